Background: an optimization exercise with open tools, aiming at small area, a short achievable clock period and few clock cycles. Do not read the settings as production practice.
In this exercise RTL edits were held to simulation tests only and were not proved equivalent to the original.
Order is by start time. A run may have started before the one above it ended, and the first run may already hold edits.
The series may have gaps, and a smaller design here may also do less where the tests do not look.
Power figures rest on the tool's default switching activity, not on a simulated workload.

==> design/flow/design.v <==
module MyDesign (
  input   wire dut_run,
  output  reg  dut_busy,
  input   wire reset_b,
  input   wire clk,
  output wire        input_sram_write_enable,
  output wire [11:0] input_sram_write_addresss,
  output wire [15:0] input_sram_write_data,
  output reg  [11:0] input_sram_read_address,
  input  wire [15:0] input_sram_read_data,
  output reg         output_sram_write_enable,
  output reg  [11:0] output_sram_write_addresss,
  output reg  [15:0] output_sram_write_data,
  output wire [11:0] output_sram_read_address,
  input  wire [15:0] output_sram_read_data,
  output reg         scratchpad_sram_write_enable,
  output reg  [11:0] scratchpad_sram_write_addresss,
  output reg  [15:0] scratchpad_sram_write_data,
  output wire [11:0] scratchpad_sram_read_address,
  input  wire [15:0] scratchpad_sram_read_data,
  output wire        weights_sram_write_enable,
  output wire [11:0] weights_sram_write_addresss,
  output wire [15:0] weights_sram_write_data,
  output reg  [11:0] weights_sram_read_address,
  input  wire [15:0] weights_sram_read_data
);
  assign input_sram_write_enable   = 1'b0;
  assign input_sram_write_addresss = 12'h0;
  assign input_sram_write_data     = 16'h0;
  assign output_sram_read_address  = 12'h0;
  assign weights_sram_write_enable = 1'b0;
  assign weights_sram_write_addresss = 12'h0;
  assign weights_sram_write_data   = 16'h0;
  localparam M_IDLE = 2'd0, M_SIZE = 2'd1, M_PRE = 2'd2, M_STRIP = 2'd3;
  reg  [1:0] mode;
  reg        draining;      
  reg        first;         
  reg        phi;           
  reg  [3:0] w;             
  reg  [3:0] s;             
  reg  [3:0] nh;            
  reg  [2:0] kcnt;
  wire [4:0] hN = {nh, 1'b0};           
  wire [3:0] hNm1 = hN[3:0] - 4'd1;     
  wire       wlast = (w == hNm1);
  wire       slast = (s == hNm1);
  wire       endword = (input_sram_read_data == 16'hffff);
  wire       stop = first & endword;
  assign scratchpad_sram_read_address = {7'd0, phi, w};
  wire dv0  = (mode == M_PRE & ~stop) | (mode == M_STRIP);
  wire cv0  = (mode == M_STRIP) & phi & (w != 4'd0);
  wire lst0 = (mode == M_STRIP) & phi & wlast & slast;
  always @(posedge clk) begin
    if (~reset_b) begin
      mode <= M_IDLE;
      first <= 1'b0;
      phi <= 1'b0;
      w <= 4'd0;
      s <= 4'd0;
      nh <= 4'b0001;
      input_sram_read_address <= 12'd0;
    end else begin
      first <= 1'b0;
      case (mode)
        M_IDLE: begin
          input_sram_read_address <= 12'd0;
          phi <= 1'b0; w <= 4'd0; s <= 4'd0;
          if (dut_run & ~dut_busy) mode <= M_SIZE;
        end
        M_SIZE: begin
          mode <= M_PRE;
          first <= 1'b1;
          phi <= 1'b0; w <= 4'd0; s <= 4'd0;
          input_sram_read_address <= input_sram_read_address + 12'd1;
        end
        M_PRE: begin
          if (first)
            nh <= input_sram_read_data[5:2];
          input_sram_read_address <= input_sram_read_address + 12'd1;
          if (stop) begin
            mode <= M_IDLE;
            input_sram_read_address <= 12'd0;
          end else if (wlast & ~first) begin
            w <= 4'd0;
            phi <= ~phi;
            if (phi) begin
              mode <= M_STRIP;
              phi <= 1'b0;
              s <= 4'd1;
            end
          end else
            w <= w + 4'd1;
        end
        M_STRIP: begin
          phi <= ~phi;
          if (~phi)
            input_sram_read_address <= input_sram_read_address + {7'd0, hN};
          else if (~wlast)
            input_sram_read_address <= input_sram_read_address - {7'd0, hN} + 12'd1;
          else
            input_sram_read_address <= input_sram_read_address + 12'd1;
          if (phi) begin
            w <= w + 4'd1;
            if (wlast) begin
              w <= 4'd0;
              s <= s + 4'd1;
              if (slast) begin
                mode <= M_SIZE;
              end
            end
          end
        end
      endcase
    end
  end
  reg [7:0] K [0:8];
  reg [5:0] kld;
  always @(posedge clk) begin
    if (~reset_b) begin
      weights_sram_read_address <= 12'd0;
      kld <= 6'd0;
    end else begin
      kld <= {kld[4:0], (mode == M_IDLE) & dut_run & ~dut_busy};
      if (mode == M_IDLE)
        weights_sram_read_address <= 12'd0;
      else if (weights_sram_read_address != 12'd4)
        weights_sram_read_address <= weights_sram_read_address + 12'd1;
    end
  end
  always @(posedge clk) begin
    if (kld[1]) begin K[0] <= weights_sram_read_data[15:8]; K[1] <= weights_sram_read_data[7:0]; end
    if (kld[2]) begin K[2] <= weights_sram_read_data[15:8]; K[3] <= weights_sram_read_data[7:0]; end
    if (kld[3]) begin K[4] <= weights_sram_read_data[15:8]; K[5] <= weights_sram_read_data[7:0]; end
    if (kld[4]) begin K[6] <= weights_sram_read_data[15:8]; K[7] <= weights_sram_read_data[7:0]; end
    if (kld[5]) begin K[8] <= weights_sram_read_data[15:8]; end
  end
  reg dv1, cv1, lst1, phi1;
  reg [3:0] w1;
  always @(posedge clk) begin
    if (~reset_b) begin
      dv1 <= 1'b0; cv1 <= 1'b0; lst1 <= 1'b0;
    end else begin
      dv1 <= dv0; cv1 <= cv0; lst1 <= lst0;
    end
    phi1 <= phi;
    w1 <= w;
  end
  reg [15:0] I0, I1, I2, I3, I4;
  reg [15:0] S0, S1, S2, S3, S4;
  reg cv2, lst2, ph3;
  always @(posedge clk) begin
    I0 <= input_sram_read_data; I1 <= I0; I2 <= I1; I3 <= I2; I4 <= I3;
    S0 <= scratchpad_sram_read_data; S1 <= S0; S2 <= S1; S3 <= S2; S4 <= S3;
    scratchpad_sram_write_data <= input_sram_read_data;
    scratchpad_sram_write_addresss <= {7'd0, phi1, w1};
  end
  always @(posedge clk) begin
    if (~reset_b) begin
      cv2 <= 1'b0; lst2 <= 1'b0; ph3 <= 1'b0;
      scratchpad_sram_write_enable <= 1'b0;
    end else begin
      cv2 <= cv1; lst2 <= lst1;
      ph3 <= cv2;
      scratchpad_sram_write_enable <= dv1;
    end
  end
  wire e2 = stop;    
  wire [15:0] ra_c = ph3 ? S2 : S0;
  wire [15:0] ra_p = ph3 ? S4 : S2;
  wire [15:0] rb_c = ph3 ? S1 : I1;
  wire [15:0] rb_p = ph3 ? S3 : I3;
  wire [15:0] rc_c = ph3 ? I2 : I0;
  wire [15:0] rc_p = ph3 ? I4 : I2;
  wire signed [7:0] px [0:11];
  assign px[0] = ra_p[15:8]; assign px[1] = ra_p[7:0]; assign px[2]  = ra_c[15:8]; assign px[3]  = ra_c[7:0];
  assign px[4] = rb_p[15:8]; assign px[5] = rb_p[7:0]; assign px[6]  = rb_c[15:8]; assign px[7]  = rb_c[7:0];
  assign px[8] = rc_p[15:8]; assign px[9] = rc_p[7:0]; assign px[10] = rc_c[15:8]; assign px[11] = rc_c[7:0];
  wire signed [7:0] k0 = K[0], k1 = K[1], k2 = K[2], k3 = K[3], k4 = K[4], k5 = K[5], k6 = K[6], k7 = K[7], k8 = K[8];
  reg signed [16:0] ha0, ha1, ha2, hb0, hb1, hb2;
  always @(posedge clk) begin
    ha0 <= px[0]*k0 + px[1]*k1 + px[2]*k2;
    ha1 <= px[4]*k3 + px[5]*k4 + px[6]*k5;
    ha2 <= px[8]*k6 + px[9]*k7 + px[10]*k8;
    hb0 <= px[1]*k0 + px[2]*k1 + px[3]*k2;
    hb1 <= px[5]*k3 + px[6]*k4 + px[7]*k5;
    hb2 <= px[9]*k6 + px[10]*k7 + px[11]*k8;
  end
  reg cv3, lst3, e3;
  always @(posedge clk) begin
    if (~reset_b) begin
      cv3 <= 1'b0; lst3 <= 1'b0; e3 <= 1'b0;
    end else begin
      cv3 <= cv2; lst3 <= lst2; e3 <= e2;
    end
  end
  wire signed [18:0] ca = ha0 + ha1 + ha2;
  wire signed [18:0] cb = hb0 + hb1 + hb2;
  wire [6:0] qa = ca[18] ? 7'd0 : (|ca[17:7]) ? 7'd127 : ca[6:0];
  wire [6:0] qb = cb[18] ? 7'd0 : (|cb[17:7]) ? 7'd127 : cb[6:0];
  wire [6:0] qm = (qa > qb) ? qa : qb;
  reg  [6:0] modd;
  always @(posedge clk) modd <= qm;
  wire [6:0] pooled = (qm > modd) ? qm : modd;
  reg c4, lst4, e4;
  reg pv4, plst4, pe4;
  reg [6:0] pool4;
  always @(posedge clk) begin
    if (~reset_b) begin
      c4 <= 1'b0; lst4 <= 1'b0; e4 <= 1'b0;
      pv4 <= 1'b0; plst4 <= 1'b0; pe4 <= 1'b0;
    end else begin
      c4 <= cv3; lst4 <= lst3; e4 <= e3;
      pv4 <= c4; plst4 <= lst4; pe4 <= e4;
    end
    pool4 <= pooled;
  end
  reg have;
  reg [6:0] held;
  reg e5;
  always @(posedge clk) begin
    if (~reset_b) begin
      have <= 1'b0;
      e5 <= 1'b0;
      output_sram_write_enable <= 1'b0;
      output_sram_write_addresss <= 12'd0;
      dut_busy <= 1'b0;
    end else begin
      e5 <= pe4;
      output_sram_write_enable <= 1'b0;
      if (output_sram_write_enable)
        output_sram_write_addresss <= output_sram_write_addresss + 12'd1;
      if (~dut_busy)
        output_sram_write_addresss <= 12'd0;
      if (pv4) begin
        if (have) begin
          output_sram_write_enable <= 1'b1;
          output_sram_write_data <= {1'b0, held, 1'b0, pool4};
          have <= 1'b0;
        end else if (plst4) begin
          output_sram_write_enable <= 1'b1;
          output_sram_write_data <= {1'b0, pool4, 8'h00};
        end else begin
          held <= pool4;
          have <= 1'b1;
        end
      end
      if (~dut_busy) have <= 1'b0;
      if (dut_run & ~dut_busy) dut_busy <= 1'b1;
      if (e5) dut_busy <= 1'b0;
    end
  end
endmodule
==> design/flow/run.sh <==
#!/bin/bash
# synth_recipe.tcl (not shown) runs the flow's synth.tcl, then flattens the netlist and writes it again
# the make line also repeats each setting of config.mk as NAME=value (left out here)
make -C /OpenROAD-flow-scripts/flow DESIGN_CONFIG=/design/flow/config.mk WORK_HOME=/design/flow/orfs CLKGATE_MAP_FILE= SYNTH_SCRIPT=/design/flow/synth_recipe.tcl finish
==> design/flow/config.mk <==
export PLATFORM = sky130hd
export DESIGN_NAME = MyDesign
export DESIGN_NICKNAME = MyDesign
export VERILOG_FILES = /design/flow/design.v
export SDC_FILE = /design/flow/constraint.sdc
export NUM_CORES = 4
export LEC_CHECK = 0
export CAP_MARGIN = 20
export CORE_MARGIN = 2
export CORE_UTILIZATION = 40
export SLEW_MARGIN = 20
==> design/flow/constraint.sdc <==
create_clock -name core_clock -period 10.0 [get_ports {clk}]
set_input_delay 2.0000 -clock core_clock [delete_from_list [all_inputs] [get_ports {clk}]]
set_output_delay 2.0000 -clock core_clock [all_outputs]
set_load 0.01 [all_outputs]
==> metrics list, run 1 <==
* CTS tree: built
* RSZ-0062 raised after global routing: false
* Buffers inserted by post-CTS timing repair: 0
* Critical path fanouts, max: 36
- Root buffer cell: sky130_fd_sc_hd__clkbuf_16
- The number of antenna violations at the first check in global routing came to 14.
- For this design, the sink count on the clock tree is between 400 and 500.
- Estimated wirelength of the detail-placed design: ~140 mm
* Proportion of layout cells with a drive suffix above 1: 0.0400
- Gates resized during post-CTS repair numbered 0.
- WP data required: approximately 11 ns
* Portion of the post-synthesis area used by sequential elements: 0.155
* Largest net degree at the start of global routing: 38
- The first global-routing pass estimated around 270 mm of wire.
- Clock-pin slew was measured on the worst setup and hold paths at 0.08 ns.
- Dividing the synthesized area by the synthesized cell count gives 10.1 um^2.
- Clock latency of the later-clocked register in the worst-skew pair: around 0.66 ns
* Outcome: timing/DRC/antenna clean
- Area of the multi-input gates: 48100 um^2
- The die is around 400 um wide.
- Primary FF master, synth: sky130_fd_sc_hd__dfxtp_1
- The via count of the first global-routing pass was approximately 46000.
* Buffers added on ports: 129
- Fin crit period: around 8.6 ns
* Top-area cell type share of the netlist area: 0.427
- Relative to the synthesized area, the layout overhead comes to 7.92%.
- Reg-to-reg critical path endpoint: hb1[16]$_DFF_P_
- At the end of the flow, the number of nets in the layout was approximately 8500.
- At the end of routability-driven placement, the weighted congestion stood at around 0.89.
* Final setup TNS: 0 ns
- Via count: around 42000
- The path with the worst hold slack has its endpoint at scratchpad_sram_write_addresss[2]$_DFF_P_.
- Worst R2R Path Depth: 24
- Number of cells traversed by the worst hold path: 0
- Of the available clock period, the critical path in the final layout requires 0.860.
* Combined flip-flop and latch cell area: around 10000 um^2
* Total wirelength of the detailed-routed design: 174 mm
* Commonest cells after routing, fill and taps aside: sky130_fd_sc_hd__inv_1, sky130_fd_sc_hd__fa_1, sky130_fd_sc_hd__nand2_1, sky130_fd_sc_hd__ha_1, sky130_fd_sc_hd__and2_1
- The total area inside the core boundary comes to between 150000 and 200000 um^2.
* Slew HR: 0.310
- Using the TritonRoute via totals, the vias-per-cell ratio works out to roughly 4.9.
- The cell area that synthesis handed to floorplanning was between 60000 and 70000 um^2.
- Wire length per cell after detailed routing: 19.9 um
* Hold_sp: w1[2]$_DFF_P_
* Number of buffers inserted during clock tree synthesis: 52
- Setup violations remaining at the end of the flow were counted as 0.
* Kind of capture point of the worst setup path: flop
- Most common cell after layout, fill and taps aside: sky130_fd_sc_hd__inv_1
- Worst-case clock skew: approximately 0.031 ns
* Remaining design rule violation count: 0
- Hold/Removal Path Class: flop to flop
- The pre-antenna-repair detailed-routing pass consisted of 5 iterations.
- In this run, distinct cell masters in the synthesized netlist total 73.
* Violation count after the first detailed-routing iteration: around 2900
- Counting flops with an async set or reset pin after synthesis yields a share of 0.
- Boundary Pins: roughly 230
- In the post-synthesis netlist, the biggest area contributors are sky130_fd_sc_hd__fa_1, sky130_fd_sc_hd__dfxtp_1, sky130_fd_sc_hd__ha_1.
- Yosys warning count: 2
- The number of hold buffers added after CTS was 0.
* Post-synthesis register bit count: between 400 and 500
* Fillers: approximately 15000
- The count of nets left with antenna violations once routing finished came out at 0.
- Data arrival time of the worst path: just over 9 ns
- Counting flops with a built-in enable in the synthesized netlist gives 93.
- In this run the critical register-to-register path is launched from cv3$_SDFF_PN0_.
* Final Hold Vio Count: 0
* Tightest Pin Transition: slightly above 1 ns
* R2R Setup Slk: 1.40 ns
- Die Outline Area: about 170000 um^2
* Library cell occupying the most area in the post-synthesis netlist: sky130_fd_sc_hd__fa_1
- Deepest level of the CTS H-tree: 2
- The critical path is of the flop to flop type.
- Row generation in the floorplan step produced 147 rows.
- From bottom edge to top edge, the die measures 407 um.
- Effective utilization at floorplan: 0.403
- Number of cells produced by synthesis: roughly 6500
- Overall global routing resource usage: 0.218
- Final slew viol count: 0
- Across the run, the number of max-cap violations was 0.
- For this run, the top clock speed supported by timing is 116 MHz.
* Critical path launch point type: flop
* Clock Tree Buf Depth: 3
- Aggregate global routing overflow: 0
[kinds of logic after synthesis]
logic type,after synthesis,synth area share
mux,128,0.0214
other cells,1,0.0000578
fa+ha+maj,1901,0.527
buf+inv,1798,0.109
xor+xnor,246,0.0334
flops,456,0.155
compound gates,321,0.0317
simple gates,1599,0.123
[worst max path at each step]
stage,slack (ns),cells after the start,to,start
2_1_floorplan,2.47,25,ha0[16]$_DFF_P_,cv3$_SDFF_PN0_
3_3_place_gp,1.51,24,hb1[16]$_DFF_P_,cv3$_SDFF_PN0_
3_5_place_dp,1.53,24,hb1[16]$_DFF_P_,cv3$_SDFF_PN0_
4_1_cts,1.46,24,hb1[16]$_DFF_P_,cv3$_SDFF_PN0_
5_1_grt,1.05,24,hb1[16]$_DFF_P_,cv3$_SDFF_PN0_
6_report,1.40,24,hb1[16]$_DFF_P_,cv3$_SDFF_PN0_
[stage by stage]
step,hold slack (ns),cell area [um^2],setup WS [ns],util,cells
floorplan,0.310,65200,2.47,-,6535
global placement,0.310,68200,1.51,0.424,8613
finish,0.326,70100,1.40,0.435,8712
detailed placement,0.312,68200,1.53,0.424,8613
CTS,0.326,70000,1.46,0.435,8711
global route,0.330,70000,1.05,0.435,8711
[metal layers]
metal,routed length (um),vias to the layer above,track usage
li1,-,19100,-
met1,76800,21900,0.306
met2,80700,1154,0.349
met3,10600,214,0.0323
met4,5750,6,0.0656
met5,33,-,0
[synth_stat cells, types with 34 or more instances]
cell                       number
sky130_fd_sc_hd__a21oi_1       91
sky130_fd_sc_hd__and2_1       403
sky130_fd_sc_hd__buf_4         87
sky130_fd_sc_hd__clkbuf_1     142
sky130_fd_sc_hd__dfxtp_1      363
sky130_fd_sc_hd__edfxtp_1      93
sky130_fd_sc_hd__fa_1        1385
sky130_fd_sc_hd__ha_1         516
sky130_fd_sc_hd__inv_1       1553
sky130_fd_sc_hd__mux2_2        84
sky130_fd_sc_hd__mux2i_1       44
sky130_fd_sc_hd__nand2_1      573
sky130_fd_sc_hd__nand2b_1      45
sky130_fd_sc_hd__nand3_1       41
sky130_fd_sc_hd__nor2_1       212
sky130_fd_sc_hd__nor2b_1      201
sky130_fd_sc_hd__nor3_1        34
sky130_fd_sc_hd__o21ai_0       89
sky130_fd_sc_hd__or2_2         39
sky130_fd_sc_hd__xnor2_1      197
sky130_fd_sc_hd__xor2_1        48
[flip-flops by register name, summed over array words and instances (netlist names), 17 cells and up]
| name | flops |
|---|---|
| K | 72 |
| ha0 | 17 |
| ha1 | 17 |
| ha2 | 17 |
| hb0 | 17 |
| hb1 | 17 |
| hb2 | 17 |
[critical path, stage by stage, from the launching register on]
cell                      delay [ns]
sky130_fd_sc_hd__dfxtp_4        0.78
sky130_fd_sc_hd__buf_4          0.52
sky130_fd_sc_hd__buf_4          0.31
sky130_fd_sc_hd__mux2_2         0.52
sky130_fd_sc_hd__and2_1         0.24
sky130_fd_sc_hd__fa_1           0.51
sky130_fd_sc_hd__fa_1           0.55
sky130_fd_sc_hd__inv_1          0.06
sky130_fd_sc_hd__fa_1           0.53
sky130_fd_sc_hd__inv_1          0.05
sky130_fd_sc_hd__fa_1           0.49
sky130_fd_sc_hd__inv_1          0.06
sky130_fd_sc_hd__fa_1           0.50
sky130_fd_sc_hd__fa_1           0.49
sky130_fd_sc_hd__inv_1          0.05
sky130_fd_sc_hd__fa_1           0.44
sky130_fd_sc_hd__ha_1           0.33
sky130_fd_sc_hd__a21oi_1        0.26
sky130_fd_sc_hd__o21ai_0        0.15
sky130_fd_sc_hd__a31oi_1        0.28
sky130_fd_sc_hd__nor2b_1        0.12
sky130_fd_sc_hd__o21a_1         0.22
sky130_fd_sc_hd__o41ai_1        0.58
sky130_fd_sc_hd__o21ai_0        0.23
sky130_fd_sc_hd__xnor2_1        0.16
[cell type report]
| cell class | instances | share of cell area |
|---|---|---|
| Multi-Input combinational cell | 4281 | 0.686 |
| Antenna cell | 1 | 0.0000357 |
| Sequential cell | 456 | 0.144 |
| Tap cell | 2160 | 0.0386 |
| Clock inverter | 33 | 0.00564 |
| Timing Repair Buffer | 161 | 0.0220 |
| Clock buffer | 65 | 0.0204 |
| Inverter | 1555 | 0.0833 |
Testbench counts, summed over its fixed seeds: cycles 34,034.
Power of run 1 is left out: the tool's default activity adds up to more than one toggle a clock period on the data nets, which glitch-free logic cannot reach.
==> run 2: too many edits to list; what changed since run 1 <==
design/flow/design.v: 252 -> 1123 lines; modules unchanged: 0
  MyDesign: edited, 252 -> 1123 lines, shown in part
==> module MyDesign, changes in run 2, first 44 of 1174 lines <==
@@ -14,14 +14,14 @@
   output wire [11:0] output_sram_read_address,
   input  wire [15:0] output_sram_read_data,
   output reg         scratchpad_sram_write_enable,
-  output reg  [11:0] scratchpad_sram_write_addresss,
-  output reg  [15:0] scratchpad_sram_write_data,
+  output wire [11:0] scratchpad_sram_write_addresss,
+  output wire [15:0] scratchpad_sram_write_data,
   output wire [11:0] scratchpad_sram_read_address,
   input  wire [15:0] scratchpad_sram_read_data,
   output wire        weights_sram_write_enable,
   output wire [11:0] weights_sram_write_addresss,
   output wire [15:0] weights_sram_write_data,
-  output reg  [11:0] weights_sram_read_address,
+  output wire [11:0] weights_sram_read_address,
   input  wire [15:0] weights_sram_read_data
 );
   assign input_sram_write_enable   = 1'b0;
@@ -33,19 +33,19 @@
   assign weights_sram_write_data   = 16'h0;
   localparam M_IDLE = 2'd0, M_SIZE = 2'd1, M_PRE = 2'd2, M_STRIP = 2'd3;
   reg  [1:0] mode;
-  reg        draining;      
   reg        first;         
   reg        phi;           
   reg  [3:0] w;             
   reg  [3:0] s;             
   reg  [3:0] nh;            
-  reg  [2:0] kcnt;
   wire [4:0] hN = {nh, 1'b0};           
   wire [3:0] hNm1 = hN[3:0] - 4'd1;     
   wire       wlast = (w == hNm1);
   wire       slast = (s == hNm1);
   wire       endword = (input_sram_read_data == 16'hffff);
-  wire       stop = first & endword;
+  reg        isend;         
+  wire       stop = isend;
+  wire       start = (mode == M_IDLE) & dut_run & ~dut_busy;
   assign scratchpad_sram_read_address = {7'd0, phi, w};
   wire dv0  = (mode == M_PRE & ~stop) | (mode == M_STRIP);
   wire cv0  = (mode == M_STRIP) & phi & (w != 4'd0);
@@ -54,6 +54,7 @@
     if (~reset_b) begin
       mode <= M_IDLE;
==> run 2 against run 1 <==
  * Cell count fell by 30%
  * Still clean
  * Critical path type unchanged
  * Sequential share of layout area rose by 9.4 points
  * Largest cell class unchanged
  * Synthesized cell count fell by 28%
==> metrics list, run 2 <==
- The flip-flop count of the largest register after layout is 72 (unchanged).
* CP Class: flop to flop
- Hold/Removal Path Class: flop to flop
- Worst R2R Path Depth: 14 (-42%)
* Primary FF master, synth: sky130_fd_sc_hd__dfxtp_1
- Overall global routing resource usage: 0.245 (+0.0272)
- Final #Nets: 5365 (-37%)
* First-pass GRT wire length: 214 mm (-22%)
* Estimated wirelength of the detail-placed design: 106 mm (-26%)
- The number of buffers inserted during clock tree synthesis was 67 (+29%).
- Post-cts repair resize count: 0 (unchanged)
- The iteration-0 DRC count of the detailed router was 4154 (+45%).
- WP data required: 10.53 ns (about the same)
* # rows: 124 (-16%)
- Critical path fanouts, max: 34 (-5.6%)
- sky130_fd_sc_hd__fa_1 takes more of the synthesized area than any other cell.
* Final setup violating endpoints: 0 (unchanged)
* Clock latency of the later-clocked register in the worst-skew pair: 0.66 ns (about the same)
- Commonest cells after routing, fill and taps aside: sky130_fd_sc_hd__inv_1, sky130_fd_sc_hd__fa_1, sky130_fd_sc_hd__xor2_1, sky130_fd_sc_hd__dfxtp_1, sky130_fd_sc_hd__a22oi_1
- Critical path launch point type: flop
- Deepest level of the CTS H-tree: 3 (+1)
* Final RePlAce weighted congestion: 0.915 (+3.0%)
- The number of synthesized register bits is 551 (+21%).
- Commonest cells post-synth: sky130_fd_sc_hd__inv_1, sky130_fd_sc_hd__fa_1, sky130_fd_sc_hd__xor2_1
- Async set or reset register ratio after synthesis: 0 (unchanged)
- Worst R2R Start: K[1][1]$_DFFE_PP_
- The number of flops mapped to enable cells by yosys came to 103 (+11%).
* Buffers added on ports: 120 (-7.0%)
- In the final layout, the registers with the most flip-flops are K x72, ri1 x16, rs1 x16.
- The per-instance average area after synthesis is 10.0 um^2 (-0.58%).
- The part of the Yosys area used for sequential elements was 0.261 (+0.106).
- CTS tree: built
- Total wirelength of the detailed-routed design: 145 mm (-16%)
- Synthesis-to-finish area growth: 9.89%
* Number of cells traversed by the worst hold path: 0 (unchanged)
- Drt via density: 5.47 (+13%)
- More flip-flops sit in one register than any other, and that register is K.
- The worst setup path is captured at a flop.
- The total of hold buffers inserted after clock tree synthesis was 0 (unchanged).
* Reg-to-reg critical path endpoint: uo_r10_5$_DFF_P_
- Number of max-cap violations: 0 (unchanged)
- Detail Route Antenna Nets: 0 (unchanged)
- Number of global-route vias before repair: 33400 (-27%)
- The total congestion overflow was 0 (unchanged).
- The gate count of the mapped netlist was 4619 (-28%).
* Share of the clock period used by the worst path: 0.545 (-0.315)
* Top-area cell type share of the netlist area: 0.260 (-0.167)
- Std-Cell Core Area: 115000 um^2 (-29%)
- Wire length per cell after detailed routing: 23.8 um (+20%)
- In this run the most critical hold path is launched from w1[3]$_DFF_P_.
* Largest net degree at the start of global routing: 35 (-7.9%)
- The clock-pin slew reported for the worst setup and hold paths after clock tree synthesis came to 0.06 ns (-0.02 ns).
- The count of unresolved DRC violations after routing came to 0 (unchanged).
- The total of warnings raised by yosys is 2 (unchanged).
- Final setup TNS: 0 ns (unchanged)
- # diodes: 0 (-1)
- Fillers: 10800 (-30%)
- Final slew viol count: 0 (unchanged)
- The number of unique standard cell types used by synthesis is 78 (+6.8%).
- The floorplan die area is 118000 um^2 (-29%).
- RSZ-0062 raised after global routing: false
- The horizontal extent of the die is 344 um (-15%).
- The worst-case register-to-register setup slack is 4.55 ns (+3.15 ns).
* Fin crit period: 5.45 ns (-3.15 ns)
* Worst-case clock skew: 0.0357 ns (+0.00493 ns)
* Buffers inserted by post-CTS timing repair: 0 (unchanged)
- The data arrival time of the critical path is 5.98 ns (-3.15 ns).
- Post-synth design cell area: 46200 um^2 (-29%)
- Effective utilization at floorplan: 0.404 (about the same)
* Boundary Pins: 232 (unchanged)
* Most common cell after layout, fill and taps aside: sky130_fd_sc_hd__inv_1
* Antenna violations before repair: 2 (-12)
* Proportion of layout cells with a drive suffix above 1: 0.0690 (+0.0290)
- The via total after detailed routing is 33300 (-21%).
- The path with the worst hold slack has its endpoint at wa2[3]$_DFF_P_.
- The run finished with no timing, DRC or antenna violations.
* Top area cells in the synthesized netlist: sky130_fd_sc_hd__fa_1, sky130_fd_sc_hd__dfxtp_1, sky130_fd_sc_hd__xor2_1
* Peak Freq: 184 MHz (+58%)
* Root buffer cell: sky130_fd_sc_hd__clkbuf_16
- The worst slew margin relative to its limit came to 0.173 (-0.137).
* Tightest Pin Transition: 1.24 ns (+0.205 ns)
* Die Height: 344 um (-15%)
* First drt pass iteration count: 9 (+4)
* Clock Tree Buf Depth: 3 (unchanged)
- The count of clock tree sinks came to 551 (+21%).
- The number of hold violations in the final report is 0 (unchanged).
- Yosys instantiated no cell more often than sky130_fd_sc_hd__inv_1.
[run 2: cell types whose count changed after synthesis, sizes merged, moves of 85 or more]
cell,change
inv,-939
a22oi,+387
nand2,-375
and2,-383
xor2,+420
nor2b,-148
dfxtp,+85
ha,-351
fa,-785
clkbuf,+163
[run 2: kinds of logic (layout without fill, tap and decap cells)]
logic type / Yosys count / count (layout) / share of synthesized area
other: 1 / 95 / 0.0000811
buffers and inverters: 1069 / 938 / 0.0951
xor gates and xnor gates: 658 / 658 / 0.125
and+or+nand+nor: 625 / 625 / 0.0681
AOI/OAI and AO/OA: 840 / 840 / 0.121
adders and majority gates: 765 / 765 / 0.305
muxes: 110 / 110 / 0.0251
DFF: 551 / 551 / 0.261
[run 2: worst max-delay path, stage by stage (launching register included)]
cell                       delay (ns)
sky130_fd_sc_hd__edfxtp_1        0.36
sky130_fd_sc_hd__buf_4           0.30
sky130_fd_sc_hd__ha_1            1.17
sky130_fd_sc_hd__o21ai_0         0.27
sky130_fd_sc_hd__xnor2_1         0.21
sky130_fd_sc_hd__fa_1            0.56
sky130_fd_sc_hd__inv_1           0.06
sky130_fd_sc_hd__fa_1            0.53
sky130_fd_sc_hd__inv_1           0.05
sky130_fd_sc_hd__fa_1            0.63
sky130_fd_sc_hd__inv_1           0.09
sky130_fd_sc_hd__fa_1            0.53
sky130_fd_sc_hd__inv_1           0.05
sky130_fd_sc_hd__fa_1            0.49
sky130_fd_sc_hd__inv_1           0.04
[run 2: final cells by class]
class	count	area [um^2]	share of cell area
multi-input cells	3093	30400	0.598
flip-flops and latches	551	12100	0.238
inverters	614	2300	0.0454
clock buffers	84	1900	0.0375
well taps	1512	1890	0.0373
repair buffers	206	1870	0.0367
clock inverters	34	403	0.00793
[run 2: worst max path at each step]
| stage | startpoint | endpoint | slack [ns] |
|---|---|---|---|
| 6_report | K[1][1]$_DFFE_PP_ | uo_r10_5$_DFF_P_ | 4.55 |
| 5_1_grt | K[1][1]$_DFFE_PP_ | uo_r10_5$_DFF_P_ | 4.51 |
| 4_1_cts | K[1][1]$_DFFE_PP_ | uo_r10_5$_DFF_P_ | 4.69 |
| 3_5_place_dp | K[1][1]$_DFFE_PP_ | uo_r10_5$_DFF_P_ | 4.70 |
| 3_3_place_gp | K[1][1]$_DFFE_PP_ | uo_r10_5$_DFF_P_ | 4.74 |
| 2_1_floorplan | K[1][5]$_DFFE_PP_ | ue_r10_5$_DFF_P_ | 5.42 |
[run 2: metal layers]
layer	routed length, um	GRT usage
met1	57300	0.329
met2	62200	0.362
met3	17300	0.0726
met4	8400	0.121
met5	25	0
[run 2: through the flow]
stage,area [um^2],instances,util,setup WS (ns),hold WS [ns]
2_1_floorplan,46600,4713,-,5.42,0.310
3_3_place_gp,48400,5972,0.423,4.74,0.311
3_5_place_dp,48400,5972,0.423,4.70,0.314
4_1_cts,50700,6090,0.443,4.69,0.326
5_1_grt,50800,6094,0.444,4.51,0.331
6_report,50800,6094,0.444,4.55,0.325
Testbench counts for the RTL of run 2, summed over its fixed seeds: cycles 34,034.
Power of run 2 is not shown: the default activity estimate is doubtful for this run.
==> inputs of run 3 (changes only) <==
--- a/design/flow/design.v
+++ b/design/flow/design.v
@@ -114,7 +114,6 @@
       endcase
     end
   end
-  reg [7:0] K [0:8];
   reg [5:0] kld;
   reg [2:0] waddr;
   reg [9:0] cacc;           
@@ -140,81 +139,37 @@
         waddr <= waddr + 3'd1;
     end
   end
+  reg [3:0] one0, one1, one2, one3, one4, one5, one6, one7, one8;
+  reg [3:0] two0, two1, two2, two3, two4, two5, two6, two7, two8;
+  reg [3:0] neg0, neg1, neg2, neg3, neg4, neg5, neg6, neg7, neg8;
+  function [3:0] bone;
+    input [7:0] k;
+    bone = {k[6] ^ k[5], k[4] ^ k[3], k[2] ^ k[1], k[0]};
+  endfunction
+  function [3:0] btwo;
+    input [7:0] k;
+    btwo = {(k[7] & ~k[6] & ~k[5]) | (~k[7] & k[6] & k[5]),
+            (k[5] & ~k[4] & ~k[3]) | (~k[5] & k[4] & k[3]),
+            (k[3] & ~k[2] & ~k[1]) | (~k[3] & k[2] & k[1]),
+            k[1] & ~k[0]};
+  endfunction
+  function [3:0] bneg;
+    input [7:0] k;
+    bneg = {k[7] & ~(k[6] & k[5]), k[5] & ~(k[4] & k[3]), k[3] & ~(k[2] & k[1]), k[1]};
+  endfunction
   always @(posedge clk) begin
     if (start) cacc <= 10'd0;
-    if (kld[1]) begin K[0] <= weights_sram_read_data[15:8]; K[1] <= weights_sram_read_data[7:0]; end
-    if (kld[2]) begin K[2] <= weights_sram_read_data[15:8]; K[3] <= weights_sram_read_data[7:0]; end
-    if (kld[3]) begin K[4] <= weights_sram_read_data[15:8]; K[5] <= weights_sram_read_data[7:0]; end
-    if (kld[4]) begin K[6] <= weights_sram_read_data[15:8]; K[7] <= weights_sram_read_data[7:0]; end
-    if (kld[5]) begin K[8] <= weights_sram_read_data[15:8]; end
+    if (kld[1]) begin one0 <= bone(weights_sram_read_data[15:8]); two0 <= btwo(weights_sram_read_data[15:8]); neg0 <= bneg(weights_sram_read_data[15:8]); one1 <= bone(weights_sram_read_data[7:0]); two1 <= btwo(weights_sram_read_data[7:0]); neg1 <= bneg(weights_sram_read_data[7:0]); end
+    if (kld[2]) begin one2 <= bone(weights_sram_read_data[15:8]); two2 <= btwo(weights_sram_read_data[15:8]); neg2 <= bneg(weights_sram_read_data[15:8]); one3 <= bone(weights_sram_read_data[7:0]); two3 <= btwo(weights_sram_read_data[7:0]); neg3 <= bneg(weights_sram_read_data[7:0]); end
+    if (kld[3]) begin one4 <= bone(weights_sram_read_data[15:8]); two4 <= btwo(weights_sram_read_data[15:8]); neg4 <= bneg(weights_sram_read_data[15:8]); one5 <= bone(weights_sram_read_data[7:0]); two5 <= btwo(weights_sram_read_data[7:0]); neg5 <= bneg(weights_sram_read_data[7:0]); end
+    if (kld[4]) begin one6 <= bone(weights_sram_read_data[15:8]); two6 <= btwo(weights_sram_read_data[15:8]); neg6 <= bneg(weights_sram_read_data[15:8]); one7 <= bone(weights_sram_read_data[7:0]); two7 <= btwo(weights_sram_read_data[7:0]); neg7 <= bneg(weights_sram_read_data[7:0]); end
+    if (kld[5]) begin one8 <= bone(weights_sram_read_data[15:8]); two8 <= btwo(weights_sram_read_data[15:8]); neg8 <= bneg(weights_sram_read_data[15:8]); end
     kw <= weights_sram_read_data;
     if (|kacc[4:1])
       cacc <= cacc + gneg(kw[15:8]) + gneg(kw[7:0]);
     else if (kacc[5])
       cacc <= cacc + gneg(kw[15:8]);
   end
-  wire [3:0] one0, one1, one2, one3, one4, one5, one6, one7, one8;
-  wire [3:0] two0, two1, two2, two3, two4, two5, two6, two7, two8;
-  wire [3:0] neg0, neg1, neg2, neg3, neg4, neg5, neg6, neg7, neg8;
-  genvar gi, gd;
-  generate
-    for (gd = 0; gd < 4; gd = gd + 1) begin : booth
-        wire b2_0 = K[0][2*gd+1]; 
-        wire b1_0 = K[0][2*gd]; 
-        wire b0_0 = (gd == 0) ? 1'b0 : K[0][(gd == 0) ? 0 : 2*gd-1]; 
-        assign one0[gd] = b1_0 ^ b0_0; 
-        assign two0[gd] = (b2_0 & ~b1_0 & ~b0_0) | (~b2_0 & b1_0 & b0_0); 
-        assign neg0[gd] = b2_0 & ~(b1_0 & b0_0);
-        wire b2_1 = K[1][2*gd+1]; 
-        wire b1_1 = K[1][2*gd]; 
-        wire b0_1 = (gd == 0) ? 1'b0 : K[1][(gd == 0) ? 0 : 2*gd-1]; 
-        assign one1[gd] = b1_1 ^ b0_1; 
-        assign two1[gd] = (b2_1 & ~b1_1 & ~b0_1) | (~b2_1 & b1_1 & b0_1); 
-        assign neg1[gd] = b2_1 & ~(b1_1 & b0_1);
-        wire b2_2 = K[2][2*gd+1]; 
-        wire b1_2 = K[2][2*gd]; 
-        wire b0_2 = (gd == 0) ? 1'b0 : K[2][(gd == 0) ? 0 : 2*gd-1]; 
-        assign one2[gd] = b1_2 ^ b0_2; 
-        assign two2[gd] = (b2_2 & ~b1_2 & ~b0_2) | (~b2_2 & b1_2 & b0_2); 
-        assign neg2[gd] = b2_2 & ~(b1_2 & b0_2);
-        wire b2_3 = K[3][2*gd+1]; 
-        wire b1_3 = K[3][2*gd]; 
-        wire b0_3 = (gd == 0) ? 1'b0 : K[3][(gd == 0) ? 0 : 2*gd-1]; 
-        assign one3[gd] = b1_3 ^ b0_3; 
-        assign two3[gd] = (b2_3 & ~b1_3 & ~b0_3) | (~b2_3 & b1_3 & b0_3); 
-        assign neg3[gd] = b2_3 & ~(b1_3 & b0_3);
-        wire b2_4 = K[4][2*gd+1]; 
-        wire b1_4 = K[4][2*gd]; 
-        wire b0_4 = (gd == 0) ? 1'b0 : K[4][(gd == 0) ? 0 : 2*gd-1]; 
-        assign one4[gd] = b1_4 ^ b0_4; 
-        assign two4[gd] = (b2_4 & ~b1_4 & ~b0_4) | (~b2_4 & b1_4 & b0_4); 
-        assign neg4[gd] = b2_4 & ~(b1_4 & b0_4);
-        wire b2_5 = K[5][2*gd+1]; 
-        wire b1_5 = K[5][2*gd]; 
-        wire b0_5 = (gd == 0) ? 1'b0 : K[5][(gd == 0) ? 0 : 2*gd-1]; 
-        assign one5[gd] = b1_5 ^ b0_5; 
-        assign two5[gd] = (b2_5 & ~b1_5 & ~b0_5) | (~b2_5 & b1_5 & b0_5); 
-        assign neg5[gd] = b2_5 & ~(b1_5 & b0_5);
-        wire b2_6 = K[6][2*gd+1]; 
-        wire b1_6 = K[6][2*gd]; 
-        wire b0_6 = (gd == 0) ? 1'b0 : K[6][(gd == 0) ? 0 : 2*gd-1]; 
-        assign one6[gd] = b1_6 ^ b0_6; 
-        assign two6[gd] = (b2_6 & ~b1_6 & ~b0_6) | (~b2_6 & b1_6 & b0_6); 
-        assign neg6[gd] = b2_6 & ~(b1_6 & b0_6);
-        wire b2_7 = K[7][2*gd+1]; 
-        wire b1_7 = K[7][2*gd]; 
-        wire b0_7 = (gd == 0) ? 1'b0 : K[7][(gd == 0) ? 0 : 2*gd-1]; 
-        assign one7[gd] = b1_7 ^ b0_7; 
-        assign two7[gd] = (b2_7 & ~b1_7 & ~b0_7) | (~b2_7 & b1_7 & b0_7); 
-        assign neg7[gd] = b2_7 & ~(b1_7 & b0_7);
-        wire b2_8 = K[8][2*gd+1]; 
-        wire b1_8 = K[8][2*gd]; 
-        wire b0_8 = (gd == 0) ? 1'b0 : K[8][(gd == 0) ? 0 : 2*gd-1]; 
-        assign one8[gd] = b1_8 ^ b0_8; 
-        assign two8[gd] = (b2_8 & ~b1_8 & ~b0_8) | (~b2_8 & b1_8 & b0_8); 
-        assign neg8[gd] = b2_8 & ~(b1_8 & b0_8);
-    end
-  endgenerate
   reg dv1, phi1, ph2;
   reg [3:0] w1;
   reg [4:0] pvd, lstd;
@@ -1079,13 +1034,12 @@
   wire uof_126, uof_127; assign {uof_127, uof_126} = {1'b0, uof_91} + {1'b0, uof_92} + {1'b0, uof_60};
   wire uof_128, uof_129; assign {uof_129, uof_128} = {1'b0, uof_93} + {1'b0, uof_94} + {1'b0, 1'b1};
   wire [18:0] uo_s = {1'b1, uof_129, uof_127, uof_125, uof_123, uof_121, uof_119, uof_117, uof_115, uof_113, uof_111, uof_109, uof_107, uof_105, uof_103, uof_101, uof_99, uof_97, uof_96} + {1'b0, uof_95, uof_128, uof_126, uof_124, uof_122, uof_120, uof_118, uof_116, uof_114, uof_112, uof_110, uof_108, uof_106, uof_104, uof_102, uof_100, uof_98, uo_r0_5};
-  wire [6:0] qe = ue_s[18] ? 7'd0 : (|ue_s[17:7]) ? 7'd127 : ue_s[6:0];
-  wire [6:0] qo = uo_s[18] ? 7'd0 : (|uo_s[17:7]) ? 7'd127 : uo_s[6:0];
-  reg  [6:0] qe_r, qo_r, mo;
-  always @(posedge clk) begin
-    qe_r <= qe; qo_r <= qo;
-    mo <= (qe_r > qo_r) ? qe_r : qo_r;
-  end
+  reg  [18:0] se_r, so_r;
+  always @(posedge clk) begin se_r <= ue_s; so_r <= uo_s; end
+  wire [6:0] qe_r = se_r[18] ? 7'd0 : (|se_r[17:7]) ? 7'd127 : se_r[6:0];
+  wire [6:0] qo_r = so_r[18] ? 7'd0 : (|so_r[17:7]) ? 7'd127 : so_r[6:0];
+  reg  [6:0] mo;
+  always @(posedge clk) mo <= (qe_r > qo_r) ? qe_r : qo_r;
   wire ab = qe_r > qo_r, am = qe_r > mo, bm = qo_r > mo;
   wire [6:0] pooled = (ab & am) ? qe_r : (~ab & bm) ? qo_r : mo;
   reg have;
--- a/design/flow/config.mk
+++ b/design/flow/config.mk
@@ -5,7 +5,8 @@
 export SDC_FILE = /design/flow/constraint.sdc
 export NUM_CORES = 4
 export LEC_CHECK = 0
+export ABC_AREA = 1
 export CAP_MARGIN = 20
 export CORE_MARGIN = 2
-export CORE_UTILIZATION = 40
+export CORE_UTILIZATION = 50
 export SLEW_MARGIN = 20
==> run 3 against run 2 <==
  * Die area fell by 18%
  * Setup slack improved by 0.28 ns
  * Critical path type unchanged
  * Largest cell class unchanged
  * Routed wire length rose by 15%
  * Highest routed layer unchanged
  * Synthesized area rose by 1.9%
  * First-iteration DRC count rose by 8.6%
  * Sequential share of layout area rose by 2.8 points
==> metrics list, run 3 <==
- Outcome: timing/DRC/antenna clean
- Detail Route Antenna Nets: 0 (unchanged)
- Via count: 35500 (+6.5%)
- Buffers added on ports: 120 (unchanged)
- Final slew viol count: 0 (unchanged)
- Boundary Pins: 232 (unchanged)
- Drt via density: 5.69 (+4.2%)
- Die Height: 311 um (-9.6%)
- Number of buffers inserted during clock tree synthesis: 69 (+3.0%)
- By area the synthesized netlist is led by sky130_fd_sc_hd__fa_1, sky130_fd_sc_hd__dfxtp_1, sky130_fd_sc_hd__xor2_1.
- Worst hold slack across all endpoints: 0.326 ns (+0.000685 ns)
* Library cell occupying the most area in the post-synthesis netlist: sky130_fd_sc_hd__fa_1
* Clock latency of the later-clocked register in the worst-skew pair: 0.66 ns (about the same)
- Buffers inserted by post-CTS timing repair: 0 (unchanged)
* Aggregate global routing overflow: 0 (unchanged)
- Wire length per cell after detailed routing: 26.8 um (+12%)
* CTS Hold Buffers Added: 0 (unchanged)
- Most instantiated library cell after synthesis: sky130_fd_sc_hd__inv_1
- Std-Cell Core Area: 93300 um^2 (-18%)
* Portion of the post-synthesis area used by sequential elements: 0.289 (+0.0282)
- Clock transition at the registers of the reported paths: 0.06 ns (about the same)
- CP Class: flop to flop
- The number of H-tree levels was 3 (unchanged).
- Data arrival time of the worst path: 5.67 ns (-0.31 ns)
- The iteration-0 DRC count of the detailed router came to 4511 (+8.6%).
* Yosys warning count: 1 (-1)
- Number of global-route vias before repair: 34400 (+3.0%)
- Registers with the most flip-flops: se_r x19, so_r x19
- The worst hold path belongs to the class flop to flop.
- The global-route wire length before repair is 238 mm (+11%).
- Peak Freq: 194 MHz (+5.5%)
- Number of synthesized flops with an enable pin: 139 (+35%)
- The shortest period the worst path allows is 5.16 ns (-0.283 ns).
* Cell with the largest stage delay on the worst path: sky130_fd_sc_hd__clkinv_1
* Clock Tree Buf Depth: 3 (unchanged)
- Critical path fanouts, max: 14 (-59%)
* Worst-path cell chain: clkinv_1, xor2_1, fa_1, fa_1, inv_1, fa_1, inv_1, fa_1, inv_1, fa_1
* Final Hold Vio Count: 0 (unchanged)
- Post-synth design cell area: 47100 um^2 (+1.9%)
- Async set or reset register ratio after synthesis: 0 (unchanged)
- Number of cells produced by synthesis: 4902 (+6.1%)
- Largest net degree at the start of global routing: 34 (-2.9%)
* First drt pass iteration count: 6 (-3)
* Post-cts repair resize count: 0 (unchanged)
- The number of fill cells came to 8552 (-21%).
* Crit-path most repeated cell: sky130_fd_sc_hd__fa_1
* Clock sink count: 611 (+11%)
* Number of max-cap violations: 0 (unchanged)
- The fraction of the cycle the final worst path needs was 0.516 (-0.0283).
* Antenna violations before repair: 9 (+7)
- Proportion of layout cells with a drive suffix above 1: 0.0450 (-0.0239)
* Commonest cells after routing, fill and taps aside: sky130_fd_sc_hd__inv_1, sky130_fd_sc_hd__xor2_1, sky130_fd_sc_hd__fa_1, sky130_fd_sc_hd__o22ai_1, sky130_fd_sc_hd__dfxtp_1
* Remaining design rule violation count: 0 (unchanged)
* Root buffer cell: sky130_fd_sc_hd__clkbuf_16
* Final RePlAce weighted congestion: 1.05 (+15%)
- The share of the synthesized area in the top cell type came to 0.255 (-0.00489).
* Synthesized area divided by synthesized cell count: 9.61 um^2 (-4.0%)
- Total wirelength of the detailed-routed design: 167 mm (+15%)
- The count of nets after finishing is 5732 (+6.8%).
* Primary FF master, synth: sky130_fd_sc_hd__dfxtp_1
- By count the netlist is led by sky130_fd_sc_hd__inv_1, sky130_fd_sc_hd__xor2_1, sky130_fd_sc_hd__fa_1.
- The critical path data required time was 10.51 ns (-0.02 ns).
- The number of synthesized register bits came to 611 (+11%).
- Leaving out fill and tap cells, the most frequent cell in the layout is sky130_fd_sc_hd__inv_1.
- TritonCTS built the clock tree.
* Effective utilization at floorplan: 0.505 (+0.101)
* Estimated wirelength of the detail-placed design: 132 mm (+24%)
* Final setup TNS: 0 ns (unchanged)
- Yosys cell types: 55 (-29%)
- Kind of capture point of the worst setup path: flop
* Largest stage delay on the critical path: 1.01 ns (-0.16 ns)
* Synthesis-to-finish area growth: 8.96%
- The final-report setup violation count was 0 (unchanged).
- The cell row count came to 112 (-9.7%).
* Overall global routing resource usage: 0.343 (+0.0975)
- The worst slew margin relative to its limit was 0.245 (+0.0717).
- The slew at the pin with the worst max-slew slack came to 1.13 ns (-0.110 ns).
- STA classifies the critical path startpoint as a flop.
* Worst-case clock skew: 0.0494 ns (+0.0138 ns)
- Die extent in x: 311 um (-9.6%)
- The floorplan die area came to 96700 um^2 (-18%).
* RSZ-0062 raised after global routing: false
-- run 3: changes by cell type in the layout (fill, tap and decap cells not counted), sizes merged, moves of 36 or more --
cell    before  now
a21oi      173   94
nand2b      54    0
edfxtp     103  139
xnor2      189   11
o22ai        6  504
xor2       468  683
inv        625  955
nand3       41  115
nor3b       43    2
buf         86   26
mux2i       63    0
nor2b       53    0
nand2      198  462
a22oi      389    1
-- run 3: area by class of cell --
type	instances	area [um^2]	share of cell area
inverter	963	3610	0.0704
clock buffer	84	1850	0.0360
sequential	611	13600	0.266
antenna	2	5.00	0.0000975
tap	1254	1570	0.0306
multi-input combinational	3129	28700	0.559
timing repair buffer	146	1400	0.0272
clock inverter	42	594	0.0116
-- run 3: critical path: cells and delay by family, from the launching register on --
family	cells	cell delay, ns
xor gates and xnor gates	1	0.52
DFF	1	0.75
buffers and inverters	4	1.19
adders and majority gates	5	2.54
-- run 3: cells by family (layout without fill, tap and decap cells) --
kind of cell	after synthesis	after routing	synth area share
adders and majority gates	745	745	0.294
muxes	32	32	0.00765
AOI/OAI and AO/OA	772	772	0.0982
other	1	97	0.0000796
xor gates and xnor gates	694	694	0.129
DFF	611	611	0.289
and+or+nand+nor	791	791	0.0724
buffers and inverters	1256	1235	0.110
-- run 3: path summary, 6_finish.rpt --
path / start / end / slack [ns] / depth (start not counted)
max: neg4[0]$_DFFE_PP_ / ue_r7_5$_DFF_P_ / 4.84 / 10
min: w1[0]$_DFF_P_ / wa2[0]$_DFF_P_ / 0.33 / 0
max reg2reg: neg4[0]$_DFFE_PP_ / ue_r7_5$_DFF_P_ / 4.84 / 10
min reg2reg: w1[0]$_DFF_P_ / wa2[0]$_DFF_P_ / 0.33 / 0
-- run 3: routing by layer --
metal  global-route usage  up-vias  part of all wire
li1                     -    15400                 -
met1                0.458    17400              0.39
met2                0.488     2285              0.41
met3                0.130      422              0.14
met4                0.170        4             0.060
met5                    0        -           0.00014
-- run 3: per-stage QoR --
stage          instances  utilization  cell area, um^2  setup slack (ns)
6_report            6231        0.550            51300              4.84
5_1_grt             6229        0.550            51300              4.85
4_1_cts             6229        0.550            51300              5.01
3_5_place_dp        6103        0.524            48900              5.02
3_3_place_gp        6103        0.524            48900              5.00
2_1_floorplan       4996            -            47500              6.12
Testbench counts for the RTL of run 3, summed over its fixed seeds: cycles 34,034.
Power of run 3 is not shown: default switching activity piles up to over one toggle a cycle in this logic, so the estimate is an artifact.
==> inputs of run 4 (changes only) <==
--- a/design/flow/config.mk
+++ b/design/flow/config.mk
@@ -6,7 +6,7 @@
 export NUM_CORES = 4
 export LEC_CHECK = 0
 export ABC_AREA = 1
-export CAP_MARGIN = 20
+export CAP_MARGIN = 50
 export CORE_MARGIN = 2
 export CORE_UTILIZATION = 50
-export SLEW_MARGIN = 20
+export SLEW_MARGIN = 70
==> run 4 against run 3 <==
  * Worst hold slack lost 0.0027 ns
  * Flip-flop and latch count stayed put
  * Design area rose by 1.0%
  * Non-clock buffer count up 67
  * Critical endpoint unchanged
==> metrics list, run 4 <==
- The run finished with no timing, DRC or antenna violations.
* Buffers inserted by post-CTS timing repair: 0 (unchanged)
- Yosys cell types: 55 (unchanged)
- The final weighted congestion in routability-driven placement was 1.05 (unchanged).
- RSZ-0062 raised after global routing: false
- In the layout the commonest cells are sky130_fd_sc_hd__inv_1, sky130_fd_sc_hd__xor2_1, sky130_fd_sc_hd__fa_1, sky130_fd_sc_hd__o22ai_1, sky130_fd_sc_hd__dfxtp_1.
- STA classifies the critical path endpoint as a flop.
- The wire length per cell is 26.7 um (-0.48%).
- The max-slew violation count was 0 (unchanged).
* Clock sink count: 611 (unchanged)
- Proportion of layout cells with a drive suffix above 1: 0.0935 (+0.0485)
- The number of nets with antenna violations after routing was 0 (unchanged).
- In this run the critical register-to-register path is captured at ue_r7_5$_DFF_P_.
- The total routing usage reported by global routing is 0.345 (+0.00207).
- Summed over all instances, the cell type with the most area after synthesis is sky130_fd_sc_hd__fa_1.
- In the post-synthesis netlist, the cell with the most instances is sky130_fd_sc_hd__inv_1.
- Effective utilization at floorplan: 0.505 (unchanged)
- Final setup violating endpoints: 0 (unchanged)
* Die Height: 311 um (unchanged)
- The cell row count came to 112 (unchanged).
- The floorplan die area is 96700 um^2 (unchanged).
- Drt via density: 5.67 (-0.35%)
* Number of cells traversed by the worst hold path: 0 (unchanged)
- CP Class: flop to flop
- Buffers added on ports: 120 (unchanged)
* Post-synthesis register bit count: 611 (unchanged)
* Hold_sp: phi1$_DFF_P_
- Remaining design rule violation count: 0 (unchanged)
- The detailed-route wire length was 168 mm (+0.52%).
- The number of iterations in the first detailed-routing pass came to 6 (unchanged).
* Number of buffers inserted during clock tree synthesis: 68 (-1.4%)
- The logic depth of the worst register-to-register path is 13 (+3).
- CTS tree: built
- Antenna violations before repair: 6 (-3)
- Post-synth design cell area: 47100 um^2 (unchanged)
- Hold/Removal Path Class: flop to flop
- Worst R2R Start: neg4[1]$_DFFE_PP_
- Worst-case clock skew: 0.0632 ns (+0.0138 ns)
* Peak Freq: 216 MHz (+11%)
* Boundary Pins: 232 (unchanged)
- The via count of the first global-routing pass came to 35000 (+1.6%).
- Share of the clock period used by the worst path: 0.464 (-0.0528)
- Hold Crit Endpoint: ph2$_DFF_P_
- The largest driver fanout on the critical path is 7 (-7).
- Leaving out fill and tap cells, the most frequent cell in the layout is sky130_fd_sc_hd__inv_1.
- Largest net degree at the start of global routing: 33 (-2.9%)
- Post-cts repair resize count: 0 (unchanged)
- The commonest cells after synthesis are sky130_fd_sc_hd__inv_1, sky130_fd_sc_hd__xor2_1, sky130_fd_sc_hd__fa_1.
- Root buffer cell: sky130_fd_sc_hd__clkbuf_16
* Fin crit period: 4.64 ns (-0.528 ns)
- Among all flip-flop cells after synthesis, the most frequent one is sky130_fd_sc_hd__dfxtp_1.
- The data arrival time of the critical path came to 5.16 ns (-0.51 ns).
- The reported max-cap violation count is 0 (unchanged).
- STA classifies the critical path startpoint as a flop.
* Yosys warning count: 1 (unchanged)
- WP data required: 10.52 ns (about the same)
* Std-Cell Core Area: 93300 um^2 (unchanged)
- Deepest level of the CTS H-tree: 3 (unchanged)
* Clock transition at the registers of the reported paths: 0.06 ns (about the same)
* First-pass GRT wire length: 240 mm (+1.0%)
- Die extent in x: 311 um (unchanged)
* Aggregate global routing overflow: 0 (unchanged)
- The number of flops mapped to enable cells by yosys came to 139 (unchanged).
- The count of nets after finishing came to 5798 (+1.2%).
* Registers with the most flip-flops: se_r x19, so_r x19
- The sum of negative setup slack was 0 ns (unchanged).
- Violation count after the first detailed-routing iteration: 4791 (+6.2%)
- Clock latency of the later-clocked register in the worst-skew pair: 0.67 ns (about the same)
* Synthesis-to-finish area growth: 10.1%
* Tightest Pin Transition: 0.526 ns (-0.603 ns)
- Top area cells in the synthesized netlist: sky130_fd_sc_hd__fa_1, sky130_fd_sc_hd__dfxtp_1, sky130_fd_sc_hd__xor2_1
- The number of buffers on the longest clock path is 3 (unchanged).
- Slew HR: 0.649 (+0.405)
- Final Hold Vio Count: 0 (unchanged)
- The HPWL after detailed placement is 134 mm (+1.6%).
- Async set or reset register ratio after synthesis: 0 (unchanged)
- Synthesized area divided by synthesized cell count: 9.61 um^2 (unchanged)
* Via count: 35700 (+0.66%)
- Number of cells produced by synthesis: 4902 (unchanged)
- R2R Setup Slk: 5.36 ns (+0.53 ns)
- The share of the synthesized area in the top cell type was 0.255 (unchanged).
* Portion of the post-synthesis area used by sequential elements: 0.289 (unchanged)
* CTS Hold Buffers Added: 0 (unchanged)
## run 4: through the flow
stage / hold slack [ns] / worst slack [ns] / util / area [um^2] / cells
5_1_grt: 0.333 / 5.32 / 0.556 / 51800 / 6292
3_3_place_gp: 0.311 / 5.00 / 0.524 / 48900 / 6103
6_report: 0.323 / 5.36 / 0.556 / 51900 / 6294
3_5_place_dp: 0.312 / 5.48 / 0.530 / 49500 / 6162
4_1_cts: 0.324 / 5.45 / 0.554 / 51700 / 6284
2_1_floorplan: 0.310 / 6.12 / - / 47500 / 4996
## run 4: worst max path at each step
stage / startpoint / to / slack [ns] / depth (start not counted)
finish: neg4[1]$_DFFE_PP_ / ue_r7_5$_DFF_P_ / 5.36 / 13
global route: neg4[1]$_DFFE_PP_ / ue_r7_5$_DFF_P_ / 5.32 / 13
CTS: neg4[1]$_DFFE_PP_ / ue_r7_5$_DFF_P_ / 5.45 / 13
detailed placement: neg4[1]$_DFFE_PP_ / ue_r7_5$_DFF_P_ / 5.48 / 13
global placement: neg4[0]$_DFFE_PP_ / ue_r7_5$_DFF_P_ / 5.00 / 10
floorplan: one0[0]$_DFFE_PP_ / uo_r7_5$_DFF_P_ / 6.12 / 12
## run 4: worst max-delay path: stages (launching register included)
cell	delay [ns]
sky130_fd_sc_hd__edfxtp_1	0.47
sky130_fd_sc_hd__buf_2	0.24
sky130_fd_sc_hd__buf_2	0.18
sky130_fd_sc_hd__inv_1	0.35
sky130_fd_sc_hd__buf_4	0.30
sky130_fd_sc_hd__xor2_1	0.22
sky130_fd_sc_hd__fa_1	0.48
sky130_fd_sc_hd__fa_1	0.51
sky130_fd_sc_hd__inv_1	0.06
sky130_fd_sc_hd__fa_1	0.54
sky130_fd_sc_hd__inv_1	0.08
sky130_fd_sc_hd__fa_1	0.53
sky130_fd_sc_hd__inv_1	0.05
sky130_fd_sc_hd__fa_1	0.45
## run 4: final cells by class
type | count | area [um^2]
antenna | 2 | 5.00
inverter | 963 | 3670
timing repair buffer | 213 | 1820
clock buffer | 91 | 1840
clock inverter | 31 | 393
tap | 1254 | 1570
fill | 8542 | 41500
sequential | 611 | 13600
multi-input combinational | 3129 | 28900
## run 4: routing by layer
layer	global-route usage	part of all wire	vias to the layer above
li1	-	-	15500
met1	0.458	0.39	17500
met2	0.490	0.41	2253
met3	0.136	0.14	413
met4	0.169	0.059	4
met5	0	0.00016	-
## run 4: cell families (layout without fill, tap and decap cells)
kind of cell	Yosys count	count (layout)	share of synthesized area
AOI/OAI and AO/OA	772	772	0.0982
xor gates and xnor gates	694	694	0.129
adders and majority gates	745	745	0.294
buffers and inverters	1256	1298	0.110
DFF	611	611	0.289
muxes	32	32	0.00765
other	1	97	0.0000796
and+or+nand+nor	791	791	0.0724
Power of run 4 is left out for the same reason.
==> inputs of run 5 (changes only) <==
--- a/design/flow/config.mk
+++ b/design/flow/config.mk
@@ -9,4 +9,5 @@
 export CAP_MARGIN = 50
 export CORE_MARGIN = 2
 export CORE_UTILIZATION = 50
+export SETUP_SLACK_MARGIN = 5
 export SLEW_MARGIN = 70
==> run 5 against run 4 <==
  * Non-clock buffer count unchanged
  * Die area unchanged
  * Via count did not move
  * Fmax unchanged
  * Highest routed layer unchanged
  * Core utilization did not move
  * Clock-buffer cell count is the same
  * Still clean on timing, DRC and antenna
==> metrics list, run 5 <==
* Kind of capture point of the worst setup path: flop
- Library cell occupying the most area in the post-synthesis netlist: sky130_fd_sc_hd__fa_1
* Data arrival time of the worst path: 5.16 ns (about the same)
- The worst setup path is of the flop to flop kind.
- The number of buffers on the longest clock path is 3 (unchanged).
* Die extent in x: 311 um (unchanged)
- The HPWL after detailed placement was 134 mm (unchanged).
- The commonest cells after synthesis are sky130_fd_sc_hd__inv_1, sky130_fd_sc_hd__xor2_1, sky130_fd_sc_hd__fa_1.
* Total wirelength of the detailed-routed design: 168 mm (unchanged)
* Non-filler cells, final: 6294 (unchanged)
* Buffers inserted by post-CTS timing repair: 0 (unchanged)
- Number of synthesized flops with an enable pin: 139 (unchanged)
* Final #Nets: 5798 (unchanged)
- Worst R2R Start: neg4[1]$_DFFE_PP_
* WP data required: 10.52 ns (about the same)
- Portion of the post-synthesis area used by sequential elements: 0.289 (unchanged)
- The wire length per cell came to 26.7 um (unchanged).
* Number of buffers inserted during clock tree synthesis: 68 (unchanged)
- Number of global-route vias before repair: 35000 (unchanged)
- Yosys cell types: 55 (unchanged)
* Clock transition at the registers of the reported paths: 0.06 ns (about the same)
* Final setup violating endpoints: 0 (unchanged)
- Antenna violations before repair: 6 (unchanged)
- The total of hold buffers inserted after clock tree synthesis is 0 (unchanged).
- Number of cells traversed by the worst hold path: 0 (unchanged)
- Grt peak-use layer: met2
* Final slew viol count: 0 (unchanged)
* Final Hold Vio Count: 0 (unchanged)
- The logic depth of the worst register-to-register path came to 13 (unchanged).
* CTS tree: built
- Aggregate global routing overflow: 0 (unchanged)
- The cell row count was 112 (unchanged).
* Outcome: timing/DRC/antenna clean
- The library cell used most frequently in the layout, excluding fill and tap cells, is sky130_fd_sc_hd__inv_1.
- R2R Setup Slk: 5.36 ns (about the same)
* Final RePlAce weighted congestion: 1.05 (unchanged)
- In this run the critical register-to-register path is captured at ue_r7_5$_DFF_P_.
- The per-instance average area after synthesis came to 9.61 um^2 (unchanged).
- The height of the die was 311 um (unchanged).
* Boundary Pins: 232 (unchanged)
* Number of cells produced by synthesis: 4902 (unchanged)
- DP Cell Count: 6162 (unchanged)
- Crit path from: neg4[1]$_DFFE_PP_
- Drt via density: 5.67 (unchanged)
- The met3 layer usage reported by global route was 0.136 (unchanged).
- The share of the synthesized area in the top cell type came to 0.255 (unchanged).
- sky130_fd_sc_hd__inv_1 is the most common cell in the netlist.
- Tightest Pin Transition: 0.526 ns (unchanged)
* Die Outline Area: 96700 um^2 (unchanged)
* First drt pass iteration count: 6 (unchanged)
* Post-synth design cell area: 47100 um^2 (unchanged)
- The maximum operating frequency came to 216 MHz (unchanged).
* Met1 track demand over resource in global routing: 0.458 (unchanged)
* Final setup TNS: 0 ns (unchanged)
- Violation count after the first detailed-routing iteration: 4791 (unchanged)
* First-pass GRT wire length: 240 mm (unchanged)
* Largest net degree at the start of global routing: 33 (unchanged)
- Clock sink count: 611 (unchanged)
* Worst-case clock skew: 0.0632 ns (unchanged)
- The min-delay analysis places its worst path in the category flop to flop.
* Registers with the most flip-flops: se_r x19, so_r x19
- Setup repair after global routing left no endpoint under its margin.
* Effective utilization at floorplan: 0.505 (unchanged)
* Deepest level of the CTS H-tree: 3 (unchanged)
- Yosys warning count: 1 (unchanged)
* Primary FF master, synth: sky130_fd_sc_hd__dfxtp_1
- Ranked by total cell area, the synthesized netlist is headed by sky130_fd_sc_hd__fa_1, sky130_fd_sc_hd__dfxtp_1, sky130_fd_sc_hd__xor2_1.
- The latest clock arrival within the worst-skew pair came to 0.67 ns (about the same).
- Post-synthesis register bit count: 611 (unchanged)
- The library cells used most frequently in the layout, excluding fill and tap cells, are sky130_fd_sc_hd__inv_1, sky130_fd_sc_hd__xor2_1, sky130_fd_sc_hd__fa_1, sky130_fd_sc_hd__o22ai_1, sky130_fd_sc_hd__dfxtp_1.
- GRT met2 Usage: 0.490 (unchanged)
* Critical path launch point type: flop
- The fraction of layout cells with a size suffix above 1 came to 0.0935 (unchanged).
- Number of max-cap violations: 0 (unchanged)
- Post-cts repair resize count: 0 (unchanged)
- The area added between synthesis and finish came to 10.1% (unchanged).
* Critical path fanouts, max: 7 (unchanged)
- Overall global routing resource usage: 0.345 (unchanged)
* Root buffer cell: sky130_fd_sc_hd__clkbuf_16
- Buffers added on ports: 120 (unchanged)
* Hold_sp: phi1$_DFF_P_
* Remaining design rule violation count: 0 (unchanged)
* Async set or reset register ratio after synthesis: 0 (unchanged)
- The fraction of the cycle the final worst path needs came to 0.464 (unchanged).
- The utilization of the core after routing came to 0.556 (unchanged).
* Hold Crit Endpoint: ph2$_DFF_P_
- The number of nets with antenna violations after routing came to 0 (unchanged).
- The via total after detailed routing came to 35700 (unchanged).
- The core area came to 93300 um^2 (unchanged).
* Slew HR: 0.649 (unchanged)
* Fin crit period: 4.64 ns (unchanged)
-- run 5: worst max path at each step --
stage	to	slack, ns	depth (start not counted)
2_1_floorplan	uo_r7_5$_DFF_P_	6.12	12
3_3_place_gp	ue_r7_5$_DFF_P_	5.00	10
3_5_place_dp	ue_r7_5$_DFF_P_	5.48	13
4_1_cts	ue_r7_5$_DFF_P_	5.45	13
5_1_grt	ue_r7_5$_DFF_P_	5.32	13
6_report	ue_r7_5$_DFF_P_	5.36	13
-- run 5: area by class of cell --
| cell class | instances | area (um^2) |
|---|---|---|
| Fill cell | 8542 | 41500 |
| Multi-Input combinational cell | 3129 | 28900 |
| Sequential cell | 611 | 13600 |
| Inverter | 963 | 3670 |
| Clock buffer | 91 | 1840 |
| Timing Repair Buffer | 213 | 1820 |
| Tap cell | 1254 | 1570 |
| Clock inverter | 31 | 393 |
| Antenna cell | 2 | 5.00 |
-- run 5: cell families after synthesis --
group | Yosys count | share of synthesized area
and+or+nand+nor | 791 | 0.0724
other | 1 | 0.0000796
adders and majority gates | 745 | 0.294
buffers and inverters | 1256 | 0.110
AOI/OAI and AO/OA | 772 | 0.0982
DFF | 611 | 0.289
xor gates and xnor gates | 694 | 0.129
muxes | 32 | 0.00765
-- run 5: routing by layer --
layer	up-vias	routed length, um
met4	4	9840
met5	-	27
met1	17500	65800
li1	15500	-
met2	2253	69000
met3	413	23300
-- run 5: per-stage QoR --
step | cell area, um^2 | setup WS (ns) | hold slack (ns)
after floorplan | 47500 | 6.12 | 0.310
after global placement | 48900 | 5.00 | 0.311
after CTS | 51700 | 5.45 | 0.324
final | 51900 | 5.36 | 0.323
after global routing | 51800 | 5.32 | 0.333
after detailed placement | 49500 | 5.48 | 0.312
-- run 5: critical path, cell delays in order, from the launching register on --
cell,delay (ns)
sky130_fd_sc_hd__edfxtp_1,0.47
sky130_fd_sc_hd__buf_2,0.24
sky130_fd_sc_hd__buf_2,0.18
sky130_fd_sc_hd__inv_1,0.35
sky130_fd_sc_hd__buf_4,0.30
sky130_fd_sc_hd__xor2_1,0.22
sky130_fd_sc_hd__fa_1,0.48
sky130_fd_sc_hd__fa_1,0.51
sky130_fd_sc_hd__inv_1,0.06
sky130_fd_sc_hd__fa_1,0.54
sky130_fd_sc_hd__inv_1,0.08
sky130_fd_sc_hd__fa_1,0.53
sky130_fd_sc_hd__inv_1,0.05
sky130_fd_sc_hd__fa_1,0.45
Power of run 5 is left out for the same reason.
--- run 6: outline of the changes from run 5 ---
design/flow/design.v: 1077 -> 1157 lines; modules unchanged: 0
  MyDesign: edited, 1077 -> 1157 lines, shown in part
==> module MyDesign, changes in run 6, first 11 of 916 lines <==
@@ -415,212 +415,252 @@
   wire ue_408, ue_409; assign {ue_409, ue_408} = {1'b0, ue_307} + {1'b0, ue_309} + {1'b0, ~((neg0[3] ^ ((one0[3] | two0[3]) & w0_0[7])))};
   wire ue_410, ue_411; assign {ue_411, ue_410} = {1'b0, ~((neg1[3] ^ ((one1[3] | two1[3]) & w0_1[7])))} + {1'b0, ~((neg2[3] ^ ((one2[3] | two2[3]) & w0_2[7])))} + {1'b0, ~((neg3[3] ^ ((one3[3] | two3[3]) & w1_0[7])))};
   wire ue_412, ue_413; assign {ue_413, ue_412} = {1'b0, ~((neg4[3] ^ ((one4[3] | two4[3]) & w1_1[7])))} + {1'b0, ~((neg5[3] ^ ((one5[3] | two5[3]) & w1_2[7])))} + {1'b0, ~((neg6[3] ^ ((one6[3] | two6[3]) & w2_0[7])))};
-  wire ue_414, ue_415; assign {ue_415, ue_414} = {1'b0, ue_310} + {1'b0, (neg2[0] ^ (one2[0] & w0_2[0]))} + {1'b0, (neg3[0] ^ (one3[0] & w1_0[0]))};
-  wire ue_416, ue_417; assign {ue_417, ue_416} = {1'b0, (neg4[0] ^ (one4[0] & w1_1[0]))} + {1'b0, (neg5[0] ^ (one5[0] & w1_2[0]))};
-  wire ue_418, ue_419; assign {ue_419, ue_418} = {1'b0, ue_311} + {1'b0, ue_312} + {1'b0, (neg3[0] ^ ((one3[0] & w1_0[1]) | (two3[0] & w1_0[0])))};
-  wire ue_420, ue_421; assign {ue_421, ue_420} = {1'b0, (neg4[0] ^ ((one4[0] & w1_1[1]) | (two4[0] & w1_1[0])))} + {1'b0, (neg5[0] ^ ((one5[0] & w1_2[1]) | (two5[0] & w1_2[0])))} + {1'b0, (neg6[0] ^ ((one6[0] & w2_0[1]) | (two6[0] & w2_0[0])))};
-  wire ue_422, ue_423; assign {ue_423, ue_422} = {1'b0, (neg7[0] ^ ((one7[0] & w2_1[1]) | (two7[0] & w2_1[0])))} + {1'b0, (neg8[0] ^ ((one8[0] & w2_2[1]) | (two8[0] & w2_2[0])))};
-  wire ue_424, ue_425; assign {ue_425, ue_424} = {1'b0, ue_313} + {1'b0, ue_314} + {1'b0, ue_316};
-  wire ue_426, ue_427; assign {ue_427, ue_426} = {1'b0, ue_318} + {1'b0, (neg7[0] ^ ((one7[0] & w2_1[2]) | (two7[0] & w2_1[1])))} + {1'b0, (neg7[1] ^ (one7[1] & w2_1[0]))};
--- a/design/flow/config.mk
+++ b/design/flow/config.mk
@@ -9,5 +9,4 @@
 export CAP_MARGIN = 50
 export CORE_MARGIN = 2
 export CORE_UTILIZATION = 50
-export SETUP_SLACK_MARGIN = 5
 export SLEW_MARGIN = 70
==> run 6 against run 5 <==
  * Still clean on timing, DRC and antenna
  * Sequential share of layout area is 1.6 points higher
  * Routed wire length is 1.3% higher
  * Core utilization is 0.48 points higher
  * Register-to-register slack better by 0.43 ns
==> metrics list, run 6 <==
- CTS Hold Buffers Added: 0 (unchanged)
- The cell row count came to 114 (+1.8%).
- Hold_sp: phi1$_DFF_P_
* Estimated wirelength of the detail-placed design: 137 mm (+2.1%)
* Deepest level of the CTS H-tree: 3 (unchanged)
* Aggregate global routing overflow: 0 (unchanged)
* Synthesis-to-finish area growth: 11.2%
- Worst-path cell chain: clkinv_1, o22ai_1, xor2_1, fa_1, fa_1, inv_1, fa_1, inv_1, fa_1, inv_1
- The via total after detailed routing is 36500 (+2.1%).
* Hold/Removal Path Class: flop to flop
* Final #Nets: 5972 (+3.0%)
- The number of unique standard cell types used by synthesis was 49 (-11%).
- Largest stage delay on the critical path: 0.61 ns (+0.07 ns)
* Yosys warning count: 1 (unchanged)
- The vias per cell is 5.61 (-1.2%).
- CTS tree: built
- Post-synth design cell area: 48800 um^2 (+3.5%)
- Post-layout utilization of the core: 0.560 (+0.00479)
- The max-slew violation count was 0 (unchanged).
- Counting stages on the worst path, the most repeated cell is sky130_fd_sc_hd__fa_1.
- The number of buffers on the longest clock path was 3 (unchanged).
- First drt pass iteration count: 6 (unchanged)
- Largest net degree at the start of global routing: 34 (+3.0%)
* Commonest cells post-synth: sky130_fd_sc_hd__inv_1, sky130_fd_sc_hd__xor2_1, sky130_fd_sc_hd__fa_1
- The share of the synthesized area in the top cell type came to 0.246 (-0.00865).
- Total wirelength of the detailed-routed design: 170 mm (+1.3%)
- Setup repair after global routing left no endpoint under its margin.
* Portion of the post-synthesis area used by sequential elements: 0.310 (+0.0206)
- The number of nets with antenna violations after routing is 0 (unchanged).
- Buffers added on ports: 120 (unchanged)
- STA classifies the critical path endpoint as a flop.
- Registers with the most flip-flops: se_r x19, so_r x19
- The via count of the first global-routing pass was 36300 (+3.8%).
- Crit path from: w1_2[7]$_DFF_P_
* Tightest Pin Transition: 0.509 ns (-0.0171 ns)
- WP data required: 10.56 ns (+0.04 ns)
- Worst R2R Start: w1_2[7]$_DFF_P_
- For this run, the leading register cell type out of synthesis is sky130_fd_sc_hd__dfxtp_1.
- Most common cell after layout, fill and taps aside: sky130_fd_sc_hd__inv_1
- The latest clock arrival within the worst-skew pair is 0.70 ns (+0.03 ns).
- The clock-pin slew reported for the worst setup and hold paths after clock tree synthesis was 0.06 ns (about the same).
- Effective utilization at floorplan: 0.504 (-0.000538)
- The shortest period the worst path allows was 4.20 ns (-0.433 ns).
- The number of buffers inserted during clock tree synthesis is 77 (+13%).
- GRT met2 Usage: 0.497 (+0.00761)
- Sorting the synthesized cells by area gives the leading types as sky130_fd_sc_hd__fa_1, sky130_fd_sc_hd__dfxtp_1, sky130_fd_sc_hd__xor2_1.
- Wire length per cell after detailed routing: 26.2 um (-1.9%)
- Remaining design rule violation count: 0 (unchanged)
- Among all stages on the critical path, the largest delay is contributed by sky130_fd_sc_hd__fa_1.
- The iteration-0 DRC count of the detailed router is 4174 (-13%).
- The largest driver fanout on the critical path came to 10 (+3).
* Hold Crit Endpoint: ph2$_DFF_P_
* Number of max-cap violations: 0 (unchanged)
* First-pass GRT wire length: 245 mm (+2.2%)
* Synthesized area divided by synthesized cell count: 9.65 um^2 (+0.42%)
* Boundary Pins: 232 (unchanged)
* Antenna violations before repair: 7 (+1)
- The core area was 96700 um^2 (+3.6%).
- The fraction of the cycle the final worst path needs came to 0.420 (-0.0433).
- Number of cells produced by synthesis: 5053 (+3.1%)
* Final setup TNS: 0 ns (unchanged)
- Reg-to-reg critical path endpoint: uo_r7_7$_DFF_P_
- Commonest cells after routing, fill and taps aside: sky130_fd_sc_hd__inv_1, sky130_fd_sc_hd__xor2_1, sky130_fd_sc_hd__fa_1, sky130_fd_sc_hd__dfxtp_1, sky130_fd_sc_hd__o22ai_1
- The number of flops mapped to enable cells by yosys is 139 (unchanged).
* Library cell occupying the most area in the post-synthesis netlist: sky130_fd_sc_hd__fa_1
- Broken down by cell family, the worst path's largest delay share belongs to adder cells.
- The worst-case register-to-register setup slack came to 5.80 ns (+0.43 ns).
* Met1 track demand over resource in global routing: 0.463 (+0.00489)
- Worst R2R Path Depth: 10 (-3)
- Number of cells traversed by the worst hold path: 0 (unchanged)
- Outcome: timing/DRC/antenna clean
* Buffers inserted by post-CTS timing repair: 0 (unchanged)
* CP Class: flop to flop
* Root buffer cell: sky130_fd_sc_hd__clkbuf_16
- The worst clock skew on the final layout came to 0.0398 ns (-0.0234 ns).
* Met3 usage in global routing: 0.112 (-0.0239)
* Die Height: 316 um (+1.7%)
- Final RePlAce weighted congestion: 1.02 (-2.5%)
- The proportion of synthesized flip-flops having asynchronous set or reset was 0 (unchanged).
* Peak Freq: 238 MHz (+10%)
* Data arrival time of the worst path: 4.77 ns (-0.39 ns)
* Post-cts repair resize count: 0 (unchanged)
- Grt peak-use layer: met2
- Most instantiated library cell after synthesis: sky130_fd_sc_hd__inv_1
- The fraction of layout cells with a size suffix above 1 was 0.0919 (-0.00161).
* Critical path buffer and inverter count: 4 (-3)
- Overall global routing resource usage: 0.344 (-0.000860)
- The number of synthesized register bits was 685 (+12%).
- The worst slew margin relative to its limit is 0.661 (+0.0114).
* Die extent in x: 316 um (+1.7%)
- Final setup violating endpoints: 0 (unchanged)
* Clock sink count: 685 (+12%)
* Die Outline Area: 100000 um^2 (+3.5%)
- The number of hold violations in the final report came to 0 (unchanged).
- The worst setup path is launched from a flop.
-- run 6: changes by cell type after synthesis, sizes merged, moves of 7 or more --
cell	change
nand3	+9
buf	-39
nand2	-7
clkbuf	+30
inv	+90
dfxtp	+74
-- run 6: per-layer routing --
| metal | vias up | wire [um] |
|---|---|---|
| met5 | - | 87 |
| met4 | 12 | 10100 |
| met3 | 421 | 21300 |
| met2 | 2169 | 71200 |
| met1 | 17900 | 67500 |
| li1 | 16000 | - |
-- run 6: cell families after synthesis --
group / synth area share
other: 0.0000769
flip-flops: 0.310
XOR/XNOR: 0.125
AO/OA/AOI/OAI: 0.0954
adder cells (fa/ha/maj): 0.283
AND/OR/NAND/NOR: 0.0684
multiplexers: 0.00739
buffers and inverters: 0.111
-- run 6: how the worst max path moves through the flow --
| stage | end | slack, ns | depth (start not counted) |
|---|---|---|---|
| finish | uo_r7_7$_DFF_P_ | 5.80 | 10 |
| global route | se_r[16]$_DFF_P_ | 5.63 | 15 |
| CTS | so_r[16]$_DFF_P_ | 5.83 | 14 |
| detailed placement | so_r[16]$_DFF_P_ | 5.83 | 14 |
| global placement | uo_r7_7$_DFF_P_ | 5.38 | 9 |
| floorplan | output_sram_write_data[0]$_SDFFCE_PN0P_ | 6.27 | 3 |
-- run 6: per-stage QoR --
step	hold slack (ns)	instances	area, um^2	worst slack, ns
2_1_floorplan	0.310	5147	49100	6.27
3_3_place_gp	0.310	6306	50800	5.38
3_5_place_dp	0.313	6356	51400	5.83
4_1_cts	0.327	6498	54100	5.83
5_1_grt	0.330	6500	54200	5.63
6_report	0.326	6502	54200	5.80
-- run 6: final cells by class --
class / count / area [um^2]
Antenna cell: 2 / 5.00
Clock buffer: 101 / 2200
Clock inverter: 41 / 568
Fill cell: 8677 / 42500
Inverter: 1047 / 3960
Multi-Input combinational cell: 3131 / 28900
Sequential cell: 685 / 15100
Tap cell: 1276 / 1600
Timing Repair Buffer: 219 / 1880
Testbench counts for the RTL of run 6, summed over its fixed seeds: cycles 34,034.
Power of run 6 is left out for the same reason.
==> run 7: too many edits to list; what changed since run 6 <==
design/flow/design.v: 1157 -> 1157 lines; modules unchanged: 0
  MyDesign: edited, 1157 -> 1157 lines, shown in part
==> module MyDesign as of run 7, first 44 of 1157 lines <==
module MyDesign (
  input   wire dut_run,
  output  reg  dut_busy,
  input   wire reset_b,
  input   wire clk,
  output wire        input_sram_write_enable,
  output wire [11:0] input_sram_write_addresss,
  output wire [15:0] input_sram_write_data,
  output reg  [11:0] input_sram_read_address,
  input  wire [15:0] input_sram_read_data,
  output reg         output_sram_write_enable,
  output reg  [11:0] output_sram_write_addresss,
  output reg  [15:0] output_sram_write_data,
  output wire [11:0] output_sram_read_address,
  input  wire [15:0] output_sram_read_data,
  output reg         scratchpad_sram_write_enable,
  output wire [11:0] scratchpad_sram_write_addresss,
  output wire [15:0] scratchpad_sram_write_data,
  output wire [11:0] scratchpad_sram_read_address,
  input  wire [15:0] scratchpad_sram_read_data,
  output wire        weights_sram_write_enable,
  output wire [11:0] weights_sram_write_addresss,
  output wire [15:0] weights_sram_write_data,
  output wire [11:0] weights_sram_read_address,
  input  wire [15:0] weights_sram_read_data
);
  assign input_sram_write_enable   = 1'b0;
  assign input_sram_write_addresss = 12'h0;
  assign input_sram_write_data     = 16'h0;
  assign output_sram_read_address  = 12'h0;
  assign weights_sram_write_enable = 1'b0;
  assign weights_sram_write_addresss = 12'h0;
  assign weights_sram_write_data   = 16'h0;
  localparam M_IDLE = 2'd0, M_SIZE = 2'd1, M_PRE = 2'd2, M_STRIP = 2'd3;
  reg  [1:0] mode;
  reg        first;         
  reg        phi;           
  reg  [3:0] w;             
  reg  [3:0] s;             
  reg  [3:0] nh;            
  wire [4:0] hN = {nh, 1'b0};           
  wire [3:0] hNm1 = hN[3:0] - 4'd1;     
  wire       wlast = (w == hNm1);
  wire       slast = (s == hNm1);
==> run 7 against run 6 <==
  * Die area barely moved
  * Critical path type unchanged
  * Global-route usage fell by 2.7 points
  * Setup slack improved by 0.077 ns
  * Critical endpoint is now so_r[16]$_DFF_P_
  * Via count fell by 0.12%
  * Synthesized cell count rose by 0.26%
  * Largest cell class unchanged
  * Synthesized area barely moved
  * First-iteration DRC count rose by 18%
  * Non-clock buffer count rose by 140
  * Still clean on timing, DRC and antenna
==> metrics list, run 7 <==
* Outcome: timing/DRC/antenna clean
- The worst hold path terminates at wa2[3]$_DFF_P_.
- STA classifies the critical path startpoint as a flop.
- Number of synthesized flops with an enable pin: 125 (-10%)
* Number of max-cap violations: 0 (unchanged)
- Share of the synthesized area in compound gates (AO/OA/AOI/OAI): 0.0981 (+0.00272)
* Final #Nets: 5942 (-0.50%)
- Counting stages on the worst path, the most repeated cell is sky130_fd_sc_hd__fa_1.
- Clock sink count: 685 (unchanged)
- Async set or reset register ratio after synthesis: 0 (unchanged)
* Deepest level of the CTS H-tree: 3 (unchanged)
- Cell with the largest stage delay on the worst path: sky130_fd_sc_hd__fa_1
- The number of synthesized register bits is 685 (unchanged).
- The number of antenna violations at the first check in global routing is 0 (-7).
* Kind of capture point of the worst setup path: flop
- Remaining design rule violation count: 0 (unchanged)
* Portion of the post-synthesis area used by sequential elements: 0.307 (-0.00289)
- The core area came to 96700 um^2 (unchanged).
- Final RePlAce weighted congestion: 0.942 (-7.8%)
* Worst R2R Start: uo_r1_0$_DFF_P_
- The synthesized-area fraction occupied by xor and xnor cells came to 0.125 (+0.000173).
* Most instantiated library cell after synthesis: sky130_fd_sc_hd__inv_1
* Violation count after the first detailed-routing iteration: 4932 (+18%)
- First-pass GRT wire length: 231 mm (-5.7%)
- Post-synth design cell area: 48800 um^2 (about the same)
* CTS Hold Buffers Added: 0 (unchanged)
- Top area cells in the synthesized netlist: sky130_fd_sc_hd__fa_1, sky130_fd_sc_hd__dfxtp_1, sky130_fd_sc_hd__xor2_1
* Slew HR: 0.653 (-0.00779)
* R2R Setup Slk: 5.87 ns (+0.08 ns)
* Primary FF master, synth: sky130_fd_sc_hd__dfxtp_1
- Number of cells traversed by the worst hold path: 0 (unchanged)
* Registers with the most flip-flops: se_r x19, so_r x19
- The logic depth of the worst register-to-register path came to 14 (+4).
- By area, the combinational part of the netlist is dominated by adder cells.
- The total inserted antenna cells is 0 (-2).
* Die Outline Area: 100000 um^2 (about the same)
- The largest driver fanout on the critical path came to 4 (-6).
- Die extent in x: 316 um (about the same)
* Fillers: 8662 (-0.17%)
- Commonest cells after routing, fill and taps aside: sky130_fd_sc_hd__inv_1, sky130_fd_sc_hd__xor2_1, sky130_fd_sc_hd__fa_1, sky130_fd_sc_hd__o22ai_1, sky130_fd_sc_hd__dfxtp_1
* Cell class contributing the biggest share of worst-path delay: adder cells
- The latest clock arrival within the worst-skew pair was 0.68 ns (-0.02 ns).
* Clock Tree Buf Depth: 3 (unchanged)
- The number of ports placed on the die boundary is 232 (unchanged).
* Buffers added on ports: 120 (unchanged)
- Hold_sp: w1[3]$_DFF_P_
* Wire length per cell after detailed routing: 24.3 um (-7.2%)
- The fraction of the cycle the final worst path needs came to 0.413 (-0.00766).
* Yosys cell types: 59 (+20%)
- Library cell occupying the most area in the post-synthesis netlist: sky130_fd_sc_hd__fa_1
- Tracing the worst setup path back leads to its startpoint at uo_r1_0$_DFF_P_.
- Peak Freq: 242 MHz (+1.9%)
- First drt pass iteration count: 8 (+2)
- The via count of the first global-routing pass was 36400 (+0.24%).
* Yosys warning count: 1 (unchanged)
- Aggregate global routing overflow: 0 (unchanged)
- The share of the synthesized area in the top cell type is 0.246 (about the same).
* Estimated wirelength of the detail-placed design: 122 mm (-11%)
* Final setup TNS: 0 ns (unchanged)
- The area occupied by registers was 15100 um^2 (-0.11%).
- The height of the die was 316 um (about the same).
- TritonCTS built the clock tree.
* Tightest Pin Transition: 0.520 ns (+0.0110 ns)
- Fin crit period: 4.13 ns (-0.0766 ns)
- Proportion of layout cells with a drive suffix above 1: 0.102 (+0.0101)
* Commonest cells post-synth: sky130_fd_sc_hd__inv_1, sky130_fd_sc_hd__xor2_1, sky130_fd_sc_hd__fa_1
* Synthesized area divided by synthesized cell count: 9.62 um^2 (-0.25%)
- The data arrival time of the critical path was 4.67 ns (-0.10 ns).
* # rows: 114 (unchanged)
- Hold/Removal Path Class: flop to flop
* Total wirelength of the detailed-routed design: 157 mm (-7.6%)
* Synthesized-area fraction occupied by and/or/nand/nor cells: 0.0654 (-0.00298)
* Number of cells produced by synthesis: 5066 (+0.26%)
- The area of the multi-input gates came to 28700 um^2 (-0.53%).
- Synthesis-to-finish area growth: 11.1% (about the same)
- Drt via density: 5.63 (+0.36%)
* Most common cell after layout, fill and taps aside: sky130_fd_sc_hd__inv_1
* Final slew viol count: 0 (unchanged)
- Number of buffers inserted during clock tree synthesis: 79 (+2.6%)
- RSZ-0062 raised after global routing: false
- The via total after detailed routing came to 36400 (-0.12%).
- The number of setup buffers added after CTS came to 0 (unchanged).
* Final Hold Vio Count: 0 (unchanged)
- Worst-case clock skew: 0.0346 ns (-0.00521 ns)
- Overall global routing resource usage: 0.317 (-0.0274)
- The critical path data required time came to 10.54 ns (-0.02 ns).
* Post-synthesis adder-cell area fraction: 0.284 (about the same)
- Root buffer cell: sky130_fd_sc_hd__clkbuf_16
- Final setup violating endpoints: 0 (unchanged)
* Largest net degree at the start of global routing: 42 (+24%)
* Effective utilization at floorplan: 0.504 (about the same)
* Largest stage delay on the critical path: 0.58 ns (-0.03 ns)
* Reg-to-reg critical path endpoint: so_r[16]$_DFF_P_
* CP Class: flop to flop
- The number of nets with antenna violations after routing was 0 (unchanged).
- Critical path buffer and inverter count: 3 (-1)
- Clock transition at the registers of the reported paths: 0.06 ns (about the same)
- Worst-path cell chain: inv_1, fa_1, fa_1, fa_1, inv_1, fa_1, inv_1, fa_1, o21ai_2, a21oi_1, o21bai_1, nand3_1, nand3_1, nand2_1
* Proportion of synthesized area in mux cells: 0.00657 (-0.000822)
- Post-cts repair resize count: 0 (unchanged)
==> run 7: cell types whose count changed after synthesis, sizes merged, moves of 37 or more <==
cell,before,now
nand2,455,381
o21ai,136,82
nor2,143,180
inv,1037,883
buf,139,186
a21oi,88,164
clkbuf,145,284
==> run 7: worst max path at each step <==
stage	slack (ns)	cells after the start	to
final	5.87	14	so_r[16]$_DFF_P_
after global routing	5.71	14	so_r[16]$_DFF_P_
after CTS	5.85	14	so_r[16]$_DFF_P_
after detailed placement	5.89	14	so_r[16]$_DFF_P_
after global placement	5.50	8	uo_r10_7$_DFF_P_
after floorplan	6.31	14	so_r[16]$_DFF_P_
==> run 7: layout make-up <==
| cell class | instances | area share |
|---|---|---|
| clock buffers | 104 | 0.0414 |
| clock inverters | 42 | 0.00919 |
| inverters | 891 | 0.0619 |
| multi-input cells | 3114 | 0.530 |
| flip-flops and latches | 685 | 0.279 |
| well taps | 1276 | 0.0295 |
| repair buffers | 359 | 0.0496 |
==> run 7: cells by family after synthesis <==
group | count (synthesis)
flip-flops | 685
buffers and inverters | 1361
other | 1
XOR/XNOR | 696
adder cells (fa/ha/maj) | 745
AND/OR/NAND/NOR | 748
AO/OA/AOI/OAI | 798
multiplexers | 32
==> run 7: stage by stage <==
step / instances / instance area [um^2] / setup WS, ns / hold slack, ns / util
2_1_floorplan: 5160 / 49100 / 6.31 / 0.310 / -
3_3_place_gp: 6155 / 50200 / 5.50 / 0.312 / 0.519
3_5_place_dp: 6321 / 51300 / 5.89 / 0.315 / 0.531
4_1_cts: 6467 / 54100 / 5.85 / 0.329 / 0.559
5_1_grt: 6471 / 54200 / 5.71 / 0.330 / 0.560
6_report: 6471 / 54200 / 5.87 / 0.327 / 0.560
==> run 7: metal layers <==
metal,part of all wire,vias up,track usage
met5,0,-,0.00237
met4,0.061,0,0.161
met3,0.14,463,0.103
met2,0.41,2548,0.447
met1,0.39,17500,0.436
li1,-,15900,-
==> run 7: worst register-to-register path, delay by kind of cell (launching register included) <==
kind                       cells  cell delay (ns)
adders and majority gates      5             2.59
DFF                            1             0.30
and+or+nand+nor                3             0.35
buffers and inverters          3             0.18
AOI/OAI and AO/OA              3             0.59
Testbench counts for the RTL of run 7, summed over its fixed seeds: cycles 34,034.
Power of run 7 is left out for the same reason.
==> inputs of run 8 (changes only) <==
==> design/flow/flow/run.sh (new file) <==
#!/bin/bash
# Standard layout, with one netlist pass between synthesis and floorplan:
# flow/polarity.py removes inverters between full adders (a full adder is
# self-dual, so it can take its inputs in the other polarity). Registers and
# all other logic stay as the standard synthesis made them.
set -uo pipefail
W=$PWD
R=$W/orfs/results/$FLOW_PLATFORM/MyDesign/base
LIB=$FLOW_HOME/platforms/$FLOW_PLATFORM/lib/sky130_fd_sc_hd__tt_025C_1v80.lib

bash standard.sh synth > $W/synth.log 2>&1 || { echo "synthesis failed"; exit 1; }

cp $R/1_2_yosys.v $W/1_2_yosys.standard.v
if python3 flow/polarity.py $W/1_2_yosys.standard.v $W/1_2_yosys.polarity.v "$LIB" > $W/polarity.log 2>&1; then
  # the synthesis netlist is now newer than 1_synth.odb: make rebuilds it
  cp $W/1_2_yosys.polarity.v $R/1_2_yosys.v
  echo "polarity pass applied"
else
  echo "polarity pass failed, keeping the standard netlist"
fi

bash standard.sh finish > $W/finish.log 2>&1 || { echo "layout failed"; exit 1; }
==> design/flow/flow/polarity.py (new file) <==
#!/usr/bin/env python3
"""Removes inverters between full adders in a mapped sky130 netlist.

A full adder is self-dual: FA(~a, ~b, ~c) = (~cout, ~sum). Each full adder may
therefore be flipped (its inputs taken in the other polarity, its outputs then
carrying the complements), and each xor2/xnor2 gate may be swapped for the
other. This picks flips that need fewest inverters, then rewires the netlist:
every inverter is replaced by at most one inverter per signal that some pin
needs in the other polarity. Registers, ports and all other cells are kept.

usage: polarity.py IN.v OUT.v LIBERTY
"""
import re, sys, random, collections

src, dst, lib = sys.argv[1], sys.argv[2], sys.argv[3]

# pin directions from the liberty file
outpins = collections.defaultdict(set)
cell = None
pin = None
for line in open(lib):
    m = re.match(r'\s*cell\s*\(\s*"?([\w]+)"?\s*\)', line)
    if m:
        cell = m.group(1); continue
    m = re.match(r'\s*pin\s*\(\s*"?([\w]+)"?\s*\)', line)
    if m:
        pin = m.group(1); continue
    m = re.match(r'\s*direction\s*:\s*"?(\w+)"?', line)
    if m and cell and pin:
        if m.group(1) == 'output':
            outpins[cell].add(pin)

text = open(src).read()
mod_start = text.index('module ')
body_start = text.index(');', mod_start) + 2
end = text.rindex('endmodule')
header = text[:body_start]
body = text[body_start:end]

inst_re = re.compile(r'((?:\s*\(\*[^*]*\*\))*)\s*(sky130_fd_sc_hd__\w+)\s+(\S+)\s*\((.*?)\);', re.S)
pin_re = re.compile(r'\.(\w+)\(\s*([^()]*?)\s*\)')

decls = []
cells = []
pos = 0
for m in inst_re.finditer(body):
    decls.append(body[pos:m.start()])
    pos = m.end()
    attrs, typ, name, pins = m.group(1), m.group(2), m.group(3), m.group(4)
    cells.append({'attrs': attrs, 'type': typ, 'name': name,
                  'pins': [(p, n) for p, n in pin_re.findall(pins)]})
decls.append(body[pos:])
decl_text = ''.join(decls)
assert 'assign' not in decl_text, 'assign statements not handled'

ports = set()
for m in re.finditer(r'^\s*(input|output)\s+(?:\[(\d+):(\d+)\]\s+)?(\S+);', header + decl_text, re.M):
    d, hi, lo, nm = m.groups()
    if hi is None:
        ports.add(nm)
    else:
        for i in range(int(lo), int(hi) + 1):
            ports.add('%s[%d]' % (nm, i))

def is_inv(c):
    return re.match(r'sky130_fd_sc_hd__(clk)?inv_\d+$', c['type']) is not None
def is_fa(c):
    return c['type'].startswith('sky130_fd_sc_hd__fa_')
def is_x(c):
    return re.match(r'sky130_fd_sc_hd__x(n)?or2_\d+$', c['type']) is not None

driver = {}
for c in cells:
    for p, n in c['pins']:
        if p in outpins[c['type']]:
            driver[n] = (c, p)

def lit(n):
    par = 0
    while n in driver and is_inv(driver[n][0]) and n not in ports:
        c = driver[n][0]
        n = dict(c['pins'])['A']
        par ^= 1
    # a port driven by an inverter stays as it is: treat the port as a base
    return n, par

# flippable drivers: full adders and xor/xnor gates, unless they drive a port
flip = {}
for c in cells:
    if is_fa(c) or is_x(c):
        outs = [n for p, n in c['pins'] if p in outpins[c['type']]]
        flip[c['name']] = 0 if not any(n in ports for n in outs) else None

def avail(base):
    d = driver.get(base)
    if d is None:
        return 0
    f = flip.get(d[0]['name'])
    return f if f else 0

# requirements: (cell, pin) -> (base, parity required before flips)
req = []
for c in cells:
    if is_inv(c):
        continue
    for p, n in c['pins']:
        if p in outpins[c['type']]:
            continue
        if re.match(r"\d+'", n) or n == '':
            continue
        b, par = lit(n)
        req.append((c, p, b, par))
# inverters that drive ports are kept: their input is a requirement
keep_inv = [c for c in cells if is_inv(c) and dict(c['pins'])['Y'] in ports]
for c in keep_inv:
    b, par = lit(dict(c['pins'])['A'])
    req.append((c, 'A', b, par))

def need(c, par):
    if is_fa(c) and flip.get(c['name']):
        return par ^ 1
    return par

def cost():
    s = set()
    for c, p, b, par in req:
        q = need(c, par)
        if q != avail(b):
            s.add(b)
    return len(s)

# local search over FA flips and xor swaps
by_cell = collections.defaultdict(list)
by_base = collections.defaultdict(list)
for r in req:
    by_cell[r[0]['name']].append(r)
    by_base[r[2]].append(r)
outs_of = {c['name']: [n for p, n in c['pins'] if p in outpins[c['type']]] for c in cells}

def local(name):
    # requirements touched by flipping `name`: its own inputs (FA) and users of its outputs
    bases = set()
    for r in by_cell[name]:
        bases.add(r[2])
    for n in outs_of[name]:
        bases.add(n)
    tot = 0
    for b in bases:
        a = avail(b)
        if any(need(c, par) != a for c, p, bb, par in by_base[b]):
            tot += 1
    return tot

cands = [n for n, f in flip.items() if f is not None]
before = cost()
random.seed(1)
for it in range(20):
    changed = 0
    random.shuffle(cands)
    for n in cands:
        c0 = local(n)
        flip[n] ^= 1
        c1 = local(n)
        if c1 < c0:
            changed += 1
        else:
            flip[n] ^= 1
    if not changed:
        break
after = cost()
ninv = sum(1 for c in cells if is_inv(c))
sys.stderr.write('inverters: %d before, %d needed after (%d kept on ports); flips %d\n'
                 % (ninv, after, len(keep_inv), sum(1 for f in flip.values() if f)))

# rewrite
newinv = {}
extra = []
def net_for(b, q):
    if q == avail(b):
        return b
    if b not in newinv:
        k = len(newinv)
        y = 'polinv_%d_y' % k
        newinv[b] = y
        extra.append((k, b, y))
    return newinv[b]

out_cells = []
for c in cells:
    if is_inv(c) and c not in keep_inv:
        continue
    if is_x(c) and flip.get(c['name']):
        t = c['type']
        if '__xor2_' in t:
            c['type'] = t.replace('__xor2_', '__xnor2_')
            c['rename'] = {'X': 'Y'}
        else:
            c['type'] = t.replace('__xnor2_', '__xor2_')
            c['rename'] = {'Y': 'X'}
    out_cells.append(c)
pinmap = {}
for c, p, b, par in req:
    pinmap[(c['name'], p)] = net_for(b, need(c, par))

lines = [header, decl_text.rstrip('\n') + '\n']
for k, b, y in extra:
    lines.append('  wire %s;\n' % y)
for c in out_cells:
    ps = []
    for p, n in c['pins']:
        n2 = pinmap.get((c['name'], p), n)
        ps.append('    .%s(%s%s)' % (c.get('rename', {}).get(p, p), n2, ' ' if n2.startswith('\\') else ''))
    lines.append('%s\n  %s %s (\n%s\n  );\n' % (c['attrs'], c['type'], c['name'], ',\n'.join(ps)))
for k, b, y in extra:
    lines.append('  sky130_fd_sc_hd__inv_1 polinv_%d (\n    .A(%s%s),\n    .Y(%s)\n  );\n' % (k, b, ' ' if b.startswith('\\') else '', y))
lines.append('endmodule\n')
open(dst, 'w').write(''.join(lines))
if len(sys.argv) > 4:
    st = collections.Counter()
    for c, p, b, par in req:
        if need(c, par) != avail(b):
            d = driver.get(b)
            dt = d[0]['type'].split('__')[1] + '.' + d[1] if d else 'port'
            st[(dt, c['type'].split('__')[1], 'flippable' if flip.get(d[0]['name'] if d else '') is not None else 'fixed')] += 1
    for k, v in st.most_common(25):
        sys.stderr.write('%s %d\n' % (k, v))
==> design/flow/standard.sh (new file) <==
#!/bin/bash
# synth_recipe.tcl (not shown) runs the flow's synth.tcl, then flattens the netlist and writes it again
# the make line also repeats each setting of config.mk as NAME=value (left out here)
make -C /OpenROAD-flow-scripts/flow DESIGN_CONFIG=/design/flow/config.mk WORK_HOME=/design/flow/orfs CLKGATE_MAP_FILE= SYNTH_SCRIPT=/design/flow/synth_recipe.tcl "${@:-finish}"
removed: design/flow/run.sh
==> run 8 against run 7 <==
  * Register-to-register slack better by 0.19 ns
  * Largest cell class unchanged
  * Highest routed layer unchanged
  * Global-route usage fell by 0.070 points
  * Design area down 3.3%
  * Flip-flop and latch count unchanged
==> metrics list, run 8 <==
- The core area is 93500 um^2 (-3.3%).
- The critical path's largest stage delay was 0.58 ns (about the same).
* Largest net degree at the start of global routing: 42 (unchanged)
- The max-slew violation count came to 0 (unchanged).
* Proportion of layout cells with a drive suffix above 1: 0.106 (+0.00359)
- First drt pass iteration count: 7 (-1)
- The cell count of the worst hold path is 0 (unchanged).
- Worst-path cell chain: fa_1, fa_1, fa_1, fa_1, ha_1, nand2_1, nor2_1, nand2_1, o211ai_1, buf_2, nand2_1, nand2_1, xor2_1
* Hold Crit Endpoint: wa2[2]$_DFF_P_
* Cell with the largest stage delay on the worst path: sky130_fd_sc_hd__dfxtp_2
- Number of cells produced by synthesis: 4645 (-8.3%)
* Kind of capture point of the worst setup path: flop
- In the final layout, the registers with the most flip-flops are se_r x19, so_r x19.
* Reg-to-reg critical path endpoint: se_r[12]$_DFF_P_
- STA classifies the critical path startpoint as a flop.
* Total wirelength of the detailed-routed design: 154 mm (-2.1%)
- First-pass GRT wire length: 225 mm (-2.8%)
- The vias per cell is 5.78 (+2.7%).
* Detail Route Antenna Nets: 0 (unchanged)
* WP data required: 10.57 ns (+0.03 ns)
- R2R Setup Slk: 6.06 ns (+0.19 ns)
- The flow ran to the end and the layout has no timing, DRC or antenna violations.
- The latest clock arrival within the worst-skew pair came to 0.68 ns (about the same).
- CTS Hold Buffers Added: 0 (unchanged)
- The final weighted congestion in routability-driven placement came to 0.951 (+1.0%).
* Peak Freq: 254 MHz (+4.8%)
* Hold/Removal Path Class: flop to flop
* Via count: 34800 (-4.4%)
- Yosys warning count: 1 (unchanged)
* Final setup TNS: 0 ns (unchanged)
- # rows: 112 (-1.8%)
- Deepest level of the CTS H-tree: 3 (unchanged)
* Estimated wirelength of the detail-placed design: 119 mm (-2.5%)
- The reported max-cap violation count is 0 (unchanged).
- Clock transition at the registers of the reported paths: 0.06 ns (about the same)
* Synthesis-to-finish area growth: 11.1% (about the same)
* Antenna violations before repair: 0 (unchanged)
- The shortest period the worst path allows came to 3.94 ns (-0.188 ns).
* Worst R2R Path Depth: 13 (-1)
- Overall global routing resource usage: 0.316 (-0.000705)
- The floorplan die area came to 96800 um^2 (-3.2%).
- The worst clock skew on the final layout was 0.0373 ns (+0.00269 ns).
* Violation count after the first detailed-routing iteration: 4592 (-6.9%)
* Final Hold Vio Count: 0 (unchanged)
- Post-synth design cell area: 47200 um^2 (-3.2%)
* Remaining design rule violation count: 0 (unchanged)
* Post-cts repair resize count: 0 (unchanged)
- The via count of the first global-routing pass came to 34700 (-4.7%).
- Die Height: 311 um (-1.6%)
- Boundary Pins: 232 (unchanged)
- The worst hold path begins at w1[2]$_DFF_P_.
* Root buffer cell: sky130_fd_sc_hd__clkbuf_16
- Buffers inserted by post-CTS timing repair: 0 (unchanged)
- The total congestion overflow is 0 (unchanged).
- The count of nets after finishing was 5520 (-7.1%).
- CP Class: flop to flop
- The effective utilization at floorplan came to 0.505 (+0.000532).
- The per-instance average area after synthesis was 10.2 um^2 (+5.5%).
- Leaving out fill and tap cells, the most frequent cell in the layout is sky130_fd_sc_hd__xor2_1.
- The wire length per cell was 25.6 um (+5.1%).
* Clock sink count: 685 (unchanged)
- The worst slew margin relative to its limit came to 0.670 (+0.0171).
- Share of the clock period used by the worst path: 0.394 (-0.0188)
- The largest driver fanout on the critical path came to 4 (unchanged).
- Tightest Pin Transition: 0.492 ns (-0.0280 ns)
* Number of buffers inserted during clock tree synthesis: 78 (-1.3%)
- The horizontal extent of the die is 311 um (-1.6%).
* Final setup violating endpoints: 0 (unchanged)
* Worst R2R Start: ue_r7_8$_DFF_P_
- The number of buffers on the longest clock path was 3 (unchanged).
- TritonCTS built the clock tree.
- Buffers added on ports: 120 (unchanged)
- Data arrival time of the worst path: 4.51 ns (-0.16 ns)
- Commonest cells after routing, fill and taps aside: sky130_fd_sc_hd__xor2_1, sky130_fd_sc_hd__fa_1, sky130_fd_sc_hd__o22ai_1, sky130_fd_sc_hd__dfxtp_1, sky130_fd_sc_hd__inv_1
- # diodes: 0 (unchanged)
- Setup repair after global routing left no endpoint under its margin.
run 8: changes by cell type in the layout (fill, tap and decap cells not counted), moves of 4 or more:
cell	previous run	this run
sky130_fd_sc_hd__inv_1	854	448
sky130_fd_sc_hd__buf_2	139	148
sky130_fd_sc_hd__clkinv_2	21	11
sky130_fd_sc_hd__xnor2_1	14	24
sky130_fd_sc_hd__inv_6	8	3
sky130_fd_sc_hd__inv_2	26	20
sky130_fd_sc_hd__xor2_1	677	668
sky130_fd_sc_hd__dfxtp_1	493	497
sky130_fd_sc_hd__buf_4	93	87
run 8: critical path, delay by kind of cell (launching register included):
kind	cells	cell delay (ns)
simple gates	5	0.52
buf+inv	1	0.18
fa+ha+maj	5	2.26
flops	1	0.58
xor+xnor	1	0.16
compound gates	1	0.15
run 8: metrics by stage:
step                      hold WS [ns]  utilization  area (um^2)  setup slack, ns  cells
after floorplan                  0.310            -        47500             6.48   4739
after global placement           0.311        0.520        48600             5.75   5709
after detailed placement         0.314        0.532        49700             6.12   5879
after CTS                        0.327        0.560        52300             6.01   6023
after global routing             0.328        0.561        52400             5.86   6026
final                            0.326        0.561        52400             6.06   6026
run 8: worst max-delay path by stage:
stage	from	end	slack, ns	depth (start not counted)
6_report	ue_r7_8$_DFF_P_	se_r[12]$_DFF_P_	6.06	13
5_1_grt	ue_r7_8$_DFF_P_	se_r[12]$_DFF_P_	5.86	13
4_1_cts	ph2$_DFF_P_	scratchpad_sram_write_addresss[4]	6.01	2
3_5_place_dp	uo_r0_0$_DFF_P_	so_r[16]$_DFF_P_	6.12	13
3_3_place_gp	ue_r7_8$_DFF_P_	se_r[12]$_DFF_P_	5.75	12
2_1_floorplan	uo_r1_0$_DFF_P_	so_r[16]$_DFF_P_	6.48	13
run 8: cell type report:
type | count | area, um^2
Fill cell | 8248 | 41100
Multi-Input combinational cell | 3114 | 28700
Sequential cell | 685 | 15100
Timing Repair Buffer | 359 | 2640
Clock buffer | 107 | 2250
Inverter | 470 | 1770
Tap cell | 1254 | 1570
Clock inverter | 37 | 377
run 8: layer usage:
metal	routed length (um)	up-vias	global-route usage
met5	0	-	0.000494
met4	9850	0	0.176
met3	20700	414	0.102
met2	62900	2489	0.443
met1	60500	16900	0.431
li1	-	15100	-
Power of run 8 is left out for the same reason.
--- run 9: outline of the changes from run 8 ---
design/flow/design.v: 1157 -> 1027 lines; modules unchanged: 0
  MyDesign: edited, 1157 -> 1027 lines, shown in part
==> module MyDesign, changes in run 9, first 39 of 1722 lines <==
@@ -170,7 +170,7 @@
     else if (kacc[5])
       cacc <= cacc + gneg(kw[15:8]);
   end
-  reg dv1, phi1, ph2;
+  reg dv1, phi1, ph2n;
   reg [3:0] w1;
   reg [4:0] pvd, lstd;
   reg [2:0] ed;
@@ -187,7 +187,7 @@
       scratchpad_sram_write_enable <= dv1;
     end
     phi1 <= phi; w1 <= w;
-    ph2 <= phi1;
+    ph2n <= ~phi1;            
     wa2 <= {phi1, w1};
   end
   assign scratchpad_sram_write_addresss = {7'd0, wa2};
@@ -197,10 +197,10 @@
     rs1 <= scratchpad_sram_read_data; rs2 <= rs1;
   end
   assign scratchpad_sram_write_data = ri1;
-  wire [7:0] in0 = ph2 ? rs2[7:0] : rs1[15:8];
-  wire [7:0] in1 = ph2 ? rs1[7:0] : scratchpad_sram_read_data[15:8];
-  wire [7:0] in2 = ph2 ? ri2[7:0] : ri1[15:8];
-  wire [7:0] in3 = ph2 ? ri1[7:0] : input_sram_read_data[15:8];
+  wire [7:0] in0 = ~ph2n ? rs2[7:0] : rs1[15:8];
+  wire [7:0] in1 = ~ph2n ? rs1[7:0] : scratchpad_sram_read_data[15:8];
+  wire [7:0] in2 = ~ph2n ? ri2[7:0] : ri1[15:8];
+  wire [7:0] in3 = ~ph2n ? ri1[7:0] : input_sram_read_data[15:8];
   reg [7:0] w0_0, w0_1, w0_2, w1_0, w1_1, w1_2, w2_0, w2_1, w2_2, w3_0, w3_1, w3_2;
   always @(posedge clk) begin
     w0_0 <= w0_1; w0_1 <= w0_2; w0_2 <= ~in0;
@@ -208,912 +208,782 @@
     w2_0 <= w2_1; w2_1 <= w2_2; w2_2 <= ~in2;
     w3_0 <= w3_1; w3_1 <= w3_2; w3_2 <= ~in3;
   end
-  wire ue_0, ue_1; assign {ue_1, ue_0} = {1'b0, (~ngn0[0] ^ ((~onn0[0] & ~w0_0[6]) | (~twn0[0] & ~w0_0[5])))} + {1'b0, (~ngn0[1] ^ ((~onn0[1] & ~w0_0[4]) | (~twn0[1] & ~w0_0[3])))} + {1'b0, (~ngn0[2] ^ ((~onn0[2] & ~w0_0[2]) | (~twn0[2] & ~w0_0[1])))};
-  wire ue_2, ue_3; assign {ue_3, ue_2} = {1'b0, (~ngn0[3] ^ (~onn0[3] & ~w0_0[0]))} + {1'b0, (~ngn1[0] ^ ((~onn1[0] & ~w0_1[6]) | (~twn1[0] & ~w0_1[5])))} + {1'b0, (~ngn1[1] ^ ((~onn1[1] & ~w0_1[4]) | (~twn1[1] & ~w0_1[3])))};
==> run 9 against run 8 <==
  * Clock-buffer cell count is 22 lower
  * Synthesized area decreased by 5.0%
  * Routed wire length shrank 1.5%
  * Still clean on timing, DRC and antenna
==> metrics list, run 9 <==
- STA classifies the critical path startpoint as a flop.
- Wire length per cell after detailed routing: 26.1 um (+2.0%)
- Root buffer cell: sky130_fd_sc_hd__clkbuf_16
- The shortest period the worst path allows is 4.09 ns (+0.147 ns).
- The total routing usage reported by global routing is 0.333 (+0.0168).
- The worst clock skew on the final layout was 0.0337 ns (-0.00357 ns).
- Fillers: 7856 (-4.8%)
- Share of the clock period used by the worst path: 0.409 (+0.0147)
- The floorplan die area came to 92000 um^2 (-4.9%).
- The max-slew violation count came to 0 (unchanged).
- Buffers inserted by post-CTS timing repair: 0 (unchanged)
- The detailed-route wire length is 152 mm (-1.5%).
- Number of max-cap violations: 0 (unchanged)
- The effective utilization at floorplan is 0.506 (+0.000903).
- The count of clock tree sinks came to 574 (-16%).
- Final setup violating endpoints: 0 (unchanged)
- The final weighted congestion in routability-driven placement is 1.00 (+5.1%).
- The iteration-0 DRC count of the detailed router is 4765 (+3.8%).
- Most common cell after layout, fill and taps aside: sky130_fd_sc_hd__xor2_1
* Commonest cells after routing, fill and taps aside: sky130_fd_sc_hd__xor2_1, sky130_fd_sc_hd__fa_1, sky130_fd_sc_hd__o22ai_1, sky130_fd_sc_hd__inv_1, sky130_fd_sc_hd__nand2_1
- Drt via density: 5.94 (+2.8%)
- The summed instance area of the synthesized netlist came to 44800 um^2 (-5.0%).
- Largest net degree at the start of global routing: 37 (-12%)
- The total congestion overflow came to 0 (unchanged).
* Hold/Removal Path Class: flop to flop
- CP Class: flop to flop
- Die Height: 303 um (-2.5%)
- The total inserted antenna cells is 0 (unchanged).
* First drt pass iteration count: 10 (+3)
- Peak Freq: 245 MHz (-3.6%)
- Estimated wirelength of the detail-placed design: 119 mm (-0.19%)
- Final Hold Vio Count: 0 (unchanged)
- The count of unresolved DRC violations after routing was 0 (unchanged).
* Post-cts repair resize count: 0 (unchanged)
* Deepest level of the CTS H-tree: 3 (unchanged)
- Number of buffers inserted during clock tree synthesis: 67 (-14%)
* Std-Cell Core Area: 88600 um^2 (-5.2%)
* Clock Tree Buf Depth: 3 (unchanged)
- Buffers added on ports: 120 (unchanged)
- Registers with the most flip-flops: se_r x19, so_r x19
- Antenna violations before repair: 2 (+2)
- The clock-pin slew reported for the worst setup and hold paths after clock tree synthesis is 0.06 ns (about the same).
- WP data required: 10.53 ns (-0.04 ns)
- Via count: 34600 (-0.79%)
- The global-route wire length before repair was 222 mm (-1.4%).
- The worst slew margin relative to its limit was 0.650 (-0.0203).
- Data arrival time of the worst path: 4.62 ns (+0.11 ns)
- Proportion of layout cells with a drive suffix above 1: 0.118 (+0.0119)
- Boundary Pins: 232 (unchanged)
* Yosys warning count: 1 (unchanged)
- TritonCTS built the clock tree.
- Critical path fanouts, max: 15 (+11)
- Tightest Pin Transition: 0.522 ns (+0.0303 ns)
* Clock latency of the later-clocked register in the worst-skew pair: 0.66 ns (-0.02 ns)
- The via count of the first global-routing pass is 34100 (-1.7%).
* Final #Nets: 5396 (-2.2%)
* Kind of capture point of the worst setup path: flop
- RSZ-0062 raised after global routing: false
- The sum of negative setup slack is 0 ns (unchanged).
- The horizontal extent of the die was 303 um (-2.5%).
* Synthesized area divided by synthesized cell count: 9.94 um^2 (-2.1%)
- The total of hold buffers inserted after clock tree synthesis came to 0 (unchanged).
- Detail Route Antenna Nets: 0 (unchanged)
- Outcome: timing/DRC/antenna clean
- The cell row count is 109 (-2.7%).
- Number of cells produced by synthesis: 4510 (-2.9%)
- The area growth from synthesis to layout is 11.4%.
run 9: worst paths after layout:
kind	startpoint	endpoint	slack, ns	depth (start not counted)
setup / recovery	ngn4[3]$_DFFE_PP_	ue_r12_4$_DFF_P_	5.91	9
hold / removal	w1[2]$_DFF_P_	wa2[2]$_DFF_P_	0.32	0
setup reg to reg	ngn4[3]$_DFFE_PP_	ue_r12_4$_DFF_P_	5.91	9
hold reg to reg	w1[2]$_DFF_P_	wa2[2]$_DFF_P_	0.32	0
run 9: critical path, cell delays in order, from the launching register on:
cell and delay (ns):
sky130_fd_sc_hd__edfxtp_1 0.32, sky130_fd_sc_hd__buf_4 0.35, sky130_fd_sc_hd__clkinv_1 0.54, sky130_fd_sc_hd__xor2_1 0.34
sky130_fd_sc_hd__fa_1 0.55, sky130_fd_sc_hd__inv_1 0.05, sky130_fd_sc_hd__fa_1 0.70, sky130_fd_sc_hd__fa_1 0.52
sky130_fd_sc_hd__fa_1 0.53, sky130_fd_sc_hd__inv_1 0.04
run 9: layout make-up:
class | count | area, um^2 | area share
multi-input cells | 3117 | 28600 | 0.573
flip-flops and latches | 574 | 13000 | 0.260
repair buffers | 404 | 2960 | 0.0593
clock buffers | 85 | 1930 | 0.0387
inverters | 436 | 1640 | 0.0328
well taps | 1165 | 1460 | 0.0292
clock inverters | 37 | 380 | 0.00762
run 9: through the flow:
stage	hold slack [ns]	std cells	utilization	setup WS [ns]	cell area, um^2
after floorplan	0.310	4604	-	6.58	45200
after global placement	0.310	5458	0.518	5.49	45900
after detailed placement	0.313	5694	0.535	5.91	47500
after CTS	0.322	5816	0.561	6.09	49800
after global routing	0.326	5818	0.563	5.93	49900
final	0.322	5818	0.563	5.91	49900
run 9: per-layer routing:
| metal | track usage | wire length, um | share of wire |
|---|---|---|---|
| met5 | 0 | 0 | 0 |
| met4 | 0.182 | 10300 | 0.068 |
| met3 | 0.116 | 20900 | 0.14 |
| met2 | 0.480 | 63100 | 0.42 |
| met1 | 0.439 | 57400 | 0.38 |
Testbench counts for the RTL of run 9, summed over its fixed seeds: cycles 34,034.
Power of run 9 is left out for the same reason.
==> inputs of run 10 (changes only) <==
--- a/design/flow/config.mk
+++ b/design/flow/config.mk
@@ -8,5 +8,6 @@
 export ABC_AREA = 1
 export CAP_MARGIN = 50
 export CORE_MARGIN = 2
-export CORE_UTILIZATION = 50
+export CORE_UTILIZATION = 60
+export CTS_BUF_LIST = sky130_fd_sc_hd__clkbuf_8
 export SLEW_MARGIN = 70
==> run 10 against run 9 <==
  * Clock skew increased by 0.044 ns
  * Via count decreased by 0.23%
  * Core utilization increased by 9.9 points
  * Sequential share of layout area increased by 0.40 points
  * Synthesized cell count unchanged
  * Critical path depth decreased by 8
  * Fmax increased by 4.4%
  * Worst hold slack improved by 0.0032 ns
  * Register-to-register slack improved by 0.31 ns
  * Setup slack improved by 0.17 ns
  * Critical path type is now flop to output pin
  * Critical endpoint is now input_sram_read_address[5]
  * Highest routed layer unchanged
==> metrics list, run 10 <==
- The post-cts resize count came to 0 (unchanged).
- Cell class contributing the biggest share of worst-path delay: buffers and inverters
* Most common cell after layout, fill and taps aside: sky130_fd_sc_hd__xor2_1
- The critical path's largest stage delay came to 0.61 ns (-0.09 ns).
- WP data required: 8.00 ns (-2.53 ns)
- Worst R2R Start: uo_r10_0$_DFF_P_
- Violation count after the first detailed-routing iteration: 4766 (+0.021%)
- Tightest Pin Transition: 0.511 ns (-0.0111 ns)
* Hold_sp: w1[0]$_DFF_P_
- The via count of the first global-routing pass came to 34200 (+0.22%).
- CTS Hold Buffers Added: 0 (unchanged)
- The reported max-cap violation count was 0 (unchanged).
- TritonCTS built the clock tree.
- Largest net degree at the start of global routing: 37 (unchanged)
- STA classifies the critical path startpoint as a flop.
- Outcome: timing/DRC/antenna clean
- Peak Freq: 255 MHz (+4.4%)
* Wire length per cell after detailed routing: 26.2 um (+0.46%)
- The data arrival time of the critical path is 1.91 ns (-2.71 ns).
- Synthesized area divided by synthesized cell count: 9.94 um^2 (unchanged)
- The count of nets after finishing is 5397 (+0.019%).
- The summed instance area of the synthesized netlist is 44800 um^2 (unchanged).
- Clock transition at the registers of the reported paths: 0.06 ns (about the same)
- Number of buffers inserted during clock tree synthesis: 98 (+46%)
- Root buffer cell: sky130_fd_sc_hd__clkbuf_8
- The cell count of the worst hold path came to 0 (unchanged).
- The sum of negative setup slack was 0 ns (unchanged).
* Commonest cells after routing, fill and taps aside: sky130_fd_sc_hd__xor2_1, sky130_fd_sc_hd__fa_1, sky130_fd_sc_hd__o22ai_1, sky130_fd_sc_hd__inv_1, sky130_fd_sc_hd__nand2_1
- The worst setup path is of the flop to output pin kind.
* Antenna violations before repair: 2 (unchanged)
- Yosys warning count: 1 (unchanged)
- The min-delay analysis places its worst path in the category flop to flop.
- Via count: 34500 (-0.23%)
- The vias per cell came to 6.10 (+2.7%).
- The HPWL after detailed placement was 116 mm (-2.1%).
* Buffers added on ports: 120 (unchanged)
- Routed length on met2: 60.1 mm (-4.7%)
* Aggregate global routing overflow: 0 (unchanged)
- Buffers inserted by post-CTS timing repair: 0 (unchanged)
- Final slew viol count: 0 (unchanged)
- The cell row count is 100 (-8.3%).
- Critical path fanouts, max: 10 (-5)
* Registers with the most flip-flops: se_r x19, so_r x19
- Clock latency of the later-clocked register in the worst-skew pair: 0.80 ns (+0.14 ns)
* First drt pass iteration count: 7 (-3)
* Worst-path cell chain: clkdlybuf4s50_1
- Proportion of layout cells with a drive suffix above 1: 0.118 (about the same)
- The number of nets with antenna violations after routing was 0 (unchanged).
- The floorplan die area came to 76900 um^2 (-16%).
- The fraction of the cycle the final worst path needs came to 0.391 (-0.0172).
* Final setup violating endpoints: 0 (unchanged)
- The final weighted congestion in routability-driven placement came to 0.965 (-3.5%).
- Wire length on met3: 21.1 mm (+1.1%)
- The count of unresolved DRC violations after routing came to 0 (unchanged).
* Std-Cell Core Area: 74200 um^2 (-16%)
* Boundary Pins: 232 (unchanged)
- The height of the die is 277 um (-8.6%).
- The total routing usage reported by global routing was 0.388 (+0.0551).
- The shortest period the worst path allows is 3.91 ns (-0.172 ns).
- Setup repair after global routing left no endpoint under its margin.
* Die extent in x: 277 um (-8.6%)
- The met1 wire length came to 56.7 mm (-1.2%).
- The count of clock tree sinks came to 574 (unchanged).
- In this run the top signal layer used is met4.
- Clock Tree Buf Depth: 3 (unchanged)
- The worst clock skew on the final layout is 0.0777 ns (+0.0440 ns).
* Slew HR: 0.659 (+0.00911)
* Effective utilization at floorplan: 0.604 (+0.0985)
* Number of cells produced by synthesis: 4510 (unchanged)
- The detailed-route wire length is 148 mm (-2.4%).
- The critical path buffer and inverter count is 1 (-3).
- Fillers: 6070 (-23%)
- Crit path from: input_sram_read_address[5]$_SDFF_PN0_
- The logic depth of the worst register-to-register path is 10 (+1).
- The worst setup path is captured at an output pin.
- Worst path depth: 1 (-8)
* Deepest level of the CTS H-tree: 3 (unchanged)
- Final Hold Vio Count: 0 (unchanged)
- The slowest stage of the critical path is the sky130_fd_sc_hd__clkdlybuf4s50_1 cell.
* First-pass GRT wire length: 218 mm (-1.7%)
* Synthesis-to-finish area growth: 9.54%
## run 10: layout make-up
type / instances / area [um^2] / area share
clock inverter: 71 / 528 / 0.0108
tap: 969 / 1210 / 0.0247
clock buffer: 111 / 1530 / 0.0311
multi-input combinational: 3117 / 28500 / 0.582
antenna: 1 / 2.50 / 0.0000510
inverter: 436 / 1640 / 0.0334
timing repair buffer: 374 / 2690 / 0.0548
sequential: 574 / 12900 / 0.264
## run 10: worst reg2reg max path, stage by stage, from the launching register on
cell and delay (ns):
sky130_fd_sc_hd__dfxtp_1 0.32, sky130_fd_sc_hd__fa_1 0.47, sky130_fd_sc_hd__fa_1 0.47, sky130_fd_sc_hd__fa_1 0.45
sky130_fd_sc_hd__fa_1 0.61, sky130_fd_sc_hd__ha_1 0.47, sky130_fd_sc_hd__nand4_1 0.15, sky130_fd_sc_hd__nor3_1 0.32
sky130_fd_sc_hd__nand4_1 0.20, sky130_fd_sc_hd__nand4_1 0.14, sky130_fd_sc_hd__nand2_1 0.05
## run 10: layer usage
| layer | up-vias | global-route usage |
|---|---|---|
| met5 | - | 0 |
| met4 | 0 | 0.213 |
| met3 | 442 | 0.133 |
| met2 | 2675 | 0.539 |
| met1 | 16600 | 0.532 |
| li1 | 14800 | - |
## run 10: final timing paths
path,to,slack [ns]
hold reg to reg,wa2[0]$_DFF_P_,0.33
setup reg to reg,so_r[17]$_DFF_P_,6.22
setup / recovery,input_sram_read_address[5],6.09
hold / removal,wa2[0]$_DFF_P_,0.33
## run 10: per-stage QoR
| stage | std cells | setup WS, ns | utilization | cell area [um^2] | hold slack, ns |
|---|---|---|---|---|---|
| floorplan | 4604 | 6.58 | - | 45200 | 0.310 |
| global placement | 5258 | 5.82 | 0.615 | 45600 | 0.314 |
| detailed placement | 5469 | 5.78 | 0.633 | 47000 | 0.313 |
| CTS | 5651 | 6.03 | 0.661 | 49000 | 0.328 |
| global route | 5653 | 6.01 | 0.662 | 49100 | 0.332 |
| finish | 5653 | 6.09 | 0.662 | 49100 | 0.326 |
Power of run 10 is left out for the same reason.
==> inputs of run 11 (changes only) <==
--- a/design/flow/design.v
+++ b/design/flow/design.v
@@ -45,11 +45,73 @@
   wire       endword = (input_sram_read_data == 16'hffff);
   reg        isend;         
   wire       stop = isend;
-  wire       start = (mode == M_IDLE) & dut_run & ~dut_busy;
-  assign scratchpad_sram_read_address = {7'd0, phi, w};
+  wire       start = (mode == M_IDLE) & dut_run & idle;
   wire dv0  = (mode == M_PRE & ~stop) | (mode == M_STRIP);
   wire cv0  = (mode == M_STRIP) & phi & (w != 4'd0);
   wire lst0 = (mode == M_STRIP) & phi & wlast & slast;
+  reg [1:0] mode_nx;
+  reg first_nx, isend_nx, phi_nx;
+  reg [3:0] w_nx, s_nx, nh_nx;
+  reg [11:0] ia_nx;
+  reg [11:0] ian;           
+  wire [11:0] ia = ~ian;
+  reg [4:0] sran;           
+  assign scratchpad_sram_read_address = {7'd0, sran};
+  always @(*) begin
+    mode_nx = mode; first_nx = first; isend_nx = isend; phi_nx = phi;
+    w_nx = w; s_nx = s; nh_nx = nh; ia_nx = ia;
+    first_nx = 1'b0;
+    isend_nx = first & endword;
+    case (mode)
+      M_IDLE: begin
+        ia_nx = 12'd0;
+        phi_nx = 1'b0; w_nx = 4'd0; s_nx = 4'd0;
+        if (start) mode_nx = M_SIZE;
+      end
+      M_SIZE: begin
+        mode_nx = M_PRE;
+        first_nx = 1'b1;
+        phi_nx = 1'b0; w_nx = 4'd0; s_nx = 4'd0;
+        ia_nx = ia + 12'd1;
+      end
+      M_PRE: begin
+        if (first)
+          nh_nx = input_sram_read_data[5:2];
+        ia_nx = ia + 12'd1;
+        if (stop) begin
+          mode_nx = M_IDLE;
+          ia_nx = 12'd0;
+        end else if (wlast & ~first & ~isend) begin
+          w_nx = 4'd0;
+          phi_nx = ~phi;
+          if (phi) begin
+            mode_nx = M_STRIP;
+            phi_nx = 1'b0;
+            s_nx = 4'd1;
+          end
+        end else
+          w_nx = w + 4'd1;
+      end
+      M_STRIP: begin
+        phi_nx = ~phi;
+        if (~phi)
+          ia_nx = ia + {7'd0, hN};
+        else if (~wlast)
+          ia_nx = ia - {7'd0, hN} + 12'd1;
+        else
+          ia_nx = ia + 12'd1;
+        if (phi) begin
+          w_nx = w + 4'd1;
+          if (wlast) begin
+            w_nx = 4'd0;
+            s_nx = s + 4'd1;
+            if (slast)
+              mode_nx = M_SIZE;
+          end
+        end
+      end
+    endcase
+  end
   always @(posedge clk) begin
     if (~reset_b) begin
       mode <= M_IDLE;
@@ -60,58 +122,19 @@
       s <= 4'd0;
       nh <= 4'b0001;
       input_sram_read_address <= 12'd0;
+      ian <= 12'hfff;
+      sran <= 5'h1f;
     end else begin
-      first <= 1'b0;
-      isend <= first & endword;
-      case (mode)
-        M_IDLE: begin
-          input_sram_read_address <= 12'd0;
-          phi <= 1'b0; w <= 4'd0; s <= 4'd0;
-          if (start) mode <= M_SIZE;
-        end
-        M_SIZE: begin
-          mode <= M_PRE;
-          first <= 1'b1;
-          phi <= 1'b0; w <= 4'd0; s <= 4'd0;
-          input_sram_read_address <= input_sram_read_address + 12'd1;
-        end
-        M_PRE: begin
-          if (first)
-            nh <= input_sram_read_data[5:2];
-          input_sram_read_address <= input_sram_read_address + 12'd1;
-          if (stop) begin
-            mode <= M_IDLE;
-            input_sram_read_address <= 12'd0;
-          end else if (wlast & ~first & ~isend) begin
-            w <= 4'd0;
-            phi <= ~phi;
-            if (phi) begin
-              mode <= M_STRIP;
-              phi <= 1'b0;
-              s <= 4'd1;
-            end
-          end else
-            w <= w + 4'd1;
-        end
-        M_STRIP: begin
-          phi <= ~phi;
-          if (~phi)
-            input_sram_read_address <= input_sram_read_address + {7'd0, hN};
-          else if (~wlast)
-            input_sram_read_address <= input_sram_read_address - {7'd0, hN} + 12'd1;
-          else
-            input_sram_read_address <= input_sram_read_address + 12'd1;
-          if (phi) begin
-            w <= w + 4'd1;
-            if (wlast) begin
-              w <= 4'd0;
-              s <= s + 4'd1;
-              if (slast)
-                mode <= M_SIZE;
-            end
-          end
-        end
-      endcase
+      mode <= mode_nx;
+      first <= first_nx;
+      isend <= isend_nx;
+      phi <= phi_nx;
+      w <= w_nx;
+      s <= s_nx;
+      nh <= nh_nx;
+      input_sram_read_address <= ia_nx;
+      ian <= ~ia_nx;
+      sran <= ~{phi_nx, w_nx};
     end
   end
   reg [5:0] kld;
@@ -188,7 +211,7 @@
     end
     phi1 <= phi; w1 <= w;
     ph2n <= ~phi1;            
-    wa2 <= {phi1, w1};
+    wa2 <= ~{phi1, w1};
   end
   assign scratchpad_sram_write_addresss = {7'd0, wa2};
   reg [15:0] ri1, ri2, rs1, rs2;
@@ -994,6 +1017,9 @@
   wire [6:0] pooled = (ab & am) ? qe_r : (~ab & bm) ? qo_r : mo;
   reg have;
   reg [6:0] held;
+  reg idle;                 
+  reg [11:0] oan;           
+  wire [11:0] oa_inc = ~oan + 12'd1;
   always @(posedge clk)
     output_sram_write_data <= have ? {1'b0, held, 1'b0, pooled} : {1'b0, pooled, 8'h00};
   always @(posedge clk) begin
@@ -1001,27 +1027,33 @@
       have <= 1'b0;
       output_sram_write_enable <= 1'b0;
       output_sram_write_addresss <= 12'hfff;
+      oan <= 12'h000;
       dut_busy <= 1'b0;
+      idle <= 1'b1;
     end else begin
       output_sram_write_enable <= 1'b0;
-      if (~dut_busy)
+      if (idle) begin
         output_sram_write_addresss <= 12'hfff;
+        oan <= 12'h000;
+      end
       if (pvd[4]) begin
         if (have) begin
           output_sram_write_enable <= 1'b1;
-          output_sram_write_addresss <= output_sram_write_addresss + 12'd1;
+          output_sram_write_addresss <= oa_inc;
+          oan <= ~oa_inc;
           have <= 1'b0;
         end else if (lstd[4]) begin
           output_sram_write_enable <= 1'b1;
-          output_sram_write_addresss <= output_sram_write_addresss + 12'd1;
+          output_sram_write_addresss <= oa_inc;
+          oan <= ~oa_inc;
         end else begin
           held <= pooled;
           have <= 1'b1;
         end
       end
-      if (~dut_busy) have <= 1'b0;
-      if (start) dut_busy <= 1'b1;
-      if (ed[2]) dut_busy <= 1'b0;
+      if (idle) have <= 1'b0;
+      if (start) begin dut_busy <= 1'b1; idle <= 1'b0; end
+      if (ed[2]) begin dut_busy <= 1'b0; idle <= 1'b1; end
     end
   end
 endmodule
--- a/design/flow/flow/polarity.py
+++ b/design/flow/flow/polarity.py
@@ -100,10 +100,16 @@
 
 # requirements: (cell, pin) -> (base, parity required before flips)
 req = []
+xin = []   # inputs of xor/xnor gates: any polarity will do (the gate type absorbs it)
 for c in cells:
     if is_inv(c):
         continue
     for p, n in c['pins']:
+        if is_x(c) and p not in outpins[c['type']]:
+            if not (re.match(r"\d+'", n) or n == ''):
+                b, par = lit(n)
+                xin.append((c, p, b, par))
+            continue
         if p in outpins[c['type']]:
             continue
         if re.match(r"\d+'", n) or n == '':
@@ -154,19 +160,32 @@
 cands = [n for n, f in flip.items() if f is not None]
 before = cost()
 random.seed(1)
-for it in range(20):
-    changed = 0
-    random.shuffle(cands)
-    for n in cands:
-        c0 = local(n)
+def descend():
+    for it in range(50):
+        changed = 0
+        random.shuffle(cands)
+        for n in cands:
+            c0 = local(n)
+            flip[n] ^= 1
+            c1 = local(n)
+            if c1 < c0 or (c1 == c0 and random.random() < 0.3):
+                changed += c1 < c0
+            else:
+                flip[n] ^= 1
+        if not changed:
+            break
+descend()
+best = cost(); best_flip = dict(flip)
+for rnd in range(30):
+    # perturb: flip a few random adders and descend again
+    for n in random.sample(cands, max(1, len(cands) // 20)):
         flip[n] ^= 1
-        c1 = local(n)
-        if c1 < c0:
-            changed += 1
-        else:
-            flip[n] ^= 1
-    if not changed:
-        break
+    descend()
+    c = cost()
+    if c < best:
+        best = c; best_flip = dict(flip)
+    else:
+        flip.clear(); flip.update(best_flip)
 after = cost()
 ninv = sum(1 for c in cells if is_inv(c))
 sys.stderr.write('inverters: %d before, %d needed after (%d kept on ports); flips %d\n'
@@ -186,19 +205,27 @@
     return newinv[b]
 
 out_cells = []
+pinmap = {}
+xin_by_cell = collections.defaultdict(list)
+for r in xin:
+    xin_by_cell[r[0]['name']].append(r)
 for c in cells:
     if is_inv(c) and c not in keep_inv:
         continue
-    if is_x(c) and flip.get(c['name']):
+    if is_x(c):
+        dev = flip.get(c['name']) or 0
+        for cc, p, b, par in xin_by_cell.get(c['name'], []):
+            dev ^= avail(b) ^ par
+            pinmap[(c['name'], p)] = b
         t = c['type']
-        if '__xor2_' in t:
-            c['type'] = t.replace('__xor2_', '__xnor2_')
-            c['rename'] = {'X': 'Y'}
-        else:
-            c['type'] = t.replace('__xnor2_', '__xor2_')
-            c['rename'] = {'Y': 'X'}
+        if dev:
+            if '__xor2_' in t:
+                c['type'] = t.replace('__xor2_', '__xnor2_')
+                c['rename'] = {'X': 'Y'}
+            else:
+                c['type'] = t.replace('__xnor2_', '__xor2_')
+                c['rename'] = {'Y': 'X'}
     out_cells.append(c)
-pinmap = {}
 for c, p, b, par in req:
     pinmap[(c['name'], p)] = net_for(b, need(c, par))
 
==> run 11 against run 10 <==
  * Fmax fell by 2.5%
  * Non-clock buffer count rose by 9
  * First-iteration DRC count is 1.4% higher
  * Register-to-register slack got worse by 0.23 ns
  * Synthesized cell count rose by 1.6%
  * Core utilization grew 0.22 points
  * Synthesized area grew 1.6%
  * Critical path depth up 11
  * Via count grew 1.5%
  * Clock skew decreased by 0.0073 ns
==> metrics list, run 11 <==
- Violation count after the first detailed-routing iteration: 4834 (+1.4%)
* Synthesized area divided by synthesized cell count: 9.94 um^2 (about the same)
- Number of buffers inserted during clock tree synthesis: 100 (+2.0%)
* DP Cell Count: 5547 (+1.4%)
- Share of the clock period used by the worst path: 0.401 (+0.0100)
* Fillers: 6185 (+1.9%)
- Area of the multi-input gates: 28700 um^2 (+0.69%)
- Tightest Pin Transition: 0.499 ns (-0.0123 ns)
- The wire length per cell was 25.9 um (-1.0%).
* Die extent in x: 279 um (+0.78%)
* Detail Route Antenna Nets: 0 (unchanged)
- The shortest period the worst path allows came to 4.01 ns (+0.100 ns).
- The slowest stage of the critical path is the sky130_fd_sc_hd__fa_1 cell.
- The effective utilization at floorplan is 0.602 (-0.00158).
- The library cells used most frequently in the layout, excluding fill and tap cells, are sky130_fd_sc_hd__fa_1, sky130_fd_sc_hd__xor2_1, sky130_fd_sc_hd__o22ai_1, sky130_fd_sc_hd__inv_1, sky130_fd_sc_hd__nand2_1.
* First-pass GRT wire length: 218 mm (-0.17%)
- Proportion of layout cells with a drive suffix above 1: 0.120 (+0.00237)
- Std-Cell Core Area: 75600 um^2 (+1.9%)
- The root buffer cell chosen for the clock tree is sky130_fd_sc_hd__clkbuf_8.
- R2R Setup Slk: 5.99 ns (-0.23 ns)
- Largest stage delay on the critical path: 0.57 ns (-0.04 ns)
- The number of setup buffers added after CTS is 0 (unchanged).
- The total of hold buffers inserted after clock tree synthesis is 0 (unchanged).
- The detailed-route wire length was 149 mm (+0.46%).
- The final weighted congestion in routability-driven placement was 1.00 (+4.1%).
- Crit-path most repeated cell: sky130_fd_sc_hd__fa_1
- The latest clock arrival within the worst-skew pair is 0.78 ns (-0.02 ns).
* First drt pass iteration count: 8 (+1)
* Final slew viol count: 0 (unchanged)
- The maximum operating frequency came to 249 MHz (-2.5%).
- Remaining design rule violation count: 0 (unchanged)
- Post-synth design cell area: 45500 um^2 (+1.6%)
* Kind of capture point of the worst setup path: flop
- Data arrival time of the worst path: 4.61 ns (+2.70 ns)
* Die Outline Area: 78100 um^2 (+1.6%)
- The flow ran to the end and the layout has no timing, DRC or antenna violations.
- CP Class: flop to flop
- Worst-path cell chain: fa_1, fa_1, fa_1, fa_1, ha_1, a21oi_1, a21boi_0, o211ai_1, clkbuf_1, nand2_1, nand2_1, xor2_1
- The post-cts resize count was 0 (unchanged).
- Final Hold Vio Count: 0 (unchanged)
- The count of nets after finishing was 5472 (+1.4%).
- The HPWL after detailed placement was 114 mm (-1.6%).
* CTS tree: built
- The worst slew margin relative to its limit was 0.667 (+0.00766).
- Boundary Pins: 232 (unchanged)
- RSZ-0062 raised after global routing: false
* Antenna violations before repair: 3 (+1)
* Critical path fanouts, max: 4 (-6)
- Final setup violating endpoints: 0 (unchanged)
- WP data required: 10.60 ns (+2.60 ns)
- Number of cells produced by synthesis: 4580 (+1.6%)
- Drt via density: 6.10 (about the same)
* # rows: 101 (+1.0%)
- The area occupied by registers is 13500 um^2 (+4.7%).
- The largest registers in the layout are se_r x19, so_r x19.
- Synthesis-to-finish area growth: 10.2%
- Number of global-route vias before repair: 33900 (-0.76%)
- Yosys warning count: 1 (unchanged)
- The largest net degree at the start of global routing was 44 (+19%).
- Aggregate global routing overflow: 0 (unchanged)
- Deepest level of the CTS H-tree: 3 (unchanged)
* Clock sink count: 603 (+5.1%)
- The via total after detailed routing is 35000 (+1.5%).
* Clock transition at the registers of the reported paths: 0.06 ns (about the same)
* Worst-case clock skew: 0.0704 ns (-0.00732 ns)
* Non-filler cells, final: 5737 (+1.5%)
* Final setup TNS: 0 ns (unchanged)
- Number of max-cap violations: 0 (unchanged)
- Leaving out fill and tap cells, the most frequent cell in the layout is sky130_fd_sc_hd__fa_1.
* Hold/Removal Path Class: flop to flop
- The number of buffers on the longest clock path is 3 (unchanged).
* Die Height: 279 um (+0.78%)
- Overall global routing resource usage: 0.383 (-0.00515)
- Critical path launch point type: flop
- The number of buffer cells added on primary ports is 120 (unchanged).
## run 11: changes by cell type in the layout (fill, tap and decap cells not counted), sizes merged, moves of 10 or more
cell,previous run,this run
xnor2,25,119
xor2,666,572
nand2,396,427
dfxtp,449,478
clkbuf,112,125
inv,471,458
buf,253,263
## run 11: metal layers
layer  global-route usage  up-vias  share of wire
met5                    0        -        0.00024
met4                0.156        4          0.050
met3                0.170      385           0.17
met2                0.509     2850           0.39
met1                0.541    16800           0.40
li1                     -    15000              -
## run 11: through the flow
stage / utilization / instance area (um^2) / hold slack, ns / setup WS [ns]
6_report: 0.664 / 50200 / 0.348 / 5.99
3_3_place_gp: 0.614 / 46400 / 0.334 / 5.77
3_5_place_dp: 0.632 / 47800 / 0.336 / 6.07
2_1_floorplan: - / 45900 / 0.326 / 6.32
4_1_cts: 0.661 / 49900 / 0.350 / 5.97
5_1_grt: 0.664 / 50200 / 0.361 / 5.72
## run 11: layout make-up
cell class / instances / area share
Antenna cell: 2 / 0.0000998
Clock buffer: 124 / 0.0340
Clock inverter: 59 / 0.00900
Inverter: 432 / 0.0323
Multi-Input combinational cell: 3156 / 0.573
Sequential cell: 603 / 0.270
Tap cell: 978 / 0.0244
Timing Repair Buffer: 383 / 0.0572
## run 11: worst paths after layout
check                  startpoint               end  cells after the start
hold reg to reg    rs1[0]$_DFF_P_    rs2[0]$_DFF_P_                      0
setup reg to reg  uo_r9_0$_DFF_P_  so_r[14]$_DFF_P_                     12
setup / recovery  uo_r9_0$_DFF_P_  so_r[14]$_DFF_P_                     12
hold / removal     rs1[0]$_DFF_P_    rs2[0]$_DFF_P_                      0
## run 11: worst max-delay path: cells and delay by family, from the launching register on
family | cells | cell delay, ns
XOR/XNOR | 1 | 0.15
adder cells (fa/ha/maj) | 5 | 2.33
AND/OR/NAND/NOR | 2 | 0.11
buffers and inverters | 1 | 0.17
AO/OA/AOI/OAI | 3 | 0.82
flip-flops | 1 | 0.32
Testbench counts for the RTL of run 11, summed over its fixed seeds: cycles 34,034.
Power of run 11 is not shown: the default activity estimate is doubtful for this run.
==> inputs of run 12 (changes only) <==
--- a/design/flow/design.v
+++ b/design/flow/design.v
@@ -193,7 +193,7 @@
     else if (kacc[5])
       cacc <= cacc + gneg(kw[15:8]);
   end
-  reg dv1, phi1, ph2n;
+  reg dv1, phi1, ph2;
   reg [3:0] w1;
   reg [4:0] pvd, lstd;
   reg [2:0] ed;
@@ -210,7 +210,7 @@
       scratchpad_sram_write_enable <= dv1;
     end
     phi1 <= phi; w1 <= w;
-    ph2n <= ~phi1;            
+    ph2 <= phi1;              
     wa2 <= ~{phi1, w1};
   end
   assign scratchpad_sram_write_addresss = {7'd0, wa2};
@@ -220,10 +220,10 @@
     rs1 <= scratchpad_sram_read_data; rs2 <= rs1;
   end
   assign scratchpad_sram_write_data = ri1;
-  wire [7:0] in0 = ~ph2n ? rs2[7:0] : rs1[15:8];
-  wire [7:0] in1 = ~ph2n ? rs1[7:0] : scratchpad_sram_read_data[15:8];
-  wire [7:0] in2 = ~ph2n ? ri2[7:0] : ri1[15:8];
-  wire [7:0] in3 = ~ph2n ? ri1[7:0] : input_sram_read_data[15:8];
+  wire [7:0] in0 = ph2 ? rs2[7:0] : rs1[15:8];
+  wire [7:0] in1 = ph2 ? rs1[7:0] : scratchpad_sram_read_data[15:8];
+  wire [7:0] in2 = ph2 ? ri2[7:0] : ri1[15:8];
+  wire [7:0] in3 = ph2 ? ri1[7:0] : input_sram_read_data[15:8];
   reg [7:0] w0_0, w0_1, w0_2, w1_0, w1_1, w1_2, w2_0, w2_1, w2_2, w3_0, w3_1, w3_2;
   always @(posedge clk) begin
     w0_0 <= w0_1; w0_1 <= w0_2; w0_2 <= ~in0;
==> run 12 against run 11 <==
  * Synthesized cell count grew 0.41%
  * Critical path type unchanged
  * Clock-buffer cell count fell by 3
  * Largest cell class unchanged
  * Routed wire length rose by 0.35%
  * Core utilization up 0.16 points
==> metrics list, run 12 <==
* Outcome: timing/DRC/antenna clean
- The final-report setup violation count came to 0 (unchanged).
- The number of antenna violations at the first check in global routing came to 3 (unchanged).
* Final worst slack: 6.18 ns (+0.191 ns)
- The library cell used most frequently in the layout, excluding fill and tap cells, is sky130_fd_sc_hd__fa_1.
- Final Hold Vio Count: 0 (unchanged)
- Hold/Removal Path Class: flop to flop
- Buffers inserted by post-CTS timing repair: 0 (unchanged)
* Die Height: 280 um (about the same)
- RSZ-0062 raised after global routing: false
- Grt peak-use layer: met1
- The post-cts resize count is 0 (unchanged).
- The number of nets with antenna violations after routing was 0 (unchanged).
- Std-Cell Core Area: 75600 um^2 (unchanged)
- The shortest period the worst path allows was 3.82 ns (-0.191 ns).
- The count of nets after finishing came to 5495 (+0.42%).
- The met1 usage in global routing is 0.544 (+0.00261).
* Number of max-cap violations: 0 (unchanged)
- The slew at the pin with the worst max-slew slack is 0.506 ns (+0.00685 ns).
* Registers with the most flip-flops: se_r x19, so_r x19
* Number of buffers inserted during clock tree synthesis: 100 (unchanged)
- First drt pass iteration count: 9 (+1)
- The critical path is of the flop to flop type.
* Final slew viol count: 0 (unchanged)
- The number of buffers on the longest clock path came to 3 (unchanged).
* Aggregate global routing overflow: 0 (unchanged)
- GRT met2 Usage: 0.517 (+0.00828)
* Wire length per cell after detailed routing: 25.9 um (about the same)
- # rows: 101 (unchanged)
* Remaining design rule violation count: 0 (unchanged)
* Total wirelength of the detailed-routed design: 149 mm (+0.35%)
- The floorplan die area is 78200 um^2 (+0.15%).
* Worst-path cell chain: fa_1, fa_1, fa_1, fa_1, ha_1, a21oi_1, o21ai_0, a21oi_1, o21ai_0, xor2_1
- The sum of negative setup slack was 0 ns (unchanged).
- Leaving out fill and tap cells, the most frequent cells in the layout are sky130_fd_sc_hd__fa_1, sky130_fd_sc_hd__xor2_1, sky130_fd_sc_hd__o22ai_1, sky130_fd_sc_hd__inv_1, sky130_fd_sc_hd__nand2_1.
- The horizontal extent of the die came to 280 um (about the same).
- Post-layout utilization of the core: 0.665 (+0.00159)
- The number of H-tree levels is 3 (unchanged).
* Cell class contributing the biggest share of worst-path delay: adder cells
* Effective utilization at floorplan: 0.603 (+0.000927)
* Met3 usage in global routing: 0.172 (+0.00150)
- The final weighted congestion in routability-driven placement is 1.01 (+0.32%).
* Yosys warning count: 1 (unchanged)
* WP data required: 10.63 ns (+0.03 ns)
- CTS tree: built
- Violation count after the first detailed-routing iteration: 4782 (-1.1%)
- Number of cells produced by synthesis: 4599 (+0.41%)
- The total of hold buffers inserted after clock tree synthesis is 0 (unchanged).
- Post-synth design cell area: 45600 um^2 (+0.15%)
- The HPWL after detailed placement is 115 mm (+0.40%).
- Counting stages on the worst path, the most repeated cell is sky130_fd_sc_hd__fa_1.
- The total routing usage reported by global routing is 0.386 (+0.00340).
* Pre-CTS worst setup slack: 6.15 ns (+0.0742 ns)
- The latest clock arrival within the worst-skew pair came to 0.76 ns (-0.02 ns).
* Slew HR: 0.663 (-0.00405)
- The slowest stage of the critical path belongs to the cell sky130_fd_sc_hd__fa_1.
* Clock sink count: 604 (+0.17%)
* Critical path launch point type: flop
- The clock-pin slew reported for the worst setup and hold paths after clock tree synthesis is 0.06 ns (about the same).
- The number of ports placed on the die boundary is 232 (unchanged).
- Critical path buffer and inverter count: 0 (-1)
- The cell sitting at the root of the clock tree is a sky130_fd_sc_hd__clkbuf_8.
- The largest driver fanout on the critical path was 5 (+1).
* Synthesized area divided by synthesized cell count: 9.91 um^2 (-0.26%)
- STA classifies the critical path endpoint as a flop.
- The worst clock skew on the final layout came to 0.0608 ns (-0.00966 ns).
- The critical path's largest stage delay came to 0.60 ns (+0.03 ns).
- Buffers added on ports: 120 (unchanged)
- Proportion of layout cells with a drive suffix above 1: 0.117 (-0.00290)
* Largest net degree at the start of global routing: 46 (+4.5%)
- Number of global-route vias before repair: 34700 (+2.5%)
- Peak Freq: 262 MHz (+5.0%)
- The global-route wire length before repair is 220 mm (+1.3%).
- Data arrival time of the worst path: 4.45 ns (-0.16 ns)
- The vias per cell was 6.10 (about the same).
- Share of the clock period used by the worst path: 0.382 (-0.0191)
- The via total after detailed routing is 35200 (+0.43%).
* Synthesis-to-finish area growth: 10.3% (about the same)
==> run 12: path summary, 6_finish.rpt <==
path,startpoint,to,slack [ns],cells past startpoint
max,ue_r11_0$_DFF_P_,se_r[12]$_DFF_P_,6.18,10
min,w1[2]$_DFF_P_,wa2[2]$_DFF_P_,0.34,1
max reg2reg,ue_r11_0$_DFF_P_,se_r[12]$_DFF_P_,6.18,10
min reg2reg,w1[2]$_DFF_P_,wa2[2]$_DFF_P_,0.34,1
==> run 12: cell type report <==
type / instances / area [um^2]
multi-input cells: 3165 / 28800
fillers: 6151 / 25300
flip-flops and latches: 604 / 13600
repair buffers: 384 / 2950
inverters: 444 / 1670
clock buffers: 121 / 1670
well taps: 978 / 1220
clock inverters: 63 / 445
diodes: 3 / 7.51
==> run 12: worst register-to-register path, stage by stage, from the launching register on <==
cell and delay (ns):
sky130_fd_sc_hd__dfxtp_1 0.32, sky130_fd_sc_hd__fa_1 0.56, sky130_fd_sc_hd__fa_1 0.45, sky130_fd_sc_hd__fa_1 0.60
sky130_fd_sc_hd__fa_1 0.48, sky130_fd_sc_hd__ha_1 0.41, sky130_fd_sc_hd__a21oi_1 0.26, sky130_fd_sc_hd__o21ai_0 0.20
sky130_fd_sc_hd__a21oi_1 0.16, sky130_fd_sc_hd__o21ai_0 0.12, sky130_fd_sc_hd__xor2_1 0.16
==> run 12: through the flow <==
stage | std cells | hold slack (ns) | cell area (um^2)
finish | 5762 | 0.342 | 50300
global route | 5760 | 0.360 | 50300
CTS | 5753 | 0.350 | 50000
detailed placement | 5569 | 0.336 | 47900
global placement | 5360 | 0.335 | 46400
floorplan | 4693 | 0.326 | 46000
==> run 12: per-layer routing <==
| metal | wire, um | share of wire |
|---|---|---|
| met5 | 7 | 0.000047 |
| met1 | 59300 | 0.40 |
| met4 | 7000 | 0.047 |
| met2 | 58600 | 0.39 |
| met3 | 24300 | 0.16 |
Testbench counts for the RTL of run 12, summed over its fixed seeds: cycles 34,034.
Power of run 12 is not shown: the default activity estimate is doubtful for this run.
==> inputs of run 13 (changes only) <==
--- a/design/flow/config.mk
+++ b/design/flow/config.mk
@@ -9,5 +9,7 @@
 export CAP_MARGIN = 50
 export CORE_MARGIN = 2
 export CORE_UTILIZATION = 60
-export CTS_BUF_LIST = sky130_fd_sc_hd__clkbuf_8
+export CTS_BUF_LIST = sky130_fd_sc_hd__clkbuf_16
+export CTS_CLUSTER_DIAMETER = 80
+export CTS_CLUSTER_SIZE = 16
 export SLEW_MARGIN = 70
==> run 13 against run 12 <==
  * Still clean on timing, DRC and antenna
  * Highest routed layer unchanged
  * Design area fell by 1.5%
  * Global-route usage fell by 0.40 points
  * Core utilization fell by 1.0 points
  * Setup slack improved by 0.011 ns
  * First-iteration DRC count fell by 0.33%
==> metrics list, run 13 <==
- Fin crit period: 3.81 ns (-0.0113 ns)
* Drt via density: 6.12 (+0.27%)
- The clock-pin slew reported for the worst setup and hold paths after clock tree synthesis came to 0.08 ns (+0.02 ns).
- The area occupied by registers was 13600 um^2 (about the same).
- RSZ-0062 raised after global routing: false
* Outcome: timing/DRC/antenna clean
- Fillers: 6218 (+1.1%)
* Proportion of layout cells with a drive suffix above 1: 0.0988 (-0.0183)
- Area of the multi-input gates: 28800 um^2 (unchanged)
- The post-cts resize count came to 0 (unchanged).
- The worst slew margin relative to its limit is 0.647 (-0.0159).
- The max-slew violation count is 0 (unchanged).
* Overall global routing resource usage: 0.382 (-0.00399)
* Final RePlAce weighted congestion: 1.01 (unchanged)
- The data arrival time of the critical path came to 4.34 ns (-0.11 ns).
- Worst R2R Start: ue_r10_0$_DFF_P_
- The critical path starts at ue_r10_0$_DFF_P_.
- The per-instance average area after synthesis came to 9.91 um^2 (unchanged).
- WP data required: 10.52 ns (-0.11 ns)
* Antenna violations before repair: 3 (unchanged)
* Number of global-route vias before repair: 34200 (-1.6%)
- Largest net degree at the start of global routing: 46 (unchanged)
* CTS Hold Buffers Added: 0 (unchanged)
* Std-Cell Core Area: 75600 um^2 (unchanged)
- Critical path buffer and inverter count: 0 (unchanged)
- Root buffer cell: sky130_fd_sc_hd__clkbuf_16
- The cell row count was 101 (unchanged).
* Die Height: 280 um (unchanged)
* Cell class contributing the biggest share of worst-path delay: adder cells
- Yosys warning count: 1 (unchanged)
* Hold/Removal Path Class: flop to flop
* Boundary Pins: 232 (unchanged)
- Buffers added on ports: 120 (unchanged)
* Clock latency of the later-clocked register in the worst-skew pair: 0.65 ns (-0.11 ns)
- Clock Tree Buf Depth: 3 (unchanged)
- The count of nets after finishing is 5441 (-0.98%).
- Detail Route Antenna Nets: 0 (unchanged)
- Synthesis-to-finish area growth: 8.64%
* Critical path fanouts, max: 5 (unchanged)
- Die extent in x: 280 um (unchanged)
- In this run the most critical hold path is launched from rs1[1]$_DFF_P_.
- Number of buffers inserted during clock tree synthesis: 47 (-53%)
* Remaining design rule violation count: 0 (unchanged)
- Violation count after the first detailed-routing iteration: 4766 (-0.33%)
- The number of H-tree levels was 2 (-1).
* Aggregate global routing overflow: 0 (unchanged)
- The worst clock skew on the final layout came to 0.0721 ns (+0.0114 ns).
- The global-route wire length before repair was 218 mm (-0.91%).
* Clock sink count: 604 (unchanged)
* Die Outline Area: 78200 um^2 (unchanged)
- Most common cell after layout, fill and taps aside: sky130_fd_sc_hd__fa_1
* Wire length per cell after detailed routing: 26.2 um (+0.98%)
- The reported max-cap violation count came to 0 (unchanged).
- CTS tree: built
- Estimated wirelength of the detail-placed design: 115 mm (unchanged)
- The most numerous cell type found on the critical path is sky130_fd_sc_hd__fa_1.
* Kind of capture point of the worst setup path: flop
- Largest stage delay on the critical path: 0.62 ns (+0.02 ns)
- Tightest Pin Transition: 0.529 ns (+0.0238 ns)
- The maximum operating frequency was 262 MHz (+0.30%).
- The number of iterations in the first detailed-routing pass is 10 (+1).
- The top cell types in the final layout, fill and taps aside, are sky130_fd_sc_hd__fa_1, sky130_fd_sc_hd__xor2_1, sky130_fd_sc_hd__o22ai_1, sky130_fd_sc_hd__inv_1, sky130_fd_sc_hd__nand2_1.
- Traced cell by cell, the critical path runs through fa_1, fa_1, fa_1, fa_1, ha_1, a21oi_1, o21ai_0, a21oi_1, o21ai_0, xor2_1.
- STA classifies the critical path startpoint as a flop.
- The gate count of the mapped netlist was 4599 (unchanged).
* Post-synth design cell area: 45600 um^2 (unchanged)
- Final Hold Vio Count: 0 (unchanged)
* Share of the clock period used by the worst path: 0.381 (-0.00113)
- Registers with the most flip-flops: se_r x19, so_r x19
* Buffers inserted by post-CTS timing repair: 0 (unchanged)
- For this design, the slowest cell found on the critical path is sky130_fd_sc_hd__fa_1.
- The effective utilization at floorplan is 0.603 (unchanged).
- CP Class: flop to flop
* Total wirelength of the detailed-routed design: 148 mm (-0.89%)
- The via total after detailed routing was 34600 (-1.6%).
- Final setup violating endpoints: 0 (unchanged)
- Final setup TNS: 0 ns (unchanged)
run 13: worst paths after layout:
kind / to / slack (ns) / cells past startpoint
max: se_r[12]$_DFF_P_ / 6.19 / 10
min: rs2[1]$_DFF_P_ / 0.34 / 0
max reg2reg: se_r[12]$_DFF_P_ / 6.19 / 10
min reg2reg: rs2[1]$_DFF_P_ / 0.34 / 0
run 13: layout make-up:
class | instances | share of cell area
diodes | 1 | 0.0000505
clock buffers | 47 | 0.0237
clock inverters | 33 | 0.00442
inverters | 444 | 0.0336
multi-input cells | 3165 | 0.581
flip-flops and latches | 604 | 0.274
well taps | 978 | 0.0247
repair buffers | 383 | 0.0589
run 13: metal layers:
layer / vias up / GRT usage / routed length (um)
met5: - / 0.00188 / 15
met4: 4 / 0.144 / 7020
met3: 357 / 0.168 / 24000
met2: 2719 / 0.514 / 58000
met1: 16700 / 0.541 / 58900
li1: 14900 / - / -
run 13: worst register-to-register path, delay by kind of cell, from the launching register on:
kind	cells	cell delay, ns
AOI/OAI and AO/OA	4	0.72
DFF	1	0.32
xor gates and xnor gates	1	0.16
adders and majority gates	5	2.52
run 13: stage by stage:
step	util	instances	setup WS (ns)	hold WS (ns)	area, um^2
floorplan	-	4693	6.43	0.326	46000
detailed placement	0.634	5569	6.15	0.336	47900
finish	0.656	5655	6.19	0.344	49500
global placement	0.615	5360	5.48	0.335	46400
CTS	0.653	5649	6.13	0.345	49300
global route	0.656	5654	5.99	0.359	49500
Power of run 13 is not shown: the default activity estimate is doubtful for this run.
==> inputs of run 14 (changes only) <==
--- a/design/flow/design.v
+++ b/design/flow/design.v
@@ -195,18 +195,18 @@
   end
   reg dv1, phi1, ph2;
   reg [3:0] w1;
-  reg [4:0] pvd, lstd;
-  reg [2:0] ed;
+  reg [5:0] pvd, lstd;
+  reg [3:0] ed;
   reg [4:0] wa2;
   always @(posedge clk) begin
     if (~reset_b) begin
-      dv1 <= 1'b0; pvd <= 5'd0; lstd <= 5'd0; ed <= 3'd0;
+      dv1 <= 1'b0; pvd <= 6'd0; lstd <= 6'd0; ed <= 4'd0;
       scratchpad_sram_write_enable <= 1'b0;
     end else begin
       dv1 <= dv0;
-      pvd <= {pvd[3:0], cv0};
-      lstd <= {lstd[3:0], lst0};
-      ed <= {ed[1:0], stop};
+      pvd <= {pvd[4:0], cv0};
+      lstd <= {lstd[4:0], lst0};
+      ed <= {ed[2:0], stop};
       scratchpad_sram_write_enable <= dv1;
     end
     phi1 <= phi; w1 <= w;
@@ -618,7 +618,9 @@
   wire uef_96, uef_97; assign {uef_97, uef_96} = {1'b0, uef_69} + {1'b0, uef_70} + {1'b0, ue_r14_4};
   wire uef_98, uef_99; assign {uef_99, uef_98} = {1'b0, uef_71} + {1'b0, uef_72} + {1'b0, ue_r15_2};
   wire uef_100, uef_101; assign {uef_101, uef_100} = {1'b0, uef_73} + {1'b0, ue_r16_0};
-  wire [18:0] ue_s = {1'b1, uef_101, uef_99, uef_97, uef_95, uef_93, uef_91, uef_89, uef_87, uef_85, uef_83, uef_81, uef_79, uef_77, uef_75, uef_74, ue_r2_0, ue_r1_0, ue_r0_0} + {1'b0, ue_r17_0, uef_100, uef_98, uef_96, uef_94, uef_92, uef_90, uef_88, uef_86, uef_84, uef_82, uef_80, uef_78, uef_76, ue_r3_2, 1'b0, ue_r1_1, ue_r0_1};
+  reg [18:0] ue_c0, ue_c1;
+  always @(posedge clk) begin ue_c0 <= {1'b1, uef_101, uef_99, uef_97, uef_95, uef_93, uef_91, uef_89, uef_87, uef_85, uef_83, uef_81, uef_79, uef_77, uef_75, uef_74, ue_r2_0, ue_r1_0, ue_r0_0}; ue_c1 <= {1'b0, ue_r17_0, uef_100, uef_98, uef_96, uef_94, uef_92, uef_90, uef_88, uef_86, uef_84, uef_82, uef_80, uef_78, uef_76, ue_r3_2, 1'b0, ue_r1_1, ue_r0_1}; end
+  wire [18:0] ue_s = ue_c0 + ue_c1;
   wire uo_0, uo_1; assign {uo_1, uo_0} = {1'b0, (~ngn0[0] ^ (~onn0[0] & ~w1_0[0]))} + {1'b0, (~ngn1[0] ^ (~onn1[0] & ~w1_1[0]))} + {1'b0, (~ngn2[0] ^ (~onn2[0] & ~w1_2[0]))};
   wire uo_2, uo_3; assign {uo_3, uo_2} = {1'b0, (~ngn3[0] ^ (~onn3[0] & ~w2_0[0]))} + {1'b0, (~ngn4[0] ^ (~onn4[0] & ~w2_1[0]))} + {1'b0, (~ngn5[0] ^ (~onn5[0] & ~w2_2[0]))};
   wire uo_4, uo_5; assign {uo_5, uo_4} = {1'b0, (~ngn6[0] ^ (~onn6[0] & ~w3_0[0]))} + {1'b0, (~ngn7[0] ^ (~onn7[0] & ~w3_1[0]))} + {1'b0, (~ngn8[0] ^ (~onn8[0] & ~w3_2[0]))};
@@ -1006,11 +1008,14 @@
   wire uof_96, uof_97; assign {uof_97, uof_96} = {1'b0, uof_69} + {1'b0, uof_70} + {1'b0, uo_r14_4};
   wire uof_98, uof_99; assign {uof_99, uof_98} = {1'b0, uof_71} + {1'b0, uof_72} + {1'b0, uo_r15_2};
   wire uof_100, uof_101; assign {uof_101, uof_100} = {1'b0, uof_73} + {1'b0, uo_r16_0};
-  wire [18:0] uo_s = {1'b1, uof_101, uof_99, uof_97, uof_95, uof_93, uof_91, uof_89, uof_87, uof_85, uof_83, uof_81, uof_79, uof_77, uof_75, uof_74, uo_r2_0, uo_r1_0, uo_r0_0} + {1'b0, uo_r17_0, uof_100, uof_98, uof_96, uof_94, uof_92, uof_90, uof_88, uof_86, uof_84, uof_82, uof_80, uof_78, uof_76, uo_r3_2, 1'b0, uo_r1_1, uo_r0_1};
-  reg  [18:0] se_r, so_r;
-  always @(posedge clk) begin se_r <= ue_s; so_r <= uo_s; end
-  wire [6:0] qe_r = se_r[18] ? 7'd0 : (|se_r[17:7]) ? 7'd127 : se_r[6:0];
-  wire [6:0] qo_r = so_r[18] ? 7'd0 : (|so_r[17:7]) ? 7'd127 : so_r[6:0];
+  reg [18:0] uo_c0, uo_c1;
+  always @(posedge clk) begin uo_c0 <= {1'b1, uof_101, uof_99, uof_97, uof_95, uof_93, uof_91, uof_89, uof_87, uof_85, uof_83, uof_81, uof_79, uof_77, uof_75, uof_74, uo_r2_0, uo_r1_0, uo_r0_0}; uo_c1 <= {1'b0, uo_r17_0, uof_100, uof_98, uof_96, uof_94, uof_92, uof_90, uof_88, uof_86, uof_84, uof_82, uof_80, uof_78, uof_76, uo_r3_2, 1'b0, uo_r1_1, uo_r0_1}; end
+  wire [18:0] uo_s = uo_c0 + uo_c1;
+  reg  [6:0] qe_r, qo_r;
+  always @(posedge clk) begin
+    qe_r <= ue_s[18] ? 7'd0 : (|ue_s[17:7]) ? 7'd127 : ue_s[6:0];
+    qo_r <= uo_s[18] ? 7'd0 : (|uo_s[17:7]) ? 7'd127 : uo_s[6:0];
+  end
   reg  [6:0] mo;
   always @(posedge clk) mo <= (qe_r > qo_r) ? qe_r : qo_r;
   wire ab = qe_r > qo_r, am = qe_r > mo, bm = qo_r > mo;
@@ -1036,13 +1041,13 @@
         output_sram_write_addresss <= 12'hfff;
         oan <= 12'h000;
       end
-      if (pvd[4]) begin
+      if (pvd[5]) begin
         if (have) begin
           output_sram_write_enable <= 1'b1;
           output_sram_write_addresss <= oa_inc;
           oan <= ~oa_inc;
           have <= 1'b0;
-        end else if (lstd[4]) begin
+        end else if (lstd[5]) begin
           output_sram_write_enable <= 1'b1;
           output_sram_write_addresss <= oa_inc;
           oan <= ~oa_inc;
@@ -1053,7 +1058,7 @@
       end
       if (idle) have <= 1'b0;
       if (start) begin dut_busy <= 1'b1; idle <= 1'b0; end
-      if (ed[2]) begin dut_busy <= 1'b0; idle <= 1'b1; end
+      if (ed[3]) begin dut_busy <= 1'b0; idle <= 1'b1; end
     end
   end
 endmodule
--- a/design/flow/config.mk
+++ b/design/flow/config.mk
@@ -9,7 +9,5 @@
 export CAP_MARGIN = 50
 export CORE_MARGIN = 2
 export CORE_UTILIZATION = 60
-export CTS_BUF_LIST = sky130_fd_sc_hd__clkbuf_16
-export CTS_CLUSTER_DIAMETER = 80
-export CTS_CLUSTER_SIZE = 16
+export CTS_BUF_LIST = sky130_fd_sc_hd__clkbuf_8
 export SLEW_MARGIN = 70
==> run 14 against run 13 <==
  * Fmax increased by 3.6%
  * Synthesized area rose by 1.9%
  * Non-clock buffer count decreased by 3
  * Global-route usage shrank 1.3 points
  * Clock-buffer cell count rose by 84
  * Die area is 1.9% higher
  * Register-to-register slack better by 0.21 ns
  * Synthesized cell count grew 0.96%
  * Cell count grew 4.0%
  * Routed wire length is 2.3% lower
  * Clock skew decreased by 0.0035 ns
==> metrics list, run 14 <==
- Outcome: timing/DRC/antenna clean
- The fraction of layout cells with a size suffix above 1 was 0.115 (+0.0158).
* CP Class: flop to output pin
* Detail Route Antenna Nets: 0 (unchanged)
* Post-synth design cell area: 46500 um^2 (+1.9%)
- Remaining design rule violation count: 0 (unchanged)
* Die extent in x: 282 um (+0.93%)
- The max-slew violation count came to 0 (unchanged).
- STA classifies the critical path endpoint as an output pin.
- Critical path fanouts, max: 3 (-2)
- The gate count of the mapped netlist came to 4643 (+0.96%).
- Dividing total power by cell area gives a power density of between 300 and 400 nW/um^2.
- The via total after detailed routing is 34700 (+0.39%).
- Critical path buffer and inverter count: 1 (+1)
* Aggregate global routing overflow: 0 (unchanged)
- Cell with the largest stage delay on the worst path: sky130_fd_sc_hd__clkdlybuf4s50_1
- The number of iterations in the first detailed-routing pass was 8 (-2).
- The effective utilization at floorplan came to 0.603 (about the same).
- The number of buffer cells added on primary ports came to 120 (unchanged).
- The HPWL after detailed placement is 112 mm (-2.4%).
- The cell family contributing the most delay on the critical path is buffers and inverters.
- The clock-pin slew reported for the worst setup and hold paths after clock tree synthesis is 0.06 ns (-0.02 ns).
- The number of setup buffers added after CTS came to 0 (unchanged).
- The smallest setup slack after layout was 6.32 ns (+0.132 ns).
* Total wirelength of the detailed-routed design: 144 mm (-2.3%)
- The global-route wire length before repair is 215 mm (-1.7%).
* Hold/Removal Path Class: flop to flop
* WP data required: 8.00 ns (-2.52 ns)
* Worst path depth: 1 (-9)
- The vias per cell was 5.91 (-3.4%).
- In this run the static leakage power is about 22 nW.
* Peak Freq: 272 MHz (+3.6%)
* CTS Hold Buffers Added: 0 (unchanged)
* Final #Nets: 5544 (+1.9%)
- The worst clock skew on the final layout came to 0.0686 ns (-0.00354 ns).
- Worst R2R Start: twn8[0]$_DFFE_PP_
* CTS tree: built
* Clock latency of the later-clocked register in the worst-skew pair: 0.77 ns (+0.12 ns)
- Setup repair after global routing left no endpoint under its margin.
- Clock sink count: 651 (+7.8%)
* Post-cts repair resize count: 0 (unchanged)
* Number of max-cap violations: 0 (unchanged)
- The final weighted congestion in routability-driven placement came to 0.966 (-4.1%).
- Hold_sp: uo_r1_0$_DFF_P_
* Overall global routing resource usage: 0.369 (-0.0132)
- The per-instance average area after synthesis was 10.0 um^2 (+0.94%).
- The area of the multi-input gates is 28600 um^2 (-0.68%).
- # rows: 102 (+0.99%)
- Largest net degree at the start of global routing: 49 (+6.5%)
- Deepest level of the CTS H-tree: 3 (+1)
- Peak supply drop: slightly above 0.3 mV
* Boundary Pins: 232 (unchanged)
* Final Hold Vio Count: 0 (unchanged)
- The worst register-to-register path ends at uo_r7_5$_DFF_P_.
- Antenna violations before repair: 5 (+2)
- Registers with the most flip-flops: ue_c0 x18, uo_c0 x18, uo_c1 x17
- From synthesis to final layout, the design area changed by 10.5%.
- Final setup violating endpoints: 0 (unchanged)
* Wire length per cell after detailed routing: 24.6 um (-6.0%)
- The via count of the first global-routing pass came to 34600 (+1.3%).
- Tracing the worst setup path back leads to its startpoint at waddr[2]$_SDFFE_PP0P_.
- Leaving out fill and tap cells, the most frequent cells in the layout are sky130_fd_sc_hd__fa_1, sky130_fd_sc_hd__xor2_1, sky130_fd_sc_hd__o22ai_1, sky130_fd_sc_hd__inv_1, sky130_fd_sc_hd__dfxtp_1.
- Data arrival time of the worst path: 1.68 ns (-2.66 ns)
* Most common cell after layout, fill and taps aside: sky130_fd_sc_hd__fa_1
* Share of the clock period used by the worst path: 0.368 (-0.0132)
- The shortest period the worst path allows came to 3.68 ns (-0.132 ns).
- Final setup TNS: 0 ns (unchanged)
* Number of cells traversed by the worst hold path: 0 (unchanged)
- The worst slack after detailed placement is 6.32 ns (+0.167 ns).
* Number of buffers inserted during clock tree synthesis: 107 (+130%)
* Violation count after the first detailed-routing iteration: 4815 (+1.0%)
- Combined flip-flop and latch cell area: 14500 um^2 (+6.8%)
* Die Outline Area: 79700 um^2 (+1.9%)
- R2R Setup Slk: 6.40 ns (+0.21 ns)
- The worst hold path terminates at uo_c0[1]$_DFF_P_.
- Total power: between 15 and 20 mW
- Die Height: 282 um (+0.93%)
* Largest stage delay on the critical path: 0.56 ns (-0.06 ns)
- The root buffer cell chosen for the clock tree is sky130_fd_sc_hd__clkbuf_8.
* Clock Tree Buf Depth: 3 (unchanged)
* Std-Cell Core Area: 77100 um^2 (+2.0%)
* Critical path launch point type: flop
- Yosys warning count: 1 (unchanged)
- Worst R2R Path Depth: 10 (unchanged)
* Fillers: 6358 (+2.3%)
- The critical path goes through clkdlybuf4s50_1.
run 14: worst max path at each step:
stage / endpoint
3_3_place_gp: mode[0]$_SDFFE_PN0P_
4_1_cts: weights_sram_read_address[2]
6_report: weights_sram_read_address[2]
2_1_floorplan: held[0]$_DFFE_PP_
3_5_place_dp: mode[0]$_SDFFE_PN0P_
5_1_grt: weights_sram_read_address[2]
run 14: worst register-to-register path, cell delays in order, from the launching register on:
cell,delay [ns]
sky130_fd_sc_hd__edfxtp_1,0.46
sky130_fd_sc_hd__buf_2,0.23
sky130_fd_sc_hd__buf_2,0.20
sky130_fd_sc_hd__buf_2,0.18
sky130_fd_sc_hd__o22ai_1,0.22
sky130_fd_sc_hd__xor2_1,0.23
sky130_fd_sc_hd__fa_1,0.48
sky130_fd_sc_hd__fa_1,0.41
sky130_fd_sc_hd__fa_1,0.51
sky130_fd_sc_hd__fa_1,0.54
sky130_fd_sc_hd__inv_1,0.04
run 14: report_power, final:
part / switching, mW / internal, mW / leakage (nW)
clock network: 1.11 / 1.45 / 1.34
logic: 5.40 / 3.96 / 15.5
registers: 0.621 / 3.60 / 5.54
run 14: layer usage:
metal,GRT usage,vias up,wire length (um),share of wire
met5,0.00244,-,0,0
met4,0.167,0,7500,0.052
met3,0.139,363,22000,0.15
met2,0.514,2668,58100,0.40
met1,0.511,16600,56800,0.39
li1,-,15100,-,-
run 14: area by class of cell:
type | instances | area share
Clock buffer | 131 | 0.0351
Multi-Input combinational cell | 3140 | 0.556
Tap cell | 1040 | 0.0253
Clock inverter | 66 | 0.0117
Inverter | 468 | 0.0342
Timing Repair Buffer | 380 | 0.0547
Sequential cell | 651 | 0.282
Antenna cell | 3 | 0.000146
run 14: per-stage QoR:
stage / hold slack, ns / cell area [um^2] / utilization / std cells
after floorplan: 0.310 / 46800 / - / 4737
after global placement: 0.311 / 47400 / 0.615 / 5465
after detailed placement: 0.312 / 48800 / 0.633 / 5675
after CTS: 0.326 / 51200 / 0.664 / 5872
after global routing: 0.335 / 51300 / 0.666 / 5877
final: 0.323 / 51300 / 0.666 / 5879
Testbench counts for the RTL of run 14, summed over its fixed seeds: cycles 34,066.
==> inputs of run 15 (changes only) <==
--- a/design/flow/flow/run.sh
+++ b/design/flow/flow/run.sh
@@ -2,7 +2,8 @@
 # Standard layout, with one netlist pass between synthesis and floorplan:
 # flow/polarity.py removes inverters between full adders (a full adder is
 # self-dual, so it can take its inputs in the other polarity). Registers and
-# all other logic stay as the standard synthesis made them.
+# all other logic stay as the standard synthesis made them. Every port still
+# gets a buffer, of a faster cell (buf_2) than the one buffer_ports picks.
 set -uo pipefail
 W=$PWD
 R=$W/orfs/results/$FLOW_PLATFORM/MyDesign/base
@@ -19,4 +20,4 @@
   echo "polarity pass failed, keeping the standard netlist"
 fi
 
-bash standard.sh finish > $W/finish.log 2>&1 || { echo "layout failed"; exit 1; }
+bash standard.sh "BUFFER_PORTS_ARGS=-buffer_cell sky130_fd_sc_hd__buf_2" finish > $W/finish.log 2>&1 || { echo "layout failed"; exit 1; }
--- a/design/flow/config.mk
+++ b/design/flow/config.mk
@@ -9,5 +9,7 @@
 export CAP_MARGIN = 50
 export CORE_MARGIN = 2
 export CORE_UTILIZATION = 60
-export CTS_BUF_LIST = sky130_fd_sc_hd__clkbuf_8
+export CTS_BUF_LIST = sky130_fd_sc_hd__clkbuf_16
+export CTS_CLUSTER_DIAMETER = 80
+export CTS_CLUSTER_SIZE = 16
 export SLEW_MARGIN = 70
==> run 15 against run 14 <==
  * Still clean
  * Non-clock buffer count decreased by 2
  * Via count decreased by 1.0%
  * Sequential power about the same
  * Global-route usage increased by 0.12 points
  * Sequential share of layout area increased by 0.80 points
  * Design area decreased by 2.7%
  * Routed wire length decreased by 0.16%
  * Worst hold slack about the same
  * Synthesized cell count unchanged
  * Critical endpoint is now uo_r9_6$_DFF_P_
  * Largest power group unchanged
==> metrics list, run 15 <==
- Outcome: timing/DRC/antenna clean
* Largest stage delay on the critical path: 0.60 ns (+0.04 ns)
- The fraction of layout cells with a size suffix above 1 came to 0.122 (+0.00742).
- In this run the worst hold path is classified as flop to flop.
- Deepest level of the CTS H-tree: 2 (-1)
- Met3 usage in global routing: 0.138 (-0.00107)
- Worst R2R Start: onn0[2]$_DFFE_PP_
* Peak supply drop: 0.382 mV (+24%)
- Switching share of power: 0.451 (+0.00894)
- Number of max-cap violations: 0 (unchanged)
- Violation count after the first detailed-routing iteration: 4686 (-2.7%)
* First drt pass iteration count: 9 (+1)
- Overall global routing resource usage: 0.370 (+0.00118)
- GRT met2 Usage: 0.509 (-0.00503)
- Number of global-route vias before repair: 34000 (-1.9%)
- Total wirelength of the detailed-routed design: 144 mm (-0.16%)
- Final RePlAce weighted congestion: 0.975 (+0.87%)
- The number of nets with antenna violations after routing was 0 (unchanged).
* Largest net degree at the start of global routing: 49 (unchanged)
* Final setup TNS: 0 ns (unchanged)
- The critical path in this run is classified as flop to flop.
- Root buffer cell: sky130_fd_sc_hd__clkbuf_16
* R2R Setup Slk: 6.42 ns (+0.02 ns)
* Via count: 34400 (-1.0%)
- The total congestion overflow was 0 (unchanged).
* Cell with the largest stage delay on the worst path: sky130_fd_sc_hd__fa_1
* Buffers inserted by post-CTS timing repair: 0 (unchanged)
- The total of warnings raised by yosys was 1 (unchanged).
* Post-cts repair resize count: 0 (unchanged)
- Boundary Pins: 232 (unchanged)
- The data arrival time of the critical path came to 4.09 ns (+2.41 ns).
- Final #Nets: 5486 (-1.0%)
* Die extent in x: 282 um (unchanged)
- CTS tree: built
- Relative to the synthesized area, the layout overhead comes to 7.46%.
- Clock latency of the later-clocked register in the worst-skew pair: 0.65 ns (-0.12 ns)
* Power density relative to cell area: 310 nW/um^2 (-1.6%)
* Remaining design rule violation count: 0 (unchanged)
* Antenna violations before repair: 4 (-1)
- Final worst slack: 6.42 ns (+0.0975 ns)
- Critical path launch point type: flop
- Final Hold Vio Count: 0 (unchanged)
- Final slew viol count: 0 (unchanged)
* Kind of capture point of the worst setup path: flop
- Clock power share: 0.128 (-0.031)
* Fin crit period: 3.58 ns (-0.0975 ns)
* Pre-CTS worst setup slack: 6.29 ns (-0.0277 ns)
- The power spent charging and discharging nets was 6.96 mW (-2.3%).
- Registers with the most flip-flops: ue_c0 x18, uo_c0 x18, uo_c1 x17
- The total inserted antenna cells was 0 (-3).
* Drt via density: 5.97 (+0.96%)
- Critical path fanouts, max: 6 (+3)
- Clock sink count: 651 (unchanged)
- Wire length per cell after detailed routing: 25.0 um (+1.9%)
* Crit-path most repeated cell: sky130_fd_sc_hd__fa_1
- The floorplan die area is 79700 um^2 (unchanged).
* WP data required: 10.51 ns (+2.51 ns)
* Met1 track demand over resource in global routing: 0.523 (+0.0117)
- Effective utilization at floorplan: 0.603 (unchanged)
* Std-Cell Core Area: 77100 um^2 (unchanged)
- Post-synth design cell area: 46500 um^2 (unchanged)
- Setup repair after global routing left no endpoint under its margin.
- Tracing the worst setup path back leads to its startpoint at onn0[2]$_DFFE_PP_.
- Peak Freq: 279 MHz (+2.7%)
- Comb pwr share: 0.599 (+0.019)
- First-pass GRT wire length: 215 mm (+0.22%)
* Die Height: 282 um (unchanged)
- CTS Hold Buffers Added: 0 (unchanged)
- Grt peak-use layer: met1
- Estimated wirelength of the detail-placed design: 113 mm (+0.42%)
- The fraction of the cycle the final worst path needs was 0.358 (-0.00975).
* Part of the total power dissipated in sequential elements: 0.273 (+0.012)
- Synthesized area divided by synthesized cell count: 10.0 um^2 (unchanged)
- Most common cell after layout, fill and taps aside: sky130_fd_sc_hd__fa_1
* Internal portion of total power: 8.49 mW (-5.8%)
- The gate count of the mapped netlist was 4643 (unchanged).
- The worst clock skew on the final layout was 0.0312 ns (-0.0374 ns).
- The static power due to leakage came to 21.9 nW (-2.2%).
- The cell row count came to 102 (unchanged).
* Number of buffers inserted during clock tree synthesis: 51 (-52%)
- Clock transition at the registers of the reported paths: 0.07 ns (about the same)
- Final setup violating endpoints: 0 (unchanged)
- Worst-path cell chain: buf_4, buf_2, o22ai_1, xor2_1, fa_1, fa_1, fa_1, inv_1, fa_1
* Buffers added on ports: 120 (unchanged)
* Clock Tree Buf Depth: 3 (unchanged)
- Commonest cells after routing, fill and taps aside: sky130_fd_sc_hd__fa_1, sky130_fd_sc_hd__xor2_1, sky130_fd_sc_hd__o22ai_1, sky130_fd_sc_hd__inv_1, sky130_fd_sc_hd__dfxtp_1
- The worst hold path begins at ue_r17_0$_DFF_P_.
run 15: cell types whose count changed in the layout (fill, tap and decap cells not counted), moves of 5 or more:
| cell | before | now |
|---|---|---|
| sky130_fd_sc_hd__inv_1 | 496 | 483 |
| sky130_fd_sc_hd__bufinv_16 | 10 | 1 |
| sky130_fd_sc_hd__clkbuf_16 | 0 | 53 |
| sky130_fd_sc_hd__clkinv_2 | 6 | 1 |
| sky130_fd_sc_hd__clkdlybuf4s50_1 | 119 | 0 |
| sky130_fd_sc_hd__buf_2 | 178 | 286 |
| sky130_fd_sc_hd__clkbuf_8 | 131 | 1 |
| sky130_fd_sc_hd__buf_4 | 72 | 79 |
run 15: worst max-delay path: cells and delay by family, from the launching register on:
family | cells | cell delay, ns
AOI/OAI and AO/OA | 1 | 0.21
DFF | 1 | 0.51
buffers and inverters | 3 | 0.46
adders and majority gates | 4 | 2.07
xor gates and xnor gates | 1 | 0.20
run 15: through the flow:
step | instances | area [um^2] | utilization | hold WS, ns | power (mW)
after floorplan | 4737 | 46800 | - | 0.310 | 10.4
after global placement | 5465 | 46800 | 0.607 | 0.310 | 13.4
after detailed placement | 5672 | 48200 | 0.625 | 0.312 | 13.6
after CTS | 5757 | 49800 | 0.646 | 0.324 | 15.6
after global routing | 5762 | 49900 | 0.648 | 0.332 | 17.1
final | 5762 | 49900 | 0.648 | 0.323 | 15.5
run 15: worst paths after layout:
kind,end,depth (start not counted)
setup reg to reg,uo_r9_6$_DFF_P_,9
setup / recovery,uo_r9_6$_DFF_P_,9
hold reg to reg,ue_c1[17]$_DFF_P_,0
hold / removal,ue_c1[17]$_DFF_P_,0
run 15: area by class of cell:
class | instances | area (um^2)
Clock buffer | 53 | 1330
Fill cell | 6399 | 27200
Timing Repair Buffer | 378 | 2250
Multi-Input combinational cell | 3140 | 28600
Sequential cell | 651 | 14500
Inverter | 468 | 1760
Tap cell | 1040 | 1300
Clock inverter | 32 | 223
run 15: per-layer routing:
metal / part of all wire / routed length (um)
met4: 0.055 / 7860
met1: 0.40 / 57200
met3: 0.15 / 21800
met5: 0.00018 / 26
met2: 0.40 / 57200
run 15: power groups by stage:
stage / clock (mW) / sequential (mW) / combinational, mW
6_report: 1.98 / 4.22 / 9.26
5_1_grt: 2.12 / 4.27 / 10.7
3_5_place_dp: 0 / 4.25 / 9.35
3_3_place_gp: 0 / 4.30 / 9.11
2_1_floorplan: 0 / 3.91 / 6.48
4_1_cts: 2.02 / 4.19 / 9.40
==> inputs of run 16 (changes only) <==
--- a/design/flow/design.v
+++ b/design/flow/design.v
@@ -457,169 +457,200 @@
   wire ue_446, ue_447; assign {ue_447, ue_446} = {1'b0, ue_347} + {1'b0, ue_348} + {1'b0, ue_350};
   wire ue_448, ue_449; assign {ue_449, ue_448} = {1'b0, ue_349} + {1'b0, ue_351} + {1'b0, ue_353};
   wire ue_450, ue_451; assign {ue_451, ue_450} = {1'b0, ue_355} + {1'b0, ue_357} + {1'b0, ue_358};
-  wire ue_452, ue_453; assign {ue_453, ue_452} = {1'b0, ue_361} + {1'b0, ue_362} + {1'b0, ue_364};
-  wire ue_454, ue_455; assign {ue_455, ue_454} = {1'b0, ue_363} + {1'b0, ue_365} + {1'b0, ue_366};
-  wire ue_456, ue_457; assign {ue_457, ue_456} = {1'b0, ue_368} + {1'b0, ue_234} + {1'b0, cacc[3]};
-  wire ue_458, ue_459; assign {ue_459, ue_458} = {1'b0, ue_367} + {1'b0, ue_369} + {1'b0, ue_370};
-  wire ue_460, ue_461; assign {ue_461, ue_460} = {1'b0, ue_372} + {1'b0, ue_374} + {1'b0, cacc[4]};
-  wire ue_462, ue_463; assign {ue_463, ue_462} = {1'b0, ue_371} + {1'b0, ue_373} + {1'b0, ue_375};
-  wire ue_464, ue_465; assign {ue_465, ue_464} = {1'b0, ue_376} + {1'b0, ue_378} + {1'b0, ue_380};
-  wire ue_466, ue_467; assign {ue_467, ue_466} = {1'b0, ue_377} + {1'b0, ue_379} + {1'b0, ue_381};
-  wire ue_468, ue_469; assign {ue_469, ue_468} = {1'b0, ue_383} + {1'b0, ue_384} + {1'b0, ue_386};
-  wire ue_470, ue_471; assign {ue_471, ue_470} = {1'b0, ue_388} + {1'b0, ue_390} + {1'b0, ue_270};
-  wire ue_472, ue_473; assign {ue_473, ue_472} = {1'b0, ue_385} + {1'b0, ue_387} + {1'b0, ue_389};
-  wire ue_474, ue_475; assign {ue_475, ue_474} = {1'b0, ue_391} + {1'b0, ue_392} + {1'b0, ue_394};
-  wire ue_476, ue_477; assign {ue_477, ue_476} = {1'b0, ue_396} + {1'b0, ue_398} + {1'b0, ue_400};
-  wire ue_478, ue_479; assign {ue_479, ue_478} = {1'b0, ue_393} + {1'b0, ue_395} + {1'b0, ue_397};
-  wire ue_480, ue_481; assign {ue_481, ue_480} = {1'b0, ue_399} + {1'b0, ue_401} + {1'b0, ue_402};
-  wire ue_482, ue_483; assign {ue_483, ue_482} = {1'b0, ue_404} + {1'b0, ue_406} + {1'b0, ue_408};
-  wire ue_484, ue_485; assign {ue_485, ue_484} = {1'b0, ue_403} + {1'b0, ue_405} + {1'b0, ue_407};
-  wire ue_486, ue_487; assign {ue_487, ue_486} = {1'b0, ue_409} + {1'b0, ue_411} + {1'b0, ue_413};
-  wire ue_488, ue_489; assign {ue_489, ue_488} = {1'b0, ue_414} + {1'b0, ue_416} + {1'b0, ue_418};
-  wire ue_490, ue_491; assign {ue_491, ue_490} = {1'b0, ue_420} + {1'b0, ue_422} + {1'b0, cacc[9]};
-  wire ue_492, ue_493; assign {ue_493, ue_492} = {1'b0, ue_415} + {1'b0, ue_417} + {1'b0, ue_419};
-  wire ue_494, ue_495; assign {ue_495, ue_494} = {1'b0, ue_421} + {1'b0, ue_423} + {1'b0, ue_424};
-  wire ue_496, ue_497; assign {ue_497, ue_496} = {1'b0, ue_426} + {1'b0, ue_428} + {1'b0, ue_430};
-  wire ue_498, ue_499; assign {ue_499, ue_498} = {1'b0, ue_425} + {1'b0, ue_427} + {1'b0, ue_429};
-  wire ue_500, ue_501; assign {ue_501, ue_500} = {1'b0, ue_431} + {1'b0, ue_432} + {1'b0, ue_434};
-  wire ue_502, ue_503; assign {ue_503, ue_502} = {1'b0, ue_436} + {1'b0, ue_336} + {1'b0, ue_338};
-  wire ue_504, ue_505; assign {ue_505, ue_504} = {1'b0, ue_433} + {1'b0, ue_435} + {1'b0, ue_437};
-  wire ue_506, ue_507; assign {ue_507, ue_506} = {1'b0, ue_438} + {1'b0, ue_440} + {1'b0, ue_442};
-  wire ue_508, ue_509; assign {ue_509, ue_508} = {1'b0, ue_439} + {1'b0, ue_441} + {1'b0, ue_443};
-  wire ue_510, ue_511; assign {ue_511, ue_510} = {1'b0, ue_444} + {1'b0, ue_446} + {1'b0, ue_352};
-  wire ue_512, ue_513; assign {ue_513, ue_512} = {1'b0, ue_445} + {1'b0, ue_447} + {1'b0, ue_448};
-  wire ue_514, ue_515; assign {ue_515, ue_514} = {1'b0, ue_451} + {1'b0, ue_359} + {1'b0, 1'b1};
   reg ue_r0_0; always @(posedge clk) ue_r0_0 <= ue_216;
   reg ue_r0_1; always @(posedge clk) ue_r0_1 <= cacc[0];
   reg ue_r1_0; always @(posedge clk) ue_r1_0 <= ue_360;
   reg ue_r1_1; always @(posedge clk) ue_r1_1 <= cacc[1];
-  reg ue_r2_0; always @(posedge clk) ue_r2_0 <= ue_452;
-  reg ue_r3_0; always @(posedge clk) ue_r3_0 <= ue_453;
-  reg ue_r3_1; always @(posedge clk) ue_r3_1 <= ue_454;
-  reg ue_r3_2; always @(posedge clk) ue_r3_2 <= ue_456;
-  reg ue_r4_0; always @(posedge clk) ue_r4_0 <= ue_455;
-  reg ue_r4_1; always @(posedge clk) ue_r4_1 <= ue_457;
-  reg ue_r4_2; always @(posedge clk) ue_r4_2 <= ue_458;
-  reg ue_r4_3; always @(posedge clk) ue_r4_3 <= ue_460;
-  reg ue_r5_0; always @(posedge clk) ue_r5_0 <= ue_459;
-  reg ue_r5_1; always @(posedge clk) ue_r5_1 <= ue_461;
-  reg ue_r5_2; always @(posedge clk) ue_r5_2 <= ue_462;
-  reg ue_r5_3; always @(posedge clk) ue_r5_3 <= ue_464;
-  reg ue_r5_4; always @(posedge clk) ue_r5_4 <= ue_382;
-  reg ue_r6_0; always @(posedge clk) ue_r6_0 <= ue_463;
-  reg ue_r6_1; always @(posedge clk) ue_r6_1 <= ue_465;
-  reg ue_r6_2; always @(posedge clk) ue_r6_2 <= ue_466;
-  reg ue_r6_3; always @(posedge clk) ue_r6_3 <= ue_468;
-  reg ue_r6_4; always @(posedge clk) ue_r6_4 <= ue_470;
-  reg ue_r6_5; always @(posedge clk) ue_r6_5 <= cacc[6];
-  reg ue_r7_0; always @(posedge clk) ue_r7_0 <= ue_467;
-  reg ue_r7_1; always @(posedge clk) ue_r7_1 <= ue_469;
-  reg ue_r7_2; always @(posedge clk) ue_r7_2 <= ue_471;
-  reg ue_r7_3; always @(posedge clk) ue_r7_3 <= ue_472;
-  reg ue_r7_4; always @(posedge clk) ue_r7_4 <= ue_474;
-  reg ue_r7_5; always @(posedge clk) ue_r7_5 <= ue_476;
-  reg ue_r7_6; always @(posedge clk) ue_r7_6 <= cacc[7];
-  reg ue_r8_0; always @(posedge clk) ue_r8_0 <= ue_473;
-  reg ue_r8_1; always @(posedge clk) ue_r8_1 <= ue_475;
-  reg ue_r8_2; always @(posedge clk) ue_r8_2 <= ue_477;
-  reg ue_r8_3; always @(posedge clk) ue_r8_3 <= ue_478;
-  reg ue_r8_4; always @(posedge clk) ue_r8_4 <= ue_480;
-  reg ue_r8_5; always @(posedge clk) ue_r8_5 <= ue_482;
-  reg ue_r8_6; always @(posedge clk) ue_r8_6 <= ue_410;
-  reg ue_r8_7; always @(posedge clk) ue_r8_7 <= ue_412;
-  reg ue_r9_0; always @(posedge clk) ue_r9_0 <= ue_479;
-  reg ue_r9_1; always @(posedge clk) ue_r9_1 <= ue_481;
-  reg ue_r9_2; always @(posedge clk) ue_r9_2 <= ue_483;
-  reg ue_r9_3; always @(posedge clk) ue_r9_3 <= ue_484;
-  reg ue_r9_4; always @(posedge clk) ue_r9_4 <= ue_486;
-  reg ue_r9_5; always @(posedge clk) ue_r9_5 <= ue_488;
-  reg ue_r9_6; always @(posedge clk) ue_r9_6 <= ue_490;
-  reg ue_r10_0; always @(posedge clk) ue_r10_0 <= ue_485;
-  reg ue_r10_1; always @(posedge clk) ue_r10_1 <= ue_487;
-  reg ue_r10_2; always @(posedge clk) ue_r10_2 <= ue_489;
-  reg ue_r10_3; always @(posedge clk) ue_r10_3 <= ue_491;
-  reg ue_r10_4; always @(posedge clk) ue_r10_4 <= ue_492;
-  reg ue_r10_5; always @(posedge clk) ue_r10_5 <= ue_494;
-  reg ue_r10_6; always @(posedge clk) ue_r10_6 <= ue_496;
-  reg ue_r10_7; always @(posedge clk) ue_r10_7 <= ue_328;
-  reg ue_r11_0; always @(posedge clk) ue_r11_0 <= ue_493;
-  reg ue_r11_1; always @(posedge clk) ue_r11_1 <= ue_495;
-  reg ue_r11_2; always @(posedge clk) ue_r11_2 <= ue_497;
-  reg ue_r11_3; always @(posedge clk) ue_r11_3 <= ue_498;
-  reg ue_r11_4; always @(posedge clk) ue_r11_4 <= ue_500;
-  reg ue_r11_5; always @(posedge clk) ue_r11_5 <= ue_502;
-  reg ue_r12_0; always @(posedge clk) ue_r12_0 <= ue_499;
-  reg ue_r12_1; always @(posedge clk) ue_r12_1 <= ue_501;
-  reg ue_r12_2; always @(posedge clk) ue_r12_2 <= ue_503;
-  reg ue_r12_3; always @(posedge clk) ue_r12_3 <= ue_504;
-  reg ue_r12_4; always @(posedge clk) ue_r12_4 <= ue_506;
-  reg ue_r13_0; always @(posedge clk) ue_r13_0 <= ue_505;
-  reg ue_r13_1; always @(posedge clk) ue_r13_1 <= ue_507;
-  reg ue_r13_2; always @(posedge clk) ue_r13_2 <= ue_508;
-  reg ue_r13_3; always @(posedge clk) ue_r13_3 <= ue_510;
-  reg ue_r14_0; always @(posedge clk) ue_r14_0 <= ue_509;
-  reg ue_r14_1; always @(posedge clk) ue_r14_1 <= ue_511;
-  reg ue_r14_2; always @(posedge clk) ue_r14_2 <= ue_512;
+  reg ue_r2_0; always @(posedge clk) ue_r2_0 <= ue_361;
+  reg ue_r2_1; always @(posedge clk) ue_r2_1 <= ue_362;
+  reg ue_r2_2; always @(posedge clk) ue_r2_2 <= ue_364;
+  reg ue_r3_0; always @(posedge clk) ue_r3_0 <= ue_363;
+  reg ue_r3_1; always @(posedge clk) ue_r3_1 <= ue_365;
+  reg ue_r3_2; always @(posedge clk) ue_r3_2 <= ue_366;
+  reg ue_r3_3; always @(posedge clk) ue_r3_3 <= ue_368;
+  reg ue_r3_4; always @(posedge clk) ue_r3_4 <= ue_234;
+  reg ue_r3_5; always @(posedge clk) ue_r3_5 <= cacc[3];
+  reg ue_r4_0; always @(posedge clk) ue_r4_0 <= ue_367;
+  reg ue_r4_1; always @(posedge clk) ue_r4_1 <= ue_369;
+  reg ue_r4_2; always @(posedge clk) ue_r4_2 <= ue_370;
+  reg ue_r4_3; always @(posedge clk) ue_r4_3 <= ue_372;
+  reg ue_r4_4; always @(posedge clk) ue_r4_4 <= ue_374;
+  reg ue_r4_5; always @(posedge clk) ue_r4_5 <= cacc[4];
+  reg ue_r5_0; always @(posedge clk) ue_r5_0 <= ue_371;
+  reg ue_r5_1; always @(posedge clk) ue_r5_1 <= ue_373;
+  reg ue_r5_2; always @(posedge clk) ue_r5_2 <= ue_375;
+  reg ue_r5_3; always @(posedge clk) ue_r5_3 <= ue_376;
+  reg ue_r5_4; always @(posedge clk) ue_r5_4 <= ue_378;
+  reg ue_r5_5; always @(posedge clk) ue_r5_5 <= ue_380;
+  reg ue_r5_6; always @(posedge clk) ue_r5_6 <= ue_382;
+  reg ue_r6_0; always @(posedge clk) ue_r6_0 <= ue_377;
+  reg ue_r6_1; always @(posedge clk) ue_r6_1 <= ue_379;
+  reg ue_r6_2; always @(posedge clk) ue_r6_2 <= ue_381;
+  reg ue_r6_3; always @(posedge clk) ue_r6_3 <= ue_383;
+  reg ue_r6_4; always @(posedge clk) ue_r6_4 <= ue_384;
+  reg ue_r6_5; always @(posedge clk) ue_r6_5 <= ue_386;
+  reg ue_r6_6; always @(posedge clk) ue_r6_6 <= ue_388;
+  reg ue_r6_7; always @(posedge clk) ue_r6_7 <= ue_390;
+  reg ue_r6_8; always @(posedge clk) ue_r6_8 <= ue_270;
+  reg ue_r6_9; always @(posedge clk) ue_r6_9 <= cacc[6];
+  reg ue_r7_0; always @(posedge clk) ue_r7_0 <= ue_385;
+  reg ue_r7_1; always @(posedge clk) ue_r7_1 <= ue_387;
+  reg ue_r7_2; always @(posedge clk) ue_r7_2 <= ue_389;
+  reg ue_r7_3; always @(posedge clk) ue_r7_3 <= ue_391;
+  reg ue_r7_4; always @(posedge clk) ue_r7_4 <= ue_392;
+  reg ue_r7_5; always @(posedge clk) ue_r7_5 <= ue_394;
+  reg ue_r7_6; always @(posedge clk) ue_r7_6 <= ue_396;
+  reg ue_r7_7; always @(posedge clk) ue_r7_7 <= ue_398;
+  reg ue_r7_8; always @(posedge clk) ue_r7_8 <= ue_400;
+  reg ue_r7_9; always @(posedge clk) ue_r7_9 <= cacc[7];
+  reg ue_r8_0; always @(posedge clk) ue_r8_0 <= ue_393;
+  reg ue_r8_1; always @(posedge clk) ue_r8_1 <= ue_395;
+  reg ue_r8_2; always @(posedge clk) ue_r8_2 <= ue_397;
+  reg ue_r8_3; always @(posedge clk) ue_r8_3 <= ue_399;
+  reg ue_r8_4; always @(posedge clk) ue_r8_4 <= ue_401;
+  reg ue_r8_5; always @(posedge clk) ue_r8_5 <= ue_402;
+  reg ue_r8_6; always @(posedge clk) ue_r8_6 <= ue_404;
+  reg ue_r8_7; always @(posedge clk) ue_r8_7 <= ue_406;
+  reg ue_r8_8; always @(posedge clk) ue_r8_8 <= ue_408;
+  reg ue_r8_9; always @(posedge clk) ue_r8_9 <= ue_410;
+  reg ue_r8_10; always @(posedge clk) ue_r8_10 <= ue_412;
+  reg ue_r9_0; always @(posedge clk) ue_r9_0 <= ue_403;
+  reg ue_r9_1; always @(posedge clk) ue_r9_1 <= ue_405;
+  reg ue_r9_2; always @(posedge clk) ue_r9_2 <= ue_407;
+  reg ue_r9_3; always @(posedge clk) ue_r9_3 <= ue_409;
+  reg ue_r9_4; always @(posedge clk) ue_r9_4 <= ue_411;
+  reg ue_r9_5; always @(posedge clk) ue_r9_5 <= ue_413;
+  reg ue_r9_6; always @(posedge clk) ue_r9_6 <= ue_414;
+  reg ue_r9_7; always @(posedge clk) ue_r9_7 <= ue_416;
+  reg ue_r9_8; always @(posedge clk) ue_r9_8 <= ue_418;
+  reg ue_r9_9; always @(posedge clk) ue_r9_9 <= ue_420;
+  reg ue_r9_10; always @(posedge clk) ue_r9_10 <= ue_422;
+  reg ue_r9_11; always @(posedge clk) ue_r9_11 <= cacc[9];
+  reg ue_r10_0; always @(posedge clk) ue_r10_0 <= ue_415;
+  reg ue_r10_1; always @(posedge clk) ue_r10_1 <= ue_417;
+  reg ue_r10_2; always @(posedge clk) ue_r10_2 <= ue_419;
+  reg ue_r10_3; always @(posedge clk) ue_r10_3 <= ue_421;
+  reg ue_r10_4; always @(posedge clk) ue_r10_4 <= ue_423;
+  reg ue_r10_5; always @(posedge clk) ue_r10_5 <= ue_424;
+  reg ue_r10_6; always @(posedge clk) ue_r10_6 <= ue_426;
+  reg ue_r10_7; always @(posedge clk) ue_r10_7 <= ue_428;
+  reg ue_r10_8; always @(posedge clk) ue_r10_8 <= ue_430;
+  reg ue_r10_9; always @(posedge clk) ue_r10_9 <= ue_328;
+  reg ue_r11_0; always @(posedge clk) ue_r11_0 <= ue_425;
+  reg ue_r11_1; always @(posedge clk) ue_r11_1 <= ue_427;
+  reg ue_r11_2; always @(posedge clk) ue_r11_2 <= ue_429;
+  reg ue_r11_3; always @(posedge clk) ue_r11_3 <= ue_431;
+  reg ue_r11_4; always @(posedge clk) ue_r11_4 <= ue_432;
+  reg ue_r11_5; always @(posedge clk) ue_r11_5 <= ue_434;
+  reg ue_r11_6; always @(posedge clk) ue_r11_6 <= ue_436;
+  reg ue_r11_7; always @(posedge clk) ue_r11_7 <= ue_336;
+  reg ue_r11_8; always @(posedge clk) ue_r11_8 <= ue_338;
+  reg ue_r12_0; always @(posedge clk) ue_r12_0 <= ue_433;
+  reg ue_r12_1; always @(posedge clk) ue_r12_1 <= ue_435;
+  reg ue_r12_2; always @(posedge clk) ue_r12_2 <= ue_437;
+  reg ue_r12_3; always @(posedge clk) ue_r12_3 <= ue_438;
+  reg ue_r12_4; always @(posedge clk) ue_r12_4 <= ue_440;
+  reg ue_r12_5; always @(posedge clk) ue_r12_5 <= ue_442;
+  reg ue_r13_0; always @(posedge clk) ue_r13_0 <= ue_439;
+  reg ue_r13_1; always @(posedge clk) ue_r13_1 <= ue_441;
+  reg ue_r13_2; always @(posedge clk) ue_r13_2 <= ue_443;
+  reg ue_r13_3; always @(posedge clk) ue_r13_3 <= ue_444;
+  reg ue_r13_4; always @(posedge clk) ue_r13_4 <= ue_446;
+  reg ue_r13_5; always @(posedge clk) ue_r13_5 <= ue_352;
+  reg ue_r14_0; always @(posedge clk) ue_r14_0 <= ue_445;
+  reg ue_r14_1; always @(posedge clk) ue_r14_1 <= ue_447;
+  reg ue_r14_2; always @(posedge clk) ue_r14_2 <= ue_448;
   reg ue_r14_3; always @(posedge clk) ue_r14_3 <= ue_354;
   reg ue_r14_4; always @(posedge clk) ue_r14_4 <= ue_356;
-  reg ue_r15_0; always @(posedge clk) ue_r15_0 <= ue_513;
-  reg ue_r15_1; always @(posedge clk) ue_r15_1 <= ue_449;
-  reg ue_r15_2; always @(posedge clk) ue_r15_2 <= ue_450;
-  reg ue_r16_0; always @(posedge clk) ue_r16_0 <= ue_514;
-  reg ue_r17_0; always @(posedge clk) ue_r17_0 <= ue_515;
-  wire uef_0, uef_1; assign {uef_1, uef_0} = {1'b0, ue_r7_0} + {1'b0, ue_r7_1};
-  wire uef_2, uef_3; assign {uef_3, uef_2} = {1'b0, ue_r8_0} + {1'b0, ue_r8_1} + {1'b0, ue_r8_2};
-  wire uef_4, uef_5; assign {uef_5, uef_4} = {1'b0, ue_r8_3} + {1'b0, ue_r8_4};
-  wire uef_6, uef_7; assign {uef_7, uef_6} = {1'b0, ue_r9_0} + {1'b0, ue_r9_1} + {1'b0, ue_r9_2};
-  wire uef_8, uef_9; assign {uef_9, uef_8} = {1'b0, ue_r9_3} + {1'b0, ue_r9_4} + {1'b0, ue_r9_5};
-  wire uef_10, uef_11; assign {uef_11, uef_10} = {1'b0, ue_r10_0} + {1'b0, ue_r10_1} + {1'b0, ue_r10_2};
-  wire uef_12, uef_13; assign {uef_13, uef_12} = {1'b0, ue_r10_3} + {1'b0, ue_r10_4} + {1'b0, ue_r10_5};
-  wire uef_14, uef_15; assign {uef_15, uef_14} = {1'b0, ue_r11_0} + {1'b0, ue_r11_1} + {1'b0, ue_r11_2};
-  wire uef_16, uef_17; assign {uef_17, uef_16} = {1'b0, ue_r5_0} + {1'b0, ue_r5_1};
-  wire uef_18, uef_19; assign {uef_19, uef_18} = {1'b0, ue_r6_0} + {1'b0, ue_r6_1} + {1'b0, ue_r6_2};
-  wire uef_20, uef_21; assign {uef_21, uef_20} = {1'b0, ue_r6_3} + {1'b0, ue_r6_4};
-  wire uef_22, uef_23; assign {uef_23, uef_22} = {1'b0, uef_0} + {1'b0, ue_r7_2} + {1'b0, ue_r7_3};
-  wire uef_24, uef_25; assign {uef_25, uef_24} = {1'b0, ue_r7_4} + {1'b0, ue_r7_5} + {1'b0, ue_r7_6};
-  wire uef_26, uef_27; assign {uef_27, uef_26} = {1'b0, uef_1} + {1'b0, uef_2} + {1'b0, uef_4};
-  wire uef_28, uef_29; assign {uef_29, uef_28} = {1'b0, ue_r8_5} + {1'b0, ue_r8_6} + {1'b0, ue_r8_7};
-  wire uef_30, uef_31; assign {uef_31, uef_30} = {1'b0, uef_3} + {1'b0, uef_5} + {1'b0, uef_6};
-  wire uef_32, uef_33; assign {uef_33, uef_32} = {1'b0, uef_8} + {1'b0, ue_r9_6} + {1'b0, 1'b1};
-  wire uef_34, uef_35; assign {uef_35, uef_34} = {1'b0, uef_7} + {1'b0, uef_9} + {1'b0, uef_10};
-  wire uef_36, uef_37; assign {uef_37, uef_36} = {1'b0, uef_12} + {1'b0, ue_r10_6} + {1'b0, ue_r10_7};
-  wire uef_38, uef_39; assign {uef_39, uef_38} = {1'b0, uef_11} + {1'b0, uef_13} + {1'b0, uef_14};
-  wire uef_40, uef_41; assign {uef_41, uef_40} = {1'b0, ue_r11_3} + {1'b0, ue_r11_4} + {1'b0, ue_r11_5};
-  wire uef_42, uef_43; assign {uef_43, uef_42} = {1'b0, uef_15} + {1'b0, ue_r12_0} + {1'b0, ue_r12_1};
-  wire uef_44, uef_45; assign {uef_45, uef_44} = {1'b0, ue_r12_2} + {1'b0, ue_r12_3} + {1'b0, ue_r12_4};
-  wire uef_46, uef_47; assign {uef_47, uef_46} = {1'b0, ue_r13_0} + {1'b0, ue_r13_1} + {1'b0, ue_r13_2};
-  wire uef_48, uef_49; assign {uef_49, uef_48} = {1'b0, ue_r14_0} + {1'b0, ue_r14_1} + {1'b0, ue_r14_2};
-  wire uef_50, uef_51; assign {uef_51, uef_50} = {1'b0, ue_r4_0} + {1'b0, ue_r4_1};
-  wire uef_52, uef_53; assign {uef_53, uef_52} = {1'b0, uef_16} + {1'b0, ue_r5_2} + {1'b0, ue_r5_3};
-  wire uef_54, uef_55; assign {uef_55, uef_54} = {1'b0, uef_17} + {1'b0, uef_18} + {1'b0, uef_20};
-  wire uef_56, uef_57; assign {uef_57, uef_56} = {1'b0, uef_19} + {1'b0, uef_21} + {1'b0, uef_22};
-  wire uef_58, uef_59; assign {uef_59, uef_58} = {1'b0, uef_23} + {1'b0, uef_25} + {1'b0, uef_26};
-  wire uef_60, uef_61; assign {uef_61, uef_60} = {1'b0, uef_27} + {1'b0, uef_29} + {1'b0, uef_30};
-  wire uef_62, uef_63; assign {uef_63, uef_62} = {1'b0, uef_31} + {1'b0, uef_33} + {1'b0, uef_34};
-  wire uef_64, uef_65; assign {uef_65, uef_64} = {1'b0, uef_35} + {1'b0, uef_37} + {1'b0, uef_38};
-  wire uef_66, uef_67; assign {uef_67, uef_66} = {1'b0, uef_39} + {1'b0, uef_41} + {1'b0, uef_42};
-  wire uef_68, uef_69; assign {uef_69, uef_68} = {1'b0, uef_43} + {1'b0, uef_45} + {1'b0, uef_46};
-  wire uef_70, uef_71; assign {uef_71, uef_70} = {1'b0, uef_47} + {1'b0, uef_48} + {1'b0, ue_r14_3};
-  wire uef_72, uef_73; assign {uef_73, uef_72} = {1'b0, uef_49} + {1'b0, ue_r15_0} + {1'b0, ue_r15_1};
-  wire uef_74, uef_75; assign {uef_75, uef_74} = {1'b0, ue_r3_0} + {1'b0, ue_r3_1};
-  wire uef_76, uef_77; assign {uef_77, uef_76} = {1'b0, uef_50} + {1'b0, ue_r4_2} + {1'b0, ue_r4_3};
-  wire uef_78, uef_79; assign {uef_79, uef_78} = {1'b0, uef_51} + {1'b0, uef_52} + {1'b0, ue_r5_4};
-  wire uef_80, uef_81; assign {uef_81, uef_80} = {1'b0, uef_53} + {1'b0, uef_54} + {1'b0, ue_r6_5};
-  wire uef_82, uef_83; assign {uef_83, uef_82} = {1'b0, uef_55} + {1'b0, uef_56} + {1'b0, uef_24};
-  wire uef_84, uef_85; assign {uef_85, uef_84} = {1'b0, uef_57} + {1'b0, uef_58} + {1'b0, uef_28};
-  wire uef_86, uef_87; assign {uef_87, uef_86} = {1'b0, uef_59} + {1'b0, uef_60} + {1'b0, uef_32};
-  wire uef_88, uef_89; assign {uef_89, uef_88} = {1'b0, uef_61} + {1'b0, uef_62} + {1'b0, uef_36};
-  wire uef_90, uef_91; assign {uef_91, uef_90} = {1'b0, uef_63} + {1'b0, uef_64} + {1'b0, uef_40};
-  wire uef_92, uef_93; assign {uef_93, uef_92} = {1'b0, uef_65} + {1'b0, uef_66} + {1'b0, uef_44};
-  wire uef_94, uef_95; assign {uef_95, uef_94} = {1'b0, uef_67} + {1'b0, uef_68} + {1'b0, ue_r13_3};
-  wire uef_96, uef_97; assign {uef_97, uef_96} = {1'b0, uef_69} + {1'b0, uef_70} + {1'b0, ue_r14_4};
-  wire uef_98, uef_99; assign {uef_99, uef_98} = {1'b0, uef_71} + {1'b0, uef_72} + {1'b0, ue_r15_2};
-  wire uef_100, uef_101; assign {uef_101, uef_100} = {1'b0, uef_73} + {1'b0, ue_r16_0};
+  reg ue_r15_0; always @(posedge clk) ue_r15_0 <= ue_449;
+  reg ue_r15_1; always @(posedge clk) ue_r15_1 <= ue_450;
+  reg ue_r16_0; always @(posedge clk) ue_r16_0 <= ue_451;
+  reg ue_r16_1; always @(posedge clk) ue_r16_1 <= ue_359;
+  wire uef_0, uef_1; assign {uef_1, uef_0} = {1'b0, ue_r6_0} + {1'b0, ue_r6_1};
+  wire uef_2, uef_3; assign {uef_3, uef_2} = {1'b0, ue_r7_0} + {1'b0, ue_r7_1} + {1'b0, ue_r7_2};
+  wire uef_4, uef_5; assign {uef_5, uef_4} = {1'b0, ue_r8_0} + {1'b0, ue_r8_1} + {1'b0, ue_r8_2};
+  wire uef_6, uef_7; assign {uef_7, uef_6} = {1'b0, ue_r8_3} + {1'b0, ue_r8_4};
+  wire uef_8, uef_9; assign {uef_9, uef_8} = {1'b0, ue_r9_0} + {1'b0, ue_r9_1} + {1'b0, ue_r9_2};
+  wire uef_10, uef_11; assign {uef_11, uef_10} = {1'b0, ue_r9_3} + {1'b0, ue_r9_4} + {1'b0, ue_r9_5};
+  wire uef_12, uef_13; assign {uef_13, uef_12} = {1'b0, ue_r9_6} + {1'b0, ue_r9_7} + {1'b0, ue_r9_8};
+  wire uef_14, uef_15; assign {uef_15, uef_14} = {1'b0, ue_r10_0} + {1'b0, ue_r10_1} + {1'b0, ue_r10_2};
+  wire uef_16, uef_17; assign {uef_17, uef_16} = {1'b0, ue_r10_3} + {1'b0, ue_r10_4} + {1'b0, ue_r10_5};
+  wire uef_18, uef_19; assign {uef_19, uef_18} = {1'b0, ue_r11_0} + {1'b0, ue_r11_1} + {1'b0, ue_r11_2};
+  wire uef_20, uef_21; assign {uef_21, uef_20} = {1'b0, ue_r5_0} + {1'b0, ue_r5_1};
+  wire uef_22, uef_23; assign {uef_23, uef_22} = {1'b0, uef_0} + {1'b0, ue_r6_2} + {1'b0, ue_r6_3};
+  wire uef_24, uef_25; assign {uef_25, uef_24} = {1'b0, ue_r6_4} + {1'b0, ue_r6_5} + {1'b0, ue_r6_6};
+  wire uef_26, uef_27; assign {uef_27, uef_26} = {1'b0, uef_1} + {1'b0, uef_2} + {1'b0, ue_r7_3};
+  wire uef_28, uef_29; assign {uef_29, uef_28} = {1'b0, ue_r7_4} + {1'b0, ue_r7_5} + {1'b0, ue_r7_6};
+  wire uef_30, uef_31; assign {uef_31, uef_30} = {1'b0, ue_r7_7} + {1'b0, ue_r7_8};
+  wire uef_32, uef_33; assign {uef_33, uef_32} = {1'b0, uef_3} + {1'b0, uef_4} + {1'b0, uef_6};
+  wire uef_34, uef_35; assign {uef_35, uef_34} = {1'b0, ue_r8_5} + {1'b0, ue_r8_6} + {1'b0, ue_r8_7};
+  wire uef_36, uef_37; assign {uef_37, uef_36} = {1'b0, ue_r8_8} + {1'b0, ue_r8_9} + {1'b0, ue_r8_10};
+  wire uef_38, uef_39; assign {uef_39, uef_38} = {1'b0, uef_5} + {1'b0, uef_7} + {1'b0, uef_8};
+  wire uef_40, uef_41; assign {uef_41, uef_40} = {1'b0, uef_10} + {1'b0, uef_12} + {1'b0, ue_r9_9};
+  wire uef_42, uef_43; assign {uef_43, uef_42} = {1'b0, ue_r9_10} + {1'b0, ue_r9_11} + {1'b0, 1'b1};
+  wire uef_44, uef_45; assign {uef_45, uef_44} = {1'b0, uef_9} + {1'b0, uef_11} + {1'b0, uef_13};
+  wire uef_46, uef_47; assign {uef_47, uef_46} = {1'b0, uef_14} + {1'b0, uef_16} + {1'b0, ue_r10_6};
+  wire uef_48, uef_49; assign {uef_49, uef_48} = {1'b0, ue_r10_7} + {1'b0, ue_r10_8} + {1'b0, ue_r10_9};
+  wire uef_50, uef_51; assign {uef_51, uef_50} = {1'b0, uef_15} + {1'b0, uef_17} + {1'b0, uef_18};
+  wire uef_52, uef_53; assign {uef_53, uef_52} = {1'b0, ue_r11_3} + {1'b0, ue_r11_4} + {1'b0, ue_r11_5};
+  wire uef_54, uef_55; assign {uef_55, uef_54} = {1'b0, ue_r11_6} + {1'b0, ue_r11_7} + {1'b0, ue_r11_8};
+  wire uef_56, uef_57; assign {uef_57, uef_56} = {1'b0, uef_19} + {1'b0, ue_r12_0} + {1'b0, ue_r12_1};
+  wire uef_58, uef_59; assign {uef_59, uef_58} = {1'b0, ue_r12_2} + {1'b0, ue_r12_3} + {1'b0, ue_r12_4};
+  wire uef_60, uef_61; assign {uef_61, uef_60} = {1'b0, ue_r13_0} + {1'b0, ue_r13_1} + {1'b0, ue_r13_2};
+  wire uef_62, uef_63; assign {uef_63, uef_62} = {1'b0, ue_r3_0} + {1'b0, ue_r3_1} + {1'b0, ue_r3_2};
+  wire uef_64, uef_65; assign {uef_65, uef_64} = {1'b0, ue_r4_0} + {1'b0, ue_r4_1} + {1'b0, ue_r4_2};
+  wire uef_66, uef_67; assign {uef_67, uef_66} = {1'b0, ue_r4_3} + {1'b0, ue_r4_4};
+  wire uef_68, uef_69; assign {uef_69, uef_68} = {1'b0, uef_20} + {1'b0, ue_r5_2} + {1'b0, ue_r5_3};
+  wire uef_70, uef_71; assign {uef_71, uef_70} = {1'b0, ue_r5_4} + {1'b0, ue_r5_5} + {1'b0, ue_r5_6};
+  wire uef_72, uef_73; assign {uef_73, uef_72} = {1'b0, uef_21} + {1'b0, uef_22} + {1'b0, uef_24};
+  wire uef_74, uef_75; assign {uef_75, uef_74} = {1'b0, ue_r6_7} + {1'b0, ue_r6_8} + {1'b0, ue_r6_9};
+  wire uef_76, uef_77; assign {uef_77, uef_76} = {1'b0, uef_23} + {1'b0, uef_25} + {1'b0, uef_26};
+  wire uef_78, uef_79; assign {uef_79, uef_78} = {1'b0, uef_28} + {1'b0, uef_30} + {1'b0, ue_r7_9};
+  wire uef_80, uef_81; assign {uef_81, uef_80} = {1'b0, uef_27} + {1'b0, uef_29} + {1'b0, uef_31};
+  wire uef_82, uef_83; assign {uef_83, uef_82} = {1'b0, uef_32} + {1'b0, uef_34} + {1'b0, uef_36};
+  wire uef_84, uef_85; assign {uef_85, uef_84} = {1'b0, uef_33} + {1'b0, uef_35} + {1'b0, uef_37};
+  wire uef_86, uef_87; assign {uef_87, uef_86} = {1'b0, uef_38} + {1'b0, uef_40} + {1'b0, uef_42};
+  wire uef_88, uef_89; assign {uef_89, uef_88} = {1'b0, uef_39} + {1'b0, uef_41} + {1'b0, uef_43};
+  wire uef_90, uef_91; assign {uef_91, uef_90} = {1'b0, uef_44} + {1'b0, uef_46} + {1'b0, uef_48};
+  wire uef_92, uef_93; assign {uef_93, uef_92} = {1'b0, uef_45} + {1'b0, uef_47} + {1'b0, uef_49};
+  wire uef_94, uef_95; assign {uef_95, uef_94} = {1'b0, uef_50} + {1'b0, uef_52} + {1'b0, uef_54};
+  wire uef_96, uef_97; assign {uef_97, uef_96} = {1'b0, uef_51} + {1'b0, uef_53} + {1'b0, uef_55};
+  wire uef_98, uef_99; assign {uef_99, uef_98} = {1'b0, uef_56} + {1'b0, uef_58} + {1'b0, ue_r12_5};
+  wire uef_100, uef_101; assign {uef_101, uef_100} = {1'b0, uef_57} + {1'b0, uef_59} + {1'b0, uef_60};
+  wire uef_102, uef_103; assign {uef_103, uef_102} = {1'b0, ue_r13_3} + {1'b0, ue_r13_4} + {1'b0, ue_r13_5};
+  wire uef_104, uef_105; assign {uef_105, uef_104} = {1'b0, uef_61} + {1'b0, ue_r14_0} + {1'b0, ue_r14_1};
+  wire uef_106, uef_107; assign {uef_107, uef_106} = {1'b0, ue_r14_2} + {1'b0, ue_r14_3} + {1'b0, ue_r14_4};
+  wire uef_108, uef_109; assign {uef_109, uef_108} = {1'b0, uef_62} + {1'b0, ue_r3_3};
+  wire uef_110, uef_111; assign {uef_111, uef_110} = {1'b0, uef_63} + {1'b0, uef_64} + {1'b0, uef_66};
+  wire uef_112, uef_113; assign {uef_113, uef_112} = {1'b0, uef_65} + {1'b0, uef_67} + {1'b0, uef_68};
+  wire uef_114, uef_115; assign {uef_115, uef_114} = {1'b0, uef_69} + {1'b0, uef_71} + {1'b0, uef_72};
+  wire uef_116, uef_117; assign {uef_117, uef_116} = {1'b0, uef_73} + {1'b0, uef_75} + {1'b0, uef_76};
+  wire uef_118, uef_119; assign {uef_119, uef_118} = {1'b0, uef_77} + {1'b0, uef_79} + {1'b0, uef_80};
+  wire uef_120, uef_121; assign {uef_121, uef_120} = {1'b0, uef_81} + {1'b0, uef_83} + {1'b0, uef_84};
+  wire uef_122, uef_123; assign {uef_123, uef_122} = {1'b0, uef_85} + {1'b0, uef_87} + {1'b0, uef_88};
+  wire uef_124, uef_125; assign {uef_125, uef_124} = {1'b0, uef_89} + {1'b0, uef_91} + {1'b0, uef_92};
+  wire uef_126, uef_127; assign {uef_127, uef_126} = {1'b0, uef_93} + {1'b0, uef_95} + {1'b0, uef_96};
+  wire uef_128, uef_129; assign {uef_129, uef_128} = {1'b0, uef_97} + {1'b0, uef_99} + {1'b0, uef_100};
+  wire uef_130, uef_131; assign {uef_131, uef_130} = {1'b0, uef_101} + {1'b0, uef_103} + {1'b0, uef_104};
+  wire uef_132, uef_133; assign {uef_133, uef_132} = {1'b0, uef_105} + {1'b0, uef_107} + {1'b0, ue_r15_0};
+  wire uef_134, uef_135; assign {uef_135, uef_134} = {1'b0, ue_r16_0} + {1'b0, ue_r16_1};
+  wire uef_136, uef_137; assign {uef_137, uef_136} = {1'b0, ue_r2_0} + {1'b0, ue_r2_1};
+  wire uef_138, uef_139; assign {uef_139, uef_138} = {1'b0, uef_108} + {1'b0, ue_r3_4} + {1'b0, ue_r3_5};
+  wire uef_140, uef_141; assign {uef_141, uef_140} = {1'b0, uef_109} + {1'b0, uef_110} + {1'b0, ue_r4_5};
+  wire uef_142, uef_143; assign {uef_143, uef_142} = {1'b0, uef_111} + {1'b0, uef_112} + {1'b0, uef_70};
+  wire uef_144, uef_145; assign {uef_145, uef_144} = {1'b0, uef_113} + {1'b0, uef_114} + {1'b0, uef_74};
+  wire uef_146, uef_147; assign {uef_147, uef_146} = {1'b0, uef_115} + {1'b0, uef_116} + {1'b0, uef_78};
+  wire uef_148, uef_149; assign {uef_149, uef_148} = {1'b0, uef_117} + {1'b0, uef_118} + {1'b0, uef_82};
+  wire uef_150, uef_151; assign {uef_151, uef_150} = {1'b0, uef_119} + {1'b0, uef_120} + {1'b0, uef_86};
+  wire uef_152, uef_153; assign {uef_153, uef_152} = {1'b0, uef_121} + {1'b0, uef_122} + {1'b0, uef_90};
+  wire uef_154, uef_155; assign {uef_155, uef_154} = {1'b0, uef_123} + {1'b0, uef_124} + {1'b0, uef_94};
+  wire uef_156, uef_157; assign {uef_157, uef_156} = {1'b0, uef_125} + {1'b0, uef_126} + {1'b0, uef_98};
+  wire uef_158, uef_159; assign {uef_159, uef_158} = {1'b0, uef_127} + {1'b0, uef_128} + {1'b0, uef_102};
+  wire uef_160, uef_161; assign {uef_161, uef_160} = {1'b0, uef_129} + {1'b0, uef_130} + {1'b0, uef_106};
+  wire uef_162, uef_163; assign {uef_163, uef_162} = {1'b0, uef_131} + {1'b0, uef_132} + {1'b0, ue_r15_1};
+  wire uef_164, uef_165; assign {uef_165, uef_164} = {1'b0, uef_133} + {1'b0, uef_134} + {1'b0, 1'b1};
   reg [18:0] ue_c0, ue_c1;
-  always @(posedge clk) begin ue_c0 <= {1'b1, uef_101, uef_99, uef_97, uef_95, uef_93, uef_91, uef_89, uef_87, uef_85, uef_83, uef_81, uef_79, uef_77, uef_75, uef_74, ue_r2_0, ue_r1_0, ue_r0_0}; ue_c1 <= {1'b0, ue_r17_0, uef_100, uef_98, uef_96, uef_94, uef_92, uef_90, uef_88, uef_86, uef_84, uef_82, uef_80, uef_78, uef_76, ue_r3_2, 1'b0, ue_r1_1, ue_r0_1}; end
+  always @(posedge clk) begin ue_c0 <= {1'b1, uef_165, uef_163, uef_161, uef_159, uef_157, uef_155, uef_153, uef_151, uef_149, uef_147, uef_145, uef_143, uef_141, uef_139, uef_137, uef_136, ue_r1_0, ue_r0_0}; ue_c1 <= {1'b0, uef_135, uef_164, uef_162, uef_160, uef_158, uef_156, uef_154, uef_152, uef_150, uef_148, uef_146, uef_144, uef_142, uef_140, uef_138, ue_r2_2, ue_r1_1, ue_r0_1}; end
   wire [18:0] ue_s = ue_c0 + ue_c1;
   wire uo_0, uo_1; assign {uo_1, uo_0} = {1'b0, (~ngn0[0] ^ (~onn0[0] & ~w1_0[0]))} + {1'b0, (~ngn1[0] ^ (~onn1[0] & ~w1_1[0]))} + {1'b0, (~ngn2[0] ^ (~onn2[0] & ~w1_2[0]))};
   wire uo_2, uo_3; assign {uo_3, uo_2} = {1'b0, (~ngn3[0] ^ (~onn3[0] & ~w2_0[0]))} + {1'b0, (~ngn4[0] ^ (~onn4[0] & ~w2_1[0]))} + {1'b0, (~ngn5[0] ^ (~onn5[0] & ~w2_2[0]))};
@@ -847,169 +878,200 @@
   wire uo_446, uo_447; assign {uo_447, uo_446} = {1'b0, uo_347} + {1'b0, uo_348} + {1'b0, uo_350};
   wire uo_448, uo_449; assign {uo_449, uo_448} = {1'b0, uo_349} + {1'b0, uo_351} + {1'b0, uo_353};
   wire uo_450, uo_451; assign {uo_451, uo_450} = {1'b0, uo_355} + {1'b0, uo_357} + {1'b0, uo_358};
-  wire uo_452, uo_453; assign {uo_453, uo_452} = {1'b0, uo_361} + {1'b0, uo_362} + {1'b0, uo_364};
-  wire uo_454, uo_455; assign {uo_455, uo_454} = {1'b0, uo_363} + {1'b0, uo_365} + {1'b0, uo_366};
-  wire uo_456, uo_457; assign {uo_457, uo_456} = {1'b0, uo_368} + {1'b0, uo_234} + {1'b0, cacc[3]};
-  wire uo_458, uo_459; assign {uo_459, uo_458} = {1'b0, uo_367} + {1'b0, uo_369} + {1'b0, uo_370};
-  wire uo_460, uo_461; assign {uo_461, uo_460} = {1'b0, uo_372} + {1'b0, uo_374} + {1'b0, cacc[4]};
-  wire uo_462, uo_463; assign {uo_463, uo_462} = {1'b0, uo_371} + {1'b0, uo_373} + {1'b0, uo_375};
-  wire uo_464, uo_465; assign {uo_465, uo_464} = {1'b0, uo_376} + {1'b0, uo_378} + {1'b0, uo_380};
-  wire uo_466, uo_467; assign {uo_467, uo_466} = {1'b0, uo_377} + {1'b0, uo_379} + {1'b0, uo_381};
-  wire uo_468, uo_469; assign {uo_469, uo_468} = {1'b0, uo_383} + {1'b0, uo_384} + {1'b0, uo_386};
-  wire uo_470, uo_471; assign {uo_471, uo_470} = {1'b0, uo_388} + {1'b0, uo_390} + {1'b0, uo_270};
-  wire uo_472, uo_473; assign {uo_473, uo_472} = {1'b0, uo_385} + {1'b0, uo_387} + {1'b0, uo_389};
-  wire uo_474, uo_475; assign {uo_475, uo_474} = {1'b0, uo_391} + {1'b0, uo_392} + {1'b0, uo_394};
-  wire uo_476, uo_477; assign {uo_477, uo_476} = {1'b0, uo_396} + {1'b0, uo_398} + {1'b0, uo_400};
-  wire uo_478, uo_479; assign {uo_479, uo_478} = {1'b0, uo_393} + {1'b0, uo_395} + {1'b0, uo_397};
-  wire uo_480, uo_481; assign {uo_481, uo_480} = {1'b0, uo_399} + {1'b0, uo_401} + {1'b0, uo_402};
-  wire uo_482, uo_483; assign {uo_483, uo_482} = {1'b0, uo_404} + {1'b0, uo_406} + {1'b0, uo_408};
-  wire uo_484, uo_485; assign {uo_485, uo_484} = {1'b0, uo_403} + {1'b0, uo_405} + {1'b0, uo_407};
-  wire uo_486, uo_487; assign {uo_487, uo_486} = {1'b0, uo_409} + {1'b0, uo_411} + {1'b0, uo_413};
-  wire uo_488, uo_489; assign {uo_489, uo_488} = {1'b0, uo_414} + {1'b0, uo_416} + {1'b0, uo_418};
-  wire uo_490, uo_491; assign {uo_491, uo_490} = {1'b0, uo_420} + {1'b0, uo_422} + {1'b0, cacc[9]};
-  wire uo_492, uo_493; assign {uo_493, uo_492} = {1'b0, uo_415} + {1'b0, uo_417} + {1'b0, uo_419};
-  wire uo_494, uo_495; assign {uo_495, uo_494} = {1'b0, uo_421} + {1'b0, uo_423} + {1'b0, uo_424};
-  wire uo_496, uo_497; assign {uo_497, uo_496} = {1'b0, uo_426} + {1'b0, uo_428} + {1'b0, uo_430};
-  wire uo_498, uo_499; assign {uo_499, uo_498} = {1'b0, uo_425} + {1'b0, uo_427} + {1'b0, uo_429};
-  wire uo_500, uo_501; assign {uo_501, uo_500} = {1'b0, uo_431} + {1'b0, uo_432} + {1'b0, uo_434};
-  wire uo_502, uo_503; assign {uo_503, uo_502} = {1'b0, uo_436} + {1'b0, uo_336} + {1'b0, uo_338};
-  wire uo_504, uo_505; assign {uo_505, uo_504} = {1'b0, uo_433} + {1'b0, uo_435} + {1'b0, uo_437};
-  wire uo_506, uo_507; assign {uo_507, uo_506} = {1'b0, uo_438} + {1'b0, uo_440} + {1'b0, uo_442};
-  wire uo_508, uo_509; assign {uo_509, uo_508} = {1'b0, uo_439} + {1'b0, uo_441} + {1'b0, uo_443};
-  wire uo_510, uo_511; assign {uo_511, uo_510} = {1'b0, uo_444} + {1'b0, uo_446} + {1'b0, uo_352};
-  wire uo_512, uo_513; assign {uo_513, uo_512} = {1'b0, uo_445} + {1'b0, uo_447} + {1'b0, uo_448};
-  wire uo_514, uo_515; assign {uo_515, uo_514} = {1'b0, uo_451} + {1'b0, uo_359} + {1'b0, 1'b1};
   reg uo_r0_0; always @(posedge clk) uo_r0_0 <= uo_216;
   reg uo_r0_1; always @(posedge clk) uo_r0_1 <= cacc[0];
   reg uo_r1_0; always @(posedge clk) uo_r1_0 <= uo_360;
   reg uo_r1_1; always @(posedge clk) uo_r1_1 <= cacc[1];
-  reg uo_r2_0; always @(posedge clk) uo_r2_0 <= uo_452;
-  reg uo_r3_0; always @(posedge clk) uo_r3_0 <= uo_453;
-  reg uo_r3_1; always @(posedge clk) uo_r3_1 <= uo_454;
-  reg uo_r3_2; always @(posedge clk) uo_r3_2 <= uo_456;
-  reg uo_r4_0; always @(posedge clk) uo_r4_0 <= uo_455;
-  reg uo_r4_1; always @(posedge clk) uo_r4_1 <= uo_457;
-  reg uo_r4_2; always @(posedge clk) uo_r4_2 <= uo_458;
-  reg uo_r4_3; always @(posedge clk) uo_r4_3 <= uo_460;
-  reg uo_r5_0; always @(posedge clk) uo_r5_0 <= uo_459;
-  reg uo_r5_1; always @(posedge clk) uo_r5_1 <= uo_461;
-  reg uo_r5_2; always @(posedge clk) uo_r5_2 <= uo_462;
-  reg uo_r5_3; always @(posedge clk) uo_r5_3 <= uo_464;
-  reg uo_r5_4; always @(posedge clk) uo_r5_4 <= uo_382;
-  reg uo_r6_0; always @(posedge clk) uo_r6_0 <= uo_463;
-  reg uo_r6_1; always @(posedge clk) uo_r6_1 <= uo_465;
-  reg uo_r6_2; always @(posedge clk) uo_r6_2 <= uo_466;
-  reg uo_r6_3; always @(posedge clk) uo_r6_3 <= uo_468;
-  reg uo_r6_4; always @(posedge clk) uo_r6_4 <= uo_470;
-  reg uo_r6_5; always @(posedge clk) uo_r6_5 <= cacc[6];
-  reg uo_r7_0; always @(posedge clk) uo_r7_0 <= uo_467;
-  reg uo_r7_1; always @(posedge clk) uo_r7_1 <= uo_469;
-  reg uo_r7_2; always @(posedge clk) uo_r7_2 <= uo_471;
-  reg uo_r7_3; always @(posedge clk) uo_r7_3 <= uo_472;
-  reg uo_r7_4; always @(posedge clk) uo_r7_4 <= uo_474;
-  reg uo_r7_5; always @(posedge clk) uo_r7_5 <= uo_476;
-  reg uo_r7_6; always @(posedge clk) uo_r7_6 <= cacc[7];
-  reg uo_r8_0; always @(posedge clk) uo_r8_0 <= uo_473;
-  reg uo_r8_1; always @(posedge clk) uo_r8_1 <= uo_475;
-  reg uo_r8_2; always @(posedge clk) uo_r8_2 <= uo_477;
-  reg uo_r8_3; always @(posedge clk) uo_r8_3 <= uo_478;
-  reg uo_r8_4; always @(posedge clk) uo_r8_4 <= uo_480;
-  reg uo_r8_5; always @(posedge clk) uo_r8_5 <= uo_482;
-  reg uo_r8_6; always @(posedge clk) uo_r8_6 <= uo_410;
-  reg uo_r8_7; always @(posedge clk) uo_r8_7 <= uo_412;
-  reg uo_r9_0; always @(posedge clk) uo_r9_0 <= uo_479;
-  reg uo_r9_1; always @(posedge clk) uo_r9_1 <= uo_481;
-  reg uo_r9_2; always @(posedge clk) uo_r9_2 <= uo_483;
-  reg uo_r9_3; always @(posedge clk) uo_r9_3 <= uo_484;
-  reg uo_r9_4; always @(posedge clk) uo_r9_4 <= uo_486;
-  reg uo_r9_5; always @(posedge clk) uo_r9_5 <= uo_488;
-  reg uo_r9_6; always @(posedge clk) uo_r9_6 <= uo_490;
-  reg uo_r10_0; always @(posedge clk) uo_r10_0 <= uo_485;
-  reg uo_r10_1; always @(posedge clk) uo_r10_1 <= uo_487;
-  reg uo_r10_2; always @(posedge clk) uo_r10_2 <= uo_489;
-  reg uo_r10_3; always @(posedge clk) uo_r10_3 <= uo_491;
-  reg uo_r10_4; always @(posedge clk) uo_r10_4 <= uo_492;
-  reg uo_r10_5; always @(posedge clk) uo_r10_5 <= uo_494;
-  reg uo_r10_6; always @(posedge clk) uo_r10_6 <= uo_496;
-  reg uo_r10_7; always @(posedge clk) uo_r10_7 <= uo_328;
-  reg uo_r11_0; always @(posedge clk) uo_r11_0 <= uo_493;
-  reg uo_r11_1; always @(posedge clk) uo_r11_1 <= uo_495;
-  reg uo_r11_2; always @(posedge clk) uo_r11_2 <= uo_497;
-  reg uo_r11_3; always @(posedge clk) uo_r11_3 <= uo_498;
-  reg uo_r11_4; always @(posedge clk) uo_r11_4 <= uo_500;
-  reg uo_r11_5; always @(posedge clk) uo_r11_5 <= uo_502;
-  reg uo_r12_0; always @(posedge clk) uo_r12_0 <= uo_499;
-  reg uo_r12_1; always @(posedge clk) uo_r12_1 <= uo_501;
-  reg uo_r12_2; always @(posedge clk) uo_r12_2 <= uo_503;
-  reg uo_r12_3; always @(posedge clk) uo_r12_3 <= uo_504;
-  reg uo_r12_4; always @(posedge clk) uo_r12_4 <= uo_506;
-  reg uo_r13_0; always @(posedge clk) uo_r13_0 <= uo_505;
-  reg uo_r13_1; always @(posedge clk) uo_r13_1 <= uo_507;
-  reg uo_r13_2; always @(posedge clk) uo_r13_2 <= uo_508;
-  reg uo_r13_3; always @(posedge clk) uo_r13_3 <= uo_510;
-  reg uo_r14_0; always @(posedge clk) uo_r14_0 <= uo_509;
-  reg uo_r14_1; always @(posedge clk) uo_r14_1 <= uo_511;
-  reg uo_r14_2; always @(posedge clk) uo_r14_2 <= uo_512;
+  reg uo_r2_0; always @(posedge clk) uo_r2_0 <= uo_361;
+  reg uo_r2_1; always @(posedge clk) uo_r2_1 <= uo_362;
+  reg uo_r2_2; always @(posedge clk) uo_r2_2 <= uo_364;
+  reg uo_r3_0; always @(posedge clk) uo_r3_0 <= uo_363;
+  reg uo_r3_1; always @(posedge clk) uo_r3_1 <= uo_365;
+  reg uo_r3_2; always @(posedge clk) uo_r3_2 <= uo_366;
+  reg uo_r3_3; always @(posedge clk) uo_r3_3 <= uo_368;
+  reg uo_r3_4; always @(posedge clk) uo_r3_4 <= uo_234;
+  reg uo_r3_5; always @(posedge clk) uo_r3_5 <= cacc[3];
+  reg uo_r4_0; always @(posedge clk) uo_r4_0 <= uo_367;
+  reg uo_r4_1; always @(posedge clk) uo_r4_1 <= uo_369;
+  reg uo_r4_2; always @(posedge clk) uo_r4_2 <= uo_370;
+  reg uo_r4_3; always @(posedge clk) uo_r4_3 <= uo_372;
+  reg uo_r4_4; always @(posedge clk) uo_r4_4 <= uo_374;
+  reg uo_r4_5; always @(posedge clk) uo_r4_5 <= cacc[4];
+  reg uo_r5_0; always @(posedge clk) uo_r5_0 <= uo_371;
+  reg uo_r5_1; always @(posedge clk) uo_r5_1 <= uo_373;
+  reg uo_r5_2; always @(posedge clk) uo_r5_2 <= uo_375;
+  reg uo_r5_3; always @(posedge clk) uo_r5_3 <= uo_376;
+  reg uo_r5_4; always @(posedge clk) uo_r5_4 <= uo_378;
+  reg uo_r5_5; always @(posedge clk) uo_r5_5 <= uo_380;
+  reg uo_r5_6; always @(posedge clk) uo_r5_6 <= uo_382;
+  reg uo_r6_0; always @(posedge clk) uo_r6_0 <= uo_377;
+  reg uo_r6_1; always @(posedge clk) uo_r6_1 <= uo_379;
+  reg uo_r6_2; always @(posedge clk) uo_r6_2 <= uo_381;
+  reg uo_r6_3; always @(posedge clk) uo_r6_3 <= uo_383;
+  reg uo_r6_4; always @(posedge clk) uo_r6_4 <= uo_384;
+  reg uo_r6_5; always @(posedge clk) uo_r6_5 <= uo_386;
+  reg uo_r6_6; always @(posedge clk) uo_r6_6 <= uo_388;
+  reg uo_r6_7; always @(posedge clk) uo_r6_7 <= uo_390;
+  reg uo_r6_8; always @(posedge clk) uo_r6_8 <= uo_270;
+  reg uo_r6_9; always @(posedge clk) uo_r6_9 <= cacc[6];
+  reg uo_r7_0; always @(posedge clk) uo_r7_0 <= uo_385;
+  reg uo_r7_1; always @(posedge clk) uo_r7_1 <= uo_387;
+  reg uo_r7_2; always @(posedge clk) uo_r7_2 <= uo_389;
+  reg uo_r7_3; always @(posedge clk) uo_r7_3 <= uo_391;
+  reg uo_r7_4; always @(posedge clk) uo_r7_4 <= uo_392;
+  reg uo_r7_5; always @(posedge clk) uo_r7_5 <= uo_394;
+  reg uo_r7_6; always @(posedge clk) uo_r7_6 <= uo_396;
+  reg uo_r7_7; always @(posedge clk) uo_r7_7 <= uo_398;
+  reg uo_r7_8; always @(posedge clk) uo_r7_8 <= uo_400;
+  reg uo_r7_9; always @(posedge clk) uo_r7_9 <= cacc[7];
+  reg uo_r8_0; always @(posedge clk) uo_r8_0 <= uo_393;
+  reg uo_r8_1; always @(posedge clk) uo_r8_1 <= uo_395;
+  reg uo_r8_2; always @(posedge clk) uo_r8_2 <= uo_397;
+  reg uo_r8_3; always @(posedge clk) uo_r8_3 <= uo_399;
+  reg uo_r8_4; always @(posedge clk) uo_r8_4 <= uo_401;
+  reg uo_r8_5; always @(posedge clk) uo_r8_5 <= uo_402;
+  reg uo_r8_6; always @(posedge clk) uo_r8_6 <= uo_404;
+  reg uo_r8_7; always @(posedge clk) uo_r8_7 <= uo_406;
+  reg uo_r8_8; always @(posedge clk) uo_r8_8 <= uo_408;
+  reg uo_r8_9; always @(posedge clk) uo_r8_9 <= uo_410;
+  reg uo_r8_10; always @(posedge clk) uo_r8_10 <= uo_412;
+  reg uo_r9_0; always @(posedge clk) uo_r9_0 <= uo_403;
+  reg uo_r9_1; always @(posedge clk) uo_r9_1 <= uo_405;
+  reg uo_r9_2; always @(posedge clk) uo_r9_2 <= uo_407;
+  reg uo_r9_3; always @(posedge clk) uo_r9_3 <= uo_409;
+  reg uo_r9_4; always @(posedge clk) uo_r9_4 <= uo_411;
+  reg uo_r9_5; always @(posedge clk) uo_r9_5 <= uo_413;
+  reg uo_r9_6; always @(posedge clk) uo_r9_6 <= uo_414;
+  reg uo_r9_7; always @(posedge clk) uo_r9_7 <= uo_416;
+  reg uo_r9_8; always @(posedge clk) uo_r9_8 <= uo_418;
+  reg uo_r9_9; always @(posedge clk) uo_r9_9 <= uo_420;
+  reg uo_r9_10; always @(posedge clk) uo_r9_10 <= uo_422;
+  reg uo_r9_11; always @(posedge clk) uo_r9_11 <= cacc[9];
+  reg uo_r10_0; always @(posedge clk) uo_r10_0 <= uo_415;
+  reg uo_r10_1; always @(posedge clk) uo_r10_1 <= uo_417;
+  reg uo_r10_2; always @(posedge clk) uo_r10_2 <= uo_419;
+  reg uo_r10_3; always @(posedge clk) uo_r10_3 <= uo_421;
+  reg uo_r10_4; always @(posedge clk) uo_r10_4 <= uo_423;
+  reg uo_r10_5; always @(posedge clk) uo_r10_5 <= uo_424;
+  reg uo_r10_6; always @(posedge clk) uo_r10_6 <= uo_426;
+  reg uo_r10_7; always @(posedge clk) uo_r10_7 <= uo_428;
+  reg uo_r10_8; always @(posedge clk) uo_r10_8 <= uo_430;
+  reg uo_r10_9; always @(posedge clk) uo_r10_9 <= uo_328;
+  reg uo_r11_0; always @(posedge clk) uo_r11_0 <= uo_425;
+  reg uo_r11_1; always @(posedge clk) uo_r11_1 <= uo_427;
+  reg uo_r11_2; always @(posedge clk) uo_r11_2 <= uo_429;
+  reg uo_r11_3; always @(posedge clk) uo_r11_3 <= uo_431;
+  reg uo_r11_4; always @(posedge clk) uo_r11_4 <= uo_432;
+  reg uo_r11_5; always @(posedge clk) uo_r11_5 <= uo_434;
+  reg uo_r11_6; always @(posedge clk) uo_r11_6 <= uo_436;
+  reg uo_r11_7; always @(posedge clk) uo_r11_7 <= uo_336;
+  reg uo_r11_8; always @(posedge clk) uo_r11_8 <= uo_338;
+  reg uo_r12_0; always @(posedge clk) uo_r12_0 <= uo_433;
+  reg uo_r12_1; always @(posedge clk) uo_r12_1 <= uo_435;
+  reg uo_r12_2; always @(posedge clk) uo_r12_2 <= uo_437;
+  reg uo_r12_3; always @(posedge clk) uo_r12_3 <= uo_438;
+  reg uo_r12_4; always @(posedge clk) uo_r12_4 <= uo_440;
+  reg uo_r12_5; always @(posedge clk) uo_r12_5 <= uo_442;
+  reg uo_r13_0; always @(posedge clk) uo_r13_0 <= uo_439;
+  reg uo_r13_1; always @(posedge clk) uo_r13_1 <= uo_441;
+  reg uo_r13_2; always @(posedge clk) uo_r13_2 <= uo_443;
+  reg uo_r13_3; always @(posedge clk) uo_r13_3 <= uo_444;
+  reg uo_r13_4; always @(posedge clk) uo_r13_4 <= uo_446;
+  reg uo_r13_5; always @(posedge clk) uo_r13_5 <= uo_352;
+  reg uo_r14_0; always @(posedge clk) uo_r14_0 <= uo_445;
+  reg uo_r14_1; always @(posedge clk) uo_r14_1 <= uo_447;
+  reg uo_r14_2; always @(posedge clk) uo_r14_2 <= uo_448;
   reg uo_r14_3; always @(posedge clk) uo_r14_3 <= uo_354;
   reg uo_r14_4; always @(posedge clk) uo_r14_4 <= uo_356;
-  reg uo_r15_0; always @(posedge clk) uo_r15_0 <= uo_513;
-  reg uo_r15_1; always @(posedge clk) uo_r15_1 <= uo_449;
-  reg uo_r15_2; always @(posedge clk) uo_r15_2 <= uo_450;
-  reg uo_r16_0; always @(posedge clk) uo_r16_0 <= uo_514;
-  reg uo_r17_0; always @(posedge clk) uo_r17_0 <= uo_515;
-  wire uof_0, uof_1; assign {uof_1, uof_0} = {1'b0, uo_r7_0} + {1'b0, uo_r7_1};
-  wire uof_2, uof_3; assign {uof_3, uof_2} = {1'b0, uo_r8_0} + {1'b0, uo_r8_1} + {1'b0, uo_r8_2};
-  wire uof_4, uof_5; assign {uof_5, uof_4} = {1'b0, uo_r8_3} + {1'b0, uo_r8_4};
-  wire uof_6, uof_7; assign {uof_7, uof_6} = {1'b0, uo_r9_0} + {1'b0, uo_r9_1} + {1'b0, uo_r9_2};
-  wire uof_8, uof_9; assign {uof_9, uof_8} = {1'b0, uo_r9_3} + {1'b0, uo_r9_4} + {1'b0, uo_r9_5};
-  wire uof_10, uof_11; assign {uof_11, uof_10} = {1'b0, uo_r10_0} + {1'b0, uo_r10_1} + {1'b0, uo_r10_2};
-  wire uof_12, uof_13; assign {uof_13, uof_12} = {1'b0, uo_r10_3} + {1'b0, uo_r10_4} + {1'b0, uo_r10_5};
-  wire uof_14, uof_15; assign {uof_15, uof_14} = {1'b0, uo_r11_0} + {1'b0, uo_r11_1} + {1'b0, uo_r11_2};
-  wire uof_16, uof_17; assign {uof_17, uof_16} = {1'b0, uo_r5_0} + {1'b0, uo_r5_1};
-  wire uof_18, uof_19; assign {uof_19, uof_18} = {1'b0, uo_r6_0} + {1'b0, uo_r6_1} + {1'b0, uo_r6_2};
-  wire uof_20, uof_21; assign {uof_21, uof_20} = {1'b0, uo_r6_3} + {1'b0, uo_r6_4};
-  wire uof_22, uof_23; assign {uof_23, uof_22} = {1'b0, uof_0} + {1'b0, uo_r7_2} + {1'b0, uo_r7_3};
-  wire uof_24, uof_25; assign {uof_25, uof_24} = {1'b0, uo_r7_4} + {1'b0, uo_r7_5} + {1'b0, uo_r7_6};
-  wire uof_26, uof_27; assign {uof_27, uof_26} = {1'b0, uof_1} + {1'b0, uof_2} + {1'b0, uof_4};
-  wire uof_28, uof_29; assign {uof_29, uof_28} = {1'b0, uo_r8_5} + {1'b0, uo_r8_6} + {1'b0, uo_r8_7};
-  wire uof_30, uof_31; assign {uof_31, uof_30} = {1'b0, uof_3} + {1'b0, uof_5} + {1'b0, uof_6};
-  wire uof_32, uof_33; assign {uof_33, uof_32} = {1'b0, uof_8} + {1'b0, uo_r9_6} + {1'b0, 1'b1};
-  wire uof_34, uof_35; assign {uof_35, uof_34} = {1'b0, uof_7} + {1'b0, uof_9} + {1'b0, uof_10};
-  wire uof_36, uof_37; assign {uof_37, uof_36} = {1'b0, uof_12} + {1'b0, uo_r10_6} + {1'b0, uo_r10_7};
-  wire uof_38, uof_39; assign {uof_39, uof_38} = {1'b0, uof_11} + {1'b0, uof_13} + {1'b0, uof_14};
-  wire uof_40, uof_41; assign {uof_41, uof_40} = {1'b0, uo_r11_3} + {1'b0, uo_r11_4} + {1'b0, uo_r11_5};
-  wire uof_42, uof_43; assign {uof_43, uof_42} = {1'b0, uof_15} + {1'b0, uo_r12_0} + {1'b0, uo_r12_1};
-  wire uof_44, uof_45; assign {uof_45, uof_44} = {1'b0, uo_r12_2} + {1'b0, uo_r12_3} + {1'b0, uo_r12_4};
-  wire uof_46, uof_47; assign {uof_47, uof_46} = {1'b0, uo_r13_0} + {1'b0, uo_r13_1} + {1'b0, uo_r13_2};
-  wire uof_48, uof_49; assign {uof_49, uof_48} = {1'b0, uo_r14_0} + {1'b0, uo_r14_1} + {1'b0, uo_r14_2};
-  wire uof_50, uof_51; assign {uof_51, uof_50} = {1'b0, uo_r4_0} + {1'b0, uo_r4_1};
-  wire uof_52, uof_53; assign {uof_53, uof_52} = {1'b0, uof_16} + {1'b0, uo_r5_2} + {1'b0, uo_r5_3};
-  wire uof_54, uof_55; assign {uof_55, uof_54} = {1'b0, uof_17} + {1'b0, uof_18} + {1'b0, uof_20};
-  wire uof_56, uof_57; assign {uof_57, uof_56} = {1'b0, uof_19} + {1'b0, uof_21} + {1'b0, uof_22};
-  wire uof_58, uof_59; assign {uof_59, uof_58} = {1'b0, uof_23} + {1'b0, uof_25} + {1'b0, uof_26};
-  wire uof_60, uof_61; assign {uof_61, uof_60} = {1'b0, uof_27} + {1'b0, uof_29} + {1'b0, uof_30};
-  wire uof_62, uof_63; assign {uof_63, uof_62} = {1'b0, uof_31} + {1'b0, uof_33} + {1'b0, uof_34};
-  wire uof_64, uof_65; assign {uof_65, uof_64} = {1'b0, uof_35} + {1'b0, uof_37} + {1'b0, uof_38};
-  wire uof_66, uof_67; assign {uof_67, uof_66} = {1'b0, uof_39} + {1'b0, uof_41} + {1'b0, uof_42};
-  wire uof_68, uof_69; assign {uof_69, uof_68} = {1'b0, uof_43} + {1'b0, uof_45} + {1'b0, uof_46};
-  wire uof_70, uof_71; assign {uof_71, uof_70} = {1'b0, uof_47} + {1'b0, uof_48} + {1'b0, uo_r14_3};
-  wire uof_72, uof_73; assign {uof_73, uof_72} = {1'b0, uof_49} + {1'b0, uo_r15_0} + {1'b0, uo_r15_1};
-  wire uof_74, uof_75; assign {uof_75, uof_74} = {1'b0, uo_r3_0} + {1'b0, uo_r3_1};
-  wire uof_76, uof_77; assign {uof_77, uof_76} = {1'b0, uof_50} + {1'b0, uo_r4_2} + {1'b0, uo_r4_3};
-  wire uof_78, uof_79; assign {uof_79, uof_78} = {1'b0, uof_51} + {1'b0, uof_52} + {1'b0, uo_r5_4};
-  wire uof_80, uof_81; assign {uof_81, uof_80} = {1'b0, uof_53} + {1'b0, uof_54} + {1'b0, uo_r6_5};
-  wire uof_82, uof_83; assign {uof_83, uof_82} = {1'b0, uof_55} + {1'b0, uof_56} + {1'b0, uof_24};
-  wire uof_84, uof_85; assign {uof_85, uof_84} = {1'b0, uof_57} + {1'b0, uof_58} + {1'b0, uof_28};
-  wire uof_86, uof_87; assign {uof_87, uof_86} = {1'b0, uof_59} + {1'b0, uof_60} + {1'b0, uof_32};
-  wire uof_88, uof_89; assign {uof_89, uof_88} = {1'b0, uof_61} + {1'b0, uof_62} + {1'b0, uof_36};
-  wire uof_90, uof_91; assign {uof_91, uof_90} = {1'b0, uof_63} + {1'b0, uof_64} + {1'b0, uof_40};
-  wire uof_92, uof_93; assign {uof_93, uof_92} = {1'b0, uof_65} + {1'b0, uof_66} + {1'b0, uof_44};
-  wire uof_94, uof_95; assign {uof_95, uof_94} = {1'b0, uof_67} + {1'b0, uof_68} + {1'b0, uo_r13_3};
-  wire uof_96, uof_97; assign {uof_97, uof_96} = {1'b0, uof_69} + {1'b0, uof_70} + {1'b0, uo_r14_4};
-  wire uof_98, uof_99; assign {uof_99, uof_98} = {1'b0, uof_71} + {1'b0, uof_72} + {1'b0, uo_r15_2};
-  wire uof_100, uof_101; assign {uof_101, uof_100} = {1'b0, uof_73} + {1'b0, uo_r16_0};
+  reg uo_r15_0; always @(posedge clk) uo_r15_0 <= uo_449;
+  reg uo_r15_1; always @(posedge clk) uo_r15_1 <= uo_450;
+  reg uo_r16_0; always @(posedge clk) uo_r16_0 <= uo_451;
+  reg uo_r16_1; always @(posedge clk) uo_r16_1 <= uo_359;
+  wire uof_0, uof_1; assign {uof_1, uof_0} = {1'b0, uo_r6_0} + {1'b0, uo_r6_1};
+  wire uof_2, uof_3; assign {uof_3, uof_2} = {1'b0, uo_r7_0} + {1'b0, uo_r7_1} + {1'b0, uo_r7_2};
+  wire uof_4, uof_5; assign {uof_5, uof_4} = {1'b0, uo_r8_0} + {1'b0, uo_r8_1} + {1'b0, uo_r8_2};
+  wire uof_6, uof_7; assign {uof_7, uof_6} = {1'b0, uo_r8_3} + {1'b0, uo_r8_4};
+  wire uof_8, uof_9; assign {uof_9, uof_8} = {1'b0, uo_r9_0} + {1'b0, uo_r9_1} + {1'b0, uo_r9_2};
+  wire uof_10, uof_11; assign {uof_11, uof_10} = {1'b0, uo_r9_3} + {1'b0, uo_r9_4} + {1'b0, uo_r9_5};
+  wire uof_12, uof_13; assign {uof_13, uof_12} = {1'b0, uo_r9_6} + {1'b0, uo_r9_7} + {1'b0, uo_r9_8};
+  wire uof_14, uof_15; assign {uof_15, uof_14} = {1'b0, uo_r10_0} + {1'b0, uo_r10_1} + {1'b0, uo_r10_2};
+  wire uof_16, uof_17; assign {uof_17, uof_16} = {1'b0, uo_r10_3} + {1'b0, uo_r10_4} + {1'b0, uo_r10_5};
+  wire uof_18, uof_19; assign {uof_19, uof_18} = {1'b0, uo_r11_0} + {1'b0, uo_r11_1} + {1'b0, uo_r11_2};
+  wire uof_20, uof_21; assign {uof_21, uof_20} = {1'b0, uo_r5_0} + {1'b0, uo_r5_1};
+  wire uof_22, uof_23; assign {uof_23, uof_22} = {1'b0, uof_0} + {1'b0, uo_r6_2} + {1'b0, uo_r6_3};
+  wire uof_24, uof_25; assign {uof_25, uof_24} = {1'b0, uo_r6_4} + {1'b0, uo_r6_5} + {1'b0, uo_r6_6};
+  wire uof_26, uof_27; assign {uof_27, uof_26} = {1'b0, uof_1} + {1'b0, uof_2} + {1'b0, uo_r7_3};
+  wire uof_28, uof_29; assign {uof_29, uof_28} = {1'b0, uo_r7_4} + {1'b0, uo_r7_5} + {1'b0, uo_r7_6};
+  wire uof_30, uof_31; assign {uof_31, uof_30} = {1'b0, uo_r7_7} + {1'b0, uo_r7_8};
+  wire uof_32, uof_33; assign {uof_33, uof_32} = {1'b0, uof_3} + {1'b0, uof_4} + {1'b0, uof_6};
+  wire uof_34, uof_35; assign {uof_35, uof_34} = {1'b0, uo_r8_5} + {1'b0, uo_r8_6} + {1'b0, uo_r8_7};
+  wire uof_36, uof_37; assign {uof_37, uof_36} = {1'b0, uo_r8_8} + {1'b0, uo_r8_9} + {1'b0, uo_r8_10};
+  wire uof_38, uof_39; assign {uof_39, uof_38} = {1'b0, uof_5} + {1'b0, uof_7} + {1'b0, uof_8};
+  wire uof_40, uof_41; assign {uof_41, uof_40} = {1'b0, uof_10} + {1'b0, uof_12} + {1'b0, uo_r9_9};
+  wire uof_42, uof_43; assign {uof_43, uof_42} = {1'b0, uo_r9_10} + {1'b0, uo_r9_11} + {1'b0, 1'b1};
+  wire uof_44, uof_45; assign {uof_45, uof_44} = {1'b0, uof_9} + {1'b0, uof_11} + {1'b0, uof_13};
+  wire uof_46, uof_47; assign {uof_47, uof_46} = {1'b0, uof_14} + {1'b0, uof_16} + {1'b0, uo_r10_6};
+  wire uof_48, uof_49; assign {uof_49, uof_48} = {1'b0, uo_r10_7} + {1'b0, uo_r10_8} + {1'b0, uo_r10_9};
+  wire uof_50, uof_51; assign {uof_51, uof_50} = {1'b0, uof_15} + {1'b0, uof_17} + {1'b0, uof_18};
+  wire uof_52, uof_53; assign {uof_53, uof_52} = {1'b0, uo_r11_3} + {1'b0, uo_r11_4} + {1'b0, uo_r11_5};
+  wire uof_54, uof_55; assign {uof_55, uof_54} = {1'b0, uo_r11_6} + {1'b0, uo_r11_7} + {1'b0, uo_r11_8};
+  wire uof_56, uof_57; assign {uof_57, uof_56} = {1'b0, uof_19} + {1'b0, uo_r12_0} + {1'b0, uo_r12_1};
+  wire uof_58, uof_59; assign {uof_59, uof_58} = {1'b0, uo_r12_2} + {1'b0, uo_r12_3} + {1'b0, uo_r12_4};
+  wire uof_60, uof_61; assign {uof_61, uof_60} = {1'b0, uo_r13_0} + {1'b0, uo_r13_1} + {1'b0, uo_r13_2};
+  wire uof_62, uof_63; assign {uof_63, uof_62} = {1'b0, uo_r3_0} + {1'b0, uo_r3_1} + {1'b0, uo_r3_2};
+  wire uof_64, uof_65; assign {uof_65, uof_64} = {1'b0, uo_r4_0} + {1'b0, uo_r4_1} + {1'b0, uo_r4_2};
+  wire uof_66, uof_67; assign {uof_67, uof_66} = {1'b0, uo_r4_3} + {1'b0, uo_r4_4};
+  wire uof_68, uof_69; assign {uof_69, uof_68} = {1'b0, uof_20} + {1'b0, uo_r5_2} + {1'b0, uo_r5_3};
+  wire uof_70, uof_71; assign {uof_71, uof_70} = {1'b0, uo_r5_4} + {1'b0, uo_r5_5} + {1'b0, uo_r5_6};
+  wire uof_72, uof_73; assign {uof_73, uof_72} = {1'b0, uof_21} + {1'b0, uof_22} + {1'b0, uof_24};
+  wire uof_74, uof_75; assign {uof_75, uof_74} = {1'b0, uo_r6_7} + {1'b0, uo_r6_8} + {1'b0, uo_r6_9};
+  wire uof_76, uof_77; assign {uof_77, uof_76} = {1'b0, uof_23} + {1'b0, uof_25} + {1'b0, uof_26};
+  wire uof_78, uof_79; assign {uof_79, uof_78} = {1'b0, uof_28} + {1'b0, uof_30} + {1'b0, uo_r7_9};
+  wire uof_80, uof_81; assign {uof_81, uof_80} = {1'b0, uof_27} + {1'b0, uof_29} + {1'b0, uof_31};
+  wire uof_82, uof_83; assign {uof_83, uof_82} = {1'b0, uof_32} + {1'b0, uof_34} + {1'b0, uof_36};
+  wire uof_84, uof_85; assign {uof_85, uof_84} = {1'b0, uof_33} + {1'b0, uof_35} + {1'b0, uof_37};
+  wire uof_86, uof_87; assign {uof_87, uof_86} = {1'b0, uof_38} + {1'b0, uof_40} + {1'b0, uof_42};
+  wire uof_88, uof_89; assign {uof_89, uof_88} = {1'b0, uof_39} + {1'b0, uof_41} + {1'b0, uof_43};
+  wire uof_90, uof_91; assign {uof_91, uof_90} = {1'b0, uof_44} + {1'b0, uof_46} + {1'b0, uof_48};
+  wire uof_92, uof_93; assign {uof_93, uof_92} = {1'b0, uof_45} + {1'b0, uof_47} + {1'b0, uof_49};
+  wire uof_94, uof_95; assign {uof_95, uof_94} = {1'b0, uof_50} + {1'b0, uof_52} + {1'b0, uof_54};
+  wire uof_96, uof_97; assign {uof_97, uof_96} = {1'b0, uof_51} + {1'b0, uof_53} + {1'b0, uof_55};
+  wire uof_98, uof_99; assign {uof_99, uof_98} = {1'b0, uof_56} + {1'b0, uof_58} + {1'b0, uo_r12_5};
+  wire uof_100, uof_101; assign {uof_101, uof_100} = {1'b0, uof_57} + {1'b0, uof_59} + {1'b0, uof_60};
+  wire uof_102, uof_103; assign {uof_103, uof_102} = {1'b0, uo_r13_3} + {1'b0, uo_r13_4} + {1'b0, uo_r13_5};
+  wire uof_104, uof_105; assign {uof_105, uof_104} = {1'b0, uof_61} + {1'b0, uo_r14_0} + {1'b0, uo_r14_1};
+  wire uof_106, uof_107; assign {uof_107, uof_106} = {1'b0, uo_r14_2} + {1'b0, uo_r14_3} + {1'b0, uo_r14_4};
+  wire uof_108, uof_109; assign {uof_109, uof_108} = {1'b0, uof_62} + {1'b0, uo_r3_3};
+  wire uof_110, uof_111; assign {uof_111, uof_110} = {1'b0, uof_63} + {1'b0, uof_64} + {1'b0, uof_66};
+  wire uof_112, uof_113; assign {uof_113, uof_112} = {1'b0, uof_65} + {1'b0, uof_67} + {1'b0, uof_68};
+  wire uof_114, uof_115; assign {uof_115, uof_114} = {1'b0, uof_69} + {1'b0, uof_71} + {1'b0, uof_72};
+  wire uof_116, uof_117; assign {uof_117, uof_116} = {1'b0, uof_73} + {1'b0, uof_75} + {1'b0, uof_76};
+  wire uof_118, uof_119; assign {uof_119, uof_118} = {1'b0, uof_77} + {1'b0, uof_79} + {1'b0, uof_80};
+  wire uof_120, uof_121; assign {uof_121, uof_120} = {1'b0, uof_81} + {1'b0, uof_83} + {1'b0, uof_84};
+  wire uof_122, uof_123; assign {uof_123, uof_122} = {1'b0, uof_85} + {1'b0, uof_87} + {1'b0, uof_88};
+  wire uof_124, uof_125; assign {uof_125, uof_124} = {1'b0, uof_89} + {1'b0, uof_91} + {1'b0, uof_92};
+  wire uof_126, uof_127; assign {uof_127, uof_126} = {1'b0, uof_93} + {1'b0, uof_95} + {1'b0, uof_96};
+  wire uof_128, uof_129; assign {uof_129, uof_128} = {1'b0, uof_97} + {1'b0, uof_99} + {1'b0, uof_100};
+  wire uof_130, uof_131; assign {uof_131, uof_130} = {1'b0, uof_101} + {1'b0, uof_103} + {1'b0, uof_104};
+  wire uof_132, uof_133; assign {uof_133, uof_132} = {1'b0, uof_105} + {1'b0, uof_107} + {1'b0, uo_r15_0};
+  wire uof_134, uof_135; assign {uof_135, uof_134} = {1'b0, uo_r16_0} + {1'b0, uo_r16_1};
+  wire uof_136, uof_137; assign {uof_137, uof_136} = {1'b0, uo_r2_0} + {1'b0, uo_r2_1};
+  wire uof_138, uof_139; assign {uof_139, uof_138} = {1'b0, uof_108} + {1'b0, uo_r3_4} + {1'b0, uo_r3_5};
+  wire uof_140, uof_141; assign {uof_141, uof_140} = {1'b0, uof_109} + {1'b0, uof_110} + {1'b0, uo_r4_5};
+  wire uof_142, uof_143; assign {uof_143, uof_142} = {1'b0, uof_111} + {1'b0, uof_112} + {1'b0, uof_70};
+  wire uof_144, uof_145; assign {uof_145, uof_144} = {1'b0, uof_113} + {1'b0, uof_114} + {1'b0, uof_74};
+  wire uof_146, uof_147; assign {uof_147, uof_146} = {1'b0, uof_115} + {1'b0, uof_116} + {1'b0, uof_78};
+  wire uof_148, uof_149; assign {uof_149, uof_148} = {1'b0, uof_117} + {1'b0, uof_118} + {1'b0, uof_82};
+  wire uof_150, uof_151; assign {uof_151, uof_150} = {1'b0, uof_119} + {1'b0, uof_120} + {1'b0, uof_86};
+  wire uof_152, uof_153; assign {uof_153, uof_152} = {1'b0, uof_121} + {1'b0, uof_122} + {1'b0, uof_90};
+  wire uof_154, uof_155; assign {uof_155, uof_154} = {1'b0, uof_123} + {1'b0, uof_124} + {1'b0, uof_94};
+  wire uof_156, uof_157; assign {uof_157, uof_156} = {1'b0, uof_125} + {1'b0, uof_126} + {1'b0, uof_98};
+  wire uof_158, uof_159; assign {uof_159, uof_158} = {1'b0, uof_127} + {1'b0, uof_128} + {1'b0, uof_102};
+  wire uof_160, uof_161; assign {uof_161, uof_160} = {1'b0, uof_129} + {1'b0, uof_130} + {1'b0, uof_106};
+  wire uof_162, uof_163; assign {uof_163, uof_162} = {1'b0, uof_131} + {1'b0, uof_132} + {1'b0, uo_r15_1};
+  wire uof_164, uof_165; assign {uof_165, uof_164} = {1'b0, uof_133} + {1'b0, uof_134} + {1'b0, 1'b1};
   reg [18:0] uo_c0, uo_c1;
-  always @(posedge clk) begin uo_c0 <= {1'b1, uof_101, uof_99, uof_97, uof_95, uof_93, uof_91, uof_89, uof_87, uof_85, uof_83, uof_81, uof_79, uof_77, uof_75, uof_74, uo_r2_0, uo_r1_0, uo_r0_0}; uo_c1 <= {1'b0, uo_r17_0, uof_100, uof_98, uof_96, uof_94, uof_92, uof_90, uof_88, uof_86, uof_84, uof_82, uof_80, uof_78, uof_76, uo_r3_2, 1'b0, uo_r1_1, uo_r0_1}; end
+  always @(posedge clk) begin uo_c0 <= {1'b1, uof_165, uof_163, uof_161, uof_159, uof_157, uof_155, uof_153, uof_151, uof_149, uof_147, uof_145, uof_143, uof_141, uof_139, uof_137, uof_136, uo_r1_0, uo_r0_0}; uo_c1 <= {1'b0, uof_135, uof_164, uof_162, uof_160, uof_158, uof_156, uof_154, uof_152, uof_150, uof_148, uof_146, uof_144, uof_142, uof_140, uof_138, uo_r2_2, uo_r1_1, uo_r0_1}; end
   wire [18:0] uo_s = uo_c0 + uo_c1;
   reg  [6:0] qe_r, qo_r;
   always @(posedge clk) begin
==> run 16 against run 15 <==
  * Critical path type is now flop to output pin
  * Power is 12% higher
  * Still clean on timing, DRC and antenna
  * Critical path depth shrank 8
  * Fmax grew 12%
  * Setup slack gained 0.37 ns
  * Non-clock buffer count up 2
  * Clock-buffer cell count rose by 2
==> metrics list, run 16 <==
- Outcome: timing/DRC/antenna clean
- The reported max-cap violation count came to 0 (unchanged).
- The number of antenna violations at the first check in global routing came to 4 (unchanged).
- The number of buffers on the longest clock path was 3 (unchanged).
- The global-route wire length before repair is 217 mm (+0.93%).
* Power density relative to cell area: 338 nW/um^2 (+9.2%)
* Post-cts repair resize count: 0 (unchanged)
- Std-Cell Core Area: 78900 um^2 (+2.3%)
- Final RePlAce weighted congestion: 0.981 (+0.67%)
- The maximum VDD drop is 0.607 mV (+59%).
* Number of global-route vias before repair: 34200 (+0.62%)
- Wire length per cell after detailed routing: 25.0 um (about the same)
* Buffers added on ports: 120 (unchanged)
- Combined flip-flop and latch cell area: 15700 um^2 (+8.3%)
- Final worst slack: 6.79 ns (+0.374 ns)
- Clock sink count: 712 (+9.4%)
- The per-instance average area after synthesis was 10.1 um^2 (+0.64%).
- Final instance area: 51200 um^2 (+2.6%)
* CTS Hold Buffers Added: 0 (unchanged)
- Detail Route Antenna Nets: 0 (unchanged)
- Largest net degree at the start of global routing: 50 (+2.0%)
- The area of the multi-input gates came to 28500 um^2 (-0.29%).
* Worst R2R Start: onn0[2]$_DFFE_PP_
- Total wirelength of the detailed-routed design: 147 mm (+1.9%)
- Violation count after the first detailed-routing iteration: 4717 (+0.66%)
- Via count: 34900 (+1.5%)
- The static power due to leakage came to 22.6 nW (+3.1%).
- The horizontal extent of the die came to 286 um (+1.4%).
* Critical path fanouts, max: 3 (-3)
- The total of warnings raised by yosys came to 1 (unchanged).
- Tightest Pin Transition: between 0.4 and 0.5 ns
- The fraction of layout cells with a size suffix above 1 came to 0.118 (-0.00403).
* First drt pass iteration count: 8 (-1)
- Largest stage delay on the critical path: 0.41 ns (-0.19 ns)
- Timing endpoint of the critical path: scratchpad_sram_write_data[2]
- The final worst hold slack was 0.325 ns (+0.00199 ns).
- The count of nets after finishing came to 5593 (+2.0%).
- The max-slew violation count is 0 (unchanged).
- Post-layout utilization of the core: 0.650 (+0.00187)
* Clock latency of the later-clocked register in the worst-skew pair: 0.66 ns (about the same)
* Number of buffers inserted during clock tree synthesis: 54 (+5.9%)
* CTS tree: built
- Remaining design rule violation count: 0 (unchanged)
- Final setup violating endpoints: 0 (unchanged)
* Cell with the largest stage delay on the worst path: sky130_fd_sc_hd__dfxtp_1
- Hold/Removal Path Class: flop to flop
- Critical path buffer and inverter count: 1 (-2)
- The fraction of the cycle the final worst path needs is 0.321 (-0.0374).
- The worst setup path is of the flop to output pin kind.
- Registers with the most flip-flops: ue_c0 x18, ue_c1 x18, uo_c0 x18
* Boundary Pins: 232 (unchanged)
* Worst-case clock skew: 0.0506 ns (+0.0194 ns)
- Slew HR: 0.667
* Commonest cells after routing, fill and taps aside: sky130_fd_sc_hd__fa_1, sky130_fd_sc_hd__xor2_1, sky130_fd_sc_hd__inv_1, sky130_fd_sc_hd__dfxtp_1, sky130_fd_sc_hd__o22ai_1
* Area after DPL: 49500 um^2 (+2.7%)
- Aggregate global routing overflow: 0 (unchanged)
* # rows: 103 (+0.98%)
- Die Outline Area: 81900 um^2 (+2.8%)
- Data arrival time of the worst path: 1.21 ns (-2.88 ns)
- Overall global routing resource usage: 0.362 (-0.00769)
- Crit path from: ri1[2]$_DFF_P_
- The logic depth of the worst register-to-register path came to 8 (-1).
- The height of the die was 286 um (+1.4%).
* Estimated wirelength of the detail-placed design: 115 mm (+2.0%)
- Final setup TNS: 0 ns (unchanged)
* Kind of capture point of the worst setup path: output pin
- Fin crit period: 3.21 ns (-0.374 ns)
- The maximum operating frequency came to 312 MHz (+12%).
- The number of H-tree levels is 2 (unchanged).
- CTS placed an instance of sky130_fd_sc_hd__clkbuf_16 at the clock tree root.
* R2R Setup Slk: 6.83 ns (+0.41 ns)
- Number of cells produced by synthesis: 4743 (+2.2%)
* Post-synth design cell area: 47800 um^2 (+2.8%)
- Worst path depth: 1 (-8)
- Buffers inserted by post-CTS timing repair: 0 (unchanged)
- Fillers: 6616 (+3.4%)
- Relative to the synthesized area, the layout overhead comes to 7.26%.
- The worst slack after detailed placement was 6.47 ns (+0.183 ns).
* Cell class contributing the biggest share of worst-path delay: flip-flops
- The worst setup path is launched from a flop.
- Final Hold Vio Count: 0 (unchanged)
- The worst register-to-register path ends at uo_r8_9$_DFF_P_.
- The effective utilization at floorplan is 0.606 (+0.00286).
- Most common cell after layout, fill and taps aside: sky130_fd_sc_hd__fa_1
* Clock transition at the registers of the reported paths: 0.07 ns (about the same)
* RSZ-0062 raised after global routing: false
- Drt via density: 5.94 (-0.43%)
* Worst-path cell chain: buf_2
- WP data required: 8.00 ns (-2.51 ns)
-- run 16: worst min-delay path by stage --
stage / from / end / cells past startpoint
finish: uo_r2_2$_DFF_P_ / uo_c1[2]$_DFF_P_ / 0
floorplan: ue_r0_0$_DFF_P_ / ue_c0[0]$_DFF_P_ / 0
CTS: ue_r1_0$_DFF_P_ / ue_c0[1]$_DFF_P_ / 0
global route: ue_r1_0$_DFF_P_ / ue_c0[1]$_DFF_P_ / 0
global placement: uo_r0_1$_DFF_P_ / ue_c1[0]$_DFF_P_ / 0
detailed placement: ue_r1_0$_DFF_P_ / ue_c0[1]$_DFF_P_ / 0
-- run 16: per-layer routing --
metal  up-vias  global-route usage  share of wire
met1     16700               0.517           0.40
met5         -                   0              0
met4         0               0.148          0.051
met2      2678               0.491           0.40
li1      15200                   -              -
met3       336               0.145           0.15
-- run 16: final cells by class --
| class | count | share of cell area |
|---|---|---|
| flip-flops and latches | 712 | 0.306 |
| repair buffers | 380 | 0.0433 |
| clock inverters | 30 | 0.00371 |
| clock buffers | 55 | 0.0269 |
| multi-input cells | 3130 | 0.556 |
| well taps | 1050 | 0.0256 |
| inverters | 517 | 0.0379 |
| diodes | 1 | 0.0000488 |
-- run 16: power by group --
| group | switching (mW) | internal (mW) | leakage, nW |
|---|---|---|---|
| sequential | 0.685 | 3.99 | 6.06 |
| clock | 1.06 | 1.00 | 0.838 |
| combinational | 6.14 | 4.45 | 15.7 |
| total | 7.88 | 9.44 | 22.6 |
-- run 16: stage by stage --
stage                     power (mW)  instances
after floorplan                 11.2       4837
after global placement          15.1       5579
after detailed placement        15.3       5782
after CTS                       17.4       5867
after global routing            19.0       5874
final                           17.3       5875
Testbench counts for the RTL of run 16, summed over its fixed seeds: cycles 34,066.
==> inputs of run 17 (changes only) <==
--- a/design/flow/design.v
+++ b/design/flow/design.v
@@ -148,18 +148,20 @@
     gneg = {3'd0, k[7] & ~(k[6] & k[5]), 1'b0, k[5] & ~(k[4] & k[3]), 1'b0,
             k[3] & ~(k[2] & k[1]), 1'b0, k[1]};
   endfunction
+  reg [2:0] waddrn;
+  wire [2:0] wa_cur = ~waddrn;
+  wire [2:0] wa_nx = (mode == M_IDLE) ? 3'd0 : (wa_cur != 3'd4) ? wa_cur + 3'd1 : wa_cur;
   always @(posedge clk) begin
     if (~reset_b) begin
       waddr <= 3'd0;
+      waddrn <= 3'd7;
       kld <= 6'd0;
       kacc <= 6'd0;
     end else begin
       kld <= {kld[4:0], start};
       kacc <= kld;
-      if (mode == M_IDLE)
-        waddr <= 3'd0;
-      else if (waddr != 3'd4)
-        waddr <= waddr + 3'd1;
+      waddr <= wa_nx;
+      waddrn <= ~wa_nx;
     end
   end
   reg [3:0] onn0, onn1, onn2, onn3, onn4, onn5, onn6, onn7, onn8;
==> run 17 against run 16 <==
  * Still clean on timing, DRC and antenna
  * Clock power is 3% higher
  * Power grew 2.0%
  * Non-clock buffer count did not move
  * Clock skew rose by 0.018 ns
  * Cell count grew 0.66%
  * Fmax is 0.72% lower
  * Routed wire length rose by 0.82%
  * Flip-flop and latch count increased by 3
  * Critical endpoint unchanged
  * Largest cell class unchanged
  * Highest routed layer is now met5
==> metrics list, run 17 <==
* Outcome: timing/DRC/antenna clean
- The total routing usage reported by global routing was 0.362 (about the same).
- CP Class: flop to output pin
- The number of buffer cells added on primary ports was 120 (unchanged).
- Via count: 35200 (+0.87%)
- The root buffer cell chosen for the clock tree is sky130_fd_sc_hd__clkbuf_16.
- Final Hold Vio Count: 0 (unchanged)
* Kind of capture point of the worst setup path: output pin
* RSZ-0062 raised after global routing: false
- Part of the total power dissipated in sequential elements: 0.266 (-0.004)
* Post-cts repair resize count: 0 (unchanged)
- The worst hold path belongs to the class flop to flop.
* Critical path buffer and inverter count: 1 (unchanged)
- The kind of cell with the highest combined delay along the critical path is flip-flops.
- Violation count after the first detailed-routing iteration: 5078 (+7.7%)
* Detail Route Antenna Nets: 0 (unchanged)
- Most common cell after layout, fill and taps aside: sky130_fd_sc_hd__fa_1
* Effective utilization at floorplan: 0.607 (+0.00145)
- Number of global-route vias before repair: 34600 (+1.3%)
- The reported max-cap violation count is 0 (unchanged).
- Comb pwr share: 0.614 (+0.003)
- Met3 usage in global routing: 0.135 (-0.00922)
* Proportion of layout cells with a drive suffix above 1: 0.118 (+0.000277)
- Clock transition at the registers of the reported paths: 0.07 ns (about the same)
- The count of clock tree sinks is 715 (+0.42%).
- Synthesized area divided by synthesized cell count: 10.1 um^2 (-0.21%)
- Met1 track demand over resource in global routing: 0.515 (-0.00148)
- The largest driver fanout on the critical path is 3 (unchanged).
- The count of cell instances traversed by the critical path came to 1 (unchanged).
* Total power: 17.7 mW (+2.0%)
- Final setup TNS: 0 ns (unchanged)
- CTS Hold Buffers Added: 0 (unchanged)
- The total power per unit cell area is 343 nW/um^2 (+1.5%).
* Number of cells produced by synthesis: 4772 (+0.61%)
* Post-layout utilization of the core: 0.652 (+0.00217)
- Boundary Pins: 232 (unchanged)
* Fillers: 6504 (-1.7%)
- The power spent charging and discharging nets is 8.07 mW (+2.3%).
- The global-route wire length before repair is 219 mm (+0.67%).
- The final-report setup violation count came to 0 (unchanged).
* Registers with the most flip-flops: ue_c0 x18, ue_c1 x18, uo_c0 x18
* Die Height: 287 um (+0.20%)
- The design internal power was 9.61 mW (+1.8%).
* Yosys warning count: 1 (unchanged)
- Peak supply drop: 0.519 mV (-14%)
* Largest stage delay on the critical path: 0.42 ns (about the same)
* Cell with the largest stage delay on the worst path: sky130_fd_sc_hd__dfxtp_1
- Antenna violations before repair: 3 (-1)
- Clock power share: 0.120 (about the same)
- The count of unresolved DRC violations after routing is 0 (unchanged).
- TritonCTS built the clock tree.
* DP Cell Count: 5813 (+0.54%)
* Deepest level of the CTS H-tree: 2 (unchanged)
* Clock latency of the later-clocked register in the worst-skew pair: 0.68 ns (+0.02 ns)
- Number of buffers inserted during clock tree synthesis: 55 (+1.9%)
* Die Outline Area: 82200 um^2 (+0.40%)
* Worst-path cell chain: buf_2
- Fin crit period: 3.23 ns (+0.0233 ns)
* Commonest cells after routing, fill and taps aside: sky130_fd_sc_hd__fa_1, sky130_fd_sc_hd__xor2_1, sky130_fd_sc_hd__inv_1, sky130_fd_sc_hd__dfxtp_1, sky130_fd_sc_hd__o22ai_1
- The HPWL after detailed placement came to 115 mm (+0.45%).
- Leakage power: 22.9 nW (+1.4%)
- The core area was 79000 um^2 (+0.16%).
- Buffers inserted by post-CTS timing repair: 0 (unchanged)
- Area of the multi-input gates: 28600 um^2 (+0.24%)
- The fraction of met2 tracks used by global routing came to 0.494 (+0.00298).
- Worst R2R Path Depth: 8 (unchanged)
- Aggregate global routing overflow: 0 (unchanged)
- Number of cells traversed by the worst hold path: 0 (unchanged)
- The maximum operating frequency was 309 MHz (-0.72%).
- Non-filler cells, final: 5914 (+0.66%)
* Clock Tree Buf Depth: 3 (unchanged)
- Critical path launch point type: flop
- Share of the clock period used by the worst path: 0.323 (+0.00233)
* First drt pass iteration count: 10 (+2)
- Final #Nets: 5624 (+0.55%)
- The detailed-route wire length was 148 mm (+0.82%).
* Post-synth design cell area: 48000 um^2 (+0.40%)
* Grt peak-use layer: met1
- Drt via density: 5.95 (+0.21%)
* Die extent in x: 287 um (+0.20%)
* Synthesis-to-finish area growth: 7.36% (about the same)
* Worst-case clock skew: 0.0683 ns (+0.0177 ns)
- The net switching share of the total power is 0.456 (+0.00128).
- The final weighted congestion in routability-driven placement was 0.967 (-1.4%).
* Final slew viol count: 0 (unchanged)
* Combined flip-flop and latch cell area: 15800 um^2 (+0.43%)
* Wire length per cell after detailed routing: 25.1 um (+0.16%)
- The final worst hold slack is 0.328 ns (+0.00303 ns).
* Data arrival time of the worst path: 1.23 ns (+0.02 ns)
- The critical path data required time is 8.00 ns (about the same).
- The cell row count was 103 (unchanged).
- The largest net degree at the start of global routing is 48 (-4.0%).
-- run 17: power by group through the flow --
stage	registers [mW]	clock network, mW	logic [mW]
finish	4.70	2.13	10.8
global route	4.76	2.28	12.2
CTS	4.68	2.17	10.9
detailed placement	4.74	0	10.9
global placement	4.77	0	10.6
floorplan	4.36	0	6.92
-- run 17: layout make-up --
type | count | share of cell area
diodes | 9 | 0.000437
clock buffers | 57 | 0.0277
clock inverters | 29 | 0.00471
inverters | 531 | 0.0387
multi-input cells | 3143 | 0.555
flip-flops and latches | 715 | 0.306
well taps | 1050 | 0.0255
repair buffers | 380 | 0.0420
-- run 17: worst paths after layout --
check,start,end,slack (ns)
max,ri1[2]$_DFF_P_,scratchpad_sram_write_data[2],6.77
min,ue_r2_2$_DFF_P_,ue_c1[2]$_DFF_P_,0.33
max reg2reg,onn0[2]$_DFFE_PP_,uo_r8_9$_DFF_P_,6.78
min reg2reg,ue_r2_2$_DFF_P_,ue_c1[2]$_DFF_P_,0.33
-- run 17: layer usage --
| metal | vias to the layer above | share of wire |
|---|---|---|
| li1 | 15300 | - |
| met1 | 16800 | 0.41 |
| met2 | 2695 | 0.39 |
| met3 | 393 | 0.14 |
| met4 | 4 | 0.055 |
| met5 | - | 0.00037 |
-- run 17: per-stage QoR --
| step | worst slack [ns] | area, um^2 |
|---|---|---|
| 4_1_cts | 6.70 | 51300 |
| 3_3_place_gp | 5.29 | 48400 |
| 2_1_floorplan | 6.83 | 48300 |
| 3_5_place_dp | 6.41 | 49700 |
| 6_report | 6.77 | 51500 |
| 5_1_grt | 6.72 | 51500 |
Testbench counts for the RTL of run 17, summed over its fixed seeds: cycles 34,066.
==> inputs of run 18 (changes only) <==
--- a/design/flow/design.v
+++ b/design/flow/design.v
@@ -216,16 +216,17 @@
     wa2 <= ~{phi1, w1};
   end
   assign scratchpad_sram_write_addresss = {7'd0, wa2};
-  reg [15:0] ri1, ri2, rs1, rs2;
+  reg [15:0] ri1, ri1n, ri2n, rs1n, rs2n;
   always @(posedge clk) begin
-    ri1 <= input_sram_read_data; ri2 <= ri1;
-    rs1 <= scratchpad_sram_read_data; rs2 <= rs1;
+    ri1 <= input_sram_read_data;
+    ri1n <= ~input_sram_read_data; ri2n <= ri1n;
+    rs1n <= ~scratchpad_sram_read_data; rs2n <= rs1n;
   end
   assign scratchpad_sram_write_data = ri1;
-  wire [7:0] in0 = ph2 ? rs2[7:0] : rs1[15:8];
-  wire [7:0] in1 = ph2 ? rs1[7:0] : scratchpad_sram_read_data[15:8];
-  wire [7:0] in2 = ph2 ? ri2[7:0] : ri1[15:8];
-  wire [7:0] in3 = ph2 ? ri1[7:0] : input_sram_read_data[15:8];
+  wire [7:0] in0 = ph2 ? ~rs2n[7:0] : ~rs1n[15:8];
+  wire [7:0] in1 = ph2 ? ~rs1n[7:0] : scratchpad_sram_read_data[15:8];
+  wire [7:0] in2 = ph2 ? ~ri2n[7:0] : ~ri1n[15:8];
+  wire [7:0] in3 = ph2 ? ~ri1n[7:0] : input_sram_read_data[15:8];
   reg [7:0] w0_0, w0_1, w0_2, w1_0, w1_1, w1_2, w2_0, w2_1, w2_2, w3_0, w3_1, w3_2;
   always @(posedge clk) begin
     w0_0 <= w0_1; w0_1 <= w0_2; w0_2 <= ~in0;
==> run 18 against run 17 <==
  * Flip-flop and latch count grew 16
  * Sequential power rose by 2%
  * Die area rose by 1.1%
  * Cell count up 1.8%
  * Sequential share of layout area is 0.21 points higher
  * Critical path depth is 6 higher
  * Setup slack better by 0.059 ns
  * Non-clock buffer count up 5
  * Synthesized area grew 1.1%
  * Clock skew grew 0.013 ns
  * Worst hold slack improved by 0.00062 ns
  * Design area grew 1.3%
==> metrics list, run 18 <==
* Tightest Pin Transition: approximately 0.5 ns
- The largest net degree at the start of global routing was 47 (-2.1%).
- Post-synth design cell area: 48500 um^2 (+1.1%)
- Std-Cell Core Area: 80300 um^2 (+1.6%)
* Most common cell after layout, fill and taps aside: sky130_fd_sc_hd__fa_1
- Antenna violations before repair: 3 (unchanged)
- Final RePlAce weighted congestion: 0.985 (+1.8%)
- Fin crit period: 3.17 ns (-0.0591 ns)
- Worst-case clock skew: 0.0817 ns (+0.0134 ns)
* Boundary Pins: 232 (unchanged)
- The smallest setup slack after layout came to 6.83 ns (+0.0591 ns).
- The number of nets with antenna violations after routing was 0 (unchanged).
- Data arrival time of the worst path: 3.70 ns (+2.47 ns)
* Root buffer cell: sky130_fd_sc_hd__clkbuf_16
- The maximum operating frequency was 315 MHz (+1.9%).
* Final setup TNS: 0 ns (unchanged)
* Slew HR: 0.660
- Hold/Removal Path Class: flop to flop
- The number of buffer cells added on primary ports is 120 (unchanged).
- Post-layout utilization of the core: 0.649 (-0.00233)
* Synthesized area divided by synthesized cell count: 9.96 um^2 (-0.89%)
* CTS Hold Buffers Added: 0 (unchanged)
- Final #Nets: 5725 (+1.8%)
- The fraction of the cycle the final worst path needs was 0.317 (-0.00591).
- Post-cts repair resize count: 0 (unchanged)
* Worst hold slack across all endpoints: 0.329 ns (+0.000621 ns)
* Drt via density: 5.98 (+0.40%)
- Registers with the most flip-flops: ue_c0 x18, ue_c1 x18, uo_c0 x18
- Total wirelength of the detailed-routed design: 151 mm (+2.1%)
- Leakage power: 23.3 nW (+1.6%)
* Kind of capture point of the worst setup path: flop
- Remaining design rule violation count: 0 (unchanged)
- The max-slew violation count came to 0 (unchanged).
* Total power: 17.7 mW (+0.24%)
- The total routing usage reported by global routing came to 0.366 (+0.00384).
- Via count: 36000 (+2.2%)
* Number of max-cap violations: 0 (unchanged)
* Estimated wirelength of the detail-placed design: 118 mm (+2.6%)
- The number of buffers inserted during clock tree synthesis is 56 (+1.8%).
* Clock sink count: 731 (+2.2%)
- The number of iterations in the first detailed-routing pass is 6 (-4).
- The largest driver fanout on the critical path is 46 (+43).
- The number of setup buffers added after CTS is 0 (unchanged).
* Effective utilization at floorplan: 0.604 (-0.00300)
- The number of cells after detailed placement is 5926 (+1.9%).
- The fraction of layout cells with a size suffix above 1 came to 0.120 (+0.00196).
* Power density relative to cell area: 340 nW/um^2 (-1.0%)
- The latest clock arrival within the worst-skew pair came to 0.69 ns (about the same).
- Pre-CTS worst setup slack: 6.32 ns (-0.0864 ns)
- The final-report setup violation count came to 0 (unchanged).
- The number of buffers on the longest clock path is 3 (unchanged).
* Number of global-route vias before repair: 35400 (+2.2%)
- The wire length per cell came to 25.1 um (+0.30%).
- Critical path launch point type: input port
- Die extent in x: 288 um (+0.55%)
- RSZ-0062 raised after global routing: false
- The critical path is of the input port to flop type.
* Commonest cells after routing, fill and taps aside: sky130_fd_sc_hd__fa_1, sky130_fd_sc_hd__inv_1, sky130_fd_sc_hd__xor2_1, sky130_fd_sc_hd__dfxtp_1, sky130_fd_sc_hd__o22ai_1
* WP data required: 10.53 ns (+2.53 ns)
* Yosys warning count: 1 (unchanged)
- The iteration-0 DRC count of the detailed router was 4925 (-3.0%).
- The number of standard cells in the final layout excluding fillers is 6020 (+1.8%).
* Deepest level of the CTS H-tree: 2 (unchanged)
* Die Outline Area: 83100 um^2 (+1.1%)
* # rows: 104 (+0.97%)
- TritonCTS built the clock tree.
* Peak supply drop: 0.429 mV (-17%)
* First-pass GRT wire length: 221 mm (+1.3%)
- Area after DPL: 50300 um^2 (+1.3%)
- The final design instance area without fill came to 52100 um^2 (+1.3%).
- The gate count of the mapped netlist came to 4869 (+2.0%).
- Aggregate global routing overflow: 0 (unchanged)
* Clock transition at the registers of the reported paths: 0.07 ns (about the same)
* Final Hold Vio Count: 0 (unchanged)
* Synthesis-to-finish area growth: 7.51%
- The height of the die came to 288 um (+0.55%).
- Outcome: timing/DRC/antenna clean
[run 18: worst max-delay path, cell delays in order]
cell,delay [ns]
sky130_fd_sc_hd__buf_2,0.08
sky130_fd_sc_hd__buf_6,0.34
sky130_fd_sc_hd__inv_1,0.16
sky130_fd_sc_hd__nor2_4,0.28
sky130_fd_sc_hd__clkinv_1,0.41
sky130_fd_sc_hd__nor3_1,0.33
sky130_fd_sc_hd__inv_1,0.06
[run 18: path summary, 6_finish.rpt]
kind	slack, ns	depth (start not counted)	end	from
worst max-delay path	6.83	7	waddrn[1]$_SDFF_PN1_	reset_b
worst min-delay path	0.33	0	uo_c1[2]$_DFF_P_	uo_r2_2$_DFF_P_
worst max register to register	6.84	8	ue_r8_7$_DFF_P_	onn4[2]$_DFFE_PP_
worst min register to register	0.33	0	uo_c1[2]$_DFF_P_	uo_r2_2$_DFF_P_
[run 18: power breakdown]
part / internal [mW] / switching (mW) / total [mW]
sequential: 4.09 / 0.716 / 4.80
combinational: 4.54 / 6.25 / 10.8
clock: 1.04 / 1.08 / 2.12
total: 9.67 / 8.05 / 17.7
[run 18: area by class of cell]
type / count / area [um^2]
clock inverters: 33 / 235
well taps: 1060 / 1330
diodes: 1 / 2.50
multi-input cells: 3176 / 28600
clock buffers: 57 / 1430
inverters: 577 / 2170
fillers: 6635 / 28100
repair buffers: 385 / 2270
flip-flops and latches: 731 / 16100
[run 18: routing by layer]
metal / track usage / share of wire / routed length, um
met5: 0.00284 / 0 / 0
met4: 0.159 / 0.054 / 8120
met3: 0.138 / 0.15 / 22900
met2: 0.500 / 0.39 / 59700
met1: 0.519 / 0.40 / 60500
Testbench counts for the RTL of run 18, summed over its fixed seeds: cycles 34,066.
==> inputs of run 19 (changes only) <==
--- a/design/flow/design.v
+++ b/design/flow/design.v
@@ -148,20 +148,18 @@
     gneg = {3'd0, k[7] & ~(k[6] & k[5]), 1'b0, k[5] & ~(k[4] & k[3]), 1'b0,
             k[3] & ~(k[2] & k[1]), 1'b0, k[1]};
   endfunction
-  reg [2:0] waddrn;
-  wire [2:0] wa_cur = ~waddrn;
-  wire [2:0] wa_nx = (mode == M_IDLE) ? 3'd0 : (wa_cur != 3'd4) ? wa_cur + 3'd1 : wa_cur;
   always @(posedge clk) begin
     if (~reset_b) begin
       waddr <= 3'd0;
-      waddrn <= 3'd7;
       kld <= 6'd0;
       kacc <= 6'd0;
     end else begin
       kld <= {kld[4:0], start};
       kacc <= kld;
-      waddr <= wa_nx;
-      waddrn <= ~wa_nx;
+      if (mode == M_IDLE)
+        waddr <= 3'd0;
+      else if (waddr != 3'd4)
+        waddr <= waddr + 3'd1;
     end
   end
   reg [3:0] onn0, onn1, onn2, onn3, onn4, onn5, onn6, onn7, onn8;
@@ -216,17 +214,16 @@
     wa2 <= ~{phi1, w1};
   end
   assign scratchpad_sram_write_addresss = {7'd0, wa2};
-  reg [15:0] ri1, ri1n, ri2n, rs1n, rs2n;
+  reg [15:0] ri1, ri2, rs1, rs2;
   always @(posedge clk) begin
-    ri1 <= input_sram_read_data;
-    ri1n <= ~input_sram_read_data; ri2n <= ri1n;
-    rs1n <= ~scratchpad_sram_read_data; rs2n <= rs1n;
+    ri1 <= input_sram_read_data; ri2 <= ri1;
+    rs1 <= scratchpad_sram_read_data; rs2 <= rs1;
   end
   assign scratchpad_sram_write_data = ri1;
-  wire [7:0] in0 = ph2 ? ~rs2n[7:0] : ~rs1n[15:8];
-  wire [7:0] in1 = ph2 ? ~rs1n[7:0] : scratchpad_sram_read_data[15:8];
-  wire [7:0] in2 = ph2 ? ~ri2n[7:0] : ~ri1n[15:8];
-  wire [7:0] in3 = ph2 ? ~ri1n[7:0] : input_sram_read_data[15:8];
+  wire [7:0] in0 = ph2 ? rs2[7:0] : rs1[15:8];
+  wire [7:0] in1 = ph2 ? rs1[7:0] : scratchpad_sram_read_data[15:8];
+  wire [7:0] in2 = ph2 ? ri2[7:0] : ri1[15:8];
+  wire [7:0] in3 = ph2 ? ri1[7:0] : input_sram_read_data[15:8];
   reg [7:0] w0_0, w0_1, w0_2, w1_0, w1_1, w1_2, w2_0, w2_1, w2_2, w3_0, w3_1, w3_2;
   always @(posedge clk) begin
     w0_0 <= w0_1; w0_1 <= w0_2; w0_2 <= ~in0;
--- a/design/flow/config.mk
+++ b/design/flow/config.mk
@@ -6,10 +6,10 @@
 export NUM_CORES = 4
 export LEC_CHECK = 0
 export ABC_AREA = 1
-export CAP_MARGIN = 50
+export CAP_MARGIN = 30
 export CORE_MARGIN = 2
 export CORE_UTILIZATION = 60
 export CTS_BUF_LIST = sky130_fd_sc_hd__clkbuf_16
 export CTS_CLUSTER_DIAMETER = 80
 export CTS_CLUSTER_SIZE = 16
-export SLEW_MARGIN = 70
+export SLEW_MARGIN = 50
==> run 19 against run 18 <==
  * Design area decreased by 3.1%
  * Clock-buffer cell count decreased by 2
  * Sequential power shrank 2%
  * Fmax decreased by 2.3%
  * Via count fell by 4.0%
  * Critical path depth down 6
  * Synthesized area fell by 1.5%
  * Cell count decreased by 4.6%
  * Clock skew is 0.035 ns lower
  * Synthesized cell count fell by 2.6%
  * Highest routed layer is now met5
==> metrics list, run 19 <==
- The run finished with no timing, DRC or antenna violations.
- The critical path data required time was 8.00 ns (-2.53 ns).
- The number of buffers on the longest clock path came to 3 (unchanged).
- Final #Nets: 5461 (-4.6%)
- The tightest min-delay check is of the flop to flop type.
- Total power: 17.2 mW (-2.8%)
- Via count: 34600 (-4.0%)
- The number of buffer cells added on primary ports was 120 (unchanged).
- Worst R2R Path Depth: 7 (-1)
* Number of cells produced by synthesis: 4743 (-2.6%)
- The worst clock skew on the final layout was 0.0464 ns (-0.0353 ns).
- Std-Cell Core Area: 78900 um^2 (-1.8%)
- Final setup violating endpoints: 0 (unchanged)
- The fraction of the cycle the final worst path needs came to 0.325 (+0.00759).
- Deepest level of the CTS H-tree: 2 (unchanged)
- The global-route wire length before repair was 215 mm (-3.1%).
* Aggregate global routing overflow: 0 (unchanged)
* Largest net degree at the start of global routing: 50 (+6.4%)
- The data arrival time of the critical path is 1.25 ns (-2.45 ns).
* Die Height: 286 um (-0.75%)
- Leaving out fill and tap cells, the most frequent cell in the layout is sky130_fd_sc_hd__fa_1.
* Clock transition at the registers of the reported paths: 0.07 ns (about the same)
* Internal portion of total power: 9.39 mW (-2.9%)
- Met3 usage in global routing: 0.145 (+0.00668)
- The number of buffers inserted during clock tree synthesis is 54 (-3.6%).
* Kind of capture point of the worst setup path: output pin
- The number of nets with antenna violations after routing is 0 (unchanged).
- The slew at the pin with the worst max-slew slack was 0.769 ns (+0.260 ns).
- Wire length per cell after detailed routing: 25.5 um (+1.6%)
- The fraction of layout cells with a size suffix above 1 came to 0.0840 (-0.0362).
- Post-cts repair resize count: 0 (unchanged)
* GRT met2 Usage: 0.492 (-0.00859)
* Fillers: 6602 (-0.50%)
- Slew HR: 0.487 (-0.173)
* Synthesized area divided by synthesized cell count: 10.1 um^2 (+1.1%)
- The number of antenna violations at the first check in global routing was 5 (+2).
- The sum of negative setup slack was 0 ns (unchanged).
- Critical path buffer and inverter count: 1 (-4)
* Power density relative to cell area: 341 nW/um^2 (+0.30%)
- The largest registers in the layout are ue_c0 x18, ue_c1 x18, uo_c0 x18.
* Post-layout utilization of the core: 0.641 (-0.00855)
* CP Class: flop to output pin
- Die Outline Area: 81900 um^2 (-1.5%)
- The total of warnings raised by yosys is 1 (unchanged).
- Boundary Pins: 232 (unchanged)
* Drt via density: 6.02 (+0.69%)
* Clock power share: 0.119 (about the same)
- The count of cell instances traversed by the critical path was 1 (-6).
* Comb pwr share: 0.607 (-0.002)
* CTS tree: built
* Overall global routing resource usage: 0.359 (-0.00703)
- The via count of the first global-routing pass was 33800 (-4.6%).
* Final Hold Vio Count: 0 (unchanged)
* Met1 track demand over resource in global routing: 0.506 (-0.0129)
- Die extent in x: 286 um (-0.75%)
* Switching component of the power: 7.84 mW (-2.6%)
* RSZ-0062 raised after global routing: false
- Total wirelength of the detailed-routed design: 147 mm (-3.1%)
* Critical path fanouts, max: 3 (-93%)
- The net switching share of the total power came to 0.455 (+0.000591).
- The shortest period the worst path allows is 3.25 ns (+0.0759 ns).
- Effective utilization at floorplan: 0.606 (+0.00155)
- Cell class contributing the biggest share of worst-path delay: flip-flops
* Post-synth design cell area: 47800 um^2 (-1.5%)
- The latest clock arrival within the worst-skew pair came to 0.64 ns (-0.05 ns).
* Final RePlAce weighted congestion: 0.981 (-0.36%)
- The fraction of power consumed by sequential logic came to 0.274 (+0.003).
- Buffers inserted by post-CTS timing repair: 0 (unchanged)
* Clock sink count: 712 (-2.6%)
- Worst-path cell chain: buf_2
- The reported max-cap violation count was 0 (unchanged).
- Leakage power: 22.1 nW (-5.0%)
* Estimated wirelength of the detail-placed design: 114 mm (-3.7%)
- Peak Freq: 308 MHz (-2.3%)
- Final slew viol count: 0 (unchanged)
- First drt pass iteration count: 8 (+2)
- Violation count after the first detailed-routing iteration: 5029 (+2.1%)
- The total of hold buffers inserted after clock tree synthesis is 0 (unchanged).
- For this design, the slowest cell found on the critical path is sky130_fd_sc_hd__dfxtp_1.
* Peak supply drop: 0.647 mV (+51%)
- Commonest cells after routing, fill and taps aside: sky130_fd_sc_hd__fa_1, sky130_fd_sc_hd__xor2_1, sky130_fd_sc_hd__dfxtp_1, sky130_fd_sc_hd__inv_1, sky130_fd_sc_hd__o22ai_1
* Root buffer cell: sky130_fd_sc_hd__clkbuf_16
- Synthesis-to-finish area growth: 5.82%
- Number of cells traversed by the worst hold path: 0 (unchanged)
- Largest stage delay on the critical path: 0.44 ns (+0.03 ns)
- Grt peak-use layer: met1
- The cell row count is 103 (-0.96%).
- The count of unresolved DRC violations after routing came to 0 (unchanged).
- Critical path launch point type: flop
## run 19: cell types whose count changed in the layout (fill, tap and decap cells not counted), moves of 21 or more
cell                      previous run  this run
sky130_fd_sc_hd__buf_2             294       120
sky130_fd_sc_hd__inv_1             593       537
sky130_fd_sc_hd__nand2_1           461       409
sky130_fd_sc_hd__dfxtp_4            42         1
sky130_fd_sc_hd__mux2i_1             0        32
sky130_fd_sc_hd__nand3_1           135       109
sky130_fd_sc_hd__buf_6              10        31
## run 19: final cells by class
class / instances / area (um^2) / share of cell area
multi-input cells: 3130 / 28500 / 0.563
inverters: 517 / 1940 / 0.0384
well taps: 1050 / 1310 / 0.0260
repair buffers: 248 / 1710 / 0.0338
clock buffers: 55 / 1380 / 0.0272
clock inverters: 29 / 191 / 0.00379
flip-flops and latches: 712 / 15600 / 0.308
diodes: 1 / 2.50 / 0.0000495
## run 19: routing by layer
metal  vias up  wire, um
met4         2      7270
li1      14900         -
met3       336     22300
met1     16600     58800
met5         -        13
met2      2643     58200
## run 19: metrics by stage
stage	area, um^2	setup WS (ns)	hold WS (ns)	instances
final	50500	6.75	0.323	5742
after global routing	50500	6.61	0.333	5741
after CTS	50500	6.77	0.327	5741
after detailed placement	49000	6.34	0.312	5657
after global placement	48200	6.36	0.310	5579
after floorplan	48100	6.63	0.310	4837
## run 19: power by group through the flow
stage,combinational (mW),sequential [mW],clock [mW]
finish,10.5,4.72,2.05
global route,11.9,4.77,2.19
CTS,10.6,4.67,2.08
detailed placement,10.5,4.74,0
global placement,10.3,4.74,0
floorplan,6.87,4.35,0
## run 19: worst paths after layout
check	start	end	slack [ns]
worst min-delay path	uo_r1_0$_DFF_P_	uo_c0[1]$_DFF_P_	0.32
worst max-delay path	ri1[2]$_DFF_P_	scratchpad_sram_write_data[2]	6.75
worst min register to register	uo_r1_0$_DFF_P_	uo_c0[1]$_DFF_P_	0.32
worst max register to register	onn2[1]$_DFFE_PP_	uo_r9_10$_DFF_P_	6.78
Testbench counts for the RTL of run 19, summed over its fixed seeds: cycles 34,066.
==> inputs of run 20 (changes only) <==
--- a/design/flow/config.mk
+++ b/design/flow/config.mk
@@ -6,10 +6,11 @@
 export NUM_CORES = 4
 export LEC_CHECK = 0
 export ABC_AREA = 1
-export CAP_MARGIN = 30
+export CAP_MARGIN = 50
 export CORE_MARGIN = 2
 export CORE_UTILIZATION = 60
 export CTS_BUF_LIST = sky130_fd_sc_hd__clkbuf_16
 export CTS_CLUSTER_DIAMETER = 80
 export CTS_CLUSTER_SIZE = 16
-export SLEW_MARGIN = 50
+export GPL_TIMING_DRIVEN = 1
+export SLEW_MARGIN = 70
==> run 20 against run 19 <==
  * Clock power is essentially flat
  * Clock skew grew 0.0042 ns
  * Highest routed layer is now met4
  * Synthesized cell count is the same
  * Global-route usage grew 0.33 points
  * Largest cell class unchanged
  * Setup slack gained 0.040 ns
  * Worst hold slack gained 0.0019 ns
  * Still clean
==> metrics list, run 20 <==
- The run finished with no timing, DRC or antenna violations.
* Wire length per cell after detailed routing: 25.0 um (-2.0%)
- Setup repair after global routing left no endpoint under its margin.
- Final slew viol count: 0 (unchanged)
- The placement-stage cell area came to 49500 um^2 (+1.1%).
- Cell with the largest stage delay on the worst path: sky130_fd_sc_hd__dfxtp_1
- Die extent in x: 286 um (unchanged)
- The HPWL after detailed placement came to 115 mm (+0.77%).
* Synthesis-to-finish area growth: 7.26%
* Deepest level of the CTS H-tree: 2 (unchanged)
- The sum of negative setup slack is 0 ns (unchanged).
* Worst R2R Start: onn0[2]$_DFFE_PP_
- Number of cells traversed by the worst hold path: 0 (unchanged)
- The total of warnings raised by yosys was 1 (unchanged).
- DP Cell Count: 5782 (+2.2%)
- Buffers added on ports: 120 (unchanged)
- The final worst hold slack is 0.325 ns (+0.00185 ns).
* Final instance area: 51200 um^2 (+1.4%)
- The most critical setup path has its startpoint at ri1[2]$_DFF_P_.
- Violation count after the first detailed-routing iteration: 4717 (-6.2%)
- Die Height: 286 um (unchanged)
* Proportion of layout cells with a drive suffix above 1: 0.118 (+0.0340)
* Final Hold Vio Count: 0 (unchanged)
* Effective utilization at floorplan: 0.606 (unchanged)
* Overall global routing resource usage: 0.362 (+0.00326)
- The summed instance area of the synthesized netlist was 47800 um^2 (unchanged).
- Total wirelength of the detailed-routed design: 147 mm (+0.29%)
* Clock transition at the registers of the reported paths: 0.07 ns (about the same)
- The via total after detailed routing is 34900 (+0.99%).
* Kind of capture point of the worst setup path: output pin
- Largest stage delay on the critical path: 0.41 ns (-0.03 ns)
- Final RePlAce weighted congestion: 0.981 (unchanged)
* Clock latency of the later-clocked register in the worst-skew pair: 0.66 ns (+0.02 ns)
* Remaining design rule violation count: 0 (unchanged)
* Clock Tree Buf Depth: 3 (unchanged)
- Final setup violating endpoints: 0 (unchanged)
* Fillers: 6616 (+0.21%)
- Die Outline Area: 81900 um^2 (unchanged)
- CTS Hold Buffers Added: 0 (unchanged)
- Critical path buffer and inverter count: 1 (unchanged)
- The signal on the critical path passes through buf_2.
* Clock sink count: 712 (unchanged)
- Leakage power: 22.6 nW (+2.2%)
- The worst-case register-to-register setup slack came to 6.83 ns (+0.05 ns).
* Timing endpoint of the critical path: scratchpad_sram_write_data[2]
- Power density relative to cell area: 338 nW/um^2 (-0.80%)
* Post-layout utilization of the core: 0.650 (+0.00871)
- Reg-to-reg critical path endpoint: uo_r8_9$_DFF_P_
- The count of nets after finishing is 5593 (+2.4%).
- The data arrival time of the critical path is 1.21 ns (-0.04 ns).
* Peak Freq: 312 MHz (+1.3%)
- The total congestion overflow was 0 (unchanged).
- Most common cell after layout, fill and taps aside: sky130_fd_sc_hd__fa_1
* # rows: 103 (unchanged)
- The number of ports placed on the die boundary is 232 (unchanged).
* WP data required: 8.00 ns (about the same)
- Slew HR: 0.667 (+0.181)
- The core area was 78900 um^2 (unchanged).
- The kind of cell with the highest combined delay along the critical path is flip-flops.
* Fin crit period: 3.21 ns (-0.0401 ns)
- Share of the clock period used by the worst path: 0.321 (-0.00401)
* Drt via density: 5.94 (-1.3%)
* Detail Route Antenna Nets: 0 (unchanged)
- The global-route wire length before repair is 217 mm (+1.2%).
- The largest driver fanout on the critical path came to 3 (unchanged).
- Hold/Removal Path Class: flop to flop
- CTS tree: built
- The count of cell instances traversed by the critical path is 1 (unchanged).
- The number of iterations in the first detailed-routing pass was 8 (unchanged).
* Critical path launch point type: flop
- Worst-case clock skew: 0.0506 ns (+0.00422 ns)
- Post-cts repair resize count: 0 (unchanged)
* Root buffer cell: sky130_fd_sc_hd__clkbuf_16
- The gate count of the mapped netlist is 4743 (unchanged).
- The number of standard cells in the final layout excluding fillers is 5875 (+2.3%).
* CP Class: flop to output pin
- Number of max-cap violations: 0 (unchanged)
* Peak supply drop: 0.607 mV (-6.2%)
- Synthesized area divided by synthesized cell count: 10.1 um^2 (unchanged)
- Largest net degree at the start of global routing: 50 (unchanged)
* Commonest cells after routing, fill and taps aside: sky130_fd_sc_hd__fa_1, sky130_fd_sc_hd__xor2_1, sky130_fd_sc_hd__inv_1, sky130_fd_sc_hd__dfxtp_1, sky130_fd_sc_hd__o22ai_1
- The logic depth of the worst register-to-register path was 8 (+1).
- Buffers inserted by post-CTS timing repair: 0 (unchanged)
- The via count of the first global-routing pass is 34200 (+1.2%).
- The number of buffers inserted during clock tree synthesis was 54 (unchanged).
- The number of antenna violations at the first check in global routing came to 4 (-1).
- In the final layout, the registers with the most flip-flops are ue_c0 x18, ue_c1 x18, uo_c0 x18.
- Tightest Pin Transition: 0.498 ns (-0.271 ns)
[run 20: area by class of cell]
class | instances | area (um^2) | area share
Antenna cell | 1 | 2.50 | 0.0000488
Inverter | 517 | 1940 | 0.0379
Clock inverter | 30 | 190 | 0.00371
Sequential cell | 712 | 15700 | 0.306
Multi-Input combinational cell | 3130 | 28500 | 0.556
Timing Repair Buffer | 380 | 2220 | 0.0433
Clock buffer | 55 | 1380 | 0.0269
Tap cell | 1050 | 1310 | 0.0256
[run 20: routing by layer]
metal | track usage | vias to the layer above | share of wire
met2 | 0.491 | 2678 | 0.40
li1 | - | 15200 | -
met3 | 0.145 | 336 | 0.15
met4 | 0.148 | 0 | 0.051
met5 | 0 | - | 0
met1 | 0.517 | 16700 | 0.40
[run 20: worst min-delay path by stage]
stage / from / to / slack (ns)
2_1_floorplan: ue_r0_0$_DFF_P_ / ue_c0[0]$_DFF_P_ / 0.31
3_3_place_gp: uo_r0_1$_DFF_P_ / ue_c1[0]$_DFF_P_ / 0.31
3_5_place_dp: ue_r1_0$_DFF_P_ / ue_c0[1]$_DFF_P_ / 0.31
4_1_cts: ue_r1_0$_DFF_P_ / ue_c0[1]$_DFF_P_ / 0.33
5_1_grt: ue_r1_0$_DFF_P_ / ue_c0[1]$_DFF_P_ / 0.34
6_report: uo_r2_2$_DFF_P_ / uo_c1[2]$_DFF_P_ / 0.33
[run 20: power by group]
part	internal, mW	switching (mW)	leakage (nW)
clock network	1.00	1.06	0.838
logic	4.45	6.14	15.7
registers	3.99	0.685	6.06
[run 20: metrics by stage]
step | total power [mW] | setup WS [ns]
2_1_floorplan | 11.2 | 6.63
5_1_grt | 19.0 | 6.74
6_report | 17.3 | 6.79
3_3_place_gp | 15.1 | 6.36
3_5_place_dp | 15.3 | 6.47
4_1_cts | 17.4 | 6.77
==> inputs of run 21 (changes only) <==
--- a/design/flow/config.mk
+++ b/design/flow/config.mk
@@ -8,9 +8,8 @@
 export ABC_AREA = 1
 export CAP_MARGIN = 50
 export CORE_MARGIN = 2
-export CORE_UTILIZATION = 60
+export CORE_UTILIZATION = 65
 export CTS_BUF_LIST = sky130_fd_sc_hd__clkbuf_16
 export CTS_CLUSTER_DIAMETER = 80
 export CTS_CLUSTER_SIZE = 16
-export GPL_TIMING_DRIVEN = 1
 export SLEW_MARGIN = 70
==> run 21 against run 20 <==
  * Combinational power barely moved
  * Global-route usage grew 2.8 points
  * Largest cell class unchanged
  * Critical path depth grew 7
  * Still clean on timing, DRC and antenna
  * First-iteration DRC count is 15% higher
  * Fmax is 0.14% higher
  * Sequential power barely moved
==> metrics list, run 21 <==
- The run finished with no timing, DRC or antenna violations.
- Largest stage delay on the critical path: 0.63 ns (+0.22 ns)
- Violation count after the first detailed-routing iteration: 5402 (+15%)
* Antenna violations before repair: 5 (+1)
- The count of unresolved DRC violations after routing was 0 (unchanged).
* Non-filler cells, final: 5775 (-1.7%)
- The count of nets after finishing was 5584 (-0.16%).
* Total wirelength of the detailed-routed design: 147 mm (about the same)
- First-pass GRT wire length: 215 mm (-1.1%)
- The vias per cell came to 6.13 (+3.2%).
- The utilization of the core after routing was 0.702 (+0.0526).
- The post-cts resize count was 0 (unchanged).
- The via count of the first global-routing pass was 34800 (+1.7%).
* CP Class: flop to flop
- Relative to the synthesized area, the layout overhead comes to 7.07%.
* Worst-path cell chain: buf_2, buf_2, buf_4, xnor2_1, fa_1, fa_1, fa_1, inv_1
* # rows: 99 (-3.9%)
- The sum of negative setup slack is 0 ns (unchanged).
- RSZ-0062 raised after global routing: false
* Die Height: 275 um (-3.9%)
- Commonest cells after routing, fill and taps aside: sky130_fd_sc_hd__fa_1, sky130_fd_sc_hd__xor2_1, sky130_fd_sc_hd__inv_1, sky130_fd_sc_hd__dfxtp_1, sky130_fd_sc_hd__o22ai_1
- The worst slew margin relative to its limit came to 0.658 (-0.00900).
* Clock sink count: 712 (unchanged)
- Largest net degree at the start of global routing: 50 (unchanged)
- The slowest stage of the critical path belongs to the cell sky130_fd_sc_hd__fa_1.
- Worst hold slack across all endpoints: 0.327 ns (+0.00133 ns)
* Clock Tree Buf Depth: 3 (unchanged)
- The maximum VDD drop was 0.578 mV (-4.7%).
- The overall power is 17.4 mW (+0.34%).
- The per-instance average area after synthesis came to 10.1 um^2 (unchanged).
- Yosys warning count: 1 (unchanged)
- The critical path data required time came to 10.53 ns (+2.53 ns).
- Power density relative to cell area: 340 nW/um^2 (+0.51%)
* Proportion of layout cells with a drive suffix above 1: 0.117 (-0.00142)
* CTS Hold Buffers Added: 0 (unchanged)
- First drt pass iteration count: 9 (+1)
* Final worst slack: 6.80 ns (+0.00439 ns)
- CTS placed an instance of sky130_fd_sc_hd__clkbuf_16 at the clock tree root.
- Critical path fanouts, max: 9 (+6)
* Fillers: 5618 (-15%)
* Number of max-cap violations: 0 (unchanged)
* Combined flip-flop and latch cell area: 15700 um^2 (about the same)
- The min-delay analysis places its worst path in the category flop to flop.
- Final setup violating endpoints: 0 (unchanged)
- Wire length per cell after detailed routing: 25.4 um (+1.7%)
- Kind of capture point of the worst setup path: flop
* Buffers added on ports: 120 (unchanged)
- Clock latency of the later-clocked register in the worst-skew pair: 0.67 ns (about the same)
- The worst slack after detailed placement is 6.30 ns (-0.169 ns).
* Std-Cell Core Area: 72800 um^2 (-7.7%)
* Leakage power: 22.6 nW (about the same)
* Data arrival time of the worst path: 3.73 ns (+2.52 ns)
- Deepest level of the CTS H-tree: 2 (unchanged)
- The final weighted congestion in routability-driven placement came to 0.999 (+1.8%).
- Final Hold Vio Count: 0 (unchanged)
- Share of the clock period used by the worst path: 0.320 (-0.000439)
* Via count: 35400 (+1.4%)
- Critical path launch point type: flop
- Final instance area: 51100 um^2 (-0.17%)
- The number of nets with antenna violations after routing was 0 (unchanged).
- The area of the multi-input gates is 28500 um^2 (unchanged).
- CTS tree: built
* Number of cells produced by synthesis: 4743 (unchanged)
- Peak Freq: 312 MHz (+0.14%)
- The logic depth of the worst register-to-register path was 8 (unchanged).
- Most common cell after layout, fill and taps aside: sky130_fd_sc_hd__fa_1
- Number of buffers inserted during clock tree synthesis: 55 (+1.9%)
- Aggregate global routing overflow: 0 (unchanged)
- The number of cells after detailed placement came to 5683 (-1.7%).
* Area after DPL: 49400 um^2 (-0.31%)
* Registers with the most flip-flops: ue_c0 x18, ue_c1 x18, uo_c0 x18
- Die extent in x: 275 um (-3.9%)
* Number of cells traversed by the worst hold path: 0 (unchanged)
- The floorplan die area came to 75700 um^2 (-7.6%).
- Clock transition at the registers of the reported paths: 0.07 ns (about the same)
- Effective utilization at floorplan: 0.656 (+0.0502)
- The number of ports placed on the die boundary came to 232 (unchanged).
* Estimated wirelength of the detail-placed design: 114 mm (-0.65%)
- Buffers inserted by post-CTS timing repair: 0 (unchanged)
- Overall global routing resource usage: 0.390 (+0.0280)
* Fin crit period: 3.20 ns (-0.00439 ns)
- Post-synth design cell area: 47800 um^2 (unchanged)
- Worst-case clock skew: 0.0495 ns (-0.00104 ns)
* Tightest Pin Transition: 0.512 ns (+0.0135 ns)
- The max-slew violation count was 0 (unchanged).
- By instance count, the cell type seen most on the critical path is sky130_fd_sc_hd__fa_1.
run 21: layout make-up:
type | instances | area share
Clock buffer | 55 | 0.0269
Multi-Input combinational cell | 3130 | 0.557
Sequential cell | 712 | 0.307
Inverter | 517 | 0.0379
Tap cell | 959 | 0.0235
Timing Repair Buffer | 370 | 0.0429
Clock inverter | 30 | 0.00462
Antenna cell | 2 | 0.0000978
run 21: layer usage:
layer / track usage / share of wire / vias to the layer above
li1: - / - / 15200
met2: 0.525 / 0.39 / 2911
met5: 0.00439 / 0.000089 / -
met1: 0.553 / 0.39 / 16900
met3: 0.153 / 0.16 / 412
met4: 0.182 / 0.060 / 2
run 21: worst paths after layout:
kind                            slack (ns)               end              start
worst max-delay path                  6.80   uo_r8_9$_DFF_P_  ngn0[0]$_DFFE_PP_
worst min-delay path                  0.33  ue_c1[2]$_DFF_P_    ue_r2_2$_DFF_P_
worst max register to register        6.80   uo_r8_9$_DFF_P_  ngn0[0]$_DFFE_PP_
worst min register to register        0.33  ue_c1[2]$_DFF_P_    ue_r2_2$_DFF_P_
run 21: critical path: cells and delay by family, from the launching register on:
kind / cells / cell delay (ns)
adders and majority gates: 3 / 1.71
buffers and inverters: 4 / 0.81
xor gates and xnor gates: 1 / 0.13
DFF: 1 / 0.42
run 21: where the power goes:
group          switching [mW]  internal, mW
combinational            6.14          4.48
clock                    1.06          1.01
sequential              0.707          3.99
==> inputs of run 22 (changes only) <==
--- a/design/flow/config.mk
+++ b/design/flow/config.mk
@@ -8,8 +8,9 @@
 export ABC_AREA = 1
 export CAP_MARGIN = 50
 export CORE_MARGIN = 2
-export CORE_UTILIZATION = 65
+export CORE_UTILIZATION = 60
 export CTS_BUF_LIST = sky130_fd_sc_hd__clkbuf_16
 export CTS_CLUSTER_DIAMETER = 80
 export CTS_CLUSTER_SIZE = 16
+export PLACE_DENSITY = 0.72
 export SLEW_MARGIN = 70
==> run 22 against run 21 <==
  * Synthesized area unchanged
  * Clock-buffer cell count stayed put
  * Critical path type is now flop to output pin
  * First-iteration DRC count shrank 1.8%
  * Still clean on timing, DRC and antenna
  * Routed wire length shrank 1.9%
  * Highest routed layer is now met4
==> metrics list, run 22 <==
- The final worst hold slack came to 0.330 ns (+0.00367 ns).
- Synthesis-to-finish area growth: 7.07% (about the same)
- The critical path data required time was 8.00 ns (-2.53 ns).
- The largest individual stage delay along the critical path comes from the cell sky130_fd_sc_hd__dfxtp_1.
- CTS tree: built
- Clock tree synthesis selected as its root buffer the cell sky130_fd_sc_hd__clkbuf_16.
* Combined flip-flop and latch cell area: 15700 um^2 (about the same)
- Critical path buffer and inverter count: 1 (-3)
* Worst-case clock skew: 0.0475 ns (-0.00208 ns)
* Number of max-cap violations: 0 (unchanged)
- The number of setup buffers added after CTS was 0 (unchanged).
- The run finished with no timing, DRC or antenna violations.
* # rows: 103 (+4.0%)
- STA classifies the critical path endpoint as an output pin.
* Registers with the most flip-flops: ue_c0 x18, ue_c1 x18, uo_c0 x18
- The area of the multi-input gates was 28500 um^2 (about the same).
- Post-synth design cell area: 47800 um^2 (unchanged)
- The count of unresolved DRC violations after routing came to 0 (unchanged).
* Clock transition at the registers of the reported paths: 0.08 ns (about the same)
- The number of nets with antenna violations after routing is 0 (unchanged).
- Synthesized area divided by synthesized cell count: 10.1 um^2 (unchanged)
- The number of buffers on the longest clock path is 3 (unchanged).
- CTS Hold Buffers Added: 0 (unchanged)
- Critical path launch point type: flop
* Leakage power: 22.5 nW (-0.27%)
- The core area is 78900 um^2 (+8.3%).
- The critical path goes through buf_2.
- The horizontal extent of the die was 286 um (+4.0%).
- The height of the die was 286 um (+4.0%).
- Final setup TNS: 0 ns (unchanged)
* Final #Nets: 5578 (-0.11%)
- The number of hold violations in the final report was 0 (unchanged).
- Critical path fanouts, max: 3 (-6)
- RSZ-0062 raised after global routing: false
* Deepest level of the CTS H-tree: 2 (unchanged)
* Overall global routing resource usage: 0.353 (-0.0372)
* Clock latency of the later-clocked register in the worst-skew pair: 0.65 ns (-0.02 ns)
- The total power per unit cell area came to 332 nW/um^2 (-2.4%).
- The number of iterations in the first detailed-routing pass came to 8 (-1).
* Largest net degree at the start of global routing: 50 (unchanged)
- The via count of the first global-routing pass was 35700 (+2.7%).
- The kind of cell with the highest combined delay along the critical path is flip-flops.
- The fraction of layout cells with a size suffix above 1 came to 0.116 (-0.000687).
- Die Outline Area: 81900 um^2 (+8.2%)
- Aggregate global routing overflow: 0 (unchanged)
- Most common cell after layout, fill and taps aside: sky130_fd_sc_hd__fa_1
- Number of cells produced by synthesis: 4743 (unchanged)
- The maximum VDD drop was 0.475 mV (-18%).
- The final weighted congestion in routability-driven placement is 1.01 (+1.5%).
- The wire length per cell is 24.6 um (-3.3%).
* Fillers: 6187 (+10%)
* Drt via density: 6.12 (-0.11%)
- Total wirelength of the detailed-routed design: 144 mm (-1.9%)
- The maximum operating frequency is 308 MHz (-1.4%).
- The number of ports placed on the die boundary is 232 (unchanged).
* Fin crit period: 3.25 ns (+0.0447 ns)
- The count of clock tree sinks is 712 (unchanged).
- The path class of the tightest hold or removal check is flop to flop.
* First-pass GRT wire length: 215 mm (+0.14%)
- Antenna violations before repair: 5 (unchanged)
- The number of buffers inserted during clock tree synthesis was 54 (-1.8%).
- Effective utilization at floorplan: 0.606 (-0.0502)
* Final setup violating endpoints: 0 (unchanged)
* Yosys warning count: 1 (unchanged)
* Via count: 35900 (+1.4%)
* Post-cts repair resize count: 0 (unchanged)
* Buffers added on ports: 120 (unchanged)
- The setup path with the least slack is of type flop to output pin.
- Violation count after the first detailed-routing iteration: 5303 (-1.8%)
- Largest stage delay on the critical path: 0.43 ns (-0.20 ns)
- The data arrival time of the critical path is 1.25 ns (-2.48 ns).
- The HPWL after detailed placement was 112 mm (-2.1%).
- The fraction of the cycle the final worst path needs is 0.325 (+0.00447).
- The max-slew violation count came to 0 (unchanged).
- Leaving out fill and tap cells, the most frequent cells in the layout are sky130_fd_sc_hd__fa_1, sky130_fd_sc_hd__xor2_1, sky130_fd_sc_hd__inv_1, sky130_fd_sc_hd__o22ai_1, sky130_fd_sc_hd__dfxtp_1.
## run 22: path summary, 6_finish.rpt
| path | startpoint | end | slack, ns | cells past startpoint |
|---|---|---|---|---|
| setup / recovery | ri1[4]$_DFF_P_ | scratchpad_sram_write_data[4] | 6.75 | 1 |
| hold / removal | uo_r1_0$_DFF_P_ | uo_c0[1]$_DFF_P_ | 0.33 | 0 |
| setup reg to reg | onn0[1]$_DFFE_PP_ | uo_r6_7$_DFF_P_ | 6.82 | 8 |
| hold reg to reg | uo_r1_0$_DFF_P_ | uo_c0[1]$_DFF_P_ | 0.33 | 0 |
## run 22: layer usage
metal,wire (um),global-route usage
met4,10300,0.198
met3,23100,0.144
met2,57200,0.484
met1,53600,0.475
met5,0,0.00174
## run 22: final cells by class
type / instances / area share
Inverter: 517 / 0.0379
Tap cell: 1050 / 0.0257
Sequential cell: 712 / 0.307
Clock buffer: 55 / 0.0269
Clock inverter: 29 / 0.00428
Multi-Input combinational cell: 3130 / 0.557
Antenna cell: 2 / 0.0000979
Timing Repair Buffer: 365 / 0.0406
## run 22: per-stage QoR
step / power, mW / setup WS [ns] / instance area [um^2] / util / cells
3_3_place_gp: 14.5 / 5.90 / 48200 / 0.611 / 5574
4_1_cts: 17.0 / 6.75 / 51000 / 0.647 / 5855
2_1_floorplan: 11.2 / 6.63 / 48100 / - / 4837
5_1_grt: 18.5 / 6.74 / 51100 / 0.648 / 5858
3_5_place_dp: 14.9 / 6.40 / 49400 / 0.627 / 5771
6_report: 17.0 / 6.75 / 51100 / 0.648 / 5860
## run 22: power breakdown
| group | switching (mW) | internal [mW] |
|---|---|---|
| logic | 5.88 | 4.33 |
| registers | 0.691 | 3.99 |
| clock network | 1.04 | 1.03 |
| total | 7.62 | 9.34 |
==> inputs of run 23 (changes only) <==
--- a/design/flow/config.mk
+++ b/design/flow/config.mk
@@ -10,7 +10,6 @@
 export CORE_MARGIN = 2
 export CORE_UTILIZATION = 60
 export CTS_BUF_LIST = sky130_fd_sc_hd__clkbuf_16
-export CTS_CLUSTER_DIAMETER = 80
-export CTS_CLUSTER_SIZE = 16
-export PLACE_DENSITY = 0.72
+export CTS_CLUSTER_DIAMETER = 120
+export CTS_CLUSTER_SIZE = 30
 export SLEW_MARGIN = 70
==> run 23 against run 22 <==
  * Still clean on timing, DRC and antenna
  * Routed wire length up 1.2%
  * Clock power shrank 28%
  * Sequential power barely moved
  * Synthesized cell count did not move
  * Register-to-register slack gained 0.02 ns
  * Global-route usage is 0.60 points higher
  * Via count down 3.3%
  * Design area shrank 1.2%
  * Clock skew up 0.0076 ns
  * Critical path depth unchanged
  * Core utilization decreased by 0.79 points
  * Worst hold slack improved by 0.0092 ns
  * Critical endpoint is now scratchpad_sram_write_data[2]
  * Largest power group unchanged
==> metrics list, run 23 <==
- Outcome: timing/DRC/antenna clean
* Clock sink count: 712 (unchanged)
- The reported max-cap violation count is 0 (unchanged).
- The count of nets after finishing is 5566 (-0.22%).
- Detail Route Antenna Nets: 0 (unchanged)
- Synthesis-to-finish area growth: 5.76%
- The shortest period the worst path allows came to 3.23 ns (-0.0155 ns).
* Die extent in x: 286 um (unchanged)
- The maximum operating frequency was 309 MHz (+0.48%).
- The placement-stage cell area came to 49500 um^2 (+0.16%).
* Proportion of layout cells with a drive suffix above 1: 0.112 (-0.00339)
- Violation count after the first detailed-routing iteration: 4781 (-9.8%)
- The post-cts resize count came to 0 (unchanged).
- Die Height: 286 um (unchanged)
- Leakage power: 22.2 nW (-1.4%)
- Yosys warning count: 1 (unchanged)
* Critical path fanouts, max: 3 (unchanged)
* Largest stage delay on the critical path: 0.43 ns (about the same)
- Cell with the largest stage delay on the worst path: sky130_fd_sc_hd__dfxtp_1
- The max-slew violation count is 0 (unchanged).
* Clock transition at the registers of the reported paths: 0.11 ns (+0.03 ns)
- Largest net degree at the start of global routing: 50 (unchanged)
- The final design instance area without fill is 50500 um^2 (-1.2%).
* Buffers added on ports: 120 (unchanged)
* Clock latency of the later-clocked register in the worst-skew pair: 0.68 ns (+0.03 ns)
- The HPWL after detailed placement was 115 mm (+2.8%).
- The total power per unit cell area came to 332 nW/um^2 (about the same).
- Clock Tree Buf Depth: 3 (unchanged)
* Buffers inserted by post-CTS timing repair: 0 (unchanged)
* Aggregate global routing overflow: 0 (unchanged)
* Critical path buffer and inverter count: 1 (unchanged)
- The cell row count came to 103 (unchanged).
* Overall global routing resource usage: 0.359 (+0.00596)
- Die Outline Area: 81900 um^2 (unchanged)
* Boundary Pins: 232 (unchanged)
* RSZ-0062 raised after global routing: false
- The total of hold buffers inserted after clock tree synthesis was 0 (unchanged).
* Number of cells produced by synthesis: 4743 (unchanged)
- The critical path goes through buf_2.
- The number of antenna violations at the first check in global routing was 4 (-1).
* Drt via density: 5.94 (-2.9%)
* Synthesized area divided by synthesized cell count: 10.1 um^2 (unchanged)
- The effective utilization at floorplan came to 0.606 (unchanged).
- The number of buffers inserted during clock tree synthesis is 29 (-46%).
- The core area is 78900 um^2 (unchanged).
* Kind of capture point of the worst setup path: output pin
- The number of cells after detailed placement was 5782 (+0.19%).
- Worst-case clock skew: 0.0550 ns (+0.00756 ns)
- Final setup TNS: 0 ns (unchanged)
* Peak supply drop: 0.623 mV (+31%)
* Worst hold slack across all endpoints: 0.339 ns (+0.00922 ns)
* CTS tree: built
- Final setup violating endpoints: 0 (unchanged)
* Commonest cells after routing, fill and taps aside: sky130_fd_sc_hd__fa_1, sky130_fd_sc_hd__xor2_1, sky130_fd_sc_hd__inv_1, sky130_fd_sc_hd__dfxtp_1, sky130_fd_sc_hd__o22ai_1
* Share of the clock period used by the worst path: 0.323 (-0.00155)
- Among cell families on the critical path, the largest total delay comes from flip-flops.
* Deepest level of the CTS H-tree: 1 (-1)
* Critical path launch point type: flop
* WP data required: 8.00 ns (about the same)
- The detailed-route wire length came to 146 mm (+1.2%).
* First drt pass iteration count: 7 (-1)
- Wire length per cell after detailed routing: 25.0 um (+1.5%)
- Number of global-route vias before repair: 33900 (-5.1%)
* Remaining design rule violation count: 0 (unchanged)
- Most common cell after layout, fill and taps aside: sky130_fd_sc_hd__fa_1
- Registers with the most flip-flops: ue_c0 x18, ue_c1 x18, uo_c0 x18
- Data arrival time of the worst path: 1.23 ns (-0.02 ns)
* CP Class: flop to output pin
- The number of hold violations in the final report came to 0 (unchanged).
- The worst pin sits at a relative slew slack of 0.658.
* Via count: 34700 (-3.3%)
* Post-synth design cell area: 47800 um^2 (unchanged)
* Root buffer cell: sky130_fd_sc_hd__clkbuf_16
* Hold/Removal Path Class: flop to flop
- First-pass GRT wire length: 216 mm (+0.35%)
- Post-layout utilization of the core: 0.641 (-0.00795)
* Non-filler cells, final: 5841 (-0.32%)
- Tightest Pin Transition: 0.513 ns
* Final RePlAce weighted congestion: 0.981 (-3.2%)
[run 23: through the flow]
step                setup slack, ns  power [mW]
floorplan                      6.63        11.2
global placement               6.36        15.1
detailed placement             6.47        15.3
CTS                            6.74        16.8
global route                   6.72        18.4
finish                         6.77        16.8
[run 23: report_power, final]
part / switching, mW / internal [mW]
sequential: 0.686 / 3.98
combinational: 6.14 / 4.46
clock: 0.933 / 0.560
[run 23: final cells by class]
cell class / count / area (um^2)
Fill cell: 6694 / 28400
Clock buffer: 30 / 751
Multi-Input combinational cell: 3130 / 28500
Inverter: 517 / 1940
Timing Repair Buffer: 378 / 2190
Sequential cell: 712 / 15700
Clock inverter: 17 / 116
Antenna cell: 7 / 17.5
Tap cell: 1050 / 1310
[run 23: final timing paths]
path	slack, ns	from	cells after the start	endpoint
worst min register to register	0.34	uo_r1_0$_DFF_P_	0	uo_c0[1]$_DFF_P_
worst min-delay path	0.34	uo_r1_0$_DFF_P_	0	uo_c0[1]$_DFF_P_
worst max-delay path	6.77	ri1[2]$_DFF_P_	1	scratchpad_sram_write_data[2]
worst max register to register	6.84	onn0[3]$_DFFE_PP_	8	uo_r9_10$_DFF_P_
[run 23: worst reg2reg max path: stages, from the launching register on]
cell,delay [ns]
sky130_fd_sc_hd__edfxtp_1,0.49
sky130_fd_sc_hd__buf_4,0.22
sky130_fd_sc_hd__buf_2,0.20
sky130_fd_sc_hd__o22ai_1,0.22
sky130_fd_sc_hd__xor2_1,0.21
sky130_fd_sc_hd__fa_1,0.48
sky130_fd_sc_hd__fa_1,0.57
sky130_fd_sc_hd__fa_1,0.60
sky130_fd_sc_hd__inv_1,0.05
[run 23: routing by layer]
metal	up-vias	track usage	part of all wire
met5	-	0	0.0012
met1	16700	0.517	0.41
met4	2	0.140	0.049
li1	15200	-	-
met2	2573	0.487	0.39
met3	312	0.139	0.15
==> inputs of run 24 (changes only) <==
==> design/flow/config.mk (replaced) <==
export PLATFORM = sky130hd
export DESIGN_NAME = MyDesign
export DESIGN_NICKNAME = MyDesign
export VERILOG_FILES = /design/flow/design.v
export SDC_FILE = /design/flow/constraint.sdc
export NUM_CORES = 4
export LEC_CHECK = 0
export ABC_AREA = 1
export CAP_MARGIN = 70
export CORE_MARGIN = 2
export CORE_UTILIZATION = 60
export CTS_BUF_LIST = sky130_fd_sc_hd__clkbuf_16
export CTS_CLUSTER_DIAMETER = 80
export CTS_CLUSTER_SIZE = 16
export SLEW_MARGIN = 85
==> run 24 against run 23 <==
  * Still clean on timing, DRC and antenna
  * Combinational power up 8%
  * Cell count is 8.4% higher
  * Fmax down 22%
  * Power is 8.4% higher
  * Global-route usage increased by 1.9 points
  * Clock skew is 0.032 ns higher
  * Design area is 18% higher
  * Worst hold slack lost 0.016 ns
  * Via count up 10%
  * Critical endpoint is now have$_SDFFE_PP0P_
  * Largest cell class unchanged
  * Largest power group unchanged
  * Highest routed layer unchanged
==> metrics list, run 24 <==
- The combinational power share came to 0.632 (about the same).
- The final design instance area without fill was 59700 um^2 (+18%).
- Fin crit period: 4.17 ns (+0.935 ns)
* Clock latency of the later-clocked register in the worst-skew pair: 0.70 ns (+0.02 ns)
* CTS tree: built
- Hold/Removal Path Class: flop to flop
* Buffers added on ports: 120 (unchanged)
- Root buffer cell: sky130_fd_sc_hd__clkbuf_16
- Drt via density: 6.04 (+1.7%)
- The power spent charging and discharging nets came to 8.29 mW (+6.8%).
- Final #Nets: 6045 (+8.6%)
- The met3 layer usage reported by global route came to 0.137 (-0.00159).
* WP data required: 10.57 ns (+2.57 ns)
- Clock transition at the registers of the reported paths: 0.07 ns (-0.04 ns)
- Setup repair after global routing left no endpoint under its margin.
- The largest net degree at the start of global routing came to 24 (-52%).
* Grt peak-use layer: met1
- The number of H-tree levels was 2 (+1).
* Total wirelength of the detailed-routed design: 164 mm (+12%)
- Number of max-cap violations: 0 (unchanged)
- Non-filler cells, final: 6334 (+8.4%)
* Overall global routing resource usage: 0.378 (+0.0185)
- The number of nets with antenna violations after routing came to 0 (unchanged).
- The maximum operating frequency came to 240 MHz (-22%).
* DP Cell Count: 6211 (+7.4%)
* Most common cell after layout, fill and taps aside: sky130_fd_sc_hd__fa_1
* Number of buffers inserted during clock tree synthesis: 54 (+86%)
* Die Height: 286 um (unchanged)
- Total power: 18.2 mW (+8.4%)
- The post-cts resize count was 0 (unchanged).
- The placement-stage cell area came to 54300 um^2 (+9.6%).
- The number of fill cells was 5249 (-22%).
- Leakage power: 25.9 nW (+17%)
* Clock power share: 0.115 (+0.026)
* Switching share of power: 0.456 (-0.00675)
* GRT met2 Usage: 0.515 (+0.0277)
* Number of cells produced by synthesis: 4743 (unchanged)
- Die extent in x: 286 um (unchanged)
* Estimated wirelength of the detail-placed design: 129 mm (+12%)
- Kind of capture point of the worst setup path: flop
- # rows: 103 (unchanged)
- Aggregate global routing overflow: 0 (unchanged)
* Antenna violations before repair: 4 (unchanged)
- Final slew viol count: 0 (unchanged)
* First drt pass iteration count: 7 (unchanged)
- Die Outline Area: 81900 um^2 (unchanged)
- Synthesized area divided by synthesized cell count: 10.1 um^2 (unchanged)
* Outcome: timing/DRC/antenna clean
- The number of ports placed on the die boundary came to 232 (unchanged).
- Yosys warning count: 1 (unchanged)
- The total of hold buffers inserted after clock tree synthesis is 0 (unchanged).
- Commonest cells after routing, fill and taps aside: sky130_fd_sc_hd__fa_1, sky130_fd_sc_hd__inv_1, sky130_fd_sc_hd__dfxtp_1, sky130_fd_sc_hd__nand2_1, sky130_fd_sc_hd__xor2_1
- The effective utilization at floorplan is 0.606 (unchanged).
- The total power per unit cell area is 304 nW/um^2 (-8.3%).
- First-pass GRT wire length: 228 mm (+5.7%)
* Final RePlAce weighted congestion: 0.981 (unchanged)
- Clock Tree Buf Depth: 3 (unchanged)
- Critical path launch point type: input port
- The core area was 78900 um^2 (unchanged).
- Final Hold Vio Count: 0 (unchanged)
- The fraction of layout cells with a size suffix above 1 was 0.300 (+0.188).
- CP Class: input port to flop
* Post-synth design cell area: 47800 um^2 (unchanged)
* Clock sink count: 712 (unchanged)
* Registers with the most flip-flops: ue_c0 x18, ue_c1 x18, uo_c0 x18
* Final setup violating endpoints: 0 (unchanged)
- Violation count after the first detailed-routing iteration: 5623 (+18%)
- The fraction of power consumed by sequential logic came to 0.253 (-0.025).
- The count of unresolved DRC violations after routing was 0 (unchanged).
- Wire length per cell after detailed routing: 25.9 um (+3.6%)
- Met1 track demand over resource in global routing: 0.530 (+0.0131)
- The largest driver fanout on the critical path is 21 (+18).
- Compared with the post-synthesis result, the final layout area differs by 25.0%.
* Via count: 38300 (+10%)
* Peak supply drop: 0.651 mV (+4.5%)
- The worst clock skew on the final layout is 0.0871 ns (+0.0321 ns).
- Share of the clock period used by the worst path: 0.417 (+0.0935)
- The sum of negative setup slack came to 0 ns (unchanged).
- The data arrival time of the critical path is 4.74 ns (+3.51 ns).
- The via count of the first global-routing pass came to 36800 (+8.7%).
- Internal portion of total power: 9.88 mW (+9.7%)
- The number of setup buffers added after CTS was 0 (unchanged).
==> run 24: path summary, 6_finish.rpt <==
| path | startpoint | end | slack, ns | cells after the start |
|---|---|---|---|---|
| worst min register to register | uo_r1_0$_DFF_P_ | uo_c0[1]$_DFF_P_ | 0.32 | 0 |
| worst min-delay path | uo_r1_0$_DFF_P_ | uo_c0[1]$_DFF_P_ | 0.32 | 0 |
| worst max-delay path | reset_b | have$_SDFFE_PP0P_ | 5.83 | 9 |
| worst max register to register | ngn7[0]$_DFFE_PP_ | uo_r1_0$_DFF_P_ | 6.18 | 12 |
==> run 24: metal layers <==
layer  part of all wire  vias up
met3               0.15      728
met1               0.37    18300
li1                   -    15900
met5            0.00060        -
met2               0.40     3314
met4              0.076        2
==> run 24: final cells by class <==
cell class / instances / area [um^2] / share of cell area
timing repair buffer: 832 / 5790 / 0.0970
tap: 1050 / 1310 / 0.0220
clock buffer: 55 / 1380 / 0.0230
antenna: 1 / 2.50 / 0.0000419
clock inverter: 37 / 239 / 0.00400
inverter: 517 / 1950 / 0.0326
multi-input combinational: 3130 / 33100 / 0.555
sequential: 712 / 15900 / 0.266
==> run 24: worst max-delay path, cell delays in order <==
cell	delay, ns
sky130_fd_sc_hd__buf_2	0.09
sky130_fd_sc_hd__buf_8	0.14
sky130_fd_sc_hd__inv_1	0.08
sky130_fd_sc_hd__buf_8	0.17
sky130_fd_sc_hd__a2111oi_4	0.28
sky130_fd_sc_hd__clkdlybuf4s50_1	0.53
sky130_fd_sc_hd__clkdlybuf4s50_1	0.47
sky130_fd_sc_hd__clkdlybuf4s50_1	0.47
sky130_fd_sc_hd__clkdlybuf4s50_1	0.47
==> run 24: power groups by stage <==
stage / logic [mW] / registers (mW) / clock network [mW]
2_1_floorplan: 6.87 / 4.35 / 0
3_5_place_dp: 11.1 / 4.63 / 0
6_report: 11.5 / 4.60 / 2.09
3_3_place_gp: 10.3 / 4.74 / 0
4_1_cts: 11.2 / 4.57 / 2.12
5_1_grt: 12.9 / 4.66 / 2.23
==> run 24: through the flow <==
step | utilization | hold WS (ns) | setup slack, ns
detailed placement | 0.688 | 0.312 | 6.15
finish | 0.757 | 0.323 | 5.83
CTS | 0.709 | 0.324 | 6.27
floorplan | - | 0.310 | 6.63
global placement | 0.611 | 0.310 | 6.36
global route | 0.757 | 0.332 | 5.73
==> inputs of run 25 (changes only) <==
==> design/flow/config.mk (replaced) <==
export PLATFORM = sky130hd
export DESIGN_NAME = MyDesign
export DESIGN_NICKNAME = MyDesign
export VERILOG_FILES = /design/flow/design.v
export SDC_FILE = /design/flow/constraint.sdc
export NUM_CORES = 4
export LEC_CHECK = 0
export ABC_AREA = 1
export CAP_MARGIN = 50
export CORE_MARGIN = 2
export CORE_UTILIZATION = 60
export CTS_BUF_LIST = sky130_fd_sc_hd__clkbuf_16
export CTS_CLUSTER_DIAMETER = 100
export CTS_CLUSTER_SIZE = 24
export SLEW_MARGIN = 70
==> run 25 against run 24 <==
  * Still clean on timing, DRC and antenna
  * Synthesized area did not move
  * Die area did not move
  * Clock power fell by 11%
==> metrics list, run 25 <==
* Antenna violations before repair: 4 (unchanged)
- The horizontal extent of the die is 286 um (unchanged).
* Cell with the largest stage delay on the worst path: sky130_fd_sc_hd__dfxtp_1
* Worst-path cell chain: buf_2
* Leakage power: 22.4 nW (-13%)
- Number of cells produced by synthesis: 4743 (unchanged)
* Share of the clock period used by the worst path: 0.322 (-0.0949)
* Worst-case clock skew: 0.0527 ns (-0.0344 ns)
- The power spent charging and discharging nets is 7.86 mW (-5.1%).
* Final Hold Vio Count: 0 (unchanged)
- Fin crit period: 3.22 ns (-0.949 ns)
- Area of the multi-input gates: 28500 um^2 (-14%)
* Post-synth design cell area: 47800 um^2 (unchanged)
* Largest net degree at the start of global routing: 50 (+110%)
* Boundary Pins: 232 (unchanged)
* Die Height: 286 um (unchanged)
* # rows: 103 (unchanged)
- The number of fill cells came to 6638 (+26%).
* Kind of capture point of the worst setup path: output pin
- The count of clock tree sinks is 712 (unchanged).
- Tracing the worst setup path back leads to its startpoint at ri1[2]$_DFF_P_.
- Violation count after the first detailed-routing iteration: 4841 (-14%)
- The core area is 78900 um^2 (unchanged).
- Via count: 34800 (-9.2%)
* Detail Route Antenna Nets: 0 (unchanged)
* Yosys warning count: 1 (unchanged)
* Combined flip-flop and latch cell area: 15700 um^2 (-1.3%)
- Clock Tree Buf Depth: 3 (unchanged)
- Die Outline Area: 81900 um^2 (unchanged)
- For the pin with the worst max-slew slack, the measured transition is slightly above 0.5 ns.
- Largest stage delay on the critical path: 0.42 ns (-0.11 ns)
- The detailed-route wire length came to 147 mm (-11%).
* Commonest cells after routing, fill and taps aside: sky130_fd_sc_hd__fa_1, sky130_fd_sc_hd__xor2_1, sky130_fd_sc_hd__inv_1, sky130_fd_sc_hd__dfxtp_1, sky130_fd_sc_hd__o22ai_1
- Compared with the post-synthesis result, the final layout area differs by 6.80%.
- WP data required: 8.00 ns (-2.57 ns)
- Worst R2R Path Depth: 8 (-4)
- The number of buffers inserted during clock tree synthesis came to 41 (-24%).
- TritonCTS built the clock tree.
- The fraction of power consumed by sequential logic was 0.273 (+0.020).
- Reg-to-reg critical path endpoint: uo_r8_9$_DFF_P_
* Slew HR: 0.654
- Buffers added on ports: 120 (unchanged)
* Number of max-cap violations: 0 (unchanged)
- Hold Crit Endpoint: ue_c0[1]$_DFF_P_
* Pre-CTS worst setup slack: 6.47 ns (+0.325 ns)
- Drt via density: 5.93 (-1.8%)
- Peak supply drop: 0.603 mV (-7.4%)
* Most common cell after layout, fill and taps aside: sky130_fd_sc_hd__fa_1
* Clock latency of the later-clocked register in the worst-skew pair: 0.64 ns (-0.06 ns)
- Power density relative to cell area: 335 nW/um^2 (+10%)
- The final-report setup violation count is 0 (unchanged).
- Switching share of power: 0.460 (+0.00355)
- The combinational power share is 0.618 (-0.014).
- Post-cts repair resize count: 0 (unchanged)
- The total congestion overflow was 0 (unchanged).
- Final setup TNS: 0 ns (unchanged)
- Number of cells traversed by the worst hold path: 0 (unchanged)
- First drt pass iteration count: 8 (+1)
- The total routing usage reported by global routing is 0.362 (-0.0159).
- Hold_sp: ue_r1_0$_DFF_P_
* CTS Hold Buffers Added: 0 (unchanged)
- Clock tree synthesis selected as its root buffer the cell sky130_fd_sc_hd__clkbuf_16.
* Registers with the most flip-flops: ue_c0 x18, ue_c1 x18, uo_c0 x18
- CP Class: flop to output pin
- Broken down by cell family, the worst path's largest delay share belongs to flip-flops.
- Hold/Removal Path Class: flop to flop
- The final worst hold slack was 0.334 ns (+0.0109 ns).
* Number of global-route vias before repair: 34100 (-7.5%)
- The number of setup buffers added after CTS is 0 (unchanged).
- The count of unresolved DRC violations after routing was 0 (unchanged).
- The worst register-to-register path begins at onn0[2]$_DFFE_PP_.
- Worst path depth: 1 (-8)
* Final RePlAce weighted congestion: 0.981 (unchanged)
- Final #Nets: 5581 (-7.7%)
- Critical path buffer and inverter count: 1 (-7)
- Estimated wirelength of the detail-placed design: 115 mm (-11%)
- The smallest setup slack after layout is 6.78 ns (+0.949 ns).
- Peak Freq: 311 MHz (+29%)
- Critical path fanouts, max: 3 (-86%)
- Deepest level of the CTS H-tree: 2 (unchanged)
- Outcome: timing/DRC/antenna clean
- Clock power share: 0.109 (-0.006)
- Data arrival time of the worst path: 1.22 ns (-3.52 ns)
- Synthesized area divided by synthesized cell count: 10.1 um^2 (unchanged)
- The fraction of layout cells with a size suffix above 1 is 0.117 (-0.183).
- The effective utilization at floorplan came to 0.606 (unchanged).
* Clock transition at the registers of the reported paths: 0.09 ns (+0.02 ns)
* Critical path launch point type: flop
- RSZ-0062 raised after global routing: false
* Wire length per cell after detailed routing: 25.0 um (-3.3%)
- The design internal power is 9.23 mW (-6.5%).
- The global-route wire length before repair is 217 mm (-5.0%).
- R2R Setup Slk: 6.86 ns (+0.68 ns)
* Final slew viol count: 0 (unchanged)
run 25: through the flow:
stage | total power [mW] | util | cells | cell area (um^2)
finish | 17.1 | 0.647 | 5861 | 51000
detailed placement | 15.3 | 0.628 | 5782 | 49500
global placement | 15.1 | 0.611 | 5579 | 48200
floorplan | 11.2 | - | 4837 | 48100
CTS | 17.2 | 0.645 | 5852 | 50800
global route | 18.8 | 0.647 | 5860 | 51000
run 25: worst max-delay path by stage:
| stage | to |
|---|---|
| after floorplan | held[0]$_DFFE_PP_ |
| after global placement | held[0]$_DFFE_PP_ |
| after detailed placement | held[0]$_DFFE_PP_ |
| after CTS | scratchpad_sram_write_data[2] |
| after global routing | scratchpad_sram_write_data[2] |
| final | scratchpad_sram_write_data[2] |
run 25: final cells by class:
| cell class | count | share of cell area |
|---|---|---|
| Timing Repair Buffer | 381 | 0.0441 |
| Sequential cell | 712 | 0.308 |
| Inverter | 517 | 0.0380 |
| Tap cell | 1050 | 0.0258 |
| Clock buffer | 42 | 0.0206 |
| Multi-Input combinational cell | 3130 | 0.558 |
| Antenna cell | 1 | 0.0000491 |
| Clock inverter | 28 | 0.00520 |
run 25: power groups by stage:
stage | Sequential, mW | Clock (mW) | Combinational, mW
finish | 4.67 | 1.87 | 10.6
global route | 4.73 | 2.00 | 12.0
CTS | 4.64 | 1.91 | 10.6
detailed placement | 4.71 | 0 | 10.6
global placement | 4.74 | 0 | 10.3
floorplan | 4.35 | 0 | 6.87
run 25: metal layers:
layer  vias up  routed length [um]  global-route usage
met5         -                   7                   0
li1      15200                   -                   -
met3       322               22300               0.141
met4         2                7190               0.146
met1     16600               59000               0.516
met2      2622               58100               0.492
==> inputs of run 26 (changes only) <==
--- a/design/flow/config.mk
+++ b/design/flow/config.mk
@@ -10,6 +10,6 @@
 export CORE_MARGIN = 2
 export CORE_UTILIZATION = 60
 export CTS_BUF_LIST = sky130_fd_sc_hd__clkbuf_16
-export CTS_CLUSTER_DIAMETER = 100
-export CTS_CLUSTER_SIZE = 24
+export CTS_CLUSTER_DIAMETER = 80
+export CTS_CLUSTER_SIZE = 30
 export SLEW_MARGIN = 70
==> run 26 against run 25 <==
  * Critical path type unchanged
  * Synthesized area did not move
  * Sequential power barely moved
  * Combinational power barely moved
  * Fmax barely moved
  * Core utilization rose by 0.31 points
  * Design area rose by 0.48%
  * Synthesized cell count did not move
  * Clock skew rose by 0.012 ns
  * Clock power rose by 9.6%
  * Cell count rose by 0.10%
  * Routed wire length fell by 0.31%
  * Critical path depth did not move
==> metrics list, run 26 <==
- The run finished with no timing, DRC or antenna violations.
- The worst slew margin relative to its limit came to 0.656 (+0.00215).
- Post-layout utilization of the core: 0.650 (+0.00311)
- The via count of the first global-routing pass came to 34100 (+0.17%).
- The detailed-route wire length is 146 mm (-0.31%).
- Effective utilization at floorplan: 0.606 (unchanged)
- Die Outline Area: 81900 um^2 (unchanged)
- Clock Tree Buf Depth: 3 (unchanged)
- The count of unresolved DRC violations after routing was 0 (unchanged).
- The worst clock skew on the final layout is 0.0645 ns (+0.0119 ns).
* Die Height: 286 um (unchanged)
* Final worst slack: 6.78 ns (-0.00227 ns)
* Leakage power: 22.5 nW (+0.33%)
- Largest stage delay on the critical path: 0.43 ns (about the same)
- Most common cell after layout, fill and taps aside: sky130_fd_sc_hd__fa_1
- Peak supply drop: 0.640 mV (+6.0%)
- Cell class contributing the biggest share of worst-path delay: flip-flops
- Aggregate global routing overflow: 0 (unchanged)
* Fin crit period: 3.22 ns (+0.00227 ns)
- STA classifies the critical path startpoint as a flop.
* Number of buffers inserted during clock tree synthesis: 41 (unchanged)
- Registers with the most flip-flops: ue_c0 x18, ue_c1 x18, uo_c0 x18
* Peak Freq: 310 MHz (about the same)
* Final slew viol count: 0 (unchanged)
* Hold/Removal Path Class: flop to flop
- Number of cells produced by synthesis: 4743 (unchanged)
- Buffers inserted by post-CTS timing repair: 0 (unchanged)
* Clock sink count: 712 (unchanged)
- # rows: 103 (unchanged)
- CTS placed an instance of sky130_fd_sc_hd__clkbuf_16 at the clock tree root.
- The summed instance area of the synthesized netlist came to 47800 um^2 (unchanged).
- The worst setup path is captured at an output pin.
* Non-filler cells, final: 5867 (+0.10%)
- First-pass GRT wire length: 216 mm (-0.18%)
- Proportion of layout cells with a drive suffix above 1: 0.119 (+0.00219)
* Final setup TNS: 0 ns (unchanged)
- Yosys warning count: 1 (unchanged)
* Final RePlAce weighted congestion: 0.981 (unchanged)
- The count of nets after finishing came to 5580 (-0.018%).
- Drt via density: 5.92 (-0.15%)
- The per-instance average area after synthesis was 10.1 um^2 (unchanged).
- The total of hold buffers inserted after clock tree synthesis came to 0 (unchanged).
- The number of buffer cells added on primary ports is 120 (unchanged).
- Data arrival time of the worst path: 1.22 ns (about the same)
* Fillers: 6618 (-0.30%)
- The number of iterations in the first detailed-routing pass came to 8 (unchanged).
* WP data required: 8.00 ns (about the same)
* Largest net degree at the start of global routing: 50 (unchanged)
- The total power per unit cell area came to 338 nW/um^2 (+0.74%).
- The number of antenna violations at the first check in global routing was 3 (-1).
- The critical path is of the flop to output pin type.
- DP Cell Count: 5782 (unchanged)
- Std-Cell Core Area: 78900 um^2 (unchanged)
- Commonest cells after routing, fill and taps aside: sky130_fd_sc_hd__fa_1, sky130_fd_sc_hd__xor2_1, sky130_fd_sc_hd__inv_1, sky130_fd_sc_hd__dfxtp_1, sky130_fd_sc_hd__o22ai_1
* Share of the clock period used by the worst path: 0.322 (about the same)
* Final setup violating endpoints: 0 (unchanged)
* Critical path buffer and inverter count: 1 (unchanged)
- Deepest level of the CTS H-tree: 2 (unchanged)
- The reported max-cap violation count was 0 (unchanged).
- Pre-CTS worst setup slack: 6.47 ns (unchanged)
- The overall power was 17.3 mW (+1.2%).
- The number of hold violations in the final report is 0 (unchanged).
* Boundary Pins: 232 (unchanged)
- The iteration-0 DRC count of the detailed router came to 4666 (-3.6%).
- The total routing usage reported by global routing was 0.361 (-0.000936).
- Cell with the largest stage delay on the worst path: sky130_fd_sc_hd__dfxtp_1
- The latest clock arrival within the worst-skew pair came to 0.64 ns (about the same).
- The HPWL after detailed placement was 115 mm (unchanged).
- Post-cts repair resize count: 0 (unchanged)
- CTS tree: built
* Critical path fanouts, max: 3 (unchanged)
- Detail Route Antenna Nets: 0 (unchanged)
* RSZ-0062 raised after global routing: false
- Die extent in x: 286 um (unchanged)
- From synthesis to final layout, the design area changed by 7.31%.
- Wire length per cell after detailed routing: 24.9 um (-0.41%)
* Tightest Pin Transition: 0.515 ns (-0.00322 ns)
- The signal on the critical path passes through buf_2.
- Via count: 34700 (-0.049%)
* Clock transition at the registers of the reported paths: 0.11 ns (+0.02 ns)
-- run 26: through the flow --
step / cell area, um^2 / hold slack [ns]
after global placement: 48200 / 0.310
final: 51300 / 0.335
after detailed placement: 49500 / 0.312
after CTS: 51100 / 0.335
after floorplan: 48100 / 0.310
after global routing: 51300 / 0.344
-- run 26: final timing paths --
path	slack, ns	from	to	cells past startpoint
worst min-delay path	0.34	ue_r1_0$_DFF_P_	ue_c0[1]$_DFF_P_	0
worst min register to register	0.34	ue_r1_0$_DFF_P_	ue_c0[1]$_DFF_P_	0
worst max-delay path	6.78	ri1[2]$_DFF_P_	scratchpad_sram_write_data[2]	1
worst max register to register	6.85	onn0[3]$_DFFE_PP_	uo_r9_10$_DFF_P_	8
-- run 26: layout make-up --
cell class	instances	area, um^2	share of cell area
tap	1050	1310	0.0256
timing repair buffer	380	2220	0.0434
antenna	3	7.51	0.000146
inverter	517	1940	0.0379
multi-input combinational	3130	28500	0.556
clock inverter	33	531	0.0103
sequential	712	15700	0.306
clock buffer	42	1050	0.0205
-- run 26: routing by layer --
metal	up-vias	GRT usage	wire [um]	share of wire
met5	-	0.00291	0	0
met4	0	0.145	7270	0.050
met3	341	0.143	21500	0.15
met2	2619	0.491	57800	0.40
met1	16600	0.514	59500	0.41
li1	15200	-	-	-
-- run 26: power by group --
part	internal, mW	switching [mW]
sequential	3.98	0.685
clock	0.902	1.15
combinational	4.44	6.15
total	9.33	7.98

-- re-timing with driven ports --
The flow's constraints put no driver on any port. The routed layouts listed below were extracted and timed again, unchanged, in two steps.
Step 1 (the two cells are an assumption about what drives the block):
set clk [get_ports {clk}]
set_driving_cell -lib_cell sky130_fd_sc_hd__clkbuf_16 $clk
set_driving_cell -lib_cell sky130_fd_sc_hd__buf_2 [delete_from_list [all_inputs] $clk]
Step 2, shift: input delay + t, output delay - t, t = (earliest + latest rising clock arrival at the registers) / 2. This alone moves slack from input paths to output paths.
Three values: no drivers, after step 1, after step 2; two values: the first two.
run	t (ns)	setup slack, ns	latest minus earliest clock arrival (ns)
run 1	0.719	1.402 / 1.402 / 1.402	0.032 / 0.032
run 2	0.710	4.553 / 4.553 / 4.553	0.036 / 0.037
run 3	0.708	4.836 / 4.836 / 4.836	0.050 / 0.049
run 4	0.712	5.364 / 5.364 / 5.364	0.064 / 0.064
run 5	0.712	5.364 / 5.364 / 5.364	0.064 / 0.064
run 6	0.750	5.797 / 5.797 / 5.797	0.039 / 0.039
run 7	0.739	5.873 / 5.873 / 5.873	0.041 / 0.042
run 8	0.732	6.061 / 6.009 / 6.061	0.037 / 0.038
run 9	0.712	5.914 / 5.914 / 5.914	0.037 / 0.037
run 10	0.828	6.086 / 6.016 / 5.870	0.077 / 0.078
run 11	0.805	5.986 / 5.972 / 5.986	0.072 / 0.072
run 12	0.794	6.177 / 6.177 / 6.177	0.066 / 0.066
run 13	0.679	6.189 / 6.189 / 6.189	0.072 / 0.072
run 14	0.801	6.320 / 6.259 / 6.294	0.069 / 0.068
run 15	0.702	6.418 / 6.418 / 6.400	0.031 / 0.031
run 16	0.706	6.792 / 6.720 / 6.472	0.056 / 0.057
run 17	0.720	6.768 / 6.693 / 6.400	0.070 / 0.070
run 18	0.713	6.827 / 6.800 / 6.163	0.083 / 0.084
run 19	0.691	6.752 / 6.681 / 6.331	0.050 / 0.050
run 20	0.706	6.792 / 6.720 / 6.472	0.056 / 0.057
run 21	0.707	6.796 / 6.732 / 6.301	0.055 / 0.054
run 22	0.698	6.751 / 6.681 / 6.411	0.050 / 0.050
run 23	0.724	6.767 / 6.698 / 6.483	0.057 / 0.057
run 24	0.719	5.832 / 5.881 / 5.163	0.097 / 0.097
run 25	0.688	6.781 / 6.712 / 6.472	0.059 / 0.059
run 26	0.678	6.779 / 6.708 / 6.478	0.067 / 0.067
After both steps every run listed still meets setup and hold. For run 24, which loses most, drivers alone change the setup slack by +0.049 ns; drivers and shift together by -0.669 ns.
